From an optimization exercise on the open Yosys and OpenROAD flow, aimed at small area, a short achievable clock period and few clock cycles; shortcuts taken in it are not production practice.
At most, simulation tests tie the RTL to the original design; equivalence was not proved.
The runs stand in the order in which they began. Some may have run side by side, so a run need not build on the results above it, and the first need not be the original design.
Some runs may be left out. An edit can pass the tests and still lose a function that they never use.
No functional check of the RTL was part of runs 3, 4, 11, 13, 14, 17, 22, 23 and 28.
Power and IR drop assume default switching activity.

File: run.sh
#!/bin/bash
# synth_recipe.tcl (not shown) runs the flow's synth.tcl, then flattens the netlist and writes it again
# the make line also repeats each setting of config.mk as NAME=value (left out here)
make -C /OpenROAD-flow-scripts/flow DESIGN_CONFIG=/design/flow/config.mk WORK_HOME=/design/flow/orfs CLKGATE_MAP_FILE= SYNTH_SCRIPT=/design/flow/synth_recipe.tcl finish
File: config.mk
export PLATFORM = sky130hd
export DESIGN_NAME = CNN
export DESIGN_NICKNAME = CNN
export VERILOG_FILES = /design/flow/design.v
export SDC_FILE = /design/flow/constraint.sdc
export NUM_CORES = 4
export LEC_CHECK = 0
export CAP_MARGIN = 20
export CORE_MARGIN = 2
export CORE_UTILIZATION = 40
export PLACE_DENSITY = 0.6
export SLEW_MARGIN = 20
File: constraint.sdc
create_clock -name core_clock -period 14.0 [get_ports {clk}]
set_input_delay 2.8000 -clock core_clock [delete_from_list [all_inputs] [get_ports {clk}]]
set_output_delay 2.8000 -clock core_clock [all_outputs]
set_load 0.01 [all_outputs]
File: design.v
module CNN(
    input                       clk,
    input                       rst_n,
    input                       in_valid,
    input      signed [15:0]    in_data,
    input                       opt,
    output reg                  out_valid,
    output reg signed [15:0]    out_data
);
reg [15:0] ring [0:35];
reg [15:0] kr [0:8];
reg [6:0] cnt;           
reg       opt_r;
localparam LAST = 7'd68;    
integer n;
always @(posedge clk) begin
    ring[0] <= (cnt < 7'd36) ? in_data : ring[35];
    for (n = 1; n < 36; n = n + 1) ring[n] <= ring[n-1];
    if (cnt >= 7'd36 && cnt <= 7'd44) begin
        kr[0] <= in_data;
        for (n = 1; n < 9; n = n + 1) kr[n] <= kr[n-1];
    end
end
always @(posedge clk or negedge rst_n) begin
    if (!rst_n) begin
        cnt <= 7'd0;
        opt_r <= 1'b0;
    end else begin
        if (cnt == 7'd0) begin
            if (in_valid) begin
                cnt <= 7'd1;
                opt_r <= opt;
            end
        end else if (cnt == LAST)
            cnt <= 7'd0;
        else
            cnt <= cnt + 7'd1;
    end
end
wire [15:0] t0 = ring[8],  t1 = ring[7],  t2 = ring[6];
wire [15:0] t3 = ring[2],  t4 = ring[1],  t5 = ring[0];
wire [15:0] t6 = ring[32], t7 = ring[31], t8 = ring[30];
wire signed [15:0] t8s = t8;
wire signed [15:0] k8s = kr[0];
reg [15:0] a0_q, a1_q;
reg signed [31:0] p8_q;
always @(posedge clk) begin
    a0_q <= t0*kr[8] + t1*kr[7] + t2*kr[6] + t3*kr[5];
    a1_q <= t4*kr[4] + t5*kr[3] + t6*kr[2] + t7*kr[1];
    p8_q <= t8s * k8s;
end
wire [15:0] a = a0_q + a1_q;
wire signed [31:0] s = {{16{a[15]}}, a} + p8_q;
wire [15:0] f = (s < 0 && !opt_r) ? 16'd0 : s[15:0];
reg signed [15:0] f_q;
always @(posedge clk) f_q <= f;
wire [6:0] w = cnt - 7'd47;
wire [2:0] wr = w / 6;         
wire [2:0] wc = w % 6;         
wire       fv = (cnt >= 7'd47) && (cnt <= 7'd68) && (wc < 3'd4);
wire       g  = wc[1];         
reg signed [15:0] mx0, mx1;
wire signed [15:0] mx = g ? mx1 : mx0;
wire signed [15:0] mxn = (f_q > mx) ? f_q : mx;
wire first = !wr[0] && !wc[0];
wire last  =  wr[0] &&  wc[0];
always @(posedge clk) begin
    if (fv && !last) begin
        if (g) mx1 <= first ? f_q : mxn;
        else   mx0 <= first ? f_q : mxn;
    end
    out_data <= mxn;
end
always @(posedge clk or negedge rst_n) begin
    if (!rst_n) out_valid <= 1'b0;
    else out_valid <= fv && last;
end
endmodule
==> results of run 1 <==
cell families after synthesis:
family | Yosys count | synth area share, %
simple gates | 1566 | 11.42
fa+ha+maj | 1550 | 42.23
buf+inv | 1470 | 8.655
flops | 857 | 29.41
xor+xnor | 341 | 4.701
compound gates | 250 | 2.728
mux | 53 | 0.8654
cells in the mapped netlist, drive strengths merged, types with 15 or more instances:
cell and instances:
inv 1286, fa 1044, nand2 932, dfxtp 672
ha 506, and2 460, xnor2 272, edfxtp 176
clkbuf 172, xor2 69, a21oi 67, nor2 50
o21ai 38, mux2i 34, a21o 32, nor3 24
mux2 19, nand2b 18, a222oi 16, a211oi 15
nand4 15
state kept, by name, indices dropped and copies added (netlist names):
name and count:
mx0 16, p8_q 32, kr 144, out_valid 1, f_q 16, cnt 7, mx1 16, ring 576
out_data 16, a1_q 16, a0_q 16, opt_r 1
per-layer routing:
metal  vias up  wire length (um)
met5         -                 0
met4         0              5613
met3       292             10240
met2      1238             78360
met1     20650             73340
li1      18160                 -
area by class of cell:
class,count,area (um^2)
Inverter,1286,4827
Sequential cell,857,18960
Tap cell,2160,2703
Fill cell,15310,89920
Clock buffer,119,2557
Multi-Input combinational cell,3760,39980
Timing Repair Buffer,74,658.1
Clock inverter,57,779.5
worst max-delay path, stage by stage, from the launching register on:
cell and delay, ns:
edfxtp_1 0.92, nand2_1 0.16, fa_1 0.51, inv_1 0.05
fa_1 0.54, inv_1 0.06, fa_1 0.60, fa_1 0.46
fa_1 0.49, fa_1 0.50, inv_1 0.07, fa_1 0.56
inv_1 0.07, fa_1 0.53, inv_1 0.06, fa_1 0.55
fa_1 0.51, ha_1 0.38, and3_1 0.17, a21oi_1 0.18
a31oi_1 0.17, a21o_1 0.20, a21oi_1 0.30, xnor2_1 0.15
metrics by stage:
stage	utilization (%)	cell area, um^2
after floorplan	-	64490
after global routing	43.94	70470
after CTS	43.94	70470
after global placement	41.85	67130
final	43.94	70470
after detailed placement	41.85	67130
worst max path at each step:
stage / start / end / slack (ns) / depth (start not counted)
4_1_cts: kr[6][2]$_DFFE_PP_ / a0_q[15]$_DFF_P_ / 5.81 / 23
3_3_place_gp: kr[6][2]$_DFFE_PP_ / a0_q[15]$_DFF_P_ / 5.79 / 23
2_1_floorplan: cnt[0]$_DFFE_PN0P_ / kr[0][0]$_DFFE_PP_ / 4.66 / 4
3_5_place_dp: kr[6][2]$_DFFE_PP_ / a0_q[15]$_DFF_P_ / 5.79 / 23
6_report: kr[6][2]$_DFFE_PP_ / a0_q[15]$_DFF_P_ / 5.76 / 23
5_1_grt: ring[32][2]$_DFF_P_ / a1_q[15]$_DFF_P_ / 5.45 / 24
==> impl_metrics.ini, run 1 <==
[timing]
rsz0062_at_grt = no
hold_viol = 0
fin_crit_ns = 8.237
setup_viol = 0
fin_crit_sh_pct = 58.83
max_freq_mhz = 121.4
worst_slew_pin_slew_ns = 1.428
tns_ns = 0
fin_ws_ns = 5.763
hold_slack_ns = 0.2958
drv_slew = 0
skew_ns = 0.07562
slew_headroom_pct = 4.781

[detailed_routing]
drtPass1Iterations = 6
routedWlPerCell_um = 20.16
drt_iter0_drc = 2728
vias = 40340
vias_per_cell = 4.853
detail-route-antenna-nets = 0
drc = 0
totalWireLength_um = 167600

[logic_synthesis]
ys_seq_area_share_pct = 29.41
synth_ff_type = dfxtp_1
synth-seq-cells = 857
avgSynthCellArea_um2 = 10.59
async_flop_share_pct = 1.050
ys_types = 84
syn_area_mm2 = 0.06449
synth_top_area_share_pct = 32.41
synth_edf_count = 176
synth_cells = 6087
yosysTopAreaCell = fa_1
synth_warnings = 3
ys_top_cells_by_area = fa_1 (32%), dfxtp_1 (21%), ha_1 (9.8%)

[die]
die_width_um = 405.5
io_pins = 37
die_h_um = 405.5
fp.coreArea_mm2 = 0.1604
rows = 147
die_area_mm2 = 0.1644
start_util_pct = 40.21

[grt]
grt_busiest_layer = met2
grt_pass1_vias = 44050
antenna_found_initial = 8
grt_max_degree = 142
groute.usage.overall_pct = 21.18
gr-total-overflow = 0
use_met3_pct = 2.915
met1_usage_pct = 29.01
grt_pass1_wl_um = 263200
gr-usage-met2_pct = 34.48

[worst_setup_path]
reg2reg_setup_slack_ns = 5.76
r2r-end = a0_q[15]$_DFF_P_
crit_type = reg -> reg
rr_worst_depth = 23
critPathLaunchType = flop
worstPathRequired_ns = 14.67
worstPathArrival_ns = 8.91
critPathMaxFanout = 15
crit_path_end_kind = flop
regToRegStartpoint = kr[6][2]$_DFFE_PP_

[layout]
final_cell_mix = inv_1 (1284), fa_1 (1044), nand2_1 (932)
insertedDiodeCount = 0
final_common_cell = inv_1
area_delta_synth_final_pct = 9.270
nNetsFinal = 7642
finalNonFillerCells = 8313
final_layout_size_suffix_gt1_share_pct = 4.096

[clock_tree]
clkLatencyLatePin_ns = 0.75
htree_levels = 3
clock-sinks = 857
clk_path_buf_depth = 3
hold_buffers = 0
cts_buffers = 93
cts_root_buf = clkbuf_16
post_cts_resize_count = 0
clkTransAtPathRegs_ns = 0.06
cts_tree = done
cts_setup_buffers = 0

[status]
status = complete, no violations

[place]
preCtsSetupSlack_ns = 5.789
hpwl_um = 131800
placed_cells = 8137
port_buffers = 36
gp_congestion = 0.9170

[job]
max_cap_violations = 0

[worst_hold_path]
holdPathStages = 0
hp-start = ring[3][10]$_DFF_P_
whs_endpoint = ring[4][10]$_DFF_P_
min_path_type = reg -> reg
Testbench counts, summed over its fixed seeds: cycles 13,248.
Power of run 1 is not shown: default switching activity piles up to over one toggle a cycle in this logic, so the estimate is an artifact.
--- run 2: outline of the changes from run 1 ---
design.v: 78 -> 2398 lines; modules unchanged: 0
  CNN: edited, 78 -> 2394 lines, shown in part
  fa: new, 4 lines
==> module CNN, changes in run 2, first 54 of 2415 lines <==
@@ -8,18 +8,22 @@
     output reg signed [15:0]    out_data
 );
 reg [15:0] ring [0:35];
-reg [15:0] kr [0:8];
+reg [15:0] kr0, kr1, kr2, kr3, kr4, kr5, kr6, kr7, kr8;
 reg [6:0] cnt;           
 reg       opt_r;
-localparam LAST = 7'd68;    
 integer n;
 always @(posedge clk) begin
     ring[0] <= (cnt < 7'd36) ? in_data : ring[35];
     for (n = 1; n < 36; n = n + 1) ring[n] <= ring[n-1];
-    if (cnt >= 7'd36 && cnt <= 7'd44) begin
-        kr[0] <= in_data;
-        for (n = 1; n < 9; n = n + 1) kr[n] <= kr[n-1];
-    end
+    if (cnt == 7'd36) kr0 <= in_data;
+    if (cnt == 7'd37) kr1 <= in_data;
+    if (cnt == 7'd38) kr2 <= in_data;
+    if (cnt == 7'd39) kr3 <= in_data;
+    if (cnt == 7'd40) kr4 <= in_data;
+    if (cnt == 7'd41) kr5 <= in_data;
+    if (cnt == 7'd42) kr6 <= in_data;
+    if (cnt == 7'd43) kr7 <= in_data;
+    if (cnt == 7'd44) kr8 <= in_data;
 end
 always @(posedge clk or negedge rst_n) begin
     if (!rst_n) begin
@@ -31,44 +35,2356 @@
                 cnt <= 7'd1;
                 opt_r <= opt;
             end
-        end else if (cnt == LAST)
+        end else if (cnt == 7'd67)
             cnt <= 7'd0;
         else
             cnt <= cnt + 7'd1;
     end
 end
-wire [15:0] t0 = ring[8],  t1 = ring[7],  t2 = ring[6];
-wire [15:0] t3 = ring[2],  t4 = ring[1],  t5 = ring[0];
-wire [15:0] t6 = ring[32], t7 = ring[31], t8 = ring[30];
-wire signed [15:0] t8s = t8;
-wire signed [15:0] k8s = kr[0];
-reg [15:0] a0_q, a1_q;
-reg signed [31:0] p8_q;
-always @(posedge clk) begin
-    a0_q <= t0*kr[8] + t1*kr[7] + t2*kr[6] + t3*kr[5];
-    a1_q <= t4*kr[4] + t5*kr[3] + t6*kr[2] + t7*kr[1];
-    p8_q <= t8s * k8s;
+wire [15:0] t1 = ring[4];
+wire [15:0] t2 = ring[3];
+wire s3, c4;
==> module fa as of run 2 <==
module fa(input a, b, c, output s, co);
assign s = a ^ b ^ c;
assign co = (a & b) | (a & c) | (b & c);
endmodule
--- a/config.mk
+++ b/config.mk
@@ -10,3 +10,5 @@
 export CORE_UTILIZATION = 40
 export PLACE_DENSITY = 0.6
 export SLEW_MARGIN = 20
+export SYNTH_HIERARCHICAL = 1
+export SYNTH_MINIMUM_KEEP_SIZE = 0
==> run 2 against run 1 <==
Against the previous run:
- still clean
- final cell count shrank 21%
- fmax is 20% higher
- die area is 13% lower
- synthesized cell count is 24% lower
- sequential cell count increased by 125
- first-iteration DRC count rose by 7.1%
- worst hold slack improved by 0.018 ns
- wire length fell by 13%
- count of clock-buffer cells in the layout grew 24
- clock skew shrank 0.013 ns
- via count decreased by 17%
- critical endpoint is now mx0[0]$_DFFE_PP_
==> impl_metrics.ini, run 2 <==
[timing]
worst_slew_pin_slew_ns = 1.206
tns_ns = 0
drv_slew = 0
max_freq_mhz = 146.2
rsz0062_at_grt = no
setup_viol = 0
fin_crit_sh_pct = 48.86
fin_ws_ns = 7.160
hold_viol = 0
fin_crit_ns = 6.840
skew_ns = 0.06293
slew_headroom_pct = 19.37

[worst_setup_path]
worst-path-stages = 21
crit_type = reg -> reg
rr_worst_depth = 21
regToRegStartpoint = a_q[15]$_DFF_P_
reg2reg_setup_slack_ns = 7.16
cpLargestDelayFamily = simple AND/OR/NAND/NOR gates
r2r-end = mx0[0]$_DFFE_PP_
crit_path_end_kind = flop
slowest_stage = dfxtp_1
worstPathArrival_ns = 7.31
worstPathRequired_ns = 14.47
crit_buf_inv = 4
startpoint = a_q[15]$_DFF_P_
critPathMaxFanout = 16
slowest_delay_ns = 0.68
endpoint = mx0[0]$_DFFE_PP_
path_cells = inv_1, fa_1, inv_1, ha_1, ha_1, nand4_1, nor4_2, nand3b_1, nor4_2, or4b_1, nand3_1, inv_1, ha_1, nor2b_1, o21ai_0, a21oi_1, o31ai_1, o211ai_1, a21oi_2, buf_4, mux2_2
critPathLaunchType = flop

[grt]
antenna_found_initial = 3
grt_pass1_wl_um = 223600
gr-total-overflow = 0
groute.usage.overall_pct = 20.91
grt_pass1_vias = 36940
grt_max_degree = 34

[clock_tree]
cts_buffers = 100
hold_buffers = 0
clock-sinks = 982
clkTransAtPathRegs_ns = 0.07
cts_tree = done
cts_root_buf = clkbuf_16
clk_path_buf_depth = 3
cts_setup_buffers = 0
htree_levels = 3
post_cts_resize_count = 0
clkLatencyLatePin_ns = 0.73

[layout]
top_register = ring
final_cell_mix = nand2_1 (1226), fa_1 (1043), dfxtp_1 (796)
reg_top3 = ring x576, p8a x31, p8b x30
largest_register_ffs = 576
area_delta_synth_final_pct = 10.63
seq_area_mm2 = 0.02147
multi_input_comb_area_mm2 = 0.03277
nNetsFinal = 5832
finalNonFillerCells = 6562
nFillCells = 12570
final_common_cell = nand2_1
final_layout_size_suffix_gt1_share_pct = 5.743

[detailed_routing]
vias = 33480
drc = 0
totalWireLength_um = 146100
detail-route-antenna-nets = 0
top_layer = met5
drt_iter0_drc = 2921
vias_per_cell = 5.102
drtPass1Iterations = 6
met2_length_um = 68810
met1_length_um = 60330
met3_length_um = 11750
routedWlPerCell_um = 22.26

[place]
preCtsSetupSlack_ns = 7.052
gp_congestion = 0.8969
port_buffers = 36
placed_cells = 6374
hpwl_um = 104100

[logic_synthesis]
synth_top_area_share_pct = 37.19
async_flop_share_pct = 0.9165
synth_warnings = 8
syn_area_mm2 = 0.05614
synth_cells = 4612
synth_ff_type = dfxtp_1
ys_seq_area_share_pct = 38.24
yosysTopAreaCell = fa_1
synth_edf_count = 176
ys_types = 64
synth-seq-cells = 982
post-synth-top-count-cell = nand2_1
ys_top_cells_by_area = fa_1 (37%), dfxtp_1 (28%), edfxtp_1 (9.4%)
synthTopCellsByCount = nand2_1 (1226), fa_1 (1043), dfxtp_1 (797)
avgSynthCellArea_um2 = 12.17

[die]
start_util_pct = 40.28
die_width_um = 378.6
die_h_um = 378.6
die_area_mm2 = 0.1434
io_pins = 37
fp.coreArea_mm2 = 0.1394
rows = 137

[worst_hold_path]
hp-start = ring[32][8]$_DFF_P_
min_path_type = reg -> reg

[status]
status = complete, no violations

[job]
max_cap_violations = 0
-- run 2: cell count changes after synthesis, sizes merged, moves of 23 or more --
cell and delta:
inv -993, ha -337, and2 -310, nand2 +294
dfxtp +125, xnor2 -51, a21oi -41, clkbuf +30
nor2 -23, xor2 -23
-- run 2: kinds of logic after synthesis --
kind of cell / count (synthesis) / share of synthesized area (%)
and+or+nand+nor: 1487 / 10.97
adders and majority gates: 1212 / 40.96
DFF: 982 / 38.24
buffers and inverters: 509 / 3.426
xor gates and xnor gates: 267 / 4.166
AOI/OAI and AO/OA: 104 / 1.279
muxes: 51 / 0.9584
-- run 2: routing by layer --
metal | global-route usage [%] | up-vias
met4 | 7.179 | 4
li1 | - | 14090
met5 | 0 | -
met1 | 28.00 | 17490
met3 | 4.350 | 333
met2 | 33.80 | 1553
-- run 2: area by class of cell --
class | count | share of cell area [%]
Sequential cell | 982 | 34.57
Clock inverter | 43 | 0.8844
Tap cell | 1876 | 3.780
Inverter | 293 | 1.771
Antenna cell | 2 | 0.008059
Timing Repair Buffer | 102 | 1.378
Multi-Input combinational cell | 3121 | 52.76
Clock buffer | 143 | 4.851
-- run 2: worst reg2reg max path, cell delays in order (launching register included) --
cell and delay, ns:
dfxtp_1 0.68, inv_1 0.49, fa_1 0.65, inv_1 0.04, ha_1 0.29, ha_1 0.28
nand4_1 0.16, nor4_2 0.43, nand3b_1 0.19, nor4_2 0.36, or4b_1 0.55, nand3_1 0.19
inv_1 0.09, ha_1 0.24, nor2b_1 0.13, o21ai_0 0.15, a21oi_1 0.09, o31ai_1 0.21
o211ai_1 0.16, a21oi_2 0.54, buf_4 0.31, mux2_2 0.37
-- run 2: worst min-delay path by stage --
stage | endpoint | slack (ns) | depth (start not counted)
3_5_place_dp | ring[10][1]$_DFF_P_ | 0.31 | 0
4_1_cts | ring[21][13]$_DFF_P_ | 0.32 | 0
2_1_floorplan | ring[10][0]$_DFF_P_ | 0.31 | 0
6_report | ring[33][8]$_DFF_P_ | 0.31 | 0
5_1_grt | ring[21][13]$_DFF_P_ | 0.32 | 0
3_3_place_gp | ring[30][0]$_DFF_P_ | 0.31 | 0
-- run 2: stage by stage --
step                      cell area (um^2)  hold WS, ns  utilization, %
after floorplan                      56140       0.3096               -
after global placement               58530       0.3095           42.00
after detailed placement             58540       0.3121           42.00
after CTS                            62100       0.3178           44.56
after global routing                 62100       0.3217           44.56
final                                62100       0.3139           44.56
-- run 2: per-module statistics from Yosys, one instance, submodules excluded --
module  area, um^2  cells  copies in the design
CNN          35900   3601                     1
fa           20.02      1                  1011
Testbench counts for the RTL of run 2, summed over its fixed seeds: cycles 13,056.
Power of run 2 is left out for the same reason.
==> run 3: too many edits to list; what changed since run 2 <==
design.v: 2398 -> 2743 lines; modules unchanged: 1
  CNN: edited, 2394 -> 2733 lines, shown in part
  xnr: new, 3 lines
  orr: new, 3 lines
==> module CNN, changes in run 3, first 34 of 4570 lines <==
@@ -41,2321 +41,2660 @@
             cnt <= cnt + 7'd1;
     end
 end
-wire [15:0] t1 = ring[4];
-wire [15:0] t2 = ring[3];
+wire [15:0] tp0 = ring[0];
+wire s1, c2;
+xnr us1 (.a(~(tp0[0] & kr0[13])), .b(~(tp0[10] & kr0[3])), .y(s1));
+orr uc2 (.a(~(tp0[0] & kr0[13])), .b(~(tp0[10] & kr0[3])), .y(c2));
 wire s3, c4;
-fa us3 (.a(~(t1[0] & kr0[14])), .b(~(t1[1] & kr0[13])), .c(~(t1[2] & kr0[12])), .s(s3), .co(c4));
-wire s5 = ~(t1[0] & kr0[15]) ^ ~(t1[1] & kr0[14]) ^ ~(t1[2] & kr0[13]);
-wire s6 = ~(t1[3] & kr0[12]) ^ ~(t1[4] & kr0[11]) ^ ~(t1[5] & kr0[10]);
-wire s7 = ~(~(t1[6] & kr0[9]) ^ ~(t1[7] & kr0[8]));
-wire s8 = ~(~(t1[0] & kr0[9]) ^ ~(t1[1] & kr0[8]));
-wire c9 = ~(t1[0] & kr0[9]) | ~(t1[1] & kr0[8]);
+fa us3 (.a(~(tp0[0] & kr0[14])), .b(~(tp0[10] & kr0[4])), .c(~(tp0[11] & kr0[3])), .s(s3), .co(c4));
+wire s5, c6;
+xnr us5 (.a(~(tp0[12] & kr0[2])), .b(~(tp0[13] & kr0[1])), .y(s5));
+orr uc6 (.a(~(tp0[12] & kr0[2])), .b(~(tp0[13] & kr0[1])), .y(c6));
+wire s7 = ~(tp0[0] & kr0[15]) ^ ~(tp0[10] & kr0[5]) ^ ~(tp0[11] & kr0[4]);
+wire s8 = ~(tp0[12] & kr0[3]) ^ ~(tp0[13] & kr0[2]) ^ ~(tp0[14] & kr0[1]);
+wire s9;
+xnr us9 (.a(~(tp0[15] & kr0[0])), .b(~(tp0[1] & kr0[14])), .y(s9));
 wire s10, c11;
-fa us10 (.a(~(t1[0] & kr0[10])), .b(~(t1[1] & kr0[9])), .c(~(t1[2] & kr0[8])), .s(s10), .co(c11));
+xnr us10 (.a(~(tp0[0] & kr0[9])), .b(~(tp0[1] & kr0[8])), .y(s10));
+orr uc11 (.a(~(tp0[0] & kr0[9])), .b(~(tp0[1] & kr0[8])), .y(c11));
 wire s12, c13;
-fa us12 (.a(~(t1[3] & kr0[7])), .b(~(t1[4] & kr0[6])), .c(~(t1[5] & kr0[5])), .s(s12), .co(c13));
+fa us12 (.a(~(tp0[0] & kr0[10])), .b(~(tp0[10] & kr0[0])), .c(~(tp0[1] & kr0[9])), .s(s12), .co(c13));
 wire s14, c15;
-fa us14 (.a(~(t1[0] & kr0[11])), .b(~(t1[1] & kr0[10])), .c(~(t1[2] & kr0[9])), .s(s14), .co(c15));
==> module xnr as of run 3 <==
module xnr(input a, b, output y);
assign y = ~(a ^ b);
endmodule
==> module orr as of run 3 <==
module orr(input a, b, output y);
assign y = a | b;
endmodule
--- a/config.mk
+++ b/config.mk
@@ -5,6 +5,7 @@
 export SDC_FILE = /design/flow/constraint.sdc
 export NUM_CORES = 4
 export LEC_CHECK = 0
+export ABC_CLOCK_PERIOD_IN_PS = 3000
 export CAP_MARGIN = 20
 export CORE_MARGIN = 2
 export CORE_UTILIZATION = 40
==> run 3 against run 2 <==
Against the previous run:
- utilization is 0.10 points higher
- wire length fell by 6.7%
- critical path type unchanged
- final cell count up 1.6%
- global-route usage fell by 2.1 points
- register-to-register slack improved by 1.4 ns
- first-iteration DRC count fell by 12%
- clock skew shrank 0.0012 ns
==> impl_metrics.ini, run 3 <==
[status]
status = complete, no violations

[logic_synthesis]
synth-seq-cells = 1095
synth_ff_type = dfxtp_1
ys_top_cells_by_area = fa_1 (35%), dfxtp_1 (31%), edfxtp_1 (9.1%)
post-synth-top-count-cell = nand2_1
synth_top_area_share_pct = 35.31
async_flop_share_pct = 0.8219
syn_area_mm2 = 0.05812
synth_cells = 4717
synth_edf_count = 176
ys_types = 71
yosysTopAreaCell = fa_1
avgSynthCellArea_um2 = 12.32
synth_warnings = 8
ys_seq_area_share_pct = 40.83
synthTopCellsByCount = nand2_1 (1340), fa_1 (1025), dfxtp_1 (910)

[layout]
finalNonFillerCells = 6670
nNetsFinal = 5778
final_layout_size_suffix_gt1_share_pct = 6.358
largest_register_ffs = 576
area_delta_synth_final_pct = 10.55
final_common_cell = nand2_1
final_cell_mix = nand2_1 (1340), fa_1 (1025), dfxtp_1 (900)
top_register = ring
reg_top3 = ring x576, sa x32, sb x31
fin_util_pct = 44.67

[worst_hold_path]
min_path_type = reg -> reg
whs_endpoint = ring[26][12]$_DFF_P_
hp-start = ring[25][12]$_DFF_P_
holdPathStages = 0

[detailed_routing]
detail-route-antenna-nets = 0
drt_iter0_drc = 2567
vias = 33510
vias_per_cell = 5.023
drtPass1Iterations = 6
totalWireLength_um = 136200
drc = 0
routedWlPerCell_um = 20.43

[clock_tree]
clkTransAtPathRegs_ns = 0.06
clk_path_buf_depth = 3
htree_levels = 3
cts_buffers = 113
cts_tree = done
clkLatencyLatePin_ns = 0.75
hold_buffers = 0
post_cts_resize_count = 0
cts_setup_buffers = 0
clock-sinks = 1095
cts_root_buf = clkbuf_16

[timing]
max_freq_mhz = 182.9
hold_viol = 0
rsz0062_at_grt = no
tns_ns = 0
worst_slew_pin_slew_ns = 1.140
drv_slew = 0
fin_crit_sh_pct = 39.06
setup_viol = 0
fin_crit_ns = 5.468
slew_headroom_pct = 23.89
skew_ns = 0.06176

[worst_setup_path]
cpLargestDelayFamily = simple AND/OR/NAND/NOR gates
crit_type = reg -> reg
path_cells = ha_1, nor2b_1, o31a_2, o211ai_1, o21ai_0, a31oi_1, mux2_2, nor2_1, ha_1, and3_1, nand4_2, or4_4, o211ai_1, nand4bb_2, or2_0, o31ai_1
worstPathRequired_ns = 14.51
slowest_delay_ns = 0.69
critPathMaxFanout = 32
regToRegStartpoint = sa[1]$_DFF_P_
slowest_stage = nand4bb_2
crit_path_end_kind = flop
critPathLaunchType = flop
r2r-end = mx0[9]$_DFFE_PP_
rr_worst_depth = 16
startpoint = sa[1]$_DFF_P_
crit_buf_inv = 0
worstPathArrival_ns = 5.98
reg2reg_setup_slack_ns = 8.53

[place]
gp_congestion = 0.8698
hpwl_um = 92640
port_buffers = 36
placed_cells = 6454

[die]
die_area_mm2 = 0.1484
rows = 139
start_util_pct = 40.41
die_h_um = 385.2
fp.coreArea_mm2 = 0.1438
die_width_um = 385.2
io_pins = 37

[grt]
grt_max_degree = 50
grt_pass1_vias = 36740
grt_pass1_wl_um = 212800
antenna_found_initial = 9
groute.usage.overall_pct = 18.81
gr-total-overflow = 0

[job]
max_cap_violations = 0
-- run 3: final cells by class --
type / instances / area, um^2
Tap cell: 1903 / 2381
Fill cell: 12930 / 79580
Sequential cell: 1095 / 23740
Timing Repair Buffer: 88 / 758.2
Inverter: 30 / 112.6
Antenna cell: 1 / 2.502
Clock inverter: 68 / 805.8
Multi-Input combinational cell: 3339 / 33300
Clock buffer: 146 / 3148
-- run 3: metal layers --
layer	up-vias	GRT usage (%)	routed length [um]
li1	14490	-	-
met1	17440	24.74	55990
met2	1304	30.96	65680
met3	272	3.559	10270
met4	0	6.939	4312
met5	-	0	0
-- run 3: worst max-delay path by stage --
stage                                   to  cells after the start
after floorplan             sb[15]$_DFF_P_                     15
after global placement    mx0[9]$_DFFE_PP_                     16
after detailed placement  mx1[9]$_DFFE_PP_                     16
after CTS                 mx0[9]$_DFFE_PP_                     16
after global routing      mx0[9]$_DFFE_PP_                     16
final                     mx0[9]$_DFFE_PP_                     16
-- run 3: stage by stage --
| stage | hold WS [ns] | setup slack [ns] | area, um^2 |
|---|---|---|---|
| floorplan | 0.3096 | 9.818 | 58120 |
| global placement | 0.3097 | 8.540 | 60270 |
| detailed placement | 0.3120 | 8.500 | 60270 |
| CTS | 0.2896 | 8.440 | 64230 |
| global route | 0.3007 | 8.030 | 64240 |
| finish | 0.2959 | 8.532 | 64250 |
-- run 3: modules after synthesis, one instance, submodules excluded --
module	cell area, um^2	times used	cells	flops+latches
CNN	35340	1	3390	1095
fa	20.02	1023	1	0
xnr	8.758	156	1	0
orr	6.256	148	1	0
-- run 3: cells by family after synthesis --
| kind of cell | share of synthesized area (%) |
|---|---|
| compound gates | 1.507 |
| flops | 40.83 |
| simple gates | 11.97 |
| other cells | 0.006453 |
| fa+ha+maj | 36.73 |
| buf+inv | 1.942 |
| xor+xnor | 6.300 |
| mux | 0.7148 |
Power of run 3 is not shown: the default activity estimate is doubtful for this run.
==> inputs of run 4 (changes only) <==
--- a/config.mk
+++ b/config.mk
@@ -5,7 +5,6 @@
 export SDC_FILE = /design/flow/constraint.sdc
 export NUM_CORES = 4
 export LEC_CHECK = 0
-export ABC_CLOCK_PERIOD_IN_PS = 3000
 export CAP_MARGIN = 20
 export CORE_MARGIN = 2
 export CORE_UTILIZATION = 40
==> run 4 against run 3 <==
Against the previous run:
- fmax stayed put
- synthesized cell count stayed put
- highest routed layer unchanged
- global-route usage stayed put
- first-iteration DRC count stayed put
- critical path type unchanged
- setup slack stayed put
==> impl_metrics.ini, run 4 <==
[timing]
hold_viol = 0
slew_headroom_pct = 23.89
hold_slack_ns = 0.2959
worst_slew_pin_slew_ns = 1.140
rsz0062_at_grt = no
skew_ns = 0.06176
fin_crit_ns = 5.468
tns_ns = 0
fin_crit_sh_pct = 39.06
setup_viol = 0
max_freq_mhz = 182.9
drv_slew = 0

[layout]
reg_top3 = ring x576, sa x32, sb x31
final_layout_size_suffix_gt1_share_pct = 6.358
final_common_cell = nand2_1
largest_register_ffs = 576
final_cell_mix = nand2_1 (1340), fa_1 (1025), dfxtp_1 (900)
top_register = ring
nNetsFinal = 5778
area_delta_synth_final_pct = 10.55

[die]
die_h_um = 385.2
io_pins = 37
die_area_mm2 = 0.1484
fp.coreArea_mm2 = 0.1438
start_util_pct = 40.41
rows = 139
die_width_um = 385.2

[logic_synthesis]
synth_cells = 4717
synth_top_area_share_pct = 35.31
ys_types = 71
ys_seq_area_share_pct = 40.83
synth_ff_type = dfxtp_1
post-synth-top-count-cell = nand2_1
syn_area_mm2 = 0.05812
synth_edf_count = 176
async_flop_share_pct = 0.8219
synth_warnings = 8
avgSynthCellArea_um2 = 12.32
synthTopCellsByCount = nand2_1 (1340), fa_1 (1025), dfxtp_1 (910)
yosysTopAreaCell = fa_1
ys_top_cells_by_area = fa_1 (35%), dfxtp_1 (31%), edfxtp_1 (9.1%)
synth-seq-cells = 1095

[worst_hold_path]
min_path_type = reg -> reg

[detailed_routing]
vias = 33510
drc = 0
drt_iter0_drc = 2567
detail-route-antenna-nets = 0
totalWireLength_um = 136200
drtPass1Iterations = 6
vias_per_cell = 5.023
routedWlPerCell_um = 20.43

[status]
status = complete, no violations

[worst_setup_path]
slowest_delay_ns = 0.69
crit_buf_inv = 0
critPathMaxFanout = 32
worstPathArrival_ns = 5.98
worstPathRequired_ns = 14.51
cpLargestDelayFamily = simple AND/OR/NAND/NOR gates
path_cells = ha_1, nor2b_1, o31a_2, o211ai_1, o21ai_0, a31oi_1, mux2_2, nor2_1, ha_1, and3_1, nand4_2, or4_4, o211ai_1, nand4bb_2, or2_0, o31ai_1
crit_path_end_kind = flop
critPathLaunchType = flop
crit_type = reg -> reg
slowest_stage = nand4bb_2

[grt]
antenna_found_initial = 9
gr-total-overflow = 0
grt_max_degree = 50
grt_pass1_wl_um = 212800
groute.usage.overall_pct = 18.81
grt_pass1_vias = 36740

[clock_tree]
cts_setup_buffers = 0
cts_root_buf = clkbuf_16
hold_buffers = 0
cts_tree = done
clkLatencyLatePin_ns = 0.75
clock-sinks = 1095
clk_path_buf_depth = 3
post_cts_resize_count = 0
htree_levels = 3
clkTransAtPathRegs_ns = 0.06
cts_buffers = 113

[job]
max_cap_violations = 0

[place]
hpwl_um = 92640
gp_congestion = 0.8698
port_buffers = 36
[run 4: cell counts after synthesis]
Identical to the previous run, type by type.
[run 4: per-module statistics from Yosys, one instance, submodules excluded]
module	flops+latches	cells
orr	0	1
CNN	1095	3390
xnr	0	1
fa	0	1
[run 4: path summary, 6_finish.rpt]
kind / from / end / slack (ns) / cells past startpoint
max reg2reg: sa[1]$_DFF_P_ / mx0[9]$_DFFE_PP_ / 8.53 / 16
max: sa[1]$_DFF_P_ / mx0[9]$_DFFE_PP_ / 8.53 / 16
min: ring[25][12]$_DFF_P_ / ring[26][12]$_DFF_P_ / 0.30 / 0
max in group asynchronous: rst_n / cnt[1]$_DFFE_PN0P_ / 11.26 / 1
min reg2reg: ring[25][12]$_DFF_P_ / ring[26][12]$_DFF_P_ / 0.30 / 0
min in group asynchronous: rst_n / out_valid$_DFF_PN0_ / 2.42 / 1
[run 4: through the flow]
step / instances / cell area [um^2] / setup WS [ns] / util [%]
6_report: 6670 / 64250 / 8.532 / 44.67
5_1_grt: 6669 / 64240 / 8.030 / 44.67
4_1_cts: 6668 / 64230 / 8.440 / 44.66
3_5_place_dp: 6454 / 60270 / 8.500 / 41.91
3_3_place_gp: 6454 / 60270 / 8.540 / 41.91
2_1_floorplan: 4718 / 58120 / 9.818 / -
[run 4: logic make-up (layout without fill, tap and decap cells)]
logic type,Yosys count,in the layout,synth area share (%)
AO/OA/AOI/OAI,124,124,1.507
adder cells (fa/ha/maj),1091,1091,36.73
buffers and inverters,284,332,1.942
other,1,3,0.006453
XOR/XNOR,418,418,6.300
AND/OR/NAND/NOR,1665,1665,11.97
multiplexers,39,39,0.7148
flip-flops,1095,1095,40.83
[run 4: metal layers]
metal	up-vias	share of wire [%]	GRT usage (%)	wire (um)
met4	0	3.2	6.939	4312
met2	1304	48	30.96	65680
met3	272	7.5	3.559	10270
met5	-	0	0	0
li1	14490	-	-	-
met1	17440	41	24.74	55990
[run 4: cell type report]
cell class,instances,area (um^2)
sequential,1095,23740
clock inverter,68,805.8
timing repair buffer,88,758.2
antenna,1,2.502
fill,12930,79580
clock buffer,146,3148
tap,1903,2381
multi-input combinational,3339,33300
inverter,30,112.6
Power of run 4 is not shown: the default activity estimate is doubtful for this run.
==> inputs of run 5 (changes only) <==
--- a/design.v
+++ b/design.v
@@ -35,7 +35,7 @@
                 cnt <= 7'd1;
                 opt_r <= opt;
             end
-        end else if (cnt == 7'd67)
+        end else if (cnt == 7'd68)
             cnt <= 7'd0;
         else
             cnt <= cnt + 7'd1;
@@ -2179,542 +2179,578 @@
 wire s1988 = s1928 ^ c1956 ^ s1957;
 reg [15:0] cs7a, cs7b;
 always @(posedge clk) begin cs7a <= {c1987, c1985, c1983, c1981, c1979, c1977, c1975, c1973, c1971, c1969, c1967, c1965, c1963, c1961, c1959, ~(tp7[0] & kr7[0])}; cs7b <= {s1988, s1986, s1984, s1982, s1980, s1978, s1976, s1974, s1972, s1970, s1968, s1966, s1964, s1962, s1960, s1958}; end
-wire [15:0] a_n = cs7a + cs7b + 16'd1;
+wire [16:0] xy = {1'b0, ~cs7a} + {1'b0, ~cs7b};
 wire [15:0] tp8 = ring[30];
+reg [1:0] lc;
+always @(posedge clk) lc <= xy[16:15];
 wire s1989, c1990;
-xnr us1989 (.a(~(tp8[0] & kr8[12])), .b(~(tp8[10] & kr8[2])), .y(s1989));
-orr uc1990 (.a(~(tp8[0] & kr8[12])), .b(~(tp8[10] & kr8[2])), .y(c1990));
+xnr us1989 (.a(cs7a[11]), .b(cs7b[11]), .y(s1989));
+orr uc1990 (.a(cs7a[11]), .b(cs7b[11]), .y(c1990));
 wire s1991, c1992;
-fa us1991 (.a(~(tp8[0] & kr8[13])), .b(~(tp8[10] & kr8[3])), .c(~(tp8[11] & kr8[2])), .s(s1991), .co(c1992));
+fa us1991 (.a(cs7a[12]), .b(cs7b[12]), .c(~(tp8[0] & kr8[12])), .s(s1991), .co(c1992));
 wire s1993, c1994;
-xnr us1993 (.a(~(tp8[12] & kr8[1])), .b(~(tp8[13] & kr8[0])), .y(s1993));
-orr uc1994 (.a(~(tp8[12] & kr8[1])), .b(~(tp8[13] & kr8[0])), .y(c1994));
+xnr us1993 (.a(~(tp8[10] & kr8[2])), .b(~(tp8[11] & kr8[1])), .y(s1993));
+orr uc1994 (.a(~(tp8[10] & kr8[2])), .b(~(tp8[11] & kr8[1])), .y(c1994));
 wire s1995, c1996;
-fa us1995 (.a(~(tp8[0] & kr8[14])), .b(~(tp8[10] & kr8[4])), .c(~(tp8[11] & kr8[3])), .s(s1995), .co(c1996));
+fa us1995 (.a(cs7a[13]), .b(cs7b[13]), .c(~(tp8[0] & kr8[13])), .s(s1995), .co(c1996));
 wire s1997, c1998;
-fa us1997 (.a(~(tp8[12] & kr8[2])), .b(~(tp8[13] & kr8[1])), .c(~(tp8[14] & kr8[0])), .s(s1997), .co(c1998));
+fa us1997 (.a(~(tp8[10] & kr8[3])), .b(~(tp8[11] & kr8[2])), .c(~(tp8[12] & kr8[1])), .s(s1997), .co(c1998));
 wire s1999, c2000;
-xnr us1999 (.a(~(tp8[1] & kr8[13])), .b(~(tp8[2] & kr8[12])), .y(s1999));
-orr uc2000 (.a(~(tp8[1] & kr8[13])), .b(~(tp8[2] & kr8[12])), .y(c2000));
+xnr us1999 (.a(~(tp8[13] & kr8[0])), .b(~(tp8[1] & kr8[12])), .y(s1999));
+orr uc2000 (.a(~(tp8[13] & kr8[0])), .b(~(tp8[1] & kr8[12])), .y(c2000));
 wire s2001, c2002;
-fa us2001 (.a((tp8[0] & kr8[15])), .b((tp8[15] & kr8[0])), .c(~(tp8[10] & kr8[5])), .s(s2001), .co(c2002));
+fa us2001 (.a(cs7a[14]), .b(cs7b[14]), .c(~(tp8[0] & kr8[14])), .s(s2001), .co(c2002));
 wire s2003, c2004;
-fa us2003 (.a(~(tp8[11] & kr8[4])), .b(~(tp8[12] & kr8[3])), .c(~(tp8[13] & kr8[2])), .s(s2003), .co(c2004));
+fa us2003 (.a(~(tp8[10] & kr8[4])), .b(~(tp8[11] & kr8[3])), .c(~(tp8[12] & kr8[2])), .s(s2003), .co(c2004));
 wire s2005, c2006;
-fa us2005 (.a(~(tp8[14] & kr8[1])), .b(~(tp8[1] & kr8[14])), .c(~(tp8[2] & kr8[13])), .s(s2005), .co(c2006));
+fa us2005 (.a(~(tp8[13] & kr8[1])), .b(~(tp8[14] & kr8[0])), .c(~(tp8[1] & kr8[13])), .s(s2005), .co(c2006));
 wire s2007, c2008;
-xnr us2007 (.a(~(tp8[3] & kr8[12])), .b(~(tp8[4] & kr8[11])), .y(s2007));
-orr uc2008 (.a(~(tp8[3] & kr8[12])), .b(~(tp8[4] & kr8[11])), .y(c2008));
+xnr us2007 (.a(~(tp8[2] & kr8[12])), .b(~(tp8[3] & kr8[11])), .y(s2007));
+orr uc2008 (.a(~(tp8[2] & kr8[12])), .b(~(tp8[3] & kr8[11])), .y(c2008));
 wire s2009, c2010;
-fa us2009 (.a((tp8[15] & kr8[1])), .b((tp8[1] & kr8[15])), .c(~(tp8[10] & kr8[6])), .s(s2009), .co(c2010));
+fa us2009 (.a(cs7a[15]), .b(cs7b[15]), .c((tp8[0] & kr8[15])), .s(s2009), .co(c2010));
 wire s2011, c2012;
-fa us2011 (.a(~(tp8[11] & kr8[5])), .b(~(tp8[12] & kr8[4])), .c(~(tp8[13] & kr8[3])), .s(s2011), .co(c2012));
+fa us2011 (.a((tp8[15] & kr8[0])), .b(~(tp8[10] & kr8[5])), .c(~(tp8[11] & kr8[4])), .s(s2011), .co(c2012));
 wire s2013, c2014;
-fa us2013 (.a(~(tp8[14] & kr8[2])), .b(~(tp8[2] & kr8[14])), .c(~(tp8[3] & kr8[13])), .s(s2013), .co(c2014));
+fa us2013 (.a(~(tp8[12] & kr8[3])), .b(~(tp8[13] & kr8[2])), .c(~(tp8[14] & kr8[1])), .s(s2013), .co(c2014));
 wire s2015, c2016;
-xnr us2015 (.a(~(tp8[4] & kr8[12])), .b(~(tp8[5] & kr8[11])), .y(s2015));
-orr uc2016 (.a(~(tp8[4] & kr8[12])), .b(~(tp8[5] & kr8[11])), .y(c2016));
+fa us2015 (.a(~(tp8[1] & kr8[14])), .b(~(tp8[2] & kr8[13])), .c(~(tp8[3] & kr8[12])), .s(s2015), .co(c2016));
 wire s2017, c2018;
-fa us2017 (.a((tp8[15] & kr8[2])), .b((tp8[2] & kr8[15])), .c(~(tp8[10] & kr8[7])), .s(s2017), .co(c2018));
+xnr us2017 (.a(~(tp8[4] & kr8[11])), .b(~(tp8[5] & kr8[10])), .y(s2017));
+orr uc2018 (.a(~(tp8[4] & kr8[11])), .b(~(tp8[5] & kr8[10])), .y(c2018));
 wire s2019, c2020;
-fa us2019 (.a(~(tp8[11] & kr8[6])), .b(~(tp8[12] & kr8[5])), .c(~(tp8[13] & kr8[4])), .s(s2019), .co(c2020));
+fa us2019 (.a((tp8[15] & kr8[1])), .b((tp8[1] & kr8[15])), .c(~(tp8[10] & kr8[6])), .s(s2019), .co(c2020));
 wire s2021, c2022;
-xnr us2021 (.a(~(tp8[14] & kr8[3])), .b(~(tp8[3] & kr8[14])), .y(s2021));
-orr uc2022 (.a(~(tp8[14] & kr8[3])), .b(~(tp8[3] & kr8[14])), .y(c2022));
+fa us2021 (.a(~(tp8[11] & kr8[5])), .b(~(tp8[12] & kr8[4])), .c(~(tp8[13] & kr8[3])), .s(s2021), .co(c2022));
 wire s2023, c2024;
-fa us2023 (.a((tp8[15] & kr8[3])), .b((tp8[3] & kr8[15])), .c(~(tp8[10] & kr8[8])), .s(s2023), .co(c2024));
+fa us2023 (.a(~(tp8[14] & kr8[2])), .b(~(tp8[2] & kr8[14])), .c(~(tp8[3] & kr8[13])), .s(s2023), .co(c2024));
 wire s2025, c2026;
-xnr us2025 (.a(~(tp8[11] & kr8[7])), .b(~(tp8[12] & kr8[6])), .y(s2025));
-orr uc2026 (.a(~(tp8[11] & kr8[7])), .b(~(tp8[12] & kr8[6])), .y(c2026));
+xnr us2025 (.a(~(tp8[4] & kr8[12])), .b(~(tp8[5] & kr8[11])), .y(s2025));
+orr uc2026 (.a(~(tp8[4] & kr8[12])), .b(~(tp8[5] & kr8[11])), .y(c2026));
 wire s2027, c2028;
-xnr us2027 (.a((tp8[15] & kr8[4])), .b((tp8[4] & kr8[15])), .y(s2027));
-orr uc2028 (.a((tp8[15] & kr8[4])), .b((tp8[4] & kr8[15])), .y(c2028));
+fa us2027 (.a((tp8[15] & kr8[2])), .b((tp8[2] & kr8[15])), .c(~(tp8[10] & kr8[7])), .s(s2027), .co(c2028));
 wire s2029, c2030;
-xnr us2029 (.a(~(tp8[0] & kr8[8])), .b(~(tp8[1] & kr8[7])), .y(s2029));
-orr uc2030 (.a(~(tp8[0] & kr8[8])), .b(~(tp8[1] & kr8[7])), .y(c2030));
+fa us2029 (.a(~(tp8[11] & kr8[6])), .b(~(tp8[12] & kr8[5])), .c(~(tp8[13] & kr8[4])), .s(s2029), .co(c2030));
 wire s2031, c2032;
-fa us2031 (.a(~(tp8[0] & kr8[9])), .b(~(tp8[1] & kr8[8])), .c(~(tp8[2] & kr8[7])), .s(s2031), .co(c2032));
+xnr us2031 (.a(~(tp8[14] & kr8[3])), .b(~(tp8[3] & kr8[14])), .y(s2031));
+orr uc2032 (.a(~(tp8[14] & kr8[3])), .b(~(tp8[3] & kr8[14])), .y(c2032));
 wire s2033, c2034;
-xnr us2033 (.a(~(tp8[3] & kr8[6])), .b(~(tp8[4] & kr8[5])), .y(s2033));
-orr uc2034 (.a(~(tp8[3] & kr8[6])), .b(~(tp8[4] & kr8[5])), .y(c2034));
+fa us2033 (.a((tp8[15] & kr8[3])), .b((tp8[3] & kr8[15])), .c(~(tp8[10] & kr8[8])), .s(s2033), .co(c2034));
 wire s2035, c2036;
-fa us2035 (.a(~(tp8[0] & kr8[10])), .b(~(tp8[10] & kr8[0])), .c(~(tp8[1] & kr8[9])), .s(s2035), .co(c2036));
+xnr us2035 (.a(~(tp8[11] & kr8[7])), .b(~(tp8[12] & kr8[6])), .y(s2035));
+orr uc2036 (.a(~(tp8[11] & kr8[7])), .b(~(tp8[12] & kr8[6])), .y(c2036));
 wire s2037, c2038;
-fa us2037 (.a(~(tp8[2] & kr8[8])), .b(~(tp8[3] & kr8[7])), .c(~(tp8[4] & kr8[6])), .s(s2037), .co(c2038));
+xnr us2037 (.a((tp8[15] & kr8[4])), .b((tp8[4] & kr8[15])), .y(s2037));
+orr uc2038 (.a((tp8[15] & kr8[4])), .b((tp8[4] & kr8[15])), .y(c2038));
 wire s2039, c2040;
-xnr us2039 (.a(~(tp8[5] & kr8[5])), .b(~(tp8[6] & kr8[4])), .y(s2039));
-orr uc2040 (.a(~(tp8[5] & kr8[5])), .b(~(tp8[6] & kr8[4])), .y(c2040));
+xnr us2039 (.a(cs7a[7]), .b(cs7b[7]), .y(s2039));
+orr uc2040 (.a(cs7a[7]), .b(cs7b[7]), .y(c2040));
 wire s2041, c2042;
-fa us2041 (.a(~(tp8[0] & kr8[11])), .b(~(tp8[10] & kr8[1])), .c(~(tp8[11] & kr8[0])), .s(s2041), .co(c2042));
+fa us2041 (.a(cs7a[8]), .b(cs7b[8]), .c(~(tp8[0] & kr8[8])), .s(s2041), .co(c2042));
 wire s2043, c2044;
-fa us2043 (.a(~(tp8[1] & kr8[10])), .b(~(tp8[2] & kr8[9])), .c(~(tp8[3] & kr8[8])), .s(s2043), .co(c2044));
+xnr us2043 (.a(~(tp8[1] & kr8[7])), .b(~(tp8[2] & kr8[6])), .y(s2043));
+orr uc2044 (.a(~(tp8[1] & kr8[7])), .b(~(tp8[2] & kr8[6])), .y(c2044));
 wire s2045, c2046;
-fa us2045 (.a(~(tp8[4] & kr8[7])), .b(~(tp8[5] & kr8[6])), .c(~(tp8[6] & kr8[5])), .s(s2045), .co(c2046));
+fa us2045 (.a(cs7a[9]), .b(cs7b[9]), .c(~(tp8[0] & kr8[9])), .s(s2045), .co(c2046));
 wire s2047, c2048;
-xnr us2047 (.a(~(tp8[7] & kr8[4])), .b(~(tp8[8] & kr8[3])), .y(s2047));
-orr uc2048 (.a(~(tp8[7] & kr8[4])), .b(~(tp8[8] & kr8[3])), .y(c2048));
+fa us2047 (.a(~(tp8[1] & kr8[8])), .b(~(tp8[2] & kr8[7])), .c(~(tp8[3] & kr8[6])), .s(s2047), .co(c2048));
 wire s2049, c2050;
-fa us2049 (.a(~(tp8[11] & kr8[1])), .b(~(tp8[12] & kr8[0])), .c(~(tp8[1] & kr8[11])), .s(s2049), .co(c2050));
+xnr us2049 (.a(~(tp8[4] & kr8[5])), .b(~(tp8[5] & kr8[4])), .y(s2049));
+orr uc2050 (.a(~(tp8[4] & kr8[5])), .b(~(tp8[5] & kr8[4])), .y(c2050));
 wire s2051, c2052;
-fa us2051 (.a(~(tp8[2] & kr8[10])), .b(~(tp8[3] & kr8[9])), .c(~(tp8[4] & kr8[8])), .s(s2051), .co(c2052));
+fa us2051 (.a(cs7a[10]), .b(cs7b[10]), .c(~(tp8[0] & kr8[10])), .s(s2051), .co(c2052));
 wire s2053, c2054;
-fa us2053 (.a(~(tp8[5] & kr8[7])), .b(~(tp8[6] & kr8[6])), .c(~(tp8[7] & kr8[5])), .s(s2053), .co(c2054));
+fa us2053 (.a(~(tp8[10] & kr8[0])), .b(~(tp8[1] & kr8[9])), .c(~(tp8[2] & kr8[8])), .s(s2053), .co(c2054));
 wire s2055, c2056;
-fa us2055 (.a(~(tp8[8] & kr8[4])), .b(~(tp8[9] & kr8[3])), .c(s1989), .s(s2055), .co(c2056));
+fa us2055 (.a(~(tp8[3] & kr8[7])), .b(~(tp8[4] & kr8[6])), .c(~(tp8[5] & kr8[5])), .s(s2055), .co(c2056));
 wire s2057, c2058;
-fa us2057 (.a(~(tp8[1] & kr8[12])), .b(~(tp8[2] & kr8[11])), .c(~(tp8[3] & kr8[10])), .s(s2057), .co(c2058));
+xnr us2057 (.a(~(tp8[6] & kr8[4])), .b(~(tp8[7] & kr8[3])), .y(s2057));
+orr uc2058 (.a(~(tp8[6] & kr8[4])), .b(~(tp8[7] & kr8[3])), .y(c2058));
 wire s2059, c2060;
-fa us2059 (.a(~(tp8[4] & kr8[9])), .b(~(tp8[5] & kr8[8])), .c(~(tp8[6] & kr8[7])), .s(s2059), .co(c2060));
+fa us2059 (.a(~(tp8[0] & kr8[11])), .b(~(tp8[10] & kr8[1])), .c(~(tp8[11] & kr8[0])), .s(s2059), .co(c2060));
 wire s2061, c2062;
-fa us2061 (.a(~(tp8[7] & kr8[6])), .b(~(tp8[8] & kr8[5])), .c(~(tp8[9] & kr8[4])), .s(s2061), .co(c2062));
+fa us2061 (.a(~(tp8[1] & kr8[10])), .b(~(tp8[2] & kr8[9])), .c(~(tp8[3] & kr8[8])), .s(s2061), .co(c2062));
 wire s2063, c2064;
-fa us2063 (.a(c1990), .b(s1993), .c(s1991), .s(s2063), .co(c2064));
+fa us2063 (.a(~(tp8[4] & kr8[7])), .b(~(tp8[5] & kr8[6])), .c(~(tp8[6] & kr8[5])), .s(s2063), .co(c2064));
 wire s2065, c2066;
-fa us2065 (.a(~(tp8[3] & kr8[11])), .b(~(tp8[4] & kr8[10])), .c(~(tp8[5] & kr8[9])), .s(s2065), .co(c2066));
+fa us2065 (.a(~(tp8[7] & kr8[4])), .b(~(tp8[8] & kr8[3])), .c(~(tp8[9] & kr8[2])), .s(s2065), .co(c2066));
 wire s2067, c2068;
-fa us2067 (.a(~(tp8[6] & kr8[8])), .b(~(tp8[7] & kr8[7])), .c(~(tp8[8] & kr8[6])), .s(s2067), .co(c2068));
+fa us2067 (.a(~(tp8[12] & kr8[0])), .b(~(tp8[1] & kr8[11])), .c(~(tp8[2] & kr8[10])), .s(s2067), .co(c2068));
 wire s2069, c2070;
-fa us2069 (.a(~(tp8[9] & kr8[5])), .b(c1994), .c(s1999), .s(s2069), .co(c2070));
+fa us2069 (.a(~(tp8[3] & kr8[9])), .b(~(tp8[4] & kr8[8])), .c(~(tp8[5] & kr8[7])), .s(s2069), .co(c2070));
 wire s2071, c2072;
-fa us2071 (.a(c1992), .b(s1995), .c(s1997), .s(s2071), .co(c2072));
+fa us2071 (.a(~(tp8[6] & kr8[6])), .b(~(tp8[7] & kr8[5])), .c(~(tp8[8] & kr8[4])), .s(s2071), .co(c2072));
 wire s2073, c2074;
-fa us2073 (.a(~(tp8[5] & kr8[10])), .b(~(tp8[6] & kr8[9])), .c(~(tp8[7] & kr8[8])), .s(s2073), .co(c2074));
+fa us2073 (.a(~(tp8[9] & kr8[3])), .b(c1990), .c(s1993), .s(s2073), .co(c2074));
 wire s2075, c2076;
-fa us2075 (.a(~(tp8[8] & kr8[7])), .b(~(tp8[9] & kr8[6])), .c(c2000), .s(s2075), .co(c2076));
+fa us2075 (.a(~(tp8[2] & kr8[11])), .b(~(tp8[3] & kr8[10])), .c(~(tp8[4] & kr8[9])), .s(s2075), .co(c2076));
 wire s2077, c2078;
-fa us2077 (.a(s2007), .b(c1996), .c(c1998), .s(s2077), .co(c2078));
+fa us2077 (.a(~(tp8[5] & kr8[8])), .b(~(tp8[6] & kr8[7])), .c(~(tp8[7] & kr8[6])), .s(s2077), .co(c2078));
 wire s2079, c2080;
-fa us2079 (.a(s2001), .b(s2003), .c(s2005), .s(s2079), .co(c2080));
+fa us2079 (.a(~(tp8[8] & kr8[5])), .b(~(tp8[9] & kr8[4])), .c(c1994), .s(s2079), .co(c2080));
 wire s2081, c2082;
-fa us2081 (.a(~(tp8[6] & kr8[10])), .b(~(tp8[7] & kr8[9])), .c(~(tp8[8] & kr8[8])), .s(s2081), .co(c2082));
+fa us2081 (.a(s1999), .b(c1992), .c(s1995), .s(s2081), .co(c2082));
 wire s2083, c2084;
-fa us2083 (.a(~(tp8[9] & kr8[7])), .b(c2008), .c(s2015), .s(s2083), .co(c2084));
+fa us2083 (.a(~(tp8[4] & kr8[10])), .b(~(tp8[5] & kr8[9])), .c(~(tp8[6] & kr8[8])), .s(s2083), .co(c2084));
 wire s2085, c2086;
-fa us2085 (.a(c2002), .b(c2004), .c(c2006), .s(s2085), .co(c2086));
+fa us2085 (.a(~(tp8[7] & kr8[7])), .b(~(tp8[8] & kr8[6])), .c(~(tp8[9] & kr8[5])), .s(s2085), .co(c2086));
 wire s2087, c2088;
-fa us2087 (.a(s2009), .b(s2011), .c(s2013), .s(s2087), .co(c2088));
+fa us2087 (.a(c2000), .b(s2007), .c(c1996), .s(s2087), .co(c2088));
 wire s2089, c2090;
-fa us2089 (.a(~(tp8[4] & kr8[13])), .b(~(tp8[5] & kr8[12])), .c(~(tp8[6] & kr8[11])), .s(s2089), .co(c2090));
+fa us2089 (.a(c1998), .b(s2001), .c(s2003), .s(s2089), .co(c2090));
 wire s2091, c2092;
-fa us2091 (.a(~(tp8[7] & kr8[10])), .b(~(tp8[8] & kr8[9])), .c(~(tp8[9] & kr8[8])), .s(s2091), .co(c2092));
+fa us2091 (.a(~(tp8[6] & kr8[9])), .b(~(tp8[7] & kr8[8])), .c(~(tp8[8] & kr8[7])), .s(s2091), .co(c2092));
 wire s2093, c2094;
-fa us2093 (.a(c2016), .b(s2021), .c(c2010), .s(s2093), .co(c2094));
+fa us2093 (.a(~(tp8[9] & kr8[6])), .b(c2008), .c(s2017), .s(s2093), .co(c2094));
 wire s2095, c2096;
-fa us2095 (.a(c2012), .b(c2014), .c(s2017), .s(s2095), .co(c2096));
+fa us2095 (.a(c2002), .b(c2004), .c(c2006), .s(s2095), .co(c2096));
 wire s2097, c2098;
-fa us2097 (.a(~(tp8[13] & kr8[5])), .b(~(tp8[14] & kr8[4])), .c(~(tp8[4] & kr8[14])), .s(s2097), .co(c2098));
+fa us2097 (.a(s2009), .b(s2011), .c(s2013), .s(s2097), .co(c2098));
 wire s2099, c2100;
-fa us2099 (.a(~(tp8[5] & kr8[13])), .b(~(tp8[6] & kr8[12])), .c(~(tp8[7] & kr8[11])), .s(s2099), .co(c2100));
+fa us2099 (.a(~(tp8[6] & kr8[10])), .b(~(tp8[7] & kr8[9])), .c(~(tp8[8] & kr8[8])), .s(s2099), .co(c2100));
 wire s2101, c2102;
-fa us2101 (.a(~(tp8[8] & kr8[10])), .b(~(tp8[9] & kr8[9])), .c(c2022), .s(s2101), .co(c2102));
+fa us2101 (.a(~(tp8[9] & kr8[7])), .b(c2018), .c(s2025), .s(s2101), .co(c2102));
 wire s2103, c2104;
-fa us2103 (.a(s2025), .b(c2018), .c(c2020), .s(s2103), .co(c2104));
+fa us2103 (.a(c2010), .b(c2012), .c(c2014), .s(s2103), .co(c2104));
 wire s2105, c2106;
-fa us2105 (.a(~(tp8[10] & kr8[9])), .b(~(tp8[11] & kr8[8])), .c(~(tp8[12] & kr8[7])), .s(s2105), .co(c2106));
+fa us2105 (.a(c2016), .b(s2019), .c(s2021), .s(s2105), .co(c2106));
 wire s2107, c2108;
-fa us2107 (.a(~(tp8[13] & kr8[6])), .b(~(tp8[14] & kr8[5])), .c(~(tp8[5] & kr8[14])), .s(s2107), .co(c2108));
+fa us2107 (.a(~(tp8[4] & kr8[13])), .b(~(tp8[5] & kr8[12])), .c(~(tp8[6] & kr8[11])), .s(s2107), .co(c2108));
 wire s2109, c2110;
-fa us2109 (.a(~(tp8[6] & kr8[13])), .b(~(tp8[7] & kr8[12])), .c(~(tp8[8] & kr8[11])), .s(s2109), .co(c2110));
+fa us2109 (.a(~(tp8[7] & kr8[10])), .b(~(tp8[8] & kr8[9])), .c(~(tp8[9] & kr8[8])), .s(s2109), .co(c2110));
 wire s2111, c2112;
-fa us2111 (.a(~(tp8[9] & kr8[10])), .b(c2026), .c(s2027), .s(s2111), .co(c2112));
+fa us2111 (.a(c2026), .b(s2031), .c(c2020), .s(s2111), .co(c2112));
 wire s2113, c2114;
-fa us2113 (.a((tp8[15] & kr8[5])), .b((tp8[5] & kr8[15])), .c(~(tp8[10] & kr8[10])), .s(s2113), .co(c2114));
+fa us2113 (.a(c2022), .b(c2024), .c(s2027), .s(s2113), .co(c2114));
 wire s2115, c2116;
-fa us2115 (.a(~(tp8[11] & kr8[9])), .b(~(tp8[12] & kr8[8])), .c(~(tp8[13] & kr8[7])), .s(s2115), .co(c2116));
+fa us2115 (.a(~(tp8[13] & kr8[5])), .b(~(tp8[14] & kr8[4])), .c(~(tp8[4] & kr8[14])), .s(s2115), .co(c2116));
 wire s2117, c2118;
-fa us2117 (.a(~(tp8[14] & kr8[6])), .b(~(tp8[6] & kr8[14])), .c(~(tp8[7] & kr8[13])), .s(s2117), .co(c2118));
+fa us2117 (.a(~(tp8[5] & kr8[13])), .b(~(tp8[6] & kr8[12])), .c(~(tp8[7] & kr8[11])), .s(s2117), .co(c2118));
 wire s2119, c2120;
-xnr us2119 (.a(~(tp8[8] & kr8[12])), .b(~(tp8[9] & kr8[11])), .y(s2119));
-orr uc2120 (.a(~(tp8[8] & kr8[12])), .b(~(tp8[9] & kr8[11])), .y(c2120));
+fa us2119 (.a(~(tp8[8] & kr8[10])), .b(~(tp8[9] & kr8[9])), .c(c2032), .s(s2119), .co(c2120));
 wire s2121, c2122;
-fa us2121 (.a((tp8[15] & kr8[6])), .b((tp8[6] & kr8[15])), .c(~(tp8[10] & kr8[11])), .s(s2121), .co(c2122));
+fa us2121 (.a(s2035), .b(c2028), .c(c2030), .s(s2121), .co(c2122));
 wire s2123, c2124;
-fa us2123 (.a(~(tp8[11] & kr8[10])), .b(~(tp8[12] & kr8[9])), .c(~(tp8[13] & kr8[8])), .s(s2123), .co(c2124));
+fa us2123 (.a(~(tp8[10] & kr8[9])), .b(~(tp8[11] & kr8[8])), .c(~(tp8[12] & kr8[7])), .s(s2123), .co(c2124));
 wire s2125, c2126;
-xnr us2125 (.a(~(tp8[14] & kr8[7])), .b(~(tp8[7] & kr8[14])), .y(s2125));
-orr uc2126 (.a(~(tp8[14] & kr8[7])), .b(~(tp8[7] & kr8[14])), .y(c2126));
+fa us2125 (.a(~(tp8[13] & kr8[6])), .b(~(tp8[14] & kr8[5])), .c(~(tp8[5] & kr8[14])), .s(s2125), .co(c2126));
 wire s2127, c2128;
-fa us2127 (.a((tp8[15] & kr8[7])), .b((tp8[7] & kr8[15])), .c(~(tp8[10] & kr8[12])), .s(s2127), .co(c2128));
+fa us2127 (.a(~(tp8[6] & kr8[13])), .b(~(tp8[7] & kr8[12])), .c(~(tp8[8] & kr8[11])), .s(s2127), .co(c2128));
 wire s2129, c2130;
-xnr us2129 (.a(~(tp8[11] & kr8[11])), .b(~(tp8[12] & kr8[10])), .y(s2129));
-orr uc2130 (.a(~(tp8[11] & kr8[11])), .b(~(tp8[12] & kr8[10])), .y(c2130));
+fa us2129 (.a(~(tp8[9] & kr8[10])), .b(c2036), .c(s2037), .s(s2129), .co(c2130));
 wire s2131, c2132;
-xnr us2131 (.a((tp8[15] & kr8[8])), .b((tp8[8] & kr8[15])), .y(s2131));
-orr uc2132 (.a((tp8[15] & kr8[8])), .b((tp8[8] & kr8[15])), .y(c2132));
+fa us2131 (.a((tp8[15] & kr8[5])), .b((tp8[5] & kr8[15])), .c(~(tp8[10] & kr8[10])), .s(s2131), .co(c2132));
 wire s2133, c2134;
-xnr us2133 (.a(~(tp8[0] & kr8[5])), .b(~(tp8[1] & kr8[4])), .y(s2133));
-orr uc2134 (.a(~(tp8[0] & kr8[5])), .b(~(tp8[1] & kr8[4])), .y(c2134));
+fa us2133 (.a(~(tp8[11] & kr8[9])), .b(~(tp8[12] & kr8[8])), .c(~(tp8[13] & kr8[7])), .s(s2133), .co(c2134));
 wire s2135, c2136;
-fa us2135 (.a(~(tp8[0] & kr8[6])), .b(~(tp8[1] & kr8[5])), .c(~(tp8[2] & kr8[4])), .s(s2135), .co(c2136));
+fa us2135 (.a(~(tp8[14] & kr8[6])), .b(~(tp8[6] & kr8[14])), .c(~(tp8[7] & kr8[13])), .s(s2135), .co(c2136));
 wire s2137, c2138;
-xnr us2137 (.a(~(tp8[3] & kr8[3])), .b(~(tp8[4] & kr8[2])), .y(s2137));
-orr uc2138 (.a(~(tp8[3] & kr8[3])), .b(~(tp8[4] & kr8[2])), .y(c2138));
+xnr us2137 (.a(~(tp8[8] & kr8[12])), .b(~(tp8[9] & kr8[11])), .y(s2137));
+orr uc2138 (.a(~(tp8[8] & kr8[12])), .b(~(tp8[9] & kr8[11])), .y(c2138));
 wire s2139, c2140;
-fa us2139 (.a(~(tp8[0] & kr8[7])), .b(~(tp8[1] & kr8[6])), .c(~(tp8[2] & kr8[5])), .s(s2139), .co(c2140));
+fa us2139 (.a((tp8[15] & kr8[6])), .b((tp8[6] & kr8[15])), .c(~(tp8[10] & kr8[11])), .s(s2139), .co(c2140));
 wire s2141, c2142;
-fa us2141 (.a(~(tp8[3] & kr8[4])), .b(~(tp8[4] & kr8[3])), .c(~(tp8[5] & kr8[2])), .s(s2141), .co(c2142));
+fa us2141 (.a(~(tp8[11] & kr8[10])), .b(~(tp8[12] & kr8[9])), .c(~(tp8[13] & kr8[8])), .s(s2141), .co(c2142));
 wire s2143, c2144;
-xnr us2143 (.a(~(tp8[6] & kr8[1])), .b(~(tp8[7] & kr8[0])), .y(s2143));
-orr uc2144 (.a(~(tp8[6] & kr8[1])), .b(~(tp8[7] & kr8[0])), .y(c2144));
+xnr us2143 (.a(~(tp8[14] & kr8[7])), .b(~(tp8[7] & kr8[14])), .y(s2143));
+orr uc2144 (.a(~(tp8[14] & kr8[7])), .b(~(tp8[7] & kr8[14])), .y(c2144));
 wire s2145, c2146;
-fa us2145 (.a(~(tp8[2] & kr8[6])), .b(~(tp8[3] & kr8[5])), .c(~(tp8[4] & kr8[4])), .s(s2145), .co(c2146));
+fa us2145 (.a((tp8[15] & kr8[7])), .b((tp8[7] & kr8[15])), .c(~(tp8[10] & kr8[12])), .s(s2145), .co(c2146));
 wire s2147, c2148;
-fa us2147 (.a(~(tp8[5] & kr8[3])), .b(~(tp8[6] & kr8[2])), .c(~(tp8[7] & kr8[1])), .s(s2147), .co(c2148));
+xnr us2147 (.a(~(tp8[11] & kr8[11])), .b(~(tp8[12] & kr8[10])), .y(s2147));
+orr uc2148 (.a(~(tp8[11] & kr8[11])), .b(~(tp8[12] & kr8[10])), .y(c2148));
 wire s2149, c2150;
-fa us2149 (.a(~(tp8[8] & kr8[0])), .b(s2029), .c(a_n[8]), .s(s2149), .co(c2150));
+xnr us2149 (.a((tp8[15] & kr8[8])), .b((tp8[8] & kr8[15])), .y(s2149));
+orr uc2150 (.a((tp8[15] & kr8[8])), .b((tp8[8] & kr8[15])), .y(c2150));
 wire s2151, c2152;
-fa us2151 (.a(~(tp8[5] & kr8[4])), .b(~(tp8[6] & kr8[3])), .c(~(tp8[7] & kr8[2])), .s(s2151), .co(c2152));
+xnr us2151 (.a(cs7a[4]), .b(cs7b[4]), .y(s2151));
+orr uc2152 (.a(cs7a[4]), .b(cs7b[4]), .y(c2152));
 wire s2153, c2154;
-fa us2153 (.a(~(tp8[8] & kr8[1])), .b(~(tp8[9] & kr8[0])), .c(c2030), .s(s2153), .co(c2154));
+fa us2153 (.a(cs7a[5]), .b(cs7b[5]), .c(~(tp8[0] & kr8[5])), .s(s2153), .co(c2154));
 wire s2155, c2156;
-fa us2155 (.a(s2033), .b(s2031), .c(a_n[9]), .s(s2155), .co(c2156));
+xnr us2155 (.a(~(tp8[1] & kr8[4])), .b(~(tp8[2] & kr8[3])), .y(s2155));
+orr uc2156 (.a(~(tp8[1] & kr8[4])), .b(~(tp8[2] & kr8[3])), .y(c2156));
 wire s2157, c2158;
-fa us2157 (.a(~(tp8[7] & kr8[3])), .b(~(tp8[8] & kr8[2])), .c(~(tp8[9] & kr8[1])), .s(s2157), .co(c2158));
+fa us2157 (.a(cs7a[6]), .b(cs7b[6]), .c(~(tp8[0] & kr8[6])), .s(s2157), .co(c2158));
 wire s2159, c2160;
-fa us2159 (.a(c2034), .b(s2039), .c(c2032), .s(s2159), .co(c2160));
+fa us2159 (.a(~(tp8[1] & kr8[5])), .b(~(tp8[2] & kr8[4])), .c(~(tp8[3] & kr8[3])), .s(s2159), .co(c2160));
 wire s2161, c2162;
-fa us2161 (.a(s2035), .b(s2037), .c(a_n[10]), .s(s2161), .co(c2162));
+xnr us2161 (.a(~(tp8[4] & kr8[2])), .b(~(tp8[5] & kr8[1])), .y(s2161));
+orr uc2162 (.a(~(tp8[4] & kr8[2])), .b(~(tp8[5] & kr8[1])), .y(c2162));
 wire s2163, c2164;
-fa us2163 (.a(~(tp8[9] & kr8[2])), .b(c2040), .c(s2047), .s(s2163), .co(c2164));
+fa us2163 (.a(~(tp8[0] & kr8[7])), .b(~(tp8[1] & kr8[6])), .c(~(tp8[2] & kr8[5])), .s(s2163), .co(c2164));
 wire s2165, c2166;
-fa us2165 (.a(c2036), .b(c2038), .c(s2041), .s(s2165), .co(c2166));
+fa us2165 (.a(~(tp8[3] & kr8[4])), .b(~(tp8[4] & kr8[3])), .c(~(tp8[5] & kr8[2])), .s(s2165), .co(c2166));
 wire s2167, c2168;
-fa us2167 (.a(s2043), .b(s2045), .c(a_n[11]), .s(s2167), .co(c2168));
+fa us2167 (.a(~(tp8[6] & kr8[1])), .b(~(tp8[7] & kr8[0])), .c(s2039), .s(s2167), .co(c2168));
 wire s2169, c2170;
-fa us2169 (.a(c2048), .b(c2042), .c(c2044), .s(s2169), .co(c2170));
+fa us2169 (.a(~(tp8[3] & kr8[5])), .b(~(tp8[4] & kr8[4])), .c(~(tp8[5] & kr8[3])), .s(s2169), .co(c2170));
 wire s2171, c2172;
-fa us2171 (.a(c2046), .b(s2049), .c(s2051), .s(s2171), .co(c2172));
+fa us2171 (.a(~(tp8[6] & kr8[2])), .b(~(tp8[7] & kr8[1])), .c(~(tp8[8] & kr8[0])), .s(s2171), .co(c2172));
 wire s2173, c2174;
-fa us2173 (.a(s2053), .b(s2055), .c(a_n[12]), .s(s2173), .co(c2174));
+fa us2173 (.a(c2040), .b(s2043), .c(s2041), .s(s2173), .co(c2174));
 wire s2175, c2176;
-fa us2175 (.a(c2050), .b(c2052), .c(c2054), .s(s2175), .co(c2176));
+fa us2175 (.a(~(tp8[6] & kr8[3])), .b(~(tp8[7] & kr8[2])), .c(~(tp8[8] & kr8[1])), .s(s2175), .co(c2176));
 wire s2177, c2178;
-fa us2177 (.a(s2057), .b(s2059), .c(s2061), .s(s2177), .co(c2178));
+fa us2177 (.a(~(tp8[9] & kr8[0])), .b(c2044), .c(s2049), .s(s2177), .co(c2178));
 wire s2179, c2180;
-fa us2179 (.a(c2056), .b(s2063), .c(a_n[13]), .s(s2179), .co(c2180));
+fa us2179 (.a(c2042), .b(s2045), .c(s2047), .s(s2179), .co(c2180));
 wire s2181, c2182;
-fa us2181 (.a(c2058), .b(c2060), .c(c2062), .s(s2181), .co(c2182));
+fa us2181 (.a(~(tp8[8] & kr8[2])), .b(~(tp8[9] & kr8[1])), .c(c2050), .s(s2181), .co(c2182));
 wire s2183, c2184;
-fa us2183 (.a(s2065), .b(s2067), .c(s2069), .s(s2183), .co(c2184));
+fa us2183 (.a(s2057), .b(c2046), .c(c2048), .s(s2183), .co(c2184));
 wire s2185, c2186;
-fa us2185 (.a(c2064), .b(s2071), .c(a_n[14]), .s(s2185), .co(c2186));
+fa us2185 (.a(s2051), .b(s2053), .c(s2055), .s(s2185), .co(c2186));
 wire s2187, c2188;
-fa us2187 (.a(c2066), .b(c2068), .c(s2073), .s(s2187), .co(c2188));
+fa us2187 (.a(s1989), .b(c2058), .c(c2052), .s(s2187), .co(c2188));
 wire s2189, c2190;
-fa us2189 (.a(c2070), .b(s2075), .c(c2072), .s(s2189), .co(c2190));
+fa us2189 (.a(c2054), .b(c2056), .c(s2059), .s(s2189), .co(c2190));
 wire s2191, c2192;
-fa us2191 (.a(s2077), .b(s2079), .c(a_n[15]), .s(s2191), .co(c2192));
+fa us2191 (.a(s2061), .b(s2063), .c(s2065), .s(s2191), .co(c2192));
 wire s2193, c2194;
-fa us2193 (.a(c2074), .b(s2081), .c(c2076), .s(s2193), .co(c2194));
+fa us2193 (.a(c2060), .b(c2062), .c(c2064), .s(s2193), .co(c2194));
 wire s2195, c2196;
-fa us2195 (.a(s2083), .b(c2078), .c(c2080), .s(s2195), .co(c2196));
+fa us2195 (.a(c2066), .b(s1991), .c(s2067), .s(s2195), .co(c2196));
 wire s2197, c2198;
-fa us2197 (.a(s2085), .b(s2087), .c(~a_n[15]), .s(s2197), .co(c2198));
+fa us2197 (.a(s2069), .b(s2071), .c(s2073), .s(s2197), .co(c2198));
 wire s2199, c2200;
-fa us2199 (.a(c2082), .b(s2019), .c(s2089), .s(s2199), .co(c2200));
+fa us2199 (.a(c2068), .b(c2070), .c(c2072), .s(s2199), .co(c2200));
 wire s2201, c2202;
-fa us2201 (.a(s2091), .b(c2084), .c(c2086), .s(s2201), .co(c2202));
+fa us2201 (.a(s1997), .b(s2075), .c(s2077), .s(s2201), .co(c2202));
 wire s2203, c2204;
-fa us2203 (.a(c2088), .b(s2093), .c(s2095), .s(s2203), .co(c2204));
+fa us2203 (.a(c2074), .b(s2079), .c(s2081), .s(s2203), .co(c2204));
 wire s2205, c2206;
-fa us2205 (.a(c2090), .b(c2092), .c(s2023), .s(s2205), .co(c2206));
+fa us2205 (.a(c2076), .b(c2078), .c(s2005), .s(s2205), .co(c2206));
 wire s2207, c2208;
-fa us2207 (.a(s2097), .b(s2099), .c(s2101), .s(s2207), .co(c2208));
+fa us2207 (.a(s2083), .b(s2085), .c(c2080), .s(s2207), .co(c2208));
 wire s2209, c2210;
-fa us2209 (.a(c2094), .b(c2096), .c(s2103), .s(s2209), .co(c2210));
+fa us2209 (.a(c2082), .b(s2087), .c(s2089), .s(s2209), .co(c2210));
 wire s2211, c2212;
-fa us2211 (.a(c2024), .b(c2098), .c(c2100), .s(s2211), .co(c2212));
+fa us2211 (.a(c2084), .b(c2086), .c(s2015), .s(s2211), .co(c2212));
 wire s2213, c2214;
-fa us2213 (.a(s2105), .b(s2107), .c(s2109), .s(s2213), .co(c2214));
+fa us2213 (.a(s2091), .b(s2093), .c(c2088), .s(s2213), .co(c2214));
 wire s2215, c2216;
-fa us2215 (.a(c2102), .b(s2111), .c(c2104), .s(s2215), .co(c2216));
+fa us2215 (.a(c2090), .b(s2095), .c(s2097), .s(s2215), .co(c2216));
 wire s2217, c2218;
-fa us2217 (.a(c2028), .b(s2119), .c(c2106), .s(s2217), .co(c2218));
+fa us2217 (.a(c2092), .b(s2023), .c(s2099), .s(s2217), .co(c2218));
 wire s2219, c2220;
-fa us2219 (.a(c2108), .b(c2110), .c(s2113), .s(s2219), .co(c2220));
+fa us2219 (.a(c2094), .b(s2101), .c(c2096), .s(s2219), .co(c2220));
 wire s2221, c2222;
-fa us2221 (.a(s2115), .b(s2117), .c(c2112), .s(s2221), .co(c2222));
+fa us2221 (.a(c2098), .b(s2103), .c(s2105), .s(s2221), .co(c2222));
 wire s2223, c2224;
-fa us2223 (.a(~(tp8[8] & kr8[13])), .b(~(tp8[9] & kr8[12])), .c(c2120), .s(s2223), .co(c2224));
+fa us2223 (.a(c2100), .b(s2029), .c(s2107), .s(s2223), .co(c2224));
 wire s2225, c2226;
-fa us2225 (.a(s2125), .b(c2114), .c(c2116), .s(s2225), .co(c2226));
+fa us2225 (.a(s2109), .b(c2102), .c(c2104), .s(s2225), .co(c2226));
 wire s2227, c2228;
-fa us2227 (.a(c2118), .b(s2121), .c(s2123), .s(s2227), .co(c2228));
+fa us2227 (.a(c2106), .b(s2111), .c(s2113), .s(s2227), .co(c2228));
 wire s2229, c2230;
-fa us2229 (.a(~(tp8[13] & kr8[9])), .b(~(tp8[14] & kr8[8])), .c(~(tp8[8] & kr8[14])), .s(s2229), .co(c2230));
+fa us2229 (.a(c2108), .b(c2110), .c(s2033), .s(s2229), .co(c2230));
 wire s2231, c2232;
-fa us2231 (.a(~(tp8[9] & kr8[13])), .b(c2126), .c(s2129), .s(s2231), .co(c2232));
+fa us2231 (.a(s2115), .b(s2117), .c(s2119), .s(s2231), .co(c2232));
 wire s2233, c2234;
-fa us2233 (.a(c2122), .b(c2124), .c(s2127), .s(s2233), .co(c2234));
+fa us2233 (.a(c2112), .b(c2114), .c(s2121), .s(s2233), .co(c2234));
 wire s2235, c2236;
-fa us2235 (.a(~(tp8[10] & kr8[13])), .b(~(tp8[11] & kr8[12])), .c(~(tp8[12] & kr8[11])), .s(s2235), .co(c2236));
+fa us2235 (.a(c2034), .b(c2116), .c(c2118), .s(s2235), .co(c2236));
 wire s2237, c2238;
-fa us2237 (.a(~(tp8[13] & kr8[10])), .b(~(tp8[14] & kr8[9])), .c(~(tp8[9] & kr8[14])), .s(s2237), .co(c2238));
+fa us2237 (.a(s2123), .b(s2125), .c(s2127), .s(s2237), .co(c2238));
 wire s2239, c2240;
-fa us2239 (.a(c2130), .b(s2131), .c(c2128), .s(s2239), .co(c2240));
+fa us2239 (.a(c2120), .b(s2129), .c(c2122), .s(s2239), .co(c2240));
 wire s2241, c2242;
-fa us2241 (.a((tp8[15] & kr8[9])), .b((tp8[9] & kr8[15])), .c(~(tp8[10] & kr8[14])), .s(s2241), .co(c2242));
+fa us2241 (.a(c2038), .b(s2137), .c(c2124), .s(s2241), .co(c2242));
 wire s2243, c2244;
-fa us2243 (.a(~(tp8[11] & kr8[13])), .b(~(tp8[12] & kr8[12])), .c(~(tp8[13] & kr8[11])), .s(s2243), .co(c2244));
+fa us2243 (.a(c2126), .b(c2128), .c(s2131), .s(s2243), .co(c2244));
 wire s2245, c2246;
-xnr us2245 (.a(~(tp8[14] & kr8[10])), .b(c2132), .y(s2245));
-orr uc2246 (.a(~(tp8[14] & kr8[10])), .b(c2132), .y(c2246));
+fa us2245 (.a(s2133), .b(s2135), .c(c2130), .s(s2245), .co(c2246));
 wire s2247, c2248;
-fa us2247 (.a((tp8[10] & kr8[15])), .b((tp8[15] & kr8[10])), .c(~(tp8[11] & kr8[14])), .s(s2247), .co(c2248));
+fa us2247 (.a(~(tp8[8] & kr8[13])), .b(~(tp8[9] & kr8[12])), .c(c2138), .s(s2247), .co(c2248));
 wire s2249, c2250;
-xnr us2249 (.a(~(tp8[12] & kr8[13])), .b(~(tp8[13] & kr8[12])), .y(s2249));
-orr uc2250 (.a(~(tp8[12] & kr8[13])), .b(~(tp8[13] & kr8[12])), .y(c2250));
+fa us2249 (.a(s2143), .b(c2132), .c(c2134), .s(s2249), .co(c2250));
 wire s2251, c2252;
-xnr us2251 (.a((tp8[11] & kr8[15])), .b((tp8[15] & kr8[11])), .y(s2251));
-orr uc2252 (.a((tp8[11] & kr8[15])), .b((tp8[15] & kr8[11])), .y(c2252));
+fa us2251 (.a(c2136), .b(s2139), .c(s2141), .s(s2251), .co(c2252));
 wire s2253, c2254;
-xnr us2253 (.a(~(tp8[0] & kr8[3])), .b(~(tp8[1] & kr8[2])), .y(s2253));
-orr uc2254 (.a(~(tp8[0] & kr8[3])), .b(~(tp8[1] & kr8[2])), .y(c2254));
+fa us2253 (.a(~(tp8[13] & kr8[9])), .b(~(tp8[14] & kr8[8])), .c(~(tp8[8] & kr8[14])), .s(s2253), .co(c2254));
 wire s2255, c2256;
-fa us2255 (.a(~(tp8[0] & kr8[4])), .b(~(tp8[1] & kr8[3])), .c(~(tp8[2] & kr8[2])), .s(s2255), .co(c2256));
+fa us2255 (.a(~(tp8[9] & kr8[13])), .b(c2144), .c(s2147), .s(s2255), .co(c2256));
 wire s2257, c2258;
-xnr us2257 (.a(~(tp8[3] & kr8[1])), .b(~(tp8[4] & kr8[0])), .y(s2257));
-orr uc2258 (.a(~(tp8[3] & kr8[1])), .b(~(tp8[4] & kr8[0])), .y(c2258));
+fa us2257 (.a(c2140), .b(c2142), .c(s2145), .s(s2257), .co(c2258));
 wire s2259, c2260;
-fa us2259 (.a(~(tp8[2] & kr8[3])), .b(~(tp8[3] & kr8[2])), .c(~(tp8[4] & kr8[1])), .s(s2259), .co(c2260));
+fa us2259 (.a(~(tp8[10] & kr8[13])), .b(~(tp8[11] & kr8[12])), .c(~(tp8[12] & kr8[11])), .s(s2259), .co(c2260));
 wire s2261, c2262;
-fa us2261 (.a(~(tp8[5] & kr8[0])), .b(s2133), .c(a_n[5]), .s(s2261), .co(c2262));
+fa us2261 (.a(~(tp8[13] & kr8[10])), .b(~(tp8[14] & kr8[9])), .c(~(tp8[9] & kr8[14])), .s(s2261), .co(c2262));
 wire s2263, c2264;
-fa us2263 (.a(~(tp8[5] & kr8[1])), .b(~(tp8[6] & kr8[0])), .c(c2134), .s(s2263), .co(c2264));
+fa us2263 (.a(c2148), .b(s2149), .c(c2146), .s(s2263), .co(c2264));
 wire s2265, c2266;
-fa us2265 (.a(s2137), .b(s2135), .c(a_n[6]), .s(s2265), .co(c2266));
+fa us2265 (.a((tp8[15] & kr8[9])), .b((tp8[9] & kr8[15])), .c(~(tp8[10] & kr8[14])), .s(s2265), .co(c2266));
 wire s2267, c2268;
-fa us2267 (.a(c2138), .b(s2143), .c(c2136), .s(s2267), .co(c2268));
+fa us2267 (.a(~(tp8[11] & kr8[13])), .b(~(tp8[12] & kr8[12])), .c(~(tp8[13] & kr8[11])), .s(s2267), .co(c2268));
 wire s2269, c2270;
-fa us2269 (.a(s2139), .b(s2141), .c(a_n[7]), .s(s2269), .co(c2270));
+xnr us2269 (.a(~(tp8[14] & kr8[10])), .b(c2150), .y(s2269));
+orr uc2270 (.a(~(tp8[14] & kr8[10])), .b(c2150), .y(c2270));
 wire s2271, c2272;
-fa us2271 (.a(c2144), .b(c2140), .c(c2142), .s(s2271), .co(c2272));
+fa us2271 (.a((tp8[10] & kr8[15])), .b((tp8[15] & kr8[10])), .c(~(tp8[11] & kr8[14])), .s(s2271), .co(c2272));
 wire s2273, c2274;
-fa us2273 (.a(s2145), .b(s2147), .c(s2149), .s(s2273), .co(c2274));
+xnr us2273 (.a(~(tp8[12] & kr8[13])), .b(~(tp8[13] & kr8[12])), .y(s2273));
+orr uc2274 (.a(~(tp8[12] & kr8[13])), .b(~(tp8[13] & kr8[12])), .y(c2274));
 wire s2275, c2276;
-fa us2275 (.a(c2146), .b(c2148), .c(s2151), .s(s2275), .co(c2276));
+xnr us2275 (.a((tp8[11] & kr8[15])), .b((tp8[15] & kr8[11])), .y(s2275));
+orr uc2276 (.a((tp8[11] & kr8[15])), .b((tp8[15] & kr8[11])), .y(c2276));
 wire s2277, c2278;
-fa us2277 (.a(s2153), .b(c2150), .c(s2155), .s(s2277), .co(c2278));
+xnr us2277 (.a(cs7a[2]), .b(cs7b[2]), .y(s2277));
+orr uc2278 (.a(cs7a[2]), .b(cs7b[2]), .y(c2278));
 wire s2279, c2280;
-fa us2279 (.a(c2152), .b(s2157), .c(c2154), .s(s2279), .co(c2280));
+fa us2279 (.a(cs7a[3]), .b(cs7b[3]), .c(~(tp8[0] & kr8[3])), .s(s2279), .co(c2280));
 wire s2281, c2282;
-fa us2281 (.a(s2159), .b(c2156), .c(s2161), .s(s2281), .co(c2282));
+xnr us2281 (.a(~(tp8[1] & kr8[2])), .b(~(tp8[2] & kr8[1])), .y(s2281));
+orr uc2282 (.a(~(tp8[1] & kr8[2])), .b(~(tp8[2] & kr8[1])), .y(c2282));
 wire s2283, c2284;
-fa us2283 (.a(c2158), .b(s2163), .c(c2160), .s(s2283), .co(c2284));
+fa us2283 (.a(~(tp8[0] & kr8[4])), .b(~(tp8[1] & kr8[3])), .c(~(tp8[2] & kr8[2])), .s(s2283), .co(c2284));
 wire s2285, c2286;
-fa us2285 (.a(s2165), .b(c2162), .c(s2167), .s(s2285), .co(c2286));
+fa us2285 (.a(~(tp8[3] & kr8[1])), .b(~(tp8[4] & kr8[0])), .c(s2151), .s(s2285), .co(c2286));
 wire s2287, c2288;
-fa us2287 (.a(c2164), .b(c2166), .c(s2169), .s(s2287), .co(c2288));
+fa us2287 (.a(~(tp8[3] & kr8[2])), .b(~(tp8[4] & kr8[1])), .c(~(tp8[5] & kr8[0])), .s(s2287), .co(c2288));
 wire s2289, c2290;
-fa us2289 (.a(s2171), .b(c2168), .c(s2173), .s(s2289), .co(c2290));
+fa us2289 (.a(c2152), .b(s2155), .c(s2153), .s(s2289), .co(c2290));
 wire s2291, c2292;
-fa us2291 (.a(c2170), .b(c2172), .c(s2175), .s(s2291), .co(c2292));
+fa us2291 (.a(~(tp8[6] & kr8[0])), .b(c2156), .c(s2161), .s(s2291), .co(c2292));
 wire s2293, c2294;
-fa us2293 (.a(s2177), .b(c2174), .c(s2179), .s(s2293), .co(c2294));
+fa us2293 (.a(c2154), .b(s2157), .c(s2159), .s(s2293), .co(c2294));
 wire s2295, c2296;
-fa us2295 (.a(c2176), .b(c2178), .c(s2181), .s(s2295), .co(c2296));
+fa us2295 (.a(c2162), .b(c2158), .c(c2160), .s(s2295), .co(c2296));
 wire s2297, c2298;
-fa us2297 (.a(s2183), .b(c2180), .c(s2185), .s(s2297), .co(c2298));
+fa us2297 (.a(s2163), .b(s2165), .c(s2167), .s(s2297), .co(c2298));
 wire s2299, c2300;
-fa us2299 (.a(c2182), .b(s2187), .c(c2184), .s(s2299), .co(c2300));
+fa us2299 (.a(c2164), .b(c2166), .c(s2169), .s(s2299), .co(c2300));
 wire s2301, c2302;
-fa us2301 (.a(s2189), .b(c2186), .c(s2191), .s(s2301), .co(c2302));
+fa us2301 (.a(s2171), .b(c2168), .c(s2173), .s(s2301), .co(c2302));
 wire s2303, c2304;
-fa us2303 (.a(c2188), .b(s2193), .c(c2190), .s(s2303), .co(c2304));
+fa us2303 (.a(c2170), .b(c2172), .c(s2175), .s(s2303), .co(c2304));
 wire s2305, c2306;
-fa us2305 (.a(s2195), .b(c2192), .c(s2197), .s(s2305), .co(c2306));
+fa us2305 (.a(s2177), .b(c2174), .c(s2179), .s(s2305), .co(c2306));
 wire s2307, c2308;
-fa us2307 (.a(s2199), .b(c2194), .c(c2196), .s(s2307), .co(c2308));
+fa us2307 (.a(c2176), .b(c2178), .c(s2181), .s(s2307), .co(c2308));
 wire s2309, c2310;
-fa us2309 (.a(s2201), .b(s2203), .c(c2198), .s(s2309), .co(c2310));
+fa us2309 (.a(c2180), .b(s2183), .c(s2185), .s(s2309), .co(c2310));
 wire s2311, c2312;
-fa us2311 (.a(c2200), .b(s2205), .c(s2207), .s(s2311), .co(c2312));
+fa us2311 (.a(c2182), .b(c2184), .c(c2186), .s(s2311), .co(c2312));
 wire s2313, c2314;
-fa us2313 (.a(c2202), .b(c2204), .c(s2209), .s(s2313), .co(c2314));
+fa us2313 (.a(s2187), .b(s2189), .c(s2191), .s(s2313), .co(c2314));
 wire s2315, c2316;
-fa us2315 (.a(c2206), .b(s2211), .c(s2213), .s(s2315), .co(c2316));
+fa us2315 (.a(c2188), .b(c2190), .c(c2192), .s(s2315), .co(c2316));
 wire s2317, c2318;
-fa us2317 (.a(c2208), .b(c2210), .c(s2215), .s(s2317), .co(c2318));
+fa us2317 (.a(s2193), .b(s2195), .c(s2197), .s(s2317), .co(c2318));
 wire s2319, c2320;
-fa us2319 (.a(c2212), .b(c2214), .c(s2217), .s(s2319), .co(c2320));
+fa us2319 (.a(c2194), .b(c2196), .c(s2199), .s(s2319), .co(c2320));
 wire s2321, c2322;
-fa us2321 (.a(s2219), .b(s2221), .c(c2216), .s(s2321), .co(c2322));
+fa us2321 (.a(s2201), .b(c2198), .c(s2203), .s(s2321), .co(c2322));
 wire s2323, c2324;
-fa us2323 (.a(s2223), .b(c2218), .c(c2220), .s(s2323), .co(c2324));
+fa us2323 (.a(c2200), .b(c2202), .c(s2205), .s(s2323), .co(c2324));
 wire s2325, c2326;
-fa us2325 (.a(s2225), .b(s2227), .c(c2222), .s(s2325), .co(c2326));
+fa us2325 (.a(s2207), .b(c2204), .c(s2209), .s(s2325), .co(c2326));
 wire s2327, c2328;
-fa us2327 (.a(s2229), .b(c2224), .c(s2231), .s(s2327), .co(c2328));
+fa us2327 (.a(c2206), .b(s2211), .c(c2208), .s(s2327), .co(c2328));
 wire s2329, c2330;
-fa us2329 (.a(c2226), .b(c2228), .c(s2233), .s(s2329), .co(c2330));
+fa us2329 (.a(s2213), .b(c2210), .c(s2215), .s(s2329), .co(c2330));
 wire s2331, c2332;
-fa us2331 (.a(c2230), .b(s2235), .c(s2237), .s(s2331), .co(c2332));
+fa us2331 (.a(c2212), .b(s2217), .c(c2214), .s(s2331), .co(c2332));
 wire s2333, c2334;
-fa us2333 (.a(c2232), .b(c2234), .c(s2239), .s(s2333), .co(c2334));
+fa us2333 (.a(s2219), .b(c2216), .c(s2221), .s(s2333), .co(c2334));
 wire s2335, c2336;
-fa us2335 (.a(c2236), .b(c2238), .c(s2241), .s(s2335), .co(c2336));
+fa us2335 (.a(c2218), .b(s2223), .c(c2220), .s(s2335), .co(c2336));
 wire s2337, c2338;
-fa us2337 (.a(s2243), .b(s2245), .c(c2240), .s(s2337), .co(c2338));
+fa us2337 (.a(s2225), .b(c2222), .c(s2227), .s(s2337), .co(c2338));
 wire s2339, c2340;
-fa us2339 (.a(~(tp8[14] & kr8[11])), .b(s2249), .c(c2242), .s(s2339), .co(c2340));
+fa us2339 (.a(c2224), .b(s2229), .c(s2231), .s(s2339), .co(c2340));
 wire s2341, c2342;
-fa us2341 (.a(c2244), .b(c2246), .c(s2247), .s(s2341), .co(c2342));
+fa us2341 (.a(c2226), .b(c2228), .c(s2233), .s(s2341), .co(c2342));
 wire s2343, c2344;
-fa us2343 (.a(~(tp8[12] & kr8[14])), .b(~(tp8[13] & kr8[13])), .c(~(tp8[14] & kr8[12])), .s(s2343), .co(c2344));
+fa us2343 (.a(c2230), .b(s2235), .c(s2237), .s(s2343), .co(c2344));
 wire s2345, c2346;
-fa us2345 (.a(c2250), .b(s2251), .c(c2248), .s(s2345), .co(c2346));
+fa us2345 (.a(c2232), .b(c2234), .c(s2239), .s(s2345), .co(c2346));
 wire s2347, c2348;
-fa us2347 (.a((tp8[12] & kr8[15])), .b((tp8[15] & kr8[12])), .c(~(tp8[13] & kr8[14])), .s(s2347), .co(c2348));
+fa us2347 (.a(c2236), .b(c2238), .c(s2241), .s(s2347), .co(c2348));
 wire s2349, c2350;
-xnr us2349 (.a(~(tp8[14] & kr8[13])), .b(c2252), .y(s2349));
-orr uc2350 (.a(~(tp8[14] & kr8[13])), .b(c2252), .y(c2350));
+fa us2349 (.a(s2243), .b(s2245), .c(c2240), .s(s2349), .co(c2350));
 wire s2351, c2352;
-xnr us2351 (.a((tp8[13] & kr8[15])), .b((tp8[15] & kr8[13])), .y(s2351));
-orr uc2352 (.a((tp8[13] & kr8[15])), .b((tp8[15] & kr8[13])), .y(c2352));
+fa us2351 (.a(s2247), .b(c2242), .c(c2244), .s(s2351), .co(c2352));
 wire s2353, c2354;
-xnr us2353 (.a(~(tp8[0] & kr8[2])), .b(~(tp8[1] & kr8[1])), .y(s2353));
-orr uc2354 (.a(~(tp8[0] & kr8[2])), .b(~(tp8[1] & kr8[1])), .y(c2354));
+fa us2353 (.a(s2249), .b(s2251), .c(c2246), .s(s2353), .co(c2354));
 wire s2355, c2356;
-fa us2355 (.a(~(tp8[2] & kr8[1])), .b(~(tp8[3] & kr8[0])), .c(s2253), .s(s2355), .co(c2356));
+fa us2355 (.a(s2253), .b(c2248), .c(s2255), .s(s2355), .co(c2356));
 wire s2357, c2358;
-fa us2357 (.a(c2254), .b(s2257), .c(s2255), .s(s2357), .co(c2358));
+fa us2357 (.a(c2250), .b(c2252), .c(s2257), .s(s2357), .co(c2358));
 wire s2359, c2360;
-fa us2359 (.a(c2258), .b(c2256), .c(s2259), .s(s2359), .co(c2360));
+fa us2359 (.a(c2254), .b(s2259), .c(s2261), .s(s2359), .co(c2360));
 wire s2361, c2362;
-fa us2361 (.a(c2260), .b(s2263), .c(c2262), .s(s2361), .co(c2362));
+fa us2361 (.a(c2256), .b(c2258), .c(s2263), .s(s2361), .co(c2362));
 wire s2363, c2364;
-fa us2363 (.a(c2264), .b(s2267), .c(c2266), .s(s2363), .co(c2364));
+fa us2363 (.a(c2260), .b(c2262), .c(s2265), .s(s2363), .co(c2364));
 wire s2365, c2366;
-fa us2365 (.a(c2268), .b(s2271), .c(c2270), .s(s2365), .co(c2366));
+fa us2365 (.a(s2267), .b(s2269), .c(c2264), .s(s2365), .co(c2366));
 wire s2367, c2368;
-fa us2367 (.a(c2272), .b(s2275), .c(c2274), .s(s2367), .co(c2368));
+fa us2367 (.a(~(tp8[14] & kr8[11])), .b(s2273), .c(c2266), .s(s2367), .co(c2368));
 wire s2369, c2370;
-fa us2369 (.a(c2276), .b(s2279), .c(c2278), .s(s2369), .co(c2370));
+fa us2369 (.a(c2268), .b(c2270), .c(s2271), .s(s2369), .co(c2370));
 wire s2371, c2372;
-fa us2371 (.a(c2280), .b(s2283), .c(c2282), .s(s2371), .co(c2372));
+fa us2371 (.a(~(tp8[12] & kr8[14])), .b(~(tp8[13] & kr8[13])), .c(~(tp8[14] & kr8[12])), .s(s2371), .co(c2372));
 wire s2373, c2374;
-fa us2373 (.a(c2284), .b(s2287), .c(c2286), .s(s2373), .co(c2374));
+fa us2373 (.a(c2274), .b(s2275), .c(c2272), .s(s2373), .co(c2374));
 wire s2375, c2376;
-fa us2375 (.a(c2288), .b(s2291), .c(c2290), .s(s2375), .co(c2376));
+fa us2375 (.a((tp8[12] & kr8[15])), .b((tp8[15] & kr8[12])), .c(~(tp8[13] & kr8[14])), .s(s2375), .co(c2376));
 wire s2377, c2378;
-fa us2377 (.a(c2292), .b(s2295), .c(c2294), .s(s2377), .co(c2378));
+xnr us2377 (.a(~(tp8[14] & kr8[13])), .b(c2276), .y(s2377));
+orr uc2378 (.a(~(tp8[14] & kr8[13])), .b(c2276), .y(c2378));
 wire s2379, c2380;
-fa us2379 (.a(c2296), .b(s2299), .c(c2298), .s(s2379), .co(c2380));
+xnr us2379 (.a((tp8[13] & kr8[15])), .b((tp8[15] & kr8[13])), .y(s2379));
+orr uc2380 (.a((tp8[13] & kr8[15])), .b((tp8[15] & kr8[13])), .y(c2380));
 wire s2381, c2382;
-fa us2381 (.a(c2300), .b(s2303), .c(c2302), .s(s2381), .co(c2382));
+xnr us2381 (.a(cs7a[1]), .b(cs7b[1]), .y(s2381));
+orr uc2382 (.a(cs7a[1]), .b(cs7b[1]), .y(c2382));
 wire s2383, c2384;
-fa us2383 (.a(c2304), .b(s2307), .c(c2306), .s(s2383), .co(c2384));
+fa us2383 (.a(~(tp8[0] & kr8[2])), .b(~(tp8[1] & kr8[1])), .c(~(tp8[2] & kr8[0])), .s(s2383), .co(c2384));
 wire s2385, c2386;
-fa us2385 (.a(s2311), .b(c2308), .c(s2313), .s(s2385), .co(c2386));
+fa us2385 (.a(~(tp8[3] & kr8[0])), .b(c2278), .c(s2281), .s(s2385), .co(c2386));
 wire s2387, c2388;
-fa us2387 (.a(s2315), .b(c2312), .c(c2314), .s(s2387), .co(c2388));
+fa us2387 (.a(c2282), .b(c2280), .c(s2283), .s(s2387), .co(c2388));
 wire s2389, c2390;
-fa us2389 (.a(c2316), .b(s2319), .c(c2318), .s(s2389), .co(c2390));
+fa us2389 (.a(c2284), .b(s2287), .c(c2286), .s(s2389), .co(c2390));
 wire s2391, c2392;
-fa us2391 (.a(c2320), .b(s2323), .c(s2325), .s(s2391), .co(c2392));
+fa us2391 (.a(c2288), .b(s2291), .c(c2290), .s(s2391), .co(c2392));
 wire s2393, c2394;
-fa us2393 (.a(s2327), .b(c2324), .c(s2329), .s(s2393), .co(c2394));
+fa us2393 (.a(c2292), .b(c2294), .c(s2295), .s(s2393), .co(c2394));
 wire s2395, c2396;
-fa us2395 (.a(s2331), .b(c2328), .c(c2330), .s(s2395), .co(c2396));
+fa us2395 (.a(c2296), .b(s2299), .c(c2298), .s(s2395), .co(c2396));
 wire s2397, c2398;
-fa us2397 (.a(c2332), .b(s2335), .c(c2334), .s(s2397), .co(c2398));
+fa us2397 (.a(c2300), .b(s2303), .c(c2302), .s(s2397), .co(c2398));
 wire s2399, c2400;
-fa us2399 (.a(c2336), .b(s2339), .c(s2341), .s(s2399), .co(c2400));
+fa us2399 (.a(c2304), .b(s2307), .c(c2306), .s(s2399), .co(c2400));
 wire s2401, c2402;
-fa us2401 (.a(s2343), .b(c2340), .c(c2342), .s(s2401), .co(c2402));
+fa us2401 (.a(c2308), .b(c2310), .c(s2311), .s(s2401), .co(c2402));
 wire s2403, c2404;
-fa us2403 (.a(c2344), .b(s2347), .c(s2349), .s(s2403), .co(c2404));
+fa us2403 (.a(c2312), .b(c2314), .c(s2315), .s(s2403), .co(c2404));
 wire s2405, c2406;
-fa us2405 (.a(~(tp8[14] & kr8[14])), .b(s2351), .c(c2348), .s(s2405), .co(c2406));
+fa us2405 (.a(c2316), .b(s2319), .c(c2318), .s(s2405), .co(c2406));
 wire s2407, c2408;
-xnr us2407 (.a((tp8[14] & kr8[15])), .b((tp8[15] & kr8[14])), .y(s2407));
-orr uc2408 (.a((tp8[14] & kr8[15])), .b((tp8[15] & kr8[14])), .y(c2408));
+fa us2407 (.a(c2320), .b(s2323), .c(c2322), .s(s2407), .co(c2408));
 wire s2409, c2410;
-xnr us2409 (.a(~(tp8[0] & kr8[1])), .b(~(tp8[1] & kr8[0])), .y(s2409));
-orr uc2410 (.a(~(tp8[0] & kr8[1])), .b(~(tp8[1] & kr8[0])), .y(c2410));
+fa us2409 (.a(c2324), .b(s2327), .c(c2326), .s(s2409), .co(c2410));
 wire s2411, c2412;
-fa us2411 (.a(~(tp8[2] & kr8[0])), .b(s2353), .c(a_n[2]), .s(s2411), .co(c2412));
+fa us2411 (.a(c2328), .b(s2331), .c(c2330), .s(s2411), .co(c2412));
 wire s2413, c2414;
-fa us2413 (.a(c2354), .b(s2355), .c(a_n[3]), .s(s2413), .co(c2414));
+fa us2413 (.a(c2332), .b(s2335), .c(c2334), .s(s2413), .co(c2414));
 wire s2415, c2416;
-fa us2415 (.a(c2356), .b(s2357), .c(a_n[4]), .s(s2415), .co(c2416));
+fa us2415 (.a(c2336), .b(s2339), .c(c2338), .s(s2415), .co(c2416));
 wire s2417, c2418;
-fa us2417 (.a(c2358), .b(s2359), .c(s2261), .s(s2417), .co(c2418));
+fa us2417 (.a(s2343), .b(c2340), .c(c2342), .s(s2417), .co(c2418));
 wire s2419, c2420;
-fa us2419 (.a(c2360), .b(s2265), .c(s2361), .s(s2419), .co(c2420));
+fa us2419 (.a(c2344), .b(s2347), .c(c2346), .s(s2419), .co(c2420));
 wire s2421, c2422;
-fa us2421 (.a(s2269), .b(c2362), .c(s2363), .s(s2421), .co(c2422));
+fa us2421 (.a(c2348), .b(s2351), .c(s2353), .s(s2421), .co(c2422));
 wire s2423, c2424;
-fa us2423 (.a(c2364), .b(s2365), .c(s2273), .s(s2423), .co(c2424));
+fa us2423 (.a(s2355), .b(c2352), .c(s2357), .s(s2423), .co(c2424));
 wire s2425, c2426;
-fa us2425 (.a(c2366), .b(s2277), .c(s2367), .s(s2425), .co(c2426));
+fa us2425 (.a(s2359), .b(c2356), .c(c2358), .s(s2425), .co(c2426));
 wire s2427, c2428;
-fa us2427 (.a(s2281), .b(c2368), .c(s2369), .s(s2427), .co(c2428));
+fa us2427 (.a(c2360), .b(s2363), .c(c2362), .s(s2427), .co(c2428));
 wire s2429, c2430;
-fa us2429 (.a(s2285), .b(c2370), .c(s2371), .s(s2429), .co(c2430));
+fa us2429 (.a(c2364), .b(s2367), .c(s2369), .s(s2429), .co(c2430));
 wire s2431, c2432;
-fa us2431 (.a(s2289), .b(c2372), .c(s2373), .s(s2431), .co(c2432));
+fa us2431 (.a(s2371), .b(c2368), .c(c2370), .s(s2431), .co(c2432));
 wire s2433, c2434;
-fa us2433 (.a(s2293), .b(c2374), .c(s2375), .s(s2433), .co(c2434));
+fa us2433 (.a(c2372), .b(s2375), .c(s2377), .s(s2433), .co(c2434));
 wire s2435, c2436;
-fa us2435 (.a(s2297), .b(c2376), .c(s2377), .s(s2435), .co(c2436));
+fa us2435 (.a(~(tp8[14] & kr8[14])), .b(s2379), .c(c2376), .s(s2435), .co(c2436));
 wire s2437, c2438;
-fa us2437 (.a(s2301), .b(c2378), .c(s2379), .s(s2437), .co(c2438));
+xnr us2437 (.a((tp8[14] & kr8[15])), .b((tp8[15] & kr8[14])), .y(s2437));
+orr uc2438 (.a((tp8[14] & kr8[15])), .b((tp8[15] & kr8[14])), .y(c2438));
 wire s2439, c2440;
-fa us2439 (.a(s2305), .b(c2380), .c(s2381), .s(s2439), .co(c2440));
+xnr us2439 (.a(cs7a[0]), .b(cs7b[0]), .y(s2439));
+orr uc2440 (.a(cs7a[0]), .b(cs7b[0]), .y(c2440));
 wire s2441, c2442;
-fa us2441 (.a(s2309), .b(c2382), .c(s2383), .s(s2441), .co(c2442));
+fa us2441 (.a(~(tp8[0] & kr8[1])), .b(~(tp8[1] & kr8[0])), .c(s2381), .s(s2441), .co(c2442));
 wire s2443, c2444;
-fa us2443 (.a(s2385), .b(c2310), .c(c2384), .s(s2443), .co(c2444));
+fa us2443 (.a(c2382), .b(s2277), .c(s2383), .s(s2443), .co(c2444));
 wire s2445, c2446;
-fa us2445 (.a(s2317), .b(c2386), .c(s2387), .s(s2445), .co(c2446));
+fa us2445 (.a(c2384), .b(s2279), .c(s2385), .s(s2445), .co(c2446));
 wire s2447, c2448;
-fa us2447 (.a(s2321), .b(c2388), .c(s2389), .s(s2447), .co(c2448));
+fa us2447 (.a(s2285), .b(c2386), .c(s2387), .s(s2447), .co(c2448));
 wire s2449, c2450;
-fa us2449 (.a(c2322), .b(s2391), .c(c2390), .s(s2449), .co(c2450));
+fa us2449 (.a(c2388), .b(s2289), .c(s2389), .s(s2449), .co(c2450));
 wire s2451, c2452;
-fa us2451 (.a(c2326), .b(s2393), .c(c2392), .s(s2451), .co(c2452));
+fa us2451 (.a(c2390), .b(s2293), .c(s2391), .s(s2451), .co(c2452));
 wire s2453, c2454;
-fa us2453 (.a(s2333), .b(c2394), .c(s2395), .s(s2453), .co(c2454));
+fa us2453 (.a(s2297), .b(c2392), .c(s2393), .s(s2453), .co(c2454));
 wire s2455, c2456;
-fa us2455 (.a(s2337), .b(c2396), .c(s2397), .s(s2455), .co(c2456));
+fa us2455 (.a(c2394), .b(s2301), .c(s2395), .s(s2455), .co(c2456));
 wire s2457, c2458;
-fa us2457 (.a(c2338), .b(s2399), .c(c2398), .s(s2457), .co(c2458));
+fa us2457 (.a(c2396), .b(s2305), .c(s2397), .s(s2457), .co(c2458));
 wire s2459, c2460;
-fa us2459 (.a(s2345), .b(c2400), .c(s2401), .s(s2459), .co(c2460));
+fa us2459 (.a(s2309), .b(c2398), .c(s2399), .s(s2459), .co(c2460));
 wire s2461, c2462;
-fa us2461 (.a(c2346), .b(s2403), .c(c2402), .s(s2461), .co(c2462));
+fa us2461 (.a(s2313), .b(c2400), .c(s2401), .s(s2461), .co(c2462));
 wire s2463, c2464;
-fa us2463 (.a(c2350), .b(s2405), .c(c2404), .s(s2463), .co(c2464));
+fa us2463 (.a(s2317), .b(c2402), .c(s2403), .s(s2463), .co(c2464));
 wire s2465, c2466;
-fa us2465 (.a(c2352), .b(s2407), .c(c2406), .s(s2465), .co(c2466));
+fa us2465 (.a(c2404), .b(s2321), .c(s2405), .s(s2465), .co(c2466));
 wire s2467, c2468;
-xnr us2467 (.a(~(tp8[15] & kr8[15])), .b(c2408), .y(s2467));
-orr uc2468 (.a(~(tp8[15] & kr8[15])), .b(c2408), .y(c2468));
+fa us2467 (.a(s2325), .b(c2406), .c(s2407), .s(s2467), .co(c2468));
+wire s2469, c2470;
+fa us2469 (.a(s2329), .b(c2408), .c(s2409), .s(s2469), .co(c2470));
+wire s2471, c2472;
+fa us2471 (.a(s2333), .b(c2410), .c(s2411), .s(s2471), .co(c2472));
+wire s2473, c2474;
+fa us2473 (.a(s2337), .b(c2412), .c(s2413), .s(s2473), .co(c2474));
+wire s2475, c2476;
+fa us2475 (.a(s2341), .b(c2414), .c(s2415), .s(s2475), .co(c2476));
+wire s2477, c2478;
+fa us2477 (.a(s2345), .b(c2416), .c(s2417), .s(s2477), .co(c2478));
+wire s2479, c2480;
+fa us2479 (.a(s2349), .b(c2418), .c(s2419), .s(s2479), .co(c2480));
+wire s2481, c2482;
+fa us2481 (.a(c2350), .b(s2421), .c(c2420), .s(s2481), .co(c2482));
+wire s2483, c2484;
+fa us2483 (.a(c2354), .b(s2423), .c(c2422), .s(s2483), .co(c2484));
+wire s2485, c2486;
+fa us2485 (.a(s2361), .b(c2424), .c(s2425), .s(s2485), .co(c2486));
+wire s2487, c2488;
+fa us2487 (.a(s2365), .b(c2426), .c(s2427), .s(s2487), .co(c2488));
+wire s2489, c2490;
+fa us2489 (.a(c2366), .b(s2429), .c(c2428), .s(s2489), .co(c2490));
+wire s2491, c2492;
+fa us2491 (.a(s2373), .b(c2430), .c(s2431), .s(s2491), .co(c2492));
+wire s2493, c2494;
+fa us2493 (.a(c2374), .b(s2433), .c(c2432), .s(s2493), .co(c2494));
+wire s2495, c2496;
+fa us2495 (.a(c2378), .b(s2435), .c(c2434), .s(s2495), .co(c2496));
+wire s2497, c2498;
+fa us2497 (.a(c2380), .b(s2437), .c(c2436), .s(s2497), .co(c2498));
+wire s2499, c2500;
+xnr us2499 (.a(~(tp8[15] & kr8[15])), .b(c2438), .y(s2499));
+orr uc2500 (.a(~(tp8[15] & kr8[15])), .b(c2438), .y(c2500));
 reg [31:0] sa, sb;
-always @(posedge clk) begin sa <= {c2468, c2466, c2464, c2462, c2460, c2458, c2456, c2454, c2452, c2450, c2448, c2446, c2444, c2442, c2440, c2438, c2436, c2434, c2432, c2430, c2428, c2426, c2424, c2422, c2420, c2418, c2416, c2414, c2412, c2410, a_n[1], ~(tp8[0] & kr8[0])}; sb <= {1'b1, s2467, s2465, s2463, s2461, s2459, s2457, s2455, s2453, s2451, s2449, s2447, s2445, s2443, s2441, s2439, s2437, s2435, s2433, s2431, s2429, s2427, s2425, s2423, s2421, s2419, s2417, s2415, s2413, s2411, s2409, a_n[0]}; end
-wire [31:0] u = sa + sb + 32'd1;
-wire signed [15:0] f = (u[31] && !opt_r) ? 16'sd0 : ~u[15:0];
+always @(posedge clk) begin sa <= {c2500, c2498, c2496, c2494, c2492, c2490, c2488, c2486, c2484, c2482, c2480, c2478, c2476, c2474, c2472, c2470, c2468, c2466, c2464, c2462, c2460, c2458, c2456, c2454, c2452, c2450, c2448, c2446, c2444, c2442, c2440, ~(tp8[0] & kr8[0])}; sb <= {1'b1, s2499, s2497, s2495, s2493, s2491, s2489, s2487, s2485, s2483, s2481, s2479, s2477, s2475, s2473, s2471, s2469, s2467, s2465, s2463, s2461, s2459, s2457, s2455, s2453, s2451, s2449, s2447, s2445, s2443, s2441, s2439}; end
+wire [31:0] u = sa + sb + {15'd0, lc[1], 16'd0} + {15'd0, lc[0], 16'd0} + 32'h7fff0001;
+reg signed [15:0] f;
+always @(posedge clk) f <= (!u[31] && !opt_r) ? 16'sd0 : ~u[15:0];
 reg fv, g, first, last;
 always @(*) begin
     fv = 1'b0; g = 1'b0; first = 1'b0; last = 1'b0;
     case (cnt)
-        7'd46: begin fv = 1'b1; g = 1'b0; first = 1'b1; last = 1'b0; end
-        7'd47: begin fv = 1'b1; g = 1'b0; first = 1'b0; last = 1'b0; end
-        7'd48: begin fv = 1'b1; g = 1'b1; first = 1'b1; last = 1'b0; end
-        7'd49: begin fv = 1'b1; g = 1'b1; first = 1'b0; last = 1'b0; end
-        7'd52: begin fv = 1'b1; g = 1'b0; first = 1'b0; last = 1'b0; end
-        7'd53: begin fv = 1'b1; g = 1'b0; first = 1'b0; last = 1'b1; end
-        7'd54: begin fv = 1'b1; g = 1'b1; first = 1'b0; last = 1'b0; end
-        7'd55: begin fv = 1'b1; g = 1'b1; first = 1'b0; last = 1'b1; end
-        7'd58: begin fv = 1'b1; g = 1'b0; first = 1'b1; last = 1'b0; end
-        7'd59: begin fv = 1'b1; g = 1'b0; first = 1'b0; last = 1'b0; end
-        7'd60: begin fv = 1'b1; g = 1'b1; first = 1'b1; last = 1'b0; end
-        7'd61: begin fv = 1'b1; g = 1'b1; first = 1'b0; last = 1'b0; end
-        7'd64: begin fv = 1'b1; g = 1'b0; first = 1'b0; last = 1'b0; end
-        7'd65: begin fv = 1'b1; g = 1'b0; first = 1'b0; last = 1'b1; end
-        7'd66: begin fv = 1'b1; g = 1'b1; first = 1'b0; last = 1'b0; end
-        7'd67: begin fv = 1'b1; g = 1'b1; first = 1'b0; last = 1'b1; end
+        7'd47: begin fv = 1'b1; g = 1'b0; first = 1'b1; last = 1'b0; end
+        7'd48: begin fv = 1'b1; g = 1'b0; first = 1'b0; last = 1'b0; end
+        7'd49: begin fv = 1'b1; g = 1'b1; first = 1'b1; last = 1'b0; end
+        7'd50: begin fv = 1'b1; g = 1'b1; first = 1'b0; last = 1'b0; end
+        7'd53: begin fv = 1'b1; g = 1'b0; first = 1'b0; last = 1'b0; end
+        7'd54: begin fv = 1'b1; g = 1'b0; first = 1'b0; last = 1'b1; end
+        7'd55: begin fv = 1'b1; g = 1'b1; first = 1'b0; last = 1'b0; end
+        7'd56: begin fv = 1'b1; g = 1'b1; first = 1'b0; last = 1'b1; end
+        7'd59: begin fv = 1'b1; g = 1'b0; first = 1'b1; last = 1'b0; end
+        7'd60: begin fv = 1'b1; g = 1'b0; first = 1'b0; last = 1'b0; end
+        7'd61: begin fv = 1'b1; g = 1'b1; first = 1'b1; last = 1'b0; end
+        7'd62: begin fv = 1'b1; g = 1'b1; first = 1'b0; last = 1'b0; end
+        7'd65: begin fv = 1'b1; g = 1'b0; first = 1'b0; last = 1'b0; end
+        7'd66: begin fv = 1'b1; g = 1'b0; first = 1'b0; last = 1'b1; end
+        7'd67: begin fv = 1'b1; g = 1'b1; first = 1'b0; last = 1'b0; end
+        7'd68: begin fv = 1'b1; g = 1'b1; first = 1'b0; last = 1'b1; end
         default: ;
     endcase
 end
==> run 5 against run 4 <==
Against the previous run:
- area after synthesis rose by 2.6%
- die area rose by 2.6%
- via count rose by 1.7%
- sequential share of layout area fell by 0.22 points
- sequential cell count rose by 18
- wire length barely moved
- global-route usage fell by 0.45 points
- utilization fell by 0.29 points
- fmax rose by 23%
- synthesized cell count rose by 2.2%
- setup slack improved by 1.0 ns
- critical path type is now reg -> out
- critical endpoint is now out_data[8]
- highest routed layer is now met5
==> impl_metrics.ini, run 5 <==
[timing]
rsz0062_at_grt = no
slew_headroom_pct = 30.30
drv_slew = 0
max_freq_mhz = 224.3
hold_viol = 0
tns_ns = 0
skew_ns = 0.07138
setup_viol = 0
worst_slew_pin_slew_ns = 1.046
fin_crit_ns = 4.459
fin_crit_sh_pct = 31.85

[logic_synthesis]
synth_warnings = 8
synth_cells = 4823
ys_seq_area_share_pct = 40.38
synth_top_family_by_area = adder cells
post-synth-top-count-cell = nand2_1
synthAdderAreaFrac_pct = 38.10
synthMuxAreaShare_pct = 0.8663
synth-compound-area-share_pct = 0.9166
synth_xor_area_share_pct = 6.049
ys_types = 71
yosys.area_share.simple_pct = 11.24
synth_edf_count = 176
yosysTopAreaCell = fa_1
ys_top_cells_by_area = fa_1 (35%), dfxtp_1 (31%), edfxtp_1 (8.9%)
synth-seq-cells = 1113
synthTopCellsByCount = nand2_1 (1334), fa_1 (1041), dfxtp_1 (928)
synth_top_area_share_pct = 34.94
syn_area_mm2 = 0.05965
async_flop_share_pct = 0.8086
avgSynthCellArea_um2 = 12.37
synth_ff_type = dfxtp_1

[job]
max_cap_violations = 0

[clock_tree]
cts_buffers = 112
htree_levels = 3
clkLatencyLatePin_ns = 0.76
clkTransAtPathRegs_ns = 0.06
post_cts_resize_count = 0
clk_path_buf_depth = 3
cts_tree = done
hold_buffers = 0
cts_root_buf = clkbuf_16
cts_setup_buffers = 0
clock-sinks = 1113

[worst_hold_path]
holdPathStages = 0
min_path_type = reg -> reg

[place]
port_buffers = 36
placed_cells = 6586
hpwl_um = 93220
gp_congestion = 0.8545

[die]
io_pins = 37
rows = 141
start_util_pct = 40.35
fp.coreArea_mm2 = 0.1478
die_h_um = 390.2
die_width_um = 390.2
die_area_mm2 = 0.1522

[detailed_routing]
top_layer = met5
drc = 0
drtPass1Iterations = 5
routedWlPerCell_um = 20.04
met3_length_um = 9493
drt_iter0_drc = 2249
detail-route-antenna-nets = 0
vias_per_cell = 5.009
met2_length_um = 66240
vias = 34070
totalWireLength_um = 136300
met1_length_um = 56580

[layout]
final_layout_size_suffix_gt1_share_pct = 5.712
final_common_cell = nand2_1
nNetsFinal = 5983
finalNonFillerCells = 6801
top_register = ring
final_cell_mix = nand2_1 (1334), fa_1 (1041), dfxtp_1 (918)
reg_top3 = ring x576, sa x32, sb x31
largest_register_ffs = 576
area_delta_synth_final_pct = 9.988

[worst_setup_path]
worstPathArrival_ns = 1.66
worst-path-stages = 1
slowest_stage = clkdlybuf4s50_1
crit_type = reg -> out
crit_buf_inv = 1
critPathMaxFanout = 1
slowest_delay_ns = 0.55
rr_worst_depth = 14
crit_path_end_kind = primary output
critPathLaunchType = flop
worstPathRequired_ns = 11.20
reg2reg_setup_slack_ns = 9.59
cpLargestDelayFamily = buffers and inverters
path_cells = clkdlybuf4s50_1

[status]
status = complete, no violations

[grt]
groute.usage.overall_pct = 18.36
grt_pass1_vias = 37260
grt_max_degree = 50
gr-total-overflow = 0
grt_pass1_wl_um = 214500
antenna_found_initial = 3

[pwr]
power_density_mw_per_mm2 = 204.2
p_leak_nw = 24.22
peakVddDrop_uv = 117.8
[run 5: power by group]
part	internal [mW]	switching [mW]	total [mW]
logic	2.98	3.18	6.16
clock network	1.71	1.29	2.99
registers	3.95	0.293	4.24
total	8.64	4.76	13.4
[run 5: cell families after synthesis]
group	count (synthesis)
AOI/OAI and AO/OA	79
xor gates and xnor gates	412
adders and majority gates	1192
buffers and inverters	369
DFF	1113
muxes	49
other	1
and+or+nand+nor	1608
[run 5: per-stage QoR]
step	hold WS [ns]	setup slack (ns)	utilization, %	total power, mW	instance area (um^2)
CTS	0.2793	9.169	44.36	13.67	65580
finish	0.2886	9.541	44.38	13.40	65610
global route	0.2845	9.180	44.37	14.66	65600
floorplan	0.3096	10.07	-	8.837	59660
detailed placement	0.3121	9.163	41.79	10.59	61790
global placement	0.3097	9.209	41.79	10.47	61790
[run 5: layout make-up]
| type | count | area, um^2 |
|---|---|---|
| Multi-Input combinational cell | 3342 | 34130 |
| Clock buffer | 157 | 3197 |
| Antenna cell | 4 | 10.01 |
| Clock inverter | 53 | 599.3 |
| Fill cell | 13350 | 82230 |
| Tap cell | 1930 | 2415 |
| Timing Repair Buffer | 80 | 698.2 |
| Inverter | 122 | 457.9 |
| Sequential cell | 1113 | 24100 |
[run 5: per-module statistics from Yosys (local to each module, per instance)]
module  copies in the design  flip-flops and latches
fa                      1038                       0
CNN                        1                    1113
xnr                      157                       0
orr                      149                       0
[run 5: path summary, 6_finish.rpt]
path | start | endpoint
max reg2reg | cnt[2]$_DFFE_PN0P_ | mx0[11]$_DFFE_PP_
max in group asynchronous | rst_n | cnt[1]$_DFFE_PN0P_
min reg2reg | ring[25][10]$_DFF_P_ | ring[26][10]$_DFF_P_
min in group asynchronous | rst_n | cnt[2]$_DFFE_PN0P_
min | ring[25][10]$_DFF_P_ | ring[26][10]$_DFF_P_
max | out_data[8]$_DFF_P_ | out_data[8]
[run 5: metal layers]
layer / vias to the layer above / GRT usage [%]
li1: 14750 / -
met1: 17770 / 24.56
met2: 1278 / 30.26
met3: 266 / 3.171
met4: 2 / 6.206
met5: - / 0
Testbench counts for the RTL of run 5, summed over its fixed seeds: cycles 13,248.
==> inputs of run 6 (changes only) <==
==> flow/run.sh (new file) <==
#!/bin/bash
# Standard ORFS layout, with faster port buffers and timing repair aimed
# below the clock period.
set -euo pipefail
bash standard.sh SETUP_SLACK_MARGIN=10 "BUFFER_PORTS_ARGS=-buffer_cell sky130_fd_sc_hd__buf_2" finish > make.log 2>&1
==> standard.sh (new file) <==
#!/bin/bash
# synth_recipe.tcl (not shown) runs the flow's synth.tcl, then flattens the netlist and writes it again
# the make line also repeats each setting of config.mk as NAME=value (left out here)
make -C /OpenROAD-flow-scripts/flow DESIGN_CONFIG=/design/flow/config.mk WORK_HOME=/design/flow/orfs CLKGATE_MAP_FILE= SYNTH_SCRIPT=/design/flow/synth_recipe.tcl "${@:-finish}"
removed: run.sh
==> run 6 against run 5 <==
Against the previous run:
- combinational power up 0.8%
- final area up 1.7%
- sequential cell count stayed put
- via count is 0.68% higher
- clock skew shrank 0.010 ns
- global-route usage up 0.059 points
- final cell count increased by 1.4%
- worst hold slack got worse by 0.0013 ns
- total power up 1.2%
- sequential share of layout area fell by 0.56 points
- count of clock-buffer cells in the layout rose by 2
- fmax rose by 12%
==> impl_metrics.ini, run 6 <==
[layout]
largest_register_ffs = 576
final_layout_size_suffix_gt1_share_pct = 8.956
nNetsFinal = 6085
top_register = ring
final_common_cell = nand2_1
reg_top3 = ring x576, sa x32, sb x31
area_delta_synth_final_pct = 11.88
final_cell_mix = nand2_1 (1334), fa_1 (1041), dfxtp_1 (901)
fin_util_pct = 45.14
insertedDiodeCount = 0

[grt]
gr-usage-met2_pct = 29.89
grt_busiest_layer = met2
met1_usage_pct = 24.21
grt_max_degree = 50
grt_pass1_vias = 37710
use_met3_pct = 4.082
antenna_found_initial = 7
grt_pass1_wl_um = 214500
gr-total-overflow = 0
groute.usage.overall_pct = 18.42

[logic_synthesis]
post-synth-top-count-cell = nand2_1
synth_edf_count = 176
syn_area_mm2 = 0.05965
ys_seq_area_share_pct = 40.38
synth_cells = 4823
synth_ff_type = dfxtp_1
async_flop_share_pct = 0.8086
synth_top_area_share_pct = 34.94
avgSynthCellArea_um2 = 12.37
ys_types = 71
synth_warnings = 8
yosysTopAreaCell = fa_1
synthTopCellsByCount = nand2_1 (1334), fa_1 (1041), dfxtp_1 (928)
ys_top_cells_by_area = fa_1 (35%), dfxtp_1 (31%), edfxtp_1 (8.9%)
synth-seq-cells = 1113

[worst_hold_path]
hp-start = ring[18][13]$_DFF_P_
min_path_type = reg -> reg
whs_endpoint = ring[19][13]$_DFF_P_
holdPathStages = 0

[job]
max_cap_violations = 0

[worst_setup_path]
regToRegStartpoint = kr8[7]$_DFFE_PN_
worstPathRequired_ns = 11.20
crit_buf_inv = 1
critPathMaxFanout = 1
critPathLaunchType = flop
slowest_delay_ns = 0.35
path_cells = buf_6
slowest_stage = dfxtp_2
crit_type = reg -> out
rr_worst_depth = 7
cpLargestDelayFamily = flip-flops
worstPathArrival_ns = 1.20
crit_path_end_kind = primary output
r2r-end = sb[18]$_DFF_P_
reg2reg_setup_slack_ns = 10.08

[clock_tree]
clkLatencyLatePin_ns = 0.75
cts_tree = done
cts_root_buf = clkbuf_16
clkTransAtPathRegs_ns = 0.06
clock-sinks = 1113
clk_path_buf_depth = 3
htree_levels = 3
cts_buffers = 114

[timing]
max_freq_mhz = 250.3
skew_ns = 0.06116
tns_ns = 0
worst_slew_pin_slew_ns = 1.017
hold_viol = 0
drv_slew = 0
fin_ws_ns = 10.00
setup_viol = 0
fin_crit_sh_pct = 28.54
fin_crit_ns = 3.995
rsz0062_at_grt = yes
slew_headroom_pct = 32.21

[pwr]
p_leak_nw = 24.89
power_density_mw_per_mm2 = 203.2
p_seq_share_pct = 31.3
netSwitchingPower_mw = 4.790
peakVddDrop_uv = 141.9
intPower_mw = 8.773
clkPwrFrac_pct = 22.9
p_sw_share_pct = 35.32
p_comb_share_pct = 45.8

[detailed_routing]
vias_per_cell = 4.971
drtPass1Iterations = 5
totalWireLength_um = 138200
vias = 34300
drt_iter0_drc = 2331
detail-route-antenna-nets = 0
drc = 0
routedWlPerCell_um = 20.03

[place]
gp_congestion = 0.8417
port_buffers = 36
hpwl_um = 92650
preCtsSetupSlack_ns = 9.398

[die]
fp.coreArea_mm2 = 0.1478
start_util_pct = 40.35
die_h_um = 390.2
rows = 141
io_pins = 37
die_width_um = 390.2
die_area_mm2 = 0.1522

[status]
status = complete, no violations
[run 6: cell counts after synthesis]
Identical to the previous run, type by type.
[run 6: what timing repair did]
action / CTS / global route
setup endpoints to repair: 74 / 94
pin swaps: 1 / 3
cloned: 0 / 7
setup buffers: 11 / 80
gates resized for setup: 35 / 44
hold buffers: 0 / 0
[run 6: how the worst max path moves through the flow]
stage	cells after the start	endpoint	from
floorplan	13	cs3b[15]$_DFF_P_	ring[33][0]$_DFF_P_
global placement	13	mx0[0]$_DFFE_PP_	cnt[2]$_DFFE_PN0P_
detailed placement	14	mx1[0]$_DFFE_PP_	cnt[2]$_DFFE_PN0P_
CTS	1	out_data[3]	out_data[3]$_DFF_P_
global route	17	mx1[1]$_DFFE_PP_	cnt[0]$_DFFE_PN0P_
finish	1	out_data[3]	out_data[3]$_DFF_P_
[run 6: worst register-to-register path: stages, from the launching register on]
cell,delay (ns)
edfxtp_1,0.88
nand2_1,0.15
fa_1,0.55
fa_1,0.44
fa_1,0.46
fa_1,0.42
fa_1,0.51
fa_1,0.40
[run 6: routing by layer]
layer / vias up / share of wire [%] / wire length (um)
met2: 1285 / 48 / 65890
li1: 14950 / - / -
met3: 282 / 7.8 / 10850
met1: 17780 / 41 / 56420
met4: 0 / 3.7 / 5061
met5: - / 0 / 0
[run 6: power groups by stage]
stage	registers (mW)	logic, mW	clock network [mW]
2_1_floorplan	4.23	4.61	0
3_3_place_gp	4.32	6.13	0
3_5_place_dp	4.32	6.25	0
4_1_cts	4.26	6.33	3.21
5_1_grt	4.31	7.20	3.33
6_report	4.24	6.21	3.11
[run 6: final cells by class]
cell class	instances	area, um^2
clock inverter	53	663.1
inverter	122	457.9
clock buffer	159	3281
sequential	1113	24140
tap	1930	2415
timing repair buffer	180	1602
fill	13370	81100
multi-input combinational	3342	34180
[run 6: cell families after synthesis]
| group | synth area share [%] |
|---|---|
| and+or+nand+nor | 11.24 |
| xor gates and xnor gates | 6.049 |
| AOI/OAI and AO/OA | 0.9166 |
| adders and majority gates | 38.10 |
| buffers and inverters | 2.433 |
| muxes | 0.8663 |
| other | 0.006286 |
| DFF | 40.38 |
[run 6: modules after synthesis (local to each module, per instance)]
module	cells	flops+latches	copies in the design	cell area, um^2
CNN	3479	1113	1	36570
fa	1	0	1038	20.02
orr	1	0	149	6.256
xnr	1	0	157	8.758
[run 6: through the flow]
| stage | std cells | hold WS [ns] | power (mW) | cell area, um^2 |
|---|---|---|---|---|
| 5_1_grt | 6899 | 0.2873 | 14.84 | 66740 |
| 6_report | 6899 | 0.2873 | 13.56 | 66740 |
| 3_5_place_dp | 6589 | 0.3121 | 10.56 | 61640 |
| 2_1_floorplan | 4824 | 0.3096 | 8.837 | 59660 |
| 3_3_place_gp | 6588 | 0.3096 | 10.45 | 61620 |
| 4_1_cts | 6812 | 0.2829 | 13.79 | 65780 |
==> inputs of run 7 (changes only) <==
--- a/config.mk
+++ b/config.mk
@@ -7,8 +7,10 @@
 export LEC_CHECK = 0
 export CAP_MARGIN = 20
 export CORE_MARGIN = 2
-export CORE_UTILIZATION = 40
-export PLACE_DENSITY = 0.6
+export CORE_UTILIZATION = 65
+export CTS_BUF_LIST = sky130_fd_sc_hd__clkbuf_8
+export CTS_CLUSTER_SIZE = 20
+export PLACE_DENSITY = 0.8
 export SLEW_MARGIN = 20
 export SYNTH_HIERARCHICAL = 1
 export SYNTH_MINIMUM_KEEP_SIZE = 0
==> run 7 against run 6 <==
Against the previous run:
- still clean on timing, DRC and antenna
- combinational power rose by 1%
- utilization rose by 27 points
- first-iteration DRC count rose by 65%
- count of clock-buffer cells in the layout rose by 44
- worst hold slack got worse by 0.027 ns
- final cell count fell by 9.3%
- wire length fell by 2.0%
- area after synthesis did not move
- clock skew rose by 0.019 ns
- synthesized cell count did not move
- critical path depth did not move
- sequential power barely moved
- critical path type unchanged
- critical endpoint is now out_valid
==> impl_metrics.ini, run 7 <==
[die]
rows = 111
io_pins = 37
die_width_um = 306.9
start_util_pct = 65.37
die_area_mm2 = 0.09421
die_h_um = 306.9
fp.coreArea_mm2 = 0.09125

[grt]
grt_max_degree = 50
grt_pass1_vias = 39610
gr-total-overflow = 0
groute.usage.overall_pct = 29.27
antenna_found_initial = 6
grt_pass1_wl_um = 209800

[detailed_routing]
drtPass1Iterations = 9
routedWlPerCell_um = 21.64
drc = 0
detail-route-antenna-nets = 0
totalWireLength_um = 135400
drt_iter0_drc = 3847
vias_per_cell = 5.770
vias = 36100

[clock_tree]
clkTransAtPathRegs_ns = 0.06
cts_tree = done
cts_buffers = 170
clk_path_buf_depth = 3
htree_levels = 4
clock-sinks = 1113
hold_buffers = 0
cts_root_buf = clkbuf_8
clkLatencyLatePin_ns = 0.88

[pwr]
p_sw_share_pct = 36.44
power_mw = 13.47
clkPwrFrac_pct = 21.7
p_leak_nw = 25.11
peakVddDrop_uv = 151.2
power_density_mw_per_mm2 = 204.9
netSwitchingPower_mw = 4.909
p_comb_share_pct = 46.8
p_seq_share_pct = 31.5
intPower_mw = 8.561

[layout]
top_register = ring
final_cell_mix = nand2_1 (1334), fa_1 (1041), dfxtp_1 (904)
finalNonFillerCells = 6257
reg_top3 = ring x576, sa x32, sb x31
final_layout_size_suffix_gt1_share_pct = 10.09
fin_util_pct = 72.04
largest_register_ffs = 576
final_common_cell = nand2_1
area_delta_synth_final_pct = 10.19
nFillCells = 5583
nNetsFinal = 6137

[worst_setup_path]
critPathMaxFanout = 1
worstPathArrival_ns = 1.50
slowest_delay_ns = 0.47
path_cells = buf_6
critPathLaunchType = flop
cpLargestDelayFamily = flip-flops
crit_type = reg -> out
slowest_stage = dfrtp_2
worstPathRequired_ns = 11.20
crit_buf_inv = 1
crit_path_end_kind = primary output

[timing]
hold_viol = 0
tns_ns = 0
max_freq_mhz = 232.5
rsz0062_at_grt = yes
skew_ns = 0.08004
worst_slew_pin_slew_ns = 1.049
fin_crit_ns = 4.302
setup_viol = 0
fin_crit_sh_pct = 30.73
fin_ws_ns = 9.698
slew_headroom_pct = 30.04
drv_slew = 0

[logic_synthesis]
yosysTopAreaCell = fa_1
syn_area_mm2 = 0.05965
synth_edf_count = 176
post-synth-top-count-cell = nand2_1
synthTopCellsByCount = nand2_1 (1334), fa_1 (1041), dfxtp_1 (928)
synth_warnings = 8
async_flop_share_pct = 0.8086
synth_top_area_share_pct = 34.94
ys_seq_area_share_pct = 40.38
synth_cells = 4823
synth-seq-cells = 1113
avgSynthCellArea_um2 = 12.37
ys_top_cells_by_area = fa_1 (35%), dfxtp_1 (31%), edfxtp_1 (8.9%)
synth_ff_type = dfxtp_1
ys_types = 71

[place]
port_buffers = 36
placed_cells = 5836
hpwl_um = 88000
preCtsSetupSlack_ns = 9.035
gp_congestion = 0.9118

[status]
status = complete, no violations

[worst_hold_path]
min_path_type = reg -> reg

[job]
max_cap_violations = 0
==> run 7: cell type report <==
type                    count  area [um^2]  share of cell area (%)
clock inverters           110         1105                   1.681
repair buffers            176         1538                   2.339
flip-flops and latches   1113        24140                   36.72
diodes                      5        12.51                 0.01903
clock buffers             203         2794                   4.250
well taps                1186         1484                   2.258
multi-input cells        3342        34200                   52.03
inverters                 122        457.9                  0.6967
==> run 7: stage by stage <==
step / hold WS [ns] / instance area (um^2)
2_1_floorplan: 0.3096 / 59660
3_3_place_gp: 0.3096 / 60630
3_5_place_dp: 0.3121 / 60630
4_1_cts: 0.2551 / 64740
5_1_grt: 0.2763 / 65720
6_report: 0.2606 / 65730
==> run 7: path summary, 6_finish.rpt <==
path | start | to | slack [ns] | depth (start not counted)
hold reg to reg | ring[19][14]$_DFF_P_ | ring[20][14]$_DFF_P_ | 0.26 | 0
setup reg to reg | ring[30][2]$_DFF_P_ | sb[18]$_DFF_P_ | 10.02 | 8
max in group asynchronous | rst_n | cnt[3]$_DFFE_PN0P_ | 11.98 | 1
min in group asynchronous | rst_n | opt_r$_DFFE_PN0P_ | 1.77 | 1
setup / recovery | out_valid$_DFF_PN0_ | out_valid | 9.70 | 1
hold / removal | ring[19][14]$_DFF_P_ | ring[20][14]$_DFF_P_ | 0.26 | 0
==> run 7: routing by layer <==
layer | routed length (um) | share of wire [%] | vias up | global-route usage, %
met5 | 12 | 0.0089 | - | 0
met3 | 14890 | 11 | 504 | 8.229
met1 | 48890 | 36 | 18140 | 36.57
met2 | 65360 | 48 | 2390 | 47.81
li1 | - | - | 15070 | -
met4 | 6267 | 4.6 | 2 | 13.34
==> run 7: cell families after synthesis <==
kind of cell    after synthesis  synth area share, %
xor+xnor                    412                6.049
mux                          49               0.8663
fa+ha+maj                  1192                38.10
compound gates               79               0.9166
buf+inv                     369                2.433
other cells                   1             0.006286
flops                      1113                40.38
simple gates               1608                11.24
==> run 7: worst register-to-register path: cells and delay by family, from the launching register on <==
family        cells  cell delay (ns)
fa+ha+maj         6             2.85
buf+inv           1             0.40
flops             1             0.34
simple gates      1             0.24
==> run 7: repair_timing <==
item,CTS,global route
endpoints found under the hold margin,0,0
cloned,0,5
buffers inserted,12,86
gates resized for setup,37,48
pin swaps,1,4
setup endpoints to repair,73,102
==> run 7: modules after synthesis (local to each module, per instance) <==
module | copies in the design | flip-flops and latches
orr | 149 | 0
xnr | 157 | 0
fa | 1038 | 0
CNN | 1 | 1113
==> run 7: power by group through the flow <==
stage / Combinational, mW / Clock, mW / Sequential [mW]
finish: 6.30 / 2.92 / 4.25
global route: 7.13 / 3.13 / 4.31
CTS: 6.27 / 2.98 / 4.25
detailed placement: 6.18 / 0 / 4.31
global placement: 5.96 / 0 / 4.30
floorplan: 4.61 / 0 / 4.23
==> inputs of run 8 (changes only) <==
--- a/config.mk
+++ b/config.mk
@@ -8,8 +8,6 @@
 export CAP_MARGIN = 20
 export CORE_MARGIN = 2
 export CORE_UTILIZATION = 65
-export CTS_BUF_LIST = sky130_fd_sc_hd__clkbuf_8
-export CTS_CLUSTER_SIZE = 20
 export PLACE_DENSITY = 0.8
 export SLEW_MARGIN = 20
 export SYNTH_HIERARCHICAL = 1
==> run 8 against run 7 <==
Against the previous run:
- sequential cell count did not move
- clock power is 3% higher
- sequential share of layout area rose by 0.11 points
- first-iteration DRC count fell by 3.1%
- area after synthesis is the same
- critical endpoint unchanged
- largest cell class unchanged
- largest power group unchanged
==> impl_metrics.ini, run 8 <==
[pwr]
power_mw = 13.54
power_density_mw_per_mm2 = 206.6
peakVddDrop_uv = 152.3
p_leak_nw = 24.71

[worst_setup_path]
worstPathRequired_ns = 11.20
crit_type = reg -> out
rr_worst_depth = 7
worstPathArrival_ns = 1.32
slowest_delay_ns = 0.47
r2r-end = sb[19]$_DFF_P_
critPathLaunchType = flop
reg2reg_setup_slack_ns = 10.08
cpLargestDelayFamily = flip-flops
path_cells = buf_6
crit_buf_inv = 1
crit_path_end_kind = primary output
critPathMaxFanout = 1
regToRegStartpoint = kr8[13]$_DFFE_PN_
slowest_stage = dfrtp_2

[grt]
antenna_found_initial = 5
gr-total-overflow = 0
groute.usage.overall_pct = 29.42
grt_pass1_vias = 39570
grt_pass1_wl_um = 211400
grt_max_degree = 50

[detailed_routing]
vias_per_cell = 5.856
drc = 0
vias = 35910
totalWireLength_um = 136900
drt_iter0_drc = 3727
detail-route-antenna-nets = 0
routedWlPerCell_um = 22.34
drtPass1Iterations = 8

[place]
place_area_mm2 = 0.06063
hpwl_um = 88000
placed_cells = 5836
port_buffers = 36
gp_congestion = 0.9118

[logic_synthesis]
synth_ff_type = dfxtp_1
synth_warnings = 8
ys_seq_area_share_pct = 40.38
post-synth-top-count-cell = nand2_1
ys_types = 71
avgSynthCellArea_um2 = 12.37
syn_area_mm2 = 0.05965
ys_top_cells_by_area = fa_1 (35%), dfxtp_1 (31%), edfxtp_1 (8.9%)
synthTopCellsByCount = nand2_1 (1334), fa_1 (1041), dfxtp_1 (928)
async_flop_share_pct = 0.8086
synth_edf_count = 176
synth-seq-cells = 1113
synth_cells = 4823
synth_top_area_share_pct = 34.94
yosysTopAreaCell = fa_1

[timing]
rsz0062_at_grt = yes
max_freq_mhz = 242.5
slew_headroom_pct = 33.21
drv_slew = 0
tns_ns = 0
setup_viol = 0
hold_viol = 0
fin_crit_ns = 4.124
fin_crit_sh_pct = 29.45
skew_ns = 0.09666
worst_slew_pin_slew_ns = 1.002

[clock_tree]
clkLatencyLatePin_ns = 0.74
clk_path_buf_depth = 3
clkTransAtPathRegs_ns = 0.06
cts_root_buf = clkbuf_16
htree_levels = 3
cts_tree = done
hold_buffers = 0
clock-sinks = 1113
cts_buffers = 107

[job]
max_cap_violations = 0

[layout]
area_delta_synth_final_pct = 9.858
top_register = ring
finalNonFillerCells = 6131
nNetsFinal = 6062
final_cell_mix = nand2_1 (1334), fa_1 (1041), dfxtp_1 (905)
stdcell_area_mm2 = 0.06553
reg_top3 = ring x576, sa x32, sb x31
final_layout_size_suffix_gt1_share_pct = 8.580
largest_register_ffs = 576
final_common_cell = nand2_1

[die]
die_area_mm2 = 0.09421
die_width_um = 306.9
io_pins = 37
rows = 111
start_util_pct = 65.37
fp.coreArea_mm2 = 0.09125
die_h_um = 306.9

[worst_hold_path]
whs_endpoint = ring[15][15]$_DFF_P_
min_path_type = reg -> reg
holdPathStages = 0
hp-start = ring[14][15]$_DFF_P_

[status]
status = complete, no violations
-- run 8: cell counts after synthesis --
No cell type changed its count.
-- run 8: where the power goes --
| part | switching, mW | internal, mW |
|---|---|---|
| clock network | 1.29 | 1.71 |
| logic | 3.27 | 3.02 |
| registers | 0.296 | 3.95 |
-- run 8: Yosys stat by module (local to each module, per instance) --
module | cell area [um^2] | flip-flops and latches
fa | 20.02 | 0
orr | 6.256 | 0
CNN | 36570 | 1113
xnr | 8.758 | 0
-- run 8: kinds of logic (layout without fill, tap and decap cells) --
group	Yosys count	in the layout	synth area share (%)
simple gates	1608	1608	11.24
flops	1113	1113	40.38
mux	49	49	0.8663
compound gates	79	79	0.9166
other cells	1	5	0.006286
fa+ha+maj	1192	1192	38.10
xor+xnor	412	412	6.049
buf+inv	369	487	2.433
-- run 8: routing by layer --
metal / part of all wire (%) / up-vias / track usage (%)
met5: 0.0095 / - / 0
met4: 4.3 / 2 / 13.19
met3: 11 / 529 / 7.795
met2: 49 / 2416 / 48.65
met1: 36 / 18070 / 36.62
li1: - / 14890 / -
-- run 8: how the worst max path moves through the flow --
stage,startpoint,endpoint,cells after the start
after global placement,cnt[2]$_DFFE_PN0P_,mx0[0]$_DFFE_PP_,13
after detailed placement,cnt[2]$_DFFE_PN0P_,mx0[0]$_DFFE_PP_,13
after CTS,out_valid$_DFF_PN0_,out_valid,1
final,out_valid$_DFF_PN0_,out_valid,1
after global routing,out_valid$_DFF_PN0_,out_valid,1
after floorplan,ring[33][0]$_DFF_P_,cs3b[15]$_DFF_P_,13
-- run 8: repair_timing --
action	in CTS	in global routing
gates cloned	0	6
gates resized for setup	37	47
setup buffers	10	75
pin swaps	1	4
endpoints found under the setup margin	69	76
-- run 8: layout make-up --
cell class	instances	area, um^2
multi-input cells	3342	34240
fillers	5582	25710
flip-flops and latches	1113	24140
clock buffers	147	3074
well taps	1186	1484
repair buffers	164	1411
clock inverters	54	721.9
inverters	122	457.9
diodes	3	7.507
-- run 8: per-stage QoR --
step / hold WS [ns] / utilization (%) / setup slack (ns)
2_1_floorplan: 0.3096 / - / 10.07
3_3_place_gp: 0.3096 / 66.44 / 9.132
3_5_place_dp: 0.3121 / 66.44 / 9.035
4_1_cts: 0.2831 / 70.82 / 9.859
5_1_grt: 0.2903 / 71.81 / 9.870
6_report: 0.2749 / 71.82 / 9.876
==> inputs of run 9 (changes only) <==
--- a/design.v
+++ b/design.v
@@ -2735,36 +2735,44 @@
 always @(*) begin
     fv = 1'b0; g = 1'b0; first = 1'b0; last = 1'b0;
     case (cnt)
-        7'd47: begin fv = 1'b1; g = 1'b0; first = 1'b1; last = 1'b0; end
-        7'd48: begin fv = 1'b1; g = 1'b0; first = 1'b0; last = 1'b0; end
-        7'd49: begin fv = 1'b1; g = 1'b1; first = 1'b1; last = 1'b0; end
-        7'd50: begin fv = 1'b1; g = 1'b1; first = 1'b0; last = 1'b0; end
-        7'd53: begin fv = 1'b1; g = 1'b0; first = 1'b0; last = 1'b0; end
-        7'd54: begin fv = 1'b1; g = 1'b0; first = 1'b0; last = 1'b1; end
-        7'd55: begin fv = 1'b1; g = 1'b1; first = 1'b0; last = 1'b0; end
-        7'd56: begin fv = 1'b1; g = 1'b1; first = 1'b0; last = 1'b1; end
-        7'd59: begin fv = 1'b1; g = 1'b0; first = 1'b1; last = 1'b0; end
-        7'd60: begin fv = 1'b1; g = 1'b0; first = 1'b0; last = 1'b0; end
-        7'd61: begin fv = 1'b1; g = 1'b1; first = 1'b1; last = 1'b0; end
-        7'd62: begin fv = 1'b1; g = 1'b1; first = 1'b0; last = 1'b0; end
-        7'd65: begin fv = 1'b1; g = 1'b0; first = 1'b0; last = 1'b0; end
-        7'd66: begin fv = 1'b1; g = 1'b0; first = 1'b0; last = 1'b1; end
-        7'd67: begin fv = 1'b1; g = 1'b1; first = 1'b0; last = 1'b0; end
-        7'd68: begin fv = 1'b1; g = 1'b1; first = 1'b0; last = 1'b1; end
+        7'd46: begin fv = 1'b1; g = 1'b0; first = 1'b1; last = 1'b0; end
+        7'd47: begin fv = 1'b1; g = 1'b0; first = 1'b0; last = 1'b0; end
+        7'd48: begin fv = 1'b1; g = 1'b1; first = 1'b1; last = 1'b0; end
+        7'd49: begin fv = 1'b1; g = 1'b1; first = 1'b0; last = 1'b0; end
+        7'd52: begin fv = 1'b1; g = 1'b0; first = 1'b0; last = 1'b0; end
+        7'd53: begin fv = 1'b1; g = 1'b0; first = 1'b0; last = 1'b1; end
+        7'd54: begin fv = 1'b1; g = 1'b1; first = 1'b0; last = 1'b0; end
+        7'd55: begin fv = 1'b1; g = 1'b1; first = 1'b0; last = 1'b1; end
+        7'd58: begin fv = 1'b1; g = 1'b0; first = 1'b1; last = 1'b0; end
+        7'd59: begin fv = 1'b1; g = 1'b0; first = 1'b0; last = 1'b0; end
+        7'd60: begin fv = 1'b1; g = 1'b1; first = 1'b1; last = 1'b0; end
+        7'd61: begin fv = 1'b1; g = 1'b1; first = 1'b0; last = 1'b0; end
+        7'd64: begin fv = 1'b1; g = 1'b0; first = 1'b0; last = 1'b0; end
+        7'd65: begin fv = 1'b1; g = 1'b0; first = 1'b0; last = 1'b1; end
+        7'd66: begin fv = 1'b1; g = 1'b1; first = 1'b0; last = 1'b0; end
+        7'd67: begin fv = 1'b1; g = 1'b1; first = 1'b0; last = 1'b1; end
         default: ;
     endcase
 end
+reg pv0, pv1, pfirst, plast, pg;
+always @(posedge clk or negedge rst_n) begin
+    if (!rst_n) begin
+        pv0 <= 1'b0; pv1 <= 1'b0; pfirst <= 1'b0; plast <= 1'b0; pg <= 1'b0;
+    end else begin
+        pv0 <= fv && !g; pv1 <= fv && g; pfirst <= first; plast <= fv && last; pg <= g;
+    end
+end
 reg signed [15:0] mx0, mx1;
-wire signed [15:0] mx = g ? mx1 : mx0;
-wire signed [15:0] mxn = (first || f > mx) ? f : mx;
+wire signed [15:0] n0 = (pfirst || f > mx0) ? f : mx0;
+wire signed [15:0] n1 = (pfirst || f > mx1) ? f : mx1;
 always @(posedge clk) begin
-    if (fv && !g) mx0 <= mxn;
-    if (fv &&  g) mx1 <= mxn;
-    out_data <= mxn;
+    if (pv0) mx0 <= n0;
+    if (pv1) mx1 <= n1;
+    out_data <= pg ? n1 : n0;
 end
 always @(posedge clk or negedge rst_n) begin
     if (!rst_n) out_valid <= 1'b0;
-    else out_valid <= fv && last;
+    else out_valid <= plast;
 end
 endmodule
 module xnr(input a, b, output y);
--- a/config.mk
+++ b/config.mk
@@ -7,8 +7,10 @@
 export LEC_CHECK = 0
 export CAP_MARGIN = 20
 export CORE_MARGIN = 2
-export CORE_UTILIZATION = 65
-export PLACE_DENSITY = 0.8
+export CORE_UTILIZATION = 40
+export CTS_CLUSTER_DIAMETER = 60
+export CTS_CLUSTER_SIZE = 30
+export PLACE_DENSITY = 0.6
 export SLEW_MARGIN = 20
 export SYNTH_HIERARCHICAL = 1
 export SYNTH_MINIMUM_KEEP_SIZE = 0
==> run 9 against run 8 <==
Against the previous run:
- sequential cell count increased by 5
- critical path depth unchanged
- final cell count increased by 15%
- combinational power decreased by 0.8%
- die area increased by 64%
- sequential power about the same
- count of clock-buffer cells in the layout decreased by 48
- sequential share of layout area decreased by 0.64 points
==> impl_metrics.ini, run 9 <==
[logic_synthesis]
async_flop_share_pct = 1.252
synth_xor_area_share_pct = 5.946
yosys.area_share.simple_pct = 11.45
post-synth-top-count-cell = nand2_1
synthAdderAreaFrac_pct = 37.88
synth_warnings = 8
synth_ff_type = dfxtp_1
ys_seq_area_share_pct = 40.00
ys_top_cells_by_area = fa_1 (34%), dfxtp_1 (31%), edfxtp_1 (8.7%)
synth-compound-area-share_pct = 1.387
synthMuxAreaShare_pct = 0.8433
synth_cells = 4973
syn_area_mm2 = 0.06054
synth-seq-cells = 1118
yosysTopAreaCell = fa_1
ys_types = 60
avgSynthCellArea_um2 = 12.17
synth_edf_count = 176
synthTopCellsByCount = nand2_1 (1350), fa_1 (1041), dfxtp_1 (928)
synth_top_family_by_area = adder cells
synth_top_area_share_pct = 34.43

[worst_setup_path]
critPathLaunchType = flop
worstPathRequired_ns = 11.20
slowest_delay_ns = 0.38
rr_worst_depth = 11
r2r-end = cs7b[15]$_DFF_P_
critPathMaxFanout = 1
slowest_stage = dfrtp_1
regToRegStartpoint = kr7[2]$_DFFE_PN_
crit_type = reg -> out
crit_buf_inv = 1
crit_path_end_kind = primary output
reg2reg_setup_slack_ns = 10.09
path_cells = buf_6
worstPathArrival_ns = 1.18
cpLargestDelayFamily = flip-flops

[grt]
grt_max_degree = 50
use_met3_pct = 3.679
met1_usage_pct = 24.62
groute.usage.overall_pct = 18.61
grt_busiest_layer = met2
grt_pass1_vias = 38040
gr-total-overflow = 0
grt_pass1_wl_um = 219300
gr-usage-met2_pct = 30.67
antenna_found_initial = 10

[layout]
final_common_cell = nand2_1
reg_top3 = ring x576, sa x32, sb x31
final_layout_size_suffix_gt1_share_pct = 7.532
area_delta_synth_final_pct = 10.66
finalNonFillerCells = 7062
fin_util_pct = 44.62
stdcell_area_mm2 = 0.06699
largest_register_ffs = 576
top_register = ring
final_cell_mix = nand2_1 (1349), fa_1 (1041), dfxtp_1 (910)
nNetsFinal = 6198

[place]
port_buffers = 36
hpwl_um = 95170
place_area_mm2 = 0.06256
gp_congestion = 0.8782
placed_cells = 6807

[pwr]
p_comb_share_pct = 46.7
power_density_mw_per_mm2 = 199.7
clkPwrFrac_pct = 21.4
p_seq_share_pct = 31.9
peakVddDrop_uv = 143.0
netSwitchingPower_mw = 4.996
p_leak_nw = 24.99
intPower_mw = 8.382
p_sw_share_pct = 37.34

[job]
max_cap_violations = 0

[clock_tree]
htree_levels = 3
hold_buffers = 0
clkTransAtPathRegs_ns = 0.10
clock-sinks = 1118
cts_tree = done
cts_root_buf = clkbuf_16
clk_path_buf_depth = 3
cts_buffers = 88
clkLatencyLatePin_ns = 0.73

[die]
start_util_pct = 40.32
die_area_mm2 = 0.1545
io_pins = 37
die_h_um = 393.0
fp.coreArea_mm2 = 0.1501
die_width_um = 393.0
rows = 142

[timing]
rsz0062_at_grt = yes
hold_viol = 0
skew_ns = 0.04712
hold_slack_ns = 0.2930
worst_slew_pin_slew_ns = 1.057
max_freq_mhz = 251.0
fin_crit_ns = 3.984
tns_ns = 0
drv_slew = 0
setup_viol = 0
slew_headroom_pct = 29.54
fin_crit_sh_pct = 28.46

[worst_hold_path]
holdPathStages = 0
min_path_type = reg -> reg
whs_endpoint = ring[32][0]$_DFF_P_
hp-start = ring[31][0]$_DFF_P_

[detailed_routing]
vias = 35020
detail-route-antenna-nets = 0
vias_per_cell = 4.959
drt_iter0_drc = 2527
routedWlPerCell_um = 19.93
totalWireLength_um = 140800
drtPass1Iterations = 6
drc = 0

[status]
status = complete, no violations
-- run 9: cell types whose count changed in the layout (fill, tap and decap cells not counted), sizes merged, moves of 6 or more --
cell	delta
clkinv	-6
mux2	+14
nand2	+14
o221a	+16
mux2i	-16
ha	+16
nor3	-8
nor2	+43
inv	+43
o21ai	+24
nor2b	+6
nand4	+9
clkbuf	-51
or3	+6
-- run 9: layout make-up --
type / instances / area, um^2
Fill cell: 13630 / 83140
Multi-Input combinational cell: 3461 / 34840
Sequential cell: 1118 / 24250
Tap cell: 2016 / 2522
Clock buffer: 99 / 2306
Timing Repair Buffer: 163 / 1341
Clock inverter: 66 / 1215
Inverter: 138 / 518.0
Antenna cell: 1 / 2.502
-- run 9: worst max path at each step --
stage               cells after the start                 from  slack, ns                to
floorplan                              13  ring[33][0]$_DFF_P_      10.07  cs3b[15]$_DFF_P_
CTS                                     1  out_valid$_DFF_PN0_       9.95         out_valid
detailed placement                     12  ring[33][0]$_DFF_P_       9.64  cs5b[15]$_DFF_P_
global route                           11     kr7[2]$_DFFE_PN_       9.88  cs7b[15]$_DFF_P_
finish                                  1  out_valid$_DFF_PN0_      10.02         out_valid
global placement                       12  ring[33][0]$_DFF_P_       9.72  cs5b[15]$_DFF_P_
-- run 9: kinds of logic after synthesis --
kind of cell,Yosys count
simple gates,1670
fa+ha+maj,1208
flops,1118
xor+xnor,411
buf+inv,395
compound gates,123
mux,47
other cells,1
-- run 9: per-stage QoR --
step           power, mW  worst slack (ns)
6_report           13.38             10.02
5_1_grt            14.59             9.878
4_1_cts            13.61             9.945
3_5_place_dp       10.66             9.645
3_3_place_gp       10.52             9.716
2_1_floorplan      8.897             10.07
-- run 9: modules after synthesis (local to each module, per instance) --
module	cells inside	area (um^2)	times used
xnr	1	8.758	157
CNN	3629	37450	1
fa	1	20.02	1038
orr	1	6.256	149
-- run 9: what timing repair did --
action	CTS	global route
endpoints found under the setup margin	35	32
gates cloned	0	3
pin swaps	0	0
gates resized for setup	17	21
buffers inserted	14	72
-- run 9: power groups by stage --
stage                     logic (mW)  clock network [mW]  registers (mW)
after global routing            7.18                3.08            4.33
after global placement          6.16                   0            4.35
after floorplan                 4.64                   0            4.26
final                           6.24                2.87            4.27
after CTS                       6.37                2.95            4.29
after detailed placement        6.30                   0            4.36
-- run 9: per-layer routing --
| layer | share of wire, % | up-vias | wire length [um] |
|---|---|---|---|
| li1 | - | 15330 | - |
| met1 | 42 | 18190 | 58480 |
| met2 | 48 | 1245 | 67650 |
| met3 | 7.3 | 253 | 10210 |
| met4 | 3.1 | 2 | 4355 |
| met5 | 0.043 | - | 60 |
Testbench counts for the RTL of run 9, summed over its fixed seeds: cycles 13,248.
==> inputs of run 10 (changes only) <==
--- a/config.mk
+++ b/config.mk
@@ -8,8 +8,6 @@
 export CAP_MARGIN = 20
 export CORE_MARGIN = 2
 export CORE_UTILIZATION = 40
-export CTS_CLUSTER_DIAMETER = 60
-export CTS_CLUSTER_SIZE = 30
 export PLACE_DENSITY = 0.6
 export SLEW_MARGIN = 20
 export SYNTH_HIERARCHICAL = 1
==> run 10 against run 9 <==
Against the previous run:
- sequential cell count is the same
- wire length grew 0.65%
- count of clock-buffer cells in the layout grew 54
- critical path type unchanged
- largest cell class unchanged
==> impl_metrics.ini, run 10 <==
[status]
status = complete, no violations

[worst_setup_path]
cpLargestDelayFamily = flip-flops
r2r-end = sb[18]$_DFF_P_
worstPathRequired_ns = 11.20
crit_path_end_kind = primary output
worstPathArrival_ns = 1.21
path_cells = buf_6
crit_buf_inv = 1
rr_worst_depth = 7
slowest_stage = dfrtp_1
regToRegStartpoint = kr8[6]$_DFFE_PN_
slowest_delay_ns = 0.38
reg2reg_setup_slack_ns = 10.06
crit_type = reg -> out
critPathMaxFanout = 1
critPathLaunchType = flop

[logic_synthesis]
synth_ff_type = dfxtp_1
ys_top_cells_by_area = fa_1 (34%), dfxtp_1 (31%), edfxtp_1 (8.7%)
synth_cells = 4973
yosysTopAreaCell = fa_1
synthTopCellsByCount = nand2_1 (1350), fa_1 (1041), dfxtp_1 (928)
ys_seq_area_share_pct = 40.00
syn_area_mm2 = 0.06054
post-synth-top-count-cell = nand2_1
synth_warnings = 8
synth-seq-cells = 1118
synth_edf_count = 176
avgSynthCellArea_um2 = 12.17
async_flop_share_pct = 1.252
synth_top_area_share_pct = 34.43
ys_types = 60

[layout]
final_layout_size_suffix_gt1_share_pct = 7.798
largest_register_ffs = 576
area_delta_synth_final_pct = 11.06
fin_util_pct = 44.78
reg_top3 = ring x576, sa x32, sb x31
nNetsFinal = 6210
final_cell_mix = nand2_1 (1349), fa_1 (1041), dfxtp_1 (910)
final_common_cell = nand2_1
top_register = ring

[place]
port_buffers = 36
gp_congestion = 0.8782
hpwl_um = 95170
preCtsSetupSlack_ns = 9.645

[pwr]
p_comb_share_pct = 46.1
p_sw_share_pct = 35.56
clkPwrFrac_pct = 22.5
p_seq_share_pct = 31.5
power_mw = 13.58
netSwitchingPower_mw = 4.830
power_density_mw_per_mm2 = 202.0
p_leak_nw = 25.13
intPower_mw = 8.752
peakVddDrop_uv = 149.8

[detailed_routing]
drt_iter0_drc = 2471
detail-route-antenna-nets = 0
vias_per_cell = 4.964
met3_length_um = 10590
vias = 35240
top_layer = met4
met2_length_um = 68290
met1_length_um = 58420
drtPass1Iterations = 7
drc = 0
routedWlPerCell_um = 19.96
totalWireLength_um = 141700

[die]
io_pins = 37
rows = 142
start_util_pct = 40.32
die_area_mm2 = 0.1545
fp.coreArea_mm2 = 0.1501
die_width_um = 393.0
die_h_um = 393.0

[clock_tree]
cts_root_buf = clkbuf_16
cts_tree = done
cts_buffers = 113
clkLatencyLatePin_ns = 0.73
htree_levels = 3
hold_buffers = 0
clkTransAtPathRegs_ns = 0.06
clock-sinks = 1118
clk_path_buf_depth = 3

[timing]
tns_ns = 0
fin_crit_sh_pct = 28.65
slew_headroom_pct = 30.05
drv_slew = 0
rsz0062_at_grt = yes
worst_slew_pin_slew_ns = 1.038
skew_ns = 0.05992
max_freq_mhz = 249.3
fin_crit_ns = 4.011
setup_viol = 0
fin_ws_ns = 9.989
hold_viol = 0

[worst_hold_path]
hp-start = ring[26][13]$_DFF_P_
holdPathStages = 0
whs_endpoint = ring[27][13]$_DFF_P_
min_path_type = reg -> reg

[job]
max_cap_violations = 0

[grt]
antenna_found_initial = 14
grt_pass1_vias = 38420
gr-total-overflow = 0
grt_pass1_wl_um = 220500
groute.usage.overall_pct = 18.68
grt_max_degree = 50
run 10: cell count changes in the layout (fill, tap and decap cells not counted), sizes merged:
cell / before / now
clkbuf: 103 / 156
buf: 159 / 147
inv: 173 / 146
clkinv: 27 / 36
clkinvlp: 1 / 8
diode: 1 / 4
bufinv: 3 / 6
run 10: how the worst max path moves through the flow:
stage                                    from                to  slack [ns]  cells past startpoint
after floorplan           ring[33][0]$_DFF_P_  cs3b[15]$_DFF_P_       10.07                     13
after global placement    ring[33][0]$_DFF_P_  cs5b[15]$_DFF_P_        9.72                     12
after detailed placement  ring[33][0]$_DFF_P_  cs5b[15]$_DFF_P_        9.64                     12
after CTS                 out_valid$_DFF_PN0_         out_valid        9.93                      1
after global routing         kr4[1]$_DFFE_PN_  cs4b[15]$_DFF_P_        9.89                     11
final                     out_valid$_DFF_PN0_         out_valid        9.99                      1
run 10: cell type report:
type / count / area (um^2)
Fill cell: 13630 / 82900
Multi-Input combinational cell: 3461 / 34840
Sequential cell: 1118 / 24250
Clock buffer: 153 / 3282
Tap cell: 2016 / 2522
Timing Repair Buffer: 150 / 1230
Clock inverter: 58 / 581.8
Inverter: 138 / 518.0
Antenna cell: 4 / 10.01
run 10: per-module statistics from Yosys, one instance, submodules excluded:
module  flip-flops and latches  cell area (um^2)  times used  cells
orr                          0             6.256         149      1
CNN                       1118             37450           1   3629
fa                           0             20.02        1038      1
xnr                          0             8.758         157      1
run 10: power by group through the flow:
stage / combinational [mW] / clock [mW] / sequential [mW]
2_1_floorplan: 4.64 / 0 / 4.26
3_3_place_gp: 6.16 / 0 / 4.35
3_5_place_dp: 6.30 / 0 / 4.36
4_1_cts: 6.37 / 3.14 / 4.29
5_1_grt: 7.18 / 3.27 / 4.34
6_report: 6.25 / 3.05 / 4.27
run 10: metal layers:
| layer | GRT usage [%] | vias up |
|---|---|---|
| met1 | 24.63 | 18290 |
| met5 | 0 | - |
| met3 | 3.607 | 278 |
| met2 | 30.93 | 1278 |
| li1 | - | 15390 |
| met4 | 6.221 | 0 |
run 10: logic make-up after synthesis:
group	Yosys count	share of synthesized area (%)
and+or+nand+nor	1670	11.45
adders and majority gates	1208	37.88
DFF	1118	40.00
xor gates and xnor gates	411	5.946
buffers and inverters	395	2.489
AOI/OAI and AO/OA	123	1.387
muxes	47	0.8433
other	1	0.006195
run 10: timing repair:
item / CTS / global route
pin swaps: 0 / 0
resized for setup: 18 / 23
buffers inserted: 10 / 63
gates cloned: 0 / 3
setup endpoints to repair: 45 / 43
run 10: stage by stage:
step	std cells	instance area (um^2)	hold WS (ns)
after floorplan	4974	60540	0.3096
after global placement	6807	62560	0.3097
after detailed placement	6807	62560	0.3120
after CTS	7028	66560	0.2923
after global routing	7094	67220	0.2995
final	7098	67230	0.3026
==> inputs of run 11 (changes only) <==
--- a/design.v
+++ b/design.v
@@ -35,7 +35,7 @@
                 cnt <= 7'd1;
                 opt_r <= opt;
             end
-        end else if (cnt == 7'd68)
+        end else if (cnt == 7'd67)
             cnt <= 7'd0;
         else
             cnt <= cnt + 7'd1;
@@ -2179,10 +2179,10 @@
 wire s1988 = s1928 ^ c1956 ^ s1957;
 reg [15:0] cs7a, cs7b;
 always @(posedge clk) begin cs7a <= {c1987, c1985, c1983, c1981, c1979, c1977, c1975, c1973, c1971, c1969, c1967, c1965, c1963, c1961, c1959, ~(tp7[0] & kr7[0])}; cs7b <= {s1988, s1986, s1984, s1982, s1980, s1978, s1976, s1974, s1972, s1970, s1968, s1966, s1964, s1962, s1960, s1958}; end
-wire [16:0] xy = {1'b0, ~cs7a} + {1'b0, ~cs7b};
+wire [17:0] xy = {2'b0, ~cs7a} + {2'b0, ~cs7b};
 wire [15:0] tp8 = ring[30];
-reg [1:0] lc;
-always @(posedge clk) lc <= xy[16:15];
+reg [2:0] lc;
+always @(posedge clk) lc <= xy[17:15];
 wire s1989, c1990;
 xnr us1989 (.a(cs7a[11]), .b(cs7b[11]), .y(s1989));
 orr uc1990 (.a(cs7a[11]), .b(cs7b[11]), .y(c1990));
@@ -2728,29 +2728,28 @@
 orr uc2500 (.a(~(tp8[15] & kr8[15])), .b(c2438), .y(c2500));
 reg [31:0] sa, sb;
 always @(posedge clk) begin sa <= {c2500, c2498, c2496, c2494, c2492, c2490, c2488, c2486, c2484, c2482, c2480, c2478, c2476, c2474, c2472, c2470, c2468, c2466, c2464, c2462, c2460, c2458, c2456, c2454, c2452, c2450, c2448, c2446, c2444, c2442, c2440, ~(tp8[0] & kr8[0])}; sb <= {1'b1, s2499, s2497, s2495, s2493, s2491, s2489, s2487, s2485, s2483, s2481, s2479, s2477, s2475, s2473, s2471, s2469, s2467, s2465, s2463, s2461, s2459, s2457, s2455, s2453, s2451, s2449, s2447, s2445, s2443, s2441, s2439}; end
-wire [31:0] u = sa + sb + {15'd0, lc[1], 16'd0} + {15'd0, lc[0], 16'd0} + 32'h7fff0001;
-reg signed [15:0] f;
-always @(posedge clk) f <= (!u[31] && !opt_r) ? 16'sd0 : ~u[15:0];
+wire [31:0] u = sa + sb + {14'd0, lc[2:1], 16'd0} + {15'd0, lc[0], 16'd0} + 32'h7fff0001;
+wire signed [15:0] f = (!u[31] && !opt_r) ? 16'sd0 : ~u[15:0];
 reg fv, g, first, last;
 always @(*) begin
     fv = 1'b0; g = 1'b0; first = 1'b0; last = 1'b0;
     case (cnt)
-        7'd46: begin fv = 1'b1; g = 1'b0; first = 1'b1; last = 1'b0; end
-        7'd47: begin fv = 1'b1; g = 1'b0; first = 1'b0; last = 1'b0; end
-        7'd48: begin fv = 1'b1; g = 1'b1; first = 1'b1; last = 1'b0; end
-        7'd49: begin fv = 1'b1; g = 1'b1; first = 1'b0; last = 1'b0; end
-        7'd52: begin fv = 1'b1; g = 1'b0; first = 1'b0; last = 1'b0; end
-        7'd53: begin fv = 1'b1; g = 1'b0; first = 1'b0; last = 1'b1; end
-        7'd54: begin fv = 1'b1; g = 1'b1; first = 1'b0; last = 1'b0; end
-        7'd55: begin fv = 1'b1; g = 1'b1; first = 1'b0; last = 1'b1; end
-        7'd58: begin fv = 1'b1; g = 1'b0; first = 1'b1; last = 1'b0; end
-        7'd59: begin fv = 1'b1; g = 1'b0; first = 1'b0; last = 1'b0; end
-        7'd60: begin fv = 1'b1; g = 1'b1; first = 1'b1; last = 1'b0; end
-        7'd61: begin fv = 1'b1; g = 1'b1; first = 1'b0; last = 1'b0; end
-        7'd64: begin fv = 1'b1; g = 1'b0; first = 1'b0; last = 1'b0; end
-        7'd65: begin fv = 1'b1; g = 1'b0; first = 1'b0; last = 1'b1; end
-        7'd66: begin fv = 1'b1; g = 1'b1; first = 1'b0; last = 1'b0; end
-        7'd67: begin fv = 1'b1; g = 1'b1; first = 1'b0; last = 1'b1; end
+        7'd45: begin fv = 1'b1; g = 1'b0; first = 1'b1; last = 1'b0; end
+        7'd46: begin fv = 1'b1; g = 1'b0; first = 1'b0; last = 1'b0; end
+        7'd47: begin fv = 1'b1; g = 1'b1; first = 1'b1; last = 1'b0; end
+        7'd48: begin fv = 1'b1; g = 1'b1; first = 1'b0; last = 1'b0; end
+        7'd51: begin fv = 1'b1; g = 1'b0; first = 1'b0; last = 1'b0; end
+        7'd52: begin fv = 1'b1; g = 1'b0; first = 1'b0; last = 1'b1; end
+        7'd53: begin fv = 1'b1; g = 1'b1; first = 1'b0; last = 1'b0; end
+        7'd54: begin fv = 1'b1; g = 1'b1; first = 1'b0; last = 1'b1; end
+        7'd57: begin fv = 1'b1; g = 1'b0; first = 1'b1; last = 1'b0; end
+        7'd58: begin fv = 1'b1; g = 1'b0; first = 1'b0; last = 1'b0; end
+        7'd59: begin fv = 1'b1; g = 1'b1; first = 1'b1; last = 1'b0; end
+        7'd60: begin fv = 1'b1; g = 1'b1; first = 1'b0; last = 1'b0; end
+        7'd63: begin fv = 1'b1; g = 1'b0; first = 1'b0; last = 1'b0; end
+        7'd64: begin fv = 1'b1; g = 1'b0; first = 1'b0; last = 1'b1; end
+        7'd65: begin fv = 1'b1; g = 1'b1; first = 1'b0; last = 1'b0; end
+        7'd66: begin fv = 1'b1; g = 1'b1; first = 1'b0; last = 1'b1; end
         default: ;
     endcase
 end
==> run 11 against run 10 <==
Against the previous run:
- area after synthesis down 0.72%
- largest cell class unchanged
- final area up 1.9%
- sequential power down 4%
- synthesized cell count down 0.16%
- highest routed layer is now met5
- largest power group unchanged
- clock skew down 0.0033 ns
- non-clock buffer count up 73
- combinational power up 35%
- setup slack worse by 1.5 ns
- final cell count up 0.92%
- still clean on timing, DRC and antenna
==> impl_metrics.ini, run 11 <==
[worst_hold_path]
min_path_type = reg -> reg
holdPathStages = 0
hp-start = ring[24][4]$_DFF_P_
whs_endpoint = ring[25][4]$_DFF_P_

[worst_setup_path]
regToRegStartpoint = lc[0]$_DFF_P_
critPathLaunchType = flop
rr_worst_depth = 24
crit_type = reg -> reg
worstPathArrival_ns = 6.10
r2r-end = out_data[7]$_DFF_P_
critPathMaxFanout = 6
worstPathRequired_ns = 14.64
crit_path_end_kind = flop
reg2reg_setup_slack_ns = 8.54

[pwr]
p_leak_nw = 23.49
peakVddDrop_uv = 434.0
power_mw = 15.55
power_density_mw_per_mm2 = 227.0

[logic_synthesis]
synth-seq-cells = 1102
yosys.area_share.simple_pct = 11.65
post-synth-top-count-cell = nand2_1
synth_top_family_by_area = adder cells
synth_xor_area_share_pct = 6.019
synthTopCellsByCount = nand2_1 (1367), fa_1 (1041), dfxtp_1 (912)
syn_area_mm2 = 0.06010
synth_ff_type = dfxtp_1
ys_top_cells_by_area = fa_1 (35%), dfxtp_1 (30%), edfxtp_1 (8.8%)
synth_top_area_share_pct = 34.68
ys_types = 56
synthMuxAreaShare_pct = 0.3935
synth-compound-area-share_pct = 1.534
synth_cells = 4965
synth_warnings = 8
ys_seq_area_share_pct = 39.76
synth_edf_count = 176
yosysTopAreaCell = fa_1
avgSynthCellArea_um2 = 12.10
synthAdderAreaFrac_pct = 38.15
async_flop_share_pct = 1.270

[timing]
fin_crit_ns = 5.463
worst_slew_pin_slew_ns = 1.017
skew_ns = 0.05666
fin_crit_sh_pct = 39.02
hold_viol = 0
slew_headroom_pct = 32.23
tns_ns = 0
rsz0062_at_grt = yes
setup_viol = 0
max_freq_mhz = 183.1
drv_slew = 0

[layout]
nFillCells = 13370
fin_util_pct = 45.86
largest_register_ffs = 576
reg_top3 = ring x576, sa x32, sb x31
final_common_cell = nand2_1
area_delta_synth_final_pct = 14.02
final_layout_size_suffix_gt1_share_pct = 11.19
top_register = ring
final_cell_mix = nand2_1 (1356), fa_1 (1040), dfxtp_1 (885)
nNetsFinal = 6278

[grt]
grt_max_degree = 50
antenna_found_initial = 10
use_met3_pct = 3.962
grt_pass1_wl_um = 223300
gr-usage-met2_pct = 31.62
groute.usage.overall_pct = 19.01
met1_usage_pct = 25.08
grt_pass1_vias = 38880
gr-total-overflow = 0
grt_busiest_layer = met2

[detailed_routing]
drt_iter0_drc = 2550
totalWireLength_um = 143600
detail-route-antenna-nets = 0
drtPass1Iterations = 6
vias_per_cell = 4.989
vias = 35740
routedWlPerCell_um = 20.05
drc = 0

[die]
die_h_um = 391.6
rows = 142
die_width_um = 391.6
io_pins = 37
start_util_pct = 40.22
fp.coreArea_mm2 = 0.1494
die_area_mm2 = 0.1534

[clock_tree]
hold_buffers = 0
clock-sinks = 1102
clkLatencyLatePin_ns = 0.75
htree_levels = 3
cts_tree = done
clkTransAtPathRegs_ns = 0.06
cts_buffers = 112
cts_root_buf = clkbuf_16
clk_path_buf_depth = 3

[status]
status = complete, no violations

[job]
max_cap_violations = 0

[place]
gp_congestion = 0.8636
hpwl_um = 94390
port_buffers = 36
run 11: cell types whose count changed after synthesis, moves of 15 or more:
cell | previous run | this run
nand3_1 | 6 | 30
a21oi_1 | 29 | 49
nor2_1 | 61 | 29
dfxtp_1 | 928 | 912
nand2_1 | 1350 | 1367
mux2i_1 | 15 | 0
o221a_1 | 15 | 0
o21ai_1 | 16 | 1
run 11: per-module statistics from Yosys (local to each module, per instance):
module	cells	copies in the design
xnr	1	157
CNN	3621	1
fa	1	1038
orr	1	149
run 11: layer usage:
| metal | vias to the layer above | wire length, um |
|---|---|---|
| met5 | - | 9 |
| met2 | 1449 | 69150 |
| met1 | 18430 | 59550 |
| met4 | 2 | 4160 |
| met3 | 301 | 10760 |
| li1 | 15550 | - |
run 11: worst max path at each step:
| stage | start | endpoint |
|---|---|---|
| 2_1_floorplan | sa[3]$_DFF_P_ | out_data[10]$_DFF_P_ |
| 3_3_place_gp | lc[0]$_DFF_P_ | mx0[7]$_DFFE_PP_ |
| 3_5_place_dp | sa[3]$_DFF_P_ | mx0[7]$_DFFE_PP_ |
| 4_1_cts | sb[3]$_DFF_P_ | out_data[10]$_DFF_P_ |
| 5_1_grt | lc[0]$_DFF_P_ | out_data[7]$_DFF_P_ |
| 6_report | lc[0]$_DFF_P_ | out_data[7]$_DFF_P_ |
run 11: cell type report:
type	instances	area, um^2	area share, %
antenna	1	2.502	0.003652
clock buffer	158	3259	4.757
clock inverter	52	621.8	0.9075
inverter	136	510.5	0.7450
multi-input combinational	3475	35650	52.03
sequential	1102	23940	34.93
tap	2016	2522	3.681
timing repair buffer	223	2014	2.940
run 11: where the power goes:
| part | total (mW) | switching, mW | leakage, nW | internal [mW] |
|---|---|---|---|---|
| logic | 8.43 | 4.34 | 12.3 | 4.08 |
| clock network | 3.04 | 1.29 | 1.90 | 1.75 |
| registers | 4.08 | 0.217 | 9.32 | 3.86 |
| total | 15.6 | 5.85 | 23.5 | 9.70 |
run 11: what timing repair did:
action                                 CTS  global route
setup endpoints to repair               86            77
cloned                                   9             4
gates resized for setup                 88           130
endpoints found under the hold margin    0             0
pin swaps                               47            61
setup buffers                           70            66
run 11: critical path: stages (launching register included):
cell and delay [ns]:
dfxtp_2 0.32, inv_2 0.04, ha_4 0.23, fa_1 0.50, inv_1 0.05, fa_1 0.49
ha_4 0.31, nand4_1 0.15, nor4_4 0.20, and3_4 0.26, nor4_4 0.05, buf_4 0.16
or2_4 0.33, buf_6 0.15, nor2_4 0.13, buf_4 0.12, ha_1 0.23, a21oi_2 0.13
o21ai_1 0.12, a211oi_2 0.30, xor2_2 0.29, a21oi_4 0.15, buf_6 0.18, or3_4 0.33
a32oi_1 0.17
run 11: cells by family (layout without fill, tap and decap cells):
logic type / Yosys count / in the layout
AOI/OAI and AO/OA: 145 / 148
muxes: 21 / 21
adders and majority gates: 1208 / 1208
and+or+nand+nor: 1681 / 1683
xor gates and xnor gates: 413 / 413
other: 1 / 3
DFF: 1102 / 1102
buffers and inverters: 394 / 569
run 11: per-stage QoR:
stage / cell area (um^2) / cells / setup WS, ns / hold WS (ns)
2_1_floorplan: 60270 / 4966 / 8.758 / 0.3096
3_5_place_dp: 62290 / 6803 / 7.242 / 0.3120
5_1_grt: 68520 / 7162 / 8.302 / 0.2876
6_report: 68520 / 7163 / 8.537 / 0.2804
4_1_cts: 67280 / 7092 / 8.565 / 0.2647
3_3_place_gp: 62290 / 6803 / 7.481 / 0.3097
==> inputs of run 12 (changes only) <==
==> design.v: back to that of run 9 <==
--- a/config.mk
+++ b/config.mk
@@ -7,8 +7,8 @@
 export LEC_CHECK = 0
 export CAP_MARGIN = 20
 export CORE_MARGIN = 2
-export CORE_UTILIZATION = 40
-export PLACE_DENSITY = 0.6
+export CORE_UTILIZATION = 50
+export PLACE_DENSITY = 0.65
 export SLEW_MARGIN = 20
 export SYNTH_HIERARCHICAL = 1
 export SYNTH_MINIMUM_KEEP_SIZE = 0
==> run 12 against run 11 <==
Against the previous run:
- sequential share of layout area grew 1.4 points
- first-iteration DRC count shrank 5.6%
- register-to-register slack gained 1.5 ns
- area after synthesis grew 0.73%
- non-clock buffer count shrank 75
- final area shrank 2.5%
- critical path type is now reg -> out
- worst hold slack gained 0.022 ns
- global-route usage grew 3.7 points
==> impl_metrics.ini, run 12 <==
[timing]
setup_viol = 0
fin_crit_ns = 3.974
tns_ns = 0
hold_viol = 0
drv_slew = 0
rsz0062_at_grt = yes
skew_ns = 0.06069
max_freq_mhz = 251.6
slew_headroom_pct = 29.15
worst_slew_pin_slew_ns = 1.063
hold_slack_ns = 0.3022
fin_crit_sh_pct = 28.39

[job]
max_cap_violations = 0

[die]
io_pins = 37
die_width_um = 352.0
rows = 127
die_h_um = 352.0
fp.coreArea_mm2 = 0.1200
die_area_mm2 = 0.1239
start_util_pct = 50.46

[layout]
largest_register_ffs = 576
top_register = ring
area_delta_synth_final_pct = 10.41
nNetsFinal = 6208
reg_top3 = ring x576, sa x32, sb x31
final_cell_mix = nand2_1 (1350), fa_1 (1041), dfxtp_1 (906)
final_layout_size_suffix_gt1_share_pct = 8.000
final_common_cell = nand2_1

[logic_synthesis]
synth_ff_type = dfxtp_1
syn_area_mm2 = 0.06054
ys_top_cells_by_area = fa_1 (34%), dfxtp_1 (31%), edfxtp_1 (8.7%)
avgSynthCellArea_um2 = 12.17
synthAdderAreaFrac_pct = 37.88
synthMuxAreaShare_pct = 0.8433
async_flop_share_pct = 1.252
ys_seq_area_share_pct = 40.00
synth_xor_area_share_pct = 5.946
synthTopCellsByCount = nand2_1 (1350), fa_1 (1041), dfxtp_1 (928)
synth_top_family_by_area = adder cells
ys_types = 60
synth_warnings = 8
synth_top_area_share_pct = 34.43
yosysTopAreaCell = fa_1
post-synth-top-count-cell = nand2_1
yosys.area_share.simple_pct = 11.45
synth-compound-area-share_pct = 1.387
synth_cells = 4973
synth-seq-cells = 1118
synth_edf_count = 176

[worst_hold_path]
hp-start = ring[5][7]$_DFF_P_
whs_endpoint = ring[6][7]$_DFF_P_
min_path_type = reg -> reg
holdPathStages = 0

[detailed_routing]
drt_iter0_drc = 2408
detail-route-antenna-nets = 0
totalWireLength_um = 139500
drc = 0
vias_per_cell = 5.273
vias = 35280
routedWlPerCell_um = 20.84
drtPass1Iterations = 5

[clock_tree]
clock-sinks = 1118
htree_levels = 3
clk_path_buf_depth = 3
cts_buffers = 113
clkLatencyLatePin_ns = 0.75
cts_root_buf = clkbuf_16
clkTransAtPathRegs_ns = 0.07
cts_tree = done

[pwr]
power_mw = 13.62
peakVddDrop_uv = 128.9
p_leak_nw = 25.19
power_density_mw_per_mm2 = 203.7

[place]
gp_congestion = 0.9143
port_buffers = 36
hpwl_um = 94270

[worst_setup_path]
critPathLaunchType = flop
crit_type = reg -> out
slowest_stage = dfrtp_1
reg2reg_setup_slack_ns = 10.06
slowest_delay_ns = 0.35
worstPathRequired_ns = 11.20
r2r-end = sb[18]$_DFF_P_
crit_buf_inv = 1
critPathMaxFanout = 1
cpLargestDelayFamily = flip-flops
path_cells = buf_2
regToRegStartpoint = kr8[7]$_DFFE_PN_
rr_worst_depth = 7
worstPathArrival_ns = 1.17
crit_path_end_kind = primary output

[grt]
grt_pass1_vias = 38260
antenna_found_initial = 3
grt_pass1_wl_um = 217900
grt_max_degree = 50
groute.usage.overall_pct = 22.75
gr-total-overflow = 0

[status]
status = complete, no violations
==> run 12: cell count changes after synthesis, sizes merged, moves of 16 or more <==
| cell | previous run | this run |
|---|---|---|
| nand2 | 1367 | 1350 |
| o221a | 0 | 16 |
| nand3 | 30 | 6 |
| nor2 | 29 | 61 |
| dfxtp | 912 | 928 |
| a21oi | 49 | 29 |
==> run 12: cell families (layout without fill, tap and decap cells) <==
family / count (synthesis) / after routing
other: 1 / 6
buffers and inverters: 395 / 496
multiplexers: 47 / 47
adder cells (fa/ha/maj): 1208 / 1208
AO/OA/AOI/OAI: 123 / 123
XOR/XNOR: 411 / 411
flip-flops: 1118 / 1118
AND/OR/NAND/NOR: 1670 / 1670
==> run 12: worst max-delay path by stage <==
stage | depth (start not counted) | end | startpoint | slack [ns]
after floorplan | 13 | cs3b[15]$_DFF_P_ | ring[33][0]$_DFF_P_ | 10.07
after global placement | 7 | sb[17]$_DFF_P_ | ring[30][1]$_DFF_P_ | 9.80
after detailed placement | 7 | sb[18]$_DFF_P_ | ring[30][1]$_DFF_P_ | 9.77
after CTS | 1 | out_valid | out_valid$_DFF_PN0_ | 9.96
after global routing | 11 | cs3b[15]$_DFF_P_ | kr3[2]$_DFFE_PN_ | 9.93
final | 1 | out_valid | out_valid$_DFF_PN0_ | 10.03
==> run 12: area by class of cell <==
class / count / area, um^2
fillers: 9838 / 53130
multi-input cells: 3461 / 34830
flip-flops and latches: 1118 / 24260
clock buffers: 154 / 3319
well taps: 1612 / 2017
repair buffers: 148 / 1210
clock inverters: 56 / 669.4
inverters: 138 / 518.0
diodes: 4 / 10.01
==> run 12: per-stage QoR <==
step / instances / setup slack, ns / instance area (um^2) / util (%)
final: 6691 / 10.03 / 66840 / 55.71
after global routing: 6688 / 9.930 / 66830 / 55.70
after CTS: 6608 / 9.963 / 66060 / 55.06
after detailed placement: 6398 / 9.766 / 62020 / 51.70
after global placement: 6398 / 9.799 / 62020 / 51.70
after floorplan: 4974 / 10.07 / 60540 / -
==> run 12: power by group <==
group          switching (mW)  internal (mW)
sequential              0.319           3.96
combinational            3.19           3.01
clock                    1.31           1.83
total                    4.82           8.80
==> run 12: what timing repair did <==
| item | in CTS | in global routing |
|---|---|---|
| cloned | 0 | 3 |
| resized for setup | 15 | 31 |
| endpoints found under the hold margin | 0 | 0 |
| endpoints found under the setup margin | 34 | 30 |
| hold buffers | 0 | 0 |
| buffers inserted | 0 | 76 |
==> run 12: per-layer routing <==
layer  global-route usage [%]  wire (um)  up-vias
met5                        0          0        -
li1                         -          -    15390
met3                    4.777      11050      277
met4                    8.155       4618        0
met2                    37.05      66910     1422
met1                    30.20      56880    18200
==> run 12: modules after synthesis, one instance, submodules excluded <==
module  times used  cell area, um^2
CNN              1            37450
fa            1038            20.02
orr            149            6.256
xnr            157            8.758
Testbench counts for the RTL of run 12, summed over its fixed seeds: cycles 13,248.
## Run 13: large edit since run 12, in outline
design.v: 2787 -> 2826 lines; modules unchanged: 3
  CNN: edited, 2777 -> 2816 lines, shown in part
==> module CNN, changes in run 13, first 37 of 948 lines <==
@@ -35,7 +35,7 @@
                 cnt <= 7'd1;
                 opt_r <= opt;
             end
-        end else if (cnt == 7'd68)
+        end else if (cnt == 7'd67)
             cnt <= 7'd0;
         else
             cnt <= cnt + 7'd1;
@@ -2179,578 +2179,613 @@
 wire s1988 = s1928 ^ c1956 ^ s1957;
 reg [15:0] cs7a, cs7b;
 always @(posedge clk) begin cs7a <= {c1987, c1985, c1983, c1981, c1979, c1977, c1975, c1973, c1971, c1969, c1967, c1965, c1963, c1961, c1959, ~(tp7[0] & kr7[0])}; cs7b <= {s1988, s1986, s1984, s1982, s1980, s1978, s1976, s1974, s1972, s1970, s1968, s1966, s1964, s1962, s1960, s1958}; end
-wire [16:0] xy = {1'b0, ~cs7a} + {1'b0, ~cs7b};
+wire [17:0] xy = {2'b0, ~cs7a} + {2'b0, ~cs7b};
 wire [15:0] tp8 = ring[30];
-reg [1:0] lc;
-always @(posedge clk) lc <= xy[16:15];
+reg [2:0] lc;
+always @(posedge clk) lc <= xy[17:15];
 wire s1989, c1990;
-xnr us1989 (.a(cs7a[11]), .b(cs7b[11]), .y(s1989));
-orr uc1990 (.a(cs7a[11]), .b(cs7b[11]), .y(c1990));
+xnr us1989 (.a(1'b0), .b(cs7a[10]), .y(s1989));
+orr uc1990 (.a(1'b0), .b(cs7a[10]), .y(c1990));
 wire s1991, c1992;
-fa us1991 (.a(cs7a[12]), .b(cs7b[12]), .c(~(tp8[0] & kr8[12])), .s(s1991), .co(c1992));
+fa us1991 (.a(1'b0), .b(cs7a[11]), .c(cs7b[11]), .s(s1991), .co(c1992));
 wire s1993, c1994;
-xnr us1993 (.a(~(tp8[10] & kr8[2])), .b(~(tp8[11] & kr8[1])), .y(s1993));
-orr uc1994 (.a(~(tp8[10] & kr8[2])), .b(~(tp8[11] & kr8[1])), .y(c1994));
+xnr us1993 (.a(~(tp8[0] & kr8[11])), .b(~(tp8[10] & kr8[1])), .y(s1993));
+orr uc1994 (.a(~(tp8[0] & kr8[11])), .b(~(tp8[10] & kr8[1])), .y(c1994));
 wire s1995, c1996;
-fa us1995 (.a(cs7a[13]), .b(cs7b[13]), .c(~(tp8[0] & kr8[13])), .s(s1995), .co(c1996));
+fa us1995 (.a(1'b0), .b(cs7a[12]), .c(cs7b[12]), .s(s1995), .co(c1996));
 wire s1997, c1998;
--- a/config.mk
+++ b/config.mk
@@ -7,8 +7,8 @@
 export LEC_CHECK = 0
 export CAP_MARGIN = 20
 export CORE_MARGIN = 2
-export CORE_UTILIZATION = 50
-export PLACE_DENSITY = 0.65
+export CORE_UTILIZATION = 40
+export PLACE_DENSITY = 0.6
 export SLEW_MARGIN = 20
 export SYNTH_HIERARCHICAL = 1
 export SYNTH_MINIMUM_KEEP_SIZE = 0
==> run 13 against run 12 <==
Against the previous run:
- still clean
- via count decreased by 0.52%
- final area increased by 0.48%
- wire length increased by 1.2%
- register-to-register slack got worse by 0.84 ns
- die area increased by 23%
- non-clock buffer count increased by 61
- sequential cell count decreased by 16
- utilization decreased by 10 points
- first-iteration DRC count decreased by 1.2%
- critical path type is now reg -> reg
- critical endpoint is now mx0[12]$_DFFE_PP_
==> impl_metrics.ini, run 13 <==
[timing]
worst_slew_pin_slew_ns = 1.035
tns_ns = 0
drv_slew = 0
fin_crit_sh_pct = 34.14
slew_headroom_pct = 30.99
skew_ns = 0.07210
fin_crit_ns = 4.780
max_freq_mhz = 209.2
setup_viol = 0
rsz0062_at_grt = yes
hold_viol = 0

[die]
io_pins = 37
die_h_um = 389.7
rows = 141
die_area_mm2 = 0.1519
fp.coreArea_mm2 = 0.1477
start_util_pct = 40.30
die_width_um = 389.7

[worst_hold_path]
min_path_type = reg -> reg
whs_endpoint = ring[6][7]$_DFF_P_
hp-start = ring[5][7]$_DFF_P_
holdPathStages = 0

[clock_tree]
htree_levels = 3
clkLatencyLatePin_ns = 0.75
clkTransAtPathRegs_ns = 0.07
cts_buffers = 110
clock-sinks = 1102
hold_buffers = 0
clk_path_buf_depth = 3
cts_tree = done
cts_root_buf = clkbuf_16

[logic_synthesis]
synth_warnings = 8
ys_top_cells_by_area = fa_1 (36%), dfxtp_1 (31%), edfxtp_1 (8.9%)
async_flop_share_pct = 1.270
syn_area_mm2 = 0.05950
synth_edf_count = 176
yosysTopAreaCell = fa_1
synth_ff_type = dfxtp_1
synth-seq-cells = 1102
ys_seq_area_share_pct = 40.15
post-synth-top-count-cell = nand2_1
ys_types = 79
synth_cells = 4847
avgSynthCellArea_um2 = 12.28
synth_top_area_share_pct = 35.53
synthTopCellsByCount = nand2_1 (1368), fa_1 (1056), dfxtp_1 (912)

[layout]
final_layout_size_suffix_gt1_share_pct = 10.91
top_register = ring
largest_register_ffs = 576
reg_top3 = ring x576, sb x32, sa x31
final_common_cell = nand2_1
nNetsFinal = 6103
area_delta_synth_final_pct = 12.86
final_cell_mix = nand2_1 (1346), fa_1 (1055), dfxtp_1 (881)

[worst_setup_path]
critPathLaunchType = flop
reg2reg_setup_slack_ns = 9.22
r2r-end = mx0[12]$_DFFE_PP_
regToRegStartpoint = sa[0]$_DFF_P_
crit_path_end_kind = flop
crit_type = reg -> reg
worstPathArrival_ns = 5.26
rr_worst_depth = 21
worstPathRequired_ns = 14.48
critPathMaxFanout = 8

[detailed_routing]
drtPass1Iterations = 5
detail-route-antenna-nets = 0
vias_per_cell = 5.038
totalWireLength_um = 141100
met2_length_um = 68340
met1_length_um = 58450
met3_length_um = 9665
top_layer = met5
drt_iter0_drc = 2378
drc = 0
routedWlPerCell_um = 20.26
vias = 35100

[grt]
grt_pass1_vias = 38270
gr-total-overflow = 0
grt_max_degree = 50
grt_pass1_wl_um = 219500
antenna_found_initial = 5
groute.usage.overall_pct = 18.81

[place]
gp_congestion = 0.8487
port_buffers = 36
hpwl_um = 94470

[job]
max_cap_violations = 0

[status]
status = complete, no violations
## run 13: changes by cell type after synthesis, moves of 18 or more
cell,before,now
nand2_1,1350,1368
nand3_1,6,27
o21ai_0,19,47
ha_1,167,90
inv_1,138,74
nor2_1,61,17
## run 13: repair_timing
| item | in CTS | in global routing |
|---|---|---|
| gates resized for setup | 102 | 78 |
| setup buffers | 54 | 75 |
| pin swaps | 48 | 21 |
| setup endpoints to repair | 93 | 78 |
| gates cloned | 6 | 3 |
## run 13: worst max-delay path, stage by stage, from the launching register on
cell and delay (ns):
dfxtp_2 0.33, ha_4 0.16, fa_2 0.39, a211oi_4 0.27, o21bai_2 0.11, a221oi_4 0.27
o21bai_2 0.10, a21oi_2 0.18, nor2_1 0.07, a211oi_2 0.18, o21bai_1 0.11, a21o_1 0.16
ha_1 0.28, a211oi_2 0.06, o21ai_1 0.12, a21oi_1 0.07, o31a_1 0.35, nand3_2 0.14
o311ai_4 0.11, or4_4 0.58, and3_4 0.26, a22o_1 0.22
## run 13: how the worst max path moves through the flow
stage                   from              endpoint  slack, ns  depth (start not counted)
6_report       sa[0]$_DFF_P_     mx0[12]$_DFFE_PP_       9.22                         21
2_1_floorplan  sb[0]$_DFF_P_     mx0[12]$_DFFE_PP_       9.46                         22
4_1_cts        sa[0]$_DFF_P_   out_data[3]$_DFF_P_       9.20                         24
3_5_place_dp   sb[0]$_DFF_P_  out_data[12]$_DFF_P_       8.52                         22
3_3_place_gp   sb[0]$_DFF_P_  out_data[12]$_DFF_P_       8.59                         22
5_1_grt        sa[0]$_DFF_P_      mx1[4]$_DFFE_PP_       8.97                         25
## run 13: cell families after synthesis
group	count (synthesis)	synth area share (%)
adders and majority gates	1146	37.42
buffers and inverters	331	2.134
DFF	1102	40.15
AOI/OAI and AO/OA	177	2.191
muxes	18	0.3406
xor gates and xnor gates	416	6.159
and+or+nand+nor	1655	11.59
other	2	0.01262
## run 13: final cells by class
| type | instances | area (um^2) |
|---|---|---|
| diodes | 3 | 7.507 |
| clock buffers | 148 | 3119 |
| clock inverters | 61 | 609.3 |
| fillers | 13230 | 80500 |
| inverters | 75 | 281.5 |
| multi-input cells | 3439 | 34920 |
| flip-flops and latches | 1102 | 23950 |
| well taps | 1930 | 2415 |
| repair buffers | 209 | 1854 |
## run 13: per-stage QoR
| stage | cell area (um^2) | hold slack (ns) | util [%] | setup slack (ns) | std cells |
|---|---|---|---|---|---|
| after floorplan | 59680 | 0.3096 | - | 9.461 | 4868 |
| final | 67160 | 0.2854 | 45.48 | 9.220 | 6967 |
| after global routing | 67150 | 0.2870 | 45.48 | 8.968 | 6964 |
| after CTS | 66160 | 0.2851 | 44.80 | 9.204 | 6886 |
| after detailed placement | 61580 | 0.3121 | 41.70 | 8.517 | 6617 |
| after global placement | 61580 | 0.3095 | 41.70 | 8.587 | 6617 |
## run 13: Yosys stat by module (local to each module, per instance)
module  cells  times used  flops+latches
CNN      3487           1           1102
fa          1        1054              0
orr         1         149              0
xnr         1         157              0
## run 13: metal layers
metal	global-route usage, %	vias up
met4	6.786	4
met1	24.67	18220
met2	31.32	1378
met5	0	-
li1	-	15190
met3	3.327	304
Power of run 13 is not shown: the default activity estimate is doubtful for this run.
==> inputs of run 14 (changes only) <==
--- a/design.v
+++ b/design.v
@@ -2761,10 +2761,144 @@
 reg [31:0] sa, sb;
 always @(posedge clk) begin sa <= {1'b0, c2530, c2528, c2526, c2524, c2522, c2520, c2518, c2516, c2514, c2512, c2510, c2508, c2506, c2504, c2502, c2500, c2498, c2496, c2494, c2492, c2490, c2488, c2486, c2484, c2482, c2480, c2478, c2476, c2474, c2472, s2411}; sb <= {c2532, s2531, s2529, s2527, s2525, s2523, s2521, s2519, s2517, s2515, s2513, s2511, s2509, s2507, s2505, s2503, s2501, s2499, s2497, s2495, s2493, s2491, s2489, s2487, s2485, s2483, s2481, s2479, s2477, s2475, s2473, s2471}; end
 wire [1:0] l = {1'b0, lc[0]} + lc[2:1];
-wire [16:0] ul = {1'b0, sa[15:0]} + {1'b0, sb[15:0]};
-wire cl = ul[16];
+wire [15:0] ul_p0 = sa[15:0] ^ sb[15:0];
+wire [15:0] ul_g0 = sa[15:0] & sb[15:0];
+wire [15:0] ul_p1, ul_g1;
+assign ul_g1[0] = ul_g0[0];
+assign ul_p1[0] = ul_p0[0];
+assign ul_g1[1] = ul_g0[1] | (ul_p0[1] & ul_g0[0]);
+assign ul_p1[1] = ul_p0[1] & ul_p0[0];
+assign ul_g1[2] = ul_g0[2] | (ul_p0[2] & ul_g0[1]);
+assign ul_p1[2] = ul_p0[2] & ul_p0[1];
+assign ul_g1[3] = ul_g0[3] | (ul_p0[3] & ul_g0[2]);
+assign ul_p1[3] = ul_p0[3] & ul_p0[2];
+assign ul_g1[4] = ul_g0[4] | (ul_p0[4] & ul_g0[3]);
+assign ul_p1[4] = ul_p0[4] & ul_p0[3];
+assign ul_g1[5] = ul_g0[5] | (ul_p0[5] & ul_g0[4]);
+assign ul_p1[5] = ul_p0[5] & ul_p0[4];
+assign ul_g1[6] = ul_g0[6] | (ul_p0[6] & ul_g0[5]);
+assign ul_p1[6] = ul_p0[6] & ul_p0[5];
+assign ul_g1[7] = ul_g0[7] | (ul_p0[7] & ul_g0[6]);
+assign ul_p1[7] = ul_p0[7] & ul_p0[6];
+assign ul_g1[8] = ul_g0[8] | (ul_p0[8] & ul_g0[7]);
+assign ul_p1[8] = ul_p0[8] & ul_p0[7];
+assign ul_g1[9] = ul_g0[9] | (ul_p0[9] & ul_g0[8]);
+assign ul_p1[9] = ul_p0[9] & ul_p0[8];
+assign ul_g1[10] = ul_g0[10] | (ul_p0[10] & ul_g0[9]);
+assign ul_p1[10] = ul_p0[10] & ul_p0[9];
+assign ul_g1[11] = ul_g0[11] | (ul_p0[11] & ul_g0[10]);
+assign ul_p1[11] = ul_p0[11] & ul_p0[10];
+assign ul_g1[12] = ul_g0[12] | (ul_p0[12] & ul_g0[11]);
+assign ul_p1[12] = ul_p0[12] & ul_p0[11];
+assign ul_g1[13] = ul_g0[13] | (ul_p0[13] & ul_g0[12]);
+assign ul_p1[13] = ul_p0[13] & ul_p0[12];
+assign ul_g1[14] = ul_g0[14] | (ul_p0[14] & ul_g0[13]);
+assign ul_p1[14] = ul_p0[14] & ul_p0[13];
+assign ul_g1[15] = ul_g0[15] | (ul_p0[15] & ul_g0[14]);
+assign ul_p1[15] = ul_p0[15] & ul_p0[14];
+wire [15:0] ul_p2, ul_g2;
+assign ul_g2[0] = ul_g1[0];
+assign ul_p2[0] = ul_p1[0];
+assign ul_g2[1] = ul_g1[1];
+assign ul_p2[1] = ul_p1[1];
+assign ul_g2[2] = ul_g1[2] | (ul_p1[2] & ul_g1[0]);
+assign ul_p2[2] = ul_p1[2] & ul_p1[0];
+assign ul_g2[3] = ul_g1[3] | (ul_p1[3] & ul_g1[1]);
+assign ul_p2[3] = ul_p1[3] & ul_p1[1];
+assign ul_g2[4] = ul_g1[4] | (ul_p1[4] & ul_g1[2]);
+assign ul_p2[4] = ul_p1[4] & ul_p1[2];
+assign ul_g2[5] = ul_g1[5] | (ul_p1[5] & ul_g1[3]);
+assign ul_p2[5] = ul_p1[5] & ul_p1[3];
+assign ul_g2[6] = ul_g1[6] | (ul_p1[6] & ul_g1[4]);
+assign ul_p2[6] = ul_p1[6] & ul_p1[4];
+assign ul_g2[7] = ul_g1[7] | (ul_p1[7] & ul_g1[5]);
+assign ul_p2[7] = ul_p1[7] & ul_p1[5];
+assign ul_g2[8] = ul_g1[8] | (ul_p1[8] & ul_g1[6]);
+assign ul_p2[8] = ul_p1[8] & ul_p1[6];
+assign ul_g2[9] = ul_g1[9] | (ul_p1[9] & ul_g1[7]);
+assign ul_p2[9] = ul_p1[9] & ul_p1[7];
+assign ul_g2[10] = ul_g1[10] | (ul_p1[10] & ul_g1[8]);
+assign ul_p2[10] = ul_p1[10] & ul_p1[8];
+assign ul_g2[11] = ul_g1[11] | (ul_p1[11] & ul_g1[9]);
+assign ul_p2[11] = ul_p1[11] & ul_p1[9];
+assign ul_g2[12] = ul_g1[12] | (ul_p1[12] & ul_g1[10]);
+assign ul_p2[12] = ul_p1[12] & ul_p1[10];
+assign ul_g2[13] = ul_g1[13] | (ul_p1[13] & ul_g1[11]);
+assign ul_p2[13] = ul_p1[13] & ul_p1[11];
+assign ul_g2[14] = ul_g1[14] | (ul_p1[14] & ul_g1[12]);
+assign ul_p2[14] = ul_p1[14] & ul_p1[12];
+assign ul_g2[15] = ul_g1[15] | (ul_p1[15] & ul_g1[13]);
+assign ul_p2[15] = ul_p1[15] & ul_p1[13];
+wire [15:0] ul_p3, ul_g3;
+assign ul_g3[0] = ul_g2[0];
+assign ul_p3[0] = ul_p2[0];
+assign ul_g3[1] = ul_g2[1];
+assign ul_p3[1] = ul_p2[1];
+assign ul_g3[2] = ul_g2[2];
+assign ul_p3[2] = ul_p2[2];
+assign ul_g3[3] = ul_g2[3];
+assign ul_p3[3] = ul_p2[3];
+assign ul_g3[4] = ul_g2[4] | (ul_p2[4] & ul_g2[0]);
+assign ul_p3[4] = ul_p2[4] & ul_p2[0];
+assign ul_g3[5] = ul_g2[5] | (ul_p2[5] & ul_g2[1]);
+assign ul_p3[5] = ul_p2[5] & ul_p2[1];
+assign ul_g3[6] = ul_g2[6] | (ul_p2[6] & ul_g2[2]);
+assign ul_p3[6] = ul_p2[6] & ul_p2[2];
+assign ul_g3[7] = ul_g2[7] | (ul_p2[7] & ul_g2[3]);
+assign ul_p3[7] = ul_p2[7] & ul_p2[3];
+assign ul_g3[8] = ul_g2[8] | (ul_p2[8] & ul_g2[4]);
+assign ul_p3[8] = ul_p2[8] & ul_p2[4];
+assign ul_g3[9] = ul_g2[9] | (ul_p2[9] & ul_g2[5]);
+assign ul_p3[9] = ul_p2[9] & ul_p2[5];
+assign ul_g3[10] = ul_g2[10] | (ul_p2[10] & ul_g2[6]);
+assign ul_p3[10] = ul_p2[10] & ul_p2[6];
+assign ul_g3[11] = ul_g2[11] | (ul_p2[11] & ul_g2[7]);
+assign ul_p3[11] = ul_p2[11] & ul_p2[7];
+assign ul_g3[12] = ul_g2[12] | (ul_p2[12] & ul_g2[8]);
+assign ul_p3[12] = ul_p2[12] & ul_p2[8];
+assign ul_g3[13] = ul_g2[13] | (ul_p2[13] & ul_g2[9]);
+assign ul_p3[13] = ul_p2[13] & ul_p2[9];
+assign ul_g3[14] = ul_g2[14] | (ul_p2[14] & ul_g2[10]);
+assign ul_p3[14] = ul_p2[14] & ul_p2[10];
+assign ul_g3[15] = ul_g2[15] | (ul_p2[15] & ul_g2[11]);
+assign ul_p3[15] = ul_p2[15] & ul_p2[11];
+wire [15:0] ul_p4, ul_g4;
+assign ul_g4[0] = ul_g3[0];
+assign ul_p4[0] = ul_p3[0];
+assign ul_g4[1] = ul_g3[1];
+assign ul_p4[1] = ul_p3[1];
+assign ul_g4[2] = ul_g3[2];
+assign ul_p4[2] = ul_p3[2];
+assign ul_g4[3] = ul_g3[3];
+assign ul_p4[3] = ul_p3[3];
+assign ul_g4[4] = ul_g3[4];
+assign ul_p4[4] = ul_p3[4];
+assign ul_g4[5] = ul_g3[5];
+assign ul_p4[5] = ul_p3[5];
+assign ul_g4[6] = ul_g3[6];
+assign ul_p4[6] = ul_p3[6];
+assign ul_g4[7] = ul_g3[7];
+assign ul_p4[7] = ul_p3[7];
+assign ul_g4[8] = ul_g3[8] | (ul_p3[8] & ul_g3[0]);
+assign ul_p4[8] = ul_p3[8] & ul_p3[0];
+assign ul_g4[9] = ul_g3[9] | (ul_p3[9] & ul_g3[1]);
+assign ul_p4[9] = ul_p3[9] & ul_p3[1];
+assign ul_g4[10] = ul_g3[10] | (ul_p3[10] & ul_g3[2]);
+assign ul_p4[10] = ul_p3[10] & ul_p3[2];
+assign ul_g4[11] = ul_g3[11] | (ul_p3[11] & ul_g3[3]);
+assign ul_p4[11] = ul_p3[11] & ul_p3[3];
+assign ul_g4[12] = ul_g3[12] | (ul_p3[12] & ul_g3[4]);
+assign ul_p4[12] = ul_p3[12] & ul_p3[4];
+assign ul_g4[13] = ul_g3[13] | (ul_p3[13] & ul_g3[5]);
+assign ul_p4[13] = ul_p3[13] & ul_p3[5];
+assign ul_g4[14] = ul_g3[14] | (ul_p3[14] & ul_g3[6]);
+assign ul_p4[14] = ul_p3[14] & ul_p3[6];
+assign ul_g4[15] = ul_g3[15] | (ul_p3[15] & ul_g3[7]);
+assign ul_p4[15] = ul_p3[15] & ul_p3[7];
+wire [15:0] ul = ul_p0 ^ {ul_g4[14:0], 1'b0};
+wire cl = ul_g4[15];
 wire [15:0] uh = sa[31:16] + sb[31:16] + {14'd0, l} + {15'd0, cl};
-wire signed [15:0] fs = ~ul[15:0];
+wire signed [15:0] fs = ~ul;
 wire z = !uh[15] && !opt_r;           
 reg fv, g, first, last;
 always @(*) begin
@@ -2798,16 +2932,124 @@
     end
 end
 reg signed [15:0] mx0, mx1;
-wire signed [15:0] a0 = (pfirst || fs > mx0) ? fs : mx0;
-wire signed [15:0] a1 = (pfirst || fs > mx1) ? fs : mx1;
+wire [15:0] gt0_a = {~fs[15], fs[14:0]};
+wire [15:0] gt0_b = {~mx0[15], mx0[14:0]};
+wire [15:0] gt0_g0 = gt0_a & ~gt0_b;
+wire [15:0] gt0_e0 = ~(gt0_a ^ gt0_b);
+wire gt0_g1_0 = gt0_g0[1] | (gt0_e0[1] & gt0_g0[0]);
+wire gt0_e1_0 = gt0_e0[1] & gt0_e0[0];
+wire gt0_g1_1 = gt0_g0[3] | (gt0_e0[3] & gt0_g0[2]);
+wire gt0_e1_1 = gt0_e0[3] & gt0_e0[2];
+wire gt0_g1_2 = gt0_g0[5] | (gt0_e0[5] & gt0_g0[4]);
+wire gt0_e1_2 = gt0_e0[5] & gt0_e0[4];
+wire gt0_g1_3 = gt0_g0[7] | (gt0_e0[7] & gt0_g0[6]);
+wire gt0_e1_3 = gt0_e0[7] & gt0_e0[6];
+wire gt0_g1_4 = gt0_g0[9] | (gt0_e0[9] & gt0_g0[8]);
+wire gt0_e1_4 = gt0_e0[9] & gt0_e0[8];
+wire gt0_g1_5 = gt0_g0[11] | (gt0_e0[11] & gt0_g0[10]);
+wire gt0_e1_5 = gt0_e0[11] & gt0_e0[10];
+wire gt0_g1_6 = gt0_g0[13] | (gt0_e0[13] & gt0_g0[12]);
+wire gt0_e1_6 = gt0_e0[13] & gt0_e0[12];
+wire gt0_g1_7 = gt0_g0[15] | (gt0_e0[15] & gt0_g0[14]);
+wire gt0_e1_7 = gt0_e0[15] & gt0_e0[14];
+wire gt0_g2_0 = gt0_g1_1 | (gt0_e1_1 & gt0_g1_0);
+wire gt0_e2_0 = gt0_e1_1 & gt0_e1_0;
+wire gt0_g2_1 = gt0_g1_3 | (gt0_e1_3 & gt0_g1_2);
+wire gt0_e2_1 = gt0_e1_3 & gt0_e1_2;
+wire gt0_g2_2 = gt0_g1_5 | (gt0_e1_5 & gt0_g1_4);
+wire gt0_e2_2 = gt0_e1_5 & gt0_e1_4;
+wire gt0_g2_3 = gt0_g1_7 | (gt0_e1_7 & gt0_g1_6);
+wire gt0_e2_3 = gt0_e1_7 & gt0_e1_6;
+wire gt0_g3_0 = gt0_g2_1 | (gt0_e2_1 & gt0_g2_0);
+wire gt0_e3_0 = gt0_e2_1 & gt0_e2_0;
+wire gt0_g3_1 = gt0_g2_3 | (gt0_e2_3 & gt0_g2_2);
+wire gt0_e3_1 = gt0_e2_3 & gt0_e2_2;
+wire gt0_g4_0 = gt0_g3_1 | (gt0_e3_1 & gt0_g3_0);
+wire gt0_e4_0 = gt0_e3_1 & gt0_e3_0;
+wire gt0 = gt0_g4_0;
+wire [15:0] gt1_a = {~fs[15], fs[14:0]};
+wire [15:0] gt1_b = {~mx1[15], mx1[14:0]};
+wire [15:0] gt1_g0 = gt1_a & ~gt1_b;
+wire [15:0] gt1_e0 = ~(gt1_a ^ gt1_b);
+wire gt1_g1_0 = gt1_g0[1] | (gt1_e0[1] & gt1_g0[0]);
+wire gt1_e1_0 = gt1_e0[1] & gt1_e0[0];
+wire gt1_g1_1 = gt1_g0[3] | (gt1_e0[3] & gt1_g0[2]);
+wire gt1_e1_1 = gt1_e0[3] & gt1_e0[2];
+wire gt1_g1_2 = gt1_g0[5] | (gt1_e0[5] & gt1_g0[4]);
+wire gt1_e1_2 = gt1_e0[5] & gt1_e0[4];
+wire gt1_g1_3 = gt1_g0[7] | (gt1_e0[7] & gt1_g0[6]);
+wire gt1_e1_3 = gt1_e0[7] & gt1_e0[6];
+wire gt1_g1_4 = gt1_g0[9] | (gt1_e0[9] & gt1_g0[8]);
+wire gt1_e1_4 = gt1_e0[9] & gt1_e0[8];
+wire gt1_g1_5 = gt1_g0[11] | (gt1_e0[11] & gt1_g0[10]);
+wire gt1_e1_5 = gt1_e0[11] & gt1_e0[10];
+wire gt1_g1_6 = gt1_g0[13] | (gt1_e0[13] & gt1_g0[12]);
+wire gt1_e1_6 = gt1_e0[13] & gt1_e0[12];
+wire gt1_g1_7 = gt1_g0[15] | (gt1_e0[15] & gt1_g0[14]);
+wire gt1_e1_7 = gt1_e0[15] & gt1_e0[14];
+wire gt1_g2_0 = gt1_g1_1 | (gt1_e1_1 & gt1_g1_0);
+wire gt1_e2_0 = gt1_e1_1 & gt1_e1_0;
+wire gt1_g2_1 = gt1_g1_3 | (gt1_e1_3 & gt1_g1_2);
+wire gt1_e2_1 = gt1_e1_3 & gt1_e1_2;
+wire gt1_g2_2 = gt1_g1_5 | (gt1_e1_5 & gt1_g1_4);
+wire gt1_e2_2 = gt1_e1_5 & gt1_e1_4;
+wire gt1_g2_3 = gt1_g1_7 | (gt1_e1_7 & gt1_g1_6);
+wire gt1_e2_3 = gt1_e1_7 & gt1_e1_6;
+wire gt1_g3_0 = gt1_g2_1 | (gt1_e2_1 & gt1_g2_0);
+wire gt1_e3_0 = gt1_e2_1 & gt1_e2_0;
+wire gt1_g3_1 = gt1_g2_3 | (gt1_e2_3 & gt1_g2_2);
+wire gt1_e3_1 = gt1_e2_3 & gt1_e2_2;
+wire gt1_g4_0 = gt1_g3_1 | (gt1_e3_1 & gt1_g3_0);
+wire gt1_e4_0 = gt1_e3_1 & gt1_e3_0;
+wire gt1 = gt1_g4_0;
+wire [15:0] gto_a = {~fs[15], fs[14:0]};
+wire [15:0] gto_b = {~mo[15], mo[14:0]};
+wire [15:0] gto_g0 = gto_a & ~gto_b;
+wire [15:0] gto_e0 = ~(gto_a ^ gto_b);
+wire gto_g1_0 = gto_g0[1] | (gto_e0[1] & gto_g0[0]);
+wire gto_e1_0 = gto_e0[1] & gto_e0[0];
+wire gto_g1_1 = gto_g0[3] | (gto_e0[3] & gto_g0[2]);
+wire gto_e1_1 = gto_e0[3] & gto_e0[2];
+wire gto_g1_2 = gto_g0[5] | (gto_e0[5] & gto_g0[4]);
+wire gto_e1_2 = gto_e0[5] & gto_e0[4];
+wire gto_g1_3 = gto_g0[7] | (gto_e0[7] & gto_g0[6]);
+wire gto_e1_3 = gto_e0[7] & gto_e0[6];
+wire gto_g1_4 = gto_g0[9] | (gto_e0[9] & gto_g0[8]);
+wire gto_e1_4 = gto_e0[9] & gto_e0[8];
+wire gto_g1_5 = gto_g0[11] | (gto_e0[11] & gto_g0[10]);
+wire gto_e1_5 = gto_e0[11] & gto_e0[10];
+wire gto_g1_6 = gto_g0[13] | (gto_e0[13] & gto_g0[12]);
+wire gto_e1_6 = gto_e0[13] & gto_e0[12];
+wire gto_g1_7 = gto_g0[15] | (gto_e0[15] & gto_g0[14]);
+wire gto_e1_7 = gto_e0[15] & gto_e0[14];
+wire gto_g2_0 = gto_g1_1 | (gto_e1_1 & gto_g1_0);
+wire gto_e2_0 = gto_e1_1 & gto_e1_0;
+wire gto_g2_1 = gto_g1_3 | (gto_e1_3 & gto_g1_2);
+wire gto_e2_1 = gto_e1_3 & gto_e1_2;
+wire gto_g2_2 = gto_g1_5 | (gto_e1_5 & gto_g1_4);
+wire gto_e2_2 = gto_e1_5 & gto_e1_4;
+wire gto_g2_3 = gto_g1_7 | (gto_e1_7 & gto_g1_6);
+wire gto_e2_3 = gto_e1_7 & gto_e1_6;
+wire gto_g3_0 = gto_g2_1 | (gto_e2_1 & gto_g2_0);
+wire gto_e3_0 = gto_e2_1 & gto_e2_0;
+wire gto_g3_1 = gto_g2_3 | (gto_e2_3 & gto_g2_2);
+wire gto_e3_1 = gto_e2_3 & gto_e2_2;
+wire gto_g4_0 = gto_g3_1 | (gto_e3_1 & gto_g3_0);
+wire gto_e4_0 = gto_e3_1 & gto_e3_0;
+wire gto = gto_g4_0;
+wire signed [15:0] a0 = (pfirst || gt0) ? fs : mx0;
+wire signed [15:0] a1 = (pfirst || gt1) ? fs : mx1;
 wire signed [15:0] b0 = (pfirst || mx0[15]) ? 16'sd0 : mx0;
 wire signed [15:0] b1 = (pfirst || mx1[15]) ? 16'sd0 : mx1;
 wire signed [15:0] n0 = z ? b0 : a0;
 wire signed [15:0] n1 = z ? b1 : a1;
+wire signed [15:0] mo = pg ? mx1 : mx0;
+wire signed [15:0] ao = (pfirst || gto) ? fs : mo;
+wire signed [15:0] bo = (pfirst || mo[15]) ? 16'sd0 : mo;
 always @(posedge clk) begin
     if (pv0) mx0 <= n0;
     if (pv1) mx1 <= n1;
-    out_data <= pg ? n1 : n0;
+    out_data <= z ? bo : ao;
 end
 always @(posedge clk or negedge rst_n) begin
     if (!rst_n) out_valid <= 1'b0;
==> run 14 against run 13 <==
Against the previous run:
- final cell count decreased by 0.23%
- synthesized cell count increased by 0.25%
- clock skew decreased by 0.0074 ns
- register-to-register slack improved by 0.77 ns
- fmax increased by 18%
- critical path type is now reg -> out
- count of clock-buffer cells in the layout decreased by 12
- sequential share of layout area about the same
- via count decreased by 0.16%
- highest routed layer is now met4
- largest cell class unchanged
- area after synthesis increased by 0.35%
- die area increased by 0.35%
==> impl_metrics.ini, run 14 <==
[timing]
worst_slew_pin_slew_ns = 1.049
hold_viol = 0
tns_ns = 0
rsz0062_at_grt = yes
setup_viol = 0
fin_crit_ns = 4.034
drv_slew = 0
skew_ns = 0.06470
max_freq_mhz = 247.9
slew_headroom_pct = 29.50
fin_crit_sh_pct = 28.82

[logic_synthesis]
synth_ff_type = dfxtp_1
syn_area_mm2 = 0.05971
yosys.area_share.simple_pct = 11.61
async_flop_share_pct = 1.270
synth_edf_count = 176
synth_top_area_share_pct = 35.40
synth_warnings = 8
synth-compound-area-share_pct = 1.739
synthTopCellsByCount = nand2_1 (1343), fa_1 (1056), dfxtp_1 (912)
synthMuxAreaShare_pct = 0.7983
ys_seq_area_share_pct = 40.01
post-synth-top-count-cell = nand2_1
avgSynthCellArea_um2 = 12.29
yosysTopAreaCell = fa_1
synthAdderAreaFrac_pct = 37.69
ys_top_cells_by_area = fa_1 (35%), dfxtp_1 (31%), edfxtp_1 (8.9%)
synth-seq-cells = 1102
synth_cells = 4859
ys_types = 74
synth_top_family_by_area = adder cells
synth_xor_area_share_pct = 5.999

[worst_setup_path]
worstPathRequired_ns = 11.20
path_cells = buf_6
worst-path-stages = 1
critPathMaxFanout = 1
crit_buf_inv = 1
slowest_delay_ns = 0.36
worstPathArrival_ns = 1.23
crit_path_end_kind = primary output
cpLargestDelayFamily = flip-flops
slowest_stage = dfxtp_4
rr_worst_depth = 15
critPathLaunchType = flop
crit_type = reg -> out

[detailed_routing]
detail-route-antenna-nets = 0
drtPass1Iterations = 5
routedWlPerCell_um = 20.45
totalWireLength_um = 142200
vias = 35040
vias_per_cell = 5.041
drt_iter0_drc = 2308
drc = 0

[pwr]
p_leak_nw = 24.81
peakVddDrop_uv = 149.2
power_density_mw_per_mm2 = 209.6

[worst_hold_path]
holdPathStages = 0
min_path_type = reg -> reg

[layout]
reg_top3 = ring x576, sb x32, sa x31
top_register = ring
largest_register_ffs = 576
final_common_cell = nand2_1
final_cell_mix = nand2_1 (1342), fa_1 (1055), dfxtp_1 (880)
nFillCells = 13280
area_delta_synth_final_pct = 12.57
finalNonFillerCells = 6951
nNetsFinal = 6103
final_layout_size_suffix_gt1_share_pct = 9.386
seq_area_mm2 = 0.02394
multi_input_comb_area_mm2 = 0.03487

[place]
placed_cells = 6634
gp_congestion = 0.8570
hpwl_um = 95820
port_buffers = 36

[die]
rows = 141
start_util_pct = 40.34
io_pins = 37
die_h_um = 390.4
die_area_mm2 = 0.1524
die_width_um = 390.4
fp.coreArea_mm2 = 0.1480

[grt]
grt_max_degree = 50
grt_pass1_vias = 38610
grt_pass1_wl_um = 221200
antenna_found_initial = 9
groute.usage.overall_pct = 18.92
gr-total-overflow = 0

[clock_tree]
clk_path_buf_depth = 3
cts_root_buf = clkbuf_16
clock-sinks = 1102
cts_tree = done
cts_buffers = 112
clkTransAtPathRegs_ns = 0.06
htree_levels = 3
clkLatencyLatePin_ns = 0.76

[job]
max_cap_violations = 0

[status]
status = complete, no violations
==> run 14: cell types whose count changed after synthesis, moves of 14 or more <==
cell | previous run | this run
buf_1 | 38 | 24
nor3_1 | 6 | 21
nand2_1 | 1368 | 1343
mux2i_1 | 0 | 24
ha_1 | 90 | 109
o21ai_0 | 47 | 15
nor2_1 | 17 | 42
==> run 14: path summary, 6_finish.rpt <==
kind                                     start                  end  slack, ns
max reg2reg                      sb[5]$_DFF_P_    mx1[10]$_DFFE_PP_       9.99
min                        ring[17][3]$_DFF_P_  ring[18][3]$_DFF_P_       0.32
min in group asynchronous                rst_n        pv0$_DFF_PN0_       2.05
max in group asynchronous                rst_n      plast$_DFF_PN0_      11.53
min reg2reg                ring[17][3]$_DFF_P_  ring[18][3]$_DFF_P_       0.32
max                        out_data[9]$_DFF_P_          out_data[9]       9.97
==> run 14: final cells by class <==
type | count | area share (%)
multi-input cells | 3444 | 51.88
flip-flops and latches | 1102 | 35.62
clock buffers | 136 | 4.704
well taps | 1930 | 3.593
repair buffers | 175 | 2.364
clock inverters | 78 | 1.363
inverters | 83 | 0.4635
diodes | 3 | 0.01117
==> run 14: report_power, final <==
group          switching [mW]  total [mW]  internal, mW
Sequential              0.297        4.24          3.94
Clock                    1.33        3.19          1.86
Combinational            3.52        6.66          3.14
Total                    5.15        14.1          8.94
==> run 14: routing by layer <==
| layer | GRT usage (%) | vias to the layer above | wire length, um |
|---|---|---|---|
| met3 | 3.417 | 246 | 10400 |
| li1 | - | 15190 | - |
| met5 | 0 | - | 0 |
| met2 | 31.35 | 1343 | 68570 |
| met4 | 6.128 | 0 | 3878 |
| met1 | 25.17 | 18260 | 59320 |
==> run 14: timing repair <==
| action | 4_1_cts | 5_1_grt |
|---|---|---|
| hold buffers | 0 | 0 |
| pin swaps | 14 | 9 |
| endpoints found under the setup margin | 110 | 119 |
| gates resized for setup | 49 | 59 |
| gates cloned | 0 | 7 |
| setup buffers | 23 | 70 |
==> run 14: per-module statistics from Yosys, one instance, submodules excluded <==
module  area [um^2]  copies in the design
xnr           8.758                   157
fa            20.02                  1054
CNN           36300                     1
orr           6.256                   149
==> run 14: kinds of logic (layout without fill, tap and decap cells) <==
family,count (synthesis),after routing
and+or+nand+nor,1662,1663
xor gates and xnor gates,409,409
adders and majority gates,1165,1165
other,2,26
muxes,45,45
buffers and inverters,335,472
DFF,1102,1102
AOI/OAI and AO/OA,139,139
==> run 14: through the flow <==
| stage | hold WS (ns) | utilization [%] | setup slack [ns] | instance area (um^2) | total power, mW |
|---|---|---|---|---|---|
| 4_1_cts | 0.3116 | 44.76 | 9.902 | 66250 | 14.17 |
| 6_report | 0.3162 | 45.41 | 9.966 | 67220 | 14.09 |
| 3_5_place_dp | 0.3120 | 41.73 | 9.320 | 61770 | 10.84 |
| 3_3_place_gp | 0.3095 | 41.72 | 9.383 | 61760 | 10.71 |
| 2_1_floorplan | 0.3096 | - | 10.00 | 59820 | 9.027 |
| 5_1_grt | 0.3161 | 45.41 | 9.785 | 67210 | 15.33 |
==> inputs of run 15 (changes only) <==
==> design.v: back to that of run 9 <==
--- a/config.mk
+++ b/config.mk
@@ -5,9 +5,12 @@
 export SDC_FILE = /design/flow/constraint.sdc
 export NUM_CORES = 4
 export LEC_CHECK = 0
+export ABC_AREA = 1
 export CAP_MARGIN = 20
 export CORE_MARGIN = 2
 export CORE_UTILIZATION = 40
+export CTS_CLUSTER_DIAMETER = 100
+export CTS_CLUSTER_SIZE = 25
 export PLACE_DENSITY = 0.6
 export SLEW_MARGIN = 20
 export SYNTH_HIERARCHICAL = 1
==> run 15 against run 14 <==
Against the previous run:
- register-to-register slack gained 0.09 ns
- clock power shrank 43%
- wire length grew 4.3%
- total power shrank 12%
- setup slack gained 0.0083 ns
- die area grew 7.2%
- utilization shrank 1.8 points
- sequential power is essentially flat
- via count grew 15%
- final area grew 2.9%
- area after synthesis grew 7.3%
- critical path type unchanged
- largest cell class unchanged
- highest routed layer is now met5
==> impl_metrics.ini, run 15 <==
[timing]
max_freq_mhz = 248.4
tns_ns = 0
rsz0062_at_grt = yes
fin_crit_sh_pct = 28.76
setup_viol = 0
hold_slack_ns = 0.2923
worst_slew_pin_slew_ns = 1.135
drv_slew = 0
hold_viol = 0
skew_ns = 0.06445
slew_headroom_pct = 24.09
fin_crit_ns = 4.026

[pwr]
netSwitchingPower_mw = 4.869
p_comb_share_pct = 51.3
intPower_mw = 7.592
clkPwrFrac_pct = 14.6
p_sw_share_pct = 39.07
power_density_mw_per_mm2 = 180.2
peakVddDrop_uv = 117.0
p_leak_nw = 31.52
p_seq_share_pct = 34.1

[detailed_routing]
routedWlPerCell_um = 17.65
drc = 0
totalWireLength_um = 148300
vias = 40340
drtPass1Iterations = 7
detail-route-antenna-nets = 0
vias_per_cell = 4.799
drt_iter0_drc = 2446

[grt]
antenna_found_initial = 5
gr-total-overflow = 0
grt_max_degree = 51
groute.usage.overall_pct = 18.47
grt_pass1_wl_um = 235400
grt_pass1_vias = 42910

[worst_setup_path]
worstPathRequired_ns = 11.20
cpLargestDelayFamily = flip-flops
crit_buf_inv = 1
slowest_stage = dfrtp_1
path_cells = buf_2
critPathMaxFanout = 1
crit_type = reg -> out
crit_path_end_kind = primary output
regToRegStartpoint = ring[30][12]$_DFF_P_
endpoint = out_valid
startpoint = out_valid$_DFF_PN0_
slowest_delay_ns = 0.37
worstPathArrival_ns = 1.23
worst-path-stages = 1
r2r-end = sb[16]$_DFF_P_
reg2reg_setup_slack_ns = 10.08
rr_worst_depth = 8
critPathLaunchType = flop

[logic_synthesis]
ys_seq_area_share_pct = 37.81
synth_edf_count = 176
synth-seq-cells = 1118
synthTopCellsByCount = nand2_1 (2251), fa_1 (1041), dfxtp_1 (928)
async_flop_share_pct = 1.252
avgSynthCellArea_um2 = 10.14
synth_warnings = 8
syn_area_mm2 = 0.06405
post-synth-top-count-cell = nand2_1
synth_ff_type = dfxtp_1
synth_top_area_share_pct = 32.54
synth_cells = 6319
ys_types = 52
ys_top_cells_by_area = fa_1 (33%), dfxtp_1 (29%), nand2_1 (13%)
yosysTopAreaCell = fa_1

[clock_tree]
clock-sinks = 1118
cts_buffers = 54
hold_buffers = 0
clkTransAtPathRegs_ns = 0.09
cts_tree = done
htree_levels = 2
clkLatencyLatePin_ns = 0.74
clk_path_buf_depth = 3
cts_root_buf = clkbuf_16

[status]
status = complete, no violations

[layout]
nFillCells = 14690
area_delta_synth_final_pct = 7.988
largest_register_ffs = 576
nNetsFinal = 7530
final_layout_size_suffix_gt1_share_pct = 5.749
final_cell_mix = nand2_1 (2251), fa_1 (1039), inv_1 (907)
final_common_cell = nand2_1
fin_util_pct = 43.57
top_register = ring
stdcell_area_mm2 = 0.06916
reg_top3 = ring x576, sa x32, sb x31

[place]
place_area_mm2 = 0.06611
gp_congestion = 0.8547
hpwl_um = 103200
port_buffers = 36

[die]
rows = 146
die_area_mm2 = 0.1633
start_util_pct = 40.35
die_h_um = 404.1
die_width_um = 404.1
fp.coreArea_mm2 = 0.1587
io_pins = 37

[job]
max_cap_violations = 0

[worst_hold_path]
min_path_type = reg -> reg
-- run 15: kinds of logic after synthesis --
group	Yosys count	share of synthesized area, %
DFF	1118	37.81
buffers and inverters	1175	7.086
muxes	16	0.2813
xor gates and xnor gates	203	2.835
AOI/OAI and AO/OA	70	0.6212
adders and majority gates	1208	35.80
and+or+nand+nor	2528	15.56
other	1	0.005855
-- run 15: per-module statistics from Yosys, one instance, submodules excluded --
module / cell area [um^2] / cells / times used / flip-flops and latches
fa: 20.02 / 1 / 1038 / 0
orr: 11.26 / 3 / 149 / 0
CNN: 38640 / 4049 / 1 / 1118
xnr: 18.77 / 5 / 157 / 0
-- run 15: area by class of cell --
cell class	count	area, um^2	area share (%)
sequential	1118	24260	35.07
antenna	2	5.005	0.007236
timing repair buffer	190	1846	2.668
tap	2072	2592	3.748
multi-input combinational	4028	35380	51.16
clock inverter	14	236.5	0.3419
clock buffer	72	1429	2.066
inverter	910	3416	4.939
-- run 15: stage by stage --
step	std cells	power, mW	setup slack [ns]
3_3_place_gp	8211	10.62	9.794
2_1_floorplan	6321	9.006	10.00
4_1_cts	8307	12.65	9.915
3_5_place_dp	8211	10.77	9.710
6_report	8406	12.46	9.974
5_1_grt	8404	13.79	9.906
-- run 15: how the worst min path moves through the flow --
stage                                    from             endpoint  depth (start not counted)  slack, ns
after floorplan            ring[9][0]$_DFF_P_  ring[10][0]$_DFF_P_                          0       0.31
after global placement    ring[2][14]$_DFF_P_  ring[3][14]$_DFF_P_                          0       0.31
after detailed placement  ring[32][1]$_DFF_P_  ring[33][1]$_DFF_P_                          0       0.31
after CTS                 ring[23][2]$_DFF_P_  ring[24][2]$_DFF_P_                          0       0.28
after global routing      ring[23][2]$_DFF_P_  ring[24][2]$_DFF_P_                          0       0.29
final                     ring[23][2]$_DFF_P_  ring[24][2]$_DFF_P_                          0       0.29
-- run 15: metal layers --
metal	wire length (um)	global-route usage, %
met5	13	0
met4	4884	6.441
met3	10240	3.284
met2	72550	31.62
met1	60660	23.50
-- run 15: what timing repair did --
item,in CTS,in global routing
cloned,0,7
hold endpoints to repair,0,0
setup endpoints to repair,25,21
buffers inserted,10,90
pin swaps,0,2
gates resized for setup,24,57
-- run 15: power groups by stage --
| stage | logic (mW) | clock network, mW | registers (mW) |
|---|---|---|---|
| floorplan | 4.76 | 0 | 4.24 |
| global placement | 6.29 | 0 | 4.33 |
| detailed placement | 6.43 | 0 | 4.34 |
| CTS | 6.49 | 1.90 | 4.27 |
| global route | 7.46 | 2.01 | 4.32 |
| finish | 6.39 | 1.82 | 4.25 |
Testbench counts for the RTL of run 15, summed over its fixed seeds: cycles 13,248.
==> inputs of run 16 (changes only) <==
--- a/config.mk
+++ b/config.mk
@@ -5,7 +5,6 @@
 export SDC_FILE = /design/flow/constraint.sdc
 export NUM_CORES = 4
 export LEC_CHECK = 0
-export ABC_AREA = 1
 export CAP_MARGIN = 20
 export CORE_MARGIN = 2
 export CORE_UTILIZATION = 40
==> run 16 against run 15 <==
Against the previous run:
- still clean
- fmax is 0.38% higher
- utilization decreased by 0.25 points
- critical path depth did not move
- via count fell by 14%
- register-to-register slack got worse by 0.02 ns
- synthesized cell count shrank 21%
- largest power group unchanged
==> impl_metrics.ini, run 16 <==
[timing]
setup_viol = 0
slew_headroom_pct = 25.83
drv_slew = 0
fin_crit_sh_pct = 28.65
tns_ns = 0
max_freq_mhz = 249.3
fin_crit_ns = 4.011
skew_ns = 0.05972
rsz0062_at_grt = yes
fin_ws_ns = 9.989
worst_slew_pin_slew_ns = 1.101
hold_viol = 0

[layout]
nNetsFinal = 6155
finalNonFillerCells = 6979
largest_register_ffs = 576
final_cell_mix = nand2_1 (1349), fa_1 (1041), dfxtp_1 (909)
reg_top3 = ring x576, sa x32, sb x31
top_register = ring
stdcell_area_mm2 = 0.06504
final_layout_size_suffix_gt1_share_pct = 5.764
final_common_cell = nand2_1
area_delta_synth_final_pct = 7.435

[clock_tree]
cts_buffers = 55
cts_tree = done
htree_levels = 2
clkLatencyLatePin_ns = 0.72
cts_root_buf = clkbuf_16
clk_path_buf_depth = 3
hold_buffers = 0
clkTransAtPathRegs_ns = 0.09
clock-sinks = 1118

[grt]
grt_max_degree = 50
gr-total-overflow = 0
grt_pass1_vias = 37610
groute.usage.overall_pct = 18.40
grt_pass1_wl_um = 217100
antenna_found_initial = 12

[die]
die_width_um = 393.0
fp.coreArea_mm2 = 0.1501
die_area_mm2 = 0.1545
rows = 142
die_h_um = 393.0
io_pins = 37
start_util_pct = 40.32

[logic_synthesis]
syn_area_mm2 = 0.06054
ys_seq_area_share_pct = 40.00
synthTopCellsByCount = nand2_1 (1350), fa_1 (1041), dfxtp_1 (928)
ys_types = 60
post-synth-top-count-cell = nand2_1
synthMuxAreaShare_pct = 0.8433
synth_cells = 4973
synth_edf_count = 176
synth_top_family_by_area = adder cells
synth_top_area_share_pct = 34.43
synth-compound-area-share_pct = 1.387
yosys.area_share.simple_pct = 11.45
synth_xor_area_share_pct = 5.946
async_flop_share_pct = 1.252
synthAdderAreaFrac_pct = 37.88
synth-seq-cells = 1118
synth_warnings = 8
synth_ff_type = dfxtp_1
ys_top_cells_by_area = fa_1 (34%), dfxtp_1 (31%), edfxtp_1 (8.7%)
avgSynthCellArea_um2 = 12.17
yosysTopAreaCell = fa_1

[worst_setup_path]
cpLargestDelayFamily = flip-flops
worstPathArrival_ns = 1.21
worstPathRequired_ns = 11.20
crit_path_end_kind = primary output
critPathMaxFanout = 1
path_cells = buf_6
crit_type = reg -> out
critPathLaunchType = flop
slowest_stage = dfrtp_1
slowest_delay_ns = 0.39
crit_buf_inv = 1

[pwr]
p_sw_share_pct = 37.25
p_comb_share_pct = 50.7
p_seq_share_pct = 34.6
peakVddDrop_uv = 123.0
power_mw = 12.32
netSwitchingPower_mw = 4.590
clkPwrFrac_pct = 14.7
intPower_mw = 7.734
p_leak_nw = 24.07
power_density_mw_per_mm2 = 189.5

[place]
port_buffers = 36
hpwl_um = 95170
preCtsSetupSlack_ns = 9.645
place_area_mm2 = 0.06256
gp_congestion = 0.8782
placed_cells = 6807

[detailed_routing]
drt_iter0_drc = 2443
totalWireLength_um = 139800
vias_per_cell = 4.972
vias = 34700
drtPass1Iterations = 6
detail-route-antenna-nets = 0
drc = 0
routedWlPerCell_um = 20.02

[job]
max_cap_violations = 0

[status]
status = complete, no violations

[worst_hold_path]
min_path_type = reg -> reg
==> run 16: cell types whose count changed in the layout (fill, tap and decap cells not counted), sizes merged, moves of 13 or more <==
cell | before | now
mux2i | 0 | 15
mux2 | 16 | 32
nand3 | 130 | 6
inv | 918 | 149
nand2 | 2271 | 1350
xnor2 | 99 | 360
buf | 180 | 150
nand4 | 4 | 17
o221a | 0 | 16
xor2 | 104 | 51
or2 | 10 | 150
o21ai | 14 | 35
==> run 16: stage by stage <==
stage               hold WS [ns]  utilization (%)
finish                    0.2957            43.32
floorplan                 0.3096                -
CTS                       0.2877            42.88
detailed placement        0.3120            41.67
global placement          0.3097            41.67
global route              0.2951            43.32
==> run 16: power by group through the flow <==
stage          clock network, mW  registers (mW)  logic [mW]
2_1_floorplan                  0            4.26        4.64
3_3_place_gp                   0            4.35        6.16
3_5_place_dp                   0            4.36        6.30
4_1_cts                     1.89            4.28        6.36
5_1_grt                     2.00            4.33        7.17
6_report                    1.81            4.27        6.24
==> run 16: cell families (layout without fill, tap and decap cells) <==
kind of cell	Yosys count	count (layout)
adder cells (fa/ha/maj)	1208	1208
flip-flops	1118	1118
other	1	3
XOR/XNOR	411	411
AO/OA/AOI/OAI	123	123
multiplexers	47	47
AND/OR/NAND/NOR	1670	1670
buffers and inverters	395	383
==> run 16: routing by layer <==
metal,GRT usage (%),vias up,wire length [um]
met5,0,-,47
met3,3.902,236,10980
met4,5.893,6,4559
met1,24.16,18020,57140
li1,-,15210,-
met2,30.42,1228,67030
==> run 16: what timing repair did <==
action / 4_1_cts / 5_1_grt
resized for setup: 17 / 25
endpoints found under the setup margin: 43 / 48
buffers inserted: 12 / 64
gates cloned: 0 / 3
==> run 16: final cells by class <==
cell class / count / area (um^2)
Sequential cell: 1118 / 24250
Multi-Input combinational cell: 3461 / 34840
Clock buffer: 74 / 1448
Antenna cell: 1 / 2.502
Clock inverter: 18 / 230.2
Fill cell: 13830 / 85100
Inverter: 138 / 518.0
Timing Repair Buffer: 153 / 1231
Tap cell: 2016 / 2522
==> run 16: path summary, 6_finish.rpt <==
check / startpoint / end / slack, ns / cells after the start
worst max-delay path: out_valid$_DFF_PN0_ / out_valid / 9.99 / 1
worst min-delay path: ring[28][9]$_DFF_P_ / ring[29][9]$_DFF_P_ / 0.30 / 0
worst max register to register: kr8[14]$_DFFE_PN_ / sb[18]$_DFF_P_ / 10.06 / 7
worst min register to register: ring[28][9]$_DFF_P_ / ring[29][9]$_DFF_P_ / 0.30 / 0
max in group asynchronous: rst_n / cnt[3]$_DFFE_PN0P_ / 11.50 / 1
min in group asynchronous: rst_n / pfirst$_DFF_PN0_ / 2.07 / 1
==> run 16: Yosys stat by module (local to each module, per instance) <==
module	flip-flops and latches	times used	area, um^2
CNN	1118	1	37450
orr	0	149	6.256
fa	0	1038	20.02
xnr	0	157	8.758
==> inputs of run 17 (changes only) <==
--- a/design.v
+++ b/design.v
@@ -2179,10 +2179,10 @@
 wire s1988 = s1928 ^ c1956 ^ s1957;
 reg [15:0] cs7a, cs7b;
 always @(posedge clk) begin cs7a <= {c1987, c1985, c1983, c1981, c1979, c1977, c1975, c1973, c1971, c1969, c1967, c1965, c1963, c1961, c1959, ~(tp7[0] & kr7[0])}; cs7b <= {s1988, s1986, s1984, s1982, s1980, s1978, s1976, s1974, s1972, s1970, s1968, s1966, s1964, s1962, s1960, s1958}; end
-wire [16:0] xy = {1'b0, ~cs7a} + {1'b0, ~cs7b};
+wire [17:0] xy = {2'b0, ~cs7a} + {2'b0, ~cs7b};
 wire [15:0] tp8 = ring[30];
-reg [1:0] lc;
-always @(posedge clk) lc <= xy[16:15];
+reg [2:0] lc;
+always @(posedge clk) lc <= xy[17:15];
 wire s1989, c1990;
 xnr us1989 (.a(cs7a[11]), .b(cs7b[11]), .y(s1989));
 orr uc1990 (.a(cs7a[11]), .b(cs7b[11]), .y(c1990));
@@ -2728,7 +2728,7 @@
 orr uc2500 (.a(~(tp8[15] & kr8[15])), .b(c2438), .y(c2500));
 reg [31:0] sa, sb;
 always @(posedge clk) begin sa <= {c2500, c2498, c2496, c2494, c2492, c2490, c2488, c2486, c2484, c2482, c2480, c2478, c2476, c2474, c2472, c2470, c2468, c2466, c2464, c2462, c2460, c2458, c2456, c2454, c2452, c2450, c2448, c2446, c2444, c2442, c2440, ~(tp8[0] & kr8[0])}; sb <= {1'b1, s2499, s2497, s2495, s2493, s2491, s2489, s2487, s2485, s2483, s2481, s2479, s2477, s2475, s2473, s2471, s2469, s2467, s2465, s2463, s2461, s2459, s2457, s2455, s2453, s2451, s2449, s2447, s2445, s2443, s2441, s2439}; end
-wire [31:0] u = sa + sb + {15'd0, lc[1], 16'd0} + {15'd0, lc[0], 16'd0} + 32'h7fff0001;
+wire [31:0] u = sa + sb + {14'd0, lc[2:1], 16'd0} + {15'd0, lc[0], 16'd0} + 32'h7fff0001;
 reg signed [15:0] f;
 always @(posedge clk) f <= (!u[31] && !opt_r) ? 16'sd0 : ~u[15:0];
 reg fv, g, first, last;
@@ -2762,13 +2762,12 @@
         pv0 <= fv && !g; pv1 <= fv && g; pfirst <= first; plast <= fv && last; pg <= g;
     end
 end
-reg signed [15:0] mx0, mx1;
-wire signed [15:0] n0 = (pfirst || f > mx0) ? f : mx0;
+reg signed [15:0] mx1;
+wire signed [15:0] n0 = (pfirst || f > out_data) ? f : out_data;
 wire signed [15:0] n1 = (pfirst || f > mx1) ? f : mx1;
 always @(posedge clk) begin
-    if (pv0) mx0 <= n0;
-    if (pv1) mx1 <= n1;
-    out_data <= pg ? n1 : n0;
+    if (pv1 && !plast) mx1 <= n1;
+    if (pv0 || (pv1 && plast)) out_data <= pv1 ? n1 : n0;
 end
 always @(posedge clk or negedge rst_n) begin
     if (!rst_n) out_valid <= 1'b0;
==> run 17 against run 16 <==
Against the previous run:
- global-route usage about the same
- via count shrank 0.76%
- sequential share of layout area fell by 0.13 points
- clock skew down 0.023 ns
- die area fell by 1.1%
- largest cell class unchanged
- total power fell by 1.2%
- sequential cell count fell by 17
- non-clock buffer count unchanged
- final area decreased by 1.1%
- synthesized cell count down 1.5%
- utilization is 0.081 points higher
==> impl_metrics.ini, run 17 <==
[worst_setup_path]
path_cells = buf_2
critPathLaunchType = flop
slowest_delay_ns = 0.44
worstPathArrival_ns = 1.29
regToRegStartpoint = kr3[1]$_DFFE_PN_
slowest_stage = edfxtp_1
crit_path_end_kind = primary output
worstPathRequired_ns = 11.20
crit_type = reg -> out
startpoint = out_data[4]$_DFFE_PP_
critPathMaxFanout = 2
cpLargestDelayFamily = flip-flops
endpoint = out_data[4]
rr_worst_depth = 11
worst-path-stages = 1
reg2reg_setup_slack_ns = 10.09
crit_buf_inv = 1
r2r-end = cs3b[15]$_DFF_P_

[layout]
final_layout_size_suffix_gt1_share_pct = 5.760
top_register = ring
nFillCells = 13560
multi_input_comb_area_mm2 = 0.03452
fin_util_pct = 43.40
final_common_cell = nand2_1
nNetsFinal = 6087
final_cell_mix = nand2_1 (1355), fa_1 (1041), dfxtp_1 (900)
finalNonFillerCells = 6829
largest_register_ffs = 576
seq_area_mm2 = 0.02390
reg_top3 = ring x576, sa x32, sb x31
area_delta_synth_final_pct = 7.477

[timing]
setup_viol = 0
max_freq_mhz = 244.4
hold_viol = 0
slew_headroom_pct = 35.69
skew_ns = 0.03694
rsz0062_at_grt = yes
fin_ws_ns = 9.909
drv_slew = 0
fin_crit_sh_pct = 29.22
tns_ns = 0
fin_crit_ns = 4.091
worst_slew_pin_slew_ns = 0.9602

[detailed_routing]
vias = 34440
drtPass1Iterations = 6
drc = 0
totalWireLength_um = 138200
drt_iter0_drc = 2381
detail-route-antenna-nets = 0
routedWlPerCell_um = 20.24
vias_per_cell = 5.043

[worst_hold_path]
min_path_type = reg -> reg
holdPathStages = 0

[logic_synthesis]
post-synth-top-count-cell = nand2_1
ys_top_cells_by_area = fa_1 (35%), dfxtp_1 (31%), edfxtp_1 (8.8%)
synth-seq-cells = 1101
synth_edf_count = 176
synth_top_area_share_pct = 34.82
ys_types = 60
async_flop_share_pct = 1.181
synthTopCellsByCount = nand2_1 (1355), fa_1 (1041), dfxtp_1 (912)
synth_cells = 4899
syn_area_mm2 = 0.05984
synth_ff_type = dfxtp_1
yosysTopAreaCell = fa_1
ys_seq_area_share_pct = 39.88
synth_warnings = 8
avgSynthCellArea_um2 = 12.22

[clock_tree]
clkLatencyLatePin_ns = 0.72
clkTransAtPathRegs_ns = 0.10
htree_levels = 2
cts_tree = done
clock-sinks = 1101
cts_root_buf = clkbuf_16
cts_buffers = 54
clk_path_buf_depth = 3
hold_buffers = 0

[place]
hpwl_um = 94900
gp_congestion = 0.8679
placed_cells = 6656
preCtsSetupSlack_ns = 9.645
port_buffers = 36

[die]
die_width_um = 390.8
start_util_pct = 40.38
die_area_mm2 = 0.1527
die_h_um = 390.8
rows = 141
io_pins = 37
fp.coreArea_mm2 = 0.1482

[pwr]
power_density_mw_per_mm2 = 189.3
peakVddDrop_uv = 110.0
p_leak_nw = 23.88

[status]
status = complete, no violations

[grt]
grt_pass1_vias = 37550
groute.usage.overall_pct = 18.42
grt_max_degree = 50
grt_pass1_wl_um = 216300
gr-total-overflow = 0
antenna_found_initial = 7

[job]
max_cap_violations = 0
[run 17: cell types whose count changed after synthesis, sizes merged, moves of 6 or more]
| cell | before | now |
|---|---|---|
| nor2 | 61 | 28 |
| dfxtp | 928 | 912 |
| o221a | 16 | 1 |
| mux2i | 15 | 2 |
| clkbuf | 219 | 207 |
| nand3 | 6 | 14 |
| a21o | 7 | 14 |
| nor3 | 12 | 5 |
| nor3b | 1 | 7 |
[run 17: cells by family (layout without fill, tap and decap cells)]
logic type / count (synthesis) / count (layout) / synth area share (%)
and+or+nand+nor: 1639 / 1639 / 11.36
adders and majority gates: 1208 / 1208 / 38.32
DFF: 1101 / 1101 / 39.88
xor gates and xnor gates: 409 / 409 / 5.986
buffers and inverters: 386 / 382 / 2.455
AOI/OAI and AO/OA: 119 / 119 / 1.303
muxes: 36 / 36 / 0.6942
other: 1 / 5 / 0.006266
[run 17: worst min path at each step]
stage,start,endpoint
2_1_floorplan,ring[9][0]$_DFF_P_,ring[10][0]$_DFF_P_
3_3_place_gp,ring[12][9]$_DFF_P_,ring[13][9]$_DFF_P_
3_5_place_dp,ring[10][10]$_DFF_P_,ring[11][10]$_DFF_P_
4_1_cts,ring[24][7]$_DFF_P_,ring[25][7]$_DFF_P_
5_1_grt,ring[8][8]$_DFF_P_,ring[9][8]$_DFF_P_
6_report,ring[8][8]$_DFF_P_,ring[9][8]$_DFF_P_
[run 17: area by class of cell]
class | count | area share (%)
Tap cell | 1930 | 3.755
Multi-Input combinational cell | 3413 | 53.67
Clock buffer | 78 | 2.387
Clock inverter | 15 | 0.3366
Sequential cell | 1101 | 37.15
Inverter | 136 | 0.7937
Antenna cell | 3 | 0.01167
Timing Repair Buffer | 153 | 1.889
[run 17: power by group]
part	switching, mW	internal [mW]	total, mW
combinational	3.20	2.95	6.15
clock	1.04	0.808	1.85
sequential	0.297	3.88	4.18
[run 17: Yosys stat by module, one instance, submodules excluded]
module | cell area, um^2 | flops+latches
CNN | 36760 | 1101
fa | 20.02 | 0
xnr | 8.758 | 0
orr | 6.256 | 0
[run 17: stage by stage]
stage          power [mW]  area (um^2)  hold WS, ns
4_1_cts             12.40        63660       0.3240
6_report            12.18        64320       0.3188
3_5_place_dp        10.49        61800       0.3121
3_3_place_gp        10.36        61800       0.3095
5_1_grt             13.40        64310       0.3255
2_1_floorplan       8.778        59850       0.3096
[run 17: what timing repair did]
item,CTS,global route
buffers inserted,9,65
resized for setup,12,20
endpoints found under the setup margin,31,33
cloned,0,3
[run 17: layer usage]
| layer | up-vias | track usage [%] | part of all wire (%) |
|---|---|---|---|
| met3 | 273 | 3.629 | 7.3 |
| met1 | 17980 | 24.15 | 41 |
| li1 | 14960 | - | - |
| met4 | 2 | 6.508 | 3.7 |
| met5 | - | 0 | 0.0080 |
| met2 | 1225 | 30.40 | 48 |
==> inputs of run 18 (changes only) <==
--- a/design.v
+++ b/design.v
@@ -2179,10 +2179,10 @@
 wire s1988 = s1928 ^ c1956 ^ s1957;
 reg [15:0] cs7a, cs7b;
 always @(posedge clk) begin cs7a <= {c1987, c1985, c1983, c1981, c1979, c1977, c1975, c1973, c1971, c1969, c1967, c1965, c1963, c1961, c1959, ~(tp7[0] & kr7[0])}; cs7b <= {s1988, s1986, s1984, s1982, s1980, s1978, s1976, s1974, s1972, s1970, s1968, s1966, s1964, s1962, s1960, s1958}; end
-wire [17:0] xy = {2'b0, ~cs7a} + {2'b0, ~cs7b};
+wire [16:0] xy = {1'b0, ~cs7a} + {1'b0, ~cs7b};
 wire [15:0] tp8 = ring[30];
-reg [2:0] lc;
-always @(posedge clk) lc <= xy[17:15];
+reg [1:0] lc;
+always @(posedge clk) lc <= xy[16:15];
 wire s1989, c1990;
 xnr us1989 (.a(cs7a[11]), .b(cs7b[11]), .y(s1989));
 orr uc1990 (.a(cs7a[11]), .b(cs7b[11]), .y(c1990));
@@ -2728,7 +2728,7 @@
 orr uc2500 (.a(~(tp8[15] & kr8[15])), .b(c2438), .y(c2500));
 reg [31:0] sa, sb;
 always @(posedge clk) begin sa <= {c2500, c2498, c2496, c2494, c2492, c2490, c2488, c2486, c2484, c2482, c2480, c2478, c2476, c2474, c2472, c2470, c2468, c2466, c2464, c2462, c2460, c2458, c2456, c2454, c2452, c2450, c2448, c2446, c2444, c2442, c2440, ~(tp8[0] & kr8[0])}; sb <= {1'b1, s2499, s2497, s2495, s2493, s2491, s2489, s2487, s2485, s2483, s2481, s2479, s2477, s2475, s2473, s2471, s2469, s2467, s2465, s2463, s2461, s2459, s2457, s2455, s2453, s2451, s2449, s2447, s2445, s2443, s2441, s2439}; end
-wire [31:0] u = sa + sb + {14'd0, lc[2:1], 16'd0} + {15'd0, lc[0], 16'd0} + 32'h7fff0001;
+wire [31:0] u = sa + sb + {15'd0, lc[1], 16'd0} + {15'd0, lc[0], 16'd0} + 32'h7fff0001;
 reg signed [15:0] f;
 always @(posedge clk) f <= (!u[31] && !opt_r) ? 16'sd0 : ~u[15:0];
 reg fv, g, first, last;
@@ -2762,12 +2762,13 @@
         pv0 <= fv && !g; pv1 <= fv && g; pfirst <= first; plast <= fv && last; pg <= g;
     end
 end
-reg signed [15:0] mx1;
-wire signed [15:0] n0 = (pfirst || f > out_data) ? f : out_data;
+reg signed [15:0] mx0, mx1;
+wire signed [15:0] n0 = (pfirst || f > mx0) ? f : mx0;
 wire signed [15:0] n1 = (pfirst || f > mx1) ? f : mx1;
 always @(posedge clk) begin
-    if (pv1 && !plast) mx1 <= n1;
-    if (pv0 || (pv1 && plast)) out_data <= pv1 ? n1 : n0;
+    if (pv0) mx0 <= n0;
+    if (pv1) mx1 <= n1;
+    out_data <= pg ? n1 : n0;
 end
 always @(posedge clk or negedge rst_n) begin
     if (!rst_n) out_valid <= 1'b0;
==> flow/run.sh (replaced) <==
#!/bin/bash
# Standard ORFS layout, with faster port buffers and timing repair aimed
# below the clock period.
set -euo pipefail
bash standard.sh SETUP_SLACK_MARGIN=9.85 "BUFFER_PORTS_ARGS=-buffer_cell sky130_fd_sc_hd__buf_2" finish > make.log 2>&1
==> run 18 against run 17 <==
Against the previous run:
- still clean on timing, DRC and antenna
- setup slack better by 0.065 ns
- sequential power up 2%
- wire length up 0.13%
- final area up 0.12%
- via count down 0.26%
- final cell count up 1.2%
- combinational power up 1%
- die area up 1.1%
- worst hold slack worse by 0.022 ns
- clock power down 2%
- count of clock-buffer cells in the layout down 4
- largest cell class unchanged
==> impl_metrics.ini, run 18 <==
[status]
status = complete, no violations

[worst_setup_path]
crit_path_frequent_cell = xnor2_1
reg2reg_setup_slack_ns = 9.97
crit_type = reg -> reg
slowest_delay_ns = 0.87
crit_path_end_kind = flop
critPathMaxFanout = 16
worstPathArrival_ns = 4.67
crit_buf_inv = 0
path_cells = nand2_1, or2_1, fa_1, fa_1, fa_1, fa_1, xnor2_1, xnor2_1, xnor2_1, xnor2_1, xnor2_1
slowest_stage = dfxtp_1
cpLargestDelayFamily = adder cells
critPathLaunchType = flop
r2r-end = cs2b[15]$_DFF_P_
rr_worst_depth = 11
regToRegStartpoint = ring[0][11]$_DFF_P_
worstPathRequired_ns = 14.65

[die]
rows = 142
io_pins = 37
die_area_mm2 = 0.1545
die_width_um = 393.0
die_h_um = 393.0
fp.coreArea_mm2 = 0.1501
start_util_pct = 40.32

[logic_synthesis]
synth-seq-cells = 1118
synth-compound-area-share_pct = 1.387
synthMuxAreaShare_pct = 0.8433
syn_area_mm2 = 0.06054
async_flop_share_pct = 1.252
synthAdderAreaFrac_pct = 37.88
ys_seq_area_share_pct = 40.00
avgSynthCellArea_um2 = 12.17
ys_top_cells_by_area = fa_1 (34%), dfxtp_1 (31%), edfxtp_1 (8.7%)
yosys.area_share.simple_pct = 11.45
synth_ff_type = dfxtp_1
yosysTopAreaCell = fa_1
synth_warnings = 8
ys_types = 60
synth_cells = 4973
synth_top_area_share_pct = 34.43
synth_xor_area_share_pct = 5.946
synth_edf_count = 176
post-synth-top-count-cell = nand2_1
synthTopCellsByCount = nand2_1 (1350), fa_1 (1041), dfxtp_1 (928)
synth_top_family_by_area = adder cells

[place]
gp_congestion = 0.8782
hpwl_um = 95170
preCtsSetupSlack_ns = 9.645
placed_cells = 6807
port_buffers = 36

[layout]
largest_register_ffs = 576
top_register = ring
multi_input_comb_area_mm2 = 0.03484
final_layout_size_suffix_gt1_share_pct = 4.350
area_delta_synth_final_pct = 6.374
seq_area_mm2 = 0.02423
finalNonFillerCells = 6914
final_cell_mix = nand2_1 (1349), fa_1 (1041), dfxtp_1 (917)
nFillCells = 13880
nNetsFinal = 6090
final_common_cell = nand2_1
reg_top3 = ring x576, sa x32, sb x31

[detailed_routing]
drt_iter0_drc = 2467
routedWlPerCell_um = 20.02
totalWireLength_um = 138400
drc = 0
vias = 34350
detail-route-antenna-nets = 0
drtPass1Iterations = 5
vias_per_cell = 4.968

[timing]
drv_slew = 0
fin_crit_sh_pct = 28.76
fin_crit_ns = 4.026
worst_slew_pin_slew_ns = 1.130
rsz0062_at_grt = yes
fin_ws_ns = 9.974
tns_ns = 0
max_freq_mhz = 248.4
skew_ns = 0.05912
slew_headroom_pct = 23.84
hold_viol = 0
setup_viol = 0

[grt]
grt_pass1_wl_um = 216600
grt_max_degree = 50
gr-total-overflow = 0
groute.usage.overall_pct = 18.35
antenna_found_initial = 12
grt_pass1_vias = 37570

[clock_tree]
cts_tree = done
htree_levels = 2
cts_root_buf = clkbuf_16
hold_buffers = 0
clkLatencyLatePin_ns = 0.72
clk_path_buf_depth = 3
clock-sinks = 1118
clkTransAtPathRegs_ns = 0.10
cts_buffers = 55

[pwr]
netSwitchingPower_mw = 4.586
clkPwrFrac_pct = 14.7
p_seq_share_pct = 34.7
peakVddDrop_uv = 122.9
p_leak_nw = 23.71
p_sw_share_pct = 37.26
intPower_mw = 7.722
p_comb_share_pct = 50.6
power_density_mw_per_mm2 = 191.1

[worst_hold_path]
min_path_type = reg -> reg
holdPathStages = 0
hp-start = ring[28][9]$_DFF_P_
whs_endpoint = ring[29][9]$_DFF_P_

[job]
max_cap_violations = 0
## run 18: modules after synthesis, one instance, submodules excluded
| module | cell area [um^2] | copies in the design | flip-flops and latches | cells inside |
|---|---|---|---|---|
| fa | 20.02 | 1038 | 0 | 1 |
| orr | 6.256 | 149 | 0 | 1 |
| CNN | 37450 | 1 | 1118 | 3629 |
| xnr | 8.758 | 157 | 0 | 1 |
## run 18: area by class of cell
type / instances / share of cell area, %
diodes: 1 / 0.003886
clock buffers: 74 / 2.248
clock inverters: 18 / 0.3575
inverters: 138 / 0.8044
multi-input cells: 3461 / 54.10
flip-flops and latches: 1118 / 37.63
well taps: 2016 / 3.917
repair buffers: 88 / 0.9346
## run 18: worst max-delay path by stage
stage                     cells past startpoint           startpoint  slack, ns                to
after global routing                         11     kr7[1]$_DFFE_PN_       9.84  cs7b[15]$_DFF_P_
after floorplan                              13  ring[33][0]$_DFF_P_      10.07  cs3b[15]$_DFF_P_
after global placement                       12  ring[33][0]$_DFF_P_       9.72  cs5b[15]$_DFF_P_
after detailed placement                     12  ring[33][0]$_DFF_P_       9.64  cs5b[15]$_DFF_P_
after CTS                                    12  ring[30][0]$_DFF_P_       9.86  cs7b[15]$_DFF_P_
final                                        11  ring[0][11]$_DFF_P_       9.97  cs2b[15]$_DFF_P_
## run 18: logic make-up (layout without fill, tap and decap cells)
| logic type | Yosys count | count (layout) |
|---|---|---|
| buffers and inverters | 395 | 318 |
| adders and majority gates | 1208 | 1208 |
| muxes | 47 | 47 |
| AOI/OAI and AO/OA | 123 | 123 |
| DFF | 1118 | 1118 |
| other | 1 | 3 |
| xor gates and xnor gates | 411 | 411 |
| and+or+nand+nor | 1670 | 1670 |
## run 18: metal layers
| metal | track usage, % | vias up | wire length [um] |
|---|---|---|---|
| li1 | - | 15080 | - |
| met1 | 24.00 | 17920 | 57290 |
| met2 | 30.35 | 1138 | 66720 |
| met3 | 3.994 | 201 | 10110 |
| met4 | 5.907 | 6 | 4205 |
| met5 | 0 | - | 47 |
## run 18: stage by stage
step / instance area (um^2) / util (%) / power, mW / hold WS [ns]
after global placement: 62560 / 41.67 / 10.52 / 0.3097
after floorplan: 60540 / - / 8.897 / 0.3096
after detailed placement: 62560 / 41.67 / 10.66 / 0.3120
after global routing: 64390 / 42.89 / 13.48 / 0.2951
final: 64390 / 42.89 / 12.31 / 0.2965
after CTS: 64260 / 42.80 / 12.53 / 0.2877
## run 18: worst reg2reg max path, delay by kind of cell, from the launching register on
| kind | cells | cell delay [ns] |
|---|---|---|
| xor gates and xnor gates | 5 | 0.80 |
| adders and majority gates | 4 | 1.80 |
| DFF | 1 | 0.87 |
| and+or+nand+nor | 2 | 0.50 |
## run 18: what timing repair did
| action | CTS | global route |
|---|---|---|
| resized for setup | 8 | 9 |
| endpoints found under the setup margin | 13 | 9 |
| buffers inserted | 0 | 14 |
## run 18: power by group through the flow
stage | sequential [mW] | combinational (mW) | clock, mW
6_report | 4.26 | 6.23 | 1.81
5_1_grt | 4.33 | 7.16 | 2.00
4_1_cts | 4.28 | 6.36 | 1.89
3_5_place_dp | 4.36 | 6.30 | 0
3_3_place_gp | 4.35 | 6.16 | 0
2_1_floorplan | 4.26 | 4.64 | 0
Testbench counts for the RTL of run 18, summed over its fixed seeds: cycles 13,248.
==> inputs of run 19 (changes only) <==
==> flow/run.sh (replaced) <==
#!/bin/bash
# Standard ORFS layout, with faster port buffers and timing repair aimed
# below the clock period.
set -euo pipefail
bash standard.sh SETUP_SLACK_MARGIN=10 "BUFFER_PORTS_ARGS=-buffer_cell sky130_fd_sc_hd__buf_2" finish > make.log 2>&1
--- a/config.mk
+++ b/config.mk
@@ -10,6 +10,7 @@
 export CORE_UTILIZATION = 40
 export CTS_CLUSTER_DIAMETER = 100
 export CTS_CLUSTER_SIZE = 25
+export GPL_TIMING_DRIVEN = 1
 export PLACE_DENSITY = 0.6
 export SLEW_MARGIN = 20
 export SYNTH_HIERARCHICAL = 1
==> run 19 against run 18 <==
Against the previous run:
- global-route usage is 0.051 points higher
- non-clock buffer count is 65 higher
- total power is 0.13% higher
- via count is 1.0% higher
- utilization is 0.43 points higher
- largest power group unchanged
- fmax is 0.38% higher
- critical path type is now reg -> out
- sequential cell count stayed put
- combinational power hardly changed
- final cell count is 0.94% higher
- wire length is 0.99% higher
- first-iteration DRC count is 0.97% lower
- area after synthesis stayed put
==> impl_metrics.ini, run 19 <==
[grt]
grt_pass1_vias = 37610
grt_max_degree = 50
antenna_found_initial = 12
gr-total-overflow = 0
groute.usage.overall_pct = 18.40
grt_pass1_wl_um = 217100

[worst_hold_path]
min_path_type = reg -> reg
whs_endpoint = ring[29][9]$_DFF_P_
holdPathStages = 0
hp-start = ring[28][9]$_DFF_P_

[timing]
rsz0062_at_grt = yes
tns_ns = 0
hold_slack_ns = 0.2957
skew_ns = 0.05972
fin_crit_sh_pct = 28.65
max_freq_mhz = 249.3
worst_slew_pin_slew_ns = 1.101
hold_viol = 0
fin_ws_ns = 9.989
setup_viol = 0
drv_slew = 0
fin_crit_ns = 4.011
slew_headroom_pct = 25.83

[worst_setup_path]
regToRegStartpoint = kr8[14]$_DFFE_PN_
cpLargestDelayFamily = flip-flops
worstPathRequired_ns = 11.20
crit_buf_inv = 1
path_cells = buf_6
rr_worst_depth = 7
reg2reg_setup_slack_ns = 10.06
critPathLaunchType = flop
critPathMaxFanout = 1
slowest_stage = dfrtp_1
r2r-end = sb[18]$_DFF_P_
slowest_delay_ns = 0.39
crit_path_end_kind = primary output
crit_type = reg -> out
worstPathArrival_ns = 1.21

[pwr]
p_leak_nw = 24.07
power_density_mw_per_mm2 = 189.5
peakVddDrop_uv = 123.0

[clock_tree]
clk_path_buf_depth = 3
cts_tree = done
clkTransAtPathRegs_ns = 0.09
clock-sinks = 1118
cts_buffers = 55
cts_root_buf = clkbuf_16
clkLatencyLatePin_ns = 0.72
htree_levels = 2

[place]
hpwl_um = 95170
port_buffers = 36
gp_congestion = 0.8782
place_area_mm2 = 0.06256
preCtsSetupSlack_ns = 9.645

[logic_synthesis]
async_flop_share_pct = 1.252
yosysTopAreaCell = fa_1
synth_edf_count = 176
ys_types = 60
synth_warnings = 8
synth_cells = 4973
synth_top_area_share_pct = 34.43
ys_seq_area_share_pct = 40.00
post-synth-top-count-cell = nand2_1
synth_ff_type = dfxtp_1
ys_top_cells_by_area = fa_1 (34%), dfxtp_1 (31%), edfxtp_1 (8.7%)
synth-seq-cells = 1118
syn_area_mm2 = 0.06054
synthTopCellsByCount = nand2_1 (1350), fa_1 (1041), dfxtp_1 (928)
avgSynthCellArea_um2 = 12.17

[detailed_routing]
drc = 0
totalWireLength_um = 139800
drt_iter0_drc = 2443
vias = 34700
detail-route-antenna-nets = 0
routedWlPerCell_um = 20.02
vias_per_cell = 4.972
drtPass1Iterations = 6

[layout]
reg_top3 = ring x576, sa x32, sb x31
stdcell_area_mm2 = 0.06504
final_layout_size_suffix_gt1_share_pct = 5.764
final_cell_mix = nand2_1 (1349), fa_1 (1041), dfxtp_1 (909)
nFillCells = 13830
largest_register_ffs = 576
top_register = ring
fin_util_pct = 43.32
nNetsFinal = 6155
area_delta_synth_final_pct = 7.435
final_common_cell = nand2_1

[die]
io_pins = 37
die_h_um = 393.0
rows = 142
die_width_um = 393.0
die_area_mm2 = 0.1545
start_util_pct = 40.32
fp.coreArea_mm2 = 0.1501

[status]
status = complete, no violations

[job]
max_cap_violations = 0
-- run 19: cell counts after synthesis --
No cell type changed its count.
-- run 19: power breakdown --
part           switching [mW]  internal, mW  total, mW  leakage [nW]
clock network            1.06         0.758       1.81         0.814
logic                    3.22          3.02       6.24          13.7
registers               0.310          3.96       4.27          9.57
total                    4.59          7.73       12.3          24.1
-- run 19: routing by layer --
| metal | GRT usage (%) | part of all wire, % |
|---|---|---|
| met1 | 24.16 | 41 |
| met2 | 30.42 | 48 |
| met3 | 3.902 | 7.9 |
| met4 | 5.893 | 3.3 |
| met5 | 0 | 0.034 |
-- run 19: cells by family after synthesis --
group | count (synthesis) | synth area share, %
AOI/OAI and AO/OA | 123 | 1.387
muxes | 47 | 0.8433
buffers and inverters | 395 | 2.489
adders and majority gates | 1208 | 37.88
xor gates and xnor gates | 411 | 5.946
other | 1 | 0.006195
and+or+nand+nor | 1670 | 11.45
DFF | 1118 | 40.00
-- run 19: area by class of cell --
class	instances	area (um^2)	share of cell area, %
antenna	1	2.502	0.003848
clock buffer	74	1448	2.226
clock inverter	18	230.2	0.3540
inverter	138	518.0	0.7965
multi-input combinational	3461	34840	53.57
sequential	1118	24250	37.28
tap	2016	2522	3.878
timing repair buffer	153	1231	1.893
-- run 19: stage by stage --
step                std cells  total power, mW
floorplan                4974            8.897
global placement         6807            10.52
detailed placement       6807            10.66
CTS                      6911            12.53
global route             6979            13.50
finish                   6979            12.32
-- run 19: what timing repair did --
action	in CTS	in global routing
hold buffers	0	0
gates resized for setup	17	25
endpoints found under the setup margin	43	48
buffers inserted	12	64
cloned	0	3
-- run 19: Yosys stat by module, one instance, submodules excluded --
module | flops+latches | copies in the design
CNN | 1118 | 1
xnr | 0 | 157
fa | 0 | 1038
orr | 0 | 149
-- run 19: worst max-delay path by stage --
stage                        start          endpoint  slack [ns]  cells after the start
2_1_floorplan  ring[33][0]$_DFF_P_  cs3b[15]$_DFF_P_       10.07                     13
3_3_place_gp   ring[33][0]$_DFF_P_  cs5b[15]$_DFF_P_        9.72                     12
3_5_place_dp   ring[33][0]$_DFF_P_  cs5b[15]$_DFF_P_        9.64                     12
4_1_cts        out_valid$_DFF_PN0_         out_valid        9.92                      1
5_1_grt           kr4[1]$_DFFE_PN_  cs4b[15]$_DFF_P_        9.91                     11
6_report       out_valid$_DFF_PN0_         out_valid        9.99                      1
==> inputs of run 20 (changes only) <==
==> flow/run.sh (replaced) <==
#!/bin/bash
# Standard ORFS layout, with faster port buffers and timing repair aimed
# below the clock period.
set -euo pipefail
bash standard.sh SETUP_SLACK_MARGIN=10 CTS_BUF_DISTANCE=120 "BUFFER_PORTS_ARGS=-buffer_cell sky130_fd_sc_hd__buf_2" finish > make.log 2>&1
--- a/config.mk
+++ b/config.mk
@@ -10,7 +10,6 @@
 export CORE_UTILIZATION = 40
 export CTS_CLUSTER_DIAMETER = 100
 export CTS_CLUSTER_SIZE = 25
-export GPL_TIMING_DRIVEN = 1
 export PLACE_DENSITY = 0.6
 export SLEW_MARGIN = 20
 export SYNTH_HIERARCHICAL = 1
==> run 20 against run 19 <==
Against the previous run:
- register-to-register slack is essentially flat
- final cell count is essentially flat
- sequential share of layout area is essentially flat
- largest cell class unchanged
- first-iteration DRC count shrank 10%
- sequential power is essentially flat
- clock skew shrank 0.00066 ns
- largest power group unchanged
- count of clock-buffer cells in the layout is the same
- setup slack gained 0.027 ns
- die area is the same
- wire length shrank 0.13%
- utilization is essentially flat
- total power is essentially flat
==> impl_metrics.ini, run 20 <==
[logic_synthesis]
synth_edf_count = 176
ys_types = 60
ys_top_cells_by_area = fa_1 (34%), dfxtp_1 (31%), edfxtp_1 (8.7%)
synth_warnings = 8
synth_ff_type = dfxtp_1
avgSynthCellArea_um2 = 12.17
synthTopCellsByCount = nand2_1 (1350), fa_1 (1041), dfxtp_1 (928)
async_flop_share_pct = 1.252
syn_area_mm2 = 0.06054
synth_top_area_share_pct = 34.43
post-synth-top-count-cell = nand2_1
synth_cells = 4973
yosysTopAreaCell = fa_1
synth-seq-cells = 1118
ys_seq_area_share_pct = 40.00

[worst_setup_path]
slowest_delay_ns = 0.39
crit_type = reg -> out
startpoint = out_valid$_DFF_PN0_
crit_path_end_kind = primary output
regToRegStartpoint = kr2[2]$_DFFE_PN_
slowest_stage = dfrtp_1
path_cells = buf_6
cpLargestDelayFamily = flip-flops
critPathMaxFanout = 1
rr_worst_depth = 11
r2r-end = cs2b[15]$_DFF_P_
reg2reg_setup_slack_ns = 10.07
critPathLaunchType = flop
worstPathRequired_ns = 11.20
worstPathArrival_ns = 1.18
crit_buf_inv = 1

[grt]
grt_pass1_vias = 37630
antenna_found_initial = 13
groute.usage.overall_pct = 18.33
gr-total-overflow = 0
grt_pass1_wl_um = 217000
grt_max_degree = 50

[layout]
largest_register_ffs = 576
final_common_cell = nand2_1
area_delta_synth_final_pct = 7.523
nFillCells = 13830
nNetsFinal = 6160
finalNonFillerCells = 6984
final_layout_size_suffix_gt1_share_pct = 5.859
top_register = ring
final_cell_mix = nand2_1 (1349), fa_1 (1041), dfxtp_1 (909)
reg_top3 = ring x576, sa x32, sb x31

[die]
die_h_um = 393.0
rows = 142
die_area_mm2 = 0.1545
io_pins = 37
die_width_um = 393.0
start_util_pct = 40.32
fp.coreArea_mm2 = 0.1501

[detailed_routing]
routedWlPerCell_um = 19.98
vias = 34590
totalWireLength_um = 139600
drt_iter0_drc = 2192
vias_per_cell = 4.953
drc = 0
drtPass1Iterations = 6
detail-route-antenna-nets = 0

[timing]
setup_viol = 0
worst_slew_pin_slew_ns = 1.110
max_freq_mhz = 251.1
drv_slew = 0
skew_ns = 0.05905
rsz0062_at_grt = yes
fin_crit_sh_pct = 28.45
fin_crit_ns = 3.983
tns_ns = 0
hold_viol = 0
slew_headroom_pct = 25.22

[clock_tree]
htree_levels = 2
cts_root_buf = clkbuf_16
hold_buffers = 0
cts_tree = done
clock-sinks = 1118
cts_buffers = 55
clkTransAtPathRegs_ns = 0.09
clkLatencyLatePin_ns = 0.69
clk_path_buf_depth = 3

[place]
port_buffers = 36
placed_cells = 6807
gp_congestion = 0.8782
hpwl_um = 95170

[pwr]
p_leak_nw = 24.10
peakVddDrop_uv = 108.1
power_density_mw_per_mm2 = 189.2

[worst_hold_path]
whs_endpoint = ring[29][9]$_DFF_P_
holdPathStages = 0
min_path_type = reg -> reg
hp-start = ring[28][9]$_DFF_P_

[status]
status = complete, no violations

[job]
max_cap_violations = 0
## run 20: cell counts after synthesis
No cell type changed its count.
## run 20: kinds of logic (layout without fill, tap and decap cells)
group | Yosys count | count (layout) | share of synthesized area, %
AO/OA/AOI/OAI | 123 | 123 | 1.387
XOR/XNOR | 411 | 411 | 5.946
adder cells (fa/ha/maj) | 1208 | 1208 | 37.88
buffers and inverters | 395 | 388 | 2.489
flip-flops | 1118 | 1118 | 40.00
multiplexers | 47 | 47 | 0.8433
other | 1 | 3 | 0.006195
AND/OR/NAND/NOR | 1670 | 1670 | 11.45
## run 20: modules after synthesis (local to each module, per instance)
module,cells inside,flops+latches,times used
CNN,3629,1118,1
fa,1,0,1038
xnr,1,0,157
orr,1,0,149
## run 20: through the flow
step	instance area, um^2	hold WS, ns	setup WS (ns)	total power [mW]	util (%)
2_1_floorplan	60540	0.3096	10.07	8.897	-
5_1_grt	65090	0.2873	9.947	13.49	43.36
3_5_place_dp	62560	0.3120	9.645	10.66	41.67
6_report	65090	0.2917	10.02	12.32	43.36
4_1_cts	64400	0.2778	9.952	12.53	42.90
3_3_place_gp	62560	0.3097	9.716	10.52	41.67
## run 20: worst max path at each step
stage,endpoint,slack [ns],depth (start not counted)
floorplan,cs3b[15]$_DFF_P_,10.07,13
global placement,cs5b[15]$_DFF_P_,9.72,12
detailed placement,cs5b[15]$_DFF_P_,9.64,12
CTS,out_valid,9.95,1
global route,out_valid,9.95,1
finish,out_valid,10.02,1
## run 20: timing repair
action,in CTS,in global routing
buffers inserted,15,66
gates resized for setup,16,27
gates cloned,0,3
endpoints found under the setup margin,28,34
## run 20: power by group
part / total, mW / internal (mW) / switching [mW]
Sequential: 4.27 / 3.96 / 0.310
Clock: 1.81 / 0.757 / 1.05
Combinational: 6.24 / 3.02 / 3.22
## run 20: routing by layer
layer / GRT usage (%) / wire length, um
met2: 30.43 / 67410
met5: 0 / 47
met4: 5.434 / 4117
met1: 24.09 / 57680
met3: 3.948 / 10310
## run 20: final cells by class
type	instances	area, um^2	area share (%)
antenna	1	2.502	0.003845
timing repair buffer	158	1285	1.974
clock inverter	18	230.2	0.3537
multi-input combinational	3461	34840	53.52
inverter	138	518.0	0.7958
clock buffer	74	1448	2.224
sequential	1118	24250	37.25
tap	2016	2522	3.875
==> inputs of run 21 (changes only) <==
==> flow/run.sh (replaced) <==
#!/bin/bash
# Standard ORFS layout, with faster port buffers and timing repair aimed
# below the clock period.
set -euo pipefail
bash standard.sh SETUP_SLACK_MARGIN=10.2 CTS_BUF_DISTANCE=120 "BUFFER_PORTS_ARGS=-buffer_cell sky130_fd_sc_hd__buf_2" finish > make.log 2>&1
==> run 21 against run 20 <==
Against the previous run:
- critical path depth stayed put
- sequential power barely moved
- register-to-register slack improved by 0.14 ns
- sequential share of layout area shrank 0.41 points
- global-route usage is 0.30 points higher
- critical path type unchanged
- critical endpoint unchanged
- largest cell class unchanged
==> impl_metrics.ini, run 21 <==
[worst_setup_path]
slowest_delay_ns = 0.40
crit_buf_inv = 1
path_cells = buf_6
slowest_stage = dfrtp_1
crit_path_end_kind = primary output
worstPathRequired_ns = 11.20
crit_type = reg -> out
cpLargestDelayFamily = flip-flops
worstPathArrival_ns = 1.21
critPathLaunchType = flop
critPathMaxFanout = 1

[layout]
final_layout_size_suffix_gt1_share_pct = 7.259
final_cell_mix = nand2_1 (1349), fa_1 (1038), dfxtp_1 (905)
nNetsFinal = 6219
area_delta_synth_final_pct = 8.807
insertedDiodeCount = 0
top_register = ring
reg_top3 = ring x576, sa x32, sb x31
final_common_cell = nand2_1
largest_register_ffs = 576

[logic_synthesis]
synthMuxAreaShare_pct = 0.8433
synth-seq-cells = 1118
synthAdderAreaFrac_pct = 37.88
yosys.area_share.simple_pct = 11.45
synth_cells = 4973
syn_area_mm2 = 0.06054
post-synth-top-count-cell = nand2_1
ys_seq_area_share_pct = 40.00
ys_top_cells_by_area = fa_1 (34%), dfxtp_1 (31%), edfxtp_1 (8.7%)
avgSynthCellArea_um2 = 12.17
async_flop_share_pct = 1.252
synth-compound-area-share_pct = 1.387
synth_edf_count = 176
ys_types = 60
synth_warnings = 8
synth_top_family_by_area = adder cells
yosysTopAreaCell = fa_1
synth_ff_type = dfxtp_1
synth_xor_area_share_pct = 5.946
synth_top_area_share_pct = 34.43
synthTopCellsByCount = nand2_1 (1350), fa_1 (1041), dfxtp_1 (928)

[grt]
grt_pass1_vias = 37970
groute.usage.overall_pct = 18.63
grt_pass1_wl_um = 220700
antenna_found_initial = 4
gr-total-overflow = 0
grt_max_degree = 47

[detailed_routing]
drc = 0
vias_per_cell = 4.993
drtPass1Iterations = 10
drt_iter0_drc = 2457
detail-route-antenna-nets = 0
totalWireLength_um = 141900
vias = 35170
routedWlPerCell_um = 20.15

[timing]
skew_ns = 0.07724
setup_viol = 0
fin_crit_ns = 4.009
fin_ws_ns = 9.991
drv_slew = 0
hold_viol = 0
rsz0062_at_grt = yes
slew_headroom_pct = 26.05
max_freq_mhz = 249.4
worst_slew_pin_slew_ns = 1.098
tns_ns = 0
fin_crit_sh_pct = 28.64

[clock_tree]
clkTransAtPathRegs_ns = 0.09
htree_levels = 2
clock-sinks = 1118
cts_root_buf = clkbuf_16
clk_path_buf_depth = 3
cts_tree = done
clkLatencyLatePin_ns = 0.71
cts_buffers = 56

[die]
io_pins = 37
start_util_pct = 40.32
die_area_mm2 = 0.1545
die_width_um = 393.0
rows = 142
die_h_um = 393.0
fp.coreArea_mm2 = 0.1501

[pwr]
power_density_mw_per_mm2 = 188.7
intPower_mw = 7.793
netSwitchingPower_mw = 4.635
clkPwrFrac_pct = 14.9
p_sw_share_pct = 37.30
p_leak_nw = 24.53
p_seq_share_pct = 34.3
p_comb_share_pct = 50.7
peakVddDrop_uv = 147.6

[place]
port_buffers = 36
hpwl_um = 95860
gp_congestion = 0.8761
preCtsSetupSlack_ns = 9.645

[job]
max_cap_violations = 0

[worst_hold_path]
min_path_type = reg -> reg

[status]
status = complete, no violations
-- run 21: cell counts after synthesis --
Identical to the previous run, type by type.
-- run 21: power by group through the flow --
stage	clock, mW	combinational, mW	sequential [mW]
2_1_floorplan	0	4.64	4.26
3_3_place_gp	0	6.17	4.35
3_5_place_dp	0	6.30	4.35
4_1_cts	1.92	6.38	4.28
5_1_grt	2.03	7.27	4.33
6_report	1.85	6.31	4.27
-- run 21: per-stage QoR --
stage	instance area, um^2	utilization, %	hold slack (ns)	power [mW]	std cells
finish	65870	43.87	0.2761	12.43	7044
global route	65870	43.87	0.2790	13.63	7044
CTS	65200	43.43	0.2746	12.59	6991
detailed placement	62570	41.68	0.3121	10.66	6808
global placement	62570	41.68	0.3095	10.52	6808
floorplan	60550	-	0.3096	8.897	4974
-- run 21: kinds of logic (layout without fill, tap and decap cells) --
logic type               after synthesis  after routing
AO/OA/AOI/OAI                        123            123
XOR/XNOR                             411            411
adder cells (fa/ha/maj)             1208           1208
buffers and inverters                395            449
flip-flops                          1118           1118
multiplexers                          47             47
other                                  1              2
AND/OR/NAND/NOR                     1670           1670
-- run 21: path summary, 6_finish.rpt --
path                                      start                    to  cells past startpoint  slack (ns)
setup / recovery            out_valid$_DFF_PN0_             out_valid                      1        9.99
max in group asynchronous                 rst_n    cnt[3]$_DFFE_PN0P_                      1       11.38
min in group asynchronous                 rst_n   out_valid$_DFF_PN0_                      1        2.13
setup reg to reg               kr5[3]$_DFFE_PN_      cs5b[15]$_DFF_P_                     10       10.21
hold / removal             ring[26][15]$_DFF_P_  ring[27][15]$_DFF_P_                      0        0.28
hold reg to reg            ring[26][15]$_DFF_P_  ring[27][15]$_DFF_P_                      0        0.28
-- run 21: cell type report --
cell class	instances	area, um^2
timing repair buffer	216	1923
tap	2016	2522
multi-input combinational	3461	34900
clock inverter	18	260.3
clock buffer	77	1480
sequential	1118	24260
fill	13800	84260
inverter	138	518.0
-- run 21: modules after synthesis (local to each module, per instance) --
| module | cells | flops+latches | area, um^2 |
|---|---|---|---|
| CNN | 3629 | 1118 | 37450 |
| fa | 1 | 0 | 20.02 |
| orr | 1 | 0 | 6.256 |
| xnr | 1 | 0 | 8.758 |
-- run 21: routing by layer --
metal  vias to the layer above  GRT usage, %  share of wire [%]
li1                      15340             -                  -
met1                     18270         24.98                 41
met2                      1319         30.72                 48
met3                       245         3.406                7.7
met4                         0         5.754                3.2
met5                         -             0                  0
-- run 21: what timing repair did --
item,in CTS,in global routing
resized for setup,41,57
pin swaps,0,9
hold buffers,0,0
buffers inserted,85,51
setup endpoints to repair,75,62
cloned,3,2
==> inputs of run 22 (changes only) <==
==> design.v: back to that of run 14 <==
==> flow/run.sh (replaced) <==
#!/bin/bash
# Standard ORFS layout, with faster port buffers and timing repair aimed
# below the clock period.
set -euo pipefail
bash standard.sh SETUP_SLACK_MARGIN=10 CTS_BUF_DISTANCE=120 "BUFFER_PORTS_ARGS=-buffer_cell sky130_fd_sc_hd__buf_2" finish > make.log 2>&1
==> run 22 against run 21 <==
Against the previous run:
- count of clock-buffer cells in the layout down 1
- synthesized cell count decreased by 2.3%
- setup slack better by 0.0075 ns
- area after synthesis is 1.4% lower
- total power is 3.0% higher
- via count down 1.9%
- critical path type is now reg -> reg
- highest routed layer is now met5
==> impl_metrics.ini, run 22 <==
[status]
status = complete, no violations

[detailed_routing]
drt_iter0_drc = 2527
routedWlPerCell_um = 20.50
drc = 0
vias_per_cell = 5.050
drtPass1Iterations = 6
totalWireLength_um = 140200
detail-route-antenna-nets = 0
vias = 34520

[timing]
setup_viol = 0
fin_ws_ns = 9.998
fin_crit_ns = 4.002
skew_ns = 0.06628
fin_crit_sh_pct = 28.58
drv_slew = 0
slew_headroom_pct = 31.07
hold_slack_ns = 0.3204
tns_ns = 0
rsz0062_at_grt = yes
worst_slew_pin_slew_ns = 1.034
hold_viol = 0
max_freq_mhz = 249.9

[logic_synthesis]
post-synth-top-count-cell = nand2_1
synthTopCellsByCount = nand2_1 (1343), fa_1 (1056), dfxtp_1 (912)
synth-seq-cells = 1102
synth_warnings = 8
avgSynthCellArea_um2 = 12.29
syn_area_mm2 = 0.05971
async_flop_share_pct = 1.270
synth_cells = 4859
synth_edf_count = 176
synth_top_area_share_pct = 35.40
ys_seq_area_share_pct = 40.01
ys_types = 74
ys_top_cells_by_area = fa_1 (35%), dfxtp_1 (31%), edfxtp_1 (8.9%)
yosysTopAreaCell = fa_1
synth_ff_type = dfxtp_1

[die]
io_pins = 37
rows = 141
fp.coreArea_mm2 = 0.1480
die_area_mm2 = 0.1524
die_width_um = 390.4
die_h_um = 390.4
start_util_pct = 40.34

[grt]
groute.usage.overall_pct = 18.51
grt_max_degree = 50
antenna_found_initial = 12
grt_pass1_vias = 37780
gr-total-overflow = 0
grt_pass1_wl_um = 218000

[layout]
final_layout_size_suffix_gt1_share_pct = 7.054
stdcell_area_mm2 = 0.06502
largest_register_ffs = 576
nFillCells = 13480
top_register = ring
multi_input_comb_area_mm2 = 0.03490
nNetsFinal = 6052
seq_area_mm2 = 0.02394
final_common_cell = nand2_1
reg_top3 = ring x576, sb x32, sa x31
area_delta_synth_final_pct = 8.897
final_cell_mix = nand2_1 (1342), fa_1 (1055), dfxtp_1 (885)

[job]
max_cap_violations = 0

[clock_tree]
clkLatencyLatePin_ns = 0.69
cts_buffers = 56
hold_buffers = 0
clkTransAtPathRegs_ns = 0.10
clock-sinks = 1102
htree_levels = 2
cts_root_buf = clkbuf_16
cts_tree = done
clk_path_buf_depth = 3

[place]
gp_congestion = 0.8570
preCtsSetupSlack_ns = 9.320
place_area_mm2 = 0.06177
hpwl_um = 95820
port_buffers = 36

[pwr]
peakVddDrop_uv = 122.4
power_mw = 12.80
power_density_mw_per_mm2 = 196.8
p_leak_nw = 23.74

[worst_setup_path]
slowest_stage = dfxtp_2
worst-path-stages = 17
worstPathRequired_ns = 14.46
slowest_delay_ns = 0.34
crit_buf_inv = 2
cpLargestDelayFamily = compound AO/OA/AOI/OAI gates
path_cells = ha_4, fa_2, a211o_1, and3b_2, o31ai_4, nand2b_1, a21oi_2, o21ai_1, ha_1, a211oi_2, o21ai_2, a2111oi_4, buf_4, nand2b_4, nand3_2, o221a_4, buf_12
crit_path_end_kind = flop
critPathLaunchType = flop
crit_type = reg -> reg
critPathMaxFanout = 8
worstPathArrival_ns = 4.46
reg2reg_setup_slack_ns = 10.0
rr_worst_depth = 17

[worst_hold_path]
holdPathStages = 0
min_path_type = reg -> reg
[run 22: layout make-up]
class	count	share of cell area [%]
Antenna cell	1	0.003848
Clock buffer	76	2.319
Clock inverter	20	0.5041
Inverter	83	0.4791
Multi-Input combinational cell	3444	53.67
Sequential cell	1102	36.81
Tap cell	1930	3.714
Timing Repair Buffer	180	2.501
[run 22: timing repair]
item | CTS | global route
resized for setup | 47 | 65
setup buffers | 33 | 67
pin swaps | 15 | 15
gates cloned | 1 | 4
setup endpoints to repair | 106 | 113
[run 22: final timing paths]
path,endpoint,from
min in group asynchronous,out_valid$_DFF_PN0_,rst_n
hold / removal,ring[3][6]$_DFF_P_,ring[2][6]$_DFF_P_
hold reg to reg,ring[3][6]$_DFF_P_,ring[2][6]$_DFF_P_
max in group asynchronous,cnt[4]$_DFFE_PN0P_,rst_n
setup reg to reg,mx0[10]$_DFFE_PP_,sb[0]$_DFF_P_
setup / recovery,mx0[10]$_DFFE_PP_,sb[0]$_DFF_P_
[run 22: Yosys stat by module, one instance, submodules excluded]
module / area [um^2] / times used / flip-flops and latches
orr: 6.256 / 149 / 0
xnr: 8.758 / 157 / 0
fa: 20.02 / 1054 / 0
CNN: 36300 / 1 / 1102
[run 22: cells by family after synthesis]
kind of cell / synth area share [%]
flip-flops: 40.01
AO/OA/AOI/OAI: 1.739
buffers and inverters: 2.144
adder cells (fa/ha/maj): 37.69
other: 0.01258
multiplexers: 0.7983
XOR/XNOR: 5.999
AND/OR/NAND/NOR: 11.61
[run 22: routing by layer]
metal	vias to the layer above	routed length (um)	GRT usage [%]
li1	14990	-	-
met2	1277	68070	31.18
met4	2	3058	4.226
met1	18060	59470	25.13
met3	188	9562	2.980
met5	-	2	0
[run 22: where the power goes]
group,switching (mW),internal [mW]
Clock,1.06,0.830
Combinational,3.55,3.14
Sequential,0.293,3.93
Total,4.90,7.90
[run 22: stage by stage]
stage               std cells  utilization (%)
finish                   6836            43.93
global placement         6633            41.72
CTS                      6764            43.31
detailed placement       6634            41.73
global route             6835            43.93
floorplan                4880                -
--- run 23: outline of the changes from run 22 ---
design.v: 3068 -> 2787 lines; modules unchanged: 3
  CNN: edited, 3058 -> 2777 lines, shown in part
==> module CNN, changes in run 23, first 36 of 1187 lines <==
@@ -35,7 +35,7 @@
                 cnt <= 7'd1;
                 opt_r <= opt;
             end
-        end else if (cnt == 7'd67)
+        end else if (cnt == 7'd68)
             cnt <= 7'd0;
         else
             cnt <= cnt + 7'd1;
@@ -2184,742 +2184,573 @@
 reg [2:0] lc;
 always @(posedge clk) lc <= xy[17:15];
 wire s1989, c1990;
-xnr us1989 (.a(1'b0), .b(cs7a[10]), .y(s1989));
-orr uc1990 (.a(1'b0), .b(cs7a[10]), .y(c1990));
+xnr us1989 (.a(cs7a[11]), .b(cs7b[11]), .y(s1989));
+orr uc1990 (.a(cs7a[11]), .b(cs7b[11]), .y(c1990));
 wire s1991, c1992;
-fa us1991 (.a(1'b0), .b(cs7a[11]), .c(cs7b[11]), .s(s1991), .co(c1992));
+fa us1991 (.a(cs7a[12]), .b(cs7b[12]), .c(~(tp8[0] & kr8[12])), .s(s1991), .co(c1992));
 wire s1993, c1994;
-xnr us1993 (.a(~(tp8[0] & kr8[11])), .b(~(tp8[10] & kr8[1])), .y(s1993));
-orr uc1994 (.a(~(tp8[0] & kr8[11])), .b(~(tp8[10] & kr8[1])), .y(c1994));
+xnr us1993 (.a(~(tp8[10] & kr8[2])), .b(~(tp8[11] & kr8[1])), .y(s1993));
+orr uc1994 (.a(~(tp8[10] & kr8[2])), .b(~(tp8[11] & kr8[1])), .y(c1994));
 wire s1995, c1996;
-fa us1995 (.a(1'b0), .b(cs7a[12]), .c(cs7b[12]), .s(s1995), .co(c1996));
+fa us1995 (.a(cs7a[13]), .b(cs7b[13]), .c(~(tp8[0] & kr8[13])), .s(s1995), .co(c1996));
 wire s1997, c1998;
-fa us1997 (.a(~(tp8[0] & kr8[12])), .b(~(tp8[10] & kr8[2])), .c(~(tp8[11] & kr8[1])), .s(s1997), .co(c1998));
+fa us1997 (.a(~(tp8[10] & kr8[3])), .b(~(tp8[11] & kr8[2])), .c(~(tp8[12] & kr8[1])), .s(s1997), .co(c1998));
 wire s1999, c2000;
-xnr us1999 (.a(~(tp8[12] & kr8[0])), .b(~(tp8[1] & kr8[11])), .y(s1999));
-orr uc2000 (.a(~(tp8[12] & kr8[0])), .b(~(tp8[1] & kr8[11])), .y(c2000));
+xnr us1999 (.a(~(tp8[13] & kr8[0])), .b(~(tp8[1] & kr8[12])), .y(s1999));
+orr uc2000 (.a(~(tp8[13] & kr8[0])), .b(~(tp8[1] & kr8[12])), .y(c2000));
==> run 23 against run 22 <==
Against the previous run:
- still clean on timing, DRC and antenna
- count of clock-buffer cells in the layout shrank 2
- first-iteration DRC count shrank 13%
- sequential share of layout area rose by 0.44 points
- final area barely moved
- worst hold slack worse by 0.029 ns
- area after synthesis increased by 1.4%
- setup slack improved by 0.018 ns
- clock skew is 0.0072 ns lower
- via count is 0.20% higher
- synthesized cell count rose by 2.3%
- largest cell class unchanged
- largest power group unchanged
==> impl_metrics.ini, run 23 <==
[grt]
grt_pass1_vias = 37630
antenna_found_initial = 13
grt_pass1_wl_um = 217000
grt_max_degree = 50
gr-total-overflow = 0
groute.usage.overall_pct = 18.33

[place]
place_area_mm2 = 0.06256
gp_congestion = 0.8782
port_buffers = 36
hpwl_um = 95170

[logic_synthesis]
syn_area_mm2 = 0.06054
post-synth-top-count-cell = nand2_1
avgSynthCellArea_um2 = 12.17
ys_seq_area_share_pct = 40.00
synthTopCellsByCount = nand2_1 (1350), fa_1 (1041), dfxtp_1 (928)
synth_ff_type = dfxtp_1
async_flop_share_pct = 1.252
synth_warnings = 8
ys_top_cells_by_area = fa_1 (34%), dfxtp_1 (31%), edfxtp_1 (8.7%)
synth-seq-cells = 1118
yosysTopAreaCell = fa_1
synth_edf_count = 176
ys_types = 60
synth_top_area_share_pct = 34.43
synth_cells = 4973

[clock_tree]
clkLatencyLatePin_ns = 0.69
cts_root_buf = clkbuf_16
cts_buffers = 55
clkTransAtPathRegs_ns = 0.09
htree_levels = 2
clock-sinks = 1118
clk_path_buf_depth = 3
hold_buffers = 0
cts_tree = done

[timing]
tns_ns = 0
skew_ns = 0.05905
fin_crit_sh_pct = 28.45
worst_slew_pin_slew_ns = 1.110
slew_headroom_pct = 25.22
drv_slew = 0
hold_viol = 0
rsz0062_at_grt = yes
setup_viol = 0
fin_crit_ns = 3.983
max_freq_mhz = 251.1

[detailed_routing]
vias = 34590
totalWireLength_um = 139600
detail-route-antenna-nets = 0
vias_per_cell = 4.953
drtPass1Iterations = 6
drc = 0
drt_iter0_drc = 2192
routedWlPerCell_um = 19.98

[worst_hold_path]
holdPathStages = 0
hp-start = ring[28][9]$_DFF_P_
whs_endpoint = ring[29][9]$_DFF_P_
min_path_type = reg -> reg

[pwr]
power_density_mw_per_mm2 = 189.2
peakVddDrop_uv = 108.1
power_mw = 12.32
p_leak_nw = 24.10

[worst_setup_path]
critPathMaxFanout = 1
rr_worst_depth = 11
crit_path_end_kind = primary output
worstPathRequired_ns = 11.20
worstPathArrival_ns = 1.18
crit_type = reg -> out
cpLargestDelayFamily = flip-flops
path_cells = buf_6
reg2reg_setup_slack_ns = 10.07
r2r-end = cs2b[15]$_DFF_P_
critPathLaunchType = flop
crit_buf_inv = 1
regToRegStartpoint = kr2[2]$_DFFE_PN_
slowest_delay_ns = 0.39
slowest_stage = dfrtp_1

[layout]
final_layout_size_suffix_gt1_share_pct = 5.859
stdcell_area_mm2 = 0.06509
nNetsFinal = 6160
largest_register_ffs = 576
final_common_cell = nand2_1
final_cell_mix = nand2_1 (1349), fa_1 (1041), dfxtp_1 (909)
top_register = ring
fin_util_pct = 43.36
area_delta_synth_final_pct = 7.523
reg_top3 = ring x576, sa x32, sb x31

[die]
die_area_mm2 = 0.1545
io_pins = 37
start_util_pct = 40.32
die_width_um = 393.0
die_h_um = 393.0
fp.coreArea_mm2 = 0.1501
rows = 142

[status]
status = complete, no violations

[job]
max_cap_violations = 0
==> run 23: changes by cell type after synthesis, sizes merged, moves of 8 or more <==
| cell | previous run | this run |
|---|---|---|
| ha | 109 | 167 |
| nor3 | 21 | 12 |
| buf | 30 | 38 |
| o21ai | 21 | 35 |
| fa | 1056 | 1041 |
| nor2 | 42 | 61 |
| mux2i | 24 | 15 |
| dfxtp | 912 | 928 |
| inv | 83 | 138 |
| o221a | 2 | 16 |
| nand3 | 18 | 6 |
| mux2 | 21 | 32 |
==> run 23: worst max path at each step <==
stage	startpoint	endpoint	slack (ns)	depth (start not counted)
2_1_floorplan	ring[33][0]$_DFF_P_	cs3b[15]$_DFF_P_	10.07	13
6_report	out_valid$_DFF_PN0_	out_valid	10.02	1
5_1_grt	out_valid$_DFF_PN0_	out_valid	9.95	1
3_5_place_dp	ring[33][0]$_DFF_P_	cs5b[15]$_DFF_P_	9.64	12
3_3_place_gp	ring[33][0]$_DFF_P_	cs5b[15]$_DFF_P_	9.72	12
4_1_cts	out_valid$_DFF_PN0_	out_valid	9.95	1
==> run 23: final cells by class <==
type                            instances  area, um^2
Multi-Input combinational cell       3461       34840
Clock inverter                         18       230.2
Fill cell                           13830       85040
Inverter                              138       518.0
Clock buffer                           74        1448
Timing Repair Buffer                  158        1285
Tap cell                             2016        2522
Antenna cell                            1       2.502
Sequential cell                      1118       24250
==> run 23: cells by family (layout without fill, tap and decap cells) <==
group                      Yosys count  in the layout  share of synthesized area (%)
and+or+nand+nor                   1670           1670                          11.45
adders and majority gates         1208           1208                          37.88
DFF                               1118           1118                          40.00
xor gates and xnor gates           411            411                          5.946
buffers and inverters              395            388                          2.489
AOI/OAI and AO/OA                  123            123                          1.387
muxes                               47             47                         0.8433
other                                1              3                       0.006195
==> run 23: through the flow <==
step | setup WS, ns | instances | hold WS, ns
3_5_place_dp | 9.645 | 6807 | 0.3120
3_3_place_gp | 9.716 | 6807 | 0.3097
4_1_cts | 9.952 | 6914 | 0.2778
5_1_grt | 9.947 | 6984 | 0.2873
2_1_floorplan | 10.07 | 4974 | 0.3096
6_report | 10.02 | 6984 | 0.2917
==> run 23: routing by layer <==
layer | vias to the layer above | GRT usage [%] | routed length (um)
li1 | 15220 | - | -
met1 | 17990 | 24.09 | 57680
met2 | 1152 | 30.43 | 67410
met3 | 223 | 3.948 | 10310
met4 | 6 | 5.434 | 4117
met5 | - | 0 | 47
==> run 23: per-module statistics from Yosys, one instance, submodules excluded <==
module / cells inside / times used
CNN: 3629 / 1
fa: 1 / 1038
xnr: 1 / 157
orr: 1 / 149
==> run 23: power by group <==
group          internal (mW)  leakage [nW]  switching (mW)  total (mW)
clock network          0.757         0.814            1.05        1.81
registers               3.96          9.57           0.310        4.27
logic                   3.02          13.7            3.22        6.24
==> run 23: what timing repair did <==
item / in CTS / in global routing
gates cloned: 0 / 3
buffers inserted: 15 / 66
setup endpoints to repair: 28 / 34
resized for setup: 16 / 27
==> inputs of run 24 (changes only) <==
--- a/design.v
+++ b/design.v
@@ -2184,551 +2184,583 @@
 reg [2:0] lc;
 always @(posedge clk) lc <= xy[17:15];
 wire s1989, c1990;
-xnr us1989 (.a(cs7a[11]), .b(cs7b[11]), .y(s1989));
-orr uc1990 (.a(cs7a[11]), .b(cs7b[11]), .y(c1990));
-wire s1991, c1992;
-fa us1991 (.a(cs7a[12]), .b(cs7b[12]), .c(~(tp8[0] & kr8[12])), .s(s1991), .co(c1992));
+xnr us1989 (.a(1'b0), .b(cs7a[10]), .y(s1989));
+orr uc1990 (.a(1'b0), .b(cs7a[10]), .y(c1990));
+wire s1991 = cs7a[11] ^ cs7b[11];
+wire c1992 = cs7a[11] & cs7b[11];
 wire s1993, c1994;
-xnr us1993 (.a(~(tp8[10] & kr8[2])), .b(~(tp8[11] & kr8[1])), .y(s1993));
-orr uc1994 (.a(~(tp8[10] & kr8[2])), .b(~(tp8[11] & kr8[1])), .y(c1994));
-wire s1995, c1996;
-fa us1995 (.a(cs7a[13]), .b(cs7b[13]), .c(~(tp8[0] & kr8[13])), .s(s1995), .co(c1996));
+xnr us1993 (.a(~(tp8[0] & kr8[11])), .b(~(tp8[10] & kr8[1])), .y(s1993));
+orr uc1994 (.a(~(tp8[0] & kr8[11])), .b(~(tp8[10] & kr8[1])), .y(c1994));
+wire s1995 = cs7a[12] ^ cs7b[12];
+wire c1996 = cs7a[12] & cs7b[12];
 wire s1997, c1998;
-fa us1997 (.a(~(tp8[10] & kr8[3])), .b(~(tp8[11] & kr8[2])), .c(~(tp8[12] & kr8[1])), .s(s1997), .co(c1998));
+fa us1997 (.a(~(tp8[0] & kr8[12])), .b(~(tp8[10] & kr8[2])), .c(~(tp8[11] & kr8[1])), .s(s1997), .co(c1998));
 wire s1999, c2000;
-xnr us1999 (.a(~(tp8[13] & kr8[0])), .b(~(tp8[1] & kr8[12])), .y(s1999));
-orr uc2000 (.a(~(tp8[13] & kr8[0])), .b(~(tp8[1] & kr8[12])), .y(c2000));
-wire s2001, c2002;
-fa us2001 (.a(cs7a[14]), .b(cs7b[14]), .c(~(tp8[0] & kr8[14])), .s(s2001), .co(c2002));
+xnr us1999 (.a(~(tp8[12] & kr8[0])), .b(~(tp8[1] & kr8[11])), .y(s1999));
+orr uc2000 (.a(~(tp8[12] & kr8[0])), .b(~(tp8[1] & kr8[11])), .y(c2000));
+wire s2001 = cs7a[13] ^ cs7b[13];
+wire c2002 = cs7a[13] & cs7b[13];
 wire s2003, c2004;
-fa us2003 (.a(~(tp8[10] & kr8[4])), .b(~(tp8[11] & kr8[3])), .c(~(tp8[12] & kr8[2])), .s(s2003), .co(c2004));
+fa us2003 (.a(~(tp8[0] & kr8[13])), .b(~(tp8[10] & kr8[3])), .c(~(tp8[11] & kr8[2])), .s(s2003), .co(c2004));
 wire s2005, c2006;
-fa us2005 (.a(~(tp8[13] & kr8[1])), .b(~(tp8[14] & kr8[0])), .c(~(tp8[1] & kr8[13])), .s(s2005), .co(c2006));
+fa us2005 (.a(~(tp8[12] & kr8[1])), .b(~(tp8[13] & kr8[0])), .c(~(tp8[1] & kr8[12])), .s(s2005), .co(c2006));
 wire s2007, c2008;
-xnr us2007 (.a(~(tp8[2] & kr8[12])), .b(~(tp8[3] & kr8[11])), .y(s2007));
-orr uc2008 (.a(~(tp8[2] & kr8[12])), .b(~(tp8[3] & kr8[11])), .y(c2008));
-wire s2009, c2010;
-fa us2009 (.a(cs7a[15]), .b(cs7b[15]), .c((tp8[0] & kr8[15])), .s(s2009), .co(c2010));
+xnr us2007 (.a(~(tp8[2] & kr8[11])), .b(~(tp8[3] & kr8[10])), .y(s2007));
+orr uc2008 (.a(~(tp8[2] & kr8[11])), .b(~(tp8[3] & kr8[10])), .y(c2008));
+wire s2009 = cs7a[14] ^ cs7b[14];
+wire c2010 = cs7a[14] & cs7b[14];
 wire s2011, c2012;
-fa us2011 (.a((tp8[15] & kr8[0])), .b(~(tp8[10] & kr8[5])), .c(~(tp8[11] & kr8[4])), .s(s2011), .co(c2012));
+fa us2011 (.a(~(tp8[0] & kr8[14])), .b(~(tp8[10] & kr8[4])), .c(~(tp8[11] & kr8[3])), .s(s2011), .co(c2012));
 wire s2013, c2014;
-fa us2013 (.a(~(tp8[12] & kr8[3])), .b(~(tp8[13] & kr8[2])), .c(~(tp8[14] & kr8[1])), .s(s2013), .co(c2014));
+fa us2013 (.a(~(tp8[12] & kr8[2])), .b(~(tp8[13] & kr8[1])), .c(~(tp8[14] & kr8[0])), .s(s2013), .co(c2014));
 wire s2015, c2016;
-fa us2015 (.a(~(tp8[1] & kr8[14])), .b(~(tp8[2] & kr8[13])), .c(~(tp8[3] & kr8[12])), .s(s2015), .co(c2016));
+fa us2015 (.a(~(tp8[1] & kr8[13])), .b(~(tp8[2] & kr8[12])), .c(~(tp8[3] & kr8[11])), .s(s2015), .co(c2016));
 wire s2017, c2018;
-xnr us2017 (.a(~(tp8[4] & kr8[11])), .b(~(tp8[5] & kr8[10])), .y(s2017));
-orr uc2018 (.a(~(tp8[4] & kr8[11])), .b(~(tp8[5] & kr8[10])), .y(c2018));
-wire s2019, c2020;
-fa us2019 (.a((tp8[15] & kr8[1])), .b((tp8[1] & kr8[15])), .c(~(tp8[10] & kr8[6])), .s(s2019), .co(c2020));
+xnr us2017 (.a(~(tp8[4] & kr8[10])), .b(~(tp8[5] & kr8[9])), .y(s2017));
+orr uc2018 (.a(~(tp8[4] & kr8[10])), .b(~(tp8[5] & kr8[9])), .y(c2018));
+wire s2019 = cs7a[15] ^ cs7b[15];
+wire c2020 = cs7a[15] & cs7b[15];
 wire s2021, c2022;
-fa us2021 (.a(~(tp8[11] & kr8[5])), .b(~(tp8[12] & kr8[4])), .c(~(tp8[13] & kr8[3])), .s(s2021), .co(c2022));
+fa us2021 (.a((tp8[0] & kr8[15])), .b((tp8[15] & kr8[0])), .c(~(tp8[10] & kr8[5])), .s(s2021), .co(c2022));
 wire s2023, c2024;
-fa us2023 (.a(~(tp8[14] & kr8[2])), .b(~(tp8[2] & kr8[14])), .c(~(tp8[3] & kr8[13])), .s(s2023), .co(c2024));
+fa us2023 (.a(~(tp8[11] & kr8[4])), .b(~(tp8[12] & kr8[3])), .c(~(tp8[13] & kr8[2])), .s(s2023), .co(c2024));
 wire s2025, c2026;
-xnr us2025 (.a(~(tp8[4] & kr8[12])), .b(~(tp8[5] & kr8[11])), .y(s2025));
-orr uc2026 (.a(~(tp8[4] & kr8[12])), .b(~(tp8[5] & kr8[11])), .y(c2026));
+fa us2025 (.a(~(tp8[14] & kr8[1])), .b(~(tp8[1] & kr8[14])), .c(~(tp8[2] & kr8[13])), .s(s2025), .co(c2026));
 wire s2027, c2028;
-fa us2027 (.a((tp8[15] & kr8[2])), .b((tp8[2] & kr8[15])), .c(~(tp8[10] & kr8[7])), .s(s2027), .co(c2028));
+fa us2027 (.a(~(tp8[3] & kr8[12])), .b(~(tp8[4] & kr8[11])), .c(~(tp8[5] & kr8[10])), .s(s2027), .co(c2028));
 wire s2029, c2030;
-fa us2029 (.a(~(tp8[11] & kr8[6])), .b(~(tp8[12] & kr8[5])), .c(~(tp8[13] & kr8[4])), .s(s2029), .co(c2030));
+xnr us2029 (.a(~(tp8[6] & kr8[9])), .b(~(tp8[7] & kr8[8])), .y(s2029));
+orr uc2030 (.a(~(tp8[6] & kr8[9])), .b(~(tp8[7] & kr8[8])), .y(c2030));
 wire s2031, c2032;
-xnr us2031 (.a(~(tp8[14] & kr8[3])), .b(~(tp8[3] & kr8[14])), .y(s2031));
-orr uc2032 (.a(~(tp8[14] & kr8[3])), .b(~(tp8[3] & kr8[14])), .y(c2032));
+fa us2031 (.a((tp8[15] & kr8[1])), .b((tp8[1] & kr8[15])), .c(~(tp8[10] & kr8[6])), .s(s2031), .co(c2032));
 wire s2033, c2034;
-fa us2033 (.a((tp8[15] & kr8[3])), .b((tp8[3] & kr8[15])), .c(~(tp8[10] & kr8[8])), .s(s2033), .co(c2034));
+fa us2033 (.a(~(tp8[11] & kr8[5])), .b(~(tp8[12] & kr8[4])), .c(~(tp8[13] & kr8[3])), .s(s2033), .co(c2034));
 wire s2035, c2036;
-xnr us2035 (.a(~(tp8[11] & kr8[7])), .b(~(tp8[12] & kr8[6])), .y(s2035));
-orr uc2036 (.a(~(tp8[11] & kr8[7])), .b(~(tp8[12] & kr8[6])), .y(c2036));
+fa us2035 (.a(~(tp8[14] & kr8[2])), .b(~(tp8[2] & kr8[14])), .c(~(tp8[3] & kr8[13])), .s(s2035), .co(c2036));
 wire s2037, c2038;
-xnr us2037 (.a((tp8[15] & kr8[4])), .b((tp8[4] & kr8[15])), .y(s2037));
-orr uc2038 (.a((tp8[15] & kr8[4])), .b((tp8[4] & kr8[15])), .y(c2038));
+fa us2037 (.a(~(tp8[4] & kr8[12])), .b(~(tp8[5] & kr8[11])), .c(~(tp8[6] & kr8[10])), .s(s2037), .co(c2038));
 wire s2039, c2040;
-xnr us2039 (.a(cs7a[7]), .b(cs7b[7]), .y(s2039));
-orr uc2040 (.a(cs7a[7]), .b(cs7b[7]), .y(c2040));
+fa us2039 (.a((tp8[15] & kr8[2])), .b((tp8[2] & kr8[15])), .c(~(tp8[10] & kr8[7])), .s(s2039), .co(c2040));
 wire s2041, c2042;
-fa us2041 (.a(cs7a[8]), .b(cs7b[8]), .c(~(tp8[0] & kr8[8])), .s(s2041), .co(c2042));
+fa us2041 (.a(~(tp8[11] & kr8[6])), .b(~(tp8[12] & kr8[5])), .c(~(tp8[13] & kr8[4])), .s(s2041), .co(c2042));
 wire s2043, c2044;
-xnr us2043 (.a(~(tp8[1] & kr8[7])), .b(~(tp8[2] & kr8[6])), .y(s2043));
-orr uc2044 (.a(~(tp8[1] & kr8[7])), .b(~(tp8[2] & kr8[6])), .y(c2044));
+xnr us2043 (.a(~(tp8[14] & kr8[3])), .b(~(tp8[3] & kr8[14])), .y(s2043));
+orr uc2044 (.a(~(tp8[14] & kr8[3])), .b(~(tp8[3] & kr8[14])), .y(c2044));
 wire s2045, c2046;
-fa us2045 (.a(cs7a[9]), .b(cs7b[9]), .c(~(tp8[0] & kr8[9])), .s(s2045), .co(c2046));
+fa us2045 (.a((tp8[15] & kr8[3])), .b((tp8[3] & kr8[15])), .c(~(tp8[10] & kr8[8])), .s(s2045), .co(c2046));
 wire s2047, c2048;
-fa us2047 (.a(~(tp8[1] & kr8[8])), .b(~(tp8[2] & kr8[7])), .c(~(tp8[3] & kr8[6])), .s(s2047), .co(c2048));
+xnr us2047 (.a(~(tp8[11] & kr8[7])), .b(~(tp8[12] & kr8[6])), .y(s2047));
+orr uc2048 (.a(~(tp8[11] & kr8[7])), .b(~(tp8[12] & kr8[6])), .y(c2048));
 wire s2049, c2050;
-xnr us2049 (.a(~(tp8[4] & kr8[5])), .b(~(tp8[5] & kr8[4])), .y(s2049));
-orr uc2050 (.a(~(tp8[4] & kr8[5])), .b(~(tp8[5] & kr8[4])), .y(c2050));
+xnr us2049 (.a((tp8[15] & kr8[4])), .b((tp8[4] & kr8[15])), .y(s2049));
+orr uc2050 (.a((tp8[15] & kr8[4])), .b((tp8[4] & kr8[15])), .y(c2050));
 wire s2051, c2052;
-fa us2051 (.a(cs7a[10]), .b(cs7b[10]), .c(~(tp8[0] & kr8[10])), .s(s2051), .co(c2052));
-wire s2053, c2054;
-fa us2053 (.a(~(tp8[10] & kr8[0])), .b(~(tp8[1] & kr8[9])), .c(~(tp8[2] & kr8[8])), .s(s2053), .co(c2054));
+xnr us2051 (.a(1'b0), .b(cs7a[6]), .y(s2051));
+orr uc2052 (.a(1'b0), .b(cs7a[6]), .y(c2052));
+wire s2053 = cs7a[7] ^ cs7b[7];
+wire c2054 = cs7a[7] & cs7b[7];
 wire s2055, c2056;
-fa us2055 (.a(~(tp8[3] & kr8[7])), .b(~(tp8[4] & kr8[6])), .c(~(tp8[5] & kr8[5])), .s(s2055), .co(c2056));
-wire s2057, c2058;
-xnr us2057 (.a(~(tp8[6] & kr8[4])), .b(~(tp8[7] & kr8[3])), .y(s2057));
-orr uc2058 (.a(~(tp8[6] & kr8[4])), .b(~(tp8[7] & kr8[3])), .y(c2058));
+xnr us2055 (.a(~(tp8[0] & kr8[7])), .b(~(tp8[1] & kr8[6])), .y(s2055));
+orr uc2056 (.a(~(tp8[0] & kr8[7])), .b(~(tp8[1] & kr8[6])), .y(c2056));
+wire s2057 = cs7a[8] ^ cs7b[8];
+wire c2058 = cs7a[8] & cs7b[8];
 wire s2059, c2060;
-fa us2059 (.a(~(tp8[0] & kr8[11])), .b(~(tp8[10] & kr8[1])), .c(~(tp8[11] & kr8[0])), .s(s2059), .co(c2060));
+fa us2059 (.a(~(tp8[0] & kr8[8])), .b(~(tp8[1] & kr8[7])), .c(~(tp8[2] & kr8[6])), .s(s2059), .co(c2060));
 wire s2061, c2062;
-fa us2061 (.a(~(tp8[1] & kr8[10])), .b(~(tp8[2] & kr8[9])), .c(~(tp8[3] & kr8[8])), .s(s2061), .co(c2062));
-wire s2063, c2064;
-fa us2063 (.a(~(tp8[4] & kr8[7])), .b(~(tp8[5] & kr8[6])), .c(~(tp8[6] & kr8[5])), .s(s2063), .co(c2064));
+xnr us2061 (.a(~(tp8[3] & kr8[5])), .b(~(tp8[4] & kr8[4])), .y(s2061));
+orr uc2062 (.a(~(tp8[3] & kr8[5])), .b(~(tp8[4] & kr8[4])), .y(c2062));
+wire s2063 = cs7a[9] ^ cs7b[9];
+wire c2064 = cs7a[9] & cs7b[9];
 wire s2065, c2066;
-fa us2065 (.a(~(tp8[7] & kr8[4])), .b(~(tp8[8] & kr8[3])), .c(~(tp8[9] & kr8[2])), .s(s2065), .co(c2066));
+fa us2065 (.a(~(tp8[0] & kr8[9])), .b(~(tp8[1] & kr8[8])), .c(~(tp8[2] & kr8[7])), .s(s2065), .co(c2066));
 wire s2067, c2068;
-fa us2067 (.a(~(tp8[12] & kr8[0])), .b(~(tp8[1] & kr8[11])), .c(~(tp8[2] & kr8[10])), .s(s2067), .co(c2068));
+fa us2067 (.a(~(tp8[3] & kr8[6])), .b(~(tp8[4] & kr8[5])), .c(~(tp8[5] & kr8[4])), .s(s2067), .co(c2068));
 wire s2069, c2070;
-fa us2069 (.a(~(tp8[3] & kr8[9])), .b(~(tp8[4] & kr8[8])), .c(~(tp8[5] & kr8[7])), .s(s2069), .co(c2070));
+xnr us2069 (.a(~(tp8[6] & kr8[3])), .b(~(tp8[7] & kr8[2])), .y(s2069));
+orr uc2070 (.a(~(tp8[6] & kr8[3])), .b(~(tp8[7] & kr8[2])), .y(c2070));
 wire s2071, c2072;
-fa us2071 (.a(~(tp8[6] & kr8[6])), .b(~(tp8[7] & kr8[5])), .c(~(tp8[8] & kr8[4])), .s(s2071), .co(c2072));
+fa us2071 (.a(cs7b[10]), .b(~(tp8[0] & kr8[10])), .c(~(tp8[10] & kr8[0])), .s(s2071), .co(c2072));
 wire s2073, c2074;
-fa us2073 (.a(~(tp8[9] & kr8[3])), .b(c1990), .c(s1993), .s(s2073), .co(c2074));
+fa us2073 (.a(~(tp8[1] & kr8[9])), .b(~(tp8[2] & kr8[8])), .c(~(tp8[3] & kr8[7])), .s(s2073), .co(c2074));
 wire s2075, c2076;
-fa us2075 (.a(~(tp8[2] & kr8[11])), .b(~(tp8[3] & kr8[10])), .c(~(tp8[4] & kr8[9])), .s(s2075), .co(c2076));
+fa us2075 (.a(~(tp8[4] & kr8[6])), .b(~(tp8[5] & kr8[5])), .c(~(tp8[6] & kr8[4])), .s(s2075), .co(c2076));
 wire s2077, c2078;
-fa us2077 (.a(~(tp8[5] & kr8[8])), .b(~(tp8[6] & kr8[7])), .c(~(tp8[7] & kr8[6])), .s(s2077), .co(c2078));
+fa us2077 (.a(~(tp8[7] & kr8[3])), .b(~(tp8[8] & kr8[2])), .c(~(tp8[9] & kr8[1])), .s(s2077), .co(c2078));
 wire s2079, c2080;
-fa us2079 (.a(~(tp8[8] & kr8[5])), .b(~(tp8[9] & kr8[4])), .c(c1994), .s(s2079), .co(c2080));
+fa us2079 (.a(~(tp8[11] & kr8[0])), .b(~(tp8[1] & kr8[10])), .c(~(tp8[2] & kr8[9])), .s(s2079), .co(c2080));
 wire s2081, c2082;
-fa us2081 (.a(s1999), .b(c1992), .c(s1995), .s(s2081), .co(c2082));
+fa us2081 (.a(~(tp8[3] & kr8[8])), .b(~(tp8[4] & kr8[7])), .c(~(tp8[5] & kr8[6])), .s(s2081), .co(c2082));
 wire s2083, c2084;
-fa us2083 (.a(~(tp8[4] & kr8[10])), .b(~(tp8[5] & kr8[9])), .c(~(tp8[6] & kr8[8])), .s(s2083), .co(c2084));
+fa us2083 (.a(~(tp8[6] & kr8[5])), .b(~(tp8[7] & kr8[4])), .c(~(tp8[8] & kr8[3])), .s(s2083), .co(c2084));
 wire s2085, c2086;
-fa us2085 (.a(~(tp8[7] & kr8[7])), .b(~(tp8[8] & kr8[6])), .c(~(tp8[9] & kr8[5])), .s(s2085), .co(c2086));
+fa us2085 (.a(~(tp8[9] & kr8[2])), .b(c1990), .c(s1991), .s(s2085), .co(c2086));
 wire s2087, c2088;
-fa us2087 (.a(c2000), .b(s2007), .c(c1996), .s(s2087), .co(c2088));
+fa us2087 (.a(~(tp8[2] & kr8[10])), .b(~(tp8[3] & kr8[9])), .c(~(tp8[4] & kr8[8])), .s(s2087), .co(c2088));
 wire s2089, c2090;
-fa us2089 (.a(c1998), .b(s2001), .c(s2003), .s(s2089), .co(c2090));
+fa us2089 (.a(~(tp8[5] & kr8[7])), .b(~(tp8[6] & kr8[6])), .c(~(tp8[7] & kr8[5])), .s(s2089), .co(c2090));
 wire s2091, c2092;
-fa us2091 (.a(~(tp8[6] & kr8[9])), .b(~(tp8[7] & kr8[8])), .c(~(tp8[8] & kr8[7])), .s(s2091), .co(c2092));
+fa us2091 (.a(~(tp8[8] & kr8[4])), .b(~(tp8[9] & kr8[3])), .c(c1992), .s(s2091), .co(c2092));
 wire s2093, c2094;
-fa us2093 (.a(~(tp8[9] & kr8[6])), .b(c2008), .c(s2017), .s(s2093), .co(c2094));
+fa us2093 (.a(c1994), .b(s1995), .c(s1999), .s(s2093), .co(c2094));
 wire s2095, c2096;
-fa us2095 (.a(c2002), .b(c2004), .c(c2006), .s(s2095), .co(c2096));
+fa us2095 (.a(~(tp8[4] & kr8[9])), .b(~(tp8[5] & kr8[8])), .c(~(tp8[6] & kr8[7])), .s(s2095), .co(c2096));
 wire s2097, c2098;
-fa us2097 (.a(s2009), .b(s2011), .c(s2013), .s(s2097), .co(c2098));
+fa us2097 (.a(~(tp8[7] & kr8[6])), .b(~(tp8[8] & kr8[5])), .c(~(tp8[9] & kr8[4])), .s(s2097), .co(c2098));
 wire s2099, c2100;
-fa us2099 (.a(~(tp8[6] & kr8[10])), .b(~(tp8[7] & kr8[9])), .c(~(tp8[8] & kr8[8])), .s(s2099), .co(c2100));
+fa us2099 (.a(c1996), .b(c2000), .c(s2001), .s(s2099), .co(c2100));
 wire s2101, c2102;
-fa us2101 (.a(~(tp8[9] & kr8[7])), .b(c2018), .c(s2025), .s(s2101), .co(c2102));
+fa us2101 (.a(s2007), .b(c1998), .c(s2003), .s(s2101), .co(c2102));
 wire s2103, c2104;
-fa us2103 (.a(c2010), .b(c2012), .c(c2014), .s(s2103), .co(c2104));
+fa us2103 (.a(~(tp8[6] & kr8[8])), .b(~(tp8[7] & kr8[7])), .c(~(tp8[8] & kr8[6])), .s(s2103), .co(c2104));
 wire s2105, c2106;
-fa us2105 (.a(c2016), .b(s2019), .c(s2021), .s(s2105), .co(c2106));
+fa us2105 (.a(~(tp8[9] & kr8[5])), .b(c2002), .c(c2008), .s(s2105), .co(c2106));
 wire s2107, c2108;
-fa us2107 (.a(~(tp8[4] & kr8[13])), .b(~(tp8[5] & kr8[12])), .c(~(tp8[6] & kr8[11])), .s(s2107), .co(c2108));
+fa us2107 (.a(s2009), .b(s2017), .c(c2004), .s(s2107), .co(c2108));
 wire s2109, c2110;
-fa us2109 (.a(~(tp8[7] & kr8[10])), .b(~(tp8[8] & kr8[9])), .c(~(tp8[9] & kr8[8])), .s(s2109), .co(c2110));
+fa us2109 (.a(c2006), .b(s2011), .c(s2013), .s(s2109), .co(c2110));
 wire s2111, c2112;
-fa us2111 (.a(c2026), .b(s2031), .c(c2020), .s(s2111), .co(c2112));
+fa us2111 (.a(~(tp8[8] & kr8[7])), .b(~(tp8[9] & kr8[6])), .c(c2010), .s(s2111), .co(c2112));
 wire s2113, c2114;
-fa us2113 (.a(c2022), .b(c2024), .c(s2027), .s(s2113), .co(c2114));
+fa us2113 (.a(c2018), .b(s2019), .c(s2029), .s(s2113), .co(c2114));
 wire s2115, c2116;
-fa us2115 (.a(~(tp8[13] & kr8[5])), .b(~(tp8[14] & kr8[4])), .c(~(tp8[4] & kr8[14])), .s(s2115), .co(c2116));
+fa us2115 (.a(c2012), .b(c2014), .c(c2016), .s(s2115), .co(c2116));
 wire s2117, c2118;
-fa us2117 (.a(~(tp8[5] & kr8[13])), .b(~(tp8[6] & kr8[12])), .c(~(tp8[7] & kr8[11])), .s(s2117), .co(c2118));
+fa us2117 (.a(s2021), .b(s2023), .c(s2025), .s(s2117), .co(c2118));
 wire s2119, c2120;
-fa us2119 (.a(~(tp8[8] & kr8[10])), .b(~(tp8[9] & kr8[9])), .c(c2032), .s(s2119), .co(c2120));
+fa us2119 (.a(~(tp8[7] & kr8[9])), .b(~(tp8[8] & kr8[8])), .c(~(tp8[9] & kr8[7])), .s(s2119), .co(c2120));
 wire s2121, c2122;
-fa us2121 (.a(s2035), .b(c2028), .c(c2030), .s(s2121), .co(c2122));
+fa us2121 (.a(c2020), .b(c2030), .c(c2022), .s(s2121), .co(c2122));
 wire s2123, c2124;
-fa us2123 (.a(~(tp8[10] & kr8[9])), .b(~(tp8[11] & kr8[8])), .c(~(tp8[12] & kr8[7])), .s(s2123), .co(c2124));
+fa us2123 (.a(c2024), .b(c2026), .c(c2028), .s(s2123), .co(c2124));
 wire s2125, c2126;
-fa us2125 (.a(~(tp8[13] & kr8[6])), .b(~(tp8[14] & kr8[5])), .c(~(tp8[5] & kr8[14])), .s(s2125), .co(c2126));
+fa us2125 (.a(s2031), .b(s2033), .c(s2035), .s(s2125), .co(c2126));
 wire s2127, c2128;
-fa us2127 (.a(~(tp8[6] & kr8[13])), .b(~(tp8[7] & kr8[12])), .c(~(tp8[8] & kr8[11])), .s(s2127), .co(c2128));
+fa us2127 (.a(~(tp8[4] & kr8[13])), .b(~(tp8[5] & kr8[12])), .c(~(tp8[6] & kr8[11])), .s(s2127), .co(c2128));
 wire s2129, c2130;
-fa us2129 (.a(~(tp8[9] & kr8[10])), .b(c2036), .c(s2037), .s(s2129), .co(c2130));
+fa us2129 (.a(~(tp8[7] & kr8[10])), .b(~(tp8[8] & kr8[9])), .c(~(tp8[9] & kr8[8])), .s(s2129), .co(c2130));
 wire s2131, c2132;
-fa us2131 (.a((tp8[15] & kr8[5])), .b((tp8[5] & kr8[15])), .c(~(tp8[10] & kr8[10])), .s(s2131), .co(c2132));
+fa us2131 (.a(s2043), .b(c2032), .c(c2034), .s(s2131), .co(c2132));
 wire s2133, c2134;
-fa us2133 (.a(~(tp8[11] & kr8[9])), .b(~(tp8[12] & kr8[8])), .c(~(tp8[13] & kr8[7])), .s(s2133), .co(c2134));
+fa us2133 (.a(c2036), .b(c2038), .c(s2039), .s(s2133), .co(c2134));
 wire s2135, c2136;
-fa us2135 (.a(~(tp8[14] & kr8[6])), .b(~(tp8[6] & kr8[14])), .c(~(tp8[7] & kr8[13])), .s(s2135), .co(c2136));
+fa us2135 (.a(~(tp8[13] & kr8[5])), .b(~(tp8[14] & kr8[4])), .c(~(tp8[4] & kr8[14])), .s(s2135), .co(c2136));
 wire s2137, c2138;
-xnr us2137 (.a(~(tp8[8] & kr8[12])), .b(~(tp8[9] & kr8[11])), .y(s2137));
-orr uc2138 (.a(~(tp8[8] & kr8[12])), .b(~(tp8[9] & kr8[11])), .y(c2138));
+fa us2137 (.a(~(tp8[5] & kr8[13])), .b(~(tp8[6] & kr8[12])), .c(~(tp8[7] & kr8[11])), .s(s2137), .co(c2138));
 wire s2139, c2140;
-fa us2139 (.a((tp8[15] & kr8[6])), .b((tp8[6] & kr8[15])), .c(~(tp8[10] & kr8[11])), .s(s2139), .co(c2140));
+fa us2139 (.a(~(tp8[8] & kr8[10])), .b(~(tp8[9] & kr8[9])), .c(c2044), .s(s2139), .co(c2140));
 wire s2141, c2142;
-fa us2141 (.a(~(tp8[11] & kr8[10])), .b(~(tp8[12] & kr8[9])), .c(~(tp8[13] & kr8[8])), .s(s2141), .co(c2142));
+fa us2141 (.a(s2047), .b(c2040), .c(c2042), .s(s2141), .co(c2142));
 wire s2143, c2144;
-xnr us2143 (.a(~(tp8[14] & kr8[7])), .b(~(tp8[7] & kr8[14])), .y(s2143));
-orr uc2144 (.a(~(tp8[14] & kr8[7])), .b(~(tp8[7] & kr8[14])), .y(c2144));
+fa us2143 (.a(~(tp8[10] & kr8[9])), .b(~(tp8[11] & kr8[8])), .c(~(tp8[12] & kr8[7])), .s(s2143), .co(c2144));
 wire s2145, c2146;
-fa us2145 (.a((tp8[15] & kr8[7])), .b((tp8[7] & kr8[15])), .c(~(tp8[10] & kr8[12])), .s(s2145), .co(c2146));
+fa us2145 (.a(~(tp8[13] & kr8[6])), .b(~(tp8[14] & kr8[5])), .c(~(tp8[5] & kr8[14])), .s(s2145), .co(c2146));
 wire s2147, c2148;
-xnr us2147 (.a(~(tp8[11] & kr8[11])), .b(~(tp8[12] & kr8[10])), .y(s2147));
-orr uc2148 (.a(~(tp8[11] & kr8[11])), .b(~(tp8[12] & kr8[10])), .y(c2148));
+fa us2147 (.a(~(tp8[6] & kr8[13])), .b(~(tp8[7] & kr8[12])), .c(~(tp8[8] & kr8[11])), .s(s2147), .co(c2148));
 wire s2149, c2150;
-xnr us2149 (.a((tp8[15] & kr8[8])), .b((tp8[8] & kr8[15])), .y(s2149));
-orr uc2150 (.a((tp8[15] & kr8[8])), .b((tp8[8] & kr8[15])), .y(c2150));
+fa us2149 (.a(~(tp8[9] & kr8[10])), .b(c2048), .c(s2049), .s(s2149), .co(c2150));
 wire s2151, c2152;
-xnr us2151 (.a(cs7a[4]), .b(cs7b[4]), .y(s2151));
-orr uc2152 (.a(cs7a[4]), .b(cs7b[4]), .y(c2152));
+fa us2151 (.a((tp8[15] & kr8[5])), .b((tp8[5] & kr8[15])), .c(~(tp8[10] & kr8[10])), .s(s2151), .co(c2152));
 wire s2153, c2154;
-fa us2153 (.a(cs7a[5]), .b(cs7b[5]), .c(~(tp8[0] & kr8[5])), .s(s2153), .co(c2154));
+fa us2153 (.a(~(tp8[11] & kr8[9])), .b(~(tp8[12] & kr8[8])), .c(~(tp8[13] & kr8[7])), .s(s2153), .co(c2154));
 wire s2155, c2156;
-xnr us2155 (.a(~(tp8[1] & kr8[4])), .b(~(tp8[2] & kr8[3])), .y(s2155));
-orr uc2156 (.a(~(tp8[1] & kr8[4])), .b(~(tp8[2] & kr8[3])), .y(c2156));
+fa us2155 (.a(~(tp8[14] & kr8[6])), .b(~(tp8[6] & kr8[14])), .c(~(tp8[7] & kr8[13])), .s(s2155), .co(c2156));
 wire s2157, c2158;
-fa us2157 (.a(cs7a[6]), .b(cs7b[6]), .c(~(tp8[0] & kr8[6])), .s(s2157), .co(c2158));
+xnr us2157 (.a(~(tp8[8] & kr8[12])), .b(~(tp8[9] & kr8[11])), .y(s2157));
+orr uc2158 (.a(~(tp8[8] & kr8[12])), .b(~(tp8[9] & kr8[11])), .y(c2158));
 wire s2159, c2160;
-fa us2159 (.a(~(tp8[1] & kr8[5])), .b(~(tp8[2] & kr8[4])), .c(~(tp8[3] & kr8[3])), .s(s2159), .co(c2160));
+fa us2159 (.a((tp8[15] & kr8[6])), .b((tp8[6] & kr8[15])), .c(~(tp8[10] & kr8[11])), .s(s2159), .co(c2160));
 wire s2161, c2162;
-xnr us2161 (.a(~(tp8[4] & kr8[2])), .b(~(tp8[5] & kr8[1])), .y(s2161));
-orr uc2162 (.a(~(tp8[4] & kr8[2])), .b(~(tp8[5] & kr8[1])), .y(c2162));
+fa us2161 (.a(~(tp8[11] & kr8[10])), .b(~(tp8[12] & kr8[9])), .c(~(tp8[13] & kr8[8])), .s(s2161), .co(c2162));
 wire s2163, c2164;
-fa us2163 (.a(~(tp8[0] & kr8[7])), .b(~(tp8[1] & kr8[6])), .c(~(tp8[2] & kr8[5])), .s(s2163), .co(c2164));
+xnr us2163 (.a(~(tp8[14] & kr8[7])), .b(~(tp8[7] & kr8[14])), .y(s2163));
+orr uc2164 (.a(~(tp8[14] & kr8[7])), .b(~(tp8[7] & kr8[14])), .y(c2164));
 wire s2165, c2166;
-fa us2165 (.a(~(tp8[3] & kr8[4])), .b(~(tp8[4] & kr8[3])), .c(~(tp8[5] & kr8[2])), .s(s2165), .co(c2166));
+fa us2165 (.a((tp8[15] & kr8[7])), .b((tp8[7] & kr8[15])), .c(~(tp8[10] & kr8[12])), .s(s2165), .co(c2166));
 wire s2167, c2168;
-fa us2167 (.a(~(tp8[6] & kr8[1])), .b(~(tp8[7] & kr8[0])), .c(s2039), .s(s2167), .co(c2168));
+xnr us2167 (.a(~(tp8[11] & kr8[11])), .b(~(tp8[12] & kr8[10])), .y(s2167));
+orr uc2168 (.a(~(tp8[11] & kr8[11])), .b(~(tp8[12] & kr8[10])), .y(c2168));
 wire s2169, c2170;
-fa us2169 (.a(~(tp8[3] & kr8[5])), .b(~(tp8[4] & kr8[4])), .c(~(tp8[5] & kr8[3])), .s(s2169), .co(c2170));
+xnr us2169 (.a((tp8[15] & kr8[8])), .b((tp8[8] & kr8[15])), .y(s2169));
+orr uc2170 (.a((tp8[15] & kr8[8])), .b((tp8[8] & kr8[15])), .y(c2170));
 wire s2171, c2172;
-fa us2171 (.a(~(tp8[6] & kr8[2])), .b(~(tp8[7] & kr8[1])), .c(~(tp8[8] & kr8[0])), .s(s2171), .co(c2172));
-wire s2173, c2174;
-fa us2173 (.a(c2040), .b(s2043), .c(s2041), .s(s2173), .co(c2174));
+xnr us2171 (.a(1'b0), .b(cs7a[3]), .y(s2171));
+orr uc2172 (.a(1'b0), .b(cs7a[3]), .y(c2172));
+wire s2173 = cs7a[4] ^ cs7b[4];
+wire c2174 = cs7a[4] & cs7b[4];
 wire s2175, c2176;
-fa us2175 (.a(~(tp8[6] & kr8[3])), .b(~(tp8[7] & kr8[2])), .c(~(tp8[8] & kr8[1])), .s(s2175), .co(c2176));
-wire s2177, c2178;
-fa us2177 (.a(~(tp8[9] & kr8[0])), .b(c2044), .c(s2049), .s(s2177), .co(c2178));
+xnr us2175 (.a(~(tp8[0] & kr8[4])), .b(~(tp8[1] & kr8[3])), .y(s2175));
+orr uc2176 (.a(~(tp8[0] & kr8[4])), .b(~(tp8[1] & kr8[3])), .y(c2176));
+wire s2177 = cs7a[5] ^ cs7b[5];
+wire c2178 = cs7a[5] & cs7b[5];
 wire s2179, c2180;
-fa us2179 (.a(c2042), .b(s2045), .c(s2047), .s(s2179), .co(c2180));
+fa us2179 (.a(~(tp8[0] & kr8[5])), .b(~(tp8[1] & kr8[4])), .c(~(tp8[2] & kr8[3])), .s(s2179), .co(c2180));
 wire s2181, c2182;
-fa us2181 (.a(~(tp8[8] & kr8[2])), .b(~(tp8[9] & kr8[1])), .c(c2050), .s(s2181), .co(c2182));
+xnr us2181 (.a(~(tp8[3] & kr8[2])), .b(~(tp8[4] & kr8[1])), .y(s2181));
+orr uc2182 (.a(~(tp8[3] & kr8[2])), .b(~(tp8[4] & kr8[1])), .y(c2182));
 wire s2183, c2184;
-fa us2183 (.a(s2057), .b(c2046), .c(c2048), .s(s2183), .co(c2184));
+fa us2183 (.a(cs7b[6]), .b(~(tp8[0] & kr8[6])), .c(~(tp8[1] & kr8[5])), .s(s2183), .co(c2184));
 wire s2185, c2186;
-fa us2185 (.a(s2051), .b(s2053), .c(s2055), .s(s2185), .co(c2186));
+fa us2185 (.a(~(tp8[2] & kr8[4])), .b(~(tp8[3] & kr8[3])), .c(~(tp8[4] & kr8[2])), .s(s2185), .co(c2186));
 wire s2187, c2188;
-fa us2187 (.a(s1989), .b(c2058), .c(c2052), .s(s2187), .co(c2188));
+fa us2187 (.a(~(tp8[5] & kr8[1])), .b(~(tp8[6] & kr8[0])), .c(s2051), .s(s2187), .co(c2188));
 wire s2189, c2190;
-fa us2189 (.a(c2054), .b(c2056), .c(s2059), .s(s2189), .co(c2190));
+fa us2189 (.a(~(tp8[2] & kr8[5])), .b(~(tp8[3] & kr8[4])), .c(~(tp8[4] & kr8[3])), .s(s2189), .co(c2190));
 wire s2191, c2192;
-fa us2191 (.a(s2061), .b(s2063), .c(s2065), .s(s2191), .co(c2192));
+fa us2191 (.a(~(tp8[5] & kr8[2])), .b(~(tp8[6] & kr8[1])), .c(~(tp8[7] & kr8[0])), .s(s2191), .co(c2192));
 wire s2193, c2194;
-fa us2193 (.a(c2060), .b(c2062), .c(c2064), .s(s2193), .co(c2194));
+fa us2193 (.a(c2052), .b(s2053), .c(s2055), .s(s2193), .co(c2194));
 wire s2195, c2196;
-fa us2195 (.a(c2066), .b(s1991), .c(s2067), .s(s2195), .co(c2196));
+fa us2195 (.a(~(tp8[5] & kr8[3])), .b(~(tp8[6] & kr8[2])), .c(~(tp8[7] & kr8[1])), .s(s2195), .co(c2196));
 wire s2197, c2198;
-fa us2197 (.a(s2069), .b(s2071), .c(s2073), .s(s2197), .co(c2198));
+fa us2197 (.a(~(tp8[8] & kr8[0])), .b(c2054), .c(c2056), .s(s2197), .co(c2198));
 wire s2199, c2200;
-fa us2199 (.a(c2068), .b(c2070), .c(c2072), .s(s2199), .co(c2200));
+fa us2199 (.a(s2057), .b(s2061), .c(s2059), .s(s2199), .co(c2200));
 wire s2201, c2202;
-fa us2201 (.a(s1997), .b(s2075), .c(s2077), .s(s2201), .co(c2202));
+fa us2201 (.a(~(tp8[8] & kr8[1])), .b(~(tp8[9] & kr8[0])), .c(c2058), .s(s2201), .co(c2202));
 wire s2203, c2204;
-fa us2203 (.a(c2074), .b(s2079), .c(s2081), .s(s2203), .co(c2204));
+fa us2203 (.a(c2062), .b(s2063), .c(s2069), .s(s2203), .co(c2204));
 wire s2205, c2206;
-fa us2205 (.a(c2076), .b(c2078), .c(s2005), .s(s2205), .co(c2206));
+fa us2205 (.a(c2060), .b(s2065), .c(s2067), .s(s2205), .co(c2206));
 wire s2207, c2208;
-fa us2207 (.a(s2083), .b(s2085), .c(c2080), .s(s2207), .co(c2208));
+fa us2207 (.a(s1989), .b(c2064), .c(c2070), .s(s2207), .co(c2208));
 wire s2209, c2210;
-fa us2209 (.a(c2082), .b(s2087), .c(s2089), .s(s2209), .co(c2210));
+fa us2209 (.a(c2066), .b(c2068), .c(s2071), .s(s2209), .co(c2210));
 wire s2211, c2212;
-fa us2211 (.a(c2084), .b(c2086), .c(s2015), .s(s2211), .co(c2212));
+fa us2211 (.a(s2073), .b(s2075), .c(s2077), .s(s2211), .co(c2212));
 wire s2213, c2214;
-fa us2213 (.a(s2091), .b(s2093), .c(c2088), .s(s2213), .co(c2214));
+fa us2213 (.a(s1993), .b(c2072), .c(c2074), .s(s2213), .co(c2214));
 wire s2215, c2216;
-fa us2215 (.a(c2090), .b(s2095), .c(s2097), .s(s2215), .co(c2216));
+fa us2215 (.a(c2076), .b(c2078), .c(s2079), .s(s2215), .co(c2216));
 wire s2217, c2218;
-fa us2217 (.a(c2092), .b(s2023), .c(s2099), .s(s2217), .co(c2218));
+fa us2217 (.a(s2081), .b(s2083), .c(s2085), .s(s2217), .co(c2218));
 wire s2219, c2220;
-fa us2219 (.a(c2094), .b(s2101), .c(c2096), .s(s2219), .co(c2220));
+fa us2219 (.a(c2080), .b(c2082), .c(c2084), .s(s2219), .co(c2220));
 wire s2221, c2222;
-fa us2221 (.a(c2098), .b(s2103), .c(s2105), .s(s2221), .co(c2222));
+fa us2221 (.a(s1997), .b(s2087), .c(s2089), .s(s2221), .co(c2222));
 wire s2223, c2224;
-fa us2223 (.a(c2100), .b(s2029), .c(s2107), .s(s2223), .co(c2224));
+fa us2223 (.a(c2086), .b(s2091), .c(s2093), .s(s2223), .co(c2224));
 wire s2225, c2226;
-fa us2225 (.a(s2109), .b(c2102), .c(c2104), .s(s2225), .co(c2226));
+fa us2225 (.a(c2088), .b(c2090), .c(s2005), .s(s2225), .co(c2226));
 wire s2227, c2228;
-fa us2227 (.a(c2106), .b(s2111), .c(s2113), .s(s2227), .co(c2228));
+fa us2227 (.a(s2095), .b(s2097), .c(c2092), .s(s2227), .co(c2228));
 wire s2229, c2230;
-fa us2229 (.a(c2108), .b(c2110), .c(s2033), .s(s2229), .co(c2230));
+fa us2229 (.a(c2094), .b(s2099), .c(s2101), .s(s2229), .co(c2230));
 wire s2231, c2232;
-fa us2231 (.a(s2115), .b(s2117), .c(s2119), .s(s2231), .co(c2232));
+fa us2231 (.a(c2096), .b(c2098), .c(s2015), .s(s2231), .co(c2232));
 wire s2233, c2234;
-fa us2233 (.a(c2112), .b(c2114), .c(s2121), .s(s2233), .co(c2234));
+fa us2233 (.a(s2103), .b(c2100), .c(s2105), .s(s2233), .co(c2234));
 wire s2235, c2236;
-fa us2235 (.a(c2034), .b(c2116), .c(c2118), .s(s2235), .co(c2236));
+fa us2235 (.a(c2102), .b(s2107), .c(s2109), .s(s2235), .co(c2236));
 wire s2237, c2238;
-fa us2237 (.a(s2123), .b(s2125), .c(s2127), .s(s2237), .co(c2238));
+fa us2237 (.a(c2104), .b(s2027), .c(c2106), .s(s2237), .co(c2238));
 wire s2239, c2240;
-fa us2239 (.a(c2120), .b(s2129), .c(c2122), .s(s2239), .co(c2240));
+fa us2239 (.a(s2111), .b(s2113), .c(c2108), .s(s2239), .co(c2240));
 wire s2241, c2242;
-fa us2241 (.a(c2038), .b(s2137), .c(c2124), .s(s2241), .co(c2242));
+fa us2241 (.a(c2110), .b(s2115), .c(s2117), .s(s2241), .co(c2242));
 wire s2243, c2244;
-fa us2243 (.a(c2126), .b(c2128), .c(s2131), .s(s2243), .co(c2244));
+fa us2243 (.a(s2037), .b(s2119), .c(c2112), .s(s2243), .co(c2244));
 wire s2245, c2246;
-fa us2245 (.a(s2133), .b(s2135), .c(c2130), .s(s2245), .co(c2246));
+fa us2245 (.a(c2114), .b(c2116), .c(c2118), .s(s2245), .co(c2246));
 wire s2247, c2248;
-fa us2247 (.a(~(tp8[8] & kr8[13])), .b(~(tp8[9] & kr8[12])), .c(c2138), .s(s2247), .co(c2248));
+fa us2247 (.a(s2121), .b(s2123), .c(s2125), .s(s2247), .co(c2248));
 wire s2249, c2250;
-fa us2249 (.a(s2143), .b(c2132), .c(c2134), .s(s2249), .co(c2250));
+fa us2249 (.a(c2120), .b(s2041), .c(s2127), .s(s2249), .co(c2250));
 wire s2251, c2252;
-fa us2251 (.a(c2136), .b(s2139), .c(s2141), .s(s2251), .co(c2252));
+fa us2251 (.a(s2129), .b(c2122), .c(c2124), .s(s2251), .co(c2252));
 wire s2253, c2254;
-fa us2253 (.a(~(tp8[13] & kr8[9])), .b(~(tp8[14] & kr8[8])), .c(~(tp8[8] & kr8[14])), .s(s2253), .co(c2254));
+fa us2253 (.a(c2126), .b(s2131), .c(s2133), .s(s2253), .co(c2254));
 wire s2255, c2256;
-fa us2255 (.a(~(tp8[9] & kr8[13])), .b(c2144), .c(s2147), .s(s2255), .co(c2256));
+fa us2255 (.a(c2128), .b(c2130), .c(s2045), .s(s2255), .co(c2256));
 wire s2257, c2258;
-fa us2257 (.a(c2140), .b(c2142), .c(s2145), .s(s2257), .co(c2258));
+fa us2257 (.a(s2135), .b(s2137), .c(s2139), .s(s2257), .co(c2258));
 wire s2259, c2260;
-fa us2259 (.a(~(tp8[10] & kr8[13])), .b(~(tp8[11] & kr8[12])), .c(~(tp8[12] & kr8[11])), .s(s2259), .co(c2260));
+fa us2259 (.a(c2132), .b(c2134), .c(s2141), .s(s2259), .co(c2260));
 wire s2261, c2262;
-fa us2261 (.a(~(tp8[13] & kr8[10])), .b(~(tp8[14] & kr8[9])), .c(~(tp8[9] & kr8[14])), .s(s2261), .co(c2262));
+fa us2261 (.a(c2046), .b(c2136), .c(c2138), .s(s2261), .co(c2262));
 wire s2263, c2264;
-fa us2263 (.a(c2148), .b(s2149), .c(c2146), .s(s2263), .co(c2264));
+fa us2263 (.a(s2143), .b(s2145), .c(s2147), .s(s2263), .co(c2264));
 wire s2265, c2266;
-fa us2265 (.a((tp8[15] & kr8[9])), .b((tp8[9] & kr8[15])), .c(~(tp8[10] & kr8[14])), .s(s2265), .co(c2266));
+fa us2265 (.a(c2140), .b(s2149), .c(c2142), .s(s2265), .co(c2266));
 wire s2267, c2268;
-fa us2267 (.a(~(tp8[11] & kr8[13])), .b(~(tp8[12] & kr8[12])), .c(~(tp8[13] & kr8[11])), .s(s2267), .co(c2268));
+fa us2267 (.a(c2050), .b(s2157), .c(c2144), .s(s2267), .co(c2268));
 wire s2269, c2270;
-xnr us2269 (.a(~(tp8[14] & kr8[10])), .b(c2150), .y(s2269));
-orr uc2270 (.a(~(tp8[14] & kr8[10])), .b(c2150), .y(c2270));
+fa us2269 (.a(c2146), .b(c2148), .c(s2151), .s(s2269), .co(c2270));
 wire s2271, c2272;
-fa us2271 (.a((tp8[10] & kr8[15])), .b((tp8[15] & kr8[10])), .c(~(tp8[11] & kr8[14])), .s(s2271), .co(c2272));
+fa us2271 (.a(s2153), .b(s2155), .c(c2150), .s(s2271), .co(c2272));
 wire s2273, c2274;
-xnr us2273 (.a(~(tp8[12] & kr8[13])), .b(~(tp8[13] & kr8[12])), .y(s2273));
-orr uc2274 (.a(~(tp8[12] & kr8[13])), .b(~(tp8[13] & kr8[12])), .y(c2274));
+fa us2273 (.a(~(tp8[8] & kr8[13])), .b(~(tp8[9] & kr8[12])), .c(c2158), .s(s2273), .co(c2274));
 wire s2275, c2276;
-xnr us2275 (.a((tp8[11] & kr8[15])), .b((tp8[15] & kr8[11])), .y(s2275));
-orr uc2276 (.a((tp8[11] & kr8[15])), .b((tp8[15] & kr8[11])), .y(c2276));
+fa us2275 (.a(s2163), .b(c2152), .c(c2154), .s(s2275), .co(c2276));
 wire s2277, c2278;
-xnr us2277 (.a(cs7a[2]), .b(cs7b[2]), .y(s2277));
-orr uc2278 (.a(cs7a[2]), .b(cs7b[2]), .y(c2278));
+fa us2277 (.a(c2156), .b(s2159), .c(s2161), .s(s2277), .co(c2278));
 wire s2279, c2280;
-fa us2279 (.a(cs7a[3]), .b(cs7b[3]), .c(~(tp8[0] & kr8[3])), .s(s2279), .co(c2280));
+fa us2279 (.a(~(tp8[13] & kr8[9])), .b(~(tp8[14] & kr8[8])), .c(~(tp8[8] & kr8[14])), .s(s2279), .co(c2280));
 wire s2281, c2282;
-xnr us2281 (.a(~(tp8[1] & kr8[2])), .b(~(tp8[2] & kr8[1])), .y(s2281));
-orr uc2282 (.a(~(tp8[1] & kr8[2])), .b(~(tp8[2] & kr8[1])), .y(c2282));
+fa us2281 (.a(~(tp8[9] & kr8[13])), .b(c2164), .c(s2167), .s(s2281), .co(c2282));
 wire s2283, c2284;
-fa us2283 (.a(~(tp8[0] & kr8[4])), .b(~(tp8[1] & kr8[3])), .c(~(tp8[2] & kr8[2])), .s(s2283), .co(c2284));
+fa us2283 (.a(c2160), .b(c2162), .c(s2165), .s(s2283), .co(c2284));
 wire s2285, c2286;
-fa us2285 (.a(~(tp8[3] & kr8[1])), .b(~(tp8[4] & kr8[0])), .c(s2151), .s(s2285), .co(c2286));
+fa us2285 (.a(~(tp8[10] & kr8[13])), .b(~(tp8[11] & kr8[12])), .c(~(tp8[12] & kr8[11])), .s(s2285), .co(c2286));
 wire s2287, c2288;
-fa us2287 (.a(~(tp8[3] & kr8[2])), .b(~(tp8[4] & kr8[1])), .c(~(tp8[5] & kr8[0])), .s(s2287), .co(c2288));
+fa us2287 (.a(~(tp8[13] & kr8[10])), .b(~(tp8[14] & kr8[9])), .c(~(tp8[9] & kr8[14])), .s(s2287), .co(c2288));
 wire s2289, c2290;
-fa us2289 (.a(c2152), .b(s2155), .c(s2153), .s(s2289), .co(c2290));
+fa us2289 (.a(c2168), .b(s2169), .c(c2166), .s(s2289), .co(c2290));
 wire s2291, c2292;
-fa us2291 (.a(~(tp8[6] & kr8[0])), .b(c2156), .c(s2161), .s(s2291), .co(c2292));
+fa us2291 (.a((tp8[15] & kr8[9])), .b((tp8[9] & kr8[15])), .c(~(tp8[10] & kr8[14])), .s(s2291), .co(c2292));
 wire s2293, c2294;
-fa us2293 (.a(c2154), .b(s2157), .c(s2159), .s(s2293), .co(c2294));
+fa us2293 (.a(~(tp8[11] & kr8[13])), .b(~(tp8[12] & kr8[12])), .c(~(tp8[13] & kr8[11])), .s(s2293), .co(c2294));
 wire s2295, c2296;
-fa us2295 (.a(c2162), .b(c2158), .c(c2160), .s(s2295), .co(c2296));
+xnr us2295 (.a(~(tp8[14] & kr8[10])), .b(c2170), .y(s2295));
+orr uc2296 (.a(~(tp8[14] & kr8[10])), .b(c2170), .y(c2296));
 wire s2297, c2298;
-fa us2297 (.a(s2163), .b(s2165), .c(s2167), .s(s2297), .co(c2298));
+fa us2297 (.a((tp8[10] & kr8[15])), .b((tp8[15] & kr8[10])), .c(~(tp8[11] & kr8[14])), .s(s2297), .co(c2298));
 wire s2299, c2300;
-fa us2299 (.a(c2164), .b(c2166), .c(s2169), .s(s2299), .co(c2300));
+xnr us2299 (.a(~(tp8[12] & kr8[13])), .b(~(tp8[13] & kr8[12])), .y(s2299));
+orr uc2300 (.a(~(tp8[12] & kr8[13])), .b(~(tp8[13] & kr8[12])), .y(c2300));
 wire s2301, c2302;
-fa us2301 (.a(s2171), .b(c2168), .c(s2173), .s(s2301), .co(c2302));
+xnr us2301 (.a((tp8[11] & kr8[15])), .b((tp8[15] & kr8[11])), .y(s2301));
+orr uc2302 (.a((tp8[11] & kr8[15])), .b((tp8[15] & kr8[11])), .y(c2302));
 wire s2303, c2304;
-fa us2303 (.a(c2170), .b(c2172), .c(s2175), .s(s2303), .co(c2304));
-wire s2305, c2306;
-fa us2305 (.a(s2177), .b(c2174), .c(s2179), .s(s2305), .co(c2306));
+xnr us2303 (.a(1'b0), .b(cs7a[1]), .y(s2303));
+orr uc2304 (.a(1'b0), .b(cs7a[1]), .y(c2304));
+wire s2305 = cs7a[2] ^ cs7b[2];
+wire c2306 = cs7a[2] & cs7b[2];
 wire s2307, c2308;
-fa us2307 (.a(c2176), .b(c2178), .c(s2181), .s(s2307), .co(c2308));
+xnr us2307 (.a(~(tp8[0] & kr8[2])), .b(~(tp8[1] & kr8[1])), .y(s2307));
+orr uc2308 (.a(~(tp8[0] & kr8[2])), .b(~(tp8[1] & kr8[1])), .y(c2308));
 wire s2309, c2310;
-fa us2309 (.a(c2180), .b(s2183), .c(s2185), .s(s2309), .co(c2310));
+fa us2309 (.a(cs7b[3]), .b(~(tp8[0] & kr8[3])), .c(~(tp8[1] & kr8[2])), .s(s2309), .co(c2310));
 wire s2311, c2312;
-fa us2311 (.a(c2182), .b(c2184), .c(c2186), .s(s2311), .co(c2312));
+fa us2311 (.a(~(tp8[2] & kr8[1])), .b(~(tp8[3] & kr8[0])), .c(s2171), .s(s2311), .co(c2312));
 wire s2313, c2314;
-fa us2313 (.a(s2187), .b(s2189), .c(s2191), .s(s2313), .co(c2314));
+fa us2313 (.a(~(tp8[2] & kr8[2])), .b(~(tp8[3] & kr8[1])), .c(~(tp8[4] & kr8[0])), .s(s2313), .co(c2314));
 wire s2315, c2316;
-fa us2315 (.a(c2188), .b(c2190), .c(c2192), .s(s2315), .co(c2316));
+fa us2315 (.a(c2172), .b(s2173), .c(s2175), .s(s2315), .co(c2316));
 wire s2317, c2318;
-fa us2317 (.a(s2193), .b(s2195), .c(s2197), .s(s2317), .co(c2318));
+fa us2317 (.a(~(tp8[5] & kr8[0])), .b(c2174), .c(c2176), .s(s2317), .co(c2318));
 wire s2319, c2320;
-fa us2319 (.a(c2194), .b(c2196), .c(s2199), .s(s2319), .co(c2320));
+fa us2319 (.a(s2177), .b(s2181), .c(s2179), .s(s2319), .co(c2320));
 wire s2321, c2322;
-fa us2321 (.a(s2201), .b(c2198), .c(s2203), .s(s2321), .co(c2322));
+fa us2321 (.a(c2178), .b(c2182), .c(c2180), .s(s2321), .co(c2322));
 wire s2323, c2324;
-fa us2323 (.a(c2200), .b(c2202), .c(s2205), .s(s2323), .co(c2324));
+fa us2323 (.a(s2183), .b(s2185), .c(s2187), .s(s2323), .co(c2324));
 wire s2325, c2326;
-fa us2325 (.a(s2207), .b(c2204), .c(s2209), .s(s2325), .co(c2326));
+fa us2325 (.a(c2184), .b(c2186), .c(s2189), .s(s2325), .co(c2326));
 wire s2327, c2328;
-fa us2327 (.a(c2206), .b(s2211), .c(c2208), .s(s2327), .co(c2328));
+fa us2327 (.a(s2191), .b(c2188), .c(s2193), .s(s2327), .co(c2328));
 wire s2329, c2330;
-fa us2329 (.a(s2213), .b(c2210), .c(s2215), .s(s2329), .co(c2330));
+fa us2329 (.a(c2190), .b(c2192), .c(s2195), .s(s2329), .co(c2330));
 wire s2331, c2332;
-fa us2331 (.a(c2212), .b(s2217), .c(c2214), .s(s2331), .co(c2332));
+fa us2331 (.a(c2194), .b(s2197), .c(s2199), .s(s2331), .co(c2332));
 wire s2333, c2334;
-fa us2333 (.a(s2219), .b(c2216), .c(s2221), .s(s2333), .co(c2334));
+fa us2333 (.a(c2196), .b(c2198), .c(s2201), .s(s2333), .co(c2334));
 wire s2335, c2336;
-fa us2335 (.a(c2218), .b(s2223), .c(c2220), .s(s2335), .co(c2336));
+fa us2335 (.a(s2203), .b(c2200), .c(s2205), .s(s2335), .co(c2336));
 wire s2337, c2338;
-fa us2337 (.a(s2225), .b(c2222), .c(s2227), .s(s2337), .co(c2338));
+fa us2337 (.a(c2202), .b(c2204), .c(s2207), .s(s2337), .co(c2338));
 wire s2339, c2340;
-fa us2339 (.a(c2224), .b(s2229), .c(s2231), .s(s2339), .co(c2340));
+fa us2339 (.a(c2206), .b(s2209), .c(s2211), .s(s2339), .co(c2340));
 wire s2341, c2342;
-fa us2341 (.a(c2226), .b(c2228), .c(s2233), .s(s2341), .co(c2342));
+fa us2341 (.a(c2208), .b(c2210), .c(c2212), .s(s2341), .co(c2342));
 wire s2343, c2344;
-fa us2343 (.a(c2230), .b(s2235), .c(s2237), .s(s2343), .co(c2344));
+fa us2343 (.a(s2213), .b(s2215), .c(s2217), .s(s2343), .co(c2344));
 wire s2345, c2346;
-fa us2345 (.a(c2232), .b(c2234), .c(s2239), .s(s2345), .co(c2346));
+fa us2345 (.a(c2214), .b(c2216), .c(s2219), .s(s2345), .co(c2346));
 wire s2347, c2348;
-fa us2347 (.a(c2236), .b(c2238), .c(s2241), .s(s2347), .co(c2348));
+fa us2347 (.a(s2221), .b(c2218), .c(s2223), .s(s2347), .co(c2348));
 wire s2349, c2350;
-fa us2349 (.a(s2243), .b(s2245), .c(c2240), .s(s2349), .co(c2350));
+fa us2349 (.a(c2220), .b(c2222), .c(s2225), .s(s2349), .co(c2350));
 wire s2351, c2352;
-fa us2351 (.a(s2247), .b(c2242), .c(c2244), .s(s2351), .co(c2352));
+fa us2351 (.a(s2227), .b(c2224), .c(s2229), .s(s2351), .co(c2352));
 wire s2353, c2354;
-fa us2353 (.a(s2249), .b(s2251), .c(c2246), .s(s2353), .co(c2354));
+fa us2353 (.a(c2226), .b(s2231), .c(c2228), .s(s2353), .co(c2354));
 wire s2355, c2356;
-fa us2355 (.a(s2253), .b(c2248), .c(s2255), .s(s2355), .co(c2356));
+fa us2355 (.a(s2233), .b(c2230), .c(s2235), .s(s2355), .co(c2356));
 wire s2357, c2358;
-fa us2357 (.a(c2250), .b(c2252), .c(s2257), .s(s2357), .co(c2358));
+fa us2357 (.a(c2232), .b(c2234), .c(s2237), .s(s2357), .co(c2358));
 wire s2359, c2360;
-fa us2359 (.a(c2254), .b(s2259), .c(s2261), .s(s2359), .co(c2360));
+fa us2359 (.a(s2239), .b(c2236), .c(s2241), .s(s2359), .co(c2360));
 wire s2361, c2362;
-fa us2361 (.a(c2256), .b(c2258), .c(s2263), .s(s2361), .co(c2362));
+fa us2361 (.a(c2238), .b(s2243), .c(c2240), .s(s2361), .co(c2362));
 wire s2363, c2364;
-fa us2363 (.a(c2260), .b(c2262), .c(s2265), .s(s2363), .co(c2364));
+fa us2363 (.a(c2242), .b(s2245), .c(s2247), .s(s2363), .co(c2364));
 wire s2365, c2366;
-fa us2365 (.a(s2267), .b(s2269), .c(c2264), .s(s2365), .co(c2366));
+fa us2365 (.a(s2249), .b(c2244), .c(c2246), .s(s2365), .co(c2366));
 wire s2367, c2368;
-fa us2367 (.a(~(tp8[14] & kr8[11])), .b(s2273), .c(c2266), .s(s2367), .co(c2368));
+fa us2367 (.a(s2251), .b(c2248), .c(s2253), .s(s2367), .co(c2368));
 wire s2369, c2370;
-fa us2369 (.a(c2268), .b(c2270), .c(s2271), .s(s2369), .co(c2370));
+fa us2369 (.a(c2250), .b(s2255), .c(s2257), .s(s2369), .co(c2370));
 wire s2371, c2372;
-fa us2371 (.a(~(tp8[12] & kr8[14])), .b(~(tp8[13] & kr8[13])), .c(~(tp8[14] & kr8[12])), .s(s2371), .co(c2372));
+fa us2371 (.a(c2252), .b(c2254), .c(s2259), .s(s2371), .co(c2372));
 wire s2373, c2374;
-fa us2373 (.a(c2274), .b(s2275), .c(c2272), .s(s2373), .co(c2374));
+fa us2373 (.a(c2256), .b(s2261), .c(s2263), .s(s2373), .co(c2374));
 wire s2375, c2376;
-fa us2375 (.a((tp8[12] & kr8[15])), .b((tp8[15] & kr8[12])), .c(~(tp8[13] & kr8[14])), .s(s2375), .co(c2376));
+fa us2375 (.a(c2258), .b(c2260), .c(s2265), .s(s2375), .co(c2376));
 wire s2377, c2378;
-xnr us2377 (.a(~(tp8[14] & kr8[13])), .b(c2276), .y(s2377));
-orr uc2378 (.a(~(tp8[14] & kr8[13])), .b(c2276), .y(c2378));
+fa us2377 (.a(c2262), .b(c2264), .c(s2267), .s(s2377), .co(c2378));
 wire s2379, c2380;
-xnr us2379 (.a((tp8[13] & kr8[15])), .b((tp8[15] & kr8[13])), .y(s2379));
-orr uc2380 (.a((tp8[13] & kr8[15])), .b((tp8[15] & kr8[13])), .y(c2380));
+fa us2379 (.a(s2269), .b(s2271), .c(c2266), .s(s2379), .co(c2380));
 wire s2381, c2382;
-xnr us2381 (.a(cs7a[1]), .b(cs7b[1]), .y(s2381));
-orr uc2382 (.a(cs7a[1]), .b(cs7b[1]), .y(c2382));
+fa us2381 (.a(s2273), .b(c2268), .c(c2270), .s(s2381), .co(c2382));
 wire s2383, c2384;
-fa us2383 (.a(~(tp8[0] & kr8[2])), .b(~(tp8[1] & kr8[1])), .c(~(tp8[2] & kr8[0])), .s(s2383), .co(c2384));
+fa us2383 (.a(s2275), .b(s2277), .c(c2272), .s(s2383), .co(c2384));
 wire s2385, c2386;
-fa us2385 (.a(~(tp8[3] & kr8[0])), .b(c2278), .c(s2281), .s(s2385), .co(c2386));
+fa us2385 (.a(s2279), .b(c2274), .c(s2281), .s(s2385), .co(c2386));
 wire s2387, c2388;
-fa us2387 (.a(c2282), .b(c2280), .c(s2283), .s(s2387), .co(c2388));
+fa us2387 (.a(c2276), .b(c2278), .c(s2283), .s(s2387), .co(c2388));
 wire s2389, c2390;
-fa us2389 (.a(c2284), .b(s2287), .c(c2286), .s(s2389), .co(c2390));
+fa us2389 (.a(c2280), .b(s2285), .c(s2287), .s(s2389), .co(c2390));
 wire s2391, c2392;
-fa us2391 (.a(c2288), .b(s2291), .c(c2290), .s(s2391), .co(c2392));
+fa us2391 (.a(c2282), .b(c2284), .c(s2289), .s(s2391), .co(c2392));
 wire s2393, c2394;
-fa us2393 (.a(c2292), .b(c2294), .c(s2295), .s(s2393), .co(c2394));
+fa us2393 (.a(c2286), .b(c2288), .c(s2291), .s(s2393), .co(c2394));
 wire s2395, c2396;
-fa us2395 (.a(c2296), .b(s2299), .c(c2298), .s(s2395), .co(c2396));
+fa us2395 (.a(s2293), .b(s2295), .c(c2290), .s(s2395), .co(c2396));
 wire s2397, c2398;
-fa us2397 (.a(c2300), .b(s2303), .c(c2302), .s(s2397), .co(c2398));
+fa us2397 (.a(~(tp8[14] & kr8[11])), .b(s2299), .c(c2292), .s(s2397), .co(c2398));
 wire s2399, c2400;
-fa us2399 (.a(c2304), .b(s2307), .c(c2306), .s(s2399), .co(c2400));
+fa us2399 (.a(c2294), .b(c2296), .c(s2297), .s(s2399), .co(c2400));
 wire s2401, c2402;
-fa us2401 (.a(c2308), .b(c2310), .c(s2311), .s(s2401), .co(c2402));
+fa us2401 (.a(~(tp8[12] & kr8[14])), .b(~(tp8[13] & kr8[13])), .c(~(tp8[14] & kr8[12])), .s(s2401), .co(c2402));
 wire s2403, c2404;
-fa us2403 (.a(c2312), .b(c2314), .c(s2315), .s(s2403), .co(c2404));
+fa us2403 (.a(c2300), .b(s2301), .c(c2298), .s(s2403), .co(c2404));
 wire s2405, c2406;
-fa us2405 (.a(c2316), .b(s2319), .c(c2318), .s(s2405), .co(c2406));
+fa us2405 (.a((tp8[12] & kr8[15])), .b((tp8[15] & kr8[12])), .c(~(tp8[13] & kr8[14])), .s(s2405), .co(c2406));
 wire s2407, c2408;
-fa us2407 (.a(c2320), .b(s2323), .c(c2322), .s(s2407), .co(c2408));
+xnr us2407 (.a(~(tp8[14] & kr8[13])), .b(c2302), .y(s2407));
+orr uc2408 (.a(~(tp8[14] & kr8[13])), .b(c2302), .y(c2408));
 wire s2409, c2410;
-fa us2409 (.a(c2324), .b(s2327), .c(c2326), .s(s2409), .co(c2410));
+xnr us2409 (.a((tp8[13] & kr8[15])), .b((tp8[15] & kr8[13])), .y(s2409));
+orr uc2410 (.a((tp8[13] & kr8[15])), .b((tp8[15] & kr8[13])), .y(c2410));
 wire s2411, c2412;
-fa us2411 (.a(c2328), .b(s2331), .c(c2330), .s(s2411), .co(c2412));
+xnr us2411 (.a(1'b0), .b(cs7a[0]), .y(s2411));
+orr uc2412 (.a(1'b0), .b(cs7a[0]), .y(c2412));
 wire s2413, c2414;
-fa us2413 (.a(c2332), .b(s2335), .c(c2334), .s(s2413), .co(c2414));
+fa us2413 (.a(cs7b[1]), .b(~(tp8[0] & kr8[1])), .c(~(tp8[1] & kr8[0])), .s(s2413), .co(c2414));
 wire s2415, c2416;
-fa us2415 (.a(c2336), .b(s2339), .c(c2338), .s(s2415), .co(c2416));
+fa us2415 (.a(~(tp8[2] & kr8[0])), .b(c2304), .c(s2305), .s(s2415), .co(c2416));
 wire s2417, c2418;
-fa us2417 (.a(s2343), .b(c2340), .c(c2342), .s(s2417), .co(c2418));
+fa us2417 (.a(c2306), .b(c2308), .c(s2309), .s(s2417), .co(c2418));
 wire s2419, c2420;
-fa us2419 (.a(c2344), .b(s2347), .c(c2346), .s(s2419), .co(c2420));
+fa us2419 (.a(c2310), .b(s2313), .c(c2312), .s(s2419), .co(c2420));
 wire s2421, c2422;
-fa us2421 (.a(c2348), .b(s2351), .c(s2353), .s(s2421), .co(c2422));
+fa us2421 (.a(c2314), .b(c2316), .c(s2317), .s(s2421), .co(c2422));
 wire s2423, c2424;
-fa us2423 (.a(s2355), .b(c2352), .c(s2357), .s(s2423), .co(c2424));
+fa us2423 (.a(c2318), .b(c2320), .c(s2321), .s(s2423), .co(c2424));
 wire s2425, c2426;
-fa us2425 (.a(s2359), .b(c2356), .c(c2358), .s(s2425), .co(c2426));
+fa us2425 (.a(c2322), .b(s2325), .c(c2324), .s(s2425), .co(c2426));
 wire s2427, c2428;
-fa us2427 (.a(c2360), .b(s2363), .c(c2362), .s(s2427), .co(c2428));
+fa us2427 (.a(c2326), .b(s2329), .c(c2328), .s(s2427), .co(c2428));
 wire s2429, c2430;
-fa us2429 (.a(c2364), .b(s2367), .c(s2369), .s(s2429), .co(c2430));
+fa us2429 (.a(c2330), .b(s2333), .c(c2332), .s(s2429), .co(c2430));
 wire s2431, c2432;
-fa us2431 (.a(s2371), .b(c2368), .c(c2370), .s(s2431), .co(c2432));
+fa us2431 (.a(c2334), .b(s2337), .c(c2336), .s(s2431), .co(c2432));
 wire s2433, c2434;
-fa us2433 (.a(c2372), .b(s2375), .c(s2377), .s(s2433), .co(c2434));
+fa us2433 (.a(c2338), .b(c2340), .c(s2341), .s(s2433), .co(c2434));
 wire s2435, c2436;
-fa us2435 (.a(~(tp8[14] & kr8[14])), .b(s2379), .c(c2376), .s(s2435), .co(c2436));
+fa us2435 (.a(c2342), .b(s2345), .c(c2344), .s(s2435), .co(c2436));
 wire s2437, c2438;
-xnr us2437 (.a((tp8[14] & kr8[15])), .b((tp8[15] & kr8[14])), .y(s2437));
-orr uc2438 (.a((tp8[14] & kr8[15])), .b((tp8[15] & kr8[14])), .y(c2438));
+fa us2437 (.a(c2346), .b(s2349), .c(c2348), .s(s2437), .co(c2438));
 wire s2439, c2440;
-xnr us2439 (.a(cs7a[0]), .b(cs7b[0]), .y(s2439));
-orr uc2440 (.a(cs7a[0]), .b(cs7b[0]), .y(c2440));
+fa us2439 (.a(c2350), .b(s2353), .c(c2352), .s(s2439), .co(c2440));
 wire s2441, c2442;
-fa us2441 (.a(~(tp8[0] & kr8[1])), .b(~(tp8[1] & kr8[0])), .c(s2381), .s(s2441), .co(c2442));
+fa us2441 (.a(c2354), .b(s2357), .c(c2356), .s(s2441), .co(c2442));
 wire s2443, c2444;
-fa us2443 (.a(c2382), .b(s2277), .c(s2383), .s(s2443), .co(c2444));
+fa us2443 (.a(c2358), .b(s2361), .c(c2360), .s(s2443), .co(c2444));
 wire s2445, c2446;
-fa us2445 (.a(c2384), .b(s2279), .c(s2385), .s(s2445), .co(c2446));
+fa us2445 (.a(c2362), .b(s2365), .c(c2364), .s(s2445), .co(c2446));
 wire s2447, c2448;
-fa us2447 (.a(s2285), .b(c2386), .c(s2387), .s(s2447), .co(c2448));
+fa us2447 (.a(s2369), .b(c2366), .c(c2368), .s(s2447), .co(c2448));
 wire s2449, c2450;
-fa us2449 (.a(c2388), .b(s2289), .c(s2389), .s(s2449), .co(c2450));
+fa us2449 (.a(s2373), .b(c2370), .c(c2372), .s(s2449), .co(c2450));
 wire s2451, c2452;
-fa us2451 (.a(c2390), .b(s2293), .c(s2391), .s(s2451), .co(c2452));
+fa us2451 (.a(c2374), .b(s2377), .c(c2376), .s(s2451), .co(c2452));
 wire s2453, c2454;
-fa us2453 (.a(s2297), .b(c2392), .c(s2393), .s(s2453), .co(c2454));
+fa us2453 (.a(c2378), .b(s2381), .c(s2383), .s(s2453), .co(c2454));
 wire s2455, c2456;
-fa us2455 (.a(c2394), .b(s2301), .c(s2395), .s(s2455), .co(c2456));
+fa us2455 (.a(s2385), .b(c2382), .c(s2387), .s(s2455), .co(c2456));
 wire s2457, c2458;
-fa us2457 (.a(c2396), .b(s2305), .c(s2397), .s(s2457), .co(c2458));
+fa us2457 (.a(s2389), .b(c2386), .c(c2388), .s(s2457), .co(c2458));
 wire s2459, c2460;
-fa us2459 (.a(s2309), .b(c2398), .c(s2399), .s(s2459), .co(c2460));
+fa us2459 (.a(c2390), .b(s2393), .c(c2392), .s(s2459), .co(c2460));
 wire s2461, c2462;
-fa us2461 (.a(s2313), .b(c2400), .c(s2401), .s(s2461), .co(c2462));
+fa us2461 (.a(c2394), .b(s2397), .c(s2399), .s(s2461), .co(c2462));
 wire s2463, c2464;
-fa us2463 (.a(s2317), .b(c2402), .c(s2403), .s(s2463), .co(c2464));
+fa us2463 (.a(s2401), .b(c2398), .c(c2400), .s(s2463), .co(c2464));
 wire s2465, c2466;
-fa us2465 (.a(c2404), .b(s2321), .c(s2405), .s(s2465), .co(c2466));
+fa us2465 (.a(c2402), .b(s2405), .c(s2407), .s(s2465), .co(c2466));
 wire s2467, c2468;
-fa us2467 (.a(s2325), .b(c2406), .c(s2407), .s(s2467), .co(c2468));
+fa us2467 (.a(~(tp8[14] & kr8[14])), .b(s2409), .c(c2406), .s(s2467), .co(c2468));
 wire s2469, c2470;
-fa us2469 (.a(s2329), .b(c2408), .c(s2409), .s(s2469), .co(c2470));
+xnr us2469 (.a((tp8[14] & kr8[15])), .b((tp8[15] & kr8[14])), .y(s2469));
+orr uc2470 (.a((tp8[14] & kr8[15])), .b((tp8[15] & kr8[14])), .y(c2470));
 wire s2471, c2472;
-fa us2471 (.a(s2333), .b(c2410), .c(s2411), .s(s2471), .co(c2472));
+xnr us2471 (.a(cs7b[0]), .b(~(tp8[0] & kr8[0])), .y(s2471));
+orr uc2472 (.a(cs7b[0]), .b(~(tp8[0] & kr8[0])), .y(c2472));
 wire s2473, c2474;
-fa us2473 (.a(s2337), .b(c2412), .c(s2413), .s(s2473), .co(c2474));
+fa us2473 (.a(c2412), .b(s2303), .c(s2413), .s(s2473), .co(c2474));
 wire s2475, c2476;
-fa us2475 (.a(s2341), .b(c2414), .c(s2415), .s(s2475), .co(c2476));
+fa us2475 (.a(s2307), .b(c2414), .c(s2415), .s(s2475), .co(c2476));
 wire s2477, c2478;
-fa us2477 (.a(s2345), .b(c2416), .c(s2417), .s(s2477), .co(c2478));
+fa us2477 (.a(s2311), .b(c2416), .c(s2417), .s(s2477), .co(c2478));
 wire s2479, c2480;
-fa us2479 (.a(s2349), .b(c2418), .c(s2419), .s(s2479), .co(c2480));
+fa us2479 (.a(s2315), .b(c2418), .c(s2419), .s(s2479), .co(c2480));
 wire s2481, c2482;
-fa us2481 (.a(c2350), .b(s2421), .c(c2420), .s(s2481), .co(c2482));
+fa us2481 (.a(c2420), .b(s2319), .c(s2421), .s(s2481), .co(c2482));
 wire s2483, c2484;
-fa us2483 (.a(c2354), .b(s2423), .c(c2422), .s(s2483), .co(c2484));
+fa us2483 (.a(s2323), .b(c2422), .c(s2423), .s(s2483), .co(c2484));
 wire s2485, c2486;
-fa us2485 (.a(s2361), .b(c2424), .c(s2425), .s(s2485), .co(c2486));
+fa us2485 (.a(s2327), .b(c2424), .c(s2425), .s(s2485), .co(c2486));
 wire s2487, c2488;
-fa us2487 (.a(s2365), .b(c2426), .c(s2427), .s(s2487), .co(c2488));
+fa us2487 (.a(c2426), .b(s2331), .c(s2427), .s(s2487), .co(c2488));
 wire s2489, c2490;
-fa us2489 (.a(c2366), .b(s2429), .c(c2428), .s(s2489), .co(c2490));
+fa us2489 (.a(s2335), .b(c2428), .c(s2429), .s(s2489), .co(c2490));
 wire s2491, c2492;
-fa us2491 (.a(s2373), .b(c2430), .c(s2431), .s(s2491), .co(c2492));
+fa us2491 (.a(s2339), .b(c2430), .c(s2431), .s(s2491), .co(c2492));
 wire s2493, c2494;
-fa us2493 (.a(c2374), .b(s2433), .c(c2432), .s(s2493), .co(c2494));
+fa us2493 (.a(s2343), .b(c2432), .c(s2433), .s(s2493), .co(c2494));
 wire s2495, c2496;
-fa us2495 (.a(c2378), .b(s2435), .c(c2434), .s(s2495), .co(c2496));
+fa us2495 (.a(s2347), .b(c2434), .c(s2435), .s(s2495), .co(c2496));
 wire s2497, c2498;
-fa us2497 (.a(c2380), .b(s2437), .c(c2436), .s(s2497), .co(c2498));
+fa us2497 (.a(s2351), .b(c2436), .c(s2437), .s(s2497), .co(c2498));
 wire s2499, c2500;
-xnr us2499 (.a(~(tp8[15] & kr8[15])), .b(c2438), .y(s2499));
-orr uc2500 (.a(~(tp8[15] & kr8[15])), .b(c2438), .y(c2500));
+fa us2499 (.a(s2355), .b(c2438), .c(s2439), .s(s2499), .co(c2500));
+wire s2501, c2502;
+fa us2501 (.a(s2359), .b(c2440), .c(s2441), .s(s2501), .co(c2502));
+wire s2503, c2504;
+fa us2503 (.a(s2363), .b(c2442), .c(s2443), .s(s2503), .co(c2504));
+wire s2505, c2506;
+fa us2505 (.a(s2367), .b(c2444), .c(s2445), .s(s2505), .co(c2506));
+wire s2507, c2508;
+fa us2507 (.a(s2371), .b(c2446), .c(s2447), .s(s2507), .co(c2508));
+wire s2509, c2510;
+fa us2509 (.a(s2375), .b(c2448), .c(s2449), .s(s2509), .co(c2510));
+wire s2511, c2512;
+fa us2511 (.a(s2379), .b(c2450), .c(s2451), .s(s2511), .co(c2512));
+wire s2513, c2514;
+fa us2513 (.a(c2380), .b(s2453), .c(c2452), .s(s2513), .co(c2514));
+wire s2515, c2516;
+fa us2515 (.a(c2384), .b(s2455), .c(c2454), .s(s2515), .co(c2516));
+wire s2517, c2518;
+fa us2517 (.a(s2391), .b(c2456), .c(s2457), .s(s2517), .co(c2518));
+wire s2519, c2520;
+fa us2519 (.a(s2395), .b(c2458), .c(s2459), .s(s2519), .co(c2520));
+wire s2521, c2522;
+fa us2521 (.a(c2396), .b(s2461), .c(c2460), .s(s2521), .co(c2522));
+wire s2523, c2524;
+fa us2523 (.a(s2403), .b(c2462), .c(s2463), .s(s2523), .co(c2524));
+wire s2525, c2526;
+fa us2525 (.a(c2404), .b(s2465), .c(c2464), .s(s2525), .co(c2526));
+wire s2527, c2528;
+fa us2527 (.a(c2408), .b(s2467), .c(c2466), .s(s2527), .co(c2528));
+wire s2529, c2530;
+fa us2529 (.a(c2410), .b(s2469), .c(c2468), .s(s2529), .co(c2530));
+wire s2531, c2532;
+xnr us2531 (.a(~(tp8[15] & kr8[15])), .b(c2470), .y(s2531));
+orr uc2532 (.a(~(tp8[15] & kr8[15])), .b(c2470), .y(c2532));
 reg [31:0] sa, sb;
-always @(posedge clk) begin sa <= {c2500, c2498, c2496, c2494, c2492, c2490, c2488, c2486, c2484, c2482, c2480, c2478, c2476, c2474, c2472, c2470, c2468, c2466, c2464, c2462, c2460, c2458, c2456, c2454, c2452, c2450, c2448, c2446, c2444, c2442, c2440, ~(tp8[0] & kr8[0])}; sb <= {1'b1, s2499, s2497, s2495, s2493, s2491, s2489, s2487, s2485, s2483, s2481, s2479, s2477, s2475, s2473, s2471, s2469, s2467, s2465, s2463, s2461, s2459, s2457, s2455, s2453, s2451, s2449, s2447, s2445, s2443, s2441, s2439}; end
-wire [31:0] u = sa + sb + {14'd0, lc[2:1], 16'd0} + {15'd0, lc[0], 16'd0} + 32'h7fff0001;
+always @(posedge clk) begin sa <= {1'b0, c2530, c2528, c2526, c2524, c2522, c2520, c2518, c2516, c2514, c2512, c2510, c2508, c2506, c2504, c2502, c2500, c2498, c2496, c2494, c2492, c2490, c2488, c2486, c2484, c2482, c2480, c2478, c2476, c2474, c2472, s2411}; sb <= {c2532, s2531, s2529, s2527, s2525, s2523, s2521, s2519, s2517, s2515, s2513, s2511, s2509, s2507, s2505, s2503, s2501, s2499, s2497, s2495, s2493, s2491, s2489, s2487, s2485, s2483, s2481, s2479, s2477, s2475, s2473, s2471}; end
+wire [31:0] u = sa + sb + {14'd0, lc[2:1], 16'd0} + {15'd0, lc[0], 16'd0};   
 reg signed [15:0] f;
 always @(posedge clk) f <= (!u[31] && !opt_r) ? 16'sd0 : ~u[15:0];
 reg fv, g, first, last;
==> run 24 against run 23 <==
Against the previous run:
- setup slack got worse by 0.00060 ns
- global-route usage fell by 0.11 points
- clock skew decreased by 0.017 ns
- wire length fell by 0.79%
- via count decreased by 1.1%
- critical path type unchanged
==> impl_metrics.ini, run 24 <==
[timing]
tns_ns = 0
rsz0062_at_grt = yes
skew_ns = 0.04166
worst_slew_pin_slew_ns = 0.9993
slew_headroom_pct = 33.38
drv_slew = 0
setup_viol = 0
fin_crit_ns = 3.984
fin_crit_sh_pct = 28.46
fin_ws_ns = 10.02
hold_viol = 0
max_freq_mhz = 251.0

[detailed_routing]
drc = 0
drt_iter0_drc = 2614
routedWlPerCell_um = 20.08
drtPass1Iterations = 7
vias_per_cell = 4.961
detail-route-antenna-nets = 0
vias = 34200
totalWireLength_um = 138500

[layout]
area_delta_synth_final_pct = 7.597
reg_top3 = ring x576, sb x32, sa x31
final_common_cell = nand2_1
final_cell_mix = nand2_1 (1345), fa_1 (1046), dfxtp_1 (911)
final_layout_size_suffix_gt1_share_pct = 5.535
largest_register_ffs = 576
nNetsFinal = 6059
top_register = ring

[logic_synthesis]
async_flop_share_pct = 1.252
ys_types = 56
synth-seq-cells = 1118
synth_edf_count = 176
synth_cells = 4879
post-synth-top-count-cell = nand2_1
avgSynthCellArea_um2 = 12.31
syn_area_mm2 = 0.06008
ys_seq_area_share_pct = 40.30
synth_warnings = 8
synthTopCellsByCount = nand2_1 (1346), fa_1 (1046), dfxtp_1 (928)
synth_top_area_share_pct = 34.85
synth_ff_type = dfxtp_1
ys_top_cells_by_area = fa_1 (35%), dfxtp_1 (31%), edfxtp_1 (8.8%)
yosysTopAreaCell = fa_1

[die]
start_util_pct = 40.21
die_h_um = 391.6
fp.coreArea_mm2 = 0.1494
rows = 142
die_width_um = 391.6
die_area_mm2 = 0.1533
io_pins = 37

[worst_setup_path]
slowest_delay_ns = 0.38
critPathLaunchType = flop
crit_type = reg -> out
path_cells = buf_6
worstPathArrival_ns = 1.18
crit_path_end_kind = primary output
critPathMaxFanout = 1
slowest_stage = dfrtp_1
cpLargestDelayFamily = flip-flops
worstPathRequired_ns = 11.20
crit_buf_inv = 1

[clock_tree]
clock-sinks = 1118
htree_levels = 2
clkTransAtPathRegs_ns = 0.10
clk_path_buf_depth = 3
cts_buffers = 55
hold_buffers = 0
cts_root_buf = clkbuf_16
cts_tree = done
clkLatencyLatePin_ns = 0.68

[job]
max_cap_violations = 0

[pwr]
clkPwrFrac_pct = 15.1
p_leak_nw = 23.86
p_seq_share_pct = 34.9
intPower_mw = 7.651
netSwitchingPower_mw = 4.507
p_sw_share_pct = 37.07
peakVddDrop_uv = 126.1
p_comb_share_pct = 50.0
power_density_mw_per_mm2 = 188.1

[status]
status = complete, no violations

[grt]
grt_max_degree = 50
grt_pass1_vias = 37180
grt_pass1_wl_um = 215200
groute.usage.overall_pct = 18.22
gr-total-overflow = 0
antenna_found_initial = 7

[place]
preCtsSetupSlack_ns = 9.728
gp_congestion = 0.8772
port_buffers = 36
hpwl_um = 94690

[worst_hold_path]
min_path_type = reg -> reg
[run 24: changes by cell type in the layout (fill, tap and decap cells not counted), moves of 10 or more]
| cell | delta |
|---|---|
| inv_1 | -38 |
| mux2_2 | -11 |
| conb_1 | +10 |
| ha_1 | -17 |
| mux2i_1 | +31 |
| o221a_1 | -15 |
| nor2_1 | -24 |
| o21ai_1 | -16 |
[run 24: layer usage]
layer	up-vias	global-route usage (%)	wire length [um]
met3	205	2.801	9411
met1	17840	24.56	57810
li1	14920	-	-
met2	1238	30.46	67370
met5	-	0	0
met4	0	5.265	3876
[run 24: worst paths after layout]
| kind | start | end | slack (ns) | depth (start not counted) |
|---|---|---|---|---|
| min reg2reg | ring[12][7]$_DFF_P_ | ring[13][7]$_DFF_P_ | 0.31 | 0 |
| min in group asynchronous | rst_n | out_valid$_DFF_PN0_ | 2.12 | 1 |
| max | out_valid$_DFF_PN0_ | out_valid | 10.02 | 1 |
| max in group asynchronous | rst_n | cnt[4]$_DFFE_PN0P_ | 11.42 | 1 |
| max reg2reg | ring[30][10]$_DFF_P_ | sb[17]$_DFF_P_ | 10.10 | 8 |
| min | ring[12][7]$_DFF_P_ | ring[13][7]$_DFF_P_ | 0.31 | 0 |
[run 24: worst reg2reg max path, cell delays in order, from the launching register on]
cell and delay (ns):
dfxtp_1 0.32, buf_4 0.43, nand2_1 0.19, fa_1 0.49, fa_1 0.57, fa_1 0.44, fa_1 0.40, fa_1 0.52
fa_1 0.42
[run 24: final cells by class]
type	instances	area, um^2
clock inverter	16	217.7
clock buffer	76	1496
tap	2016	2522
sequential	1118	24250
inverter	101	379.1
multi-input combinational	3418	34600
timing repair buffer	149	1179
fill	13680	84780
antenna	1	2.502
[run 24: timing repair]
item,CTS,global route
gates resized for setup,9,33
gates cloned,0,2
buffers inserted,3,71
pin swaps,0,0
endpoints found under the hold margin,0,0
endpoints found under the setup margin,21,35
[run 24: cell families (layout without fill, tap and decap cells)]
kind of cell	count (synthesis)	after routing	synth area share, %
AOI/OAI and AO/OA	92	92	1.002
xor gates and xnor gates	412	412	6.006
adders and majority gates	1196	1196	37.98
buffers and inverters	353	342	2.226
DFF	1118	1118	40.30
muxes	68	68	1.185
other	2	13	0.01250
and+or+nand+nor	1638	1638	11.29
[run 24: stage by stage]
step | hold WS [ns] | util (%) | power, mW | instances | area [um^2]
after floorplan | 0.3096 | - | 8.786 | 4889 | 60120
after global placement | 0.3095 | 41.60 | 10.33 | 6726 | 62160
after detailed placement | 0.3121 | 41.60 | 10.49 | 6726 | 62160
after CTS | 0.3140 | 42.78 | 12.36 | 6821 | 63930
after global routing | 0.3152 | 43.26 | 13.28 | 6894 | 64640
final | 0.3084 | 43.26 | 12.16 | 6895 | 64650
[run 24: power groups by stage]
stage / Combinational [mW] / Clock (mW) / Sequential, mW
after floorplan: 4.53 / 0 / 4.25
after global placement: 6.00 / 0 / 4.33
after detailed placement: 6.15 / 0 / 4.34
after CTS: 6.19 / 1.90 / 4.27
after global routing: 6.95 / 2.02 / 4.31
final: 6.08 / 1.83 / 4.25
[run 24: per-module statistics from Yosys (local to each module, per instance)]
module | cell area, um^2 | flip-flops and latches
CNN | 36890 | 1118
fa | 20.02 | 0
xnr | 8.758 | 0
orr | 6.256 | 0
Testbench counts for the RTL of run 24, summed over its fixed seeds: cycles 13,248.
==> inputs of run 25 (changes only) <==
--- a/design.v
+++ b/design.v
@@ -2795,12 +2795,12 @@
     end
 end
 reg signed [15:0] mx0, mx1;
-wire signed [15:0] n0 = (pfirst || f > mx0) ? f : mx0;
-wire signed [15:0] n1 = (pfirst || f > mx1) ? f : mx1;
+wire signed [15:0] mx = pg ? mx1 : mx0;
+wire signed [15:0] mxn = (pfirst || f > mx) ? f : mx;
 always @(posedge clk) begin
-    if (pv0) mx0 <= n0;
-    if (pv1) mx1 <= n1;
-    out_data <= pg ? n1 : n0;
+    if (pv0) mx0 <= mxn;
+    if (pv1) mx1 <= mxn;
+    out_data <= mxn;
 end
 always @(posedge clk or negedge rst_n) begin
     if (!rst_n) out_valid <= 1'b0;
==> run 25 against run 24 <==
Against the previous run:
- still clean
- clock skew increased by 0.046 ns
- fmax increased by 0.20%
- register-to-register slack lost 0.04 ns
- largest power group unchanged
==> impl_metrics.ini, run 25 <==
[status]
status = complete, no violations

[worst_setup_path]
crit_buf_inv = 1
crit_type = reg -> out
worstPathRequired_ns = 11.20
slowest_stage = dfrtp_1
startpoint = out_valid$_DFF_PN0_
critPathLaunchType = flop
rr_worst_depth = 7
worstPathArrival_ns = 1.18
critPathMaxFanout = 1
cpLargestDelayFamily = flip-flops
slowest_delay_ns = 0.37
regToRegStartpoint = kr8[10]$_DFFE_PN_
reg2reg_setup_slack_ns = 10.06
r2r-end = sb[18]$_DFF_P_
crit_path_end_kind = primary output
path_cells = buf_2

[pwr]
p_seq_share_pct = 35.0
netSwitchingPower_mw = 4.478
p_sw_share_pct = 36.90
p_leak_nw = 23.27
intPower_mw = 7.658
clkPwrFrac_pct = 15.9
power_density_mw_per_mm2 = 189.8
peakVddDrop_uv = 120.7
p_comb_share_pct = 49.1

[logic_synthesis]
synth_ff_type = dfxtp_1
synth_edf_count = 176
synth-seq-cells = 1118
ys_types = 57
synth_top_area_share_pct = 35.31
yosysTopAreaCell = fa_1
synthTopCellsByCount = nand2_1 (1341), fa_1 (1046), dfxtp_1 (928)
synth_cells = 4758
syn_area_mm2 = 0.05930
avgSynthCellArea_um2 = 12.46
ys_seq_area_share_pct = 40.83
synth_warnings = 8
async_flop_share_pct = 1.252
ys_top_cells_by_area = fa_1 (35%), dfxtp_1 (31%), edfxtp_1 (8.9%)
post-synth-top-count-cell = nand2_1

[layout]
final_cell_mix = nand2_1 (1341), fa_1 (1046), dfxtp_1 (909)
seq_area_mm2 = 0.02425
top_register = ring
final_common_cell = nand2_1
final_layout_size_suffix_gt1_share_pct = 5.816
nNetsFinal = 5922
nFillCells = 13560
area_delta_synth_final_pct = 7.845
largest_register_ffs = 576
multi_input_comb_area_mm2 = 0.03404
reg_top3 = ring x576, sb x32, sa x31

[timing]
drv_slew = 0
tns_ns = 0
rsz0062_at_grt = yes
skew_ns = 0.08722
worst_slew_pin_slew_ns = 1.013
setup_viol = 0
fin_crit_ns = 3.976
hold_slack_ns = 0.3011
slew_headroom_pct = 32.48
hold_viol = 0
max_freq_mhz = 251.5
fin_crit_sh_pct = 28.40

[grt]
gr-total-overflow = 0
grt_max_degree = 50
grt_pass1_wl_um = 213400
antenna_found_initial = 6
groute.usage.overall_pct = 18.20
grt_pass1_vias = 36810

[clock_tree]
hold_buffers = 0
cts_buffers = 58
clkTransAtPathRegs_ns = 0.10
htree_levels = 2
clock-sinks = 1118
cts_tree = done
clk_path_buf_depth = 3
cts_root_buf = clkbuf_16
clkLatencyLatePin_ns = 0.72

[die]
io_pins = 37
fp.coreArea_mm2 = 0.1475
rows = 141
die_area_mm2 = 0.1513
die_h_um = 389.0
start_util_pct = 40.21
die_width_um = 389.0

[place]
port_buffers = 36
gp_congestion = 0.8700
hpwl_um = 93100

[detailed_routing]
routedWlPerCell_um = 20.49
drtPass1Iterations = 8
drt_iter0_drc = 2603
totalWireLength_um = 137200
vias = 33570
drc = 0
vias_per_cell = 5.015
detail-route-antenna-nets = 0

[worst_hold_path]
holdPathStages = 0
min_path_type = reg -> reg
hp-start = ring[32][9]$_DFF_P_
whs_endpoint = ring[33][9]$_DFF_P_

[job]
max_cap_violations = 0
[run 25: changes by cell type after synthesis, moves of 4 or more]
cell / before / now
nand2_1: 1346 / 1341
nor4_1: 6 / 2
nor2_1: 37 / 30
mux2i_1: 46 / 16
a21oi_1: 23 / 17
clkbuf_1: 220 / 226
o31ai_1: 1 / 16
nand3_1: 13 / 6
ha_1: 150 / 134
o21a_1: 2 / 8
inv_1: 101 / 40
o21ai_0: 21 / 25
[run 25: logic make-up (layout without fill, tap and decap cells)]
group / Yosys count / count (layout) / share of synthesized area, %
AND/OR/NAND/NOR: 1610 / 1610 / 11.20
XOR/XNOR: 412 / 412 / 6.085
flip-flops: 1118 / 1118 / 40.83
adder cells (fa/ha/maj): 1180 / 1180 / 38.14
other: 2 / 14 / 0.01266
multiplexers: 36 / 36 / 0.6499
AO/OA/AOI/OAI: 106 / 106 / 1.203
buffers and inverters: 294 / 289 / 1.876
[run 25: per-layer routing]
| layer | global-route usage (%) | vias up | share of wire [%] | wire, um |
|---|---|---|---|---|
| met3 | 3.190 | 255 | 7.4 | 10150 |
| li1 | - | 14560 | - | - |
| met1 | 24.48 | 17430 | 42 | 57340 |
| met2 | 30.06 | 1332 | 48 | 65720 |
| met4 | 5.638 | 0 | 2.9 | 3992 |
| met5 | 0 | - | 0 | 0 |
[run 25: area by class of cell]
class / count / share of cell area (%)
multi-input combinational: 3356 / 53.23
tap: 1930 / 3.776
timing repair buffer: 148 / 1.872
sequential: 1118 / 37.92
clock buffer: 80 / 2.449
clock inverter: 21 / 0.5087
inverter: 40 / 0.2348
antenna: 2 / 0.007826
[run 25: worst max-delay path by stage]
stage / to / cells past startpoint
after floorplan: cs3b[15]$_DFF_P_ / 13
after global placement: sb[17]$_DFF_P_ / 7
after detailed placement: sb[18]$_DFF_P_ / 7
after CTS: out_valid / 1
after global routing: out_valid / 1
final: out_valid / 1
[run 25: per-stage QoR]
step           utilization (%)  std cells  setup WS [ns]  power, mW  instance area, um^2
6_report                 43.36       6695          10.02      12.14                63950
5_1_grt                  43.36       6694          9.967      13.31                63950
3_5_place_dp             41.53       6513          9.759      10.41                61250
4_1_cts                  42.85       6618          9.978      12.36                63200
3_3_place_gp             41.52       6513          9.758      10.28                61240
2_1_floorplan                -       4768          10.07      8.641                59340
[run 25: timing repair]
item                                   in CTS  in global routing
gates cloned                                0                  4
resized for setup                          13                 26
setup endpoints to repair                  24                 21
setup buffers                               4                 71
endpoints found under the hold margin       0                  0
[run 25: per-module statistics from Yosys, one instance, submodules excluded]
module | cells | cell area, um^2 | flip-flops and latches | copies in the design
xnr | 1 | 8.758 | 0 | 157
orr | 1 | 6.256 | 0 | 149
CNN | 3409 | 36110 | 1118 | 1
fa | 1 | 20.02 | 0 | 1043
[run 25: power by group through the flow]
stage	sequential (mW)	combinational (mW)	clock, mW
finish	4.25	5.96	1.93
global route	4.31	6.89	2.10
CTS	4.26	6.11	1.99
detailed placement	4.34	6.07	0
global placement	4.33	5.95	0
floorplan	4.25	4.39	0
Testbench counts for the RTL of run 25, summed over its fixed seeds: cycles 13,248.
==> inputs of run 26 (changes only) <==
--- a/config.mk
+++ b/config.mk
@@ -10,7 +10,7 @@
 export CORE_UTILIZATION = 40
 export CTS_CLUSTER_DIAMETER = 100
 export CTS_CLUSTER_SIZE = 25
-export PLACE_DENSITY = 0.6
+export PLACE_DENSITY = 0.72
 export SLEW_MARGIN = 20
 export SYNTH_HIERARCHICAL = 1
 export SYNTH_MINIMUM_KEEP_SIZE = 0
==> run 26 against run 25 <==
Against the previous run:
- largest power group unchanged
- register-to-register slack got worse by 0.06 ns
- global-route usage fell by 0.56 points
- die area did not move
- final area fell by 0.30%
==> impl_metrics.ini, run 26 <==
[status]
status = complete, no violations

[pwr]
peakVddDrop_uv = 110.0
p_leak_nw = 23.19
power_mw = 11.94
p_comb_share_pct = 49.5
p_seq_share_pct = 35.6
p_sw_share_pct = 36.62
netSwitchingPower_mw = 4.371
intPower_mw = 7.564
clkPwrFrac_pct = 14.9
power_density_mw_per_mm2 = 187.2

[layout]
final_common_cell = nand2_1
largest_register_ffs = 576
final_layout_size_suffix_gt1_share_pct = 5.652
nNetsFinal = 5925
area_delta_synth_final_pct = 7.524
top_register = ring
final_cell_mix = nand2_1 (1341), fa_1 (1046), dfxtp_1 (912)
reg_top3 = ring x576, sb x32, sa x31
fin_util_pct = 43.23

[worst_setup_path]
slowest_delay_ns = 0.79
critPathLaunchType = flop
path_cells = nand2_1, xnor2_1, fa_1, fa_1, fa_1, fa_1, xnor2_1, xnor2_1, xnor2_1, xnor2_1, xnor2_1
crit_type = reg -> reg
worstPathArrival_ns = 4.54
slowest_stage = dfxtp_1
crit_path_frequent_cell = xnor2_1
crit_path_end_kind = flop
worstPathRequired_ns = 14.55
critPathMaxFanout = 10
crit_buf_inv = 0
cpLargestDelayFamily = adder cells

[place]
port_buffers = 36
preCtsSetupSlack_ns = 9.782
hpwl_um = 91280
gp_congestion = 0.8816

[timing]
hold_viol = 0
rsz0062_at_grt = yes
worst_slew_pin_slew_ns = 0.9553
skew_ns = 0.07896
max_freq_mhz = 250.3
slew_headroom_pct = 36.31
drv_slew = 0
fin_ws_ns = 10.00
fin_crit_sh_pct = 28.54
tns_ns = 0
fin_crit_ns = 3.995
setup_viol = 0

[die]
die_area_mm2 = 0.1513
die_h_um = 389.0
die_width_um = 389.0
start_util_pct = 40.21
fp.coreArea_mm2 = 0.1475
rows = 141
io_pins = 37

[detailed_routing]
drt_iter0_drc = 2971
detail-route-antenna-nets = 0
drc = 0
routedWlPerCell_um = 19.97
vias_per_cell = 5.103
drtPass1Iterations = 6
totalWireLength_um = 133700
vias = 34170

[logic_synthesis]
avgSynthCellArea_um2 = 12.46
async_flop_share_pct = 1.252
synth_warnings = 8
synth_top_area_share_pct = 35.31
synth_ff_type = dfxtp_1
yosysTopAreaCell = fa_1
synth-seq-cells = 1118
synth_cells = 4758
ys_types = 57
synthTopCellsByCount = nand2_1 (1341), fa_1 (1046), dfxtp_1 (928)
post-synth-top-count-cell = nand2_1
syn_area_mm2 = 0.05930
synth_edf_count = 176
ys_top_cells_by_area = fa_1 (35%), dfxtp_1 (31%), edfxtp_1 (8.9%)
ys_seq_area_share_pct = 40.83

[clock_tree]
hold_buffers = 0
clock-sinks = 1118
cts_root_buf = clkbuf_16
clkLatencyLatePin_ns = 0.68
cts_tree = done
clkTransAtPathRegs_ns = 0.09
clk_path_buf_depth = 3
htree_levels = 2
cts_buffers = 54

[grt]
grt_max_degree = 50
grt_pass1_vias = 37510
grt_pass1_wl_um = 208700
groute.usage.overall_pct = 17.64
antenna_found_initial = 7
gr-total-overflow = 0

[worst_hold_path]
min_path_type = reg -> reg

[job]
max_cap_violations = 0
==> run 26: cell counts after synthesis <==
No cell type changed its count.
==> run 26: logic make-up (layout without fill, tap and decap cells) <==
logic type / Yosys count / count (layout) / share of synthesized area [%]
DFF: 1118 / 1118 / 40.83
buffers and inverters: 294 / 285 / 1.876
other: 2 / 18 / 0.01266
and+or+nand+nor: 1610 / 1610 / 11.20
muxes: 36 / 36 / 0.6499
xor gates and xnor gates: 412 / 412 / 6.085
AOI/OAI and AO/OA: 106 / 106 / 1.203
adders and majority gates: 1180 / 1180 / 38.14
==> run 26: power by group through the flow <==
stage | registers, mW | logic [mW] | clock network, mW
after floorplan | 4.25 | 4.39 | 0
after global placement | 4.32 | 5.77 | 0
after detailed placement | 4.33 | 5.96 | 0
after CTS | 4.26 | 6.00 | 1.84
after global routing | 4.31 | 6.77 | 1.96
final | 4.25 | 5.90 | 1.78
==> run 26: area by class of cell <==
class                      instances  area, um^2
timing repair buffer             155        1237
sequential                      1118       24240
tap                             1930        2415
clock inverter                    14       190.2
antenna                            6       15.01
inverter                          40       150.1
clock buffer                      76        1465
multi-input combinational       3356       34050
fill                           13340       83720
==> run 26: final timing paths <==
kind | cells past startpoint | to | start | slack (ns)
worst max-delay path | 11 | cs5b[15]$_DFF_P_ | ring[33][13]$_DFF_P_ | 10.00
worst min-delay path | 0 | ring[24][15]$_DFF_P_ | ring[23][15]$_DFF_P_ | 0.30
worst max register to register | 11 | cs5b[15]$_DFF_P_ | ring[33][13]$_DFF_P_ | 10.00
worst min register to register | 0 | ring[24][15]$_DFF_P_ | ring[23][15]$_DFF_P_ | 0.30
max in group asynchronous | 1 | opt_r$_DFFE_PN0P_ | rst_n | 11.37
min in group asynchronous | 1 | out_valid$_DFF_PN0_ | rst_n | 2.17
==> run 26: what timing repair did <==
action / 4_1_cts / 5_1_grt
pin swaps: 0 / 1
cloned: 0 / 2
gates resized for setup: 10 / 29
setup buffers: 4 / 81
endpoints found under the setup margin: 21 / 24
==> run 26: metrics by stage <==
step           hold WS, ns  cells  cell area, um^2
2_1_floorplan       0.3096   4768            59340
3_3_place_gp        0.3097   6512            61230
3_5_place_dp        0.3121   6512            61240
4_1_cts             0.2959   6606            62950
5_1_grt             0.3098   6690            63750
6_report            0.2987   6695            63760
==> run 26: modules after synthesis, one instance, submodules excluded <==
module | area (um^2) | times used | flip-flops and latches
fa | 20.02 | 1043 | 0
xnr | 8.758 | 157 | 0
orr | 6.256 | 149 | 0
CNN | 36110 | 1 | 1118
==> run 26: worst reg2reg max path, stage by stage (launching register included) <==
cell and delay [ns]:
dfxtp_1 0.79, nand2_1 0.17, xnor2_1 0.19, fa_1 0.57
fa_1 0.43, fa_1 0.40, fa_1 0.41, xnor2_1 0.25
xnor2_1 0.20, xnor2_1 0.17, xnor2_1 0.16, xnor2_1 0.14
==> run 26: per-layer routing <==
layer | share of wire, % | global-route usage (%) | up-vias | wire length, um
met4 | 3.6 | 6.180 | 2 | 4829
met1 | 40 | 23.07 | 17620 | 52890
met3 | 8.8 | 3.722 | 346 | 11760
met5 | 0.0097 | 0 | - | 13
li1 | - | - | 14570 | -
met2 | 48 | 29.09 | 1631 | 64190
==> inputs of run 27 (changes only) <==
==> run.sh (new file) <==
#!/bin/bash
# synth_recipe.tcl (not shown) runs the flow's synth.tcl, then flattens the netlist and writes it again
# the make line also repeats each setting of config.mk as NAME=value (left out here)
make -C /OpenROAD-flow-scripts/flow DESIGN_CONFIG=/design/flow/config.mk WORK_HOME=/design/flow/orfs CLKGATE_MAP_FILE= SYNTH_SCRIPT=/design/flow/synth_recipe.tcl finish
--- a/config.mk
+++ b/config.mk
@@ -10,7 +10,7 @@
 export CORE_UTILIZATION = 40
 export CTS_CLUSTER_DIAMETER = 100
 export CTS_CLUSTER_SIZE = 25
-export PLACE_DENSITY = 0.72
+export PLACE_DENSITY = 0.6
 export SLEW_MARGIN = 20
 export SYNTH_HIERARCHICAL = 1
 export SYNTH_MINIMUM_KEEP_SIZE = 0
removed: flow/run.sh
removed: standard.sh
==> run 27 against run 26 <==
Against the previous run:
- still clean
- clock skew is 0.022 ns lower
- global-route usage grew 0.65 points
- wire length rose by 1.3%
- critical path depth shrank 10
- synthesized cell count did not move
- area after synthesis unchanged
- clock power grew 3%
- setup slack worse by 0.40 ns
- combinational power rose by 1%
- worst hold slack got worse by 0.0069 ns
- sequential share of layout area grew 0.28 points
==> impl_metrics.ini, run 27 <==
[logic_synthesis]
async_flop_share_pct = 1.252
yosysTopAreaCell = fa_1
syn_area_mm2 = 0.05930
post-synth-top-count-cell = nand2_1
synth_ff_type = dfxtp_1
ys_seq_area_share_pct = 40.83
synth_top_area_share_pct = 35.31
synth_cells = 4758
synthTopCellsByCount = nand2_1 (1341), fa_1 (1046), dfxtp_1 (928)
avgSynthCellArea_um2 = 12.46
synth_edf_count = 176
synth-seq-cells = 1118
ys_types = 57
ys_top_cells_by_area = fa_1 (35%), dfxtp_1 (31%), edfxtp_1 (8.9%)
synth_warnings = 8

[detailed_routing]
vias_per_cell = 5.050
drtPass1Iterations = 7
detail-route-antenna-nets = 0
routedWlPerCell_um = 20.48
totalWireLength_um = 135400
vias = 33390
drt_iter0_drc = 2221
drc = 0

[grt]
gr-total-overflow = 0
grt_max_degree = 50
gr-usage-met2_pct = 30.36
met1_usage_pct = 24.81
antenna_found_initial = 3
use_met3_pct = 2.769
grt_busiest_layer = met2
groute.usage.overall_pct = 18.29
grt_pass1_vias = 36670
grt_pass1_wl_um = 213100

[clock_tree]
htree_levels = 2
hold_buffers = 0
cts_root_buf = clkbuf_16
clk_path_buf_depth = 3
post_cts_resize_count = 0
clkLatencyLatePin_ns = 0.73
cts_buffers = 55
clkTransAtPathRegs_ns = 0.09
cts_tree = done
clock-sinks = 1118
cts_setup_buffers = 0

[die]
fp.coreArea_mm2 = 0.1475
rows = 141
start_util_pct = 40.21
die_area_mm2 = 0.1513
die_h_um = 389.0
die_width_um = 389.0
io_pins = 37

[layout]
top_register = ring
reg_top3 = ring x576, sb x32, sa x31
final_common_cell = nand2_1
area_delta_synth_final_pct = 6.650
final_layout_size_suffix_gt1_share_pct = 3.184
largest_register_ffs = 576
nNetsFinal = 5849
final_cell_mix = nand2_1 (1341), fa_1 (1046), dfxtp_1 (920)

[timing]
setup_viol = 0
drv_slew = 0
fin_crit_ns = 4.398
tns_ns = 0
slew_headroom_pct = 27.01
hold_viol = 0
max_freq_mhz = 227.4
skew_ns = 0.05688
worst_slew_pin_slew_ns = 1.093
rsz0062_at_grt = no
fin_ws_ns = 9.602
fin_crit_sh_pct = 31.42

[pwr]
power_density_mw_per_mm2 = 190.6
p_leak_nw = 22.78
peakVddDrop_uv = 136.0

[worst_setup_path]
crit_type = reg -> out
critPathMaxFanout = 1
slowest_stage = clkdlybuf4s50_1
slowest_delay_ns = 0.59
crit_buf_inv = 1
reg2reg_setup_slack_ns = 9.80
worstPathRequired_ns = 11.20
worstPathArrival_ns = 1.60
cpLargestDelayFamily = buffers and inverters
path_cells = clkdlybuf4s50_1
crit_path_end_kind = primary output
critPathLaunchType = flop

[status]
status = complete, no violations

[job]
max_cap_violations = 0

[worst_hold_path]
min_path_type = reg -> reg

[place]
preCtsSetupSlack_ns = 9.668
hpwl_um = 94150
gp_congestion = 0.8562
port_buffers = 36
-- run 27: cell counts after synthesis --
Identical to the previous run, type by type.
-- run 27: worst paths after layout --
check,start,end,cells past startpoint
worst max-delay path,out_data[12]$_DFF_P_,out_data[12],1
worst min-delay path,ring[7][12]$_DFF_P_,ring[8][12]$_DFF_P_,0
worst max register to register,ring[30][14]$_DFF_P_,sb[18]$_DFF_P_,7
worst min register to register,ring[7][12]$_DFF_P_,ring[8][12]$_DFF_P_,0
max in group asynchronous,rst_n,plast$_DFF_PN0_,1
min in group asynchronous,rst_n,cnt[4]$_DFFE_PN0P_,1
-- run 27: layout make-up --
type                            count  area, um^2
Inverter                           40       150.1
Fill cell                       13630       84240
Sequential cell                  1118       24220
Antenna cell                        2       5.005
Clock buffer                       72        1483
Clock inverter                     16       250.2
Timing Repair Buffer               78       675.6
Multi-Input combinational cell   3356       34040
Tap cell                         1930        2415
-- run 27: metrics by stage --
stage | cells | total power [mW] | util (%) | instance area, um^2 | hold WS [ns]
after floorplan | 4768 | 8.641 | - | 59340 | 0.3096
after global placement | 6522 | 10.32 | 41.69 | 61490 | 0.3095
final | 6612 | 12.06 | 42.88 | 63240 | 0.2918
after detailed placement | 6522 | 10.41 | 41.69 | 61490 | 0.3121
after CTS | 6610 | 12.29 | 42.87 | 63230 | 0.3058
after global routing | 6610 | 13.20 | 42.88 | 63240 | 0.3183
-- run 27: cell families (layout without fill, tap and decap cells) --
| family | count (synthesis) | after routing | synth area share [%] |
|---|---|---|---|
| AO/OA/AOI/OAI | 106 | 106 | 1.203 |
| XOR/XNOR | 412 | 412 | 6.085 |
| buffers and inverters | 294 | 206 | 1.876 |
| multiplexers | 36 | 36 | 0.6499 |
| AND/OR/NAND/NOR | 1610 | 1610 | 11.20 |
| other | 2 | 14 | 0.01266 |
| flip-flops | 1118 | 1118 | 40.83 |
| adder cells (fa/ha/maj) | 1180 | 1180 | 38.14 |
-- run 27: modules after synthesis, one instance, submodules excluded --
module | flops+latches | times used | area [um^2]
orr | 0 | 149 | 6.256
CNN | 1118 | 1 | 36110
xnr | 0 | 157 | 8.758
fa | 0 | 1043 | 20.02
-- run 27: per-layer routing --
layer  wire (um)  vias to the layer above  share of wire, %
li1            -                    14400                 -
met1       56430                    17530                42
met2       65780                     1243                49
met3        9361                      218               6.9
met4        3857                        0               2.8
met5           0                        -                 0
-- run 27: power by group --
group	internal (mW)	switching [mW]	total, mW
sequential	3.97	0.278	4.25
combinational	2.87	3.10	5.97
clock	0.792	1.05	1.84
total	7.63	4.43	12.1
==> inputs of run 28 (changes only) <==
--- a/design.v
+++ b/design.v
@@ -35,7 +35,7 @@
                 cnt <= 7'd1;
                 opt_r <= opt;
             end
-        end else if (cnt == 7'd68)
+        end else if (cnt == 7'd67)
             cnt <= 7'd0;
         else
             cnt <= cnt + 7'd1;
@@ -2760,29 +2760,167 @@
 orr uc2532 (.a(~(tp8[15] & kr8[15])), .b(c2470), .y(c2532));
 reg [31:0] sa, sb;
 always @(posedge clk) begin sa <= {1'b0, c2530, c2528, c2526, c2524, c2522, c2520, c2518, c2516, c2514, c2512, c2510, c2508, c2506, c2504, c2502, c2500, c2498, c2496, c2494, c2492, c2490, c2488, c2486, c2484, c2482, c2480, c2478, c2476, c2474, c2472, s2411}; sb <= {c2532, s2531, s2529, s2527, s2525, s2523, s2521, s2519, s2517, s2515, s2513, s2511, s2509, s2507, s2505, s2503, s2501, s2499, s2497, s2495, s2493, s2491, s2489, s2487, s2485, s2483, s2481, s2479, s2477, s2475, s2473, s2471}; end
-wire [31:0] u = sa + sb + {14'd0, lc[2:1], 16'd0} + {15'd0, lc[0], 16'd0};   
-reg signed [15:0] f;
-always @(posedge clk) f <= (!u[31] && !opt_r) ? 16'sd0 : ~u[15:0];
+wire [15:0] ul_p0 = sa[15:0] ^ sb[15:0];
+wire [15:0] ul_g0 = sa[15:0] & sb[15:0];
+wire [15:0] ul_p1, ul_g1;
+assign ul_g1[0] = ul_g0[0];
+assign ul_p1[0] = ul_p0[0];
+assign ul_g1[1] = ul_g0[1] | (ul_p0[1] & ul_g0[0]);
+assign ul_p1[1] = ul_p0[1] & ul_p0[0];
+assign ul_g1[2] = ul_g0[2] | (ul_p0[2] & ul_g0[1]);
+assign ul_p1[2] = ul_p0[2] & ul_p0[1];
+assign ul_g1[3] = ul_g0[3] | (ul_p0[3] & ul_g0[2]);
+assign ul_p1[3] = ul_p0[3] & ul_p0[2];
+assign ul_g1[4] = ul_g0[4] | (ul_p0[4] & ul_g0[3]);
+assign ul_p1[4] = ul_p0[4] & ul_p0[3];
+assign ul_g1[5] = ul_g0[5] | (ul_p0[5] & ul_g0[4]);
+assign ul_p1[5] = ul_p0[5] & ul_p0[4];
+assign ul_g1[6] = ul_g0[6] | (ul_p0[6] & ul_g0[5]);
+assign ul_p1[6] = ul_p0[6] & ul_p0[5];
+assign ul_g1[7] = ul_g0[7] | (ul_p0[7] & ul_g0[6]);
+assign ul_p1[7] = ul_p0[7] & ul_p0[6];
+assign ul_g1[8] = ul_g0[8] | (ul_p0[8] & ul_g0[7]);
+assign ul_p1[8] = ul_p0[8] & ul_p0[7];
+assign ul_g1[9] = ul_g0[9] | (ul_p0[9] & ul_g0[8]);
+assign ul_p1[9] = ul_p0[9] & ul_p0[8];
+assign ul_g1[10] = ul_g0[10] | (ul_p0[10] & ul_g0[9]);
+assign ul_p1[10] = ul_p0[10] & ul_p0[9];
+assign ul_g1[11] = ul_g0[11] | (ul_p0[11] & ul_g0[10]);
+assign ul_p1[11] = ul_p0[11] & ul_p0[10];
+assign ul_g1[12] = ul_g0[12] | (ul_p0[12] & ul_g0[11]);
+assign ul_p1[12] = ul_p0[12] & ul_p0[11];
+assign ul_g1[13] = ul_g0[13] | (ul_p0[13] & ul_g0[12]);
+assign ul_p1[13] = ul_p0[13] & ul_p0[12];
+assign ul_g1[14] = ul_g0[14] | (ul_p0[14] & ul_g0[13]);
+assign ul_p1[14] = ul_p0[14] & ul_p0[13];
+assign ul_g1[15] = ul_g0[15] | (ul_p0[15] & ul_g0[14]);
+assign ul_p1[15] = ul_p0[15] & ul_p0[14];
+wire [15:0] ul_p2, ul_g2;
+assign ul_g2[0] = ul_g1[0];
+assign ul_p2[0] = ul_p1[0];
+assign ul_g2[1] = ul_g1[1];
+assign ul_p2[1] = ul_p1[1];
+assign ul_g2[2] = ul_g1[2] | (ul_p1[2] & ul_g1[0]);
+assign ul_p2[2] = ul_p1[2] & ul_p1[0];
+assign ul_g2[3] = ul_g1[3] | (ul_p1[3] & ul_g1[1]);
+assign ul_p2[3] = ul_p1[3] & ul_p1[1];
+assign ul_g2[4] = ul_g1[4] | (ul_p1[4] & ul_g1[2]);
+assign ul_p2[4] = ul_p1[4] & ul_p1[2];
+assign ul_g2[5] = ul_g1[5] | (ul_p1[5] & ul_g1[3]);
+assign ul_p2[5] = ul_p1[5] & ul_p1[3];
+assign ul_g2[6] = ul_g1[6] | (ul_p1[6] & ul_g1[4]);
+assign ul_p2[6] = ul_p1[6] & ul_p1[4];
+assign ul_g2[7] = ul_g1[7] | (ul_p1[7] & ul_g1[5]);
+assign ul_p2[7] = ul_p1[7] & ul_p1[5];
+assign ul_g2[8] = ul_g1[8] | (ul_p1[8] & ul_g1[6]);
+assign ul_p2[8] = ul_p1[8] & ul_p1[6];
+assign ul_g2[9] = ul_g1[9] | (ul_p1[9] & ul_g1[7]);
+assign ul_p2[9] = ul_p1[9] & ul_p1[7];
+assign ul_g2[10] = ul_g1[10] | (ul_p1[10] & ul_g1[8]);
+assign ul_p2[10] = ul_p1[10] & ul_p1[8];
+assign ul_g2[11] = ul_g1[11] | (ul_p1[11] & ul_g1[9]);
+assign ul_p2[11] = ul_p1[11] & ul_p1[9];
+assign ul_g2[12] = ul_g1[12] | (ul_p1[12] & ul_g1[10]);
+assign ul_p2[12] = ul_p1[12] & ul_p1[10];
+assign ul_g2[13] = ul_g1[13] | (ul_p1[13] & ul_g1[11]);
+assign ul_p2[13] = ul_p1[13] & ul_p1[11];
+assign ul_g2[14] = ul_g1[14] | (ul_p1[14] & ul_g1[12]);
+assign ul_p2[14] = ul_p1[14] & ul_p1[12];
+assign ul_g2[15] = ul_g1[15] | (ul_p1[15] & ul_g1[13]);
+assign ul_p2[15] = ul_p1[15] & ul_p1[13];
+wire [15:0] ul_p3, ul_g3;
+assign ul_g3[0] = ul_g2[0];
+assign ul_p3[0] = ul_p2[0];
+assign ul_g3[1] = ul_g2[1];
+assign ul_p3[1] = ul_p2[1];
+assign ul_g3[2] = ul_g2[2];
+assign ul_p3[2] = ul_p2[2];
+assign ul_g3[3] = ul_g2[3];
+assign ul_p3[3] = ul_p2[3];
+assign ul_g3[4] = ul_g2[4] | (ul_p2[4] & ul_g2[0]);
+assign ul_p3[4] = ul_p2[4] & ul_p2[0];
+assign ul_g3[5] = ul_g2[5] | (ul_p2[5] & ul_g2[1]);
+assign ul_p3[5] = ul_p2[5] & ul_p2[1];
+assign ul_g3[6] = ul_g2[6] | (ul_p2[6] & ul_g2[2]);
+assign ul_p3[6] = ul_p2[6] & ul_p2[2];
+assign ul_g3[7] = ul_g2[7] | (ul_p2[7] & ul_g2[3]);
+assign ul_p3[7] = ul_p2[7] & ul_p2[3];
+assign ul_g3[8] = ul_g2[8] | (ul_p2[8] & ul_g2[4]);
+assign ul_p3[8] = ul_p2[8] & ul_p2[4];
+assign ul_g3[9] = ul_g2[9] | (ul_p2[9] & ul_g2[5]);
+assign ul_p3[9] = ul_p2[9] & ul_p2[5];
+assign ul_g3[10] = ul_g2[10] | (ul_p2[10] & ul_g2[6]);
+assign ul_p3[10] = ul_p2[10] & ul_p2[6];
+assign ul_g3[11] = ul_g2[11] | (ul_p2[11] & ul_g2[7]);
+assign ul_p3[11] = ul_p2[11] & ul_p2[7];
+assign ul_g3[12] = ul_g2[12] | (ul_p2[12] & ul_g2[8]);
+assign ul_p3[12] = ul_p2[12] & ul_p2[8];
+assign ul_g3[13] = ul_g2[13] | (ul_p2[13] & ul_g2[9]);
+assign ul_p3[13] = ul_p2[13] & ul_p2[9];
+assign ul_g3[14] = ul_g2[14] | (ul_p2[14] & ul_g2[10]);
+assign ul_p3[14] = ul_p2[14] & ul_p2[10];
+assign ul_g3[15] = ul_g2[15] | (ul_p2[15] & ul_g2[11]);
+assign ul_p3[15] = ul_p2[15] & ul_p2[11];
+wire [15:0] ul_p4, ul_g4;
+assign ul_g4[0] = ul_g3[0];
+assign ul_p4[0] = ul_p3[0];
+assign ul_g4[1] = ul_g3[1];
+assign ul_p4[1] = ul_p3[1];
+assign ul_g4[2] = ul_g3[2];
+assign ul_p4[2] = ul_p3[2];
+assign ul_g4[3] = ul_g3[3];
+assign ul_p4[3] = ul_p3[3];
+assign ul_g4[4] = ul_g3[4];
+assign ul_p4[4] = ul_p3[4];
+assign ul_g4[5] = ul_g3[5];
+assign ul_p4[5] = ul_p3[5];
+assign ul_g4[6] = ul_g3[6];
+assign ul_p4[6] = ul_p3[6];
+assign ul_g4[7] = ul_g3[7];
+assign ul_p4[7] = ul_p3[7];
+assign ul_g4[8] = ul_g3[8] | (ul_p3[8] & ul_g3[0]);
+assign ul_p4[8] = ul_p3[8] & ul_p3[0];
+assign ul_g4[9] = ul_g3[9] | (ul_p3[9] & ul_g3[1]);
+assign ul_p4[9] = ul_p3[9] & ul_p3[1];
+assign ul_g4[10] = ul_g3[10] | (ul_p3[10] & ul_g3[2]);
+assign ul_p4[10] = ul_p3[10] & ul_p3[2];
+assign ul_g4[11] = ul_g3[11] | (ul_p3[11] & ul_g3[3]);
+assign ul_p4[11] = ul_p3[11] & ul_p3[3];
+assign ul_g4[12] = ul_g3[12] | (ul_p3[12] & ul_g3[4]);
+assign ul_p4[12] = ul_p3[12] & ul_p3[4];
+assign ul_g4[13] = ul_g3[13] | (ul_p3[13] & ul_g3[5]);
+assign ul_p4[13] = ul_p3[13] & ul_p3[5];
+assign ul_g4[14] = ul_g3[14] | (ul_p3[14] & ul_g3[6]);
+assign ul_p4[14] = ul_p3[14] & ul_p3[6];
+assign ul_g4[15] = ul_g3[15] | (ul_p3[15] & ul_g3[7]);
+assign ul_p4[15] = ul_p3[15] & ul_p3[7];
+wire [15:0] ul = ul_p0 ^ {ul_g4[14:0], 1'b0};
+wire cl = ul_g4[15];
+wire signed [15:0] fs = ~ul;
+wire [1:0] l = {1'b0, lc[0]} + lc[2:1];
+wire [16:0] hs = {1'b0, sa[31:16]} + {1'b0, sb[31:16]} + {15'd0, l};
+wire u31 = hs[15] ^ (cl & (&hs[14:0]));
+wire z = !u31 && !opt_r;              
 reg fv, g, first, last;
 always @(*) begin
     fv = 1'b0; g = 1'b0; first = 1'b0; last = 1'b0;
     case (cnt)
-        7'd46: begin fv = 1'b1; g = 1'b0; first = 1'b1; last = 1'b0; end
-        7'd47: begin fv = 1'b1; g = 1'b0; first = 1'b0; last = 1'b0; end
-        7'd48: begin fv = 1'b1; g = 1'b1; first = 1'b1; last = 1'b0; end
-        7'd49: begin fv = 1'b1; g = 1'b1; first = 1'b0; last = 1'b0; end
-        7'd52: begin fv = 1'b1; g = 1'b0; first = 1'b0; last = 1'b0; end
-        7'd53: begin fv = 1'b1; g = 1'b0; first = 1'b0; last = 1'b1; end
-        7'd54: begin fv = 1'b1; g = 1'b1; first = 1'b0; last = 1'b0; end
-        7'd55: begin fv = 1'b1; g = 1'b1; first = 1'b0; last = 1'b1; end
-        7'd58: begin fv = 1'b1; g = 1'b0; first = 1'b1; last = 1'b0; end
-        7'd59: begin fv = 1'b1; g = 1'b0; first = 1'b0; last = 1'b0; end
-        7'd60: begin fv = 1'b1; g = 1'b1; first = 1'b1; last = 1'b0; end
-        7'd61: begin fv = 1'b1; g = 1'b1; first = 1'b0; last = 1'b0; end
-        7'd64: begin fv = 1'b1; g = 1'b0; first = 1'b0; last = 1'b0; end
-        7'd65: begin fv = 1'b1; g = 1'b0; first = 1'b0; last = 1'b1; end
-        7'd66: begin fv = 1'b1; g = 1'b1; first = 1'b0; last = 1'b0; end
-        7'd67: begin fv = 1'b1; g = 1'b1; first = 1'b0; last = 1'b1; end
+        7'd45: begin fv = 1'b1; g = 1'b0; first = 1'b1; last = 1'b0; end
+        7'd46: begin fv = 1'b1; g = 1'b0; first = 1'b0; last = 1'b0; end
+        7'd47: begin fv = 1'b1; g = 1'b1; first = 1'b1; last = 1'b0; end
+        7'd48: begin fv = 1'b1; g = 1'b1; first = 1'b0; last = 1'b0; end
+        7'd51: begin fv = 1'b1; g = 1'b0; first = 1'b0; last = 1'b0; end
+        7'd52: begin fv = 1'b1; g = 1'b0; first = 1'b0; last = 1'b1; end
+        7'd53: begin fv = 1'b1; g = 1'b1; first = 1'b0; last = 1'b0; end
+        7'd54: begin fv = 1'b1; g = 1'b1; first = 1'b0; last = 1'b1; end
+        7'd57: begin fv = 1'b1; g = 1'b0; first = 1'b1; last = 1'b0; end
+        7'd58: begin fv = 1'b1; g = 1'b0; first = 1'b0; last = 1'b0; end
+        7'd59: begin fv = 1'b1; g = 1'b1; first = 1'b1; last = 1'b0; end
+        7'd60: begin fv = 1'b1; g = 1'b1; first = 1'b0; last = 1'b0; end
+        7'd63: begin fv = 1'b1; g = 1'b0; first = 1'b0; last = 1'b0; end
+        7'd64: begin fv = 1'b1; g = 1'b0; first = 1'b0; last = 1'b1; end
+        7'd65: begin fv = 1'b1; g = 1'b1; first = 1'b0; last = 1'b0; end
+        7'd66: begin fv = 1'b1; g = 1'b1; first = 1'b0; last = 1'b1; end
         default: ;
     endcase
 end
@@ -2796,7 +2934,214 @@
 end
 reg signed [15:0] mx0, mx1;
 wire signed [15:0] mx = pg ? mx1 : mx0;
-wire signed [15:0] mxn = (pfirst || f > mx) ? f : mx;
+wire [18:0] es = {{3{mx[15]}}, mx} ^ {3'b0, sa[15:0]} ^ {3'b0, sb[15:0]};
+wire [18:0] ec_w = ({{3{mx[15]}}, mx} & {3'b0, sa[15:0]}) | ({{3{mx[15]}}, mx} & {3'b0, sb[15:0]}) | ({3'b0, sa[15:0]} & {3'b0, sb[15:0]});
+wire [18:0] ec = {ec_w[17:0], 1'b1};
+wire [18:0] ee_p0 = es ^ ec;
+wire [18:0] ee_g0 = es & ec;
+wire [18:0] ee_p1, ee_g1;
+assign ee_g1[0] = ee_g0[0];
+assign ee_p1[0] = ee_p0[0];
+assign ee_g1[1] = ee_g0[1] | (ee_p0[1] & ee_g0[0]);
+assign ee_p1[1] = ee_p0[1] & ee_p0[0];
+assign ee_g1[2] = ee_g0[2] | (ee_p0[2] & ee_g0[1]);
+assign ee_p1[2] = ee_p0[2] & ee_p0[1];
+assign ee_g1[3] = ee_g0[3] | (ee_p0[3] & ee_g0[2]);
+assign ee_p1[3] = ee_p0[3] & ee_p0[2];
+assign ee_g1[4] = ee_g0[4] | (ee_p0[4] & ee_g0[3]);
+assign ee_p1[4] = ee_p0[4] & ee_p0[3];
+assign ee_g1[5] = ee_g0[5] | (ee_p0[5] & ee_g0[4]);
+assign ee_p1[5] = ee_p0[5] & ee_p0[4];
+assign ee_g1[6] = ee_g0[6] | (ee_p0[6] & ee_g0[5]);
+assign ee_p1[6] = ee_p0[6] & ee_p0[5];
+assign ee_g1[7] = ee_g0[7] | (ee_p0[7] & ee_g0[6]);
+assign ee_p1[7] = ee_p0[7] & ee_p0[6];
+assign ee_g1[8] = ee_g0[8] | (ee_p0[8] & ee_g0[7]);
+assign ee_p1[8] = ee_p0[8] & ee_p0[7];
+assign ee_g1[9] = ee_g0[9] | (ee_p0[9] & ee_g0[8]);
+assign ee_p1[9] = ee_p0[9] & ee_p0[8];
+assign ee_g1[10] = ee_g0[10] | (ee_p0[10] & ee_g0[9]);
+assign ee_p1[10] = ee_p0[10] & ee_p0[9];
+assign ee_g1[11] = ee_g0[11] | (ee_p0[11] & ee_g0[10]);
+assign ee_p1[11] = ee_p0[11] & ee_p0[10];
+assign ee_g1[12] = ee_g0[12] | (ee_p0[12] & ee_g0[11]);
+assign ee_p1[12] = ee_p0[12] & ee_p0[11];
+assign ee_g1[13] = ee_g0[13] | (ee_p0[13] & ee_g0[12]);
+assign ee_p1[13] = ee_p0[13] & ee_p0[12];
+assign ee_g1[14] = ee_g0[14] | (ee_p0[14] & ee_g0[13]);
+assign ee_p1[14] = ee_p0[14] & ee_p0[13];
+assign ee_g1[15] = ee_g0[15] | (ee_p0[15] & ee_g0[14]);
+assign ee_p1[15] = ee_p0[15] & ee_p0[14];
+assign ee_g1[16] = ee_g0[16] | (ee_p0[16] & ee_g0[15]);
+assign ee_p1[16] = ee_p0[16] & ee_p0[15];
+assign ee_g1[17] = ee_g0[17] | (ee_p0[17] & ee_g0[16]);
+assign ee_p1[17] = ee_p0[17] & ee_p0[16];
+assign ee_g1[18] = ee_g0[18] | (ee_p0[18] & ee_g0[17]);
+assign ee_p1[18] = ee_p0[18] & ee_p0[17];
+wire [18:0] ee_p2, ee_g2;
+assign ee_g2[0] = ee_g1[0];
+assign ee_p2[0] = ee_p1[0];
+assign ee_g2[1] = ee_g1[1];
+assign ee_p2[1] = ee_p1[1];
+assign ee_g2[2] = ee_g1[2] | (ee_p1[2] & ee_g1[0]);
+assign ee_p2[2] = ee_p1[2] & ee_p1[0];
+assign ee_g2[3] = ee_g1[3] | (ee_p1[3] & ee_g1[1]);
+assign ee_p2[3] = ee_p1[3] & ee_p1[1];
+assign ee_g2[4] = ee_g1[4] | (ee_p1[4] & ee_g1[2]);
+assign ee_p2[4] = ee_p1[4] & ee_p1[2];
+assign ee_g2[5] = ee_g1[5] | (ee_p1[5] & ee_g1[3]);
+assign ee_p2[5] = ee_p1[5] & ee_p1[3];
+assign ee_g2[6] = ee_g1[6] | (ee_p1[6] & ee_g1[4]);
+assign ee_p2[6] = ee_p1[6] & ee_p1[4];
+assign ee_g2[7] = ee_g1[7] | (ee_p1[7] & ee_g1[5]);
+assign ee_p2[7] = ee_p1[7] & ee_p1[5];
+assign ee_g2[8] = ee_g1[8] | (ee_p1[8] & ee_g1[6]);
+assign ee_p2[8] = ee_p1[8] & ee_p1[6];
+assign ee_g2[9] = ee_g1[9] | (ee_p1[9] & ee_g1[7]);
+assign ee_p2[9] = ee_p1[9] & ee_p1[7];
+assign ee_g2[10] = ee_g1[10] | (ee_p1[10] & ee_g1[8]);
+assign ee_p2[10] = ee_p1[10] & ee_p1[8];
+assign ee_g2[11] = ee_g1[11] | (ee_p1[11] & ee_g1[9]);
+assign ee_p2[11] = ee_p1[11] & ee_p1[9];
+assign ee_g2[12] = ee_g1[12] | (ee_p1[12] & ee_g1[10]);
+assign ee_p2[12] = ee_p1[12] & ee_p1[10];
+assign ee_g2[13] = ee_g1[13] | (ee_p1[13] & ee_g1[11]);
+assign ee_p2[13] = ee_p1[13] & ee_p1[11];
+assign ee_g2[14] = ee_g1[14] | (ee_p1[14] & ee_g1[12]);
+assign ee_p2[14] = ee_p1[14] & ee_p1[12];
+assign ee_g2[15] = ee_g1[15] | (ee_p1[15] & ee_g1[13]);
+assign ee_p2[15] = ee_p1[15] & ee_p1[13];
+assign ee_g2[16] = ee_g1[16] | (ee_p1[16] & ee_g1[14]);
+assign ee_p2[16] = ee_p1[16] & ee_p1[14];
+assign ee_g2[17] = ee_g1[17] | (ee_p1[17] & ee_g1[15]);
+assign ee_p2[17] = ee_p1[17] & ee_p1[15];
+assign ee_g2[18] = ee_g1[18] | (ee_p1[18] & ee_g1[16]);
+assign ee_p2[18] = ee_p1[18] & ee_p1[16];
+wire [18:0] ee_p3, ee_g3;
+assign ee_g3[0] = ee_g2[0];
+assign ee_p3[0] = ee_p2[0];
+assign ee_g3[1] = ee_g2[1];
+assign ee_p3[1] = ee_p2[1];
+assign ee_g3[2] = ee_g2[2];
+assign ee_p3[2] = ee_p2[2];
+assign ee_g3[3] = ee_g2[3];
+assign ee_p3[3] = ee_p2[3];
+assign ee_g3[4] = ee_g2[4] | (ee_p2[4] & ee_g2[0]);
+assign ee_p3[4] = ee_p2[4] & ee_p2[0];
+assign ee_g3[5] = ee_g2[5] | (ee_p2[5] & ee_g2[1]);
+assign ee_p3[5] = ee_p2[5] & ee_p2[1];
+assign ee_g3[6] = ee_g2[6] | (ee_p2[6] & ee_g2[2]);
+assign ee_p3[6] = ee_p2[6] & ee_p2[2];
+assign ee_g3[7] = ee_g2[7] | (ee_p2[7] & ee_g2[3]);
+assign ee_p3[7] = ee_p2[7] & ee_p2[3];
+assign ee_g3[8] = ee_g2[8] | (ee_p2[8] & ee_g2[4]);
+assign ee_p3[8] = ee_p2[8] & ee_p2[4];
+assign ee_g3[9] = ee_g2[9] | (ee_p2[9] & ee_g2[5]);
+assign ee_p3[9] = ee_p2[9] & ee_p2[5];
+assign ee_g3[10] = ee_g2[10] | (ee_p2[10] & ee_g2[6]);
+assign ee_p3[10] = ee_p2[10] & ee_p2[6];
+assign ee_g3[11] = ee_g2[11] | (ee_p2[11] & ee_g2[7]);
+assign ee_p3[11] = ee_p2[11] & ee_p2[7];
+assign ee_g3[12] = ee_g2[12] | (ee_p2[12] & ee_g2[8]);
+assign ee_p3[12] = ee_p2[12] & ee_p2[8];
+assign ee_g3[13] = ee_g2[13] | (ee_p2[13] & ee_g2[9]);
+assign ee_p3[13] = ee_p2[13] & ee_p2[9];
+assign ee_g3[14] = ee_g2[14] | (ee_p2[14] & ee_g2[10]);
+assign ee_p3[14] = ee_p2[14] & ee_p2[10];
+assign ee_g3[15] = ee_g2[15] | (ee_p2[15] & ee_g2[11]);
+assign ee_p3[15] = ee_p2[15] & ee_p2[11];
+assign ee_g3[16] = ee_g2[16] | (ee_p2[16] & ee_g2[12]);
+assign ee_p3[16] = ee_p2[16] & ee_p2[12];
+assign ee_g3[17] = ee_g2[17] | (ee_p2[17] & ee_g2[13]);
+assign ee_p3[17] = ee_p2[17] & ee_p2[13];
+assign ee_g3[18] = ee_g2[18] | (ee_p2[18] & ee_g2[14]);
+assign ee_p3[18] = ee_p2[18] & ee_p2[14];
+wire [18:0] ee_p4, ee_g4;
+assign ee_g4[0] = ee_g3[0];
+assign ee_p4[0] = ee_p3[0];
+assign ee_g4[1] = ee_g3[1];
+assign ee_p4[1] = ee_p3[1];
+assign ee_g4[2] = ee_g3[2];
+assign ee_p4[2] = ee_p3[2];
+assign ee_g4[3] = ee_g3[3];
+assign ee_p4[3] = ee_p3[3];
+assign ee_g4[4] = ee_g3[4];
+assign ee_p4[4] = ee_p3[4];
+assign ee_g4[5] = ee_g3[5];
+assign ee_p4[5] = ee_p3[5];
+assign ee_g4[6] = ee_g3[6];
+assign ee_p4[6] = ee_p3[6];
+assign ee_g4[7] = ee_g3[7];
+assign ee_p4[7] = ee_p3[7];
+assign ee_g4[8] = ee_g3[8] | (ee_p3[8] & ee_g3[0]);
+assign ee_p4[8] = ee_p3[8] & ee_p3[0];
+assign ee_g4[9] = ee_g3[9] | (ee_p3[9] & ee_g3[1]);
+assign ee_p4[9] = ee_p3[9] & ee_p3[1];
+assign ee_g4[10] = ee_g3[10] | (ee_p3[10] & ee_g3[2]);
+assign ee_p4[10] = ee_p3[10] & ee_p3[2];
+assign ee_g4[11] = ee_g3[11] | (ee_p3[11] & ee_g3[3]);
+assign ee_p4[11] = ee_p3[11] & ee_p3[3];
+assign ee_g4[12] = ee_g3[12] | (ee_p3[12] & ee_g3[4]);
+assign ee_p4[12] = ee_p3[12] & ee_p3[4];
+assign ee_g4[13] = ee_g3[13] | (ee_p3[13] & ee_g3[5]);
+assign ee_p4[13] = ee_p3[13] & ee_p3[5];
+assign ee_g4[14] = ee_g3[14] | (ee_p3[14] & ee_g3[6]);
+assign ee_p4[14] = ee_p3[14] & ee_p3[6];
+assign ee_g4[15] = ee_g3[15] | (ee_p3[15] & ee_g3[7]);
+assign ee_p4[15] = ee_p3[15] & ee_p3[7];
+assign ee_g4[16] = ee_g3[16] | (ee_p3[16] & ee_g3[8]);
+assign ee_p4[16] = ee_p3[16] & ee_p3[8];
+assign ee_g4[17] = ee_g3[17] | (ee_p3[17] & ee_g3[9]);
+assign ee_p4[17] = ee_p3[17] & ee_p3[9];
+assign ee_g4[18] = ee_g3[18] | (ee_p3[18] & ee_g3[10]);
+assign ee_p4[18] = ee_p3[18] & ee_p3[10];
+wire [18:0] ee_p5, ee_g5;
+assign ee_g5[0] = ee_g4[0];
+assign ee_p5[0] = ee_p4[0];
+assign ee_g5[1] = ee_g4[1];
+assign ee_p5[1] = ee_p4[1];
+assign ee_g5[2] = ee_g4[2];
+assign ee_p5[2] = ee_p4[2];
+assign ee_g5[3] = ee_g4[3];
+assign ee_p5[3] = ee_p4[3];
+assign ee_g5[4] = ee_g4[4];
+assign ee_p5[4] = ee_p4[4];
+assign ee_g5[5] = ee_g4[5];
+assign ee_p5[5] = ee_p4[5];
+assign ee_g5[6] = ee_g4[6];
+assign ee_p5[6] = ee_p4[6];
+assign ee_g5[7] = ee_g4[7];
+assign ee_p5[7] = ee_p4[7];
+assign ee_g5[8] = ee_g4[8];
+assign ee_p5[8] = ee_p4[8];
+assign ee_g5[9] = ee_g4[9];
+assign ee_p5[9] = ee_p4[9];
+assign ee_g5[10] = ee_g4[10];
+assign ee_p5[10] = ee_p4[10];
+assign ee_g5[11] = ee_g4[11];
+assign ee_p5[11] = ee_p4[11];
+assign ee_g5[12] = ee_g4[12];
+assign ee_p5[12] = ee_p4[12];
+assign ee_g5[13] = ee_g4[13];
+assign ee_p5[13] = ee_p4[13];
+assign ee_g5[14] = ee_g4[14];
+assign ee_p5[14] = ee_p4[14];
+assign ee_g5[15] = ee_g4[15];
+assign ee_p5[15] = ee_p4[15];
+assign ee_g5[16] = ee_g4[16] | (ee_p4[16] & ee_g4[0]);
+assign ee_p5[16] = ee_p4[16] & ee_p4[0];
+assign ee_g5[17] = ee_g4[17] | (ee_p4[17] & ee_g4[1]);
+assign ee_p5[17] = ee_p4[17] & ee_p4[1];
+assign ee_g5[18] = ee_g4[18] | (ee_p4[18] & ee_g4[2]);
+assign ee_p5[18] = ee_p4[18] & ee_p4[2];
+wire [18:0] ee = ee_p0 ^ {ee_g5[17:0], 1'b0};
+wire ee_co = ee_g5[18];
+wire signed [2:0] eh = ee[18:16];
+wire signed [2:0] kk = {1'b0, cl & ul[15], cl ^ ul[15]};
+wire gt = eh < kk;
+wire signed [15:0] an = (pfirst || gt) ? fs : mx;
+wire signed [15:0] bn = (pfirst || mx[15]) ? 16'sd0 : mx;
+wire signed [15:0] mxn = z ? bn : an;
 always @(posedge clk) begin
     if (pv0) mx0 <= mxn;
     if (pv1) mx1 <= mxn;
==> flow/run.sh (new file) <==
#!/bin/bash
# Standard ORFS layout, with faster port buffers and timing repair aimed
# below the clock period.
set -euo pipefail
bash standard.sh SETUP_SLACK_MARGIN=10 CTS_BUF_DISTANCE=120 "BUFFER_PORTS_ARGS=-buffer_cell sky130_fd_sc_hd__buf_2" finish > make.log 2>&1
==> standard.sh (new file) <==
#!/bin/bash
# synth_recipe.tcl (not shown) runs the flow's synth.tcl, then flattens the netlist and writes it again
# the make line also repeats each setting of config.mk as NAME=value (left out here)
make -C /OpenROAD-flow-scripts/flow DESIGN_CONFIG=/design/flow/config.mk WORK_HOME=/design/flow/orfs CLKGATE_MAP_FILE= SYNTH_SCRIPT=/design/flow/synth_recipe.tcl "${@:-finish}"
removed: run.sh
==> run 28 against run 27 <==
Against the previous run:
- setup slack gained 0.16 ns
- final area up 2.4%
- wire length grew 2.8%
- largest cell class unchanged
- register-to-register slack worse by 0.04 ns
- critical path type is now reg -> reg
==> impl_metrics.ini, run 28 <==
[logic_synthesis]
syn_area_mm2 = 0.05943
avgSynthCellArea_um2 = 12.38
synthTopCellsByCount = nand2_1 (1337), fa_1 (1062), dfxtp_1 (912)
ys_types = 83
synth_cells = 4802
post-synth-top-count-cell = nand2_1
synth-seq-cells = 1102
ys_top_cells_by_area = fa_1 (36%), dfxtp_1 (31%), edfxtp_1 (8.9%)
synth_ff_type = dfxtp_1
synth_warnings = 8
synth_edf_count = 176
yosysTopAreaCell = fa_1
ys_seq_area_share_pct = 40.20
async_flop_share_pct = 1.270
synth_top_area_share_pct = 35.77

[die]
start_util_pct = 40.25
rows = 141
die_width_um = 389.5
die_h_um = 389.5
io_pins = 37
die_area_mm2 = 0.1517
fp.coreArea_mm2 = 0.1477

[timing]
setup_viol = 0
drv_slew = 0
worst_slew_pin_slew_ns = 1.034
hold_slack_ns = 0.2508
fin_ws_ns = 9.758
max_freq_mhz = 235.8
hold_viol = 0
skew_ns = 0.1116
rsz0062_at_grt = yes
slew_headroom_pct = 31.06
fin_crit_ns = 4.242
fin_crit_sh_pct = 30.30
tns_ns = 0

[clock_tree]
clk_path_buf_depth = 3
cts_root_buf = clkbuf_16
htree_levels = 2
cts_buffers = 55
cts_tree = done
clock-sinks = 1102
clkTransAtPathRegs_ns = 0.10
clkLatencyLatePin_ns = 0.71

[grt]
grt_pass1_wl_um = 216100
grt_max_degree = 50
groute.usage.overall_pct = 18.47
antenna_found_initial = 7
grt_pass1_vias = 37370
use_met3_pct = 2.648
grt_busiest_layer = met2
gr-usage-met2_pct = 31.23
gr-total-overflow = 0
met1_usage_pct = 24.84

[detailed_routing]
totalWireLength_um = 139300
vias_per_cell = 5.029
drtPass1Iterations = 5
drt_iter0_drc = 2415
drc = 0
detail-route-antenna-nets = 0
routedWlPerCell_um = 20.55
vias = 34080

[layout]
reg_top3 = ring x576, sb x32, sa x31
final_layout_size_suffix_gt1_share_pct = 7.778
final_cell_mix = nand2_1 (1336), fa_1 (1062), dfxtp_1 (884)
multi_input_comb_area_mm2 = 0.03469
insertedDiodeCount = 0
final_common_cell = nand2_1
top_register = ring
finalNonFillerCells = 6777
nFillCells = 13450
nNetsFinal = 5987
area_delta_synth_final_pct = 8.998
seq_area_mm2 = 0.02395
largest_register_ffs = 576

[place]
hpwl_um = 94980
placed_cells = 6567
port_buffers = 36
preCtsSetupSlack_ns = 8.514
gp_congestion = 0.8485

[pwr]
peakVddDrop_uv = 119.1
power_mw = 12.60
p_leak_nw = 23.50
power_density_mw_per_mm2 = 194.5

[worst_hold_path]
min_path_type = reg -> reg

[worst_setup_path]
worstPathRequired_ns = 14.44
critPathLaunchType = flop
crit_type = reg -> reg
critPathMaxFanout = 6
worstPathArrival_ns = 4.68
crit_path_end_kind = flop

[status]
status = complete, no violations

[job]
max_cap_violations = 0
[run 28: cell types whose count changed in the layout (fill, tap and decap cells not counted), sizes merged, moves of 28 or more]
cell	delta
buf	+147
ha	-40
clkdlybuf4s50	-36
inv	+28
[run 28: power by group]
group          switching [mW]  internal, mW  total [mW]
logic                    3.38          3.11        6.50
registers               0.312          3.95        4.26
clock network            1.06         0.782        1.84
[run 28: metrics by stage]
step	utilization, %	instance area (um^2)
final	43.87	64780
after global routing	43.87	64780
after CTS	43.23	63840
after detailed placement	41.61	61440
after global placement	41.61	61440
after floorplan	-	59510
[run 28: worst max-delay path, cell delays in order, from the launching register on]
cell and delay, ns:
dfrtp_4 0.55, buf_12 0.17, mux2i_2 0.21, inv_1 0.08, fa_1 0.49, ha_4 0.30, nand2_1 0.07, o31ai_2 0.25
a31oi_1 0.10, o211ai_1 0.31, a21oi_1 0.13, xnor2_1 0.14, ha_1 0.28, a21boi_1 0.13, o211ai_1 0.26, mux2_4 0.26
clkbuf_16 0.17, o22ai_2 0.09
[run 28: cell families (layout without fill, tap and decap cells)]
family | Yosys count | after routing | synth area share [%]
buf+inv | 319 | 353 | 2.063
compound gates | 150 | 150 | 1.817
simple gates | 1620 | 1621 | 11.34
fa+ha+maj | 1156 | 1156 | 37.75
mux | 38 | 38 | 0.6926
other cells | 2 | 12 | 0.01264
xor+xnor | 415 | 415 | 6.116
flops | 1102 | 1102 | 40.20
[run 28: modules after synthesis (local to each module, per instance)]
module / cell area, um^2 / flops+latches / cells / copies in the design
CNN: 36240 / 1102 / 3453 / 1
xnr: 8.758 / 0 / 1 / 157
orr: 6.256 / 0 / 1 / 149
fa: 20.02 / 0 / 1 / 1043
[run 28: routing by layer]
layer	vias up	routed length (um)	part of all wire, %
met5	-	0	0
met4	0	3979	2.9
met3	211	9302	6.7
met2	1197	67710	49
met1	17890	58290	42
li1	14780	-	-
[run 28: what timing repair did]
| item | in CTS | in global routing |
|---|---|---|
| setup buffers | 38 | 72 |
| hold buffers | 0 | 0 |
| cloned | 1 | 6 |
| setup endpoints to repair | 83 | 80 |
| pin swaps | 3 | 9 |
| endpoints found under the hold margin | 0 | 0 |
| resized for setup | 75 | 52 |
[run 28: final timing paths]
path,from,to,slack (ns),cells after the start
min reg2reg,ring[21][12]$_DFF_P_,ring[22][12]$_DFF_P_,0.25,0
min in group asynchronous,rst_n,pv0$_DFF_PN0_,2.01,1
min,ring[21][12]$_DFF_P_,ring[22][12]$_DFF_P_,0.25,0
max in group asynchronous,rst_n,pg$_DFF_PN0_,11.68,1
max reg2reg,pg$_DFF_PN0_,mx1[4]$_DFFE_PP_,9.76,17
max,pg$_DFF_PN0_,mx1[4]$_DFFE_PP_,9.76,17
[run 28: cell type report]
type	count	share of cell area [%]
inverters	65	0.3766
well taps	1930	3.728
clock buffers	75	2.241
repair buffers	195	2.681
flip-flops and latches	1102	36.98
multi-input cells	3392	53.55
clock inverters	18	0.4462

-- separate check: timing with driven ports --
In the flow no input, the clock included, has a driving cell. The finished layouts below were timed again as built, in two steps. Step 1 assumes that a clkbuf_16 drives the clock port and a buf_2 every other input. Step 2 also shifts input and output timing later by t, the mid clock arrival at the registers, as if the neighbouring blocks saw the same clock. Slacks: ideal / step 1 / step 2; pairs: ideal / step 1.
run	t (ns)	slack for setup (ns)	hold WS [ns]	worst setup path at the end
run 1	0.785	5.763 / 5.763 / 5.763	0.296 / 0.296 / 0.296	register to register
run 2	0.772	7.160 / 7.160 / 7.160	0.314 / 0.314 / 0.314	register to register
run 3	0.801	8.532 / 8.532 / 8.532	0.296 / 0.296 / 0.296	register to register
run 4	0.801	8.532 / 8.532 / 8.532	0.296 / 0.296 / 0.296	register to register
run 5	0.802	9.541 / 9.459 / 9.566	0.289 / 0.289 / 0.289	input to register
run 6	0.799	10.005 / 9.926 / 10.079	0.287 / 0.287 / 0.287	register to register
run 7	0.925	9.698 / 9.626 / 10.019	0.261 / 0.261 / 0.261	register to register
run 8	0.767	9.876 / 9.805 / 10.077	0.275 / 0.275 / 0.275	register to register
run 9	0.790	10.016 / 9.936 / 10.089	0.293 / 0.293 / 0.293	register to register
run 10	0.782	9.989 / 9.908 / 10.061	0.303 / 0.303 / 0.303	register to register
run 11	0.807	8.537 / 8.537 / 8.537	0.280 / 0.280 / 0.280	register to register
run 12	0.796	10.026 / 9.950 / 10.063	0.302 / 0.302 / 0.302	register to register
run 13	0.799	9.220 / 9.220 / 9.220	0.285 / 0.285 / 0.285	register to register
run 14	0.805	9.966 / 9.886 / 9.989	0.316 / 0.316 / 0.316	register to register
run 15	0.784	9.974 / 9.892 / 10.078	0.292 / 0.292 / 0.292	register to register
run 16	0.771	9.989 / 9.913 / 10.060	0.296 / 0.296 / 0.296	register to register
run 17	0.778	9.909 / 9.827 / 10.094	0.319 / 0.319 / 0.319	register to register
run 18	0.770	9.974 / 9.913 / 9.974	0.297 / 0.297 / 0.297	register to register
run 19	0.771	9.989 / 9.913 / 10.060	0.296 / 0.296 / 0.296	register to register
run 20	0.740	10.017 / 9.939 / 10.067	0.292 / 0.292 / 0.292	register to register
run 21	0.742	9.991 / 9.912 / 10.206	0.276 / 0.276 / 0.276	register to register
run 22	0.736	9.998 / 9.950 / 9.998	0.320 / 0.320 / 0.320	register to register
run 23	0.740	10.017 / 9.939 / 10.067	0.292 / 0.292 / 0.292	register to register
run 24	0.737	10.016 / 9.937 / 10.102	0.308 / 0.308 / 0.308	register to register
run 25	0.756	10.024 / 9.946 / 10.062	0.301 / 0.301 / 0.301	register to register
run 26	0.713	10.005 / 9.962 / 10.005	0.299 / 0.299 / 0.299	register to register
run 27	0.774	9.602 / 9.522 / 9.648	0.292 / 0.292 / 0.292	input to register
run 28	0.736	9.758 / 9.758 / 9.758	0.251 / 0.251 / 0.251	register to register
After both steps setup and hold are still met in every run listed.
